Source: an optimization exercise on an open RTL-to-GDS flow (aim: small area). Production flows keep margins and buffers that such runs may drop. RTL that was checked went through simulation tests only; none was proved equivalent to the original. The runs stand in the order in which they began. Some may have run side by side, so a run need not build on the results above it, and the first need not be the original design. Some runs may be left out. An edit can pass the tests and still lose a function that they never use. No functional check of the RTL was part of runs 3 to 10, 14 and 20 to 22. Power is estimated from default activity; no workload was simulated.

### design/flow/config.mk
export PLATFORM = sky130hd
export DESIGN_NAME = tb_hw
export DESIGN_NICKNAME = tb_hw
export VERILOG_FILES = /design/flow/design.v
export SDC_FILE = /design/flow/constraint.sdc
export NUM_CORES = 4
export LEC_CHECK = 0
export CAP_MARGIN = 20
export CORE_MARGIN = 2
export CORE_UTILIZATION = 40
export SLEW_MARGIN = 20
export SYNTH_MEMORY_MAX_BITS = 262144
### design/flow/constraint.sdc
create_clock -name core_clock -period 10.0 [get_ports {clk}]
set_input_delay 2.0000 -clock core_clock [delete_from_list [all_inputs] [get_ports {clk}]]
set_output_delay 2.0000 -clock core_clock [all_outputs]
set_load 0.01 [all_outputs]
### design/flow/design.v
`default_nettype none
module sync (
    input clk,
    input in,
    input rst,
    output reg sync_out
);
    reg intermediate;
    always @(posedge clk) begin
        if ( rst ) begin
            intermediate <= 0;
        end else begin
            intermediate <= in;
        end
    end
    always @(posedge clk) begin
        if ( rst ) begin
            sync_out <= 0;
        end else begin
            sync_out <= intermediate;
        end
    end
endmodule
module edge_detect (
    input clk,
    input rst,
    input signal,
    output reg p_edge,
    output reg n_edge
);
    reg [1:0] ff;
    always @(posedge clk) begin
        if ( rst ) begin
            ff <= 2'b00;
        end else begin
            ff <= {ff[0],signal};
        end
    end
    always @(*) begin
        if (ff == 2'b01 ) begin
            p_edge = 1;
            n_edge = 0;
        end else if (ff == 2'b10 ) begin
            p_edge = 0;
            n_edge = 1;
        end else begin
            p_edge = 0;
            n_edge = 0;
        end
    end
endmodule
`default_nettype none
module i2s_decoder (
    input clk,
    input rst,
    input sck,
    input ws,
    input sd,
    output reg [15:0] left_channel,
    output reg [15:0] right_channel,
    output sample_clk
    );
    reg [15:0] buffer;
    reg [3:0] counter;
    wire sck_p;
    wire sck_n;
    wire ws_p;
    wire ws_n;
    reg wsd;
    reg wsd1;
    wire wsp;
    edge_detect u_edge_detect_sck(
    	.clk    (clk    ),
        .rst    (rst    ),
        .signal (sck ),
        .p_edge (sck_p ),
        .n_edge (sck_n) 
    );
    always @(posedge clk) begin
        if (rst) begin
            wsd <= 0;
        end else if (sck_p) begin
            wsd <= ws;
        end
    end
    always @(posedge clk) begin
        if (rst) begin
            wsd1 <= 0;
        end else if (sck_p) begin
            wsd1 <= wsd;
        end
    end
    assign wsp = wsd ^ wsd1;
    always @(posedge clk) begin
        if (rst) begin
            counter <= 4'd0;
        end else if (sck_n) begin
            if (wsp) begin
                counter <= 4'd15;
            end
            else if (counter != 0) begin
                counter <= counter - 1;
            end 
        end
    end
    always @(posedge clk) begin
        if (rst) begin
            buffer <= 16'd0;
        end else if (sck_p) begin
            buffer[counter] <= sd;
        end
    end
    always @(posedge clk) begin
        if (rst) begin
            right_channel <= 16'd0;
            left_channel <= 16'd0;
        end else if (sck_p) begin
            if ( wsp & ~wsd ) begin
                right_channel <= buffer;
            end else if (wsp & wsd) begin
                left_channel <= buffer;
            end 
        end
    end
    assign sample_clk = wsp & ~wsd;
endmodule
`default_nettype none
module dsdac(input clk, input rst, input en, input signed [15:0] signal, output reg bitstream);
    reg signed [16:0] signal_register;
    reg signed [16:0] ddc;
    always @(posedge clk) begin
        if (rst) begin
            signal_register <= 0;
        end else if (en) begin
            signal_register <= signal_register + signal - ddc;    
        end
    end
   always @(*) begin
        if ( signal_register > 0 ) begin
            bitstream = 1;
            ddc = 32767;
        end else begin
            bitstream = 0;
            ddc = -32768;
        end
    end
endmodule
module ema_filter (
    input clk,
    input rst,
    input sample_clk,
    input signed [15:0] alpha,
    input signed [15:0] signal_in,
    output reg signed [15:0] filtered
);
    reg signed [31:0] state;  
    reg signed [15:0] state_trunc;  
/*verilator lint_off WIDTH*/
    always @(posedge clk) begin
        if (rst) begin
            state <= 0;
        end else if (sample_clk) begin
            state <= state + (alpha*(signal_in-state_trunc));
        end
    end
    always_comb begin
        state_trunc = state[31:16];
        filtered = state_trunc;
    end
endmodule
/*verilator lint_on WIDTH*/
module log10_filter (
    input clk,
    input rst,
    input sample_clk,
    input [14:0] signal,
    output reg [5:0] out_log
);
  reg [5:0] log_table [0:2**15-1];  
    initial begin
        $readmemb("log_lut.mem",log_table);
    end
    always @(posedge clk) begin
        if (rst) begin
            out_log <= 6'd0;
        end else if (sample_clk) begin
            out_log <= log_table[signal];
        end
    end
endmodule
module abs_filter (
    input clk,
    input rst,
    input signed [15:0] signal,
    output [14:0] out_abs
);
    reg [15:0] out_abs_int;
    always @(posedge clk) begin
        if (rst) begin
            out_abs_int <= 16'd0;
        end else if ( signal < 0 ) begin
            out_abs_int <= -signal;
        end else begin
            out_abs_int <= signal;
        end
    end
    assign out_abs = out_abs_int[14:0];
endmodule
`default_nettype none
module tb_hw (
    input clk, 
    input rst,
    output out_test, 
    input uart_rx, 
    output rpi_tx, 
    input sck_in,
    input ws_in,
    input sd_in,
    output out_test2,
    output [7:0] led
);
    wire [15:0] right_channel;
    wire [15:0] left_channel;
    wire sample_clk;
    dsdac u_dsdac_left(
    	.clk    (clk    ),
        .rst    (rst    ),
        .en (1'b1),
        .signal (left_channel ),
        .bitstream (out_test)
    );
    dsdac u_dsdac_right(
    	.clk    (clk    ),
        .rst    (rst    ),
        .en (1'b1),
        .signal (right_channel ),
        .bitstream (out_test2)
    );
    sync u_sync_2(
        .clk      (clk      ),
        .in       (uart_rx       ),
        .rst      (rst      ),
        .sync_out (rpi_tx )
    );
    wire sck;
    wire ws;
    wire sd;
    sync u_sync_sck(
    	.clk      (clk      ),
        .in       (sck_in       ),
        .rst      (rst      ),
        .sync_out (sck) 
    );
    sync u_sync_ws(
        .clk      (clk      ),
        .in       (ws_in       ),
        .rst      (rst      ),
        .sync_out (ws )
    );
    sync u_sync_sd(
    	.clk      (clk      ),
        .in       (sd_in       ),
        .rst      (rst      ),
        .sync_out (sd )
    );
    i2s_decoder u_i2s_decoder(
    	.clk           (clk           ),
        .rst           (rst           ),
        .sck           (sck           ),
        .ws            (ws            ),
        .sd            (sd            ),
        .left_channel  (left_channel  ),
        .right_channel (right_channel ),
        .sample_clk    ( sample_clk  )
    );
    wire [15:0] ema_filtered;
    ema_filter u_ema_filter(
    	.clk        (clk        ),
        .rst        (rst        ),
        .sample_clk (sample_clk ),
        .alpha      (16'sd10      ),
        .signal_in  (right_channel  ),
        .filtered   (ema_filtered   )
    );
    wire [14:0] abs_signal;
    abs_filter u_abs_filter(
    	.clk     (clk     ),
        .rst     (rst     ),
        .signal  (ema_filtered  ),
        .out_abs (abs_signal )
    );
    wire [5:0] log_signal;
    log10_filter u_log10_filter(
    	.clk        (clk        ),
        .rst        (rst        ),
        .sample_clk (1'b1 ),
        .signal     (abs_signal     ),
        .out_log    (log_signal    )
    );
    reg [7:0] led1;
    wire [7:0] led_rev;
    always @(posedge clk) begin
        if (rst) begin
            led1 <= 8'b0000_0000;
        end else if ( log_signal <= 7 ) begin
            led1 <= 8'b0000_0001;
        end else if (log_signal > 7 && log_signal <= 13) begin
            led1 <= 8'b0000_0011;
        end else if (log_signal > 13 && log_signal <= 20) begin
            led1 <= 8'b0000_0111;
        end else if (log_signal > 20 && log_signal <= 26) begin
            led1 <= 8'b0000_1111;
        end else if (log_signal > 26 && log_signal <= 32) begin
            led1 <= 8'b0001_1111;
        end else if (log_signal > 32 && log_signal <= 39) begin
            led1 <= 8'b0011_1111;
        end else if (log_signal > 39 && log_signal < 46) begin
            led1 <= 8'b0111_1111;
        end else if (log_signal >= 46) begin
            led1 <= 8'b1111_1111;
        end
    end 
    assign led_rev = ~led1;
    assign led = {led_rev[0],led_rev[1],led_rev[2],led_rev[3],led_rev[4],led_rev[5],led_rev[6],led_rev[7]};
endmodule
### design/flow/log_lut.mem
000000
000001
000100
000110
000111
001000
001001
001001
001010
001010
001011
001011
001100
001100
001100
001101
001101
001101
001101
001110
001110
001110
001110
001110
001111
001111
001111
001111
001111
001111
010000
010000
010000
010000
010000
010000
010000
010001
010001
010001
010001
010001
010001
010001
010001
010001
010001
010010
010010
010010
010010
010010
010010
010010
010010
010010
010010
010010
010010
010011
010011
010011
010011
010011
010011
010011
010011
010011
010011
010011
010011
010011
010011
010011
010100
010100
010100
010100
010100
010100
010100
010100
010100
010100
010100
010100
010100
010100
010100
010100
010100
010100
010100
010101
010101
010101
010101
010101
010101
010101
010101
010101
010101
010101
010101
010101
010101
010101
010101
010101
010101
010101
010101
010101
010101
010101
010101
010110
010110
010110
010110
010110
010110
010110
010110
010110
010110
010110
010110
010110
010110
010110
010110
010110
010110
010110
010110
010110
010110
010110
010110
010110
010110
010110
010110
010110
010110
010111
010111
010111
010111
010111
010111
010111
010111
010111
010111
010111
010111
010111
010111
010111
010111
010111
010111
010111
010111
010111
010111
010111
010111
010111
010111
010111
010111
010111
010111
010111
010111
010111
010111
010111
010111
010111
010111
011000
011000
011000
011000
011000
011000
011000
011000
011000
011000
011000
011000
011000
011000
011000
011000
011000
011000
011000
011000
011000
011000
011000
011000
011000
011000
011000
011000
011000
011000
011000
011000
011000
011000
011000
011000
011000
011000
011000
011000
011000
011000
011000
011000
011000
011000
011000
011001
011001
011001
011001
011001
011001
011001
011001
011001
011001
011001
011001
011001
011001
011001
011001
011001
011001
011001
011001
011001
011001
011001
011001
011001
011001
011001
011001
011001
011001
011001
011001
011001
011001
011001
011001
011001
011001
011001
011001
011001
011001
011001
011001
011001
011001
011001
011001
011001
011001
011001
011001
011001
011001
011001
011001
011001
011001
011001
011001
011001
011010
011010
011010
011010
011010
011010
011010
011010
011010
011010
011010
011010
011010
011010
011010
011010
011010
011010
011010
011010
011010
011010
011010
011010
011010
011010
011010
011010
011010
011010
011010
011010
011010
011010
011010
011010
011010
011010
011010
011010
011010
011010
011010
011010
011010
011010
011010
011010
011010
011010
011010
011010
011010
011010
011010
011010
011010
011010
011010
011010
011010
011010
011010
011010
011010
011010
011010
011010
011010
011010
011010
011010
011010
011010
011010
011011
011011
011011
011011
011011
011011
011011
011011
011011
011011
011011
011011
011011
011011
011011
011011
011011
011011
011011
011011
011011
011011
011011
011011
011011
011011
011011
011011
011011
011011
011011
011011
011011
011011
011011
011011
011011
011011
011011
011011
011011
011011
011011
011011
011011
011011
011011
011011
011011
011011
011011
011011
011011
011011
011011
011011
011011
011011
011011
011011
011011
011011
011011
011011
011011
011011
011011
011011
011011
011011
011011
011011
011011
011011
011011
011011
011011
011011
011011
011011
011011
011011
011011
011011
011011
011011
011011
011011
011011
011011
011011
011011
011011
011011
011011
011100
011100
011100
011100
011100
011100
011100
011100
011100
011100
011100
011100
011100
011100
011100
011100
011100
011100
011100
011100
011100
011100
011100
011100
011100
011100
011100
011100
011100
011100
011100
011100
011100
011100
011100
011100
011100
011100
011100
011100
011100
011100
011100
011100
011100
011100
011100
011100
011100
011100
011100
011100
011100
011100
011100
011100
011100
011100
011100
011100
011100
011100
011100
011100
011100
011100
011100
011100
011100
011100
011100
011100
011100
011100
011100
011100
011100
011100
011100
011100
011100
011100
011100
011100
011100
011100
011100
011100
011100
011100
011100
011100
011100
011100
011100
011100
011100
011100
011100
011100
011100
011100
011100
011100
011100
011100
011100
011100
011100
011100
011100
011100
011100
011100
011100
011100
011100
011100
011100
011100
011101
011101
011101
011101
011101
011101
011101
011101
011101
011101
011101
011101
011101
011101
011101
011101
011101
011101
011101
011101
011101
011101
011101
011101
011101
011101
011101
011101
011101
011101
011101
011101
011101
011101
011101
011101
011101
011101
011101
011101
011101
011101
011101
011101
011101
011101
011101
011101
011101
011101
011101
011101
011101
011101
011101
011101
011101
011101
011101
011101
011101
011101
011101
011101
011101
011101
011101
011101
011101
011101
011101
011101
011101
011101
011101
011101
011101
011101
011101
011101
011101
011101
011101
011101
011101
011101
011101
011101
011101
011101
011101
011101
011101
011101
011101
011101
011101
011101
011101
011101
011101
011101
011101
011101
011101
011101
011101
011101
011101
011101
011101
011101
011101
011101
011101
011101
011101
011101
011101
011101
011101
011101
011101
011101
011101
011101
011101
011101
011101
011101
011101
011101
011101
011101
011101
011101
011101
011101
011101
011101
011101
011101
011101
011101
011101
011101
011101
011101
011101
011101
011101
011110
011110
011110
011110
011110
011110
011110
011110
011110
011110
011110
011110
011110
011110
011110
011110
011110
011110
011110
011110
011110
011110
011110
011110
011110
011110
011110
011110
011110
011110
011110
011110
011110
011110
011110
011110
011110
011110
011110
011110
011110
011110
011110
011110
011110
011110
011110
011110
011110
011110
011110
011110
011110
011110
011110
011110
011110
011110
011110
011110
011110
011110
011110
011110
011110
011110
011110
011110
011110
011110
011110
011110
011110
011110
011110
011110
011110
011110
011110
011110
011110
011110
011110
011110
011110
011110
011110
011110
011110
011110
011110
011110
011110
011110
011110
011110
011110
011110
011110
011110
011110
011110
011110
011110
011110
011110
011110
011110
011110
011110
011110
011110
011110
011110
011110
011110
011110
011110
011110
011110
011110
011110
011110
011110
011110
011110
011110
011110
011110
011110
011110
011110
011110
011110
011110
011110
011110
011110
011110
011110
011110
011110
011110
011110
011110
011110
011110
011110
011110
011110
011110
011110
011110
011110
011110
011110
011110
011110
011110
011110
011110
011110
011110
011110
011110
011110
011110
011110
011110
011110
011110
011110
011110
011110
011110
011110
011110
011110
011110
011110
011110
011110
011110
011110
011110
011110
011110
011110
011110
011110
011111
011111
011111
011111
011111
011111
011111
011111
011111
011111
011111
011111
011111
011111
011111
011111
011111
011111
011111
011111
011111
011111
011111
011111
011111
011111
011111
011111
011111
011111
011111
011111
011111
011111
011111
011111
011111
011111
011111
011111
011111
011111
011111
011111
011111
011111
011111
011111
011111
011111
011111
011111
011111
011111
011111
011111
011111
011111
011111
011111
011111
011111
011111
011111
011111
011111
011111
011111
011111
011111
011111
011111
011111
011111
011111
011111
011111
011111
011111
011111
011111
011111
011111
011111
011111
011111
011111
011111
011111
011111
011111
011111
011111
011111
011111
011111
011111
011111
011111
011111
011111
011111
011111
011111
011111
011111
011111
011111
011111
011111
011111
011111
011111
011111
011111
011111
011111
011111
011111
011111
011111
011111
011111
011111
011111
011111
011111
011111
011111
011111
011111
011111
011111
011111
011111
011111
011111
011111
011111
011111
011111
011111
011111
011111
011111
011111
011111
011111
011111
011111
011111
011111
011111
011111
011111
011111
011111
011111
011111
011111
011111
011111
011111
011111
011111
011111
011111
011111
011111
011111
011111
011111
011111
011111
011111
011111
011111
011111
011111
011111
011111
011111
011111
011111
011111
011111
011111
011111
011111
011111
011111
011111
011111
011111
011111
011111
011111
011111
011111
011111
011111
011111
011111
011111
011111
011111
011111
011111
011111
011111
011111
011111
011111
011111
011111
011111
011111
011111
011111
011111
011111
011111
011111
011111
011111
011111
011111
011111
011111
011111
011111
011111
011111
011111
011111
011111
011111
011111
011111
100000
100000
100000
100000
100000
100000
100000
100000
100000
100000
100000
100000
100000
100000
100000
100000
100000
100000
100000
100000
100000
100000
100000
100000
100000
100000
100000
100000
100000
100000
100000
100000
100000
100000
100000
100000
100000
100000
100000
100000
100000
100000
100000
100000
100000
100000
100000
100000
100000
100000
100000
100000
100000
100000
100000
100000
100000
100000
100000
100000
100000
100000
100000
100000
100000
100000
100000
100000
100000
100000
100000
100000
100000
100000
100000
100000
100000
100000
100000
100000
100000
100000
100000
100000
100000
100000
100000
100000
100000
100000
100000
100000
100000
100000
100000
100000
100000
100000
100000
100000
100000
100000
100000
100000
100000
100000
100000
100000
100000
100000
100000
100000
100000
100000
100000
100000
100000
100000
100000
100000
100000
100000
100000
100000
100000
100000
100000
100000
100000
100000
100000
100000
100000
100000
100000
100000
100000
100000
100000
100000
100000
100000
100000
100000
100000
100000
100000
100000
100000
100000
100000
100000
100000
100000
100000
100000
100000
100000
100000
100000
100000
100000
100000
100000
100000
100000
100000
100000
100000
100000
100000
100000
100000
100000
100000
100000
100000
100000
100000
100000
100000
100000
100000
100000
100000
100000
100000
100000
100000
100000
100000
100000
100000
100000
100000
100000
100000
100000
100000
100000
100000
100000
100000
100000
100000
100000
100000
100000
100000
100000
100000
100000
100000
100000
100000
100000
100000
100000
100000
100000
100000
100000
100000
100000
100000
100000
100000
100000
100000
100000
100000
100000
100000
100000
100000
100000
100000
100000
100000
100000
100000
100000
100000
100000
100000
100000
100000
100000
100000
100000
100000
100000
100000
100000
100000
100000
100000
100000
100000
100000
100000
100000
100000
100000
100000
100000
100000
100000
100000
100000
100000
100000
100000
100000
100000
100000
100000
100000
100000
100000
100000
100000
100000
100000
100000
100000
100000
100000
100000
100000
100000
100000
100000
100000
100000
100000
100000
100000
100000
100000
100000
100001
100001
100001
100001
100001
100001
100001
100001
100001
100001
100001
100001
100001
100001
100001
100001
100001
100001
100001
100001
100001
100001
100001
100001
100001
100001
100001
100001
100001
100001
100001
100001
100001
100001
100001
100001
100001
100001
100001
100001
100001
100001
100001
100001
100001
100001
100001
100001
100001
100001
100001
100001
100001
100001
100001
100001
100001
100001
100001
100001
100001
100001
100001
100001
100001
100001
100001
100001
100001
100001
100001
100001
100001
100001
100001
100001
100001
100001
100001
100001
100001
100001
100001
100001
100001
100001
100001
100001
100001
100001
100001
100001
100001
100001
100001
100001
100001
100001
100001
100001
100001
100001
100001
100001
100001
100001
100001
100001
100001
100001
100001
100001
100001
100001
100001
100001
100001
100001
100001
100001
100001
100001
100001
100001
100001
100001
100001
100001
100001
100001
100001
100001
100001
100001
100001
100001
100001
100001
100001
100001
100001
100001
100001
100001
100001
100001
100001
100001
100001
100001
100001
100001
100001
100001
100001
100001
100001
100001
100001
100001
100001
100001
100001
100001
100001
100001
100001
100001
100001
100001
100001
100001
100001
100001
100001
100001
100001
100001
100001
100001
100001
100001
100001
100001
100001
100001
100001
100001
100001
100001
100001
100001
100001
100001
100001
100001
100001
100001
100001
100001
100001
100001
100001
100001
100001
100001
100001
100001
100001
100001
100001
100001
100001
100001
100001
100001
100001
100001
100001
100001
100001
100001
100001
100001
100001
100001
100001
100001
100001
100001
100001
100001
100001
100001
100001
100001
100001
100001
100001
100001
100001
100001
100001
100001
100001
100001
100001
100001
100001
100001
100001
100001
100001
100001
100001
100001
100001
100001
100001
100001
100001
100001
100001
100001
100001
100001
100001
100001
100001
100001
100001
100001
100001
100001
100001
100001
100001
100001
100001
100001
100001
100001
100001
100001
100001
100001
100001
100001
100001
100001
100001
100001
100001
100001
100001
100001
100001
100001
100001
100001
100001
100001
100001
100001
100001
100001
100001
100001
100001
100001
100001
100001
100001
100001
100001
100001
100001
100001
100001
100001
100001
100001
100001
100001
100001
100001
100001
100001
100001
100001
100001
100001
100001
100001
100001
100001
100001
100001
100001
100001
100001
100001
100001
100001
100001
100001
100001
100001
100001
100001
100001
100001
100001
100001
100001
100001
100001
100001
100001
100001
100001
100001
100001
100001
100001
100001
100001
100001
100001
100001
100001
100001
100001
100001
100001
100001
100001
100001
100001
100010
100010
100010
100010
100010
100010
100010
100010
100010
100010
100010
100010
100010
100010
100010
100010
100010
100010
100010
100010
100010
100010
100010
100010
100010
100010
100010
100010
100010
100010
100010
100010
100010
100010
100010
100010
100010
100010
100010
100010
100010
100010
100010
100010
100010
100010
100010
100010
100010
100010
100010
100010
100010
100010
100010
100010
100010
100010
100010
100010
100010
100010
100010
100010
100010
100010
100010
100010
100010
100010
100010
100010
100010
100010
100010
100010
100010
100010
100010
100010
100010
100010
100010
100010
100010
100010
100010
100010
100010
100010
100010
100010
100010
100010
100010
100010
100010
100010
100010
100010
100010
100010
100010
100010
100010
100010
100010
100010
100010
100010
100010
100010
100010
100010
100010
100010
100010
100010
100010
100010
100010
100010
100010
100010
100010
100010
100010
100010
100010
100010
100010
100010
100010
100010
100010
100010
100010
100010
100010
100010
100010
100010
100010
100010
100010
100010
100010
100010
100010
100010
100010
100010
100010
100010
100010
100010
100010
100010
100010
100010
100010
100010
100010
100010
100010
100010
100010
100010
100010
100010
100010
100010
100010
100010
100010
100010
100010
100010
100010
100010
100010
100010
100010
100010
100010
100010
100010
100010
100010
100010
100010
100010
100010
100010
100010
100010
100010
100010
100010
100010
100010
100010
100010
100010
100010
100010
100010
100010
100010
100010
100010
100010
100010
100010
100010
100010
100010
100010
100010
100010
100010
100010
100010
100010
100010
100010
100010
100010
100010
100010
100010
100010
100010
100010
100010
100010
100010
100010
100010
100010
100010
100010
100010
100010
100010
100010
100010
100010
100010
100010
100010
100010
100010
100010
100010
100010
100010
100010
100010
100010
100010
100010
100010
100010
100010
100010
100010
100010
100010
100010
100010
100010
100010
100010
100010
100010
100010
100010
100010
100010
100010
100010
100010
100010
100010
100010
100010
100010
100010
100010
100010
100010
100010
100010
100010
100010
100010
100010
100010
100010
100010
100010
100010
100010
100010
100010
100010
100010
100010
100010
100010
100010
100010
100010
100010
100010
100010
100010
100010
100010
100010
100010
100010
100010
100010
100010
100010
100010
100010
100010
100010
100010
100010
100010
100010
100010
100010
100010
100010
100010
100010
100010
100010
100010
100010
100010
100010
100010
100010
100010
100010
100010
100010
100010
100010
100010
100010
100010
100010
100010
100010
100010
100010
100010
100010
100010
100010
100010
100010
100010
100010
100010
100010
100010
100010
100010
100010
100010
100010
100010
100010
100010
100010
100010
100010
100010
100010
100010
100010
100010
100010
100010
100010
100010
100010
100010
100010
100010
100010
100010
100010
100010
100010
100010
100010
100010
100010
100010
100010
100010
100010
100010
100010
100010
100010
100010
100010
100010
100010
100010
100010
100010
100010
100010
100010
100010
100010
100010
100010
100010
100010
100010
100010
100010
100010
100010
100010
100010
100010
100010
100010
100010
100010
100010
100010
100010
100010
100010
100010
100010
100010
100010
100010
100010
100010
100010
100010
100010
100010
100010
100010
100010
100010
100010
100010
100010
100010
100010
100010
100010
100010
100010
100010
100010
100010
100010
100010
100011
100011
100011
100011
100011
100011
100011
100011
100011
100011
100011
100011
100011
100011
100011
100011
100011
100011
100011
100011
100011
100011
100011
100011
100011
100011
100011
100011
100011
100011
100011
100011
100011
100011
100011
100011
100011
100011
100011
100011
100011
100011
100011
100011
100011
100011
100011
100011
100011
100011
100011
100011
100011
100011
100011
100011
100011
100011
100011
100011
100011
100011
100011
100011
100011
100011
100011
100011
100011
100011
100011
100011
100011
100011
100011
100011
100011
100011
100011
100011
100011
100011
100011
100011
100011
100011
100011
100011
100011
100011
100011
100011
100011
100011
100011
100011
100011
100011
100011
100011
100011
100011
100011
100011
100011
100011
100011
100011
100011
100011
100011
100011
100011
100011
100011
100011
100011
100011
100011
100011
100011
100011
100011
100011
100011
100011
100011
100011
100011
100011
100011
100011
100011
100011
100011
100011
100011
100011
100011
100011
100011
100011
100011
100011
100011
100011
100011
100011
100011
100011
100011
100011
100011
100011
100011
100011
100011
100011
100011
100011
100011
100011
100011
100011
100011
100011
100011
100011
100011
100011
100011
100011
100011
100011
100011
100011
100011
100011
100011
100011
100011
100011
100011
100011
100011
100011
100011
100011
100011
100011
100011
100011
100011
100011
100011
100011
100011
100011
100011
100011
100011
100011
100011
100011
100011
100011
100011
100011
100011
100011
100011
100011
100011
100011
100011
100011
100011
100011
100011
100011
100011
100011
100011
100011
100011
100011
100011
100011
100011
100011
100011
100011
100011
100011
100011
100011
100011
100011
100011
100011
100011
100011
100011
100011
100011
100011
100011
100011
100011
100011
100011
100011
100011
100011
100011
100011
100011
100011
100011
100011
100011
100011
100011
100011
100011
100011
100011
100011
100011
100011
100011
100011
100011
100011
100011
100011
100011
100011
100011
100011
100011
100011
100011
100011
100011
100011
100011
100011
100011
100011
100011
100011
100011
100011
100011
100011
100011
100011
100011
100011
100011
100011
100011
100011
100011
100011
100011
100011
100011
100011
100011
100011
100011
100011
100011
100011
100011
100011
100011
100011
100011
100011
100011
100011
100011
100011
100011
100011
100011
100011
100011
100011
100011
100011
100011
100011
100011
100011
100011
100011
100011
100011
100011
100011
100011
100011
100011
100011
100011
100011
100011
100011
100011
100011
100011
100011
100011
100011
100011
100011
100011
100011
100011
100011
100011
100011
100011
100011
100011
100011
100011
100011
100011
100011
100011
100011
100011
100011
100011
100011
100011
100011
100011
100011
100011
100011
100011
100011
100011
100011
100011
100011
100011
100011
100011
100011
100011
100011
100011
100011
100011
100011
100011
100011
100011
100011
100011
100011
100011
100011
100011
100011
100011
100011
100011
100011
100011
100011
100011
100011
100011
100011
100011
100011
100011
100011
100011
100011
100011
100011
100011
100011
100011
100011
100011
100011
100011
100011
100011
100011
100011
100011
100011
100011
100011
100011
100011
100011
100011
100011
100011
100011
100011
100011
100011
100011
100011
100011
100011
100011
100011
100011
100011
100011
100011
100011
100011
100011
100011
100011
100011
100011
100011
100011
100011
100011
100011
100011
100011
100011
100011
100011
100011
100011
100011
100011
100011
100011
100011
100011
100011
100011
100011
100011
100011
100011
100011
100011
100011
100011
100011
100011
100011
100011
100011
100011
100011
100011
100011
100011
100011
100011
100011
100011
100011
100011
100011
100011
100011
100011
100011
100011
100011
100011
100011
100011
100011
100011
100011
100011
100011
100011
100011
100011
100011
100011
100011
100011
100011
100011
100011
100011
100011
100011
100011
100011
100011
100011
100011
100011
100011
100011
100011
100011
100011
100011
100011
100011
100011
100011
100011
100011
100011
100011
100011
100011
100011
100011
100011
100011
100011
100011
100011
100011
100011
100011
100011
100011
100011
100011
100011
100011
100011
100011
100011
100011
100011
100011
100011
100011
100011
100011
100011
100011
100011
100011
100011
100011
100011
100011
100011
100100
100100
100100
100100
100100
100100
100100
100100
100100
100100
100100
100100
100100
100100
100100
100100
100100
100100
100100
100100
100100
100100
100100
100100
100100
100100
100100
100100
100100
100100
100100
100100
100100
100100
100100
100100
100100
100100
100100
100100
100100
100100
100100
100100
100100
100100
100100
100100
100100
100100
100100
100100
100100
100100
100100
100100
100100
100100
100100
100100
100100
100100
100100
100100
100100
100100
100100
100100
100100
100100
100100
100100
100100
100100
100100
100100
100100
100100
100100
100100
100100
100100
100100
100100
100100
100100
100100
100100
100100
100100
100100
100100
100100
100100
100100
100100
100100
100100
100100
100100
100100
100100
100100
100100
100100
100100
100100
100100
100100
100100
100100
100100
100100
100100
100100
100100
100100
100100
100100
100100
100100
100100
100100
100100
100100
100100
100100
100100
100100
100100
100100
100100
100100
100100
100100
100100
100100
100100
100100
100100
100100
100100
100100
100100
100100
100100
100100
100100
100100
100100
100100
100100
100100
100100
100100
100100
100100
100100
100100
100100
100100
100100
100100
100100
100100
100100
100100
100100
100100
100100
100100
100100
100100
100100
100100
100100
100100
100100
100100
100100
100100
100100
100100
100100
100100
100100
100100
100100
100100
100100
100100
100100
100100
100100
100100
100100
100100
100100
100100
100100
100100
100100
100100
100100
100100
100100
100100
100100
100100
100100
100100
100100
100100
100100
100100
100100
100100
100100
100100
100100
100100
100100
100100
100100
100100
100100
100100
100100
100100
100100
100100
100100
100100
100100
100100
100100
100100
100100
100100
100100
100100
100100
100100
100100
100100
100100
100100
100100
100100
100100
100100
100100
100100
100100
100100
100100
100100
100100
100100
100100
100100
100100
100100
100100
100100
100100
100100
100100
100100
100100
100100
100100
100100
100100
100100
100100
100100
100100
100100
100100
100100
100100
100100
100100
100100
100100
100100
100100
100100
100100
100100
100100
100100
100100
100100
100100
100100
100100
100100
100100
100100
100100
100100
100100
100100
100100
100100
100100
100100
100100
100100
100100
100100
100100
100100
100100
100100
100100
100100
100100
100100
100100
100100
100100
100100
100100
100100
100100
100100
100100
100100
100100
100100
100100
100100
100100
100100
100100
100100
100100
100100
100100
100100
100100
100100
100100
100100
100100
100100
100100
100100
100100
100100
100100
100100
100100
100100
100100
100100
100100
100100
100100
100100
100100
100100
100100
100100
100100
100100
100100
100100
100100
100100
100100
100100
100100
100100
100100
100100
100100
100100
100100
100100
100100
100100
100100
100100
100100
100100
100100
100100
100100
100100
100100
100100
100100
100100
100100
100100
100100
100100
100100
100100
100100
100100
100100
100100
100100
100100
100100
100100
100100
100100
100100
100100
100100
100100
100100
100100
100100
100100
100100
100100
100100
100100
100100
100100
100100
100100
100100
100100
100100
100100
100100
100100
100100
100100
100100
100100
100100
100100
100100
100100
100100
100100
100100
100100
100100
100100
100100
100100
100100
100100
100100
100100
100100
100100
100100
100100
100100
100100
100100
100100
100100
100100
100100
100100
100100
100100
100100
100100
100100
100100
100100
100100
100100
100100
100100
100100
100100
100100
100100
100100
100100
100100
100100
100100
100100
100100
100100
100100
100100
100100
100100
100100
100100
100100
100100
100100
100100
100100
100100
100100
100100
100100
100100
100100
100100
100100
100100
100100
100100
100100
100100
100100
100100
100100
100100
100100
100100
100100
100100
100100
100100
100100
100100
100100
100100
100100
100100
100100
100100
100100
100100
100100
100100
100100
100100
100100
100100
100100
100100
100100
100100
100100
100100
100100
100100
100100
100100
100100
100100
100100
100100
100100
100100
100100
100100
100100
100100
100100
100100
100100
100100
100100
100100
100100
100100
100100
100100
100100
100100
100100
100100
100100
100100
100100
100100
100100
100100
100100
100100
100100
100100
100100
100100
100100
100100
100100
100100
100100
100100
100100
100100
100100
100100
100100
100100
100100
100100
100100
100100
100100
100100
100100
100100
100100
100100
100100
100100
100100
100100
100100
100100
100100
100100
100100
100100
100100
100100
100100
100100
100100
100100
100100
100100
100100
100100
100100
100100
100100
100100
100100
100100
100100
100100
100100
100100
100100
100100
100100
100100
100100
100100
100100
100100
100100
100100
100100
100100
100100
100100
100100
100100
100100
100100
100100
100100
100100
100100
100100
100100
100100
100100
100100
100100
100100
100100
100100
100100
100100
100100
100100
100100
100100
100100
100100
100100
100100
100100
100100
100100
100100
100100
100100
100100
100100
100100
100100
100100
100100
100100
100100
100100
100100
100100
100100
100100
100100
100100
100100
100100
100100
100100
100100
100100
100100
100100
100100
100100
100100
100100
100100
100100
100100
100100
100100
100100
100100
100100
100100
100100
100100
100100
100100
100100
100100
100100
100100
100100
100100
100100
100100
100100
100100
100100
100100
100100
100100
100100
100100
100100
100100
100100
100100
100100
100100
100100
100100
100100
100100
100100
100100
100100
100100
100100
100101
100101
100101
100101
100101
100101
100101
100101
100101
100101
100101
100101
100101
100101
100101
100101
100101
100101
100101
100101
100101
100101
100101
100101
100101
100101
100101
100101
100101
100101
100101
100101
100101
100101
100101
100101
100101
100101
100101
100101
100101
100101
100101
100101
100101
100101
100101
100101
100101
100101
100101
100101
100101
100101
100101
100101
100101
100101
100101
100101
100101
100101
100101
100101
100101
100101
100101
100101
100101
100101
100101
100101
100101
100101
100101
100101
100101
100101
100101
100101
100101
100101
100101
100101
100101
100101
100101
100101
100101
100101
100101
100101
100101
100101
100101
100101
100101
100101
100101
100101
100101
100101
100101
100101
100101
100101
100101
100101
100101
100101
100101
100101
100101
100101
100101
100101
100101
100101
100101
100101
100101
100101
100101
100101
100101
100101
100101
100101
100101
100101
100101
100101
100101
100101
100101
100101
100101
100101
100101
100101
100101
100101
100101
100101
100101
100101
100101
100101
100101
100101
100101
100101
100101
100101
100101
100101
100101
100101
100101
100101
100101
100101
100101
100101
100101
100101
100101
100101
100101
100101
100101
100101
100101
100101
100101
100101
100101
100101
100101
100101
100101
100101
100101
100101
100101
100101
100101
100101
100101
100101
100101
100101
100101
100101
100101
100101
100101
100101
100101
100101
100101
100101
100101
100101
100101
100101
100101
100101
100101
100101
100101
100101
100101
100101
100101
100101
100101
100101
100101
100101
100101
100101
100101
100101
100101
100101
100101
100101
100101
100101
100101
100101
100101
100101
100101
100101
100101
100101
100101
100101
100101
100101
100101
100101
100101
100101
100101
100101
100101
100101
100101
100101
100101
100101
100101
100101
100101
100101
100101
100101
100101
100101
100101
100101
100101
100101
100101
100101
100101
100101
100101
100101
100101
100101
100101
100101
100101
100101
100101
100101
100101
100101
100101
100101
100101
100101
100101
100101
100101
100101
100101
100101
100101
100101
100101
100101
100101
100101
100101
100101
100101
100101
100101
100101
100101
100101
100101
100101
100101
100101
100101
100101
100101
100101
100101
100101
100101
100101
100101
100101
100101
100101
100101
100101
100101
100101
100101
100101
100101
100101
100101
100101
100101
100101
100101
100101
100101
100101
100101
100101
100101
100101
100101
100101
100101
100101
100101
100101
100101
100101
100101
100101
100101
100101
100101
100101
100101
100101
100101
100101
100101
100101
100101
100101
100101
100101
100101
100101
100101
100101
100101
100101
100101
100101
100101
100101
100101
100101
100101
100101
100101
100101
100101
100101
100101
100101
100101
100101
100101
100101
100101
100101
100101
100101
100101
100101
100101
100101
100101
100101
100101
100101
100101
100101
100101
100101
100101
100101
100101
100101
100101
100101
100101
100101
100101
100101
100101
100101
100101
100101
100101
100101
100101
100101
100101
100101
100101
100101
100101
100101
100101
100101
100101
100101
100101
100101
100101
100101
100101
100101
100101
100101
100101
100101
100101
100101
100101
100101
100101
100101
100101
100101
100101
100101
100101
100101
100101
100101
100101
100101
100101
100101
100101
100101
100101
100101
100101
100101
100101
100101
100101
100101
100101
100101
100101
100101
100101
100101
100101
100101
100101
100101
100101
100101
100101
100101
100101
100101
100101
100101
100101
100101
100101
100101
100101
100101
100101
100101
100101
100101
100101
100101
100101
100101
100101
100101
100101
100101
100101
100101
100101
100101
100101
100101
100101
100101
100101
100101
100101
100101
100101
100101
100101
100101
100101
100101
100101
100101
100101
100101
100101
100101
100101
100101
100101
100101
100101
100101
100101
100101
100101
100101
100101
100101
100101
100101
100101
100101
100101
100101
100101
100101
100101
100101
100101
100101
100101
100101
100101
100101
100101
100101
100101
100101
100101
100101
100101
100101
100101
100101
100101
100101
100101
100101
100101
100101
100101
100101
100101
100101
100101
100101
100101
100101
100101
100101
100101
100101
100101
100101
100101
100101
100101
100101
100101
100101
100101
100101
100101
100101
100101
100101
100101
100101
100101
100101
100101
100101
100101
100101
100101
100101
100101
100101
100101
100101
100101
100101
100101
100101
100101
100101
100101
100101
100101
100101
100101
100101
100101
100101
100101
100101
100101
100101
100101
100101
100101
100101
100101
100101
100101
100101
100101
100101
100101
100101
100101
100101
100101
100101
100101
100101
100101
100101
100101
100101
100101
100101
100101
100101
100101
100101
100101
100101
100101
100101
100101
100101
100101
100101
100101
100101
100101
100101
100101
100101
100101
100101
100101
100101
100101
100101
100101
100101
100101
100101
100101
100101
100101
100101
100101
100101
100101
100101
100101
100101
100101
100101
100101
100101
100101
100101
100101
100101
100101
100101
100101
100101
100101
100101
100101
100101
100101
100101
100101
100101
100101
100101
100101
100101
100101
100101
100101
100101
100101
100101
100101
100101
100101
100101
100101
100101
100101
100101
100101
100101
100101
100101
100101
100101
100101
100101
100101
100101
100101
100101
100101
100101
100101
100101
100101
100101
100101
100101
100101
100101
100101
100101
100101
100101
100101
100101
100101
100101
100101
100101
100101
100101
100101
100101
100101
100101
100101
100101
100101
100101
100101
100101
100101
100101
100101
100101
100101
100101
100101
100101
100101
100101
100101
100101
100101
100101
100101
100101
100101
100101
100101
100101
100101
100101
100101
100101
100101
100101
100101
100101
100101
100101
100101
100101
100101
100101
100101
100101
100101
100101
100101
100101
100101
100101
100101
100101
100101
100101
100101
100101
100101
100101
100101
100101
100101
100101
100101
100101
100101
100101
100101
100101
100101
100101
100101
100101
100101
100101
100101
100101
100101
100101
100101
100101
100101
100101
100101
100101
100101
100101
100101
100101
100101
100101
100101
100101
100101
100101
100101
100101
100101
100101
100101
100101
100101
100101
100101
100101
100101
100101
100101
100101
100101
100101
100101
100101
100101
100101
100101
100101
100101
100101
100101
100101
100101
100101
100101
100101
100101
100101
100101
100101
100101
100101
100101
100101
100101
100101
100101
100101
100101
100101
100101
100101
100101
100101
100101
100101
100101
100101
100101
100101
100101
100101
100101
100101
100101
100101
100101
100101
100101
100101
100101
100101
100101
100101
100101
100101
100101
100101
100101
100101
100101
100101
100101
100101
100101
100101
100101
100101
100101
100101
100101
100101
100101
100101
100110
100110
100110
100110
100110
100110
100110
100110
100110
100110
100110
100110
100110
100110
100110
100110
100110
100110
100110
100110
100110
100110
100110
100110
100110
100110
100110
100110
100110
100110
100110
100110
100110
100110
100110
100110
100110
100110
100110
100110
100110
100110
100110
100110
100110
100110
100110
100110
100110
100110
100110
100110
100110
100110
100110
100110
100110
100110
100110
100110
100110
100110
100110
100110
100110
100110
100110
100110
100110
100110
100110
100110
100110
100110
100110
100110
100110
100110
100110
100110
100110
100110
100110
100110
100110
100110
100110
100110
100110
100110
100110
100110
100110
100110
100110
100110
100110
100110
100110
100110
100110
100110
100110
100110
100110
100110
100110
100110
100110
100110
100110
100110
100110
100110
100110
100110
100110
100110
100110
100110
100110
100110
100110
100110
100110
100110
100110
100110
100110
100110
100110
100110
100110
100110
100110
100110
100110
100110
100110
100110
100110
100110
100110
100110
100110
100110
100110
100110
100110
100110
100110
100110
100110
100110
100110
100110
100110
100110
100110
100110
100110
100110
100110
100110
100110
100110
100110
100110
100110
100110
100110
100110
100110
100110
100110
100110
100110
100110
100110
100110
100110
100110
100110
100110
100110
100110
100110
100110
100110
100110
100110
100110
100110
100110
100110
100110
100110
100110
100110
100110
100110
100110
100110
100110
100110
100110
100110
100110
100110
100110
100110
100110
100110
100110
100110
100110
100110
100110
100110
100110
100110
100110
100110
100110
100110
100110
100110
100110
100110
100110
100110
100110
100110
100110
100110
100110
100110
100110
100110
100110
100110
100110
100110
100110
100110
100110
100110
100110
100110
100110
100110
100110
100110
100110
100110
100110
100110
100110
100110
100110
100110
100110
100110
100110
100110
100110
100110
100110
100110
100110
100110
100110
100110
100110
100110
100110
100110
100110
100110
100110
100110
100110
100110
100110
100110
100110
100110
100110
100110
100110
100110
100110
100110
100110
100110
100110
100110
100110
100110
100110
100110
100110
100110
100110
100110
100110
100110
100110
100110
100110
100110
100110
100110
100110
100110
100110
100110
100110
100110
100110
100110
100110
100110
100110
100110
100110
100110
100110
100110
100110
100110
100110
100110
100110
100110
100110
100110
100110
100110
100110
100110
100110
100110
100110
100110
100110
100110
100110
100110
100110
100110
100110
100110
100110
100110
100110
100110
100110
100110
100110
100110
100110
100110
100110
100110
100110
100110
100110
100110
100110
100110
100110
100110
100110
100110
100110
100110
100110
100110
100110
100110
100110
100110
100110
100110
100110
100110
100110
100110
100110
100110
100110
100110
100110
100110
100110
100110
100110
100110
100110
100110
100110
100110
100110
100110
100110
100110
100110
100110
100110
100110
100110
100110
100110
100110
100110
100110
100110
100110
100110
100110
100110
100110
100110
100110
100110
100110
100110
100110
100110
100110
100110
100110
100110
100110
100110
100110
100110
100110
100110
100110
100110
100110
100110
100110
100110
100110
100110
100110
100110
100110
100110
100110
100110
100110
100110
100110
100110
100110
100110
100110
100110
100110
100110
100110
100110
100110
100110
100110
100110
100110
100110
100110
100110
100110
100110
100110
100110
100110
100110
100110
100110
100110
100110
100110
100110
100110
100110
100110
100110
100110
100110
100110
100110
100110
100110
100110
100110
100110
100110
100110
100110
100110
100110
100110
100110
100110
100110
100110
100110
100110
100110
100110
100110
100110
100110
100110
100110
100110
100110
100110
100110
100110
100110
100110
100110
100110
100110
100110
100110
100110
100110
100110
100110
100110
100110
100110
100110
100110
100110
100110
100110
100110
100110
100110
100110
100110
100110
100110
100110
100110
100110
100110
100110
100110
100110
100110
100110
100110
100110
100110
100110
100110
100110
100110
100110
100110
100110
100110
100110
100110
100110
100110
100110
100110
100110
100110
100110
100110
100110
100110
100110
100110
100110
100110
100110
100110
100110
100110
100110
100110
100110
100110
100110
100110
100110
100110
100110
100110
100110
100110
100110
100110
100110
100110
100110
100110
100110
100110
100110
100110
100110
100110
100110
100110
100110
100110
100110
100110
100110
100110
100110
100110
100110
100110
100110
100110
100110
100110
100110
100110
100110
100110
100110
100110
100110
100110
100110
100110
100110
100110
100110
100110
100110
100110
100110
100110
100110
100110
100110
100110
100110
100110
100110
100110
100110
100110
100110
100110
100110
100110
100110
100110
100110
100110
100110
100110
100110
100110
100110
100110
100110
100110
100110
100110
100110
100110
100110
100110
100110
100110
100110
100110
100110
100110
100110
100110
100110
100110
100110
100110
100110
100110
100110
100110
100110
100110
100110
100110
100110
100110
100110
100110
100110
100110
100110
100110
100110
100110
100110
100110
100110
100110
100110
100110
100110
100110
100110
100110
100110
100110
100110
100110
100110
100110
100110
100110
100110
100110
100110
100110
100110
100110
100110
100110
100110
100110
100110
100110
100110
100110
100110
100110
100110
100110
100110
100110
100110
100110
100110
100110
100110
100110
100110
100110
100110
100110
100110
100110
100110
100110
100110
100110
100110
100110
100110
100110
100110
100110
100110
100110
100110
100110
100110
100110
100110
100110
100110
100110
100110
100110
100110
100110
100110
100110
100110
100110
100110
100110
100110
100110
100110
100110
100110
100110
100110
100110
100110
100110
100110
100110
100110
100110
100110
100110
100110
100110
100110
100110
100110
100110
100110
100110
100110
100110
100110
100110
100110
100110
100110
100110
100110
100110
100110
100110
100110
100110
100110
100110
100110
100110
100110
100110
100110
100110
100110
100110
100110
100110
100110
100110
100110
100110
100110
100110
100110
100110
100110
100110
100110
100110
100110
100110
100110
100110
100110
100110
100110
100110
100110
100110
100110
100110
100110
100110
100110
100110
100110
100110
100110
100110
100110
100110
100110
100110
100110
100110
100110
100110
100110
100110
100110
100110
100110
100110
100110
100110
100110
100110
100110
100110
100110
100110
100110
100110
100110
100110
100110
100110
100110
100110
100110
100110
100110
100110
100110
100110
100110
100110
100110
100110
100110
100110
100110
100110
100110
100110
100110
100110
100110
100110
100110
100110
100110
100110
100110
100110
100110
100110
100110
100110
100110
100110
100110
100110
100110
100110
100110
100110
100110
100110
100110
100110
100110
100110
100110
100110
100110
100110
100110
100110
100110
100110
100110
100110
100110
100110
100110
100110
100110
100110
100110
100110
100110
100110
100110
100110
100110
100110
100110
100110
100110
100110
100110
100110
100110
100110
100110
100110
100110
100110
100110
100110
100110
100110
100110
100110
100110
100110
100110
100110
100110
100110
100110
100110
100110
100110
100110
100110
100110
100110
100110
100110
100110
100110
100110
100110
100110
100110
100110
100110
100110
100110
100110
100110
100110
100110
100110
100110
100110
100110
100110
100110
100110
100110
100110
100110
100110
100110
100110
100110
100110
100110
100110
100110
100110
100110
100110
100110
100110
100110
100110
100110
100110
100110
100110
100110
100110
100110
100110
100110
100110
100110
100110
100110
100110
100110
100110
100110
100110
100110
100110
100110
100110
100110
100110
100110
100110
100110
100110
100110
100110
100110
100110
100110
100110
100110
100110
100110
100110
100110
100110
100110
100110
100110
100110
100110
100110
100110
100110
100110
100110
100110
100110
100110
100110
100110
100110
100110
100110
100110
100110
100110
100110
100110
100110
100110
100110
100110
100110
100110
100110
100110
100110
100110
100110
100110
100110
100110
100110
100110
100110
100110
100110
100110
100110
100110
100110
100110
100110
100110
100110
100110
100110
100110
100110
100110
100110
100110
100110
100110
100110
100110
100110
100110
100110
100110
100110
100110
100110
100110
100110
100110
100110
100110
100110
100110
100110
100110
100110
100110
100110
100110
100110
100110
100110
100110
100110
100110
100110
100110
100110
100110
100110
100110
100110
100110
100110
100110
100110
100110
100110
100110
100110
100110
100110
100110
100110
100110
100110
100110
100110
100110
100110
100110
100110
100110
100110
100110
100111
100111
100111
100111
100111
100111
100111
100111
100111
100111
100111
100111
100111
100111
100111
100111
100111
100111
100111
100111
100111
100111
100111
100111
100111
100111
100111
100111
100111
100111
100111
100111
100111
100111
100111
100111
100111
100111
100111
100111
100111
100111
100111
100111
100111
100111
100111
100111
100111
100111
100111
100111
100111
100111
100111
100111
100111
100111
100111
100111
100111
100111
100111
100111
100111
100111
100111
100111
100111
100111
100111
100111
100111
100111
100111
100111
100111
100111
100111
100111
100111
100111
100111
100111
100111
100111
100111
100111
100111
100111
100111
100111
100111
100111
100111
100111
100111
100111
100111
100111
100111
100111
100111
100111
100111
100111
100111
100111
100111
100111
100111
100111
100111
100111
100111
100111
100111
100111
100111
100111
100111
100111
100111
100111
100111
100111
100111
100111
100111
100111
100111
100111
100111
100111
100111
100111
100111
100111
100111
100111
100111
100111
100111
100111
100111
100111
100111
100111
100111
100111
100111
100111
100111
100111
100111
100111
100111
100111
100111
100111
100111
100111
100111
100111
100111
100111
100111
100111
100111
100111
100111
100111
100111
100111
100111
100111
100111
100111
100111
100111
100111
100111
100111
100111
100111
100111
100111
100111
100111
100111
100111
100111
100111
100111
100111
100111
100111
100111
100111
100111
100111
100111
100111
100111
100111
100111
100111
100111
100111
100111
100111
100111
100111
100111
100111
100111
100111
100111
100111
100111
100111
100111
100111
100111
100111
100111
100111
100111
100111
100111
100111
100111
100111
100111
100111
100111
100111
100111
100111
100111
100111
100111
100111
100111
100111
100111
100111
100111
100111
100111
100111
100111
100111
100111
100111
100111
100111
100111
100111
100111
100111
100111
100111
100111
100111
100111
100111
100111
100111
100111
100111
100111
100111
100111
100111
100111
100111
100111
100111
100111
100111
100111
100111
100111
100111
100111
100111
100111
100111
100111
100111
100111
100111
100111
100111
100111
100111
100111
100111
100111
100111
100111
100111
100111
100111
100111
100111
100111
100111
100111
100111
100111
100111
100111
100111
100111
100111
100111
100111
100111
100111
100111
100111
100111
100111
100111
100111
100111
100111
100111
100111
100111
100111
100111
100111
100111
100111
100111
100111
100111
100111
100111
100111
100111
100111
100111
100111
100111
100111
100111
100111
100111
100111
100111
100111
100111
100111
100111
100111
100111
100111
100111
100111
100111
100111
100111
100111
100111
100111
100111
100111
100111
100111
100111
100111
100111
100111
100111
100111
100111
100111
100111
100111
100111
100111
100111
100111
100111
100111
100111
100111
100111
100111
100111
100111
100111
100111
100111
100111
100111
100111
100111
100111
100111
100111
100111
100111
100111
100111
100111
100111
100111
100111
100111
100111
100111
100111
100111
100111
100111
100111
100111
100111
100111
100111
100111
100111
100111
100111
100111
100111
100111
100111
100111
100111
100111
100111
100111
100111
100111
100111
100111
100111
100111
100111
100111
100111
100111
100111
100111
100111
100111
100111
100111
100111
100111
100111
100111
100111
100111
100111
100111
100111
100111
100111
100111
100111
100111
100111
100111
100111
100111
100111
100111
100111
100111
100111
100111
100111
100111
100111
100111
100111
100111
100111
100111
100111
100111
100111
100111
100111
100111
100111
100111
100111
100111
100111
100111
100111
100111
100111
100111
100111
100111
100111
100111
100111
100111
100111
100111
100111
100111
100111
100111
100111
100111
100111
100111
100111
100111
100111
100111
100111
100111
100111
100111
100111
100111
100111
100111
100111
100111
100111
100111
100111
100111
100111
100111
100111
100111
100111
100111
100111
100111
100111
100111
100111
100111
100111
100111
100111
100111
100111
100111
100111
100111
100111
100111
100111
100111
100111
100111
100111
100111
100111
100111
100111
100111
100111
100111
100111
100111
100111
100111
100111
100111
100111
100111
100111
100111
100111
100111
100111
100111
100111
100111
100111
100111
100111
100111
100111
100111
100111
100111
100111
100111
100111
100111
100111
100111
100111
100111
100111
100111
100111
100111
100111
100111
100111
100111
100111
100111
100111
100111
100111
100111
100111
100111
100111
100111
100111
100111
100111
100111
100111
100111
100111
100111
100111
100111
100111
100111
100111
100111
100111
100111
100111
100111
100111
100111
100111
100111
100111
100111
100111
100111
100111
100111
100111
100111
100111
100111
100111
100111
100111
100111
100111
100111
100111
100111
100111
100111
100111
100111
100111
100111
100111
100111
100111
100111
100111
100111
100111
100111
100111
100111
100111
100111
100111
100111
100111
100111
100111
100111
100111
100111
100111
100111
100111
100111
100111
100111
100111
100111
100111
100111
100111
100111
100111
100111
100111
100111
100111
100111
100111
100111
100111
100111
100111
100111
100111
100111
100111
100111
100111
100111
100111
100111
100111
100111
100111
100111
100111
100111
100111
100111
100111
100111
100111
100111
100111
100111
100111
100111
100111
100111
100111
100111
100111
100111
100111
100111
100111
100111
100111
100111
100111
100111
100111
100111
100111
100111
100111
100111
100111
100111
100111
100111
100111
100111
100111
100111
100111
100111
100111
100111
100111
100111
100111
100111
100111
100111
100111
100111
100111
100111
100111
100111
100111
100111
100111
100111
100111
100111
100111
100111
100111
100111
100111
100111
100111
100111
100111
100111
100111
100111
100111
100111
100111
100111
100111
100111
100111
100111
100111
100111
100111
100111
100111
100111
100111
100111
100111
100111
100111
100111
100111
100111
100111
100111
100111
100111
100111
100111
100111
100111
100111
100111
100111
100111
100111
100111
100111
100111
100111
100111
100111
100111
100111
100111
100111
100111
100111
100111
100111
100111
100111
100111
100111
100111
100111
100111
100111
100111
100111
100111
100111
100111
100111
100111
100111
100111
100111
100111
100111
100111
100111
100111
100111
100111
100111
100111
100111
100111
100111
100111
100111
100111
100111
100111
100111
100111
100111
100111
100111
100111
100111
100111
100111
100111
100111
100111
100111
100111
100111
100111
100111
100111
100111
100111
100111
100111
100111
100111
100111
100111
100111
100111
100111
100111
100111
100111
100111
100111
100111
100111
100111
100111
100111
100111
100111
100111
100111
100111
100111
100111
100111
100111
100111
100111
100111
100111
100111
100111
100111
100111
100111
100111
100111
100111
100111
100111
100111
100111
100111
100111
100111
100111
100111
100111
100111
100111
100111
100111
100111
100111
100111
100111
100111
100111
100111
100111
100111
100111
100111
100111
100111
100111
100111
100111
100111
100111
100111
100111
100111
100111
100111
100111
100111
100111
100111
100111
100111
100111
100111
100111
100111
100111
100111
100111
100111
100111
100111
100111
100111
100111
100111
100111
100111
100111
100111
100111
100111
100111
100111
100111
100111
100111
100111
100111
100111
100111
100111
100111
100111
100111
100111
100111
100111
100111
100111
100111
100111
100111
100111
100111
100111
100111
100111
100111
100111
100111
100111
100111
100111
100111
100111
100111
100111
100111
100111
100111
100111
100111
100111
100111
100111
100111
100111
100111
100111
100111
100111
100111
100111
100111
100111
100111
100111
100111
100111
100111
100111
100111
100111
100111
100111
100111
100111
100111
100111
100111
100111
100111
100111
100111
100111
100111
100111
100111
100111
100111
100111
100111
100111
100111
100111
100111
100111
100111
100111
100111
100111
100111
100111
100111
100111
100111
100111
100111
100111
100111
100111
100111
100111
100111
100111
100111
100111
100111
100111
100111
100111
100111
100111
100111
100111
100111
100111
100111
100111
100111
100111
100111
100111
100111
100111
100111
100111
100111
100111
100111
100111
100111
100111
100111
100111
100111
100111
100111
100111
100111
100111
100111
100111
100111
100111
100111
100111
100111
100111
100111
100111
100111
100111
100111
100111
100111
100111
100111
100111
100111
100111
100111
100111
100111
100111
100111
100111
100111
100111
100111
100111
100111
100111
100111
100111
100111
100111
100111
100111
100111
100111
100111
100111
100111
100111
100111
100111
100111
100111
100111
100111
100111
100111
100111
100111
100111
100111
100111
100111
100111
100111
100111
100111
100111
100111
100111
100111
100111
100111
100111
100111
100111
100111
100111
100111
100111
100111
100111
100111
100111
100111
100111
100111
100111
100111
100111
100111
100111
100111
100111
100111
100111
100111
100111
100111
100111
100111
100111
100111
100111
100111
100111
100111
100111
100111
100111
100111
100111
100111
100111
100111
100111
100111
100111
100111
100111
100111
100111
100111
100111
100111
100111
100111
100111
100111
100111
100111
100111
100111
100111
100111
100111
100111
100111
100111
100111
100111
100111
100111
100111
100111
100111
100111
100111
100111
100111
100111
100111
100111
100111
100111
100111
100111
100111
100111
100111
100111
100111
100111
100111
100111
100111
100111
100111
100111
100111
100111
100111
100111
100111
100111
100111
100111
100111
100111
100111
100111
100111
100111
100111
100111
100111
100111
100111
100111
100111
100111
100111
100111
100111
100111
100111
100111
100111
100111
100111
100111
100111
100111
100111
100111
100111
100111
100111
100111
100111
100111
100111
100111
100111
100111
100111
100111
100111
100111
100111
100111
100111
100111
100111
100111
100111
100111
100111
100111
100111
100111
100111
100111
100111
100111
100111
100111
100111
100111
100111
100111
100111
100111
100111
100111
100111
100111
100111
100111
100111
100111
100111
100111
100111
100111
100111
100111
100111
100111
100111
100111
100111
100111
100111
100111
100111
100111
100111
100111
100111
100111
100111
100111
100111
100111
100111
100111
100111
100111
100111
100111
100111
100111
100111
100111
100111
100111
100111
100111
100111
100111
100111
100111
100111
100111
100111
100111
100111
100111
100111
100111
100111
100111
100111
100111
100111
100111
100111
100111
100111
100111
100111
100111
100111
100111
100111
100111
100111
100111
100111
100111
100111
100111
100111
100111
100111
100111
100111
100111
100111
100111
100111
100111
100111
100111
100111
100111
100111
100111
100111
100111
100111
100111
100111
100111
100111
100111
100111
100111
100111
100111
100111
100111
100111
100111
100111
100111
100111
100111
100111
100111
100111
100111
100111
100111
100111
100111
100111
100111
100111
101000
101000
101000
101000
101000
101000
101000
101000
101000
101000
101000
101000
101000
101000
101000
101000
101000
101000
101000
101000
101000
101000
101000
101000
101000
101000
101000
101000
101000
101000
101000
101000
101000
101000
101000
101000
101000
101000
101000
101000
101000
101000
101000
101000
101000
101000
101000
101000
101000
101000
101000
101000
101000
101000
101000
101000
101000
101000
101000
101000
101000
101000
101000
101000
101000
101000
101000
101000
101000
101000
101000
101000
101000
101000
101000
101000
101000
101000
101000
101000
101000
101000
101000
101000
101000
101000
101000
101000
101000
101000
101000
101000
101000
101000
101000
101000
101000
101000
101000
101000
101000
101000
101000
101000
101000
101000
101000
101000
101000
101000
101000
101000
101000
101000
101000
101000
101000
101000
101000
101000
101000
101000
101000
101000
101000
101000
101000
101000
101000
101000
101000
101000
101000
101000
101000
101000
101000
101000
101000
101000
101000
101000
101000
101000
101000
101000
101000
101000
101000
101000
101000
101000
101000
101000
101000
101000
101000
101000
101000
101000
101000
101000
101000
101000
101000
101000
101000
101000
101000
101000
101000
101000
101000
101000
101000
101000
101000
101000
101000
101000
101000
101000
101000
101000
101000
101000
101000
101000
101000
101000
101000
101000
101000
101000
101000
101000
101000
101000
101000
101000
101000
101000
101000
101000
101000
101000
101000
101000
101000
101000
101000
101000
101000
101000
101000
101000
101000
101000
101000
101000
101000
101000
101000
101000
101000
101000
101000
101000
101000
101000
101000
101000
101000
101000
101000
101000
101000
101000
101000
101000
101000
101000
101000
101000
101000
101000
101000
101000
101000
101000
101000
101000
101000
101000
101000
101000
101000
101000
101000
101000
101000
101000
101000
101000
101000
101000
101000
101000
101000
101000
101000
101000
101000
101000
101000
101000
101000
101000
101000
101000
101000
101000
101000
101000
101000
101000
101000
101000
101000
101000
101000
101000
101000
101000
101000
101000
101000
101000
101000
101000
101000
101000
101000
101000
101000
101000
101000
101000
101000
101000
101000
101000
101000
101000
101000
101000
101000
101000
101000
101000
101000
101000
101000
101000
101000
101000
101000
101000
101000
101000
101000
101000
101000
101000
101000
101000
101000
101000
101000
101000
101000
101000
101000
101000
101000
101000
101000
101000
101000
101000
101000
101000
101000
101000
101000
101000
101000
101000
101000
101000
101000
101000
101000
101000
101000
101000
101000
101000
101000
101000
101000
101000
101000
101000
101000
101000
101000
101000
101000
101000
101000
101000
101000
101000
101000
101000
101000
101000
101000
101000
101000
101000
101000
101000
101000
101000
101000
101000
101000
101000
101000
101000
101000
101000
101000
101000
101000
101000
101000
101000
101000
101000
101000
101000
101000
101000
101000
101000
101000
101000
101000
101000
101000
101000
101000
101000
101000
101000
101000
101000
101000
101000
101000
101000
101000
101000
101000
101000
101000
101000
101000
101000
101000
101000
101000
101000
101000
101000
101000
101000
101000
101000
101000
101000
101000
101000
101000
101000
101000
101000
101000
101000
101000
101000
101000
101000
101000
101000
101000
101000
101000
101000
101000
101000
101000
101000
101000
101000
101000
101000
101000
101000
101000
101000
101000
101000
101000
101000
101000
101000
101000
101000
101000
101000
101000
101000
101000
101000
101000
101000
101000
101000
101000
101000
101000
101000
101000
101000
101000
101000
101000
101000
101000
101000
101000
101000
101000
101000
101000
101000
101000
101000
101000
101000
101000
101000
101000
101000
101000
101000
101000
101000
101000
101000
101000
101000
101000
101000
101000
101000
101000
101000
101000
101000
101000
101000
101000
101000
101000
101000
101000
101000
101000
101000
101000
101000
101000
101000
101000
101000
101000
101000
101000
101000
101000
101000
101000
101000
101000
101000
101000
101000
101000
101000
101000
101000
101000
101000
101000
101000
101000
101000
101000
101000
101000
101000
101000
101000
101000
101000
101000
101000
101000
101000
101000
101000
101000
101000
101000
101000
101000
101000
101000
101000
101000
101000
101000
101000
101000
101000
101000
101000
101000
101000
101000
101000
101000
101000
101000
101000
101000
101000
101000
101000
101000
101000
101000
101000
101000
101000
101000
101000
101000
101000
101000
101000
101000
101000
101000
101000
101000
101000
101000
101000
101000
101000
101000
101000
101000
101000
101000
101000
101000
101000
101000
101000
101000
101000
101000
101000
101000
101000
101000
101000
101000
101000
101000
101000
101000
101000
101000
101000
101000
101000
101000
101000
101000
101000
101000
101000
101000
101000
101000
101000
101000
101000
101000
101000
101000
101000
101000
101000
101000
101000
101000
101000
101000
101000
101000
101000
101000
101000
101000
101000
101000
101000
101000
101000
101000
101000
101000
101000
101000
101000
101000
101000
101000
101000
101000
101000
101000
101000
101000
101000
101000
101000
101000
101000
101000
101000
101000
101000
101000
101000
101000
101000
101000
101000
101000
101000
101000
101000
101000
101000
101000
101000
101000
101000
101000
101000
101000
101000
101000
101000
101000
101000
101000
101000
101000
101000
101000
101000
101000
101000
101000
101000
101000
101000
101000
101000
101000
101000
101000
101000
101000
101000
101000
101000
101000
101000
101000
101000
101000
101000
101000
101000
101000
101000
101000
101000
101000
101000
101000
101000
101000
101000
101000
101000
101000
101000
101000
101000
101000
101000
101000
101000
101000
101000
101000
101000
101000
101000
101000
101000
101000
101000
101000
101000
101000
101000
101000
101000
101000
101000
101000
101000
101000
101000
101000
101000
101000
101000
101000
101000
101000
101000
101000
101000
101000
101000
101000
101000
101000
101000
101000
101000
101000
101000
101000
101000
101000
101000
101000
101000
101000
101000
101000
101000
101000
101000
101000
101000
101000
101000
101000
101000
101000
101000
101000
101000
101000
101000
101000
101000
101000
101000
101000
101000
101000
101000
101000
101000
101000
101000
101000
101000
101000
101000
101000
101000
101000
101000
101000
101000
101000
101000
101000
101000
101000
101000
101000
101000
101000
101000
101000
101000
101000
101000
101000
101000
101000
101000
101000
101000
101000
101000
101000
101000
101000
101000
101000
101000
101000
101000
101000
101000
101000
101000
101000
101000
101000
101000
101000
101000
101000
101000
101000
101000
101000
101000
101000
101000
101000
101000
101000
101000
101000
101000
101000
101000
101000
101000
101000
101000
101000
101000
101000
101000
101000
101000
101000
101000
101000
101000
101000
101000
101000
101000
101000
101000
101000
101000
101000
101000
101000
101000
101000
101000
101000
101000
101000
101000
101000
101000
101000
101000
101000
101000
101000
101000
101000
101000
101000
101000
101000
101000
101000
101000
101000
101000
101000
101000
101000
101000
101000
101000
101000
101000
101000
101000
101000
101000
101000
101000
101000
101000
101000
101000
101000
101000
101000
101000
101000
101000
101000
101000
101000
101000
101000
101000
101000
101000
101000
101000
101000
101000
101000
101000
101000
101000
101000
101000
101000
101000
101000
101000
101000
101000
101000
101000
101000
101000
101000
101000
101000
101000
101000
101000
101000
101000
101000
101000
101000
101000
101000
101000
101000
101000
101000
101000
101000
101000
101000
101000
101000
101000
101000
101000
101000
101000
101000
101000
101000
101000
101000
101000
101000
101000
101000
101000
101000
101000
101000
101000
101000
101000
101000
101000
101000
101000
101000
101000
101000
101000
101000
101000
101000
101000
101000
101000
101000
101000
101000
101000
101000
101000
101000
101000
101000
101000
101000
101000
101000
101000
101000
101000
101000
101000
101000
101000
101000
101000
101000
101000
101000
101000
101000
101000
101000
101000
101000
101000
101000
101000
101000
101000
101000
101000
101000
101000
101000
101000
101000
101000
101000
101000
101000
101000
101000
101000
101000
101000
101000
101000
101000
101000
101000
101000
101000
101000
101000
101000
101000
101000
101000
101000
101000
101000
101000
101000
101000
101000
101000
101000
101000
101000
101000
101000
101000
101000
101000
101000
101000
101000
101000
101000
101000
101000
101000
101000
101000
101000
101000
101000
101000
101000
101000
101000
101000
101000
101000
101000
101000
101000
101000
101000
101000
101000
101000
101000
101000
101000
101000
101000
101000
101000
101000
101000
101000
101000
101000
101000
101000
101000
101000
101000
101000
101000
101000
101000
101000
101000
101000
101000
101000
101000
101000
101000
101000
101000
101000
101000
101000
101000
101000
101000
101000
101000
101000
101000
101000
101000
101000
101000
101000
101000
101000
101000
101000
101000
101000
101000
101000
101000
101000
101000
101000
101000
101000
101000
101000
101000
101000
101000
101000
101000
101000
101000
101000
101000
101000
101000
101000
101000
101000
101000
101000
101000
101000
101000
101000
101000
101000
101000
101000
101000
101000
101000
101000
101000
101000
101000
101000
101000
101000
101000
101000
101000
101000
101000
101000
101000
101000
101000
101000
101000
101000
101000
101000
101000
101000
101000
101000
101000
101000
101000
101000
101000
101000
101000
101000
101000
101000
101000
101000
101000
101000
101000
101000
101000
101000
101000
101000
101000
101000
101000
101000
101000
101000
101000
101000
101000
101000
101000
101000
101000
101000
101000
101000
101000
101000
101000
101000
101000
101000
101000
101000
101000
101000
101000
101000
101000
101000
101000
101000
101000
101000
101000
101000
101000
101000
101000
101000
101000
101000
101000
101000
101000
101000
101000
101000
101000
101000
101000
101000
101000
101000
101000
101000
101000
101000
101000
101000
101000
101000
101000
101000
101000
101000
101000
101000
101000
101000
101000
101000
101000
101000
101000
101000
101000
101000
101000
101000
101000
101000
101000
101000
101000
101000
101000
101000
101000
101000
101000
101000
101000
101000
101000
101000
101000
101000
101000
101000
101000
101000
101000
101000
101000
101000
101000
101000
101000
101000
101000
101000
101000
101000
101000
101000
101000
101000
101000
101000
101000
101000
101000
101000
101000
101000
101000
101000
101000
101000
101000
101000
101000
101000
101000
101000
101000
101000
101000
101000
101000
101000
101000
101000
101000
101000
101000
101000
101000
101000
101000
101000
101000
101000
101000
101000
101000
101000
101000
101000
101000
101000
101000
101000
101000
101000
101000
101000
101000
101000
101000
101000
101000
101000
101000
101000
101000
101000
101000
101000
101000
101000
101000
101000
101000
101000
101000
101000
101000
101000
101000
101000
101000
101000
101000
101000
101000
101000
101000
101000
101000
101000
101000
101000
101000
101000
101000
101000
101000
101000
101000
101000
101000
101000
101000
101000
101000
101000
101000
101000
101000
101000
101000
101000
101000
101000
101000
101000
101000
101000
101000
101000
101000
101000
101000
101000
101000
101000
101000
101000
101000
101000
101000
101000
101000
101000
101000
101000
101000
101000
101000
101000
101000
101000
101000
101000
101000
101000
101000
101000
101000
101000
101000
101000
101000
101000
101000
101000
101000
101000
101000
101000
101000
101000
101000
101000
101000
101000
101000
101000
101000
101000
101000
101000
101000
101000
101000
101000
101000
101000
101000
101000
101000
101000
101000
101000
101000
101000
101000
101000
101000
101000
101000
101000
101000
101000
101000
101000
101000
101000
101000
101000
101000
101000
101000
101000
101000
101000
101000
101000
101000
101000
101000
101000
101000
101000
101000
101000
101000
101000
101000
101000
101000
101000
101000
101000
101000
101000
101000
101000
101000
101000
101000
101000
101000
101000
101000
101000
101000
101000
101000
101000
101000
101000
101000
101000
101000
101000
101000
101000
101000
101000
101000
101000
101000
101000
101000
101000
101000
101000
101000
101000
101000
101000
101000
101000
101000
101000
101000
101000
101000
101000
101000
101000
101000
101000
101000
101000
101000
101000
101000
101000
101000
101000
101000
101000
101000
101000
101000
101000
101000
101000
101000
101000
101000
101000
101000
101000
101000
101000
101000
101000
101000
101000
101000
101000
101000
101000
101000
101000
101000
101000
101000
101000
101000
101000
101000
101000
101000
101000
101000
101000
101000
101000
101000
101000
101000
101000
101000
101000
101000
101000
101000
101000
101000
101000
101000
101000
101000
101000
101000
101000
101000
101000
101000
101000
101000
101000
101000
101000
101000
101000
101000
101000
101000
101000
101000
101000
101000
101000
101000
101000
101000
101000
101000
101000
101000
101000
101000
101000
101000
101000
101000
101000
101000
101000
101000
101000
101000
101000
101000
101000
101000
101000
101000
101000
101000
101000
101000
101000
101000
101000
101000
101000
101000
101000
101000
101000
101000
101000
101000
101000
101000
101000
101000
101000
101000
101000
101000
101000
101000
101000
101000
101000
101000
101000
101000
101000
101000
101000
101000
101000
101000
101000
101000
101000
101000
101000
101000
101000
101000
101000
101000
101000
101000
101000
101000
101001
101001
101001
101001
101001
101001
101001
101001
101001
101001
101001
101001
101001
101001
101001
101001
101001
101001
101001
101001
101001
101001
101001
101001
101001
101001
101001
101001
101001
101001
101001
101001
101001
101001
101001
101001
101001
101001
101001
101001
101001
101001
101001
101001
101001
101001
101001
101001
101001
101001
101001
101001
101001
101001
101001
101001
101001
101001
101001
101001
101001
101001
101001
101001
101001
101001
101001
101001
101001
101001
101001
101001
101001
101001
101001
101001
101001
101001
101001
101001
101001
101001
101001
101001
101001
101001
101001
101001
101001
101001
101001
101001
101001
101001
101001
101001
101001
101001
101001
101001
101001
101001
101001
101001
101001
101001
101001
101001
101001
101001
101001
101001
101001
101001
101001
101001
101001
101001
101001
101001
101001
101001
101001
101001
101001
101001
101001
101001
101001
101001
101001
101001
101001
101001
101001
101001
101001
101001
101001
101001
101001
101001
101001
101001
101001
101001
101001
101001
101001
101001
101001
101001
101001
101001
101001
101001
101001
101001
101001
101001
101001
101001
101001
101001
101001
101001
101001
101001
101001
101001
101001
101001
101001
101001
101001
101001
101001
101001
101001
101001
101001
101001
101001
101001
101001
101001
101001
101001
101001
101001
101001
101001
101001
101001
101001
101001
101001
101001
101001
101001
101001
101001
101001
101001
101001
101001
101001
101001
101001
101001
101001
101001
101001
101001
101001
101001
101001
101001
101001
101001
101001
101001
101001
101001
101001
101001
101001
101001
101001
101001
101001
101001
101001
101001
101001
101001
101001
101001
101001
101001
101001
101001
101001
101001
101001
101001
101001
101001
101001
101001
101001
101001
101001
101001
101001
101001
101001
101001
101001
101001
101001
101001
101001
101001
101001
101001
101001
101001
101001
101001
101001
101001
101001
101001
101001
101001
101001
101001
101001
101001
101001
101001
101001
101001
101001
101001
101001
101001
101001
101001
101001
101001
101001
101001
101001
101001
101001
101001
101001
101001
101001
101001
101001
101001
101001
101001
101001
101001
101001
101001
101001
101001
101001
101001
101001
101001
101001
101001
101001
101001
101001
101001
101001
101001
101001
101001
101001
101001
101001
101001
101001
101001
101001
101001
101001
101001
101001
101001
101001
101001
101001
101001
101001
101001
101001
101001
101001
101001
101001
101001
101001
101001
101001
101001
101001
101001
101001
101001
101001
101001
101001
101001
101001
101001
101001
101001
101001
101001
101001
101001
101001
101001
101001
101001
101001
101001
101001
101001
101001
101001
101001
101001
101001
101001
101001
101001
101001
101001
101001
101001
101001
101001
101001
101001
101001
101001
101001
101001
101001
101001
101001
101001
101001
101001
101001
101001
101001
101001
101001
101001
101001
101001
101001
101001
101001
101001
101001
101001
101001
101001
101001
101001
101001
101001
101001
101001
101001
101001
101001
101001
101001
101001
101001
101001
101001
101001
101001
101001
101001
101001
101001
101001
101001
101001
101001
101001
101001
101001
101001
101001
101001
101001
101001
101001
101001
101001
101001
101001
101001
101001
101001
101001
101001
101001
101001
101001
101001
101001
101001
101001
101001
101001
101001
101001
101001
101001
101001
101001
101001
101001
101001
101001
101001
101001
101001
101001
101001
101001
101001
101001
101001
101001
101001
101001
101001
101001
101001
101001
101001
101001
101001
101001
101001
101001
101001
101001
101001
101001
101001
101001
101001
101001
101001
101001
101001
101001
101001
101001
101001
101001
101001
101001
101001
101001
101001
101001
101001
101001
101001
101001
101001
101001
101001
101001
101001
101001
101001
101001
101001
101001
101001
101001
101001
101001
101001
101001
101001
101001
101001
101001
101001
101001
101001
101001
101001
101001
101001
101001
101001
101001
101001
101001
101001
101001
101001
101001
101001
101001
101001
101001
101001
101001
101001
101001
101001
101001
101001
101001
101001
101001
101001
101001
101001
101001
101001
101001
101001
101001
101001
101001
101001
101001
101001
101001
101001
101001
101001
101001
101001
101001
101001
101001
101001
101001
101001
101001
101001
101001
101001
101001
101001
101001
101001
101001
101001
101001
101001
101001
101001
101001
101001
101001
101001
101001
101001
101001
101001
101001
101001
101001
101001
101001
101001
101001
101001
101001
101001
101001
101001
101001
101001
101001
101001
101001
101001
101001
101001
101001
101001
101001
101001
101001
101001
101001
101001
101001
101001
101001
101001
101001
101001
101001
101001
101001
101001
101001
101001
101001
101001
101001
101001
101001
101001
101001
101001
101001
101001
101001
101001
101001
101001
101001
101001
101001
101001
101001
101001
101001
101001
101001
101001
101001
101001
101001
101001
101001
101001
101001
101001
101001
101001
101001
101001
101001
101001
101001
101001
101001
101001
101001
101001
101001
101001
101001
101001
101001
101001
101001
101001
101001
101001
101001
101001
101001
101001
101001
101001
101001
101001
101001
101001
101001
101001
101001
101001
101001
101001
101001
101001
101001
101001
101001
101001
101001
101001
101001
101001
101001
101001
101001
101001
101001
101001
101001
101001
101001
101001
101001
101001
101001
101001
101001
101001
101001
101001
101001
101001
101001
101001
101001
101001
101001
101001
101001
101001
101001
101001
101001
101001
101001
101001
101001
101001
101001
101001
101001
101001
101001
101001
101001
101001
101001
101001
101001
101001
101001
101001
101001
101001
101001
101001
101001
101001
101001
101001
101001
101001
101001
101001
101001
101001
101001
101001
101001
101001
101001
101001
101001
101001
101001
101001
101001
101001
101001
101001
101001
101001
101001
101001
101001
101001
101001
101001
101001
101001
101001
101001
101001
101001
101001
101001
101001
101001
101001
101001
101001
101001
101001
101001
101001
101001
101001
101001
101001
101001
101001
101001
101001
101001
101001
101001
101001
101001
101001
101001
101001
101001
101001
101001
101001
101001
101001
101001
101001
101001
101001
101001
101001
101001
101001
101001
101001
101001
101001
101001
101001
101001
101001
101001
101001
101001
101001
101001
101001
101001
101001
101001
101001
101001
101001
101001
101001
101001
101001
101001
101001
101001
101001
101001
101001
101001
101001
101001
101001
101001
101001
101001
101001
101001
101001
101001
101001
101001
101001
101001
101001
101001
101001
101001
101001
101001
101001
101001
101001
101001
101001
101001
101001
101001
101001
101001
101001
101001
101001
101001
101001
101001
101001
101001
101001
101001
101001
101001
101001
101001
101001
101001
101001
101001
101001
101001
101001
101001
101001
101001
101001
101001
101001
101001
101001
101001
101001
101001
101001
101001
101001
101001
101001
101001
101001
101001
101001
101001
101001
101001
101001
101001
101001
101001
101001
101001
101001
101001
101001
101001
101001
101001
101001
101001
101001
101001
101001
101001
101001
101001
101001
101001
101001
101001
101001
101001
101001
101001
101001
101001
101001
101001
101001
101001
101001
101001
101001
101001
101001
101001
101001
101001
101001
101001
101001
101001
101001
101001
101001
101001
101001
101001
101001
101001
101001
101001
101001
101001
101001
101001
101001
101001
101001
101001
101001
101001
101001
101001
101001
101001
101001
101001
101001
101001
101001
101001
101001
101001
101001
101001
101001
101001
101001
101001
101001
101001
101001
101001
101001
101001
101001
101001
101001
101001
101001
101001
101001
101001
101001
101001
101001
101001
101001
101001
101001
101001
101001
101001
101001
101001
101001
101001
101001
101001
101001
101001
101001
101001
101001
101001
101001
101001
101001
101001
101001
101001
101001
101001
101001
101001
101001
101001
101001
101001
101001
101001
101001
101001
101001
101001
101001
101001
101001
101001
101001
101001
101001
101001
101001
101001
101001
101001
101001
101001
101001
101001
101001
101001
101001
101001
101001
101001
101001
101001
101001
101001
101001
101001
101001
101001
101001
101001
101001
101001
101001
101001
101001
101001
101001
101001
101001
101001
101001
101001
101001
101001
101001
101001
101001
101001
101001
101001
101001
101001
101001
101001
101001
101001
101001
101001
101001
101001
101001
101001
101001
101001
101001
101001
101001
101001
101001
101001
101001
101001
101001
101001
101001
101001
101001
101001
101001
101001
101001
101001
101001
101001
101001
101001
101001
101001
101001
101001
101001
101001
101001
101001
101001
101001
101001
101001
101001
101001
101001
101001
101001
101001
101001
101001
101001
101001
101001
101001
101001
101001
101001
101001
101001
101001
101001
101001
101001
101001
101001
101001
101001
101001
101001
101001
101001
101001
101001
101001
101001
101001
101001
101001
101001
101001
101001
101001
101001
101001
101001
101001
101001
101001
101001
101001
101001
101001
101001
101001
101001
101001
101001
101001
101001
101001
101001
101001
101001
101001
101001
101001
101001
101001
101001
101001
101001
101001
101001
101001
101001
101001
101001
101001
101001
101001
101001
101001
101001
101001
101001
101001
101001
101001
101001
101001
101001
101001
101001
101001
101001
101001
101001
101001
101001
101001
101001
101001
101001
101001
101001
101001
101001
101001
101001
101001
101001
101001
101001
101001
101001
101001
101001
101001
101001
101001
101001
101001
101001
101001
101001
101001
101001
101001
101001
101001
101001
101001
101001
101001
101001
101001
101001
101001
101001
101001
101001
101001
101001
101001
101001
101001
101001
101001
101001
101001
101001
101001
101001
101001
101001
101001
101001
101001
101001
101001
101001
101001
101001
101001
101001
101001
101001
101001
101001
101001
101001
101001
101001
101001
101001
101001
101001
101001
101001
101001
101001
101001
101001
101001
101001
101001
101001
101001
101001
101001
101001
101001
101001
101001
101001
101001
101001
101001
101001
101001
101001
101001
101001
101001
101001
101001
101001
101001
101001
101001
101001
101001
101001
101001
101001
101001
101001
101001
101001
101001
101001
101001
101001
101001
101001
101001
101001
101001
101001
101001
101001
101001
101001
101001
101001
101001
101001
101001
101001
101001
101001
101001
101001
101001
101001
101001
101001
101001
101001
101001
101001
101001
101001
101001
101001
101001
101001
101001
101001
101001
101001
101001
101001
101001
101001
101001
101001
101001
101001
101001
101001
101001
101001
101001
101001
101001
101001
101001
101001
101001
101001
101001
101001
101001
101001
101001
101001
101001
101001
101001
101001
101001
101001
101001
101001
101001
101001
101001
101001
101001
101001
101001
101001
101001
101001
101001
101001
101001
101001
101001
101001
101001
101001
101001
101001
101001
101001
101001
101001
101001
101001
101001
101001
101001
101001
101001
101001
101001
101001
101001
101001
101001
101001
101001
101001
101001
101001
101001
101001
101001
101001
101001
101001
101001
101001
101001
101001
101001
101001
101001
101001
101001
101001
101001
101001
101001
101001
101001
101001
101001
101001
101001
101001
101001
101001
101001
101001
101001
101001
101001
101001
101001
101001
101001
101001
101001
101001
101001
101001
101001
101001
101001
101001
101001
101001
101001
101001
101001
101001
101001
101001
101001
101001
101001
101001
101001
101001
101001
101001
101001
101001
101001
101001
101001
101001
101001
101001
101001
101001
101001
101001
101001
101001
101001
101001
101001
101001
101001
101001
101001
101001
101001
101001
101001
101001
101001
101001
101001
101001
101001
101001
101001
101001
101001
101001
101001
101001
101001
101001
101001
101001
101001
101001
101001
101001
101001
101001
101001
101001
101001
101001
101001
101001
101001
101001
101001
101001
101001
101001
101001
101001
101001
101001
101001
101001
101001
101001
101001
101001
101001
101001
101001
101001
101001
101001
101001
101001
101001
101001
101001
101001
101001
101001
101001
101001
101001
101001
101001
101001
101001
101001
101001
101001
101001
101001
101001
101001
101001
101001
101001
101001
101001
101001
101001
101001
101001
101001
101001
101001
101001
101001
101001
101001
101001
101001
101001
101001
101001
101001
101001
101001
101001
101001
101001
101001
101001
101001
101001
101001
101001
101001
101001
101001
101001
101001
101001
101001
101001
101001
101001
101001
101001
101001
101001
101001
101001
101001
101001
101001
101001
101001
101001
101001
101001
101001
101001
101001
101001
101001
101001
101001
101001
101001
101001
101001
101001
101001
101001
101001
101001
101001
101001
101001
101001
101001
101001
101001
101001
101001
101001
101001
101001
101001
101001
101001
101001
101001
101001
101001
101001
101001
101001
101001
101001
101001
101001
101001
101001
101001
101001
101001
101001
101001
101001
101001
101001
101001
101001
101001
101001
101001
101001
101001
101001
101001
101001
101001
101001
101001
101001
101001
101001
101001
101001
101001
101001
101001
101001
101001
101001
101001
101001
101001
101001
101001
101001
101001
101001
101001
101001
101001
101001
101001
101001
101001
101001
101001
101001
101001
101001
101001
101001
101001
101001
101001
101001
101001
101001
101001
101001
101001
101001
101001
101001
101001
101001
101001
101001
101001
101001
101001
101001
101001
101001
101001
101001
101001
101001
101001
101001
101001
101001
101001
101001
101001
101001
101001
101001
101001
101001
101001
101001
101001
101001
101001
101001
101001
101001
101001
101001
101001
101001
101001
101001
101001
101001
101001
101001
101001
101001
101001
101001
101001
101001
101001
101001
101001
101001
101001
101001
101001
101001
101001
101001
101001
101001
101001
101001
101001
101001
101001
101001
101001
101001
101001
101001
101001
101001
101001
101001
101001
101001
101001
101001
101001
101001
101001
101001
101001
101001
101001
101001
101001
101001
101001
101001
101001
101001
101001
101001
101001
101001
101001
101001
101001
101001
101001
101001
101001
101001
101001
101001
101001
101001
101001
101001
101001
101001
101001
101001
101001
101001
101001
101001
101001
101001
101001
101001
101001
101001
101001
101001
101001
101001
101001
101001
101001
101001
101001
101001
101001
101001
101001
101001
101001
101001
101001
101001
101001
101001
101001
101001
101001
101001
101001
101001
101001
101001
101001
101001
101001
101001
101001
101001
101001
101001
101001
101001
101001
101001
101001
101001
101001
101001
101001
101001
101001
101001
101001
101001
101001
101001
101001
101001
101001
101001
101001
101001
101001
101001
101001
101001
101001
101001
101001
101001
101001
101001
101001
101001
101001
101001
101001
101001
101001
101001
101001
101001
101001
101001
101001
101001
101001
101001
101001
101001
101001
101001
101001
101001
101001
101001
101001
101001
101001
101001
101001
101001
101001
101001
101001
101001
101001
101001
101001
101001
101001
101001
101001
101001
101001
101001
101001
101001
101001
101001
101001
101001
101001
101001
101001
101001
101001
101001
101001
101001
101001
101001
101001
101001
101001
101001
101001
101001
101001
101001
101001
101001
101001
101001
101001
101001
101001
101001
101001
101001
101001
101001
101001
101001
101001
101001
101001
101001
101001
101001
101001
101001
101001
101001
101001
101001
101001
101001
101001
101001
101001
101001
101001
101001
101001
101001
101001
101001
101001
101001
101001
101001
101001
101001
101001
101001
101001
101001
101001
101001
101001
101001
101001
101001
101001
101001
101001
101001
101001
101001
101001
101001
101001
101001
101001
101001
101001
101001
101001
101001
101001
101001
101001
101001
101001
101001
101001
101001
101001
101001
101001
101001
101001
101001
101001
101001
101001
101001
101001
101001
101001
101001
101001
101001
101001
101001
101001
101001
101001
101001
101001
101001
101001
101001
101001
101001
101001
101001
101001
101001
101001
101001
101001
101001
101001
101001
101001
101001
101001
101001
101001
101001
101001
101001
101001
101001
101001
101001
101001
101001
101001
101001
101001
101001
101001
101001
101001
101001
101001
101001
101001
101001
101001
101001
101001
101001
101001
101001
101001
101001
101001
101001
101001
101001
101001
101001
101001
101001
101001
101001
101001
101001
101001
101001
101001
101001
101001
101001
101001
101001
101001
101001
101001
101001
101001
101001
101001
101001
101001
101001
101001
101001
101001
101001
101001
101001
101001
101001
101001
101001
101001
101001
101001
101001
101001
101001
101001
101001
101001
101001
101001
101001
101001
101001
101001
101001
101001
101001
101001
101001
101001
101001
101001
101001
101001
101001
101001
101001
101001
101001
101001
101001
101001
101001
101001
101001
101001
101001
101001
101001
101001
101001
101001
101001
101001
101001
101001
101001
101001
101001
101001
101001
101010
101010
101010
101010
101010
101010
101010
101010
101010
101010
101010
101010
101010
101010
101010
101010
101010
101010
101010
101010
101010
101010
101010
101010
101010
101010
101010
101010
101010
101010
101010
101010
101010
101010
101010
101010
101010
101010
101010
101010
101010
101010
101010
101010
101010
101010
101010
101010
101010
101010
101010
101010
101010
101010
101010
101010
101010
101010
101010
101010
101010
101010
101010
101010
101010
101010
101010
101010
101010
101010
101010
101010
101010
101010
101010
101010
101010
101010
101010
101010
101010
101010
101010
101010
101010
101010
101010
101010
101010
101010
101010
101010
101010
101010
101010
101010
101010
101010
101010
101010
101010
101010
101010
101010
101010
101010
101010
101010
101010
101010
101010
101010
101010
101010
101010
101010
101010
101010
101010
101010
101010
101010
101010
101010
101010
101010
101010
101010
101010
101010
101010
101010
101010
101010
101010
101010
101010
101010
101010
101010
101010
101010
101010
101010
101010
101010
101010
101010
101010
101010
101010
101010
101010
101010
101010
101010
101010
101010
101010
101010
101010
101010
101010
101010
101010
101010
101010
101010
101010
101010
101010
101010
101010
101010
101010
101010
101010
101010
101010
101010
101010
101010
101010
101010
101010
101010
101010
101010
101010
101010
101010
101010
101010
101010
101010
101010
101010
101010
101010
101010
101010
101010
101010
101010
101010
101010
101010
101010
101010
101010
101010
101010
101010
101010
101010
101010
101010
101010
101010
101010
101010
101010
101010
101010
101010
101010
101010
101010
101010
101010
101010
101010
101010
101010
101010
101010
101010
101010
101010
101010
101010
101010
101010
101010
101010
101010
101010
101010
101010
101010
101010
101010
101010
101010
101010
101010
101010
101010
101010
101010
101010
101010
101010
101010
101010
101010
101010
101010
101010
101010
101010
101010
101010
101010
101010
101010
101010
101010
101010
101010
101010
101010
101010
101010
101010
101010
101010
101010
101010
101010
101010
101010
101010
101010
101010
101010
101010
101010
101010
101010
101010
101010
101010
101010
101010
101010
101010
101010
101010
101010
101010
101010
101010
101010
101010
101010
101010
101010
101010
101010
101010
101010
101010
101010
101010
101010
101010
101010
101010
101010
101010
101010
101010
101010
101010
101010
101010
101010
101010
101010
101010
101010
101010
101010
101010
101010
101010
101010
101010
101010
101010
101010
101010
101010
101010
101010
101010
101010
101010
101010
101010
101010
101010
101010
101010
101010
101010
101010
101010
101010
101010
101010
101010
101010
101010
101010
101010
101010
101010
101010
101010
101010
101010
101010
101010
101010
101010
101010
101010
101010
101010
101010
101010
101010
101010
101010
101010
101010
101010
101010
101010
101010
101010
101010
101010
101010
101010
101010
101010
101010
101010
101010
101010
101010
101010
101010
101010
101010
101010
101010
101010
101010
101010
101010
101010
101010
101010
101010
101010
101010
101010
101010
101010
101010
101010
101010
101010
101010
101010
101010
101010
101010
101010
101010
101010
101010
101010
101010
101010
101010
101010
101010
101010
101010
101010
101010
101010
101010
101010
101010
101010
101010
101010
101010
101010
101010
101010
101010
101010
101010
101010
101010
101010
101010
101010
101010
101010
101010
101010
101010
101010
101010
101010
101010
101010
101010
101010
101010
101010
101010
101010
101010
101010
101010
101010
101010
101010
101010
101010
101010
101010
101010
101010
101010
101010
101010
101010
101010
101010
101010
101010
101010
101010
101010
101010
101010
101010
101010
101010
101010
101010
101010
101010
101010
101010
101010
101010
101010
101010
101010
101010
101010
101010
101010
101010
101010
101010
101010
101010
101010
101010
101010
101010
101010
101010
101010
101010
101010
101010
101010
101010
101010
101010
101010
101010
101010
101010
101010
101010
101010
101010
101010
101010
101010
101010
101010
101010
101010
101010
101010
101010
101010
101010
101010
101010
101010
101010
101010
101010
101010
101010
101010
101010
101010
101010
101010
101010
101010
101010
101010
101010
101010
101010
101010
101010
101010
101010
101010
101010
101010
101010
101010
101010
101010
101010
101010
101010
101010
101010
101010
101010
101010
101010
101010
101010
101010
101010
101010
101010
101010
101010
101010
101010
101010
101010
101010
101010
101010
101010
101010
101010
101010
101010
101010
101010
101010
101010
101010
101010
101010
101010
101010
101010
101010
101010
101010
101010
101010
101010
101010
101010
101010
101010
101010
101010
101010
101010
101010
101010
101010
101010
101010
101010
101010
101010
101010
101010
101010
101010
101010
101010
101010
101010
101010
101010
101010
101010
101010
101010
101010
101010
101010
101010
101010
101010
101010
101010
101010
101010
101010
101010
101010
101010
101010
101010
101010
101010
101010
101010
101010
101010
101010
101010
101010
101010
101010
101010
101010
101010
101010
101010
101010
101010
101010
101010
101010
101010
101010
101010
101010
101010
101010
101010
101010
101010
101010
101010
101010
101010
101010
101010
101010
101010
101010
101010
101010
101010
101010
101010
101010
101010
101010
101010
101010
101010
101010
101010
101010
101010
101010
101010
101010
101010
101010
101010
101010
101010
101010
101010
101010
101010
101010
101010
101010
101010
101010
101010
101010
101010
101010
101010
101010
101010
101010
101010
101010
101010
101010
101010
101010
101010
101010
101010
101010
101010
101010
101010
101010
101010
101010
101010
101010
101010
101010
101010
101010
101010
101010
101010
101010
101010
101010
101010
101010
101010
101010
101010
101010
101010
101010
101010
101010
101010
101010
101010
101010
101010
101010
101010
101010
101010
101010
101010
101010
101010
101010
101010
101010
101010
101010
101010
101010
101010
101010
101010
101010
101010
101010
101010
101010
101010
101010
101010
101010
101010
101010
101010
101010
101010
101010
101010
101010
101010
101010
101010
101010
101010
101010
101010
101010
101010
101010
101010
101010
101010
101010
101010
101010
101010
101010
101010
101010
101010
101010
101010
101010
101010
101010
101010
101010
101010
101010
101010
101010
101010
101010
101010
101010
101010
101010
101010
101010
101010
101010
101010
101010
101010
101010
101010
101010
101010
101010
101010
101010
101010
101010
101010
101010
101010
101010
101010
101010
101010
101010
101010
101010
101010
101010
101010
101010
101010
101010
101010
101010
101010
101010
101010
101010
101010
101010
101010
101010
101010
101010
101010
101010
101010
101010
101010
101010
101010
101010
101010
101010
101010
101010
101010
101010
101010
101010
101010
101010
101010
101010
101010
101010
101010
101010
101010
101010
101010
101010
101010
101010
101010
101010
101010
101010
101010
101010
101010
101010
101010
101010
101010
101010
101010
101010
101010
101010
101010
101010
101010
101010
101010
101010
101010
101010
101010
101010
101010
101010
101010
101010
101010
101010
101010
101010
101010
101010
101010
101010
101010
101010
101010
101010
101010
101010
101010
101010
101010
101010
101010
101010
101010
101010
101010
101010
101010
101010
101010
101010
101010
101010
101010
101010
101010
101010
101010
101010
101010
101010
101010
101010
101010
101010
101010
101010
101010
101010
101010
101010
101010
101010
101010
101010
101010
101010
101010
101010
101010
101010
101010
101010
101010
101010
101010
101010
101010
101010
101010
101010
101010
101010
101010
101010
101010
101010
101010
101010
101010
101010
101010
101010
101010
101010
101010
101010
101010
101010
101010
101010
101010
101010
101010
101010
101010
101010
101010
101010
101010
101010
101010
101010
101010
101010
101010
101010
101010
101010
101010
101010
101010
101010
101010
101010
101010
101010
101010
101010
101010
101010
101010
101010
101010
101010
101010
101010
101010
101010
101010
101010
101010
101010
101010
101010
101010
101010
101010
101010
101010
101010
101010
101010
101010
101010
101010
101010
101010
101010
101010
101010
101010
101010
101010
101010
101010
101010
101010
101010
101010
101010
101010
101010
101010
101010
101010
101010
101010
101010
101010
101010
101010
101010
101010
101010
101010
101010
101010
101010
101010
101010
101010
101010
101010
101010
101010
101010
101010
101010
101010
101010
101010
101010
101010
101010
101010
101010
101010
101010
101010
101010
101010
101010
101010
101010
101010
101010
101010
101010
101010
101010
101010
101010
101010
101010
101010
101010
101010
101010
101010
101010
101010
101010
101010
101010
101010
101010
101010
101010
101010
101010
101010
101010
101010
101010
101010
101010
101010
101010
101010
101010
101010
101010
101010
101010
101010
101010
101010
101010
101010
101010
101010
101010
101010
101010
101010
101010
101010
101010
101010
101010
101010
101010
101010
101010
101010
101010
101010
101010
101010
101010
101010
101010
101010
101010
101010
101010
101010
101010
101010
101010
101010
101010
101010
101010
101010
101010
101010
101010
101010
101010
101010
101010
101010
101010
101010
101010
101010
101010
101010
101010
101010
101010
101010
101010
101010
101010
101010
101010
101010
101010
101010
101010
101010
101010
101010
101010
101010
101010
101010
101010
101010
101010
101010
101010
101010
101010
101010
101010
101010
101010
101010
101010
101010
101010
101010
101010
101010
101010
101010
101010
101010
101010
101010
101010
101010
101010
101010
101010
101010
101010
101010
101010
101010
101010
101010
101010
101010
101010
101010
101010
101010
101010
101010
101010
101010
101010
101010
101010
101010
101010
101010
101010
101010
101010
101010
101010
101010
101010
101010
101010
101010
101010
101010
101010
101010
101010
101010
101010
101010
101010
101010
101010
101010
101010
101010
101010
101010
101010
101010
101010
101010
101010
101010
101010
101010
101010
101010
101010
101010
101010
101010
101010
101010
101010
101010
101010
101010
101010
101010
101010
101010
101010
101010
101010
101010
101010
101010
101010
101010
101010
101010
101010
101010
101010
101010
101010
101010
101010
101010
101010
101010
101010
101010
101010
101010
101010
101010
101010
101010
101010
101010
101010
101010
101010
101010
101010
101010
101010
101010
101010
101010
101010
101010
101010
101010
101010
101010
101010
101010
101010
101010
101010
101010
101010
101010
101010
101010
101010
101010
101010
101010
101010
101010
101010
101010
101010
101010
101010
101010
101010
101010
101010
101010
101010
101010
101010
101010
101010
101010
101010
101010
101010
101010
101010
101010
101010
101010
101010
101010
101010
101010
101010
101010
101010
101010
101010
101010
101010
101010
101010
101010
101010
101010
101010
101010
101010
101010
101010
101010
101010
101010
101010
101010
101010
101010
101010
101010
101010
101010
101010
101010
101010
101010
101010
101010
101010
101010
101010
101010
101010
101010
101010
101010
101010
101010
101010
101010
101010
101010
101010
101010
101010
101010
101010
101010
101010
101010
101010
101010
101010
101010
101010
101010
101010
101010
101010
101010
101010
101010
101010
101010
101010
101010
101010
101010
101010
101010
101010
101010
101010
101010
101010
101010
101010
101010
101010
101010
101010
101010
101010
101010
101010
101010
101010
101010
101010
101010
101010
101010
101010
101010
101010
101010
101010
101010
101010
101010
101010
101010
101010
101010
101010
101010
101010
101010
101010
101010
101010
101010
101010
101010
101010
101010
101010
101010
101010
101010
101010
101010
101010
101010
101010
101010
101010
101010
101010
101010
101010
101010
101010
101010
101010
101010
101010
101010
101010
101010
101010
101010
101010
101010
101010
101010
101010
101010
101010
101010
101010
101010
101010
101010
101010
101010
101010
101010
101010
101010
101010
101010
101010
101010
101010
101010
101010
101010
101010
101010
101010
101010
101010
101010
101010
101010
101010
101010
101010
101010
101010
101010
101010
101010
101010
101010
101010
101010
101010
101010
101010
101010
101010
101010
101010
101010
101010
101010
101010
101010
101010
101010
101010
101010
101010
101010
101010
101010
101010
101010
101010
101010
101010
101010
101010
101010
101010
101010
101010
101010
101010
101010
101010
101010
101010
101010
101010
101010
101010
101010
101010
101010
101010
101010
101010
101010
101010
101010
101010
101010
101010
101010
101010
101010
101010
101010
101010
101010
101010
101010
101010
101010
101010
101010
101010
101010
101010
101010
101010
101010
101010
101010
101010
101010
101010
101010
101010
101010
101010
101010
101010
101010
101010
101010
101010
101010
101010
101010
101010
101010
101010
101010
101010
101010
101010
101010
101010
101010
101010
101010
101010
101010
101010
101010
101010
101010
101010
101010
101010
101010
101010
101010
101010
101010
101010
101010
101010
101010
101010
101010
101010
101010
101010
101010
101010
101010
101010
101010
101010
101010
101010
101010
101010
101010
101010
101010
101010
101010
101010
101010
101010
101010
101010
101010
101010
101010
101010
101010
101010
101010
101010
101010
101010
101010
101010
101010
101010
101010
101010
101010
101010
101010
101010
101010
101010
101010
101010
101010
101010
101010
101010
101010
101010
101010
101010
101010
101010
101010
101010
101010
101010
101010
101010
101010
101010
101010
101010
101010
101010
101010
101010
101010
101010
101010
101010
101010
101010
101010
101010
101010
101010
101010
101010
101010
101010
101010
101010
101010
101010
101010
101010
101010
101010
101010
101010
101010
101010
101010
101010
101010
101010
101010
101010
101010
101010
101010
101010
101010
101010
101010
101010
101010
101010
101010
101010
101010
101010
101010
101010
101010
101010
101010
101010
101010
101010
101010
101010
101010
101010
101010
101010
101010
101010
101010
101010
101010
101010
101010
101010
101010
101010
101010
101010
101010
101010
101010
101010
101010
101010
101010
101010
101010
101010
101010
101010
101010
101010
101010
101010
101010
101010
101010
101010
101010
101010
101010
101010
101010
101010
101010
101010
101010
101010
101010
101010
101010
101010
101010
101010
101010
101010
101010
101010
101010
101010
101010
101010
101010
101010
101010
101010
101010
101010
101010
101010
101010
101010
101010
101010
101010
101010
101010
101010
101010
101010
101010
101010
101010
101010
101010
101010
101010
101010
101010
101010
101010
101010
101010
101010
101010
101010
101010
101010
101010
101010
101010
101010
101010
101010
101010
101010
101010
101010
101010
101010
101010
101010
101010
101010
101010
101010
101010
101010
101010
101010
101010
101010
101010
101010
101010
101010
101010
101010
101010
101010
101010
101010
101010
101010
101010
101010
101010
101010
101010
101010
101010
101010
101010
101010
101010
101010
101010
101010
101010
101010
101010
101010
101010
101010
101010
101010
101010
101010
101010
101010
101010
101010
101010
101010
101010
101010
101010
101010
101010
101010
101010
101010
101010
101010
101010
101010
101010
101010
101010
101010
101010
101010
101010
101010
101010
101010
101010
101010
101010
101010
101010
101010
101010
101010
101010
101010
101010
101010
101010
101010
101010
101010
101010
101010
101010
101010
101010
101010
101010
101010
101010
101010
101010
101010
101010
101010
101010
101010
101010
101010
101010
101010
101010
101010
101010
101010
101010
101010
101010
101010
101010
101010
101010
101010
101010
101010
101010
101010
101010
101010
101010
101010
101010
101010
101010
101010
101010
101010
101010
101010
101010
101010
101010
101010
101010
101010
101010
101010
101010
101010
101010
101010
101010
101010
101010
101010
101010
101010
101010
101010
101010
101010
101010
101010
101010
101010
101010
101010
101010
101010
101010
101010
101010
101010
101010
101010
101010
101010
101010
101010
101010
101010
101010
101010
101010
101010
101010
101010
101010
101010
101010
101010
101010
101010
101010
101010
101010
101010
101010
101010
101010
101010
101010
101010
101010
101010
101010
101010
101010
101010
101010
101010
101010
101010
101010
101010
101010
101010
101010
101010
101010
101010
101010
101010
101010
101010
101010
101010
101010
101010
101010
101010
101010
101010
101010
101010
101010
101010
101010
101010
101010
101010
101010
101010
101010
101010
101010
101010
101010
101010
101010
101010
101010
101010
101010
101010
101010
101010
101010
101010
101010
101010
101010
101010
101010
101010
101010
101010
101010
101010
101010
101010
101010
101010
101010
101010
101010
101010
101010
101010
101010
101010
101010
101010
101010
101010
101010
101010
101010
101010
101010
101010
101010
101010
101010
101010
101010
101010
101010
101010
101010
101010
101010
101010
101010
101010
101010
101010
101010
101010
101010
101010
101010
101010
101010
101010
101010
101010
101010
101010
101010
101010
101010
101010
101010
101010
101010
101010
101010
101010
101010
101010
101010
101010
101010
101010
101010
101010
101010
101010
101010
101010
101010
101010
101010
101010
101010
101010
101010
101010
101010
101010
101010
101010
101010
101010
101010
101010
101010
101010
101010
101010
101010
101010
101010
101010
101010
101010
101010
101010
101010
101010
101010
101010
101010
101010
101010
101010
101010
101010
101010
101010
101010
101010
101010
101010
101010
101010
101010
101010
101010
101010
101010
101010
101010
101010
101010
101010
101010
101010
101010
101010
101010
101010
101010
101010
101010
101010
101010
101010
101010
101010
101010
101010
101010
101010
101010
101010
101010
101010
101010
101010
101010
101010
101010
101010
101010
101010
101010
101010
101010
101010
101010
101010
101010
101010
101010
101010
101010
101010
101010
101010
101010
101010
101010
101010
101010
101010
101010
101010
101010
101010
101010
101010
101010
101010
101010
101010
101010
101010
101010
101010
101010
101010
101010
101010
101010
101010
101010
101010
101010
101010
101010
101010
101010
101010
101010
101010
101010
101010
101010
101010
101010
101010
101010
101010
101010
101010
101010
101010
101010
101010
101010
101010
101010
101010
101010
101010
101010
101010
101010
101010
101010
101010
101010
101010
101010
101010
101010
101010
101010
101010
101010
101010
101010
101010
101010
101010
101010
101010
101010
101010
101010
101010
101010
101010
101010
101010
101010
101010
101010
101010
101010
101010
101010
101010
101010
101010
101010
101010
101010
101010
101010
101010
101010
101010
101010
101010
101010
101010
101010
101010
101010
101010
101010
101010
101010
101010
101010
101010
101010
101010
101010
101010
101010
101010
101010
101010
101010
101010
101010
101010
101010
101010
101010
101010
101010
101010
101010
101010
101010
101010
101010
101010
101010
101010
101010
101010
101010
101010
101010
101010
101010
101010
101010
101010
101010
101010
101010
101010
101010
101010
101010
101010
101010
101010
101010
101010
101010
101010
101010
101010
101010
101010
101010
101010
101010
101010
101010
101010
101010
101010
101010
101010
101010
101010
101010
101010
101010
101010
101010
101010
101010
101010
101010
101010
101010
101010
101010
101010
101010
101010
101010
101010
101010
101010
101010
101010
101010
101010
101010
101010
101010
101010
101010
101010
101010
101010
101010
101010
101010
101010
101010
101010
101010
101010
101010
101010
101010
101010
101010
101010
101010
101010
101010
101010
101010
101010
101010
101010
101010
101010
101010
101010
101010
101010
101010
101010
101010
101010
101010
101010
101010
101010
101010
101010
101010
101010
101010
101010
101010
101010
101010
101010
101010
101010
101010
101010
101010
101010
101010
101010
101010
101010
101010
101010
101010
101010
101010
101010
101010
101010
101010
101010
101010
101010
101010
101010
101010
101010
101010
101010
101010
101010
101010
101010
101010
101010
101010
101010
101010
101010
101010
101010
101010
101010
101010
101010
101010
101010
101010
101010
101010
101010
101010
101010
101010
101010
101010
101010
101010
101010
101010
101010
101010
101010
101010
101010
101010
101010
101010
101010
101010
101010
101010
101010
101010
101010
101010
101010
101010
101010
101010
101010
101010
101010
101010
101010
101010
101010
101010
101010
101010
101010
101010
101010
101010
101010
101010
101010
101010
101010
101010
101010
101010
101010
101010
101010
101010
101010
101010
101010
101010
101010
101010
101010
101010
101010
101010
101010
101010
101010
101010
101010
101010
101010
101010
101010
101010
101010
101010
101010
101010
101010
101010
101010
101010
101010
101010
101010
101010
101010
101010
101010
101010
101010
101010
101010
101010
101010
101010
101010
101010
101010
101010
101010
101010
101010
101010
101010
101010
101010
101010
101010
101010
101010
101010
101010
101010
101010
101010
101010
101010
101010
101010
101010
101010
101010
101010
101010
101010
101010
101010
101010
101010
101010
101010
101010
101010
101010
101010
101010
101010
101010
101010
101010
101010
101010
101010
101010
101010
101010
101010
101010
101010
101010
101010
101010
101010
101010
101010
101010
101010
101010
101010
101010
101010
101010
101010
101010
101010
101010
101010
101010
101010
101010
101010
101010
101010
101010
101010
101010
101010
101010
101010
101010
101010
101010
101010
101010
101010
101010
101010
101010
101010
101010
101010
101010
101010
101010
101010
101010
101010
101010
101010
101010
101011
101011
101011
101011
101011
101011
101011
101011
101011
101011
101011
101011
101011
101011
101011
101011
101011
101011
101011
101011
101011
101011
101011
101011
101011
101011
101011
101011
101011
101011
101011
101011
101011
101011
101011
101011
101011
101011
101011
101011
101011
101011
101011
101011
101011
101011
101011
101011
101011
101011
101011
101011
101011
101011
101011
101011
101011
101011
101011
101011
101011
101011
101011
101011
101011
101011
101011
101011
101011
101011
101011
101011
101011
101011
101011
101011
101011
101011
101011
101011
101011
101011
101011
101011
101011
101011
101011
101011
101011
101011
101011
101011
101011
101011
101011
101011
101011
101011
101011
101011
101011
101011
101011
101011
101011
101011
101011
101011
101011
101011
101011
101011
101011
101011
101011
101011
101011
101011
101011
101011
101011
101011
101011
101011
101011
101011
101011
101011
101011
101011
101011
101011
101011
101011
101011
101011
101011
101011
101011
101011
101011
101011
101011
101011
101011
101011
101011
101011
101011
101011
101011
101011
101011
101011
101011
101011
101011
101011
101011
101011
101011
101011
101011
101011
101011
101011
101011
101011
101011
101011
101011
101011
101011
101011
101011
101011
101011
101011
101011
101011
101011
101011
101011
101011
101011
101011
101011
101011
101011
101011
101011
101011
101011
101011
101011
101011
101011
101011
101011
101011
101011
101011
101011
101011
101011
101011
101011
101011
101011
101011
101011
101011
101011
101011
101011
101011
101011
101011
101011
101011
101011
101011
101011
101011
101011
101011
101011
101011
101011
101011
101011
101011
101011
101011
101011
101011
101011
101011
101011
101011
101011
101011
101011
101011
101011
101011
101011
101011
101011
101011
101011
101011
101011
101011
101011
101011
101011
101011
101011
101011
101011
101011
101011
101011
101011
101011
101011
101011
101011
101011
101011
101011
101011
101011
101011
101011
101011
101011
101011
101011
101011
101011
101011
101011
101011
101011
101011
101011
101011
101011
101011
101011
101011
101011
101011
101011
101011
101011
101011
101011
101011
101011
101011
101011
101011
101011
101011
101011
101011
101011
101011
101011
101011
101011
101011
101011
101011
101011
101011
101011
101011
101011
101011
101011
101011
101011
101011
101011
101011
101011
101011
101011
101011
101011
101011
101011
101011
101011
101011
101011
101011
101011
101011
101011
101011
101011
101011
101011
101011
101011
101011
101011
101011
101011
101011
101011
101011
101011
101011
101011
101011
101011
101011
101011
101011
101011
101011
101011
101011
101011
101011
101011
101011
101011
101011
101011
101011
101011
101011
101011
101011
101011
101011
101011
101011
101011
101011
101011
101011
101011
101011
101011
101011
101011
101011
101011
101011
101011
101011
101011
101011
101011
101011
101011
101011
101011
101011
101011
101011
101011
101011
101011
101011
101011
101011
101011
101011
101011
101011
101011
101011
101011
101011
101011
101011
101011
101011
101011
101011
101011
101011
101011
101011
101011
101011
101011
101011
101011
101011
101011
101011
101011
101011
101011
101011
101011
101011
101011
101011
101011
101011
101011
101011
101011
101011
101011
101011
101011
101011
101011
101011
101011
101011
101011
101011
101011
101011
101011
101011
101011
101011
101011
101011
101011
101011
101011
101011
101011
101011
101011
101011
101011
101011
101011
101011
101011
101011
101011
101011
101011
101011
101011
101011
101011
101011
101011
101011
101011
101011
101011
101011
101011
101011
101011
101011
101011
101011
101011
101011
101011
101011
101011
101011
101011
101011
101011
101011
101011
101011
101011
101011
101011
101011
101011
101011
101011
101011
101011
101011
101011
101011
101011
101011
101011
101011
101011
101011
101011
101011
101011
101011
101011
101011
101011
101011
101011
101011
101011
101011
101011
101011
101011
101011
101011
101011
101011
101011
101011
101011
101011
101011
101011
101011
101011
101011
101011
101011
101011
101011
101011
101011
101011
101011
101011
101011
101011
101011
101011
101011
101011
101011
101011
101011
101011
101011
101011
101011
101011
101011
101011
101011
101011
101011
101011
101011
101011
101011
101011
101011
101011
101011
101011
101011
101011
101011
101011
101011
101011
101011
101011
101011
101011
101011
101011
101011
101011
101011
101011
101011
101011
101011
101011
101011
101011
101011
101011
101011
101011
101011
101011
101011
101011
101011
101011
101011
101011
101011
101011
101011
101011
101011
101011
101011
101011
101011
101011
101011
101011
101011
101011
101011
101011
101011
101011
101011
101011
101011
101011
101011
101011
101011
101011
101011
101011
101011
101011
101011
101011
101011
101011
101011
101011
101011
101011
101011
101011
101011
101011
101011
101011
101011
101011
101011
101011
101011
101011
101011
101011
101011
101011
101011
101011
101011
101011
101011
101011
101011
101011
101011
101011
101011
101011
101011
101011
101011
101011
101011
101011
101011
101011
101011
101011
101011
101011
101011
101011
101011
101011
101011
101011
101011
101011
101011
101011
101011
101011
101011
101011
101011
101011
101011
101011
101011
101011
101011
101011
101011
101011
101011
101011
101011
101011
101011
101011
101011
101011
101011
101011
101011
101011
101011
101011
101011
101011
101011
101011
101011
101011
101011
101011
101011
101011
101011
101011
101011
101011
101011
101011
101011
101011
101011
101011
101011
101011
101011
101011
101011
101011
101011
101011
101011
101011
101011
101011
101011
101011
101011
101011
101011
101011
101011
101011
101011
101011
101011
101011
101011
101011
101011
101011
101011
101011
101011
101011
101011
101011
101011
101011
101011
101011
101011
101011
101011
101011
101011
101011
101011
101011
101011
101011
101011
101011
101011
101011
101011
101011
101011
101011
101011
101011
101011
101011
101011
101011
101011
101011
101011
101011
101011
101011
101011
101011
101011
101011
101011
101011
101011
101011
101011
101011
101011
101011
101011
101011
101011
101011
101011
101011
101011
101011
101011
101011
101011
101011
101011
101011
101011
101011
101011
101011
101011
101011
101011
101011
101011
101011
101011
101011
101011
101011
101011
101011
101011
101011
101011
101011
101011
101011
101011
101011
101011
101011
101011
101011
101011
101011
101011
101011
101011
101011
101011
101011
101011
101011
101011
101011
101011
101011
101011
101011
101011
101011
101011
101011
101011
101011
101011
101011
101011
101011
101011
101011
101011
101011
101011
101011
101011
101011
101011
101011
101011
101011
101011
101011
101011
101011
101011
101011
101011
101011
101011
101011
101011
101011
101011
101011
101011
101011
101011
101011
101011
101011
101011
101011
101011
101011
101011
101011
101011
101011
101011
101011
101011
101011
101011
101011
101011
101011
101011
101011
101011
101011
101011
101011
101011
101011
101011
101011
101011
101011
101011
101011
101011
101011
101011
101011
101011
101011
101011
101011
101011
101011
101011
101011
101011
101011
101011
101011
101011
101011
101011
101011
101011
101011
101011
101011
101011
101011
101011
101011
101011
101011
101011
101011
101011
101011
101011
101011
101011
101011
101011
101011
101011
101011
101011
101011
101011
101011
101011
101011
101011
101011
101011
101011
101011
101011
101011
101011
101011
101011
101011
101011
101011
101011
101011
101011
101011
101011
101011
101011
101011
101011
101011
101011
101011
101011
101011
101011
101011
101011
101011
101011
101011
101011
101011
101011
101011
101011
101011
101011
101011
101011
101011
101011
101011
101011
101011
101011
101011
101011
101011
101011
101011
101011
101011
101011
101011
101011
101011
101011
101011
101011
101011
101011
101011
101011
101011
101011
101011
101011
101011
101011
101011
101011
101011
101011
101011
101011
101011
101011
101011
101011
101011
101011
101011
101011
101011
101011
101011
101011
101011
101011
101011
101011
101011
101011
101011
101011
101011
101011
101011
101011
101011
101011
101011
101011
101011
101011
101011
101011
101011
101011
101011
101011
101011
101011
101011
101011
101011
101011
101011
101011
101011
101011
101011
101011
101011
101011
101011
101011
101011
101011
101011
101011
101011
101011
101011
101011
101011
101011
101011
101011
101011
101011
101011
101011
101011
101011
101011
101011
101011
101011
101011
101011
101011
101011
101011
101011
101011
101011
101011
101011
101011
101011
101011
101011
101011
101011
101011
101011
101011
101011
101011
101011
101011
101011
101011
101011
101011
101011
101011
101011
101011
101011
101011
101011
101011
101011
101011
101011
101011
101011
101011
101011
101011
101011
101011
101011
101011
101011
101011
101011
101011
101011
101011
101011
101011
101011
101011
101011
101011
101011
101011
101011
101011
101011
101011
101011
101011
101011
101011
101011
101011
101011
101011
101011
101011
101011
101011
101011
101011
101011
101011
101011
101011
101011
101011
101011
101011
101011
101011
101011
101011
101011
101011
101011
101011
101011
101011
101011
101011
101011
101011
101011
101011
101011
101011
101011
101011
101011
101011
101011
101011
101011
101011
101011
101011
101011
101011
101011
101011
101011
101011
101011
101011
101011
101011
101011
101011
101011
101011
101011
101011
101011
101011
101011
101011
101011
101011
101011
101011
101011
101011
101011
101011
101011
101011
101011
101011
101011
101011
101011
101011
101011
101011
101011
101011
101011
101011
101011
101011
101011
101011
101011
101011
101011
101011
101011
101011
101011
101011
101011
101011
101011
101011
101011
101011
101011
101011
101011
101011
101011
101011
101011
101011
101011
101011
101011
101011
101011
101011
101011
101011
101011
101011
101011
101011
101011
101011
101011
101011
101011
101011
101011
101011
101011
101011
101011
101011
101011
101011
101011
101011
101011
101011
101011
101011
101011
101011
101011
101011
101011
101011
101011
101011
101011
101011
101011
101011
101011
101011
101011
101011
101011
101011
101011
101011
101011
101011
101011
101011
101011
101011
101011
101011
101011
101011
101011
101011
101011
101011
101011
101011
101011
101011
101011
101011
101011
101011
101011
101011
101011
101011
101011
101011
101011
101011
101011
101011
101011
101011
101011
101011
101011
101011
101011
101011
101011
101011
101011
101011
101011
101011
101011
101011
101011
101011
101011
101011
101011
101011
101011
101011
101011
101011
101011
101011
101011
101011
101011
101011
101011
101011
101011
101011
101011
101011
101011
101011
101011
101011
101011
101011
101011
101011
101011
101011
101011
101011
101011
101011
101011
101011
101011
101011
101011
101011
101011
101011
101011
101011
101011
101011
101011
101011
101011
101011
101011
101011
101011
101011
101011
101011
101011
101011
101011
101011
101011
101011
101011
101011
101011
101011
101011
101011
101011
101011
101011
101011
101011
101011
101011
101011
101011
101011
101011
101011
101011
101011
101011
101011
101011
101011
101011
101011
101011
101011
101011
101011
101011
101011
101011
101011
101011
101011
101011
101011
101011
101011
101011
101011
101011
101011
101011
101011
101011
101011
101011
101011
101011
101011
101011
101011
101011
101011
101011
101011
101011
101011
101011
101011
101011
101011
101011
101011
101011
101011
101011
101011
101011
101011
101011
101011
101011
101011
101011
101011
101011
101011
101011
101011
101011
101011
101011
101011
101011
101011
101011
101011
101011
101011
101011
101011
101011
101011
101011
101011
101011
101011
101011
101011
101011
101011
101011
101011
101011
101011
101011
101011
101011
101011
101011
101011
101011
101011
101011
101011
101011
101011
101011
101011
101011
101011
101011
101011
101011
101011
101011
101011
101011
101011
101011
101011
101011
101011
101011
101011
101011
101011
101011
101011
101011
101011
101011
101011
101011
101011
101011
101011
101011
101011
101011
101011
101011
101011
101011
101011
101011
101011
101011
101011
101011
101011
101011
101011
101011
101011
101011
101011
101011
101011
101011
101011
101011
101011
101011
101011
101011
101011
101011
101011
101011
101011
101011
101011
101011
101011
101011
101011
101011
101011
101011
101011
101011
101011
101011
101011
101011
101011
101011
101011
101011
101011
101011
101011
101011
101011
101011
101011
101011
101011
101011
101011
101011
101011
101011
101011
101011
101011
101011
101011
101011
101011
101011
101011
101011
101011
101011
101011
101011
101011
101011
101011
101011
101011
101011
101011
101011
101011
101011
101011
101011
101011
101011
101011
101011
101011
101011
101011
101011
101011
101011
101011
101011
101011
101011
101011
101011
101011
101011
101011
101011
101011
101011
101011
101011
101011
101011
101011
101011
101011
101011
101011
101011
101011
101011
101011
101011
101011
101011
101011
101011
101011
101011
101011
101011
101011
101011
101011
101011
101011
101011
101011
101011
101011
101011
101011
101011
101011
101011
101011
101011
101011
101011
101011
101011
101011
101011
101011
101011
101011
101011
101011
101011
101011
101011
101011
101011
101011
101011
101011
101011
101011
101011
101011
101011
101011
101011
101011
101011
101011
101011
101011
101011
101011
101011
101011
101011
101011
101011
101011
101011
101011
101011
101011
101011
101011
101011
101011
101011
101011
101011
101011
101011
101011
101011
101011
101011
101011
101011
101011
101011
101011
101011
101011
101011
101011
101011
101011
101011
101011
101011
101011
101011
101011
101011
101011
101011
101011
101011
101011
101011
101011
101011
101011
101011
101011
101011
101011
101011
101011
101011
101011
101011
101011
101011
101011
101011
101011
101011
101011
101011
101011
101011
101011
101011
101011
101011
101011
101011
101011
101011
101011
101011
101011
101011
101011
101011
101011
101011
101011
101011
101011
101011
101011
101011
101011
101011
101011
101011
101011
101011
101011
101011
101011
101011
101011
101011
101011
101011
101011
101011
101011
101011
101011
101011
101011
101011
101011
101011
101011
101011
101011
101011
101011
101011
101011
101011
101011
101011
101011
101011
101011
101011
101011
101011
101011
101011
101011
101011
101011
101011
101011
101011
101011
101011
101011
101011
101011
101011
101011
101011
101011
101011
101011
101011
101011
101011
101011
101011
101011
101011
101011
101011
101011
101011
101011
101011
101011
101011
101011
101011
101011
101011
101011
101011
101011
101011
101011
101011
101011
101011
101011
101011
101011
101011
101011
101011
101011
101011
101011
101011
101011
101011
101011
101011
101011
101011
101011
101011
101011
101011
101011
101011
101011
101011
101011
101011
101011
101011
101011
101011
101011
101011
101011
101011
101011
101011
101011
101011
101011
101011
101011
101011
101011
101011
101011
101011
101011
101011
101011
101011
101011
101011
101011
101011
101011
101011
101011
101011
101011
101011
101011
101011
101011
101011
101011
101011
101011
101011
101011
101011
101011
101011
101011
101011
101011
101011
101011
101011
101011
101011
101011
101011
101011
101011
101011
101011
101011
101011
101011
101011
101011
101011
101011
101011
101011
101011
101011
101011
101011
101011
101011
101011
101011
101011
101011
101011
101011
101011
101011
101011
101011
101011
101011
101011
101011
101011
101011
101011
101011
101011
101011
101011
101011
101011
101011
101011
101011
101011
101011
101011
101011
101011
101011
101011
101011
101011
101011
101011
101011
101011
101011
101011
101011
101011
101011
101011
101011
101011
101011
101011
101011
101011
101011
101011
101011
101011
101011
101011
101011
101011
101011
101011
101011
101011
101011
101011
101011
101011
101011
101011
101011
101011
101011
101011
101011
101011
101011
101011
101011
101011
101011
101011
101011
101011
101011
101011
101011
101011
101011
101011
101011
101011
101011
101011
101011
101011
101011
101011
101011
101011
101011
101011
101011
101011
101011
101011
101011
101011
101011
101011
101011
101011
101011
101011
101011
101011
101011
101011
101011
101011
101011
101011
101011
101011
101011
101011
101011
101011
101011
101011
101011
101011
101011
101011
101011
101011
101011
101011
101011
101011
101011
101011
101011
101011
101011
101011
101011
101011
101011
101011
101011
101011
101011
101011
101011
101011
101011
101011
101011
101011
101011
101011
101011
101011
101011
101011
101011
101011
101011
101011
101011
101011
101011
101011
101011
101011
101011
101011
101011
101011
101011
101011
101011
101011
101011
101011
101011
101011
101011
101011
101011
101011
101011
101011
101011
101011
101011
101011
101011
101011
101011
101011
101011
101011
101011
101011
101011
101011
101011
101011
101011
101011
101011
101011
101011
101011
101011
101011
101011
101011
101011
101011
101011
101011
101011
101011
101011
101011
101011
101011
101011
101011
101011
101011
101011
101011
101011
101011
101011
101011
101011
101011
101011
101011
101011
101011
101011
101011
101011
101011
101011
101011
101011
101011
101011
101011
101011
101011
101011
101011
101011
101011
101011
101011
101011
101011
101011
101011
101011
101011
101011
101011
101011
101011
101011
101011
101011
101011
101011
101011
101011
101011
101011
101011
101011
101011
101011
101011
101011
101011
101011
101011
101011
101011
101011
101011
101011
101011
101011
101011
101011
101011
101011
101011
101011
101011
101011
101011
101011
101011
101011
101011
101011
101011
101011
101011
101011
101011
101011
101011
101011
101011
101011
101011
101011
101011
101011
101011
101011
101011
101011
101011
101011
101011
101011
101011
101011
101011
101011
101011
101011
101011
101011
101011
101011
101011
101011
101011
101011
101011
101011
101011
101011
101011
101011
101011
101011
101011
101011
101011
101011
101011
101011
101011
101011
101011
101011
101011
101011
101011
101011
101011
101011
101011
101011
101011
101011
101011
101011
101011
101011
101011
101011
101011
101011
101011
101011
101011
101011
101011
101011
101011
101011
101011
101011
101011
101011
101011
101011
101011
101011
101011
101011
101011
101011
101011
101011
101011
101011
101011
101011
101011
101011
101011
101011
101011
101011
101011
101011
101011
101011
101011
101011
101011
101011
101011
101011
101011
101011
101011
101011
101011
101011
101011
101011
101011
101011
101011
101011
101011
101011
101011
101011
101011
101011
101011
101011
101011
101011
101011
101011
101011
101011
101011
101011
101011
101011
101011
101011
101011
101011
101011
101011
101011
101011
101011
101011
101011
101011
101011
101011
101011
101011
101011
101011
101011
101011
101011
101011
101011
101011
101011
101011
101011
101011
101011
101011
101011
101011
101011
101011
101011
101011
101011
101011
101011
101011
101011
101011
101011
101011
101011
101011
101011
101011
101011
101011
101011
101011
101011
101011
101011
101011
101011
101011
101011
101011
101011
101011
101011
101011
101011
101011
101011
101011
101011
101011
101011
101011
101011
101011
101011
101011
101011
101011
101011
101011
101011
101011
101011
101011
101011
101011
101011
101011
101011
101011
101011
101011
101011
101011
101011
101011
101011
101011
101011
101011
101011
101011
101011
101011
101011
101011
101011
101011
101011
101011
101011
101011
101011
101011
101011
101011
101011
101011
101011
101011
101011
101011
101011
101011
101011
101011
101011
101011
101011
101011
101011
101011
101011
101011
101011
101011
101011
101011
101011
101011
101011
101011
101011
101011
101011
101011
101011
101011
101011
101011
101011
101011
101011
101011
101011
101011
101011
101011
101011
101011
101011
101011
101011
101011
101011
101011
101011
101011
101011
101011
101011
101011
101011
101011
101011
101011
101011
101011
101011
101011
101011
101011
101011
101011
101011
101011
101011
101011
101011
101011
101011
101011
101011
101011
101011
101011
101011
101011
101011
101011
101011
101011
101011
101011
101011
101011
101011
101011
101011
101011
101011
101011
101011
101011
101011
101011
101011
101011
101011
101011
101011
101011
101011
101011
101011
101011
101011
101011
101011
101011
101011
101011
101011
101011
101011
101011
101011
101011
101011
101011
101011
101011
101011
101011
101011
101011
101011
101011
101011
101011
101011
101011
101011
101011
101011
101011
101011
101011
101011
101011
101011
101011
101011
101011
101011
101011
101011
101011
101011
101011
101011
101011
101011
101011
101011
101011
101011
101011
101011
101011
101011
101011
101011
101011
101011
101011
101011
101011
101011
101011
101011
101011
101011
101011
101011
101011
101011
101011
101011
101011
101011
101011
101011
101011
101011
101011
101011
101011
101011
101011
101011
101011
101011
101011
101011
101011
101011
101011
101011
101011
101011
101011
101011
101011
101011
101011
101011
101011
101011
101011
101011
101011
101011
101011
101011
101011
101011
101011
101011
101011
101011
101011
101011
101011
101011
101011
101011
101011
101011
101011
101011
101011
101011
101011
101011
101011
101011
101011
101011
101011
101011
101011
101011
101011
101011
101011
101011
101011
101011
101011
101011
101011
101011
101011
101011
101011
101011
101011
101011
101011
101011
101011
101011
101011
101011
101011
101011
101011
101011
101011
101011
101011
101011
101011
101011
101011
101011
101011
101011
101011
101011
101011
101011
101011
101011
101011
101011
101011
101011
101011
101011
101011
101011
101011
101011
101011
101011
101011
101011
101011
101011
101011
101011
101011
101011
101011
101011
101011
101011
101011
101011
101011
101011
101011
101011
101011
101011
101011
101011
101011
101011
101011
101011
101011
101011
101011
101011
101011
101011
101011
101011
101011
101011
101011
101011
101011
101011
101011
101011
101011
101011
101011
101011
101011
101011
101011
101011
101011
101011
101011
101011
101011
101011
101011
101011
101011
101011
101011
101011
101011
101011
101011
101011
101011
101011
101011
101011
101011
101011
101011
101011
101011
101011
101011
101011
101011
101011
101011
101011
101011
101011
101011
101011
101011
101011
101011
101011
101011
101011
101011
101011
101011
101011
101011
101011
101011
101011
101011
101011
101011
101011
101011
101011
101011
101011
101011
101011
101011
101011
101011
101011
101011
101011
101011
101011
101011
101011
101011
101011
101011
101011
101011
101011
101011
101011
101011
101011
101011
101011
101011
101011
101011
101011
101011
101011
101011
101011
101011
101011
101011
101011
101011
101011
101011
101011
101011
101011
101011
101011
101011
101011
101011
101011
101011
101011
101011
101011
101011
101011
101011
101011
101011
101011
101011
101011
101011
101011
101011
101011
101011
101011
101011
101011
101011
101011
101011
101011
101011
101011
101011
101011
101011
101011
101011
101011
101011
101011
101011
101011
101011
101011
101011
101011
101011
101011
101011
101011
101011
101011
101011
101011
101011
101011
101011
101011
101011
101011
101011
101011
101011
101011
101011
101011
101011
101011
101011
101011
101011
101011
101011
101011
101011
101011
101011
101011
101011
101011
101011
101011
101011
101011
101011
101011
101011
101011
101011
101011
101011
101011
101011
101011
101011
101011
101011
101011
101011
101011
101011
101011
101011
101011
101011
101011
101011
101011
101011
101011
101011
101011
101011
101011
101011
101011
101011
101011
101011
101011
101011
101011
101011
101011
101011
101011
101011
101011
101011
101011
101011
101011
101011
101011
101011
101011
101011
101011
101011
101011
101011
101011
101011
101011
101011
101011
101011
101011
101011
101011
101011
101011
101011
101011
101011
101011
101011
101011
101011
101011
101011
101011
101011
101011
101011
101011
101011
101011
101011
101011
101011
101011
101011
101011
101011
101011
101011
101011
101011
101011
101011
101011
101011
101011
101011
101011
101011
101011
101011
101011
101011
101011
101011
101011
101011
101011
101011
101011
101011
101011
101011
101011
101011
101011
101011
101011
101011
101011
101011
101011
101011
101011
101011
101011
101011
101011
101011
101011
101011
101011
101011
101011
101011
101011
101011
101011
101011
101011
101011
101011
101011
101011
101011
101011
101011
101011
101011
101011
101011
101011
101011
101011
101011
101011
101011
101011
101011
101011
101011
101011
101011
101011
101011
101011
101011
101011
101011
101011
101011
101011
101011
101011
101011
101011
101011
101011
101011
101011
101011
101011
101011
101011
101011
101011
101011
101011
101011
101011
101011
101011
101011
101011
101011
101011
101011
101011
101011
101011
101011
101011
101011
101011
101011
101011
101011
101011
101011
101011
101011
101011
101011
101011
101011
101011
101011
101011
101011
101011
101011
101011
101011
101011
101011
101011
101011
101011
101011
101011
101011
101011
101011
101011
101011
101011
101011
101011
101011
101011
101011
101011
101011
101011
101011
101011
101011
101011
101011
101011
101011
101011
101011
101011
101011
101011
101011
101011
101011
101011
101011
101011
101011
101011
101011
101011
101011
101011
101011
101011
101011
101011
101011
101011
101011
101011
101011
101011
101011
101011
101011
101011
101011
101011
101011
101011
101011
101011
101011
101011
101011
101011
101011
101011
101011
101011
101011
101011
101011
101011
101011
101011
101011
101011
101011
101011
101011
101011
101011
101011
101011
101011
101011
101011
101011
101011
101011
101011
101011
101011
101011
101011
101011
101011
101011
101011
101011
101011
101011
101011
101011
101011
101011
101011
101011
101011
101011
101011
101011
101011
101011
101011
101011
101011
101011
101011
101011
101011
101011
101011
101011
101011
101011
101011
101011
101011
101011
101011
101011
101011
101011
101011
101011
101011
101011
101011
101011
101011
101011
101011
101011
101011
101011
101011
101011
101011
101011
101011
101011
101011
101011
101011
101011
101011
101011
101011
101011
101011
101011
101011
101011
101011
101011
101011
101011
101011
101011
101011
101011
101011
101011
101011
101011
101011
101011
101011
101011
101011
101011
101011
101011
101011
101011
101011
101011
101011
101011
101011
101011
101011
101011
101011
101011
101011
101011
101011
101011
101011
101011
101011
101011
101011
101011
101011
101011
101011
101011
101011
101011
101011
101011
101011
101011
101011
101011
101011
101011
101011
101011
101011
101011
101011
101011
101011
101011
101011
101011
101011
101011
101011
101011
101011
101011
101011
101011
101011
101011
101011
101011
101011
101011
101011
101011
101011
101011
101011
101011
101011
101011
101011
101011
101011
101011
101011
101011
101011
101011
101011
101011
101011
101011
101011
101011
101011
101011
101011
101011
101011
101011
101011
101011
101011
101011
101011
101011
101011
101011
101011
101011
101011
101011
101011
101011
101011
101011
101011
101011
101011
101011
101011
101011
101011
101011
101011
101011
101011
101011
101011
101011
101011
101011
101011
101011
101011
101011
101011
101100
101100
101100
101100
101100
101100
101100
101100
101100
101100
101100
101100
101100
101100
101100
101100
101100
101100
101100
101100
101100
101100
101100
101100
101100
101100
101100
101100
101100
101100
101100
101100
101100
101100
101100
101100
101100
101100
101100
101100
101100
101100
101100
101100
101100
101100
101100
101100
101100
101100
101100
101100
101100
101100
101100
101100
101100
101100
101100
101100
101100
101100
101100
101100
101100
101100
101100
101100
101100
101100
101100
101100
101100
101100
101100
101100
101100
101100
101100
101100
101100
101100
101100
101100
101100
101100
101100
101100
101100
101100
101100
101100
101100
101100
101100
101100
101100
101100
101100
101100
101100
101100
101100
101100
101100
101100
101100
101100
101100
101100
101100
101100
101100
101100
101100
101100
101100
101100
101100
101100
101100
101100
101100
101100
101100
101100
101100
101100
101100
101100
101100
101100
101100
101100
101100
101100
101100
101100
101100
101100
101100
101100
101100
101100
101100
101100
101100
101100
101100
101100
101100
101100
101100
101100
101100
101100
101100
101100
101100
101100
101100
101100
101100
101100
101100
101100
101100
101100
101100
101100
101100
101100
101100
101100
101100
101100
101100
101100
101100
101100
101100
101100
101100
101100
101100
101100
101100
101100
101100
101100
101100
101100
101100
101100
101100
101100
101100
101100
101100
101100
101100
101100
101100
101100
101100
101100
101100
101100
101100
101100
101100
101100
101100
101100
101100
101100
101100
101100
101100
101100
101100
101100
101100
101100
101100
101100
101100
101100
101100
101100
101100
101100
101100
101100
101100
101100
101100
101100
101100
101100
101100
101100
101100
101100
101100
101100
101100
101100
101100
101100
101100
101100
101100
101100
101100
101100
101100
101100
101100
101100
101100
101100
101100
101100
101100
101100
101100
101100
101100
101100
101100
101100
101100
101100
101100
101100
101100
101100
101100
101100
101100
101100
101100
101100
101100
101100
101100
101100
101100
101100
101100
101100
101100
101100
101100
101100
101100
101100
101100
101100
101100
101100
101100
101100
101100
101100
101100
101100
101100
101100
101100
101100
101100
101100
101100
101100
101100
101100
101100
101100
101100
101100
101100
101100
101100
101100
101100
101100
101100
101100
101100
101100
101100
101100
101100
101100
101100
101100
101100
101100
101100
101100
101100
101100
101100
101100
101100
101100
101100
101100
101100
101100
101100
101100
101100
101100
101100
101100
101100
101100
101100
101100
101100
101100
101100
101100
101100
101100
101100
101100
101100
101100
101100
101100
101100
101100
101100
101100
101100
101100
101100
101100
101100
101100
101100
101100
101100
101100
101100
101100
101100
101100
101100
101100
101100
101100
101100
101100
101100
101100
101100
101100
101100
101100
101100
101100
101100
101100
101100
101100
101100
101100
101100
101100
101100
101100
101100
101100
101100
101100
101100
101100
101100
101100
101100
101100
101100
101100
101100
101100
101100
101100
101100
101100
101100
101100
101100
101100
101100
101100
101100
101100
101100
101100
101100
101100
101100
101100
101100
101100
101100
101100
101100
101100
101100
101100
101100
101100
101100
101100
101100
101100
101100
101100
101100
101100
101100
101100
101100
101100
101100
101100
101100
101100
101100
101100
101100
101100
101100
101100
101100
101100
101100
101100
101100
101100
101100
101100
101100
101100
101100
101100
101100
101100
101100
101100
101100
101100
101100
101100
101100
101100
101100
101100
101100
101100
101100
101100
101100
101100
101100
101100
101100
101100
101100
101100
101100
101100
101100
101100
101100
101100
101100
101100
101100
101100
101100
101100
101100
101100
101100
101100
101100
101100
101100
101100
101100
101100
101100
101100
101100
101100
101100
101100
101100
101100
101100
101100
101100
101100
101100
101100
101100
101100
101100
101100
101100
101100
101100
101100
101100
101100
101100
101100
101100
101100
101100
101100
101100
101100
101100
101100
101100
101100
101100
101100
101100
101100
101100
101100
101100
101100
101100
101100
101100
101100
101100
101100
101100
101100
101100
101100
101100
101100
101100
101100
101100
101100
101100
101100
101100
101100
101100
101100
101100
101100
101100
101100
101100
101100
101100
101100
101100
101100
101100
101100
101100
101100
101100
101100
101100
101100
101100
101100
101100
101100
101100
101100
101100
101100
101100
101100
101100
101100
101100
101100
101100
101100
101100
101100
101100
101100
101100
101100
101100
101100
101100
101100
101100
101100
101100
101100
101100
101100
101100
101100
101100
101100
101100
101100
101100
101100
101100
101100
101100
101100
101100
101100
101100
101100
101100
101100
101100
101100
101100
101100
101100
101100
101100
101100
101100
101100
101100
101100
101100
101100
101100
101100
101100
101100
101100
101100
101100
101100
101100
101100
101100
101100
101100
101100
101100
101100
101100
101100
101100
101100
101100
101100
101100
101100
101100
101100
101100
101100
101100
101100
101100
101100
101100
101100
101100
101100
101100
101100
101100
101100
101100
101100
101100
101100
101100
101100
101100
101100
101100
101100
101100
101100
101100
101100
101100
101100
101100
101100
101100
101100
101100
101100
101100
101100
101100
101100
101100
101100
101100
101100
101100
101100
101100
101100
101100
101100
101100
101100
101100
101100
101100
101100
101100
101100
101100
101100
101100
101100
101100
101100
101100
101100
101100
101100
101100
101100
101100
101100
101100
101100
101100
101100
101100
101100
101100
101100
101100
101100
101100
101100
101100
101100
101100
101100
101100
101100
101100
101100
101100
101100
101100
101100
101100
101100
101100
101100
101100
101100
101100
101100
101100
101100
101100
101100
101100
101100
101100
101100
101100
101100
101100
101100
101100
101100
101100
101100
101100
101100
101100
101100
101100
101100
101100
101100
101100
101100
101100
101100
101100
101100
101100
101100
101100
101100
101100
101100
101100
101100
101100
101100
101100
101100
101100
101100
101100
101100
101100
101100
101100
101100
101100
101100
101100
101100
101100
101100
101100
101100
101100
101100
101100
101100
101100
101100
101100
101100
101100
101100
101100
101100
101100
101100
101100
101100
101100
101100
101100
101100
101100
101100
101100
101100
101100
101100
101100
101100
101100
101100
101100
101100
101100
101100
101100
101100
101100
101100
101100
101100
101100
101100
101100
101100
101100
101100
101100
101100
101100
101100
101100
101100
101100
101100
101100
101100
101100
101100
101100
101100
101100
101100
101100
101100
101100
101100
101100
101100
101100
101100
101100
101100
101100
101100
101100
101100
101100
101100
101100
101100
101100
101100
101100
101100
101100
101100
101100
101100
101100
101100
101100
101100
101100
101100
101100
101100
101100
101100
101100
101100
101100
101100
101100
101100
101100
101100
101100
101100
101100
101100
101100
101100
101100
101100
101100
101100
101100
101100
101100
101100
101100
101100
101100
101100
101100
101100
101100
101100
101100
101100
101100
101100
101100
101100
101100
101100
101100
101100
101100
101100
101100
101100
101100
101100
101100
101100
101100
101100
101100
101100
101100
101100
101100
101100
101100
101100
101100
101100
101100
101100
101100
101100
101100
101100
101100
101100
101100
101100
101100
101100
101100
101100
101100
101100
101100
101100
101100
101100
101100
101100
101100
101100
101100
101100
101100
101100
101100
101100
101100
101100
101100
101100
101100
101100
101100
101100
101100
101100
101100
101100
101100
101100
101100
101100
101100
101100
101100
101100
101100
101100
101100
101100
101100
101100
101100
101100
101100
101100
101100
101100
101100
101100
101100
101100
101100
101100
101100
101100
101100
101100
101100
101100
101100
101100
101100
101100
101100
101100
101100
101100
101100
101100
101100
101100
101100
101100
101100
101100
101100
101100
101100
101100
101100
101100
101100
101100
101100
101100
101100
101100
101100
101100
101100
101100
101100
101100
101100
101100
101100
101100
101100
101100
101100
101100
101100
101100
101100
101100
101100
101100
101100
101100
101100
101100
101100
101100
101100
101100
101100
101100
101100
101100
101100
101100
101100
101100
101100
101100
101100
101100
101100
101100
101100
101100
101100
101100
101100
101100
101100
101100
101100
101100
101100
101100
101100
101100
101100
101100
101100
101100
101100
101100
101100
101100
101100
101100
101100
101100
101100
101100
101100
101100
101100
101100
101100
101100
101100
101100
101100
101100
101100
101100
101100
101100
101100
101100
101100
101100
101100
101100
101100
101100
101100
101100
101100
101100
101100
101100
101100
101100
101100
101100
101100
101100
101100
101100
101100
101100
101100
101100
101100
101100
101100
101100
101100
101100
101100
101100
101100
101100
101100
101100
101100
101100
101100
101100
101100
101100
101100
101100
101100
101100
101100
101100
101100
101100
101100
101100
101100
101100
101100
101100
101100
101100
101100
101100
101100
101100
101100
101100
101100
101100
101100
101100
101100
101100
101100
101100
101100
101100
101100
101100
101100
101100
101100
101100
101100
101100
101100
101100
101100
101100
101100
101100
101100
101100
101100
101100
101100
101100
101100
101100
101100
101100
101100
101100
101100
101100
101100
101100
101100
101100
101100
101100
101100
101100
101100
101100
101100
101100
101100
101100
101100
101100
101100
101100
101100
101100
101100
101100
101100
101100
101100
101100
101100
101100
101100
101100
101100
101100
101100
101100
101100
101100
101100
101100
101100
101100
101100
101100
101100
101100
101100
101100
101100
101100
101100
101100
101100
101100
101100
101100
101100
101100
101100
101100
101100
101100
101100
101100
101100
101100
101100
101100
101100
101100
101100
101100
101100
101100
101100
101100
101100
101100
101100
101100
101100
101100
101100
101100
101100
101100
101100
101100
101100
101100
101100
101100
101100
101100
101100
101100
101100
101100
101100
101100
101100
101100
101100
101100
101100
101100
101100
101100
101100
101100
101100
101100
101100
101100
101100
101100
101100
101100
101100
101100
101100
101100
101100
101100
101100
101100
101100
101100
101100
101100
101100
101100
101100
101100
101100
101100
101100
101100
101100
101100
101100
101100
101100
101100
101100
101100
101100
101100
101100
101100
101100
101100
101100
101100
101100
101100
101100
101100
101100
101100
101100
101100
101100
101100
101100
101100
101100
101100
101100
101100
101100
101100
101100
101100
101100
101100
101100
101100
101100
101100
101100
101100
101100
101100
101100
101100
101100
101100
101100
101100
101100
101100
101100
101100
101100
101100
101100
101100
101100
101100
101100
101100
101100
101100
101100
101100
101100
101100
101100
101100
101100
101100
101100
101100
101100
101100
101100
101100
101100
101100
101100
101100
101100
101100
101100
101100
101100
101100
101100
101100
101100
101100
101100
101100
101100
101100
101100
101100
101100
101100
101100
101100
101100
101100
101100
101100
101100
101100
101100
101100
101100
101100
101100
101100
101100
101100
101100
101100
101100
101100
101100
101100
101100
101100
101100
101100
101100
101100
101100
101100
101100
101100
101100
101100
101100
101100
101100
101100
101100
101100
101100
101100
101100
101100
101100
101100
101100
101100
101100
101100
101100
101100
101100
101100
101100
101100
101100
101100
101100
101100
101100
101100
101100
101100
101100
101100
101100
101100
101100
101100
101100
101100
101100
101100
101100
101100
101100
101100
101100
101100
101100
101100
101100
101100
101100
101100
101100
101100
101100
101100
101100
101100
101100
101100
101100
101100
101100
101100
101100
101100
101100
101100
101100
101100
101100
101100
101100
101100
101100
101100
101100
101100
101100
101100
101100
101100
101100
101100
101100
101100
101100
101100
101100
101100
101100
101100
101100
101100
101100
101100
101100
101100
101100
101100
101100
101100
101100
101100
101100
101100
101100
101100
101100
101100
101100
101100
101100
101100
101100
101100
101100
101100
101100
101100
101100
101100
101100
101100
101100
101100
101100
101100
101100
101100
101100
101100
101100
101100
101100
101100
101100
101100
101100
101100
101100
101100
101100
101100
101100
101100
101100
101100
101100
101100
101100
101100
101100
101100
101100
101100
101100
101100
101100
101100
101100
101100
101100
101100
101100
101100
101100
101100
101100
101100
101100
101100
101100
101100
101100
101100
101100
101100
101100
101100
101100
101100
101100
101100
101100
101100
101100
101100
101100
101100
101100
101100
101100
101100
101100
101100
101100
101100
101100
101100
101100
101100
101100
101100
101100
101100
101100
101100
101100
101100
101100
101100
101100
101100
101100
101100
101100
101100
101100
101100
101100
101100
101100
101100
101100
101100
101100
101100
101100
101100
101100
101100
101100
101100
101100
101100
101100
101100
101100
101100
101100
101100
101100
101100
101100
101100
101100
101100
101100
101100
101100
101100
101100
101100
101100
101100
101100
101100
101100
101100
101100
101100
101100
101100
101100
101100
101100
101100
101100
101100
101100
101100
101100
101100
101100
101100
101100
101100
101100
101100
101100
101100
101100
101100
101100
101100
101100
101100
101100
101100
101100
101100
101100
101100
101100
101100
101100
101100
101100
101100
101100
101100
101100
101100
101100
101100
101100
101100
101100
101100
101100
101100
101100
101100
101100
101100
101100
101100
101100
101100
101100
101100
101100
101100
101100
101100
101100
101100
101100
101100
101100
101100
101100
101100
101100
101100
101100
101100
101100
101100
101100
101100
101100
101100
101100
101100
101100
101100
101100
101100
101100
101100
101100
101100
101100
101100
101100
101100
101100
101100
101100
101100
101100
101100
101100
101100
101100
101100
101100
101100
101100
101100
101100
101100
101100
101100
101100
101100
101100
101100
101100
101100
101100
101100
101100
101100
101100
101100
101100
101100
101100
101100
101100
101100
101100
101100
101100
101100
101100
101100
101100
101100
101100
101100
101100
101100
101100
101100
101100
101100
101100
101100
101100
101100
101100
101100
101100
101100
101100
101100
101100
101100
101100
101100
101100
101100
101100
101100
101100
101100
101100
101100
101100
101100
101100
101100
101100
101100
101100
101100
101100
101100
101100
101100
101100
101100
101100
101100
101100
101100
101100
101100
101100
101100
101100
101100
101100
101100
101100
101100
101100
101100
101100
101100
101100
101100
101100
101100
101100
101100
101100
101100
101100
101100
101100
101100
101100
101100
101100
101100
101100
101100
101100
101100
101100
101100
101100
101100
101100
101100
101100
101100
101100
101100
101100
101100
101100
101100
101100
101100
101100
101100
101100
101100
101100
101100
101100
101100
101100
101100
101100
101100
101100
101100
101100
101100
101100
101100
101100
101100
101100
101100
101100
101100
101100
101100
101100
101100
101100
101100
101100
101100
101100
101100
101100
101100
101100
101100
101100
101100
101100
101100
101100
101100
101100
101100
101100
101100
101100
101100
101100
101100
101100
101100
101100
101100
101100
101100
101100
101100
101100
101100
101100
101100
101100
101100
101100
101100
101100
101100
101100
101100
101100
101100
101100
101100
101100
101100
101100
101100
101100
101100
101100
101100
101100
101100
101100
101100
101100
101100
101100
101100
101100
101100
101100
101100
101100
101100
101100
101100
101100
101100
101100
101100
101100
101100
101100
101100
101100
101100
101100
101100
101100
101100
101100
101100
101100
101100
101100
101100
101100
101100
101100
101100
101100
101100
101100
101100
101100
101100
101100
101100
101100
101100
101100
101100
101100
101100
101100
101100
101100
101100
101100
101100
101100
101100
101100
101100
101100
101100
101100
101100
101100
101100
101100
101100
101100
101100
101100
101100
101100
101100
101100
101100
101100
101100
101100
101100
101100
101100
101100
101100
101100
101100
101100
101100
101100
101100
101100
101100
101100
101100
101100
101100
101100
101100
101100
101100
101100
101100
101100
101100
101100
101100
101100
101100
101100
101100
101100
101100
101100
101100
101100
101100
101100
101100
101100
101100
101100
101100
101100
101100
101100
101100
101100
101100
101100
101100
101100
101100
101100
101100
101100
101100
101100
101100
101100
101100
101100
101100
101100
101100
101100
101100
101100
101100
101100
101100
101100
101100
101100
101100
101100
101100
101100
101100
101100
101100
101100
101100
101100
101100
101100
101100
101100
101100
101100
101100
101100
101100
101100
101100
101100
101100
101100
101100
101100
101100
101100
101100
101100
101100
101100
101100
101100
101100
101100
101100
101100
101100
101100
101100
101100
101100
101100
101100
101100
101100
101100
101100
101100
101100
101100
101100
101100
101100
101100
101100
101100
101100
101100
101100
101100
101100
101100
101100
101100
101100
101100
101100
101100
101100
101100
101100
101100
101100
101100
101100
101100
101100
101100
101100
101100
101100
101100
101100
101100
101100
101100
101100
101100
101100
101100
101100
101100
101100
101100
101100
101100
101100
101100
101100
101100
101100
101100
101100
101100
101100
101100
101100
101100
101100
101100
101100
101100
101100
101100
101100
101100
101100
101100
101100
101100
101100
101100
101100
101100
101100
101100
101100
101100
101100
101100
101100
101100
101100
101100
101100
101100
101100
101100
101100
101100
101100
101100
101100
101100
101100
101100
101100
101100
101100
101100
101100
101100
101100
101100
101100
101100
101100
101100
101100
101100
101100
101100
101100
101100
101100
101100
101100
101100
101100
101100
101100
101100
101100
101100
101100
101100
101100
101100
101100
101100
101100
101100
101100
101100
101100
101100
101100
101100
101100
101100
101100
101100
101100
101100
101100
101100
101100
101100
101100
101100
101100
101100
101100
101100
101100
101100
101100
101100
101100
101100
101100
101100
101100
101100
101100
101100
101100
101100
101100
101100
101100
101100
101100
101100
101100
101100
101100
101100
101100
101100
101100
101100
101100
101100
101100
101100
101100
101100
101100
101100
101100
101100
101100
101100
101100
101100
101100
101100
101100
101100
101100
101100
101100
101100
101100
101100
101100
101100
101100
101100
101100
101100
101100
101100
101100
101100
101100
101100
101100
101100
101100
101100
101100
101100
101100
101100
101100
101100
101100
101100
101100
101100
101100
101100
101100
101100
101100
101100
101100
101100
101100
101100
101100
101100
101100
101100
101100
101100
101100
101100
101100
101100
101100
101100
101100
101100
101100
101100
101100
101100
101100
101100
101100
101100
101100
101100
101100
101100
101100
101100
101100
101100
101100
101100
101100
101100
101100
101100
101100
101100
101100
101100
101100
101100
101100
101100
101100
101100
101100
101100
101100
101100
101100
101100
101100
101100
101100
101100
101100
101100
101100
101100
101100
101100
101100
101100
101100
101100
101100
101100
101100
101100
101100
101100
101100
101100
101100
101100
101100
101100
101100
101100
101100
101100
101100
101100
101100
101100
101100
101100
101100
101100
101100
101100
101100
101100
101100
101100
101100
101100
101100
101100
101100
101100
101100
101100
101100
101100
101100
101100
101100
101100
101100
101100
101100
101100
101100
101100
101100
101100
101100
101100
101100
101100
101100
101100
101100
101100
101100
101100
101100
101100
101100
101100
101100
101100
101100
101100
101100
101100
101100
101100
101100
101100
101100
101100
101100
101100
101100
101100
101100
101100
101100
101100
101100
101100
101100
101100
101100
101100
101100
101100
101100
101100
101100
101100
101100
101100
101100
101100
101100
101100
101100
101100
101100
101100
101100
101100
101100
101100
101100
101100
101100
101100
101100
101100
101100
101100
101100
101100
101100
101100
101100
101100
101100
101100
101100
101100
101100
101100
101100
101100
101100
101100
101100
101100
101100
101100
101100
101100
101100
101100
101100
101100
101100
101100
101100
101100
101100
101100
101100
101100
101100
101100
101100
101100
101100
101100
101100
101100
101100
101100
101100
101100
101100
101100
101100
101100
101100
101100
101100
101100
101100
101100
101100
101100
101100
101100
101100
101100
101100
101100
101100
101100
101100
101100
101100
101100
101100
101100
101100
101100
101100
101100
101100
101100
101100
101100
101100
101100
101100
101100
101100
101100
101100
101100
101100
101100
101100
101100
101100
101100
101100
101100
101100
101100
101100
101100
101100
101100
101100
101100
101100
101100
101100
101100
101100
101100
101100
101100
101100
101100
101100
101100
101100
101100
101100
101100
101100
101100
101100
101100
101100
101100
101100
101100
101100
101100
101100
101100
101100
101100
101100
101100
101100
101100
101100
101100
101100
101100
101100
101100
101100
101100
101100
101100
101100
101100
101100
101100
101100
101100
101100
101100
101100
101100
101100
101100
101100
101100
101100
101100
101100
101100
101100
101100
101100
101100
101100
101100
101100
101100
101100
101100
101100
101100
101100
101100
101100
101100
101100
101100
101100
101100
101100
101100
101100
101100
101100
101100
101100
101100
101100
101100
101100
101100
101100
101100
101100
101100
101100
101100
101100
101100
101100
101100
101100
101100
101100
101100
101100
101100
101100
101100
101100
101100
101100
101100
101100
101100
101100
101100
101100
101100
101100
101100
101100
101100
101100
101100
101100
101100
101100
101100
101100
101100
101100
101100
101100
101100
101100
101100
101100
101100
101100
101100
101100
101100
101100
101100
101100
101100
101100
101100
101100
101100
101100
101100
101100
101100
101100
101100
101100
101100
101100
101100
101100
101100
101100
101100
101100
101100
101100
101100
101100
101100
101100
101100
101100
101100
101100
101100
101100
101100
101100
101100
101100
101100
101100
101100
101100
101100
101100
101100
101100
101100
101100
101100
101100
101100
101100
101100
101100
101100
101100
101100
101100
101100
101100
101100
101100
101100
101100
101100
101100
101100
101100
101100
101100
101100
101100
101100
101100
101100
101100
101100
101100
101100
101100
101100
101100
101100
101100
101100
101100
101100
101100
101100
101100
101100
101100
101100
101100
101100
101100
101100
101100
101100
101100
101100
101100
101100
101100
101100
101100
101100
101100
101100
101100
101100
101100
101100
101100
101100
101100
101100
101100
101100
101100
101100
101100
101100
101100
101100
101100
101100
101100
101100
101100
101100
101100
101100
101100
101100
101100
101100
101100
101100
101100
101100
101100
101100
101100
101100
101100
101100
101100
101100
101100
101100
101100
101100
101100
101100
101100
101100
101100
101100
101100
101100
101100
101100
101100
101100
101100
101100
101100
101100
101100
101100
101100
101100
101100
101100
101100
101100
101100
101100
101100
101100
101100
101100
101100
101100
101100
101100
101100
101100
101100
101100
101100
101100
101100
101100
101100
101100
101100
101100
101100
101100
101100
101100
101100
101100
101100
101100
101100
101100
101100
101100
101100
101100
101100
101100
101100
101100
101100
101100
101100
101100
101100
101100
101100
101100
101100
101100
101100
101100
101100
101100
101100
101100
101100
101100
101100
101100
101100
101100
101100
101100
101100
101100
101100
101100
101100
101100
101100
101100
101100
101100
101100
101100
101100
101100
101100
101100
101100
101100
101100
101100
101100
101100
101100
101100
101100
101100
101100
101100
101100
101100
101100
101100
101100
101100
101100
101100
101100
101100
101100
101100
101100
101100
101100
101100
101100
101100
101100
101100
101100
101100
101100
101100
101100
101100
101100
101100
101100
101100
101100
101100
101100
101100
101100
101100
101100
101100
101100
101100
101100
101100
101100
101100
101100
101100
101100
101100
101100
101100
101100
101100
101100
101100
101100
101100
101100
101100
101100
101100
101100
101100
101100
101100
101100
101100
101100
101100
101100
101100
101100
101100
101100
101100
101100
101100
101100
101100
101100
101100
101100
101100
101100
101100
101100
101100
101100
101100
101100
101100
101100
101100
101100
101100
101100
101100
101100
101100
101100
101100
101100
101100
101100
101100
101100
101100
101100
101100
101100
101100
101100
101100
101100
101100
101100
101100
101100
101100
101100
101100
101100
101100
101100
101100
101100
101100
101100
101100
101100
101100
101100
101100
101100
101100
101100
101100
101100
101100
101100
101100
101100
101100
101100
101100
101100
101100
101100
101100
101100
101100
101100
101100
101100
101100
101100
101100
101100
101100
101100
101100
101100
101100
101100
101100
101100
101100
101100
101100
101100
101100
101100
101100
101100
101100
101100
101100
101100
101100
101100
101100
101100
101100
101100
101100
101100
101100
101100
101100
101100
101100
101100
101100
101100
101100
101100
101100
101100
101100
101100
101100
101100
101100
101100
101100
101100
101100
101100
101100
101100
101100
101100
101100
101100
101100
101100
101100
101100
101100
101100
101100
101100
101100
101100
101100
101100
101100
101100
101100
101100
101100
101100
101100
101100
101100
101100
101100
101100
101100
101100
101100
101100
101100
101100
101100
101100
101100
101100
101100
101100
101100
101100
101100
101100
101100
101100
101100
101100
101100
101100
101100
101100
101100
101100
101100
101100
101100
101100
101100
101100
101100
101100
101100
101100
101100
101100
101100
101100
101100
101100
101100
101100
101100
101100
101100
101100
101100
101100
101100
101100
101100
101100
101100
101100
101100
101100
101100
101100
101100
101100
101100
101100
101100
101100
101100
101100
101100
101100
101100
101100
101100
101100
101100
101100
101100
101100
101100
101100
101100
101100
101100
101100
101100
101100
101100
101100
101100
101100
101100
101100
101100
101100
101100
101100
101100
101100
101100
101100
101100
101100
101100
101100
101100
101100
101100
101100
101100
101100
101100
101100
101100
101100
101100
101100
101100
101100
101100
101100
101100
101100
101100
101100
101100
101100
101100
101100
101100
101100
101100
101100
101100
101100
101100
101100
101100
101100
101100
101100
101100
101100
101100
101100
101100
101100
101100
101100
101100
101100
101100
101100
101100
101100
101100
101100
101100
101100
101100
101100
101100
101100
101100
101100
101100
101100
101100
101100
101100
101100
101100
101100
101100
101100
101100
101100
101100
101100
101100
101100
101100
101100
101100
101100
101100
101100
101100
101100
101100
101100
101100
101100
101100
101100
101100
101100
101100
101100
101100
101100
101100
101100
101100
101100
101100
101100
101100
101100
101100
101100
101100
101100
101100
101100
101100
101100
101100
101100
101100
101100
101100
101100
101100
101100
101100
101100
101100
101100
101100
101100
101100
101100
101100
101100
101100
101100
101100
101100
101100
101100
101100
101100
101100
101100
101100
101100
101100
101100
101100
101100
101100
101100
101100
101100
101100
101100
101100
101100
101100
101100
101100
101100
101100
101100
101100
101100
101100
101100
101100
101100
101100
101100
101100
101100
101100
101100
101100
101100
101100
101100
101100
101100
101100
101100
101100
101100
101100
101100
101100
101100
101100
101100
101100
101100
101100
101100
101100
101100
101100
101100
101100
101100
101100
101100
101100
101100
101100
101100
101100
101100
101100
101100
101100
101100
101100
101100
101100
101100
101100
101100
101100
101100
101100
101100
101100
101100
101100
101100
101100
101100
101100
101100
101100
101100
101100
101100
101100
101100
101100
101100
101100
101100
101100
101100
101100
101100
101100
101100
101100
101100
101100
101100
101100
101100
101100
101100
101100
101100
101100
101100
101100
101100
101100
101100
101100
101100
101100
101100
101100
101100
101100
101100
101100
101100
101100
101100
101100
101100
101100
101100
101100
101100
101100
101100
101100
101100
101100
101100
101100
101100
101100
101100
101100
101100
101100
101100
101100
101100
101100
101100
101100
101100
101100
101100
101100
101100
101100
101100
101100
101100
101100
101100
101100
101100
101100
101100
101100
101100
101100
101100
101100
101100
101100
101100
101100
101100
101100
101100
101100
101100
101100
101100
101100
101100
101100
101100
101100
101100
101100
101100
101100
101100
101100
101100
101100
101100
101100
101100
101100
101100
101100
101100
101100
101100
101100
101100
101100
101100
101100
101100
101100
101100
101100
101100
101100
101100
101100
101100
101100
101100
101100
101100
101100
101100
101100
101100
101100
101100
101100
101100
101100
101100
101100
101100
101100
101100
101100
101100
101100
101100
101100
101100
101100
101100
101100
101100
101100
101100
101100
101100
101100
101100
101100
101100
101100
101100
101100
101100
101100
101100
101100
101100
101100
101100
101100
101100
101100
101100
101100
101100
101100
101100
101100
101100
101100
101100
101100
101100
101100
101100
101100
101100
101100
101100
101100
101100
101100
101100
101100
101100
101100
101100
101100
101100
101100
101100
101100
101100
101100
101100
101100
101100
101100
101100
101100
101100
101100
101100
101100
101100
101100
101100
101100
101100
101100
101100
101100
101100
101100
101100
101100
101100
101100
101100
101100
101100
101100
101100
101100
101100
101100
101100
101100
101100
101100
101100
101100
101100
101100
101100
101100
101100
101100
101100
101100
101100
101100
101100
101100
101100
101100
101100
101100
101100
101100
101100
101100
101100
101100
101100
101100
101100
101100
101100
101100
101100
101100
101100
101100
101100
101100
101100
101100
101100
101100
101100
101100
101100
101100
101100
101100
101100
101100
101100
101100
101100
101100
101100
101100
101100
101100
101100
101100
101100
101100
101100
101100
101100
101100
101100
101100
101100
101100
101100
101100
101100
101100
101100
101100
101100
101100
101100
101100
101100
101100
101100
101100
101100
101100
101100
101100
101100
101100
101100
101100
101100
101100
101100
101100
101100
101100
101100
101100
101100
101100
101100
101100
101100
101100
101100
101100
101100
101100
101100
101100
101100
101100
101100
101100
101100
101100
101100
101100
101100
101100
101100
101100
101100
101100
101100
101100
101100
101100
101100
101100
101100
101100
101100
101100
101100
101100
101100
101100
101100
101100
101100
101100
101100
101100
101100
101100
101100
101100
101100
101100
101100
101100
101100
101100
101100
101100
101100
101100
101100
101100
101100
101100
101100
101100
101100
101100
101100
101100
101100
101100
101100
101100
101100
101100
101100
101100
101100
101100
101100
101100
101100
101100
101100
101100
101100
101100
101100
101100
101100
101100
101100
101100
101100
101100
101100
101100
101100
101100
101100
101100
101100
101100
101100
101100
101100
101100
101100
101100
101100
101100
101100
101100
101100
101100
101100
101100
101100
101100
101100
101100
101100
101100
101100
101100
101100
101100
101100
101100
101100
101100
101100
101100
101100
101100
101100
101100
101100
101100
101100
101100
101100
101100
101100
101100
101100
101100
101100
101100
101100
101100
101100
101100
101100
101100
101100
101100
101100
101100
101100
101100
101100
101100
101100
101100
101100
101100
101100
101100
101100
101100
101100
101100
101100
101100
101100
101100
101100
101100
101100
101100
101100
101100
101100
101100
101100
101100
101100
101100
101100
101100
101100
101100
101100
101100
101100
101100
101100
101100
101100
101100
101100
101100
101100
101100
101100
101100
101100
101100
101100
101100
101100
101100
101100
101100
101100
101100
101100
101100
101100
101100
101100
101100
101100
101100
101100
101100
101100
101100
101100
101100
101100
101100
101100
101100
101100
101100
101100
101100
101100
101100
101100
101100
101100
101100
101100
101100
101100
101100
101100
101100
101100
101100
101100
101100
101100
101100
101100
101100
101100
101100
101100
101100
101100
101100
101100
101100
101100
101100
101100
101100
101100
101100
101100
101100
101100
101100
101100
101100
101100
101100
101100
101100
101100
101100
101100
101100
101100
101100
101100
101100
101100
101100
101100
101100
101100
101100
101100
101100
101100
101100
101100
101100
101100
101100
101100
101100
101100
101100
101100
101100
101100
101100
101100
101100
101100
101100
101100
101100
101100
101100
101100
101100
101100
101100
101100
101100
101100
101100
101100
101100
101100
101100
101100
101100
101100
101100
101100
101100
101100
101100
101100
101100
101100
101100
101100
101100
101100
101100
101100
101100
101100
101100
101100
101100
101100
101100
101100
101100
101100
101100
101100
101100
101100
101100
101100
101100
101100
101100
101100
101100
101100
101100
101100
101100
101100
101100
101100
101100
101100
101100
101100
101100
101100
101100
101100
101100
101100
101100
101100
101100
101100
101100
101100
101100
101100
101100
101100
101100
101100
101100
101100
101100
101100
101100
101100
101100
101100
101100
101100
101100
101100
101100
101100
101100
101100
101100
101100
101100
101100
101100
101100
101100
101100
101100
101100
101100
101100
101100
101100
101100
101100
101100
101100
101100
101100
101100
101100
101100
101100
101100
101100
101100
101100
101100
101100
101100
101100
101100
101100
101100
101100
101100
101100
101100
101100
101100
101100
101100
101100
101100
101100
101100
101100
101100
101100
101100
101100
101100
101100
101100
101100
101100
101100
101100
101100
101100
101100
101100
101100
101100
101100
101100
101100
101100
101100
101100
101100
101100
101100
101100
101100
101100
101100
101100
101100
101100
101100
101100
101100
101100
101100
101100
101100
101100
101100
101100
101100
101100
101100
101100
101100
101100
101100
101100
101101
101101
101101
101101
101101
101101
101101
101101
101101
101101
101101
101101
101101
101101
101101
101101
101101
101101
101101
101101
101101
101101
101101
101101
101101
101101
101101
101101
101101
101101
101101
101101
101101
101101
101101
101101
101101
101101
101101
101101
101101
101101
101101
101101
101101
101101
101101
101101
101101
101101
101101
101101
101101
101101
101101
101101
101101
101101
101101
101101
101101
101101
101101
101101
101101
101101
101101
101101
101101
101101
101101
101101
101101
101101
101101
101101
101101
101101
101101
101101
101101
101101
101101
101101
101101
101101
101101
101101
101101
101101
101101
101101
101101
101101
101101
101101
101101
101101
101101
101101
101101
101101
101101
101101
101101
101101
101101
101101
101101
101101
101101
101101
101101
101101
101101
101101
101101
101101
101101
101101
101101
101101
101101
101101
101101
101101
101101
101101
101101
101101
101101
101101
101101
101101
101101
101101
101101
101101
101101
101101
101101
101101
101101
101101
101101
101101
101101
101101
101101
101101
101101
101101
101101
101101
101101
101101
101101
101101
101101
101101
101101
101101
101101
101101
101101
101101
101101
101101
101101
101101
101101
101101
101101
101101
101101
101101
101101
101101
101101
101101
101101
101101
101101
101101
101101
101101
101101
101101
101101
101101
101101
101101
101101
101101
101101
101101
101101
101101
101101
101101
101101
101101
101101
101101
101101
101101
101101
101101
101101
101101
101101
101101
101101
101101
101101
101101
101101
101101
101101
101101
101101
101101
101101
101101
101101
101101
101101
101101
101101
101101
101101
101101
101101
101101
101101
101101
101101
101101
101101
101101
101101
101101
101101
101101
101101
101101
101101
101101
101101
101101
101101
101101
101101
101101
101101
101101
101101
101101
101101
101101
101101
101101
101101
101101
101101
101101
101101
101101
101101
101101
101101
101101
101101
101101
101101
101101
101101
101101
101101
101101
101101
101101
101101
101101
101101
101101
101101
101101
101101
101101
101101
101101
101101
101101
101101
101101
101101
101101
101101
101101
101101
101101
101101
101101
101101
101101
101101
101101
101101
101101
101101
101101
101101
101101
101101
101101
101101
101101
101101
101101
101101
101101
101101
101101
101101
101101
101101
101101
101101
101101
101101
101101
101101
101101
101101
101101
101101
101101
101101
101101
101101
101101
101101
101101
101101
101101
101101
101101
101101
101101
101101
101101
101101
101101
101101
101101
101101
101101
101101
101101
101101
101101
101101
101101
101101
101101
101101
101101
101101
101101
101101
101101
101101
101101
101101
101101
101101
101101
101101
101101
101101
101101
101101
101101
101101
101101
101101
101101
101101
101101
101101
101101
101101
101101
101101
101101
101101
101101
101101
101101
101101
101101
101101
101101
101101
101101
101101
101101
101101
101101
101101
101101
101101
101101
101101
101101
101101
101101
101101
101101
101101
101101
101101
101101
101101
101101
101101
101101
101101
101101
101101
101101
101101
101101
101101
101101
101101
101101
101101
101101
101101
101101
101101
101101
101101
101101
101101
101101
101101
101101
101101
101101
101101
101101
101101
101101
101101
101101
101101
101101
101101
101101
101101
101101
101101
101101
101101
101101
101101
101101
101101
101101
101101
101101
101101
101101
101101
101101
101101
101101
101101
101101
101101
101101
101101
101101
101101
101101
101101
101101
101101
101101
101101
101101
101101
101101
101101
101101
101101
101101
101101
101101
101101
101101
101101
101101
101101
101101
101101
101101
101101
101101
101101
101101
101101
101101
101101
101101
101101
101101
101101
101101
101101
101101
101101
101101
101101
101101
101101
101101
101101
101101
101101
101101
101101
101101
101101
101101
101101
101101
101101
101101
101101
101101
101101
101101
101101
101101
101101
101101
101101
101101
101101
101101
101101
101101
101101
101101
101101
101101
101101
101101
101101
101101
101101
101101
101101
101101
101101
101101
101101
101101
101101
101101
101101
101101
101101
101101
101101
101101
101101
101101
101101
101101
101101
101101
101101
101101
101101
101101
101101
101101
101101
101101
101101
101101
101101
101101
101101
101101
101101
101101
101101
101101
101101
101101
101101
101101
101101
101101
101101
101101
101101
101101
101101
101101
101101
101101
101101
101101
101101
101101
101101
101101
101101
101101
101101
101101
101101
101101
101101
101101
101101
101101
101101
101101
101101
101101
101101
101101
101101
101101
101101
101101
101101
101101
101101
101101
101101
101101
101101
101101
101101
101101
101101
101101
101101
101101
101101
101101
101101
101101
101101
101101
101101
101101
101101
101101
101101
101101
101101
101101
101101
101101
101101
101101
101101
101101
101101
101101
101101
101101
101101
101101
101101
101101
101101
101101
101101
101101
101101
101101
101101
101101
101101
101101
101101
101101
101101
101101
101101
101101
101101
101101
101101
101101
101101
101101
101101
101101
101101
101101
101101
101101
101101
101101
101101
101101
101101
101101
101101
101101
101101
101101
101101
101101
101101
101101
101101
101101
101101
101101
101101
101101
101101
101101
101101
101101
101101
101101
101101
101101
101101
101101
101101
101101
101101
101101
101101
101101
101101
101101
101101
101101
101101
101101
101101
101101
101101
101101
101101
101101
101101
101101
101101
101101
101101
101101
101101
101101
101101
101101
101101
101101
101101
101101
101101
101101
101101
101101
101101
101101
101101
101101
101101
101101
101101
101101
101101
101101
101101
101101
101101
101101
101101
101101
101101
101101
101101
101101
101101
101101
101101
101101
101101
101101
101101
101101
101101
101101
101101
101101
101101
101101
101101
101101
101101
101101
101101
101101
101101
101101
101101
101101
101101
101101
101101
101101
101101
101101
101101
101101
101101
101101
101101
101101
101101
101101
101101
101101
101101
101101
101101
101101
101101
101101
101101
101101
101101
101101
101101
101101
101101
101101
101101
101101
101101
101101
101101
101101
101101
101101
101101
101101
101101
101101
101101
101101
101101
101101
101101
101101
101101
101101
101101
101101
101101
101101
101101
101101
101101
101101
101101
101101
101101
101101
101101
101101
101101
101101
101101
101101
101101
101101
101101
101101
101101
101101
101101
101101
101101
101101
101101
101101
101101
101101
101101
101101
101101
101101
101101
101101
101101
101101
101101
101101
101101
101101
101101
101101
101101
101101
101101
101101
101101
101101
101101
101101
101101
101101
101101
101101
101101
101101
101101
101101
101101
101101
101101
101101
101101
101101
101101
101101
101101
101101
101101
101101
101101
101101
101101
101101
101101
101101
101101
101101
101101
101101
101101
101101
101101
101101
101101
101101
101101
101101
101101
101101
101101
101101
101101
101101
101101
101101
101101
101101
101101
101101
101101
101101
101101
101101
101101
101101
101101
101101
101101
101101
101101
101101
101101
101101
101101
101101
101101
101101
101101
101101
101101
101101
101101
101101
101101
101101
101101
101101
101101
101101
101101
101101
101101
101101
101101
101101
101101
101101
101101
101101
101101
101101
101101
101101
101101
101101
101101
101101
101101
101101
101101
101101
101101
101101
101101
101101
101101
101101
101101
101101
101101
101101
101101
101101
101101
101101
101101
101101
101101
101101
101101
101101
101101
101101
101101
101101
101101
101101
101101
101101
101101
101101
101101
101101
101101
101101
101101
101101
101101
101101
101101
101101
101101
101101
101101
101101
101101
101101
101101
101101
101101
101101
101101
101101
101101
101101
101101
101101
101101
101101
101101
101101
101101
101101
101101
101101
101101
101101
101101
101101
101101
101101
101101
101101
101101
101101
101101
101101
101101
101101
101101
101101
101101
101101
101101
101101
101101
101101
101101
101101
101101
101101
101101
101101
101101
101101
101101
101101
101101
101101
101101
101101
101101
101101
101101
101101
101101
101101
101101
101101
101101
101101
101101
101101
101101
101101
101101
101101
101101
101101
101101
101101
101101
101101
101101
101101
101101
101101
101101
101101
101101
101101
101101
101101
101101
101101
101101
101101
101101
101101
101101
101101
101101
101101
101101
101101
101101
101101
101101
101101
101101
101101
101101
101101
101101
101101
101101
101101
101101
101101
101101
101101
101101
101101
101101
101101
101101
101101
101101
101101
101101
101101
101101
101101
101101
101101
101101
101101
101101
101101
101101
101101
101101
101101
101101
101101
101101
101101
101101
101101
101101
101101
101101
101101
101101
101101
101101
101101
101101
101101
101101
101101
101101
101101
101101
101101
101101
101101
101101
101101
101101
101101
101101
101101
101101
101101
101101
101101
101101
101101
101101
101101
101101
101101
101101
101101
101101
101101
101101
101101
101101
101101
101101
101101
101101
101101
101101
101101
101101
101101
101101
101101
101101
101101
101101
101101
101101
101101
101101
101101
101101
101101
101101
101101
101101
101101
101101
101101
101101
101101
101101
101101
101101
101101
101101
101101
101101
101101
101101
101101
101101
101101
101101
101101
101101
101101
101101
101101
101101
101101
101101
101101
101101
101101
101101
101101
101101
101101
101101
101101
101101
101101
101101
101101
101101
101101
101101
101101
101101
101101
101101
101101
101101
101101
101101
101101
101101
101101
101101
101101
101101
101101
101101
101101
101101
101101
101101
101101
101101
101101
101101
101101
101101
101101
101101
101101
101101
101101
101101
101101
101101
101101
101101
101101
101101
101101
101101
101101
101101
101101
101101
101101
101101
101101
101101
101101
101101
101101
101101
101101
101101
101101
101101
101101
101101
101101
101101
101101
101101
101101
101101
101101
101101
101101
101101
101101
101101
101101
101101
101101
101101
101101
101101
101101
101101
101101
101101
101101
101101
101101
101101
101101
101101
101101
101101
101101
101101
101101
101101
101101
101101
101101
101101
101101
101101
101101
101101
101101
101101
101101
101101
101101
101101
101101
101101
101101
101101
101101
101101
101101
101101
101101
101101
101101
101101
101101
101101
101101
101101
101101
101101
101101
101101
101101
101101
101101
101101
101101
101101
101101
101101
101101
101101
101101
101101
101101
101101
101101
101101
101101
101101
101101
101101
101101
101101
101101
101101
101101
101101
101101
101101
101101
101101
101101
101101
101101
101101
101101
101101
101101
101101
101101
101101
101101
101101
101101
101101
101101
101101
101101
101101
101101
101101
101101
101101
101101
101101
101101
101101
101101
101101
101101
101101
101101
101101
101101
101101
101101
101101
101101
101101
101101
101101
101101
101101
101101
101101
101101
101101
101101
101101
101101
101101
101101
101101
101101
101101
101101
101101
101101
101101
101101
101101
101101
101101
101101
101101
101101
101101
101101
101101
101101
101101
101101
101101
101101
101101
101101
101101
101101
101101
101101
101101
101101
101101
101101
101101
101101
101101
101101
101101
101101
101101
101101
101101
101101
101101
101101
101101
101101
101101
101101
101101
101101
101101
101101
101101
101101
101101
101101
101101
101101
101101
101101
101101
101101
101101
101101
101101
101101
101101
101101
101101
101101
101101
101101
101101
101101
101101
101101
101101
101101
101101
101101
101101
101101
101101
101101
101101
101101
101101
101101
101101
101101
101101
101101
101101
101101
101101
101101
101101
101101
101101
101101
101101
101101
101101
101101
101101
101101
101101
101101
101101
101101
101101
101101
101101
101101
101101
101101
101101
101101
101101
101101
101101
101101
101101
101101
101101
101101
101101
101101
101101
101101
101101
101101
101101
101101
101101
101101
101101
101101
101101
101101
101101
101101
101101
101101
101101
101101
101101
101101
101101
101101
101101
101101
101101
101101
101101
101101
101101
101101
101101
101101
101101
101101
101101
101101
101101
101101
101101
101101
101101
101101
101101
101101
101101
101101
101101
101101
101101
101101
101101
101101
101101
101101
101101
101101
101101
101101
101101
101101
101101
101101
101101
101101
101101
101101
101101
101101
101101
101101
101101
101101
101101
101101
101101
101101
101101
101101
101101
101101
101101
101101
101101
101101
101101
101101
101101
101101
101101
101101
101101
101101
101101
101101
101101
101101
101101
101101
101101
101101
101101
101101
101101
101101
101101
101101
101101
101101
101101
101101
101101
101101
101101
101101
101101
101101
101101
101101
101101
101101
101101
101101
101101
101101
101101
101101
101101
101101
101101
101101
101101
101101
101101
101101
101101
101101
101101
101101
101101
101101
101101
101101
101101
101101
101101
101101
101101
101101
101101
101101
101101
101101
101101
101101
101101
101101
101101
101101
101101
101101
101101
101101
101101
101101
101101
101101
101101
101101
101101
101101
101101
101101
101101
101101
101101
101101
101101
101101
101101
101101
101101
101101
101101
101101
101101
101101
101101
101101
101101
101101
101101
101101
101101
101101
101101
101101
101101
101101
101101
101101
101101
101101
101101
101101
101101
101101
101101
101101
101101
101101
101101
101101
101101
101101
101101
101101
101101
101101
101101
101101
101101
101101
101101
101101
101101
101101
101101
101101
101101
101101
101101
101101
101101
101101
101101
101101
101101
101101
101101
101101
101101
101101
101101
101101
101101
101101
101101
101101
101101
101101
101101
101101
101101
101101
101101
101101
101101
101101
101101
101101
101101
101101
101101
101101
101101
101101
101101
101101
101101
101101
101101
101101
101101
101101
101101
101101
101101
101101
101101
101101
101101
101101
101101
101101
101101
101101
101101
101101
101101
101101
101101
101101
101101
101101
101101
101101
101101
101101
101101
101101
101101
101101
101101
101101
101101
101101
101101
101101
101101
101101
101101
101101
101101
101101
101101
101101
101101
101101
101101
101101
101101
101101
101101
101101
101101
101101
101101
101101
101101
101101
101101
101101
101101
101101
101101
101101
101101
101101
101101
101101
101101
101101
101101
101101
101101
101101
101101
101101
101101
101101
101101
101101
101101
101101
101101
101101
101101
101101
101101
101101
101101
101101
101101
101101
101101
101101
101101
101101
101101
101101
101101
101101
101101
101101
101101
101101
101101
101101
101101
101101
101101
101101
101101
101101
101101
101101
101101
101101
101101
101101
101101
101101
101101
101101
101101
101101
101101
101101
101101
101101
101101
101101
101101
101101
101101
101101
101101
101101
101101
101101
101101
101101
101101
101101
101101
101101
101101
101101
101101
101101
101101
101101
101101
101101
101101
101101
101101
101101
101101
101101
101101
101101
101101
101101
101101
101101
101101
101101
101101
101101
101101
101101
101101
101101
101101
101101
101101
101101
101101
101101
101101
101101
101101
101101
101101
101101
101101
101101
101101
101101
101101
101101
101101
101101
101101
101101
101101
101101
101101
101101
101101
101101
101101
101101
101101
101101
101101
101101
101101
101101
101101
101101
101101
101101
101101
101101
101101
101101
101101
101101
101101
101101
101101
101101
101101
101101
101101
101101
101101
101101
101101
101101
101101
101101
101101
101101
101101
101101
101101
101101
101101
101101
101101
101101
101101
101101
101101
101101
101101
101101
101101
101101
101101
101101
101101
101101
101101
101101
101101
101101
101101
101101
101101
101101
101101
101101
101101
101101
101101
101101
101101
101101
101101
101101
101101
101101
101101
101101
101101
101101
101101
101101
101101
101101
101101
101101
101101
101101
101101
101101
101101
101101
101101
101101
101101
101101
101101
101101
101101
101101
101101
101101
101101
101101
101101
101101
101101
101101
101101
101101
101101
101101
101101
101101
101101
101101
101101
101101
101101
101101
101101
101101
101101
101101
101101
101101
101101
101101
101101
101101
101101
101101
101101
101101
101101
101101
101101
101101
101101
101101
101101
101101
101101
101101
101101
101101
101101
101101
101101
101101
101101
101101
101101
101101
101101
101101
101101
101101
101101
101101
101101
101101
101101
101101
101101
101101
101101
101101
101101
101101
101101
101101
101101
101101
101101
101101
101101
101101
101101
101101
101101
101101
101101
101101
101101
101101
101101
101101
101101
101101
101101
101101
101101
101101
101101
101101
101101
101101
101101
101101
101101
101101
101101
101101
101101
101101
101101
101101
101101
101101
101101
101101
101101
101101
101101
101101
101101
101101
101101
101101
101101
101101
101101
101101
101101
101101
101101
101101
101101
101101
101101
101101
101101
101101
101101
101101
101101
101101
101101
101101
101101
101101
101101
101101
101101
101101
101101
101101
101101
101101
101101
101101
101101
101101
101101
101101
101101
101101
101101
101101
101101
101101
101101
101101
101101
101101
101101
101101
101101
101101
101101
101101
101101
101101
101101
101101
101101
101101
101101
101101
101101
101101
101101
101101
101101
101101
101101
101101
101101
101101
101101
101101
101101
101101
101101
101101
101101
101101
101101
101101
101101
101101
101101
101101
101101
101101
101101
101101
101101
101101
101101
101101
101101
101101
101101
101101
101101
101101
101101
101101
101101
101101
101101
101101
101101
101101
101101
101101
101101
101101
101101
101101
101101
101101
101101
101101
101101
101101
101101
101101
101101
101101
101101
101101
101101
101101
101101
101101
101101
101101
101101
101101
101101
101101
101101
101101
101101
101101
101101
101101
101101
101101
101101
101101
101101
101101
101101
101101
101101
101101
101101
101101
101101
101101
101101
101101
101101
101101
101101
101101
101101
101101
101101
101101
101101
101101
101101
101101
101101
101101
101101
101101
101101
101101
101101
101101
101101
101101
101101
101101
101101
101101
101101
101101
101101
101101
101101
101101
101101
101101
101101
101101
101101
101101
101101
101101
101101
101101
101101
101101
101101
101101
101101
101101
101101
101101
101101
101101
101101
101101
101101
101101
101101
101101
101101
101101
101101
101101
101101
101101
101101
101101
101101
101101
101101
101101
101101
101101
101101
101101
101101
101101
101101
101101
101101
101101
101101
101101
101101
101101
101101
101101
101101
101101
101101
101101
101101
101101
101101
101101
101101
101101
101101
101101
101101
101101
101101
101101
101101
101101
101101
101101
101101
101101
101101
101101
101101
101101
101101
101101
101101
101101
101101
101101
101101
101101
101101
101101
101101
101101
101101
101101
101101
101101
101101
101101
101101
101101
101101
101101
101101
101101
101101
101101
101101
101101
101101
101101
101101
101101
101101
101101
101101
101101
101101
101101
101101
101101
101101
101101
101101
101101
101101
101101
101101
101101
101101
101101
101101
101101
101101
101101
101101
101101
101101
101101
101101
101101
101101
101101
101101
101101
101101
101101
101101
101101
101101
101101
101101
101101
101101
101101
101101
101101
101101
101101
101101
101101
101101
101101
101101
101101
101101
101101
101101
101101
101101
101101
101101
101101
101101
101101
101101
101101
101101
101101
101101
101101
101101
101101
101101
101101
101101
101101
101101
101101
101101
101101
101101
101101
101101
101101
101101
101101
101101
101101
101101
101101
101101
101101
101101
101101
101101
101101
101101
101101
101101
101101
101101
101101
101101
101101
101101
101101
101101
101101
101101
101101
101101
101101
101101
101101
101101
101101
101101
101101
101101
101101
101101
101101
101101
101101
101101
101101
101101
101101
101101
101101
101101
101101
101101
101101
101101
101101
101101
101101
101101
101101
101101
101101
101101
101101
101101
101101
101101
101101
101101
101101
101101
101101
101101
101101
101101
101101
101101
101101
101101
101101
101101
101101
101101
101101
101101
101101
101101
101101
101101
101101
101101
101101
101101
101101
101101
101101
101101
101101
101101
101101
101101
101101
101101
101101
101101
101101
101101
101101
101101
101101
101101
101101
101101
101101
101101
101101
101101
101101
101101
101101
101101
101101
101101
101101
101101
101101
101101
101101
101101
101101
101101
101101
101101
101101
101101
101101
101101
101101
101101
101101
101101
101101
101101
101101
101101
101101
101101
101101
101101
101101
101101
101101
101101
101101
101101
101101
101101
101101
101101
101101
101101
101101
101101
101101
101101
101101
101101
101101
101101
101101
101101
101101
101101
101101
101101
101101
101101
101101
101101
101101
101101
101101
101101
101101
101101
101101
101101
101101
101101
101101
101101
101101
101101
101101
101101
101101
101101
101101
101101
101101
101101
101101
101101
101101
101101
101101
101101
101101
101101
101101
101101
101101
101101
101101
101101
101101
101101
101101
101101
101101
101101
101101
101101
101101
101101
101101
101101
101101
101101
101101
101101
101101
101101
101101
101101
101101
101101
101101
101101
101101
101101
101101
101101
101101
101101
101101
101101
101101
101101
101101
101101
101101
101101
101101
101101
101101
101101
101101
101101
101101
101101
101101
101101
101101
101101
101101
101101
101101
101101
101101
101101
101101
101101
101101
101101
101101
101101
101101
101101
101101
101101
101101
101101
101101
101101
101101
101101
101101
101101
101101
101101
101101
101101
101101
101101
101101
101101
101101
101101
101101
101101
101101
101101
101101
101101
101101
101101
101101
101101
101101
101101
101101
101101
101101
101101
101101
101101
101101
101101
101101
101101
101101
101101
101101
101101
101101
101101
101101
101101
101101
101101
101101
101101
101101
101101
101101
101101
101101
101101
101101
101101
101101
101101
101101
101101
101101
101101
101101
101101
101101
101101
101101
101101
101101
101101
101101
101101
101101
101101
101101
101101
101101
101101
101101
101101
101101
101101
101101
101101
101101
101101
101101
101101
101101
101101
101101
101101
101101
101101
101101
101101
101101
101101
101101
101101
101101
101101
101101
101101
101101
101101
101101
101101
101101
101101
101101
101101
101101
101101
101101
101101
101101
101101
101101
101101
101101
101101
101101
101101
101101
101101
101101
101101
101101
101101
101101
101101
101101
101101
101101
101101
101101
101101
101101
101101
101101
101101
101101
101101
101101
101101
101101
101101
101101
101101
101101
101101
101101
101101
101101
101101
101101
101101
101101
101101
101101
101101
101101
101101
101101
101101
101101
101101
101101
101101
101101
101101
101101
101101
101101
101101
101101
101101
101101
101101
101101
101101
101101
101101
101101
101101
101101
101101
101101
101101
101101
101101
101101
101101
101101
101101
101101
101101
101101
101101
101101
101101
101101
101101
101101
101101
101101
101101
101101
101101
101101
101101
101101
101101
101101
101101
101101
101101
101101
101101
101101
101101
101101
101101
101101
101101
101101
101101
101101
101101
101101
101101
101101
101101
101101
101101
101101
101101
101101
101101
101101
101101
101101
101101
101101
101101
101101
101101
101101
101101
101101
101101
101101
101101
101101
101101
101101
101101
101101
101101
101101
101101
101101
101101
101101
101101
101101
101101
101101
101101
101101
101101
101101
101101
101101
101101
101101
101101
101101
101101
101101
101101
101101
101101
101101
101101
101101
101101
101101
101101
101101
101101
101101
101101
101101
101101
101101
101101
101101
101101
101101
101101
101101
101101
101101
101101
101101
101101
101101
101101
101101
101101
101101
101101
101101
101101
101101
101101
101101
101101
101101
101101
101101
101101
101101
101101
101101
101101
101101
101101
101101
101101
101101
101101
101101
101101
101101
101101
101101
101101
101101
101101
101101
101101
101101
101101
101101
101101
101101
101101
101101
101101
101101
101101
101101
101101
101101
101101
101101
101101
101101
101101
101101
101101
101101
101101
101101
101101
101101
101101
101101
101101
101101
101101
101101
101101
101101
101101
101101
101101
101101
101101
101101
101101
101101
101101
101101
101101
101101
101101
101101
101101
101101
101101
101101
101101
101101
101101
101101
101101
101101
101101
101101
101101
101101
101101
101101
101101
101101
101101
101101
101101
101101
101101
101101
101101
101101
101101
101101
101101
101101
101101
101101
101101
101101
101101
101101
101101
101101
101101
101101
101101
101101
101101
101101
101101
101101
101101
101101
101101
101101
101101
101101
101101
101101
101101
101101
101101
101101
101101
101101
101101
101101
101101
101101
101101
101101
101101
101101
101101
101101
101101
101101
101101
101101
101101
101101
101101
101101
101101
101101
101101
101101
101101
101101
101101
101101
101101
101101
101101
101101
101101
101101
101101
101101
101101
101101
101101
101101
101101
101101
101101
101101
101101
101101
101101
101101
101101
101101
101101
101101
101101
101101
101101
101101
101101
101101
101101
101101
101101
101101
101101
101101
101101
101101
101101
101101
101101
101101
101101
101101
101101
101101
101101
101101
101101
101101
101101
101101
101101
101101
101101
101101
101101
101101
101101
101101
101101
101101
101101
101101
101101
101101
101101
101101
101101
101101
101101
101101
101101
101101
101101
101101
101101
101101
101101
101101
101101
101101
101101
101101
101101
101101
101101
101101
101101
101101
101101
101101
101101
101101
101101
101101
101101
101101
101101
101101
101101
101101
101101
101101
101101
101101
101101
101101
101101
101101
101101
101101
101101
101101
101101
101101
101101
101101
101101
101101
101101
101101
101101
101101
101101
101101
101101
101101
101101
101101
101101
101101
101101
101101
101101
101101
101101
101101
101101
101101
101101
101101
101101
101101
101101
101101
101101
101101
101101
101101
101101
101101
101101
101101
101101
101101
101101
101101
101101
101101
101101
101101
101101
101101
101101
101101
101101
101101
101101
101101
101101
101101
101101
101101
101101
101101
101101
101101
101101
101101
101101
101101
101101
101101
101101
101101
101101
101101
101101
101101
101101
101101
101101
101101
101101
101101
101101
101101
101101
101101
101101
101101
101101
101101
101101
101101
101101
101101
101101
101101
101101
101101
101101
101101
101101
101101
101101
101101
101101
101101
101101
101101
101101
101101
101101
101101
101101
101101
101101
101101
101101
101101
101101
101101
101101
101101
101101
101101
101101
101101
101101
101101
101101
101101
101101
101101
101101
101101
101101
101101
101101
101101
101101
101101
101101
101101
101101
101101
101101
101101
101101
101101
101101
101101
101101
101101
101101
101101
101101
101101
101101
101101
101101
101101
101101
101101
101101
101101
101101
101101
101101
101101
101101
101101
101101
101101
101101
101101
101101
101101
101101
101101
101101
101101
101101
101101
101101
101101
101101
101101
101101
101101
101101
101101
101101
101101
101101
101101
101101
101101
101101
101101
101101
101101
101101
101101
101101
101101
101101
101101
101101
101101
101101
101101
101101
101101
101101
101101
101101
101101
101101
101101
101101
101101
101101
101101
101101
101101
101101
101101
101101
101101
101101
101101
101101
101101
101101
101101
101101
101101
101101
101101
101101
101101
101101
101101
101101
101101
101101
101101
101101
101101
101101
101101
101101
101101
101101
101101
101101
101101
101101
101101
101101
101101
101101
101101
101101
101101
101101
101101
101101
101101
101101
101101
101101
101101
101101
101101
101101
101101
101101
101101
101101
101101
101101
101101
101101
101101
101101
101101
101101
101101
101101
101101
101101
101101
101101
101101
101101
101101
101101
101101
101101
101101
101101
101101
101101
101101
101101
101101
101101
101101
101101
101101
101101
101101
101101
101101
101101
101101
101101
101101
101101
101101
101101
101101
101101
101101
101101
101101
101101
101101
101101
101101
101101
101101
101101
101101
101101
101101
101101
101101
101101
101101
101101
101101
101101
101101
101101
101101
101101
101101
101101
101101
101101
101101
101101
101101
101101
101101
101101
101101
101101
101101
101101
101101
101101
101101
101101
101101
101101
101101
101101
101101
101101
101101
101101
101101
101101
101101
101101
101101
101101
101101
101101
101101
101101
101101
101101
101101
101101
101101
101101
101101
101101
101101
101101
101101
101101
101101
101101
101101
101101
101101
101101
101101
101101
101101
101101
101101
101101
101101
101101
101101
101101
101101
101101
101101
101101
101101
101101
101101
101101
101101
101101
101101
101101
101101
101101
101101
101101
101101
101101
101101
101101
101101
101101
101101
101101
101101
101101
101101
101101
101101
101101
101101
101101
101101
101101
101101
101101
101101
101101
101101
101101
101101
101101
101101
101101
101101
101101
101101
101101
101101
101101
101101
101101
101101
101101
101101
101101
101101
101101
101101
101101
101101
101101
101101
101101
101101
101101
101101
101101
101101
101101
101101
101101
101101
101101
101101
101101
101101
101101
101101
101101
101101
101101
101101
101101
101101
101101
101101
101101
101101
101101
101101
101101
101101
101101
101101
101101
101101
101101
101101
101101
101101
101101
101101
101101
101101
101101
101101
101101
101101
101101
101101
101101
101101
101101
101101
101101
101101
101101
101101
101101
101101
101101
101101
101101
101101
101101
101101
101101
101101
101101
101101
101101
101101
101101
101101
101101
101101
101101
101101
101101
101101
101101
101101
101101
101101
101101
101101
101101
101101
101101
101101
101101
101101
101101
101101
101101
101101
101101
101101
101101
101101
101101
101101
101101
101101
101101
101101
101101
101101
101101
101101
101101
101101
101101
101101
101101
101101
101101
101101
101101
101101
101101
101101
101101
101101
101101
101101
101101
101101
101101
101101
101101
101101
101101
101101
101101
101101
101101
101101
101101
101101
101101
101101
101101
101101
101101
101101
101101
101101
101101
101101
101101
101101
101101
101101
101101
101101
101101
101101
101101
101101
101101
101101
101101
101101
101101
101101
101101
101101
101101
101101
101101
101101
101101
101101
101101
101101
101101
101101
101101
101101
101101
101101
101101
101101
101101
101101
101101
101101
101101
101101
101101
101101
101101
101101
101101
101101
101101
101101
101101
101101
101101
101101
101101
101101
101101
101101
101101
101101
101101
101101
101101
101101
101101
101101
101101
101101
101101
101101
101101
101101
101101
101101
101101
101101
101101
101101
101101
101101
101101
101101
101101
101101
101101
101101
101101
101101
101101
101101
101101
101101
101101
101101
101101
101101
101101
101101
101101
101101
101101
101101
101101
101101
101101
101101
101101
101101
101101
101101
101101
101101
101101
101101
101101
101101
101101
101101
101101
101101
101101
101101
101101
101101
101101
101101
101101
101101
101101
101101
101101
101101
101101
101101
101101
101101
101101
101101
101101
101101
101101
101101
101101
101101
101101
101101
101101
101101
101101
101101
101101
101101
101101
101101
101101
101101
101101
101101
101101
101101
101101
101101
101101
101101
101101
101101
101101
101101
101101
101101
101101
101101
101101
101101
101101
101101
101101
101101
101101
101101
101101
101101
101101
101101
101101
101101
101101
101101
101101
101101
101101
101101
101101
101101
101101
101101
101101
101101
101101
101101
101101
101101
101101
101101
101101
101101
101101
101101
101101
101101
101101
101101
101101
101101
101101
101101
101101
101101
101101
101101
101101
101101
101101
101101
101101
101101
101101
101101
101101
101101
101101
101101
101101
101101
101101
101101
101101
101101
101101
101101
101101
101101
101101
101101
101101
101101
101101
101101
101101
101101
101101
101101
101101
101101
101101
101101
101101
101101
101101
101101
101101
101101
101101
101101
101101
101101
101101
101101
101101
101101
101101
101101
101101
101101
101101
101101
101101
101101
101101
101101
101101
101101
101101
101101
101101
101101
101101
101101
101101
101101
101101
101101
101101
101101
101101
101101
101101
101101
101101
101101
101101
101101
101101
101101
101101
101101
101101
101101
101101
101101
101101
101101
101101
101101
101101
101101
101101
101101
101101
101101
101101
101101
101101
101101
101101
101101
101101
101101
101101
101101
101101
101101
101101
101101
101101
101101
101101
101101
101101
101101
101101
101101
101101
101101
101101
101101
101101
101101
101101
101101
101101
101101
101101
101101
101101
101101
101101
101101
101101
101101
101101
101101
101101
101101
101101
101101
101101
101101
101101
101101
101101
101101
101101
101101
101101
101101
101101
101101
101101
101101
101101
101101
101101
101101
101101
101101
101101
101101
101101
101101
101101
101101
101101
101101
101101
101101
101101
101101
101101
101101
101101
101101
101101
101101
101101
101101
101101
101101
101101
101101
101101
101101
101101
101101
101101
101101
101101
101101
101101
101101
101101
101101
101101
101101
101101
101101
101101
101101
101101
101101
101101
101101
101101
101101
101101
101101
101101
101101
101101
101101
101101
101101
101101
101101
101101
101101
101101
101101
101101
101101
101101
101101
101101
101101
101101
101101
101101
101101
101101
101101
101101
101101
101101
101101
101101
101101
101101
101101
101101
101101
101101
101101
101101
101101
101101
101101
101101
101101
101101
101101
101101
101101
101101
101101
101101
101101
101101
101101
101101
101101
101101
101101
101101
101101
101101
101101
101101
101101
101101
101101
101101
101101
101101
101101
101101
101101
101101
101101
101101
101101
101101
101101
101101
101101
101101
101101
101101
101101
101101
101101
101101
101101
101101
101101
101101
101101
101101
101101
101101
101101
101101
101101
101101
101101
101101
101101
101101
101101
101101
101101
101101
101101
101101
101101
101101
101101
101101
101101
101101
101101
101101
101101
101101
101101
101101
101101
101101
101101
101101
101101
101101
101101
101101
101101
101101
101101
101101
101101
101101
101101
101101
101101
101101
101101
101101
101101
101101
101101
101101
101101
101101
101101
101101
101101
101101
101101
101101
101101
101101
101101
101101
101101
101101
101101
101101
101101
101101
101101
101101
101101
101101
101101
101101
101101
101101
101101
101101
101101
101101
101101
101101
101101
101101
101101
101101
101101
101101
101101
101101
101101
101101
101101
101101
101101
101101
101101
101101
101101
101101
101101
101101
101101
101101
101101
101101
101101
101101
101101
101101
101101
101101
101101
101101
101101
101101
101101
101101
101101
101101
101101
101101
101101
101101
101101
101101
101101
101101
101101
101101
101101
101101
101101
101101
101101
101101
101101
101101
101101
101101
101101
101101
101101
101101
101101
101101
101101
101101
101101
101101
101101
101101
101101
101101
101101
101101
101101
101101
101101
101101
101101
101101
101101
101101
101101
101101
101101
101101
101101
101101
101101
101101
101101
101101
101101
101101
101101
101101
101101
101101
101101
101101
101101
101101
101101
101101
101101
101101
101101
101101
101101
101101
101101
101101
101101
101101
101101
101101
101101
101101
101101
101101
101101
101101
101101
101101
101101
101101
101101
101101
101101
101101
101101
101101
101101
101101
101101
101101
101101
101101
101101
101101
101101
101101
101101
101101
101101
101101
101101
101101
101101
101101
101101
101101
101101
101101
101101
101101
101101
101101
101101
101101
101101
101101
101101
101101
101101
101101
101101
101101
101101
101101
101101
101101
101101
101101
101101
101101
101101
101101
101101
101101
101101
101101
101101
101101
101101
101101
101101
101101
101101
101101
101101
101101
101101
101101
101101
101101
101101
101101
101101
101101
101101
101101
101101
101101
101101
101101
101101
101101
101101
101101
101101
101101
101101
101101
101101
101101
101101
101101
101101
101101
101101
101101
101101
101101
101101
101101
101101
101101
101101
101101
101101
101101
101101
101101
101101
101101
101101
101101
101101
101101
101101
101101
101101
101101
101101
101101
101101
101101
101101
101101
101101
101101
101101
101101
101101
101101
101101
101101
101101
101101
101101
101101
101101
101101
101101
101101
101101
101101
101101
101101
101101
101101
101101
101101
101101
101101
101101
101101
101101
101101
101101
101101
101101
101101
101101
101101
101101
101101
101101
101101
101101
101101
101101
101101
101101
101101
101101
101101
101101
101101
101101
101101
101101
101101
101101
101101
101101
101101
101101
101101
101101
101101
101101
101101
101101
101101
101101
101101
101101
101101
101101
101101
101101
101101
101101
101101
101101
101101
101101
101101
101101
101101
101101
101101
101101
101101
101101
101101
101101
101101
101101
101101
101101
101101
101101
101101
101101
101101
101101
101101
101101
101101
101101
101101
101101
101101
101101
101101
101101
101101
101101
101101
101101
101101
101101
101101
101101
101101
101101
101101
101101
101101
101101
101101
101101
101101
101101
101101
101101
101101
101101
101101
101101
101101
101101
101101
101101
101101
101101
101101
101101
101101
101101
101101
101101
101101
101101
101101
101101
101101
101101
101101
101101
101101
101101
101101
101101
101101
101101
101101
101101
101101
101101
101101
101101
101101
101101
101101
101101
101101
101101
101101
101101
101101
101101
101101
101101
101101
101101
101101
101101
101101
101101
101101
101101
101101
101101
101101
101101
101101
101101
101101
101101
101101
101101
101101
101101
101101
101101
101101
101101
101101
101101
101101
101101
101101
101101
101101
101101
101101
101101
101101
101101
101101
101101
101101
101101
101101
101101
101101
101101
101101
101101
101101
101101
101101
101101
101101
101101
101101
101101
101101
101101
101101
101101
101101
101101
101101
101101
101101
101101
101101
101101
101101
101101
101101
101101
101101
101101
101101
101101
101101
101101
101101
101101
101101
101101
101101
101101
101101
101101
101101
101101
101101
101101
101101
101101
101101
101101
101101
101101
101101
101101
101101
101101
101101
101101
101101
101101
101101
101101
101101
101101
101101
101101
101101
101101
101101
101101
101101
101101
101101
101101
101101
101101
101101
101101
101101
101101
101101
101101
101101
101101
101101
101101
101101
101101
101101
101101
101101
101101
101101
101101
101101
101101
101101
101101
101101
101101
101101
101101
101101
101101
101101
101101
101101
101101
101101
101101
101101
101101
101101
101101
101101
101101
101101
101101
101101
101101
101101
101101
101101
101101
101101
101101
101101
101101
101101
101101
101101
101101
101101
101101
101101
101101
101101
101101
101101
101101
101101
101101
101101
101101
101101
101101
101101
101101
101101
101101
101101
101101
101101
101101
101101
101101
101101
101101
101101
101101
101101
101101
101101
101101
101101
101101
101101
101101
101101
101101
101101
101101
101101
101101
101101
101101
101101
101101
101101
101101
101101
101101
101101
101101
101101
101101
101101
101101
101101
101101
101101
101101
101101
101101
101101
101101
101101
101101
101101
101101
101101
101101
101101
101101
101101
101101
101101
101101
101101
101101
101101
101101
101101
101101
101101
101101
101101
101101
101101
101101
101101
101101
101101
101101
101101
101101
101101
101101
101101
101101
101101
101101
101101
101101
101101
101101
101101
101101
101101
101101
101101
101101
101101
101101
101101
101101
101101
101101
101101
101101
101101
101101
101101
101101
101101
101101
101101
101101
101101
101101
101101
101101
101101
101101
101101
101101
101101
101101
101101
101101
101101
101101
101101
101101
101101
101101
101101
101101
101101
101101
101101
101101
101101
101101
101101
101101
101101
101101
101101
101101
101101
101101
101101
101101
101101
101101
101101
101101
101101
101101
101101
101101
101101
101101
101101
101101
101101
101101
101101
101101
101101
101101
101101
101101
101101
101101
101101
101101
101101
101101
101101
101101
101101
101101
101101
101101
101101
101101
101101
101101
101101
101101
101101
101101
101101
101101
101101
101101
101101
101101
101101
101101
101101
101101
101101
101101
101101
101101
101101
101101
101101
101101
101101
101101
101101
101101
101101
101101
101101
101101
101101
101101
101101
101101
101101
101101
101101
101101
101101
101101
101101
101101
101101
101101
101101
101101
101101
101101
101101
101101
101101
101101
101101
101101
101101
101101
101101
101101
101101
101101
101101
101101
101101
101101
101101
101101
101101
101101
101101
101101
101101
101101
101101
101101
101101
101101
101101
101101
101101
101101
101101
101101
101101
101101
101101
101101
101101
101101
101101
101101
101101
101101
101101
101101
101101
101101
101101
101101
101101
101101
101101
101101
101101
101101
101101
101101
101101
101101
101101
101101
101101
101101
101101
101101
101101
101101
101101
101101
101101
101101
101101
101101
101101
101101
101101
101101
101101
101101
101101
101101
101101
101101
101101
101101
101101
101101
101101
101101
101101
101101
101101
101101
101101
101101
101101
101101
101101
101101
101101
101101
101101
101101
101101
101101
101101
101101
101101
101101
101101
101101
101101
101101
101101
101101
101101
101101
101101
101101
101101
101101
101101
101101
101101
101101
101101
101101
101101
101101
101101
101101
101101
101101
101101
101101
101101
101101
101101
101101
101101
101101
101101
101101
101101
101101
101101
101101
101101
101101
101101
101101
101101
101101
101101
101101
101101
101101
101101
101101
101101
101101
101101
101101
101101
101101
101101
101101
101101
101101
101101
101101
101101
101101
101101
101101
101101
101101
101101
101101
101101
101101
101101
101101
101101
101101
101101
101101
101101
101101
101101
101101
101101
101101
101101
101101
101101
101101
101101
101101
101101
101101
101101
101101
101101
101101
101101
101101
101101
101101
101101
101101
101101
101101
101101
101101
101101
101101
101101
101101
101101
101101
101101
101101
101101
101101
101101
101101
101101
101101
101101
101101
101101
101101
101101
101101
101101
101101
101101
101101
101101
101101
101101
101101
101101
101101
101101
101101
101101
101101
101101
101101
101101
101101
101101
101101
101101
101101
101101
101101
101101
101101
101101
101101
101101
101101
101101
101101
101101
101101
101101
101101
101101
101101
101101
101101
101101
101101
101101
101101
101101
101101
101101
101101
101101
101101
101101
101101
101101
101101
101101
101101
101101
101101
101101
101101
101101
101101
101101
101101
101101
101101
101101
101101
101101
101101
101101
101101
101101
101101
101101
101101
101101
101101
101101
101101
101101
101101
101101
101101
101101
101101
101101
101101
101101
101110
101110
101110
101110
101110
101110
101110
101110
101110
101110
101110
101110
101110
101110
101110
101110
101110
101110
101110
101110
101110
101110
101110
101110
101110
101110
101110
101110
101110
101110
101110
101110
101110
101110
101110
101110
101110
101110
101110
101110
101110
101110
101110
101110
101110
101110
101110
101110
101110
101110
101110
101110
101110
101110
101110
101110
101110
101110
101110
101110
101110
101110
101110
101110
101110
101110
101110
101110
101110
101110
101110
101110
101110
101110
101110
101110
101110
101110
101110
101110
101110
101110
101110
101110
101110
101110
101110
101110
101110
101110
101110
101110
101110
101110
101110
101110
101110
101110
101110
101110
101110
101110
101110
101110
101110
101110
101110
101110
101110
101110
101110
101110
101110
101110
101110
101110
101110
101110
101110
101110
101110
101110
101110
101110
101110
101110
101110
101110
101110
101110
101110
101110
101110
101110
101110
101110
101110
101110
101110
101110
101110
101110
101110
101110
101110
101110
101110
101110
101110
101110
101110
101110
101110
101110
101110
101110
101110
101110
101110
101110
101110
101110
101110
101110
101110
101110
101110
101110
101110
101110
101110
101110
101110
101110
101110
101110
101110
101110
101110
101110
101110
101110
101110
101110
101110
101110
101110
101110
101110
101110
101110
101110
101110
101110
101110
101110
101110
101110
101110
101110
101110
101110
101110
101110
101110
101110
101110
101110
101110
101110
101110
101110
101110
101110
101110
101110
101110
101110
101110
101110
101110
101110
101110
101110
101110
101110
101110
101110
101110
101110
101110
101110
101110
101110
101110
101110
101110
101110
101110
101110
101110
101110
101110
101110
101110
101110
101110
101110
101110
101110
101110
101110
101110
101110
101110
101110
101110
101110
101110
101110
101110
101110
101110
101110
101110
101110
101110
101110
101110
101110
101110
101110
101110
101110
101110
101110
101110
101110
101110
101110
101110
101110
101110
101110
101110
101110
101110
101110
101110
101110
101110
101110
101110
101110
101110
101110
101110
101110
101110
101110
101110
101110
101110
101110
101110
101110
101110
101110
101110
101110
101110
101110
101110
101110
101110
101110
101110
101110
101110
101110
101110
101110
101110
101110
101110
101110
101110
101110
101110
101110
101110
101110
101110
101110
101110
101110
101110
101110
101110
101110
101110
101110
101110
101110
101110
101110
101110
101110
101110
101110
101110
101110
101110
101110
101110
101110
101110
101110
101110
101110
101110
101110
101110
101110
101110
101110
101110
101110
101110
101110
101110
101110
101110
101110
101110
101110
101110
101110
101110
101110
101110
101110
101110
101110
101110
101110
101110
101110
101110
101110
101110
101110
101110
101110
101110
101110
101110
101110
101110
101110
101110
101110
101110
101110
101110
101110
101110
101110
101110
101110
101110
101110
101110
101110
101110
101110
101110
101110
101110
101110
101110
101110
101110
101110
101110
101110
101110
101110
101110
101110
101110
101110
101110
101110
101110
101110
101110
101110
101110
101110
101110
101110
101110
101110
101110
101110
101110
101110
101110
101110
101110
101110
101110
101110
101110
101110
101110
101110
101110
101110
101110
101110
101110
101110
101110
101110
101110
101110
101110
101110
101110
101110
101110
101110
101110
101110
101110
101110
101110
101110
101110
101110
101110
101110
101110
101110
101110
101110
101110
101110
101110
101110
101110
101110
101110
101110
101110
101110
101110
101110
101110
101110
101110
101110
101110
101110
101110
101110
101110
101110
101110
101110
101110
101110
101110
101110
101110
101110
101110
101110
101110
101110
101110
101110
101110
101110
101110
101110
101110
101110
101110
101110
101110
101110
101110
101110
101110
101110
101110
101110
101110
101110
101110
101110
101110
101110
101110
101110
101110
101110
101110
101110
101110
101110
101110
101110
101110
101110
101110
101110
101110
101110
101110
101110
101110
101110
101110
101110
101110
101110
101110
101110
101110
101110
101110
101110
101110
101110
101110
101110
101110
101110
101110
101110
101110
101110
101110
101110
101110
101110
101110
101110
101110
101110
101110
101110
101110
101110
101110
101110
101110
101110
101110
101110
101110
101110
101110
101110
101110
101110
101110
101110
101110
101110
101110
101110
101110
101110
101110
101110
101110
101110
101110
101110
101110
101110
101110
101110
101110
101110
101110
101110
101110
101110
101110
101110
101110
101110
101110
101110
101110
101110
101110
101110
101110
101110
101110
101110
101110
101110
101110
101110
101110
101110
101110
101110
101110
101110
101110
101110
101110
101110
101110
101110
101110
101110
101110
101110
101110
101110
101110
101110
101110
101110
101110
101110
101110
101110
101110
101110
101110
101110
101110
101110
101110
101110
101110
101110
101110
101110
101110
101110
101110
101110
101110
101110
101110
101110
101110
101110
101110
101110
101110
101110
101110
101110
101110
101110
101110
101110
101110
101110
101110
101110
101110
101110
101110
101110
101110
101110
101110
101110
101110
101110
101110
101110
101110
101110
101110
101110
101110
101110
101110
101110
101110
101110
101110
101110
101110
101110
101110
101110
101110
101110
101110
101110
101110
101110
101110
101110
101110
101110
101110
101110
101110
101110
101110
101110
101110
101110
101110
101110
101110
101110
101110
101110
101110
101110
101110
101110
101110
101110
101110
101110
101110
101110
101110
101110
101110
101110
101110
101110
101110
101110
101110
101110
101110
101110
101110
101110
101110
101110
101110
101110
101110
101110
101110
101110
101110
101110
101110
101110
101110
101110
101110
101110
101110
101110
101110
101110
101110
101110
101110
101110
101110
101110
101110
101110
101110
101110
101110
101110
101110
101110
101110
101110
101110
101110
101110
101110
101110
101110
101110
101110
101110
101110
101110
101110
101110
101110
101110
101110
101110
101110
101110
101110
101110
101110
101110
101110
101110
101110
101110
101110
101110
101110
101110
101110
101110
101110
101110
101110
101110
101110
101110
101110
101110
101110
101110
101110
101110
101110
101110
101110
101110
101110
101110
101110
101110
101110
101110
101110
101110
101110
101110
101110
101110
101110
101110
101110
101110
101110
101110
101110
101110
101110
101110
101110
101110
101110
101110
101110
101110
101110
101110
101110
101110
101110
101110
101110
101110
101110
101110
101110
101110
101110
101110
101110
101110
101110
101110
101110
101110
101110
101110
101110
101110
101110
101110
101110
101110
101110
101110
101110
101110
101110
101110
101110
101110
101110
101110
101110
101110
101110
101110
101110
101110
101110
101110
101110
101110
101110
101110
101110
101110
101110
101110
101110
101110
101110
101110
101110
101110
101110
101110
101110
101110
101110
101110
101110
101110
101110
101110
101110
101110
101110
101110
101110
101110
101110
101110
101110
101110
101110
101110
101110
101110
101110
101110
101110
101110
101110
101110
101110
101110
101110
101110
101110
101110
101110
101110
101110
101110
101110
101110
101110
101110
101110
101110
101110
101110
101110
101110
101110
101110
101110
101110
101110
101110
101110
101110
101110
101110
101110
101110
101110
101110
101110
101110
101110
101110
101110
101110
101110
101110
101110
101110
101110
101110
101110
101110
101110
101110
101110
101110
101110
101110
101110
101110
101110
101110
101110
101110
101110
101110
101110
101110
101110
101110
101110
101110
101110
101110
101110
101110
101110
101110
101110
101110
101110
101110
101110
101110
101110
101110
101110
101110
101110
101110
101110
101110
101110
101110
101110
101110
101110
101110
101110
101110
101110
101110
101110
101110
101110
101110
101110
101110
101110
101110
101110
101110
101110
101110
101110
101110
101110
101110
101110
101110
101110
101110
101110
101110
101110
101110
101110
101110
101110
101110
101110
101110
101110
101110
101110
101110
101110
101110
101110
101110
101110
101110
101110
101110
101110
101110
101110
101110
101110
101110
101110
101110
101110
101110
101110
101110
101110
101110
101110
101110
101110
101110
101110
101110
101110
101110
101110
101110
101110
101110
101110
101110
101110
101110
101110
101110
101110
101110
101110
101110
101110
101110
101110
101110
101110
101110
101110
101110
101110
101110
101110
101110
101110
101110
101110
101110
101110
101110
101110
101110
101110
101110
101110
101110
101110
101110
101110
101110
101110
101110
101110
101110
101110
101110
101110
101110
101110
101110
101110
101110
101110
101110
101110
101110
101110
101110
101110
101110
101110
101110
101110
101110
101110
101110
101110
101110
101110
101110
101110
101110
101110
101110
101110
101110
101110
101110
101110
101110
101110
101110
101110
101110
101110
101110
101110
101110
101110
101110
101110
101110
101110
101110
101110
101110
101110
101110
101110
101110
101110
101110
101110
101110
101110
101110
101110
101110
101110
101110
101110
101110
101110
101110
101110
101110
101110
101110
101110
101110
101110
101110
101110
101110
101110
101110
101110
101110
101110
101110
101110
101110
101110
101110
101110
101110
101110
101110
101110
101110
101110
101110
101110
101110
101110
101110
101110
101110
101110
101110
101110
101110
101110
101110
101110
101110
101110
101110
101110
101110
101110
101110
101110
101110
101110
101110
101110
101110
101110
101110
101110
101110
101110
101110
101110
101110
101110
101110
101110
101110
101110
101110
101110
101110
101110
101110
101110
101110
101110
101110
101110
101110
101110
101110
101110
101110
101110
101110
101110
101110
101110
101110
101110
101110
101110
101110
101110
101110
101110
101110
101110
101110
101110
101110
101110
101110
101110
101110
101110
101110
101110
101110
101110
101110
101110
101110
101110
101110
101110
101110
101110
101110
101110
101110
101110
101110
101110
101110
101110
101110
101110
101110
101110
101110
101110
101110
101110
101110
101110
101110
101110
101110
101110
101110
101110
101110
101110
101110
101110
101110
101110
101110
101110
101110
101110
101110
101110
101110
101110
101110
101110
101110
101110
101110
101110
101110
101110
101110
101110
101110
101110
101110
101110
101110
101110
101110
101110
101110
101110
101110
101110
101110
101110
101110
101110
101110
101110
101110
101110
101110
101110
101110
101110
101110
101110
101110
101110
101110
101110
101110
101110
101110
101110
101110
101110
101110
101110
101110
101110
101110
101110
101110
101110
101110
101110
101110
101110
101110
101110
101110
101110
101110
101110
101110
101110
101110
101110
101110
101110
101110
101110
101110
101110
101110
101110
101110
101110
101110
101110
101110
101110
101110
101110
101110
101110
101110
101110
101110
101110
101110
101110
101110
101110
101110
101110
101110
101110
101110
101110
101110
101110
101110
101110
101110
101110
101110
101110
101110
101110
101110
101110
101110
101110
101110
101110
101110
101110
101110
101110
101110
101110
101110
101110
101110
101110
101110
101110
101110
101110
101110
101110
101110
101110
101110
101110
101110
101110
101110
101110
101110
101110
101110
101110
101110
101110
101110
101110
101110
101110
101110
101110
101110
101110
101110
101110
101110
101110
101110
101110
101110
101110
101110
101110
101110
101110
101110
101110
101110
101110
101110
101110
101110
101110
101110
101110
101110
101110
101110
101110
101110
101110
101110
101110
101110
101110
101110
101110
101110
101110
101110
101110
101110
101110
101110
101110
101110
101110
101110
101110
101110
101110
101110
101110
101110
101110
101110
101110
101110
101110
101110
101110
101110
101110
101110
101110
101110
101110
101110
101110
101110
101110
101110
101110
101110
101110
101110
101110
101110
101110
101110
101110
101110
101110
101110
101110
101110
101110
101110
101110
101110
101110
101110
101110
101110
101110
101110
101110
101110
101110
101110
101110
101110
101110
101110
101110
101110
101110
101110
101110
101110
101110
101110
101110
101110
101110
101110
101110
101110
101110
101110
101110
101110
101110
101110
101110
101110
101110
101110
101110
101110
101110
101110
101110
101110
101110
101110
101110
101110
101110
101110
101110
101110
101110
101110
101110
101110
101110
101110
101110
101110
101110
101110
101110
101110
101110
101110
101110
101110
101110
101110
101110
101110
101110
101110
101110
101110
101110
101110
101110
101110
101110
101110
101110
101110
101110
101110
101110
101110
101110
101110
101110
101110
101110
101110
101110
101110
101110
101110
101110
101110
101110
101110
101110
101110
101110
101110
101110
101110
101110
101110
101110
101110
101110
101110
101110
101110
101110
101110
101110
101110
101110
101110
101110
101110
101110
101110
101110
101110
101110
101110
101110
101110
101110
101110
101110
101110
101110
101110
101110
101110
101110
101110
101110
101110
101110
101110
101110
101110
101110
101110
101110
101110
101110
101110
101110
101110
101110
101110
101110
101110
101110
101110
101110
101110
101110
101110
101110
101110
101110
101110
101110
101110
101110
101110
101110
101110
101110
101110
101110
101110
101110
101110
101110
101110
101110
101110
101110
101110
101110
101110
101110
101110
101110
101110
101110
101110
101110
101110
101110
101110
101110
101110
101110
101110
101110
101110
101110
101110
101110
101110
101110
101110
101110
101110
101110
101110
101110
101110
101110
101110
101110
101110
101110
101110
101110
101110
101110
101110
101110
101110
101110
101110
101110
101110
101110
101110
101110
101110
101110
101110
101110
101110
101110
101110
101110
101110
101110
101110
101110
101110
101110
101110
101110
101110
101110
101110
101110
101110
101110
101110
101110
101110
101110
101110
101110
101110
101110
101110
101110
101110
101110
101110
101110
101110
101110
101110
101110
101110
101110
101110
101110
101110
101110
101110
101110
101110
101110
101110
101110
101110
101110
101110
101110
101110
101110
101110
101110
101110
101110
101110
101110
101110
101110
101110
101110
101110
101110
101110
101110
101110
101110
101110
101110
101110
101110
101110
101110
101110
101110
101110
101110
101110
101110
101110
101110
101110
101110
101110
101110
101110
101110
101110
101110
101110
101110
101110
101110
101110
101110
101110
101110
101110
101110
101110
101110
101110
101110
101110
101110
101110
101110
101110
101110
101110
101110
101110
101110
101110
101110
101110
101110
101110
101110
101110
101110
101110
101110
101110
101110
101110
101110
101110
101110
101110
101110
101110
101110
101110
101110
101110
101110
101110
101110
101110
101110
101110
101110
101110
101110
101110
101110
101110
101110
101110
101110
101110
101110
101110
101110
101110
101110
101110
101110
101110
101110
101110
101110
101110
101110
101110
101110
101110
101110
101110
101110
101110
101110
101110
101110
101110
101110
101110
101110
101110
101110
101110
101110
101110
101110
101110
101110
101110
101110
101110
101110
101110
101110
101110
101110
101110
101110
101110
101110
101110
101110
101110
101110
101110
101110
101110
101110
101110
101110
101110
101110
101110
101110
101110
101110
101110
101110
101110
101110
101110
101110
101110
101110
101110
101110
101110
101110
101110
101110
101110
101110
101110
101110
101110
101110
101110
101110
101110
101110
101110
101110
101110
101110
101110
101110
101110
101110
101110
101110
101110
101110
101110
101110
101110
101110
101110
101110
101110
101110
101110
101110
101110
101110
101110
101110
101110
101110
101110
101110
101110
101110
101110
101110
101110
101110
101110
101110
101110
101110
101110
101110
101110
101110
101110
101110
101110
101110
101110
101110
101110
101110
101110
101110
101110
101110
101110
101110
101110
101110
101110
101110
101110
101110
101110
101110
101110
101110
101110
101110
101110
101110
101110
101110
101110
101110
101110
101110
101110
101110
101110
101110
101110
101110
101110
101110
101110
101110
101110
101110
101110
101110
101110
101110
101110
101110
101110
101110
101110
101110
101110
101110
101110
101110
101110
101110
101110
101110
101110
101110
101110
101110
101110
101110
101110
101110
101110
101110
101110
101110
101110
101110
101110
101110
101110
101110
101110
101110
101110
101110
101110
101110
101110
101110
101110
101110
101110
101110
101110
101110
101110
101110
101110
101110
101110
101110
101110
101110
101110
101110
101110
101110
101110
101110
101110
101110
101110
101110
101110
101110
101110
101110
101110
101110
101110
101110
101110
101110
101110
101110
101110
101110
101110
101110
101110
101110
101110
101110
101110
101110
101110
101110
101110
101110
101110
101110
101110
101110
101110
101110
101110
101110
101110
101110
101110
101110
101110
101110
101110
101110
101110
101110
101110
101110
101110
101110
101110
101110
101110
101110
101110
101110
101110
101110
101110
101110
101110
101110
101110
101110
101110
101110
101110
101110
101110
101110
101110
101110
101110
101110
101110
101110
101110
101110
101110
101110
101110
101110
101110
101110
101110
101110
101110
101110
101110
101110
101110
101110
101110
101110
101110
101110
101110
101110
101110
101110
101110
101110
101110
101110
101110
101110
101110
101110
101110
101110
101110
101110
101110
101110
101110
101110
101110
101110
101110
101110
101110
101110
101110
101110
101110
101110
101110
101110
101110
101110
101110
101110
101110
101110
101110
101110
101110
101110
101110
101110
101110
101110
101110
101110
101110
101110
101110
101110
101110
101110
101110
101110
101110
101110
101110
101110
101110
101110
101110
101110
101110
101110
101110
101110
101110
101110
101110
101110
101110
101110
101110
101110
101110
101110
101110
101110
101110
101110
101110
101110
101110
101110
101110
101110
101110
101110
101110
101110
101110
101110
101110
101110
101110
101110
101110
101110
101110
101110
101110
101110
101110
101110
101110
101110
101110
101110
101110
101110
101110
101110
101110
101110
101110
101110
101110
101110
101110
101110
101110
101110
101110
101110
101110
101110
101110
101110
101110
101110
101110
101110
101110
101110
101110
101110
101110
101110
101110
101110
101110
101110
101110
101110
101110
101110
101110
101110
101110
101110
101110
101110
101110
101110
101110
101110
101110
101110
101110
101110
101110
101110
101110
101110
101110
101110
101110
101110
101110
101110
101110
101110
101110
101110
101110
101110
101110
101110
101110
101110
101110
101110
101110
101110
101110
101110
101110
101110
101110
101110
101110
101110
101110
101110
101110
101110
101110
101110
101110
101110
101110
101110
101110
101110
101110
101110
101110
101110
101110
101110
101110
101110
101110
101110
101110
101110
101110
101110
101110
101110
101110
101110
101110
101110
101110
101110
101110
101110
101110
101110
101110
101110
101110
101110
101110
101110
101110
101110
101110
101110
101110
101110
101110
101110
101110
101110
101110
101110
101110
101110
101110
101110
101110
101110
101110
101110
101110
101110
101110
101110
101110
101110
101110
101110
101110
101110
101110
101110
101110
101110
101110
101110
101110
101110
101110
101110
101110
101110
101110
101110
101110
101110
101110
101110
101110
101110
101110
101110
101110
101110
101110
101110
101110
101110
101110
101110
101110
101110
101110
101110
101110
101110
101110
101110
101110
101110
101110
101110
101110
101110
101110
101110
101110
101110
101110
101110
101110
101110
101110
101110
101110
101110
101110
101110
101110
101110
101110
101110
101110
101110
101110
101110
101110
101110
101110
101110
101110
101110
101110
101110
101110
101110
101110
101110
101110
101110
101110
101110
101110
101110
101110
101110
101110
101110
101110
101110
101110
101110
101110
101110
101110
101110
101110
101110
101110
101110
101110
101110
101110
101110
101110
101110
101110
101110
101110
101110
101110
101110
101110
101110
101110
101110
101110
101110
101110
101110
101110
101110
101110
101110
101110
101110
101110
101110
101110
101110
101110
101110
101110
101110
101110
101110
101110
101110
101110
101110
101110
101110
101110
101110
101110
101110
101110
101110
101110
101110
101110
101110
101110
101110
101110
101110
101110
101110
101110
101110
101110
101110
101110
101110
101110
101110
101110
101110
101110
101110
101110
101110
101110
101110
101110
101110
101110
101110
101110
101110
101110
101110
101110
101110
101110
101110
101110
101110
101110
101110
101110
101110
101110
101110
101110
101110
101110
101110
101110
101110
101110
101110
101110
101110
101110
101110
101110
101110
101110
101110
101110
101110
101110
101110
101110
101110
101110
101110
101110
101110
101110
101110
101110
101110
101110
101110
101110
101110
101110
101110
101110
101110
101110
101110
101110
101110
101110
101110
101110
101110
101110
101110
101110
101110
101110
101110
101110
101110
101110
101110
101110
101110
101110
101110
101110
101110
101110
101110
101110
101110
101110
101110
101110
101110
101110
101110
101110
101110
101110
101110
101110
101110
101110
101110
101110
101110
101110
101110
101110
101110
101110
101110
101110
101110
101110
101110
101110
101110
101110
101110
101110
101110
101110
101110
101110
101110
101110
101110
101110
101110
101110
101110
101110
101110
101110
101110
101110
101110
101110
101110
101110
101110
101110
101110
101110
101110
101110
101110
101110
101110
101110
101110
101110
101110
101110
101110
101110
101110
101110
101110
101110
101110
101110
101110
101110
101110
101110
101110
101110
101110
101110
101110
101110
101110
101110
101110
101110
101110
101110
101110
101110
101110
101110
101110
101110
101110
101110
101110
101110
101110
101110
101110
101110
101110
101110
101110
101110
101110
101110
101110
101110
101110
101110
101110
101110
101110
101110
101110
101110
101110
101110
101110
101110
101110
101110
101110
101110
101110
101110
101110
101110
101110
101110
101110
101110
101110
101110
101110
101110
101110
101110
101110
101110
101110
101110
101110
101110
101110
101110
101110
101110
101110
101110
101110
101110
101110
101110
101110
101110
101110
101110
101110
101110
101110
101110
101110
101110
101110
101110
101110
101110
101110
101110
101110
101110
101110
101110
101110
101110
101110
101110
101110
101110
101110
101110
101110
101110
101110
101110
101110
101110
101110
101110
101110
101110
101110
101110
101110
101110
101110
101110
101110
101110
101110
101110
101110
101110
101110
101110
101110
101110
101110
101110
101110
101110
101110
101110
101110
101110
101110
101110
101110
101110
101110
101110
101110
101110
101110
101110
101110
101110
101110
101110
101110
101110
101110
101110
101110
101110
101110
101110
101110
101110
101110
101110
101110
101110
101110
101110
101110
101110
101110
101110
101110
101110
101110
101110
101110
101110
101110
101110
101110
101110
101110
101110
101110
101110
101110
101110
101110
101110
101110
101110
101110
101110
101110
101110
101110
101110
101110
101110
101110
101110
101110
101110
101110
101110
101110
101110
101110
101110
101110
101110
101110
101110
101110
101110
101110
101110
101110
101110
101110
101110
101110
101110
101110
101110
101110
101110
101110
101110
101110
101110
101110
101110
101110
101110
101110
101110
101110
101110
101110
101110
101110
101110
101110
101110
101110
101110
101110
101110
101110
101110
101110
101110
101110
101110
101110
101110
101110
101110
101110
101110
101110
101110
101110
101110
101110
101110
101110
101110
101110
101110
101110
101110
101110
101110
101110
101110
101110
101110
101110
101110
101110
101110
101110
101110
101110
101110
101110
101110
101110
101110
101110
101110
101110
101110
101110
101110
101110
101110
101110
101110
101110
101110
101110
101110
101110
101110
101110
101110
101110
101110
101110
101110
101110
101110
101110
101110
101110
101110
101110
101110
101110
101110
101110
101110
101110
101110
101110
101110
101110
101110
101110
101110
101110
101110
101110
101110
101110
101110
101110
101110
101110
101110
101110
101110
101110
101110
101110
101110
101110
101110
101110
101110
101110
101110
101110
101110
101110
101110
101110
101110
101110
101110
101110
101110
101110
101110
101110
101110
101110
101110
101110
101110
101110
101110
101110
101110
101110
101110
101110
101110
101110
101110
101110
101110
101110
101110
101110
101110
101110
101110
101110
101110
101110
101110
101110
101110
101110
101110
101110
101110
101110
101110
101110
101110
101110
101110
101110
101110
101110
101110
101110
101110
101110
101110
101110
101110
101110
101110
101110
101110
101110
101110
101110
101110
101110
101110
101110
101110
101110
101110
101110
101110
101110
101110
101110
101110
101110
101110
101110
101110
101110
101110
101110
101110
101110
101110
101110
101110
101110
101110
101110
101110
101110
101110
101110
101110
101110
101110
101110
101110
101110
101110
101110
101110
101110
101110
101110
101110
101110
101110
101110
101110
101110
101110
101110
101110
101110
101110
101110
101110
101110
101110
101110
101110
101110
101110
101110
101110
101110
101110
101110
101110
101110
101110
101110
101110
101110
101110
101110
101110
101110
101110
101110
101110
101110
101110
101110
101110
101110
101110
101110
101110
101110
101110
101110
101110
101110
101110
101110
101110
101110
101110
101110
101110
101110
101110
101110
101110
101110
101110
101110
101110
101110
101110
101110
101110
101110
101110
101110
101110
101110
101110
101110
101110
101110
101110
101110
101110
101110
101110
### design/flow/run.sh
#!/bin/bash
# synth_recipe.tcl (not shown) runs the flow's synth.tcl, then flattens the netlist and writes it again
# the make line also repeats each setting of config.mk as NAME=value (left out here)
make -C /OpenROAD-flow-scripts/flow DESIGN_CONFIG=/design/flow/config.mk WORK_HOME=/design/flow/orfs CLKGATE_MAP_FILE= SYNTH_SCRIPT=/design/flow/synth_recipe.tcl finish
==> run notes, run 1 <==
By area the synthesized netlist is led by sky130_fd_sc_hd__dfxtp_1, sky130_fd_sc_hd__ha_1, sky130_fd_sc_hd__fa_1, sky130_fd_sc_hd__inv_1, sky130_fd_sc_hd__a21oi_1. For this block, the via count after detailed routing is 10,059. The logs give 1,671 for the final-stage net count and 7910 µm² for the area taken by multi-input logic gates.

Via count of the first global-routing pass: 9,498. Endpoint of the worst register-to-register path: u_ema_filter.state[25]. TritonCTS built the clock tree.

The library cell contributing the largest single delay on the critical path was sky130_fd_sc_hd__dfxtp_1. The total routing usage reported by global routing is 0.182. Cell type contributing the most total cell area after synthesis: sky130_fd_sc_hd__dfxtp_1. The post-synthesis register bit count was 158; the largest net degree at the start of global routing was 88. For hold timing, the worst endpoint is u_i2s_decoder.u_edge_detect_sck.ff[0]. For the violation count after the first detailed-routing iteration, the log shows 696. The final core utilization was 0.442; the worst hold path depth was 1.

The accumulated negative setup slack is 0 ns, and the worst setup slack for register-to-register paths is 3.12 ns. Detailed routing placed a total of 12.8 mm of wire on met2. In this run the number of H-tree levels came out at 4. The core region is 29,600 µm². The gate count of the mapped netlist was 1,528; the post-CTS setup buffer count was 0. The worst register-to-register path begins at u_ema_filter.state[17].

For this design the static power due to leakage is 0.00559 µW. The buffer type at the clock tree root is sky130_fd_sc_hd__clkbuf_16. The number of nets handed over by synthesis was 1,687. For the required time at the worst-slack endpoint, the log shows 10.28 ns. The logs give 20.7 mm for the half-perimeter wire length after placement and 0 for the post-route DRC violation count.

The share of the synthesized area in the top cell type was 0.265. The basic-gate share of the synthesized area counting and, or, nand and nor cells works out to 0.186. Summing all flip-flop and latch instances after layout gives 3160 µm².

The Yosys warning count is 8, and the total length of routed met3 wires is 928 µm. The initial antenna violation count was 1; the total of max-cap violations was 0. TritonCTS created 17 clock buffers.

Ratio of final minimum period to clock period: 0.688. Synthesized-area fraction occupied by xor and xnor cells: 0.0667. Once routing completed, OpenROAD measured the worst setup slack at 3.12 ns. The run gives 0.404 as the effective utilization at floorplan. The congestion estimate from routability-driven global placement came to 0.880. The area share of fa/ha/maj cells after synthesis came out at 0.182. VDD sags by at most 119 µV. Maximum clock skew at final layout: 0.0111 ns. For this run, the top clock speed supported by timing is 145 MHz.

The portion of the post-synthesis area used by sequential elements was 0.265; the actual slew at the worst max-slew pin was 0.979 ns. For this block, the routed nets add up to 27.3 mm of wire. The fraction of registers with async set or reset after synthesis is 0, and the final antenna diode count is 0.

The number of cells on the worst reg-to-reg path is 29. The logs give 0.439 ns for the worst hold margin and 31,300 µm² for the overall die area. By area, the combinational part of the netlist is dominated by compound AO/OA/AOI/OAI gates. The worst slew margin relative to its limit is 0.347.

The clock network latency to the later pin of the worst-skew pair is 0.43 ns. Along the worst path, the maximum fanout reaches 6. The class of the tightest hold or removal check is register to register.

After synthesis, the netlist uses 68 different library cells. The setup-violating endpoint count in the final report is 0, and the power density over the cells is 182 nW/µm². The worst setup path is captured at a register. Using the TritonRoute via totals, the vias-per-cell ratio works out to 5.26. 17 I/O pins were placed. The layout cell share with drive strength beyond 1 was 0.0322. The post-synthesis area per instance was 7.82 µm².

On the worst path, the slowest cell contributes a delay of 0.45 ns. In this run the core area contains 63 standard-cell rows. The worst path in the final design needs a cycle of 6.88 ns, including I/O delays and setup. The total overflow left after global routing is 0.

For the arrival time at the worst endpoint, the log shows 7.16 ns. The worst hold path begins at u_sync_sck.sync_out. Prior to clock tree synthesis, the placed netlist has a worst setup slack of 3.19 ns.

After clock tree synthesis, the clock-pin slew on the worst setup and hold paths is 0.07 ns. The first global-routing pass estimated 46.4 mm of wire. The post-cts hold buffer count was 0.

Counting flops with a built-in enable in the synthesized netlist gives 0. The logs give 0 for the total count of hold-check failures in the final report and 5 for the number of iterations in the first detailed-routing pass. The number of sinks on the clock net is 158, and the routed wire length per instance is 14.3 µm. The synthesized netlist occupies a cell area of 12,000 µm². From synthesis to final layout, the design area changed by 9.28%. Max-slew violation total from the final report: 0. The most used flip-flop cell after synthesis is sky130_fd_sc_hd__dfxtp_1. The tools report the sort of element at the start of the critical path as a register. The number of cells upsized or downsized after cts is 0, and the compound-gate portion of the synthesized area is 0.196. Counting along the longest clock path gives a buffer depth of 2. The flow ran to the end and the layout has no timing, DRC or antenna violations. Critical path's most frequent cell: sky130_fd_sc_hd__ha_1. The layout has 3,030 filler cells.

The die outline width is 177 µm. Setup repair after global routing left no endpoint under its margin. The number of nets with antenna violations after routing was 0. The critical path in this run is classified as register to register. The mux contribution to synthesized area was 0.0295; the routed length on met1 was 13.2 mm. From bottom edge to top edge, the die measures 177 µm.

The highest signal layer in the routed design is met4. The number of buffer cells added on primary ports was 16.
-- sequential cells by signal, indices dropped and copies added (netlist names), 4 cells and up --
signal / flops
u_i2s_decoder.left_channel: 16
led1: 8
u_i2s_decoder.counter: 4
u_i2s_decoder.right_channel: 16
u_i2s_decoder.buffer: 16
u_abs_filter.out_abs_int: 15
u_dsdac_left.signal_register: 17
u_ema_filter.state: 31
u_log10_filter.out_log: 6
u_dsdac_right.signal_register: 17
-- per-stage QoR --
step | std cells | power, µW | area [µm²]
floorplan | 1528 | 1490 | 12000
global placement | 1883 | 1660 | 12400
detailed placement | 1883 | 1680 | 12400
CTS | 1914 | 2420 | 13100
global route | 1914 | 2590 | 13100
finish | 1914 | 2380 | 13100
-- how the worst max path moves through the flow --
stage	startpoint	endpoint	slack [ns]	cells after the start
floorplan	u_ema_filter.state[17]	u_ema_filter.state[31]	3.78	29
global placement	u_ema_filter.state[17]	u_ema_filter.state[31]	3.29	29
detailed placement	u_ema_filter.state[17]	u_ema_filter.state[31]	3.19	29
CTS	u_ema_filter.state[17]	u_ema_filter.state[31]	3.16	29
global route	u_ema_filter.state[17]	u_ema_filter.state[25]	2.46	30
finish	u_ema_filter.state[17]	u_ema_filter.state[25]	3.12	29
-- cell usage after synthesis (all sizes together) (17+ instances only) --
master  count
a31oi      17
nand2     148
inv       182
xor2       25
a21oi     134
xnor2      66
nor2      163
o21ai      68
nor3       26
mux2i      33
nor2b      30
fa         35
a21o       27
nand3      29
clkbuf     49
dfxtp     158
ha        118
-- cell usage in the layout, fill, tap and decap left out, types with 14 or more instances in the layout --
cell type                         Yosys  final
sky130_fd_sc_hd__xor2_1              25     25
sky130_fd_sc_hd__a31oi_1             17     17
sky130_fd_sc_hd__clkbuf_16            0     17
sky130_fd_sc_hd__inv_1              182    182
sky130_fd_sc_hd__nor3_1              25     25
sky130_fd_sc_hd__clkdlybuf4s50_1      0     15
sky130_fd_sc_hd__xnor2_1             66     66
sky130_fd_sc_hd__a21oi_1            134    134
sky130_fd_sc_hd__nand2_1            148    148
sky130_fd_sc_hd__ha_1               118    117
sky130_fd_sc_hd__mux2i_1             33     33
sky130_fd_sc_hd__nand2b_1            14     14
sky130_fd_sc_hd__a22oi_1             14     14
sky130_fd_sc_hd__o21ai_0             64     64
sky130_fd_sc_hd__nor2_1             163    163
sky130_fd_sc_hd__and3_1              14     14
sky130_fd_sc_hd__fa_1                35     35
sky130_fd_sc_hd__a211oi_1            14     14
sky130_fd_sc_hd__a21o_1              27     27
sky130_fd_sc_hd__nand3_1             29     29
sky130_fd_sc_hd__dfxtp_1            158    158
sky130_fd_sc_hd__and2_1              15     15
sky130_fd_sc_hd__nor2b_1             30     28
-- report_power, final --
part / internal, µW / switching, µW / leakage, µW / total (µW)
combinational: 407 / 536 / 0.00400 / 943
clock: 434 / 280 / 0.000305 / 714
sequential: 693 / 33.5 / 0.00128 / 726
total: 1530 / 849 / 0.00559 / 2380
-- per-layer routing --
metal  vias to the layer above  track usage
met5                         -            0
met4                         0       0.0503
met3                        22       0.0249
met2                       158        0.302
met1                      4682        0.246
li1                       5197            -
-- layout make-up --
class	count	share of cell area
timing repair buffer	20	0.0144
inverter	183	0.0526
clock inverter	11	0.0136
sequential	158	0.242
multi-input combinational	1132	0.605
tap	390	0.0373
clock buffer	20	0.0350
-- worst max-delay path: cells and delay by family, from the launching register on --
| kind | cells | cell delay [ns] |
|---|---|---|
| flip-flops | 1 | 0.45 |
| XOR/XNOR | 2 | 0.38 |
| AO/OA/AOI/OAI | 14 | 3.08 |
| adder cells (fa/ha/maj) | 4 | 1.20 |
| buffers and inverters | 1 | 0.12 |
| AND/OR/NAND/NOR | 7 | 1.28 |
| multiplexers | 1 | 0.20 |
-- cell families (layout without fill, tap and decap cells) --
kind of cell | count (synthesis) | in the layout
xor gates and xnor gates | 91 | 91
muxes | 35 | 35
and+or+nand+nor | 484 | 484
DFF | 158 | 158
adders and majority gates | 153 | 153
buffers and inverters | 238 | 234
AOI/OAI and AO/OA | 369 | 369
==> run 2: changes to the inputs <==
==> design/flow/design.v (replaced) <==
`default_nettype none
`default_nettype none
`default_nettype none
module rca #(parameter N = 8) (
    input  [N-1:0] a,
    input  [N-1:0] b,
    input          ci,
    output [N-1:0] s
);
    wire [N:0] c;
    assign c[0] = ci;
    genvar i;
    generate
        for (i = 0; i < N; i = i + 1) begin : bit_
            assign s[i]   = a[i] ^ b[i] ^ c[i];
            assign c[i+1] = (a[i] & b[i]) | (c[i] & (a[i] ^ b[i]));
        end
    endgenerate
endmodule
`default_nettype none
module tb_hw (
    input clk,
    input rst,
    output out_test,
    input uart_rx,
    output rpi_tx,
    input sck_in,
    input ws_in,
    input sd_in,
    output out_test2,
    output [7:0] led
);
    reg uart_m, uart_s;
    reg sck_m, sck_s;
    reg ws_m, ws_s;
    reg sd_m, sd_s;
    always @(posedge clk) begin
        if (rst) begin
            uart_m <= 1'b0; uart_s <= 1'b0;
            sck_m  <= 1'b0; sck_s  <= 1'b0;
        end else begin
            uart_m <= uart_rx; uart_s <= uart_m;
            sck_m  <= sck_in;  sck_s  <= sck_m;
        end
    end
    always @(posedge clk) begin
        ws_m <= ws_in; ws_s <= ws_m;
        sd_m <= sd_in; sd_s <= sd_m;
    end
    assign rpi_tx = uart_s;
    reg [1:0] sck_ff;
    always @(posedge clk) begin
        if (rst) sck_ff <= 2'b00;
        else     sck_ff <= {sck_ff[0], sck_s};
    end
    wire sck_p = sck_ff[0] & ~sck_ff[1];
    wire sck_n = ~sck_ff[0] & sck_ff[1];
    reg wsd, wsd1;
    always @(posedge clk) begin
        if (rst) begin
            wsd <= 1'b0; wsd1 <= 1'b0;
        end else if (sck_p) begin
            wsd <= ws_s; wsd1 <= wsd;
        end
    end
    wire wsp = wsd ^ wsd1;
    wire sample_clk = wsp & ~wsd;
    reg [3:0] counter;
    always @(posedge clk) begin
        if (rst) counter <= 4'd0;
        else if (sck_n) begin
            if (wsp) counter <= 4'd15;
            else if (counter != 4'd0) counter <= counter - 4'd1;
        end
    end
    reg [15:0] buffer;
    always @(posedge clk) begin
        if (rst) buffer <= 16'd0;
        else if (sck_p) buffer[counter] <= sd_s;
    end
    reg [15:0] left_channel, right_channel;
    always @(posedge clk) begin
        if (rst) begin
            left_channel <= 16'd0; right_channel <= 16'd0;
        end else if (sck_p & wsp) begin
            if (wsd) left_channel  <= buffer;
            else     right_channel <= buffer;
        end
    end
    reg [16:0] dac_l, dac_r;
    wire [16:0] dac_l_nx, dac_r_nx;
    wire pos_l = ~dac_l[16];
    wire pos_r = ~dac_r[16];
    rca #(17) u_add_l (.a(dac_l), .b({pos_l, ~left_channel[15],  left_channel[14:0]}),  .ci(pos_l), .s(dac_l_nx));
    rca #(17) u_add_r (.a(dac_r), .b({pos_r, ~right_channel[15], right_channel[14:0]}), .ci(pos_r), .s(dac_r_nx));
    always @(posedge clk) begin
        if (rst) begin
            dac_l <= {17{1'b1}}; dac_r <= {17{1'b1}};
        end else begin
            dac_l <= dac_l_nx;
            dac_r <= dac_r_nx;
        end
    end
    assign out_test  = pos_l;
    assign out_test2 = pos_r;
    reg [30:0] ema;
    wire [15:0] ema_hi = ema[30:15];
    wire [16:0] ema_d;
    wire [19:0] ema_d5;
    wire [30:0] ema_nx;
    rca #(17) u_ema_sub (.a({right_channel[15], right_channel}), .b(~{ema_hi[15], ema_hi}), .ci(1'b1), .s(ema_d));
    wire [16:0] ema_dg = ema_d & {17{sample_clk}};
    rca #(18) u_ema_x5 (.a({{3{ema_dg[16]}}, ema_dg[16:2]}), .b({ema_dg[16], ema_dg}), .ci(1'b0), .s(ema_d5[19:2]));
    assign ema_d5[1:0] = ema_dg[1:0];
    rca #(31) u_ema_acc (.a(ema), .b({{11{ema_d5[19]}}, ema_d5}), .ci(1'b0), .s(ema_nx));
    always @(posedge clk) begin
        if (rst) ema <= 31'd0;
        else ema <= ema_nx;
    end
    wire [14:0] mag = ema_hi[15] ? (~ema_hi[14:0] + 15'd1) : ema_hi[14:0];
    wire [2:0] lvl = {2'b00, mag >= 15'd5} + {2'b00, mag >= 15'd19} + {2'b00, mag >= 15'd93}
                   + {2'b00, mag >= 15'd368} + {2'b00, mag >= 15'd1464} + {2'b00, mag >= 15'd7336}
                   + {2'b00, mag >= 15'd29205};
    reg [2:0] lvl1, lvl2, lvl3;
    reg on;
    always @(posedge clk) begin
        if (rst) begin
            lvl1 <= 3'd0; lvl2 <= 3'd0;
        end else begin
            lvl1 <= lvl; lvl2 <= lvl1;
        end
    end
    always @(posedge clk) begin
        lvl3 <= lvl2;
        on <= ~rst;
    end
    wire [7:0] bar = {8{on}} & {lvl3 == 3'd7, lvl3 >= 3'd6, lvl3 >= 3'd5, lvl3 >= 3'd4,
                                lvl3 >= 3'd3, lvl3 >= 3'd2, lvl3 >= 3'd1, 1'b1};
    assign led = ~{bar[0], bar[1], bar[2], bar[3], bar[4], bar[5], bar[6], bar[7]};
endmodule
removed: design/flow/log_lut.mem
==> run notes, run 2 <==
The run finished, with violations left. The layout checks failed on negative setup slack. The deepest level of the CTS H-tree is 4 (unchanged), and the effective utilization at floorplan is 0.410 (was 0.404).

The post-route DRC violation count is 0 (unchanged), and the floorplan core area is 18,000 µm² (was 29,600 µm²). The upper clock frequency limit was 79.9 MHz (was 145 MHz); the clock network latency to the later pin of the worst-skew pair was 0.43 ns (about the same). The tools report the largest net degree at the start of global routing as 102 (was 88).

The startpoint-to-endpoint class of the critical path was register to register (unchanged). The run gives 890 (was 1,671) as the final-stage net count. Number of nets with antenna violations after routing: 0 (unchanged).

The post-cts hold buffer count is 0 (unchanged), and the worst hold margin is 0.328 ns (was 0.439 ns). The final setup slack of the worst path is -2.52 ns (was 3.12 ns), and the routed wire length per instance is 14.8 µm (was 14.3 µm). The post-route minimum period is 12.52 ns (was 6.88 ns). The number of library cell types mapped by synthesis is 55 (was 68).

The routed via count divided by cell count came out at 4.96 (was 5.26). The tools report the source of the critical timing path as right_channel[0] (was u_ema_filter.state[17]). The I/O pin total is 17 (unchanged), and the post-CTS setup buffer count is 0 (unchanged). The number of sinks on the clock net is 139 (was 158). The peak supply drop was 134 µV (was 119 µV). Most common cell in the netlist: sky130_fd_sc_hd__dfxtp_1 (was sky130_fd_sc_hd__inv_1). The power density over the cells came out at 173 nW/µm² (was 182 nW/µm²). Largest registers: ema x31, dac_l x17, dac_r x17 (was u_ema_filter.state x31, u_dsdac_left.signal_register x17, u_dsdac_right.signal_register x17). The launch point of the worst hold path is lvl2[2] (was u_sync_sck.sync_out). The via count of the routed design is 5,072 (was 10,059), and the maximum clock skew at final layout is 0.00967 ns (was 0.0111 ns). Cell type contributing the most total cell area after synthesis: sky130_fd_sc_hd__dfxtp_1 (unchanged). Setup repair after global routing could not meet its margin everywhere. Maximum number of buffers from clock root to sink: 2 (unchanged).

The number of enable flip-flop cells after synthesis is 0 (unchanged). The layout cell share with drive strength beyond 1 was 0.227 (was 0.0322). The run gives 1,655 (was 3,030) as the number of fill cells. The critical path's largest stage delay was 0.58 ns (was 0.45 ns); the area taken by flip-flops and latches was 2790 µm² (was 3160 µm²). The initial antenna violation count is 0 (was 1), and the clock-pin slew on the worst setup and hold paths is 0.07 ns (about the same). The class of the tightest hold or removal check was register to register (unchanged). The growth of design area from synthesis to finish came out at 19.5% (was 9.28%).

The via count of the first global-routing pass is 5,356 (was 9,498). The violation count after the first detailed-routing iteration is 229 (was 696), and the number of buffer cells added on primary ports is 16 (unchanged). The library cell contributing the largest single delay on the critical path was sky130_fd_sc_hd__fa_2 (was sky130_fd_sc_hd__dfxtp_1).

The maximum fanout along the worst path works out to 2 (was 6). The logs give 0 (unchanged) for the total count of hold-check failures in the final report and 8 (was 0) for the setup-violating endpoint count in the final report. The total routing usage reported by global routing is 0.167 (was 0.182).

The tools report the critical path capture point type as a register (unchanged). The flip-flop count of the largest register, all copies and words added was 31 (unchanged). The critical path's most frequent cell was sky130_fd_sc_hd__fa_2 (was sky130_fd_sc_hd__ha_1). Overall die area: 19,600 µm² (was 31,300 µm²). Post-synthesis area per instance: 10.0 µm² (was 7.82 µm²). The routability congestion estimate is 0.875 (was 0.880).

The sort of element at the start of the critical path is a register (unchanged). The total number of placement rows came out at 49 (was 63). The worst hold path depth was 0 (was 1); the gate count of the mapped netlist was 735 (was 1,528). Net count after synthesis: 845 (was 1,687). The tools report the buffer type at the clock tree root as sky130_fd_sc_hd__clkbuf_16 (unchanged).

Portion of the post-synthesis area used by sequential elements: 0.377 (was 0.265). For the required time at the worst-slack endpoint, the log shows 10.28 ns (about the same). The worst setup slack after placement was -2.57 ns (was 3.19 ns). The tools report the overflow left after global routing as 0 (unchanged). For the synthesized area, the log shows 7390 µm² (was 12,000 µm²). Startpoint of the worst-slack reg-to-reg timing path: right_channel[0] (was u_ema_filter.state[17]). Top library cells by usage in the layout, fill and taps aside: sky130_fd_sc_hd__dfxtp_1, sky130_fd_sc_hd__nand2_1, sky130_fd_sc_hd__inv_1 (was sky130_fd_sc_hd__inv_1, sky130_fd_sc_hd__nor2_1, sky130_fd_sc_hd__dfxtp_1). The total leakage power is 0.00313 µW (was 0.00559 µW).

The die span in y was 140 µm (was 177 µm). The primary flip-flop cell chosen by synthesis mapping is sky130_fd_sc_hd__dfxtp_1 (unchanged). Actual slew at the worst max-slew pin: 0.970 ns (was 0.979 ns). The total placed instance area was 8180 µm² (was 12,400 µm²); the cell count of the worst reg-to-reg path was 38 (was 29).

Register containing the most flip-flops in the final layout: ema (was u_ema_filter.state). The total of max-cap violations was 0 (unchanged). The TritonCTS buffer count is 17 (unchanged), and the max-slew violation total from the final report is 0 (unchanged). The post-synthesis register bit count was 139 (was 158); the die outline width was 140 µm (was 177 µm). The accumulated negative setup slack came out at -11.54 ns (was 0 ns). Area taken by multi-input logic gates: 4420 µm² (was 7910 µm²). Commonest non-fill, non-tap cell in the layout: sky130_fd_sc_hd__dfxtp_1 (was sky130_fd_sc_hd__inv_1).

The first-pass GRT wire length came out at 26.1 mm (was 46.4 mm). List of most frequent post-synthesis cells: sky130_fd_sc_hd__dfxtp_1, sky130_fd_sc_hd__nand2_1, sky130_fd_sc_hd__fa_1 (was sky130_fd_sc_hd__inv_1, sky130_fd_sc_hd__nor2_1, sky130_fd_sc_hd__dfxtp_1). The run gives 4 (was 5) as the number of iterations in the first detailed-routing pass.

TritonCTS built the clock tree. The summed area of non-filler cells in the final layout is 8830 µm² (was 13,100 µm²), and the Yosys warning count is 1 (was 8). The share of the synthesized area in the top cell type works out to 0.377 (was 0.265). The run gives 11.3 mm (was 20.7 mm) as the half-perimeter wire length after placement. The arrival time at the worst endpoint is 12.80 ns (was 7.16 ns), and the wire length after detailed routing is 15.1 mm (was 27.3 mm).

Fraction of registers with async set or reset after synthesis: 0 (unchanged). Area contributors post-synth: sky130_fd_sc_hd__dfxtp_1, sky130_fd_sc_hd__fa_1, sky130_fd_sc_hd__nand2_1, sky130_fd_sc_hd__a21oi_1, sky130_fd_sc_hd__inv_1 (was sky130_fd_sc_hd__dfxtp_1, sky130_fd_sc_hd__ha_1, sky130_fd_sc_hd__fa_1, sky130_fd_sc_hd__inv_1, sky130_fd_sc_hd__a21oi_1). The ratio of final minimum period to clock period was 1.25 (was 0.688). The logs give 0 (unchanged) for the final antenna diode count and 0.353 (was 0.347) for the worst slew margin relative to its limit.
-- run 2: cell count changes after synthesis, moves of 23 or more --
cell	change
sky130_fd_sc_hd__or2_2	+32
sky130_fd_sc_hd__ha_1	-109
sky130_fd_sc_hd__o21ai_0	-60
sky130_fd_sc_hd__a21oi_1	-84
sky130_fd_sc_hd__nand2_1	-45
sky130_fd_sc_hd__inv_1	-119
sky130_fd_sc_hd__mux2i_1	-30
sky130_fd_sc_hd__a21o_1	-26
sky130_fd_sc_hd__nor2_1	-106
sky130_fd_sc_hd__xnor2_1	-54
sky130_fd_sc_hd__fa_1	+60
sky130_fd_sc_hd__xor2_1	-23
-- run 2: stage by stage --
| stage | utilization | power (µW) | instances |
|---|---|---|---|
| 3_3_place_gp | 0.454 | 855 | 990 |
| 2_1_floorplan | - | 805 | 735 |
| 4_1_cts | 0.489 | 1550 | 1022 |
| 5_1_grt | 0.490 | 1610 | 1022 |
| 6_report | 0.490 | 1530 | 1022 |
| 3_5_place_dp | 0.454 | 863 | 990 |
-- run 2: timing repair --
| action | in CTS | in global routing |
|---|---|---|
| gates resized for setup | 0 | 2 |
| pin swaps | 0 | 3 |
| setup endpoints to repair | 8 | 9 |
-- run 2: worst max-delay path: cells and delay by family, from the launching register on --
family	cells	cell delay (ns)
xor gates and xnor gates	2	0.36
adders and majority gates	32	11.49
buffers and inverters	2	0.09
DFF	1	0.32
and+or+nand+nor	2	0.11
-- run 2: layer usage --
layer  wire (µm)  GRT usage  share of wire
met1        6830      0.213           0.45
met2        7650      0.283           0.51
met3         413     0.0323          0.027
met4         241     0.0605          0.016
met5           0          0              0
-- run 2: cell type report --
| type | count | area share |
|---|---|---|
| flip-flops and latches | 139 | 0.316 |
| repair buffers | 57 | 0.0527 |
| clock buffers | 17 | 0.0482 |
| well taps | 229 | 0.0325 |
| multi-input cells | 502 | 0.501 |
| inverters | 63 | 0.0268 |
| clock inverters | 15 | 0.0232 |
-- run 2: logic make-up after synthesis --
family,after synthesis,synth area share
adder cells (fa/ha/maj),104,0.273
AO/OA/AOI/OAI,104,0.0971
AND/OR/NAND/NOR,277,0.185
multiplexers,3,0.00407
XOR/XNOR,14,0.0166
buffers and inverters,94,0.0479
flip-flops,139,0.377
-- run 2: worst paths after layout --
check	to	slack, ns
worst max-delay path	ema[30]	-2.52
worst min-delay path	lvl3[2]	0.33
worst max register to register	ema[30]	-2.52
worst min register to register	lvl3[2]	0.33
-- run 2: report_power, final --
part           leakage, µW  total (µW)  internal [µW]  switching (µW)
Combinational      0.00169         203            112            91.2
Sequential         0.00113         653            620            33.2
Clock             0.000308         671            403             268
Total              0.00313        1530           1130             393
==> run 3: changes to the inputs <==
==> design/flow/design.v (replaced) <==
`default_nettype none
`default_nettype none
`default_nettype none
module rca #(parameter N = 8) (
    input  [N-1:0] a,
    input  [N-1:0] b,
    input          ci,
    output [N-1:0] s
);
    wire [N:0] c;
    assign c[0] = ci;
    genvar i;
    generate
        for (i = 0; i < N; i = i + 1) begin : bit_
            assign s[i]   = a[i] ^ b[i] ^ c[i];
            assign c[i+1] = (a[i] & b[i]) | (c[i] & (a[i] ^ b[i]));
        end
    endgenerate
endmodule
`default_nettype none
module tb_hw (
    input clk,
    input rst,
    output out_test,
    input uart_rx,
    output rpi_tx,
    input sck_in,
    input ws_in,
    input sd_in,
    output out_test2,
    output [7:0] led
);
    wire rstn = ~rst;
    reg uart_m, uart_s;
    reg sck_m, sck_s;
    reg ws_m, ws_s;
    reg sd_m, sd_s;
    always @(posedge clk) begin
        uart_m <= uart_rx & rstn;
        uart_s <= uart_m & rstn;
        sck_m  <= sck_in & rstn;
        sck_s  <= sck_m & rstn;
    end
    always @(posedge clk) begin
        ws_m <= ws_in; ws_s <= ws_m;
        sd_m <= sd_in; sd_s <= sd_m;
    end
    assign rpi_tx = uart_s;
    reg sck_d1, sck_d2;
    always @(posedge clk) begin
        sck_d1 <= sck_s & rstn;
        sck_d2 <= sck_d1 & rstn;
    end
    wire sck_p = sck_d1 & ~sck_d2;
    wire sck_n = ~sck_d1 & sck_d2;
    wire p_ld = sck_p & rstn;
    wire p_hd = ~sck_p & rstn;
    reg wsd, wsd1;
    always @(posedge clk) begin
        wsd  <= (ws_s & p_ld) | (wsd  & p_hd);
        wsd1 <= (wsd  & p_ld) | (wsd1 & p_hd);
    end
    wire wsp = wsd ^ wsd1;
    wire sample_clk = wsp & ~wsd;
    reg [3:0] counter;
    always @(posedge clk) begin
        if (rst) counter <= 4'd0;
        else if (sck_n) begin
            if (wsp) counter <= 4'd15;
            else if (counter != 4'd0) counter <= counter - 4'd1;
        end
    end
    reg [15:0] buffer;
    wire sd_r = sd_s & rstn;
    genvar gi;
    generate
        for (gi = 0; gi < 16; gi = gi + 1) begin : g_buf
            wire wr = rst | (sck_p & (counter == gi));
            always @(posedge clk) buffer[gi] <= wr ? sd_r : buffer[gi];
        end
    endgenerate
    reg [15:0] left_channel, right_channel;
    wire ld_l = sck_p & wsp & wsd;
    wire ld_r = sck_p & wsp & ~wsd;
    wire l_ld = ld_l & rstn, l_hd = ~ld_l & rstn;
    wire r_ld = ld_r & rstn, r_hd = ~ld_r & rstn;
    always @(posedge clk) begin
        left_channel  <= (buffer & {16{l_ld}}) | (left_channel  & {16{l_hd}});
        right_channel <= (buffer & {16{r_ld}}) | (right_channel & {16{r_hd}});
    end
    reg [16:0] dac_l, dac_r;
    wire [16:0] dac_l_nx, dac_r_nx;
    wire pos_l = ~dac_l[16];
    wire pos_r = ~dac_r[16];
    rca #(17) u_add_l (.a(dac_l), .b({pos_l, ~left_channel[15],  left_channel[14:0]}),  .ci(pos_l), .s(dac_l_nx));
    rca #(17) u_add_r (.a(dac_r), .b({pos_r, ~right_channel[15], right_channel[14:0]}), .ci(pos_r), .s(dac_r_nx));
    always @(posedge clk) begin
        dac_l <= dac_l_nx | {17{rst}};
        dac_r <= dac_r_nx | {17{rst}};
    end
    assign out_test  = pos_l;
    assign out_test2 = pos_r;
    reg [30:0] ema;
    wire [15:0] ema_hi = ema[30:15];
    wire [16:0] ema_d;
    wire [19:0] ema_d5;
    rca #(17) u_ema_sub (.a({right_channel[15], right_channel}), .b(~{ema_hi[15], ema_hi}), .ci(1'b1), .s(ema_d));
    wire [16:0] ema_dg = ema_d & {17{sample_clk}};
    rca #(18) u_ema_x5 (.a({{3{ema_dg[16]}}, ema_dg[16:2]}), .b({ema_dg[16], ema_dg}), .ci(1'b0), .s(ema_d5[19:2]));
    assign ema_d5[1:0] = ema_dg[1:0];
    wire [20:0] ema_lo_nx;
    rca #(21) u_ema_lo (.a({1'b0, ema[19:0]}), .b({1'b0, ema_d5}), .ci(1'b0), .s(ema_lo_nx));
    wire ema_inc = ema_lo_nx[20] & ~ema_d5[19];
    wire ema_dec = ~ema_lo_nx[20] & ema_d5[19];
    wire [10:0] ones, zeros;
    assign ones[0] = 1'b1;
    assign zeros[0] = 1'b1;
    generate
        for (gi = 1; gi < 11; gi = gi + 1) begin : g_pre
            assign ones[gi]  = ones[gi-1] & ema[19+gi];
            assign zeros[gi] = zeros[gi-1] & ~ema[19+gi];
        end
    endgenerate
    wire [10:0] ema_flip = ({11{ema_inc}} & ones) | ({11{ema_dec}} & zeros);
    wire [30:0] ema_nx = {ema[30:20] ^ ema_flip, ema_lo_nx[19:0]};
    always @(posedge clk) ema <= ema_nx & {31{rstn}};
    wire [14:0] mlo = ema_hi[14:0];
    wire neg = ema_hi[15];
    function automatic ge(input n, input [14:0] lo, input [15:0] t);
        ge = n ? (lo != 15'd0) && ({1'b0, lo} <= 16'd32768 - t) : ({1'b0, lo} >= t);
    endfunction
    wire [6:0] th = {ge(neg, mlo, 16'd29205), ge(neg, mlo, 16'd7336), ge(neg, mlo, 16'd1464),
                     ge(neg, mlo, 16'd368), ge(neg, mlo, 16'd93), ge(neg, mlo, 16'd19), ge(neg, mlo, 16'd5)};
    wire [2:0] lvl = {th[3], th[5] | (th[1] & ~th[3]), th[6] | (th[4] & ~th[5]) | (th[2] & ~th[3]) | (th[0] & ~th[1])};
    reg [2:0] lvl1, lvl2, lvl3;
    reg on;
    always @(posedge clk) begin
        lvl1 <= lvl & {3{rstn}};
        lvl2 <= lvl1 & {3{rstn}};
        lvl3 <= lvl2;
        on <= rstn;
    end
    wire [7:0] bar = {8{on}} & {lvl3 == 3'd7, lvl3 >= 3'd6, lvl3 >= 3'd5, lvl3 >= 3'd4,
                                lvl3 >= 3'd3, lvl3 >= 3'd2, lvl3 >= 3'd1, 1'b1};
    assign led = ~{bar[0], bar[1], bar[2], bar[3], bar[4], bar[5], bar[6], bar[7]};
endmodule
==> run notes, run 3 <==
The setup-violating endpoint count in the final report came out at 0 (was 8). Most common cell in the netlist: sky130_fd_sc_hd__dfxtp_1 (unchanged). The total of max-cap violations was 0 (unchanged); the area share of fa/ha/maj cells after synthesis was 0.230 (was 0.273). The post-synthesis register bit count is 139 (unchanged), and the number of enable flip-flop cells after synthesis is 16 (was 0).

The buffer type at the clock tree root was sky130_fd_sc_hd__clkbuf_16 (unchanged). The via count of the first global-routing pass is 4,749 (was 5,356), and the total number of placement rows is 48 (was 49). The run gives 737 (was 845) as the net count after synthesis.

Maximum number of buffers from clock root to sink: 2 (unchanged). The startpoint-to-endpoint class of the critical path was register to register (unchanged). For the number of fill cells, the log shows 1,533 (was 1,655). Largest registers: ema x31, dac_l x17, dac_r x17 (unchanged). The fraction of registers with async set or reset after synthesis is 0 (unchanged).

The post-CTS setup buffer count was 0 (unchanged). The peak supply drop came out at 120 µV (was 134 µV). Critical path capture point type: a register (unchanged). The worst setup slack after placement was -0.266 ns (was -2.57 ns); the flip-flop count of the largest register, all copies and words added was 31 (unchanged). The post-synthesis area per instance was 11.2 µm² (was 10.0 µm²). The I/O pin total is 17 (unchanged), and the final antenna diode count is 0 (unchanged). Number of sinks on the clock net: 139 (unchanged). Cell type contributing the most total cell area after synthesis: sky130_fd_sc_hd__dfxtp_1 (unchanged).

The tools report the largest net degree at the start of global routing as 88 (was 102). The mux contribution to synthesized area is 0.00140 (was 0.00407), and the final setup slack of the worst path is 0.294 ns (was -2.52 ns). The portion of the post-synthesis area used by sequential elements came out at 0.412 (was 0.377). The tools report the overflow left after global routing as 0 (unchanged). List of most frequent post-synthesis cells: sky130_fd_sc_hd__dfxtp_1, sky130_fd_sc_hd__fa_1, sky130_fd_sc_hd__inv_1 (was sky130_fd_sc_hd__dfxtp_1, sky130_fd_sc_hd__nand2_1, sky130_fd_sc_hd__fa_1). The post-route minimum period came out at 9.71 ns (was 12.52 ns).

The tools report the sort of element at the start of the critical path as a register (unchanged). The run gives 4,695 (was 5,072) as the via count of the routed design. The maximum fanout along the worst path is 4 (was 2). Area contributors post-synth: sky130_fd_sc_hd__dfxtp_1, sky130_fd_sc_hd__fa_1, sky130_fd_sc_hd__edfxtp_1, sky130_fd_sc_hd__ha_1, sky130_fd_sc_hd__a22o_1 (was sky130_fd_sc_hd__dfxtp_1, sky130_fd_sc_hd__fa_1, sky130_fd_sc_hd__nand2_1, sky130_fd_sc_hd__a21oi_1, sky130_fd_sc_hd__inv_1). For the Yosys warning count, the log shows 1 (unchanged).

Library cell contributing the largest single delay on the critical path: sky130_fd_sc_hd__fa_2 (unchanged). The run finished with no timing, DRC or antenna violations. For the number of library cell types mapped by synthesis, the log shows 55 (unchanged). The run gives 0 (unchanged) as the initial antenna violation count. For the overall die area, the log shows 18,900 µm² (was 19,600 µm²). The run gives 0.367 (was 0.353) as the worst slew margin relative to its limit. The total leakage power is 0.00321 µW (was 0.00313 µW).

The run gives 17 (unchanged) as the TritonCTS buffer count. The startpoint of the worst-slack reg-to-reg timing path is right_channel[0] (unchanged). The layout cell share with drive strength beyond 1 is 0.245 (was 0.227), and the effective utilization at floorplan is 0.412 (was 0.410). Commonest non-fill, non-tap cell in the layout: sky130_fd_sc_hd__dfxtp_1 (unchanged). The run gives 0.0143 ns (was 0.00967 ns) as the maximum clock skew at final layout.

The ratio of final minimum period to clock period is 0.971 (was 1.25). The max-slew violation total from the final report was 0 (unchanged); the total count of hold-check failures in the final report was 0 (unchanged). The number of buffer cells added on primary ports came out at 16 (unchanged). The wire length after detailed routing is 14.6 mm (was 15.1 mm), and the worst setup slack for register-to-register paths is 0.29 ns (was -2.52 ns).

The dominant combinational cell family by area after synthesis is adder cells (unchanged). Half-perimeter wire length after placement: 10.4 mm (was 11.3 mm). The die outline width is 138 µm (was 140 µm).

The tools report the worst min-delay path endpoint as ws_s (was lvl3[2]). The run gives 17,400 µm² (was 18,000 µm²) as the floorplan core area. The run gives 0.167 (about the same) as the total routing usage reported by global routing. The tools report the endpoint of the worst register-to-register path as ema[28] (was ema[30]). Critical path's largest stage delay: 0.47 ns (was 0.58 ns).

Class of the tightest hold or removal check: register to register (unchanged). The tools report the clock network latency to the later pin of the worst-skew pair as 0.42 ns (was 0.43 ns). The compound-gate portion of the synthesized area is 0.129 (was 0.0971).

The routed wire length per instance came out at 16.1 µm (was 14.8 µm). The launch point of the worst hold path is ws_m (was lvl2[2]). The post-cts hold buffer count came out at 0 (unchanged). The violation count after the first detailed-routing iteration is 320 (was 229). Worst hold path depth: 0 (unchanged). Top library cells by usage in the layout, fill and taps aside: sky130_fd_sc_hd__dfxtp_1, sky130_fd_sc_hd__fa_1, sky130_fd_sc_hd__inv_1 (was sky130_fd_sc_hd__dfxtp_1, sky130_fd_sc_hd__nand2_1, sky130_fd_sc_hd__inv_1). The share of the synthesized area in the top cell type was 0.345 (was 0.377); the cell count of the worst reg-to-reg path was 45 (was 38). Synthesized-area fraction occupied by xor and xnor cells: 0.0331 (was 0.0166). The required time at the worst-slack endpoint was 10.27 ns (was 10.28 ns).

TritonCTS built the clock tree. For the final core utilization, the log shows 0.488 (was 0.490). The upper clock frequency limit is 103 MHz (was 79.9 MHz).

The clock-pin slew on the worst setup and hold paths was 0.06 ns (was 0.07 ns). The tools report the number of nets with antenna violations after routing as 0 (unchanged). The number of iterations in the first detailed-routing pass was 5 (was 4); the growth of design area from synthesis to finish was 18.5% (was 19.5%). The routed via count divided by cell count works out to 5.18 (was 4.96).

The final-stage net count came out at 765 (was 890). The basic-gate share of the synthesized area counting and, or, nand and nor cells was 0.147 (was 0.185). The synthesized area was 7140 µm² (was 7390 µm²); the actual slew at the worst max-slew pin was 0.947 ns (was 0.970 ns). Primary flip-flop cell chosen by synthesis mapping: sky130_fd_sc_hd__dfxtp_1 (unchanged). For the deepest level of the CTS H-tree, the log shows 4 (unchanged). The die span in y works out to 138 µm (was 140 µm). The critical path's most frequent cell was sky130_fd_sc_hd__ha_4 (was sky130_fd_sc_hd__fa_2). The tools report the total power as 1370 µW (was 1530 µW).

The first-pass GRT wire length is 24.1 mm (was 26.1 mm). The register containing the most flip-flops in the final layout is ema (unchanged). The post-route DRC violation count was 0 (unchanged). The gate count of the mapped netlist was 640 (was 735). Power density over the cells: 162 nW/µm² (was 173 nW/µm²). The routability congestion estimate is 0.853 (was 0.875), and the arrival time at the worst endpoint is 9.98 ns (was 12.80 ns).
-- run 3: layout make-up --
type / instances / area [µm²] / area share
timing repair buffer: 45 / 377 / 0.0445
tap: 225 / 282 / 0.0333
sequential: 139 / 2950 / 0.348
multi-input combinational: 430 / 4190 / 0.495
clock buffer: 17 / 425 / 0.0503
clock inverter: 15 / 110 / 0.0130
inverter: 35 / 131 / 0.0155
-- run 3: metrics by stage --
| stage | std cells | hold slack (ns) | setup TNS [ns] | area, µm² |
|---|---|---|---|---|
| 6_report | 906 | 0.331 | 0 | 8460 |
| 5_1_grt | 906 | 0.343 | -0.0248 | 8460 |
| 4_1_cts | 906 | 0.332 | 0 | 8250 |
| 3_5_place_dp | 874 | 0.314 | -1.24 | 7640 |
| 3_3_place_gp | 874 | 0.312 | -0.362 | 7640 |
| 2_1_floorplan | 640 | 0.310 | 0 | 7190 |
-- run 3: worst max-delay path by stage --
stage                           startpoint      end  slack (ns)  depth (start not counted)
after detailed placement  right_channel[0]  ema[28]       -0.27                         41
after global placement    right_channel[0]  ema[28]        -0.1                         43
after floorplan                    ema[15]  ema[28]        0.03                         32
after CTS                 right_channel[0]  ema[28]       0.003                         42
final                     right_channel[0]  ema[28]        0.29                         45
after global routing      right_channel[0]  ema[28]       -0.02                         45
-- run 3: power by group --
part           internal (µW)  switching, µW
combinational           87.7           73.5
clock                    320            251
sequential               614           24.7
total                   1020            350
-- run 3: metal layers --
layer | share of wire | wire length, µm | global-route usage | up-vias
met4 | 0.015 | 224 | 0.0596 | 0
li1 | - | - | - | 2257
met2 | 0.46 | 6790 | 0.258 | 105
met1 | 0.47 | 6880 | 0.226 | 2314
met3 | 0.049 | 715 | 0.0442 | 19
met5 | 0 | 0 | 0 | -
-- run 3: logic make-up (layout without fill, tap and decap cells) --
group,Yosys count,count (layout)
buffers and inverters,71,112
multiplexers,1,1
flip-flops,139,139
XOR/XNOR,27,27
AND/OR/NAND/NOR,186,186
AO/OA/AOI/OAI,125,125
adder cells (fa/ha/maj),91,91
-- run 3: critical path: cells and delay by family (launching register included) --
family | cells | cell delay, ns
AO/OA/AOI/OAI | 13 | 2.63
XOR/XNOR | 2 | 0.33
adder cells (fa/ha/maj) | 22 | 5.01
buffers and inverters | 2 | 0.09
flip-flops | 1 | 0.32
multiplexers | 1 | 0.15
AND/OR/NAND/NOR | 5 | 1.00
-- run 3: what timing repair did --
item / 4_1_cts / 5_1_grt
hold endpoints to repair: 0 / 0
gates resized for setup: 15 / 40
setup endpoints to repair: 9 / 9
pin swaps: 13 / 23
==> run 4: changes to the inputs <==
--- a/design/flow/config.mk
+++ b/design/flow/config.mk
@@ -9,4 +9,6 @@
 export CORE_MARGIN = 2
 export CORE_UTILIZATION = 40
+export CTS_BUF_LIST = sky130_fd_sc_hd__clkbuf_4 sky130_fd_sc_hd__clkbuf_8 sky130_fd_sc_hd__clkbuf_16
+export GPL_TIMING_DRIVEN = 0
 export SLEW_MARGIN = 20
 export SYNTH_MEMORY_MAX_BITS = 262144
==> run notes, run 4 <==
The flow ran to the end and the layout has no timing, DRC or antenna violations. For the final antenna diode count, the log shows 0 (unchanged). The actual slew at the worst max-slew pin was 0.784 ns (was 0.947 ns). Number of library cell types mapped by synthesis: 55 (unchanged). The run gives 0 (unchanged) as the overflow left after global routing. Primary flip-flop cell chosen by synthesis mapping: sky130_fd_sc_hd__dfxtp_1 (unchanged). The largest delay contributor family on the critical path is adder cells (unchanged). Register containing the most flip-flops in the final layout: ema (unchanged). Number of buffer cells added on primary ports: 16 (unchanged). Area contributors post-synth: sky130_fd_sc_hd__dfxtp_1, sky130_fd_sc_hd__fa_1, sky130_fd_sc_hd__edfxtp_1, sky130_fd_sc_hd__ha_1, sky130_fd_sc_hd__a22o_1 (unchanged). The gate count of the mapped netlist was 640 (unchanged). The library cell contributing the largest single delay on the critical path is sky130_fd_sc_hd__fa_2 (unchanged).

The logs give 135 µV (was 120 µV) for the peak supply drop and 7140 µm² (unchanged) for the synthesized area. The worst setup slack after placement is -0.669 ns (was -0.266 ns), and the post-route minimum period is 9.83 ns (was 9.71 ns). Power density over the cells: 169 nW/µm² (was 162 nW/µm²). The logs give 17 (unchanged) for the I/O pin total and 16.2 mm (was 14.6 mm) for the wire length after detailed routing. For the maximum clock skew at final layout, the log shows 0.0169 ns (was 0.0143 ns). The post-route DRC violation count is 0 (unchanged), and the largest net degree at the start of global routing is 17 (was 88). Routed via count divided by cell count: 5.21 (was 5.18). The TritonCTS buffer count is 17 (unchanged).

TritonCTS built the clock tree. For the final setup slack of the worst path, the log shows 0.170 ns (was 0.294 ns). The ratio of final minimum period to clock period was 0.983 (was 0.971); the layout cell share with drive strength beyond 1 was 0.243 (was 0.245).

Area taken by multi-input logic gates: 4180 µm² (was 4190 µm²). The area taken by flip-flops and latches was 2950 µm² (about the same); the max-slew violation total from the final report was 0 (unchanged). The tools report the effective utilization at floorplan as 0.412 (unchanged). Class of the tightest hold or removal check: register to register (unchanged).

The number of fill cells was 1,531 (was 1,533); the initial antenna violation count was 0 (unchanged). Top library cells by usage in the layout, fill and taps aside: sky130_fd_sc_hd__dfxtp_1, sky130_fd_sc_hd__fa_1, sky130_fd_sc_hd__inv_1, sky130_fd_sc_hd__or2_2 (was sky130_fd_sc_hd__dfxtp_1, sky130_fd_sc_hd__fa_1, sky130_fd_sc_hd__inv_1). The via count of the routed design is 4,821 (was 4,695), and the total leakage power is 0.00330 µW (was 0.00321 µW).

The logs give 0.476 (was 0.367) for the worst slew margin relative to its limit and 0 (unchanged) for the setup-violating endpoint count in the final report. The die span in y was 138 µm (unchanged). The routed wire length per instance is 17.5 µm (was 16.1 µm). The tools report the sort of element at the start of the critical path as a register (unchanged). The Yosys warning count is 1 (unchanged).

List of most frequent post-synthesis cells: sky130_fd_sc_hd__dfxtp_1, sky130_fd_sc_hd__fa_1, sky130_fd_sc_hd__inv_1 (unchanged). The tools report the accumulated negative setup slack as 0 ns (unchanged). The number of sinks on the clock net is 139 (unchanged), and the deepest level of the CTS H-tree is 4 (unchanged). The first-pass GRT wire length came out at 26.2 mm (was 24.1 mm). The critical path's largest stage delay was 0.60 ns (was 0.47 ns); the via count of the first global-routing pass was 4,873 (was 4,749). The tools report the critical path capture point type as a register (unchanged).

The routability congestion estimate is 0.913 (was 0.853), and the fraction of registers with async set or reset after synthesis is 0 (unchanged). The number of placed instances, taps included is 881 (was 874). The run gives 18,900 µm² (unchanged) as the overall die area. The summed area of non-filler cells in the final layout was 8640 µm² (was 8460 µm²); the die outline width was 138 µm (unchanged). The run gives 17,400 µm² (unchanged) as the floorplan core area. Setup repair after global routing could not meet its margin everywhere.

The most common cell in the netlist is sky130_fd_sc_hd__dfxtp_1 (unchanged). The run gives 0 (unchanged) as the total count of hold-check failures in the final report. The tools report the number of iterations in the first detailed-routing pass as 6 (was 5).

The buffering stage count on the worst path with inverters included is 2 (unchanged). Portion of the post-synthesis area used by sequential elements: 0.412 (unchanged). The flip-flop count of the largest register, all copies and words added works out to 31 (unchanged). Largest registers: ema x31, dac_l x17, dac_r x17 (unchanged).

Half-perimeter wire length after placement: 11.7 mm (was 10.4 mm). The critical path's most frequent cell is sky130_fd_sc_hd__fa_2 (was sky130_fd_sc_hd__ha_4). The number of nets with antenna violations after routing is 0 (unchanged). Required time at the worst-slack endpoint: 10.31 ns (was 10.27 ns). The logs give 7630 µm² (was 7640 µm²) for the total placed instance area and 0 (unchanged) for the total of max-cap violations.

The maximum fanout along the worst path came out at 4 (unchanged). The cell type contributing the most total cell area after synthesis was sky130_fd_sc_hd__dfxtp_1 (unchanged). The share of the synthesized area in the top cell type came out at 0.345 (unchanged). The violation count after the first detailed-routing iteration is 332 (was 320).

The arrival time at the worst endpoint was 10.14 ns (was 9.98 ns); the post-synthesis area per instance was 11.2 µm² (unchanged). Commonest non-fill, non-tap cell in the layout: sky130_fd_sc_hd__dfxtp_1 (unchanged). The startpoint-to-endpoint class of the critical path was register to register (unchanged). The maximum number of buffers from clock root to sink is 2 (unchanged), and the post-synthesis register bit count is 139 (unchanged). The non-filler instance count after layout was 926 (was 906); the total routing usage reported by global routing was 0.185 (was 0.167).

The tools report the clock network latency to the later pin of the worst-skew pair as 0.43 ns (was 0.42 ns). The total number of placement rows is 48 (unchanged). For the upper clock frequency limit, the log shows 102 MHz (was 103 MHz). Buffer type at the clock tree root: sky130_fd_sc_hd__clkbuf_16 (unchanged).

The number of enable flip-flop cells after synthesis came out at 16 (unchanged). Growth of design area from synthesis to finish: 21.0% (was 18.5%). The final-stage net count is 785 (was 765).

Clock-pin slew on the worst setup and hold paths: 0.07 ns (was 0.06 ns). Net count after synthesis: 737 (unchanged).
==> run 4: cell counts after synthesis <==
No cell type changed its count.
==> run 4: layer usage <==
layer  vias up  track usage  part of all wire
li1       2295            -                 -
met1      2360        0.250              0.46
met2       141        0.296              0.48
met3        25       0.0372             0.042
met4         0       0.0647             0.017
met5         -            0                 0
==> run 4: cell families after synthesis <==
logic type / after synthesis / synth area share
DFF: 139 / 0.412
AOI/OAI and AO/OA: 125 / 0.129
xor gates and xnor gates: 27 / 0.0331
buffers and inverters: 71 / 0.0478
muxes: 1 / 0.00140
and+or+nand+nor: 186 / 0.147
adders and majority gates: 91 / 0.230
==> run 4: final timing paths <==
check                                       from  endpoint  slack (ns)  cells past startpoint
worst max-delay path            right_channel[0]   ema[28]        0.17                     32
worst min-delay path                     lvl2[0]   lvl3[0]        0.33                      0
worst max register to register  right_channel[0]   ema[28]        0.17                     32
worst min register to register           lvl2[0]   lvl3[0]        0.33                      0
==> run 4: metrics by stage <==
| step | power, µW | utilization | hold WS, ns |
|---|---|---|---|
| 4_1_cts | 1480 | 0.485 | 0.329 |
| 2_1_floorplan | 766 | - | 0.310 |
| 3_3_place_gp | 809 | 0.440 | 0.313 |
| 5_1_grt | 1540 | 0.498 | 0.334 |
| 3_5_place_dp | 821 | 0.440 | 0.312 |
| 6_report | 1460 | 0.498 | 0.326 |
==> run 4: area by class of cell <==
cell class | instances | share of cell area
clock inverter | 14 | 0.0194
tap | 225 | 0.0326
buffer | 36 | 0.0250
multi-input combinational | 430 | 0.484
inverter | 35 | 0.0155
sequential | 139 | 0.341
timing repair buffer | 29 | 0.0298
clock buffer | 18 | 0.0521
==> run 4: what timing repair did <==
| action | in CTS | in global routing |
|---|---|---|
| hold buffers | 0 | 0 |
| setup buffers | 9 | 4 |
| endpoints found under the setup margin | 10 | 9 |
| gates resized for setup | 25 | 30 |
| pin swaps | 12 | 26 |
==> run 4: power breakdown <==
part	internal, µW	total [µW]	switching [µW]
Sequential	614	640	25.9
Clock	373	651	278
Combinational	90.3	168	77.5
==> run 5: changes to the inputs <==
--- a/design/flow/config.mk
+++ b/design/flow/config.mk
@@ -9,6 +9,6 @@
 export CORE_MARGIN = 2
 export CORE_UTILIZATION = 40
-export CTS_BUF_LIST = sky130_fd_sc_hd__clkbuf_4 sky130_fd_sc_hd__clkbuf_8 sky130_fd_sc_hd__clkbuf_16
-export GPL_TIMING_DRIVEN = 0
+export CTS_CLUSTER_DIAMETER = 100
+export CTS_CLUSTER_SIZE = 40
 export SLEW_MARGIN = 20
 export SYNTH_MEMORY_MAX_BITS = 262144
==> run notes, run 5 <==
Primary flip-flop cell chosen by synthesis mapping: sky130_fd_sc_hd__dfxtp_1 (unchanged). Library cell contributing the largest single delay on the critical path: sky130_fd_sc_hd__fa_2 (unchanged). The flip-flop count of the largest register, all copies and words added came out at 31 (unchanged). Area taken by multi-input logic gates: 4190 µm² (was 4180 µm²). Top library cells by usage in the layout, fill and taps aside: sky130_fd_sc_hd__dfxtp_1, sky130_fd_sc_hd__fa_1, sky130_fd_sc_hd__inv_1 (was sky130_fd_sc_hd__dfxtp_1, sky130_fd_sc_hd__fa_1, sky130_fd_sc_hd__inv_1, sky130_fd_sc_hd__or2_2). The logs give 0 (unchanged) for the max-slew violation total from the final report and 0 (unchanged) for the total count of hold-check failures in the final report.

For the overall die area, the log shows 18,900 µm² (unchanged). The Yosys warning count is 1 (unchanged), and the maximum number of buffers from clock root to sink is 2 (unchanged). The run gives 2950 µm² (about the same) as the area taken by flip-flops and latches. The worst min-delay path endpoint was ws_s (was lvl3[0]). The run finished with no timing, DRC or antenna violations. The tools report the total leakage power as 0.00321 µW (was 0.00330 µW).

Area contributors post-synth: sky130_fd_sc_hd__dfxtp_1, sky130_fd_sc_hd__fa_1, sky130_fd_sc_hd__edfxtp_1, sky130_fd_sc_hd__ha_1, sky130_fd_sc_hd__a22o_1 (unchanged). The portion of the post-synthesis area used by sequential elements is 0.412 (unchanged), and the layout cell share with drive strength beyond 1 is 0.245 (was 0.243). List of most frequent post-synthesis cells: sky130_fd_sc_hd__dfxtp_1, sky130_fd_sc_hd__fa_1, sky130_fd_sc_hd__inv_1 (unchanged). Ratio of final minimum period to clock period: 0.971 (was 0.983). The largest net degree at the start of global routing is 88 (was 17), and the number of library cell types mapped by synthesis is 55 (unchanged).

The run gives 7140 µm² (unchanged) as the synthesized area. The tools report the startpoint of the worst-slack reg-to-reg timing path as right_channel[0] (unchanged). Cell count of the worst reg-to-reg path: 45 (was 32). Number of buffer cells added on primary ports: 16 (unchanged). The run gives 0 (unchanged) as the post-route DRC violation count. The worst slew margin relative to its limit was 0.367 (was 0.476). The via count of the routed design is 4,695 (was 4,821). The effective utilization at floorplan was 0.412 (unchanged); the non-filler instance count after layout was 906 (was 926). The tools report the buffer type at the clock tree root as sky130_fd_sc_hd__clkbuf_16 (unchanged). Startpoint-to-endpoint class of the critical path: register to register (unchanged).

The tools report the critical path capture point type as a register (unchanged). The commonest non-fill, non-tap cell in the layout was sky130_fd_sc_hd__dfxtp_1 (unchanged). The actual slew at the worst max-slew pin is 0.947 ns (was 0.784 ns), and the post-synthesis register bit count is 139 (unchanged).

The switching share of total power was 0.255 (was 0.262). The growth of design area from synthesis to finish is 18.5% (was 21.0%). The run gives 1020 µW (was 1080 µW) as the internal cell power. The number of fill cells is 1,533 (was 1,531), and the number of iterations in the first detailed-routing pass is 5 (was 6). Class of the tightest hold or removal check: register to register (unchanged). The fraction of registers with async set or reset after synthesis was 0 (unchanged); the via count of the first global-routing pass was 4,749 (was 4,873).

The clock-pin slew on the worst setup and hold paths was 0.06 ns (was 0.07 ns). The post-route minimum period came out at 9.71 ns (was 9.83 ns). The critical path's most frequent cell was sky130_fd_sc_hd__ha_4 (was sky130_fd_sc_hd__fa_2). The tools report the routability congestion estimate as 0.853 (was 0.913). The net count after synthesis was 737 (unchanged); the die outline width was 138 µm (unchanged). The wire length after detailed routing was 14.6 mm (was 16.2 mm); the total routing usage reported by global routing was 0.167 (was 0.185). The total number of placement rows is 48 (unchanged).

For the gate count of the mapped netlist, the log shows 640 (unchanged). The logs give 0 (was 9) for the post-CTS setup buffer count and 1370 µW (was 1460 µW) for the total power. The share of the synthesized area in the top cell type was 0.345 (unchanged). The register containing the most flip-flops in the final layout was ema (unchanged). The run gives 10.4 mm (was 11.7 mm) as the half-perimeter wire length after placement. I/O pin total: 17 (unchanged). The critical path's largest stage delay works out to 0.47 ns (was 0.60 ns). For the clock network latency to the later pin of the worst-skew pair, the log shows 0.42 ns (was 0.43 ns). For the overflow left after global routing, the log shows 0 (unchanged).

For the total of max-cap violations, the log shows 0 (unchanged). The worst setup slack for register-to-register paths is 0.29 ns (was 0.17 ns), and the floorplan core area is 17,400 µm² (unchanged). The deepest level of the CTS H-tree was 4 (unchanged); the initial antenna violation count was 0 (unchanged). The required time at the worst-slack endpoint was 10.27 ns (was 10.31 ns); the number of enable flip-flop cells after synthesis was 16 (unchanged).

The post-synthesis area per instance was 11.2 µm² (unchanged); the number of nets with antenna violations after routing was 0 (unchanged). The tools report the number of sinks on the clock net as 139 (unchanged). Endpoint of the worst register-to-register path: ema[28] (unchanged). The die span in y was 138 µm (unchanged); the arrival time at the worst endpoint was 9.98 ns (was 10.14 ns). The worst hold path depth is 0 (unchanged). The cell type contributing the most total cell area after synthesis was sky130_fd_sc_hd__dfxtp_1 (unchanged). Largest registers: ema x31, dac_l x17, dac_r x17 (unchanged). TritonCTS built the clock tree. The tools report the launch point of the worst hold path as ws_m (was lvl2[0]). For the final antenna diode count, the log shows 0 (unchanged).

Routed wire length per instance: 16.1 µm (was 17.5 µm). The switching power total is 350 µW (was 382 µW), and the routed via count divided by cell count is 5.18 (was 5.21). The upper clock frequency limit was 103 MHz (was 102 MHz). The tools report the number of placed instances, taps included as 874 (was 881).

The sort of element at the start of the critical path is a register (unchanged). The most common cell in the netlist was sky130_fd_sc_hd__dfxtp_1 (unchanged). The logs give 0.416 (was 0.446) for the proportion of power drawn by the clock network and 120 µV (was 135 µV) for the peak supply drop.

The power density over the cells is 162 nW/µm² (was 169 nW/µm²), and the relative contribution of combinational cells to total power is 0.118 (was 0.115). The TritonCTS buffer count is 17 (unchanged). The tools report the setup-violating endpoint count in the final report as 0 (unchanged). The tools report the first-pass GRT wire length as 24.1 mm (was 26.2 mm).

The tools report the maximum clock skew at final layout as 0.0143 ns (was 0.0169 ns). The maximum fanout along the worst path was 4 (unchanged). The sequential power share was 0.466 (was 0.439); the violation count after the first detailed-routing iteration was 320 (was 332).

The tools report the final-stage net count as 765 (was 785).
==> run 5: cell counts after synthesis <==
No cell type changed its count.
==> run 5: kinds of logic (layout without fill, tap and decap cells) <==
logic type / count (synthesis) / after routing / share of synthesized area
AO/OA/AOI/OAI: 125 / 125 / 0.129
XOR/XNOR: 27 / 27 / 0.0331
adder cells (fa/ha/maj): 91 / 91 / 0.230
buffers and inverters: 71 / 112 / 0.0478
flip-flops: 139 / 139 / 0.412
multiplexers: 1 / 1 / 0.00140
AND/OR/NAND/NOR: 186 / 186 / 0.147
==> run 5: how the worst max path moves through the flow <==
stage                           startpoint      end
final                     right_channel[0]  ema[28]
after global routing      right_channel[0]  ema[28]
after CTS                 right_channel[0]  ema[28]
after detailed placement  right_channel[0]  ema[28]
after global placement    right_channel[0]  ema[28]
after floorplan                    ema[15]  ema[28]
==> run 5: layout make-up <==
cell class,instances,area share
Clock buffer,17,0.0503
Clock inverter,15,0.0130
Inverter,35,0.0155
Multi-Input combinational cell,430,0.495
Sequential cell,139,0.348
Tap cell,225,0.0333
Timing Repair Buffer,45,0.0445
==> run 5: layer usage <==
layer / share of wire / vias to the layer above / track usage / wire length, µm
li1: - / 2257 / - / -
met1: 0.47 / 2314 / 0.226 / 6880
met2: 0.46 / 105 / 0.258 / 6790
met4: 0.015 / 0 / 0.0596 / 224
met3: 0.049 / 19 / 0.0442 / 715
met5: 0 / - / 0 / 0
==> run 5: repair_timing <==
action                                  in CTS  in global routing
pin swaps                                   13                 23
hold endpoints to repair                     0                  0
resized for setup                           15                 40
endpoints found under the setup margin       9                  9
hold buffers                                 0                  0
==> run 5: metrics by stage <==
| stage | utilization | instance area (µm²) | hold WS, ns | TNS (ns) | worst slack [ns] |
|---|---|---|---|---|---|
| 2_1_floorplan | - | 7190 | 0.310 | 0 | 0.0341 |
| 3_3_place_gp | 0.440 | 7640 | 0.312 | -0.362 | -0.0991 |
| 3_5_place_dp | 0.440 | 7640 | 0.314 | -1.24 | -0.266 |
| 4_1_cts | 0.475 | 8250 | 0.332 | 0 | 0.00294 |
| 5_1_grt | 0.488 | 8460 | 0.343 | -0.0248 | -0.0248 |
| 6_report | 0.488 | 8460 | 0.331 | 0 | 0.294 |
==> run 5: power by group through the flow <==
stage	clock, µW	combinational, µW	sequential [µW]
after floorplan	0	120	646
after CTS	585	166	640
after global placement	0	156	651
after detailed placement	0	160	652
final	571	161	639
after global routing	607	196	646
==> run 5: worst max-delay path, delay by kind of cell, from the launching register on <==
kind                       cells  cell delay [ns]
xor gates and xnor gates       2             0.33
AOI/OAI and AO/OA             13             2.63
adders and majority gates     22             5.01
muxes                          1             0.15
and+or+nand+nor                5             1.00
buffers and inverters          2             0.09
DFF                            1             0.32
==> run 6: changes to the inputs <==
--- a/design/flow/config.mk
+++ b/design/flow/config.mk
@@ -9,6 +9,7 @@
 export CORE_MARGIN = 2
 export CORE_UTILIZATION = 40
-export CTS_CLUSTER_DIAMETER = 100
-export CTS_CLUSTER_SIZE = 40
+export CTS_BUF_LIST = sky130_fd_sc_hd__clkbuf_8
+export CTS_CLUSTER_DIAMETER = 80
+export CTS_CLUSTER_SIZE = 30
 export SLEW_MARGIN = 20
 export SYNTH_MEMORY_MAX_BITS = 262144
==> run notes, run 6 <==
The setup-violating endpoint count in the final report is 0 (unchanged). Largest registers: ema x31, dac_l x17, dac_r x17 (unchanged). The deepest level of the CTS H-tree was 4 (unchanged). The power density over the cells was 145 nW/µm² (was 162 nW/µm²). I/O pin total: 17 (unchanged). Commonest non-fill, non-tap cell in the layout: sky130_fd_sc_hd__dfxtp_1 (unchanged).

The violation count after the first detailed-routing iteration was 353 (was 320). The run gives 737 (unchanged) as the net count after synthesis. The tools report the buffer type at the clock tree root as sky130_fd_sc_hd__clkbuf_8 (was sky130_fd_sc_hd__clkbuf_16). For the upper clock frequency limit, the log shows 103 MHz (about the same). The tools report the post-route DRC violation count as 0 (unchanged). Sort of element at the start of the critical path: a register (unchanged). List of most frequent post-synthesis cells: sky130_fd_sc_hd__dfxtp_1, sky130_fd_sc_hd__fa_1, sky130_fd_sc_hd__inv_1 (unchanged). The flip-flop count of the largest register, all copies and words added is 31 (unchanged), and the ratio of final minimum period to clock period is 0.971 (about the same).

The half-perimeter wire length after placement was 10.4 mm (unchanged); the post-cts hold buffer count was 0 (unchanged). The run gives 0 (unchanged) as the total count of hold-check failures in the final report. The largest net degree at the start of global routing is 88 (unchanged).

Number of library cell types mapped by synthesis: 55 (unchanged). The effective utilization at floorplan was 0.412 (unchanged); the routed wire length per instance was 16.2 µm (was 16.1 µm). The final antenna diode count is 0 (unchanged), and the accumulated negative setup slack is 0 ns (unchanged).

The run gives 906 (unchanged) as the non-filler instance count after layout. The run gives 24.2 mm (was 24.1 mm) as the first-pass GRT wire length. The layout cell share with drive strength beyond 1 works out to 0.247 (was 0.245).

The total placed instance area is 7640 µm² (unchanged). The TritonCTS buffer count was 17 (unchanged). The synthesized area was 7140 µm² (unchanged); the number of buffer cells added on primary ports was 16 (unchanged). The run gives 0 (unchanged) as the number of nets with antenna violations after routing. The clock-pin slew on the worst setup and hold paths was 0.08 ns (was 0.06 ns). The post-route minimum period is 9.71 ns (about the same), and the max-slew violation total from the final report is 0 (unchanged). The die span in y came out at 138 µm (unchanged). The run gives 0.477 (was 0.488) as the final core utilization.

The initial antenna violation count is 0 (unchanged). Area contributors post-synth: sky130_fd_sc_hd__dfxtp_1, sky130_fd_sc_hd__fa_1, sky130_fd_sc_hd__edfxtp_1, sky130_fd_sc_hd__ha_1, sky130_fd_sc_hd__a22o_1 (unchanged). The class of the tightest hold or removal check is register to register (unchanged). For the Yosys warning count, the log shows 1 (unchanged). TritonCTS built the clock tree. The growth of design area from synthesis to finish works out to 15.9% (was 18.5%).

The worst slew margin relative to its limit was 0.391 (was 0.367). The number of enable flip-flop cells after synthesis is 16 (unchanged). The cell type contributing the most total cell area after synthesis was sky130_fd_sc_hd__dfxtp_1 (unchanged).

The critical path's largest stage delay works out to 0.55 ns (was 0.47 ns). Number of placed instances, taps included: 874 (unchanged). Most common cell in the netlist: sky130_fd_sc_hd__dfxtp_1 (unchanged). Top library cells by usage in the layout, fill and taps aside: sky130_fd_sc_hd__dfxtp_1, sky130_fd_sc_hd__fa_1, sky130_fd_sc_hd__inv_1 (unchanged). Register containing the most flip-flops in the final layout: ema (unchanged). The library cell contributing the largest single delay on the critical path is sky130_fd_sc_hd__fa_1 (was sky130_fd_sc_hd__fa_2). The clock network latency to the later pin of the worst-skew pair was 0.45 ns (was 0.42 ns). The total of max-cap violations was 0 (unchanged).

The run gives 4,750 (was 4,749) as the via count of the first global-routing pass. The number of iterations in the first detailed-routing pass is 5 (unchanged), and the maximum number of buffers from clock root to sink is 2 (unchanged). The routability congestion estimate is 0.853 (unchanged). The run gives 48 (unchanged) as the total number of placement rows. The tools report the gate count of the mapped netlist as 640 (unchanged).

The primary flip-flop cell chosen by synthesis mapping was sky130_fd_sc_hd__dfxtp_1 (unchanged). The fraction of registers with async set or reset after synthesis is 0 (unchanged), and the total power is 1200 µW (was 1370 µW). The critical path capture point type was a register (unchanged).

The via count of the routed design was 4,688 (was 4,695). The routed via count divided by cell count was 5.17 (was 5.18). The critical path's most frequent cell is sky130_fd_sc_hd__ha_4 (unchanged). The maximum fanout along the worst path is 4 (unchanged), and the die outline width is 138 µm (unchanged). The number of sinks on the clock net is 139 (unchanged), and the total routing usage reported by global routing is 0.168 (was 0.167).

The overflow left after global routing came out at 0 (unchanged). The flow ran to the end and the layout has no timing, DRC or antenna violations. The peak supply drop came out at 99.6 µV (was 120 µV). The wire length after detailed routing was 14.6 mm (about the same); the number of fill cells was 1,563 (was 1,533).

Startpoint-to-endpoint class of the critical path: register to register (unchanged). The total leakage power was 0.00313 µW (was 0.00321 µW). The logs give 0 (unchanged) for the post-CTS setup buffer count and 8280 µm² (was 8460 µm²) for the summed area of non-filler cells in the final layout.

The tools report the portion of the post-synthesis area used by sequential elements as 0.412 (unchanged). For the final-stage net count, the log shows 765 (unchanged). The overall die area is 18,900 µm² (unchanged), and the required time at the worst-slack endpoint is 10.29 ns (was 10.27 ns). The share of the synthesized area in the top cell type was 0.345 (unchanged). The post-synthesis area per instance is 11.2 µm² (unchanged), and the floorplan core area is 17,400 µm² (unchanged). For the maximum clock skew at final layout, the log shows 0.0175 ns (was 0.0143 ns). The post-synthesis register bit count is 139 (unchanged), and the actual slew at the worst max-slew pin is 0.912 ns (was 0.947 ns).

The arrival time at the worst endpoint is 10.00 ns (was 9.98 ns).
run 6: cell type report:
| type | count | area (µm²) | area share |
|---|---|---|---|
| Clock buffer | 17 | 234 | 0.0282 |
| Clock inverter | 15 | 110 | 0.0133 |
| Inverter | 35 | 131 | 0.0159 |
| Multi-Input combinational cell | 430 | 4200 | 0.507 |
| Sequential cell | 139 | 2950 | 0.356 |
| Tap cell | 225 | 282 | 0.0340 |
| Timing Repair Buffer | 45 | 377 | 0.0455 |
run 6: metal layers:
metal  vias up  track usage  routed length [µm]
met5         -            0                   0
met4         0       0.0647                 272
met2       103        0.260                6770
met3        20       0.0412                 626
met1      2315        0.227                6970
li1       2250            -                   -
run 6: kinds of logic after synthesis:
family,share of synthesized area
compound gates,0.129
xor+xnor,0.0331
fa+ha+maj,0.230
buf+inv,0.0478
flops,0.412
mux,0.00140
simple gates,0.147
run 6: worst max-delay path, delay by kind of cell (launching register included):
family	cells	cell delay [ns]
fa+ha+maj	22	5.61
xor+xnor	2	0.33
flops	1	0.32
buf+inv	2	0.09
compound gates	10	1.96
mux	1	0.15
simple gates	5	1.05
run 6: metrics by stage:
stage | hold WS [ns] | setup slack [ns]
floorplan | 0.310 | 0.0341
global placement | 0.312 | -0.0991
detailed placement | 0.314 | -0.266
CTS | 0.337 | 0.00927
global route | 0.349 | -0.0299
finish | 0.335 | 0.293
run 6: what timing repair did:
item	CTS	global route
pin swaps	14	23
resized for setup	16	43
setup endpoints to repair	9	9
run 6: where the power goes:
group / leakage, µW / switching (µW) / internal (µW) / total, µW
Clock: 0.000175 / 230 / 174 / 405
Combinational: 0.00179 / 73.5 / 87.6 / 161
Sequential: 0.00117 / 24.7 / 613 / 638
Total: 0.00313 / 328 / 875 / 1200
run 6: worst paths after layout:
kind                         start  depth (start not counted)       to  slack, ns
setup / recovery  right_channel[0]                         42  ema[28]       0.29
hold / removal                ws_m                          0     ws_s       0.34
setup reg to reg  right_channel[0]                         42  ema[28]       0.29
hold reg to reg               ws_m                          0     ws_s       0.34
==> run 7: changes to the inputs <==
--- a/design/flow/design.v
+++ b/design/flow/design.v
@@ -105,6 +105,8 @@
     wire [16:0] ema_d;
     wire [19:0] ema_d5;
-    rca #(17) u_ema_sub (.a({right_channel[15], right_channel}), .b(~{ema_hi[15], ema_hi}), .ci(1'b1), .s(ema_d));
-    wire [16:0] ema_dg = ema_d & {17{sample_clk}};
+    wire [15:0] ema_x  = right_channel & {16{sample_clk}};
+    wire [15:0] ema_nh = ~(ema_hi & {16{sample_clk}});
+    rca #(17) u_ema_sub (.a({ema_x[15], ema_x}), .b({ema_nh[15], ema_nh}), .ci(1'b1), .s(ema_d));
+    wire [16:0] ema_dg = ema_d;
     rca #(18) u_ema_x5 (.a({{3{ema_dg[16]}}, ema_dg[16:2]}), .b({ema_dg[16], ema_dg}), .ci(1'b0), .s(ema_d5[19:2]));
     assign ema_d5[1:0] = ema_dg[1:0];
--- a/design/flow/config.mk
+++ b/design/flow/config.mk
@@ -10,6 +10,4 @@
 export CORE_UTILIZATION = 40
 export CTS_BUF_LIST = sky130_fd_sc_hd__clkbuf_8
-export CTS_CLUSTER_DIAMETER = 80
-export CTS_CLUSTER_SIZE = 30
 export SLEW_MARGIN = 20
 export SYNTH_MEMORY_MAX_BITS = 262144
==> run notes, run 7 <==
The post-synthesis register bit count is 139 (unchanged). Startpoint-to-endpoint class of the critical path: register to register (unchanged). For the global-route track usage on met2, the log shows 0.246 (was 0.260). The tools report the peak supply drop as 81.4 µV (was 99.6 µV).

The maximum number of buffers from clock root to sink was 2 (unchanged). Largest registers: ema x31, dac_l x17, dac_r x17 (unchanged). The most common cell in the netlist was sky130_fd_sc_hd__dfxtp_1 (unchanged). The run gives 0 (unchanged) as the number of nets with antenna violations after routing.

The floorplan core area is 17,400 µm² (unchanged). The number of placed instances, taps included was 857 (was 874); the violation count after the first detailed-routing iteration was 422 (was 353). The tools report the gate count of the mapped netlist as 625 (was 640). The met3 track demand over resource was 0.0438 (was 0.0412). Post-route minimum period: 9.65 ns (was 9.71 ns). The met1 routing resource usage after global routing is 0.219 (was 0.227).

The setup-violating endpoint count in the final report was 0 (unchanged). The logs give 88 (unchanged) for the largest net degree at the start of global routing and 0 ns (unchanged) for the accumulated negative setup slack. The die outline width works out to 137 µm (was 138 µm).

The register containing the most flip-flops in the final layout was ema (unchanged). For the total leakage power, the log shows 0.00313 µW (about the same). The class of the tightest hold or removal check is register to register (unchanged).

The fraction of registers with async set or reset after synthesis works out to 0 (unchanged). Total number of placement rows: 48 (unchanged). For the routability congestion estimate, the log shows 0.865 (was 0.853).

The via count of the first global-routing pass was 4,730 (was 4,750). The growth of design area from synthesis to finish is 14.6% (was 15.9%). For the final setup slack of the worst path, the log shows 0.348 ns (was 0.293 ns).

The first-pass GRT wire length was 23.3 mm (was 24.2 mm). Area contributors post-synth: sky130_fd_sc_hd__dfxtp_1, sky130_fd_sc_hd__fa_1, sky130_fd_sc_hd__edfxtp_1, sky130_fd_sc_hd__a22o_1, sky130_fd_sc_hd__or2_2 (was sky130_fd_sc_hd__dfxtp_1, sky130_fd_sc_hd__fa_1, sky130_fd_sc_hd__edfxtp_1, sky130_fd_sc_hd__ha_1, sky130_fd_sc_hd__a22o_1). The worst hold margin was 0.334 ns (was 0.335 ns); the effective utilization at floorplan was 0.410 (was 0.412). The critical path capture point type was a register (unchanged). The die span in y is 137 µm (was 138 µm). For the maximum clock skew at final layout, the log shows 0.0139 ns (was 0.0175 ns).

The initial antenna violation count was 0 (unchanged); the total of max-cap violations was 0 (unchanged). The via count of the routed design was 4,500 (was 4,688). The number of library cell types mapped by synthesis came out at 61 (was 55). Post-synthesis area per instance: 11.4 µm² (was 11.2 µm²). The commonest non-fill, non-tap cell in the layout is sky130_fd_sc_hd__dfxtp_1 (unchanged). The logs give 0.413 (was 0.412) for the portion of the post-synthesis area used by sequential elements and 10.31 ns (was 10.29 ns) for the required time at the worst-slack endpoint. Top library cells by usage in the layout, fill and taps aside: sky130_fd_sc_hd__dfxtp_1, sky130_fd_sc_hd__fa_2, sky130_fd_sc_hd__fa_1 (was sky130_fd_sc_hd__dfxtp_1, sky130_fd_sc_hd__fa_1, sky130_fd_sc_hd__inv_1). For the deepest level of the CTS H-tree, the log shows 4 (unchanged).

For the clock network latency to the later pin of the worst-skew pair, the log shows 0.46 ns (was 0.45 ns). The TritonCTS buffer count is 17 (unchanged). The tools report the buffer type at the clock tree root as sky130_fd_sc_hd__clkbuf_8 (unchanged). Power density over the cells: 158 nW/µm² (was 145 nW/µm²). Sort of element at the start of the critical path: a register (unchanged). The share of the synthesized area in the top cell type came out at 0.346 (was 0.345). The critical path's largest stage delay is 0.52 ns (was 0.55 ns). The critical path's most frequent cell was sky130_fd_sc_hd__fa_2 (was sky130_fd_sc_hd__ha_4). Number of sinks on the clock net: 139 (unchanged).

TritonCTS built the clock tree. The maximum fanout along the worst path was 6 (was 4); the overall die area was 18,900 µm² (about the same). The post-route DRC violation count was 0 (unchanged).

The logs give 104 MHz (was 103 MHz) for the upper clock frequency limit and 753 (was 765) for the final-stage net count. The actual slew at the worst max-slew pin was 0.966 ns (was 0.912 ns). For the worst setup slack after placement, the log shows -0.313 ns (was -0.266 ns). List of most frequent post-synthesis cells: sky130_fd_sc_hd__dfxtp_1, sky130_fd_sc_hd__fa_1, sky130_fd_sc_hd__inv_1 (unchanged). The tools report the net count after synthesis as 725 (was 737). The half-perimeter wire length after placement is 9.46 mm (was 10.4 mm), and the arrival time at the worst endpoint is 9.96 ns (was 10.00 ns).

Number of iterations in the first detailed-routing pass: 5 (unchanged). The run gives 891 (was 906) as the non-filler instance count after layout. The final antenna diode count is 0 (unchanged). The flip-flop count of the largest register, all copies and words added came out at 31 (unchanged). The routed via count divided by cell count was 5.05 (was 5.17). The Yosys warning count was 1 (unchanged); the layout cell share with drive strength beyond 1 was 0.252 (was 0.247). Post-cts hold buffer count: 0 (unchanged). The number of enable flip-flop cells after synthesis came out at 16 (unchanged).

The clock-pin slew on the worst setup and hold paths was 0.08 ns (about the same); the wire length after detailed routing was 13.6 mm (was 14.6 mm). The run gives 17 (unchanged) as the I/O pin total. The flow ran to the end and the layout has no timing, DRC or antenna violations.

The ratio of final minimum period to clock period was 0.965 (was 0.971). The routed wire length per instance is 15.2 µm (was 16.2 µm). Primary flip-flop cell chosen by synthesis mapping: sky130_fd_sc_hd__dfxtp_1 (unchanged). For the max-slew violation total from the final report, the log shows 0 (unchanged). The number of buffer cells added on primary ports is 16 (unchanged).

The tools report the worst slew margin relative to its limit as 0.355 (was 0.391). The tools report the total count of hold-check failures in the final report as 0 (unchanged). The synthesized area was 7120 µm² (was 7140 µm²).

The run gives 0 (unchanged) as the overflow left after global routing. Library cell contributing the largest single delay on the critical path: sky130_fd_sc_hd__fa_2 (was sky130_fd_sc_hd__fa_1). Cell type contributing the most total cell area after synthesis: sky130_fd_sc_hd__dfxtp_1 (unchanged). For the total routing usage reported by global routing, the log shows 0.161 (was 0.168).

The most crowded layer after global routing is met2 (unchanged).
==> run 7: layer usage <==
metal  wire, µm  share of wire  vias to the layer above
li1           -              -                     2151
met2       6530           0.48                      110
met1       6260           0.46                     2222
met3        620          0.046                       17
met5          0              0                        -
met4        169          0.012                        0
==> run 7: report_power, final <==
| group | internal, µW | switching [µW] |
|---|---|---|
| Clock | 252 | 238 |
| Combinational | 87.1 | 73.9 |
| Sequential | 614 | 24.0 |
==> run 7: worst max-delay path, delay by kind of cell, from the launching register on <==
| kind | cells | cell delay (ns) |
|---|---|---|
| adder cells (fa/ha/maj) | 24 | 7.96 |
| AO/OA/AOI/OAI | 1 | 0.06 |
| buffers and inverters | 5 | 0.30 |
| flip-flops | 1 | 0.34 |
| XOR/XNOR | 1 | 0.18 |
| AND/OR/NAND/NOR | 4 | 0.69 |
==> run 7: through the flow <==
step	total power (µW)	cell area [µm²]	utilization
6_report	1290	8160	0.470
5_1_grt	1360	8160	0.470
4_1_cts	1310	8090	0.466
3_5_place_dp	813	7580	0.437
3_3_place_gp	808	7580	0.437
2_1_floorplan	767	7150	-
==> run 7: worst paths after layout <==
kind / start / end / slack (ns) / cells past startpoint
hold reg to reg: ws_m / ws_s / 0.33 / 0
hold / removal: ws_m / ws_s / 0.33 / 0
setup / recovery: wsd / ema[30] / 0.35 / 35
setup reg to reg: wsd / ema[30] / 0.35 / 35
==> run 7: what timing repair did <==
item | in CTS | in global routing
setup buffers | 2 | 0
resized for setup | 23 | 30
endpoints found under the setup margin | 9 | 9
pin swaps | 9 | 13
==> run 7: kinds of logic (layout without fill, tap and decap cells) <==
| logic type | Yosys count | in the layout | synth area share |
|---|---|---|---|
| buf+inv | 79 | 120 | 0.0525 |
| xor+xnor | 12 | 12 | 0.0148 |
| compound gates | 102 | 102 | 0.105 |
| simple gates | 197 | 197 | 0.160 |
| mux | 2 | 2 | 0.00281 |
| fa+ha+maj | 94 | 94 | 0.252 |
| flops | 139 | 139 | 0.413 |
==> run 7: layout make-up <==
type                       count  area, µm²
clock buffer                  17        234
fill                        1565       9200
multi-input combinational    407       3980
clock inverter                15        188
timing repair buffer          45        373
inverter                      43        161
tap                          225        282
sequential                   139       2950
==> run 8: changes to the inputs <==
==> design/flow/flow/run.sh (new file) <==
#!/bin/bash
# Standard ORFS layout with three changes: ports buffered with buf_1 cells,
# clock tree built from clkbuf_8 cells without dummy loads, and larger
# sink clusters.  Each tool's output is in orfs/logs; make's own output goes
# to flow_make.log.
set -euo pipefail
bash standard.sh \
  "BUFFER_PORTS_ARGS=-buffer_cell sky130_fd_sc_hd__buf_1" \
  "CTS_ARGS=-sink_clustering_enable -repair_clock_nets -dont_use_dummy_load -buf_list sky130_fd_sc_hd__clkbuf_8 -sink_clustering_size 20 -sink_clustering_max_diameter 60" \
  finish > flow_make.log 2>&1
==> design/flow/standard.sh (new file) <==
#!/bin/bash
# synth_recipe.tcl (not shown) runs the flow's synth.tcl, then flattens the netlist and writes it again
# the make line also repeats each setting of config.mk as NAME=value (left out here)
make -C /OpenROAD-flow-scripts/flow DESIGN_CONFIG=/design/flow/config.mk WORK_HOME=/design/flow/orfs CLKGATE_MAP_FILE= SYNTH_SCRIPT=/design/flow/synth_recipe.tcl "${@:-finish}"
removed: design/flow/run.sh
==> run notes, run 8 <==
The number of buffer cells added on primary ports was 16 (unchanged). The class of the tightest hold or removal check is register to register (unchanged). The post-synthesis register bit count is 139 (unchanged), and the maximum fanout along the worst path is 6 (unchanged). Global-route track usage on met2: 0.244 (was 0.246). The max-slew violation total from the final report came out at 0 (unchanged).

The overflow left after global routing was 0 (unchanged). The initial antenna violation count was 0 (unchanged); the routed wire length per instance was 15.4 µm (was 15.2 µm). For the overall die area, the log shows 18,900 µm² (unchanged). The commonest non-fill, non-tap cell in the layout was sky130_fd_sc_hd__dfxtp_1 (unchanged). For the number of library cell types mapped by synthesis, the log shows 61 (unchanged).

Cell type contributing the most total cell area after synthesis: sky130_fd_sc_hd__dfxtp_1 (unchanged). The number of enable flip-flop cells after synthesis works out to 16 (unchanged). The clock-pin slew on the worst setup and hold paths is 0.08 ns (about the same), and the portion of the post-synthesis area used by sequential elements is 0.413 (unchanged). The upper clock frequency limit is 104 MHz (about the same). The buffer type at the clock tree root was sky130_fd_sc_hd__clkbuf_8 (unchanged). The growth of design area from synthesis to finish is 10.6% (was 14.6%), and the setup-violating endpoint count in the final report is 0 (unchanged).

Wire length after detailed routing: 13.5 mm (was 13.6 mm). The post-route minimum period was 9.65 ns (about the same). The startpoint-to-endpoint class of the critical path is register to register (unchanged). Yosys warning count: 1 (unchanged). The maximum number of buffers from clock root to sink is 2 (unchanged).

The flow ran to the end and the layout has no timing, DRC or antenna violations. The startpoint of the worst-slack reg-to-reg timing path is wsd (unchanged). The critical path's largest stage delay was 0.45 ns (was 0.52 ns); the final antenna diode count was 0 (unchanged). The required time at the worst-slack endpoint is 10.28 ns (was 10.31 ns), and the TritonCTS buffer count is 17 (unchanged). For the net count after synthesis, the log shows 725 (unchanged). The run gives 48 (unchanged) as the total number of placement rows. The arrival time at the worst endpoint was 9.93 ns (was 9.96 ns); the synthesized area was 7120 µm² (unchanged). The power density over the cells is 143 nW/µm² (was 158 nW/µm²).

The post-synthesis area per instance came out at 11.4 µm² (unchanged). The worst setup slack for register-to-register paths is 0.35 ns (about the same). For the half-perimeter wire length after placement, the log shows 9.58 mm (was 9.46 mm). Share of the synthesized area in the top cell type: 0.346 (unchanged). The flip-flop count of the largest register, all copies and words added is 31 (unchanged). The run gives 0.0338 (was 0.0438) as the met3 track demand over resource. Largest registers: ema x31, dac_l x17, dac_r x17 (unchanged). List of most frequent post-synthesis cells: sky130_fd_sc_hd__dfxtp_1, sky130_fd_sc_hd__fa_1, sky130_fd_sc_hd__inv_1 (unchanged). The tools report the final setup slack of the worst path as 0.353 ns (was 0.348 ns). The clock network latency to the later pin of the worst-skew pair was 0.44 ns (was 0.46 ns). Most crowded layer after global routing: met2 (unchanged). The via count of the routed design was 4,455 (was 4,500); the die outline width was 137 µm (unchanged). Library cell contributing the largest single delay on the critical path: sky130_fd_sc_hd__fa_2 (unchanged).

The tools report the largest net degree at the start of global routing as 85 (was 88). The number of iterations in the first detailed-routing pass was 4 (was 5); the ratio of final minimum period to clock period was 0.965 (about the same). The register containing the most flip-flops in the final layout was ema (unchanged).

The tools report the total routing usage reported by global routing as 0.160 (was 0.161). The worst setup path endpoint was ema[29] (was ema[30]). The post-route DRC violation count was 0 (unchanged); the fraction of registers with async set or reset after synthesis was 0 (unchanged). The final-stage net count is 754 (was 753). The area taken by multi-input logic gates is 3970 µm² (was 3980 µm²), and the summed area of non-filler cells in the final layout is 7880 µm² (was 8160 µm²).

The deepest level of the CTS H-tree is 4 (unchanged). Sort of element at the start of the critical path: a register (unchanged). The number of sinks on the clock net was 139 (unchanged); the number of nets with antenna violations after routing was 0 (unchanged). The total leakage power was 0.00300 µW (was 0.00313 µW).

The non-filler instance count after layout is 877 (was 891), and the peak supply drop is 70.5 µV (was 81.4 µV). The largest delay contributor family on the critical path is adder cells (unchanged). The cell count of the worst reg-to-reg path was 35 (unchanged). Total of max-cap violations: 0 (unchanged). The most common cell in the netlist was sky130_fd_sc_hd__dfxtp_1 (unchanged). The run gives 279 (was 422) as the violation count after the first detailed-routing iteration. Top library cells by usage in the layout, fill and taps aside: sky130_fd_sc_hd__dfxtp_1, sky130_fd_sc_hd__fa_1, sky130_fd_sc_hd__fa_2 (was sky130_fd_sc_hd__dfxtp_1, sky130_fd_sc_hd__fa_2, sky130_fd_sc_hd__fa_1). The logs give 17,400 µm² (unchanged) for the floorplan core area and 0.410 (unchanged) for the effective utilization at floorplan. The number of placed instances, taps included was 858 (was 857). The routed via count divided by cell count is 5.08 (was 5.05), and the gate count of the mapped netlist is 625 (unchanged). Actual slew at the worst max-slew pin: 0.940 ns (was 0.966 ns).

The number of cells on the critical path was 35 (unchanged). The routability congestion estimate was 0.800 (was 0.865); the die span in y was 137 µm (unchanged). The critical path capture point type was a register (unchanged). The via count of the first global-routing pass was 4,628 (was 4,730). The worst setup slack after placement is -0.303 ns (was -0.313 ns), and the first-pass GRT wire length is 23.2 mm (was 23.3 mm). The worst hold path depth works out to 0 (unchanged).

Met1 routing resource usage after global routing: 0.220 (was 0.219). Buffering stage count on the worst path with inverters included: 5 (unchanged). The total count of hold-check failures in the final report is 0 (unchanged). Critical path's most frequent cell: sky130_fd_sc_hd__fa_2 (unchanged). For the total power, the log shows 1130 µW (was 1290 µW). Primary flip-flop cell chosen by synthesis mapping: sky130_fd_sc_hd__dfxtp_1 (unchanged). The endpoint of the worst register-to-register path was ema[29] (was ema[30]). The tools report the source of the critical timing path as wsd (unchanged). The run gives 0.454 (was 0.470) as the final core utilization. Area taken by flip-flops and latches: 2940 µm² (was 2950 µm²).

TritonCTS built the clock tree. Layout cell share with drive strength beyond 1: 0.227 (was 0.252). The worst slew margin relative to its limit is 0.372 (was 0.355), and the total placed instance area is 7500 µm² (was 7580 µm²). Area contributors post-synth: sky130_fd_sc_hd__dfxtp_1, sky130_fd_sc_hd__fa_1, sky130_fd_sc_hd__edfxtp_1, sky130_fd_sc_hd__a22o_1, sky130_fd_sc_hd__or2_2 (unchanged).

The I/O pin total is 17 (unchanged), and the number of fill cells is 1,612 (was 1,565). The tools report the maximum clock skew at final layout as 0.0268 ns (was 0.0139 ns).
## run 8: cell families (layout without fill, tap and decap cells)
group | after synthesis | count (layout) | share of synthesized area
AND/OR/NAND/NOR | 197 | 197 | 0.160
AO/OA/AOI/OAI | 102 | 102 | 0.105
XOR/XNOR | 12 | 12 | 0.0148
adder cells (fa/ha/maj) | 94 | 94 | 0.252
multiplexers | 2 | 2 | 0.00281
buffers and inverters | 79 | 106 | 0.0525
flip-flops | 139 | 139 | 0.413
## run 8: worst min path at each step
stage,startpoint,endpoint
after floorplan,lvl2[0],lvl3[0]
after global placement,ws_m,ws_s
after detailed placement,lvl2[0],lvl3[0]
after CTS,lvl2[0],lvl3[0]
after global routing,lvl2[2],lvl3[2]
final,lvl2[0],lvl3[0]
## run 8: layer usage
metal | up-vias | part of all wire
li1 | 2136 | -
met1 | 2219 | 0.48
met2 | 76 | 0.46
met3 | 24 | 0.035
met4 | 0 | 0.024
met5 | - | 0
## run 8: power breakdown
part | leakage (µW) | total (µW) | internal (µW) | switching, µW
clock network | 0.000122 | 330 | 149 | 181
registers | 0.00116 | 639 | 614 | 24.9
logic | 0.00171 | 159 | 84.1 | 75.4
## run 8: worst register-to-register path, delay by kind of cell, from the launching register on
family / cells / cell delay (ns)
buffers and inverters: 5 / 0.33
DFF: 1 / 0.33
xor gates and xnor gates: 1 / 0.16
adders and majority gates: 24 / 7.92
and+or+nand+nor: 4 / 0.67
muxes: 1 / 0.08
## run 8: what timing repair did
| item | in CTS | in global routing |
|---|---|---|
| pin swaps | 6 | 3 |
| endpoints found under the setup margin | 10 | 10 |
| hold buffers | 0 | 0 |
| buffers inserted | 1 | 1 |
| gates resized for setup | 21 | 24 |
## run 8: area by class of cell
type,count,area share
Multi-Input combinational cell,407,0.504
Timing Repair Buffer,46,0.0364
Sequential cell,139,0.374
Inverter,43,0.0205
Clock buffer,17,0.0297
Tap cell,225,0.0357
## run 8: per-stage QoR
| stage | TNS, ns | hold WS, ns |
|---|---|---|
| final | 0 | 0.325 |
| after global routing | -0.0237 | 0.338 |
| after CTS | 0 | 0.328 |
| after detailed placement | -1.96 | 0.315 |
| after global placement | -0.578 | 0.313 |
| after floorplan | 0 | 0.310 |
==> run 9: changes to the inputs <==
--- a/design/flow/config.mk
+++ b/design/flow/config.mk
@@ -8,6 +8,6 @@
 export CAP_MARGIN = 20
 export CORE_MARGIN = 2
-export CORE_UTILIZATION = 40
-export CTS_BUF_LIST = sky130_fd_sc_hd__clkbuf_8
+export CORE_UTILIZATION = 65
+export GPL_TIMING_DRIVEN = 1
 export SLEW_MARGIN = 20
 export SYNTH_MEMORY_MAX_BITS = 262144
==> run notes, run 9 <==
The flow ran to the end and the layout has no timing, DRC or antenna violations. The run gives 0 (unchanged) as the overflow left after global routing. Primary flip-flop cell chosen by synthesis mapping: sky130_fd_sc_hd__dfxtp_1 (unchanged). Commonest non-fill, non-tap cell in the layout: sky130_fd_sc_hd__dfxtp_1 (unchanged). The class of the tightest hold or removal check was register to register (unchanged).

The maximum fanout along the worst path was 4 (was 6). The cell type contributing the most total cell area after synthesis was sky130_fd_sc_hd__dfxtp_1 (unchanged). The tools report the met3 track demand over resource as 0.0622 (was 0.0338).

The actual slew at the worst max-slew pin was 0.929 ns (was 0.940 ns); the worst setup slack after placement was -0.356 ns (was -0.303 ns). The portion of the post-synthesis area used by sequential elements was 0.413 (unchanged). The ratio of final minimum period to clock period is 0.974 (was 0.965), and the deepest level of the CTS H-tree is 4 (unchanged). The clock network latency to the later pin of the worst-skew pair is 0.44 ns (about the same). The die span in y is 109 µm (was 137 µm). The critical path's most frequent cell was sky130_fd_sc_hd__fa_2 (unchanged). The run gives 2 (unchanged) as the maximum number of buffers from clock root to sink. The via count of the first global-routing pass was 4,758 (was 4,628).

The run gives 0 (unchanged) as the number of nets with antenna violations after routing. The logs give 625 (unchanged) for the gate count of the mapped netlist and 38 (was 48) for the total number of placement rows. The final-stage net count was 749 (was 754).

For the worst slew margin relative to its limit, the log shows 0.379 (was 0.372). Area contributors post-synth: sky130_fd_sc_hd__dfxtp_1, sky130_fd_sc_hd__fa_1, sky130_fd_sc_hd__edfxtp_1, sky130_fd_sc_hd__a22o_1, sky130_fd_sc_hd__or2_2 (unchanged). The synthesized area is 7120 µm² (unchanged), and the routed wire length per instance is 17.6 µm (was 15.4 µm). Most crowded layer after global routing: met2 (unchanged). For the maximum clock skew at final layout, the log shows 0.0220 ns (was 0.0268 ns).

The run gives 0.287 (was 0.292) as the proportion of power drawn by the clock network. The tools report the number of iterations in the first detailed-routing pass as 5 (was 4). The fraction of registers with async set or reset after synthesis is 0 (unchanged), and the post-synthesis area per instance is 11.4 µm² (unchanged). The run gives 282 µW (was 281 µW) as the switching power total. The sort of element at the start of the critical path was a register (unchanged). The critical path capture point type was a register (unchanged).

The run gives 61 (unchanged) as the number of library cell types mapped by synthesis. The relative contribution of combinational cells to total power came out at 0.146 (was 0.141). The switching share of total power was 0.249 (about the same). Largest registers: ema x31, dac_l x17, dac_r x17 (unchanged). The run gives 2950 µm² (was 2940 µm²) as the area taken by flip-flops and latches. The flip-flop count of the largest register, all copies and words added is 31 (unchanged).

The tools report the arrival time at the worst endpoint as 10.02 ns (was 9.93 ns). List of most frequent post-synthesis cells: sky130_fd_sc_hd__dfxtp_1, sky130_fd_sc_hd__fa_1, sky130_fd_sc_hd__inv_1 (unchanged). The total leakage power is 0.00298 µW (was 0.00300 µW). The setup-violating endpoint count in the final report came out at 0 (unchanged). The run gives 0.871 (was 0.800) as the routability congestion estimate.

The post-synthesis register bit count is 139 (unchanged). The critical path's largest stage delay was 0.44 ns (was 0.45 ns). For the total count of hold-check failures in the final report, the log shows 0 (unchanged). The number of fill cells is 759 (was 1,612), and the accumulated negative setup slack is 0 ns (unchanged).

The logs give 0.663 (was 0.410) for the effective utilization at floorplan and 4,521 (was 4,455) for the via count of the routed design. Top library cells by usage in the layout, fill and taps aside: sky130_fd_sc_hd__dfxtp_1, sky130_fd_sc_hd__fa_1, sky130_fd_sc_hd__inv_1 (was sky130_fd_sc_hd__dfxtp_1, sky130_fd_sc_hd__fa_1, sky130_fd_sc_hd__fa_2). The required time at the worst-slack endpoint came out at 10.29 ns (was 10.28 ns).

The routed via count divided by cell count works out to 5.74 (was 5.08). Final antenna diode count: 0 (unchanged). The sequential power share is 0.567 (was 0.566), and the upper clock frequency limit is 103 MHz (was 104 MHz). The violation count after the first detailed-routing iteration was 309 (was 279); the post-route minimum period was 9.74 ns (was 9.65 ns).

The growth of design area from synthesis to finish works out to 8.38% (was 10.6%). Final setup slack of the worst path: 0.261 ns (was 0.353 ns). The total of max-cap violations is 0 (unchanged). The global-route track usage on met2 is 0.414 (was 0.244). The register containing the most flip-flops in the final layout is ema (unchanged).

TritonCTS built the clock tree. The tools report the met1 routing resource usage after global routing as 0.354 (was 0.220). The buffer type at the clock tree root was sky130_fd_sc_hd__clkbuf_8 (unchanged). For the overall die area, the log shows 11,800 µm² (was 18,900 µm²). Area taken by multi-input logic gates: 3950 µm² (was 3970 µm²). The floorplan core area is 10,700 µm² (was 17,400 µm²), and the largest net degree at the start of global routing is 85 (unchanged). Net count after synthesis: 725 (unchanged). The library cell contributing the largest single delay on the critical path was sky130_fd_sc_hd__fa_1 (was sky130_fd_sc_hd__fa_2). The initial antenna violation count was 0 (unchanged); the clock-pin slew on the worst setup and hold paths was 0.07 ns (was 0.08 ns). The share of the synthesized area in the top cell type came out at 0.346 (unchanged). The layout cell share with drive strength beyond 1 was 0.215 (was 0.227). The number of sinks on the clock net is 139 (unchanged), and the power density over the cells is 147 nW/µm² (was 143 nW/µm²).

The TritonCTS buffer count was 17 (unchanged); the total power was 1130 µW (about the same). The startpoint-to-endpoint class of the critical path is register to register (unchanged). The half-perimeter wire length after placement is 9.55 mm (was 9.58 mm). For the max-slew violation total from the final report, the log shows 0 (unchanged). The first-pass GRT wire length came out at 23.1 mm (was 23.2 mm). The number of buffer cells added on primary ports came out at 16 (unchanged).

The die outline width is 109 µm (was 137 µm). The number of enable flip-flop cells after synthesis was 16 (unchanged). The post-route DRC violation count was 0 (unchanged).

The internal cell power was 850 µW (was 848 µW). The I/O pin total is 17 (unchanged), and the Yosys warning count is 1 (unchanged). Most common cell in the netlist: sky130_fd_sc_hd__dfxtp_1 (unchanged). The tools report the wire length after detailed routing as 13.9 mm (was 13.5 mm).

The logs give 0.260 (was 0.160) for the total routing usage reported by global routing and 129 µV (was 70.5 µV) for the peak supply drop.
## run 9: cell counts after synthesis
Identical to the previous run, type by type.
## run 9: per-layer routing
metal | part of all wire | vias up
met5 | 0 | -
met4 | 0.010 | 0
met3 | 0.041 | 13
met2 | 0.50 | 102
met1 | 0.45 | 2274
li1 | - | 2132
## run 9: cell families after synthesis
group	count (synthesis)	synth area share
AO/OA/AOI/OAI	102	0.105
XOR/XNOR	12	0.0148
adder cells (fa/ha/maj)	94	0.252
buffers and inverters	79	0.0525
flip-flops	139	0.413
multiplexers	2	0.00281
AND/OR/NAND/NOR	197	0.160
## run 9: stage by stage
stage	instance area [µm²]	std cells	util	hold slack (ns)
after floorplan	7150	625	-	0.310
after global placement	7340	766	0.683	0.312
after detailed placement	7340	766	0.683	0.312
after CTS	7660	785	0.713	0.313
after global routing	7720	787	0.718	0.311
final	7720	787	0.718	0.311
## run 9: cell type report
cell class / instances / area share
Sequential cell: 139 / 0.382
Clock buffer: 17 / 0.0303
Timing Repair Buffer: 41 / 0.0323
Inverter: 43 / 0.0209
Multi-Input combinational cell: 407 / 0.512
Tap cell: 140 / 0.0227
## run 9: what timing repair did
| item | in CTS | in global routing |
|---|---|---|
| endpoints found under the setup margin | 10 | 9 |
| pin swaps | 6 | 7 |
| buffers inserted | 2 | 2 |
| gates resized for setup | 23 | 18 |
| hold buffers | 0 | 0 |
## run 9: worst paths after layout
kind,slack [ns],to,cells past startpoint,start
worst max-delay path,0.26,ema[29],35,wsd
worst min register to register,0.31,lvl3[2],0,lvl2[2]
worst max register to register,0.26,ema[29],35,wsd
worst min-delay path,0.31,lvl3[2],0,lvl2[2]
## run 9: critical path, delay by kind of cell, from the launching register on
kind / cells / cell delay [ns]
buffers and inverters: 5 / 0.36
flip-flops: 1 / 0.32
multiplexers: 1 / 0.10
adder cells (fa/ha/maj): 24 / 7.98
AND/OR/NAND/NOR: 4 / 0.64
XOR/XNOR: 1 / 0.17
## run 9: power groups by stage
stage / Combinational (µW) / Sequential (µW) / Clock [µW]
after floorplan: 121 / 647 / 0
after global placement: 148 / 652 / 0
after detailed placement: 165 / 653 / 0
after CTS: 169 / 643 / 335
after global routing: 194 / 647 / 358
final: 165 / 642 / 325
==> run 10: changes to the inputs <==
--- a/design/flow/flow/run.sh
+++ b/design/flow/flow/run.sh
@@ -7,4 +7,4 @@
 bash standard.sh \
   "BUFFER_PORTS_ARGS=-buffer_cell sky130_fd_sc_hd__buf_1" \
-  "CTS_ARGS=-sink_clustering_enable -repair_clock_nets -dont_use_dummy_load -buf_list sky130_fd_sc_hd__clkbuf_8 -sink_clustering_size 20 -sink_clustering_max_diameter 60" \
+  "CTS_ARGS=-sink_clustering_enable -repair_clock_nets -dont_use_dummy_load -buf_list sky130_fd_sc_hd__clkbuf_4 -sink_clustering_size 20 -sink_clustering_max_diameter 60" \
   finish > flow_make.log 2>&1
==> run notes, run 10 <==
The logs give 0.257 (was 0.260) for the total routing usage reported by global routing and 0.871 (unchanged) for the routability congestion estimate. The logs give 13.8 mm (was 13.9 mm) for the wire length after detailed routing and 7340 µm² (unchanged) for the total placed instance area. The clock-pin slew on the worst setup and hold paths was 0.10 ns (was 0.07 ns); the buffering stage count on the worst path with inverters included was 5 (unchanged).

The total count of hold-check failures in the final report came out at 0 (unchanged). The final antenna diode count was 0 (unchanged). The register containing the most flip-flops in the final layout is ema (unchanged).

The largest delay contributor family on the critical path is adder cells (unchanged). The final core utilization came out at 0.710 (was 0.718). The growth of design area from synthesis to finish works out to 7.15% (was 8.38%).

The final-stage net count was 749 (unchanged). The via count of the routed design is 4,558 (was 4,521). The number of sinks on the clock net was 139 (unchanged). The maximum clock skew at final layout is 0.0378 ns (was 0.0220 ns), and the post-route minimum period is 9.70 ns (was 9.74 ns). Area contributors post-synth: sky130_fd_sc_hd__dfxtp_1, sky130_fd_sc_hd__fa_1, sky130_fd_sc_hd__edfxtp_1, sky130_fd_sc_hd__a22o_1, sky130_fd_sc_hd__or2_2 (unchanged). The run gives 0 (unchanged) as the initial antenna violation count. The run gives 0.413 (unchanged) as the portion of the post-synthesis area used by sequential elements. The cell type contributing the most total cell area after synthesis was sky130_fd_sc_hd__dfxtp_1 (unchanged). The post-synthesis register bit count is 139 (unchanged). The die span in y works out to 109 µm (unchanged).

The buffer type at the clock tree root was sky130_fd_sc_hd__clkbuf_4 (was sky130_fd_sc_hd__clkbuf_8). The ratio of final minimum period to clock period is 0.970 (was 0.974). The logs give 725 (unchanged) for the net count after synthesis and 119 µV (was 129 µV) for the peak supply drop.

The most common cell in the netlist was sky130_fd_sc_hd__dfxtp_1 (unchanged). The share of the synthesized area in the top cell type is 0.346 (unchanged). The run gives 10.39 ns (was 10.29 ns) as the required time at the worst-slack endpoint.

The run finished with no timing, DRC or antenna violations. The run gives 0.663 (unchanged) as the effective utilization at floorplan. The via count of the first global-routing pass was 4,719 (was 4,758); the violation count after the first detailed-routing iteration was 348 (was 309). The routed wire length per instance came out at 17.5 µm (was 17.6 µm).

The gate count of the mapped netlist is 625 (unchanged), and the total of max-cap violations is 0 (unchanged). The TritonCTS buffer count is 17 (unchanged), and the fraction of registers with async set or reset after synthesis is 0 (unchanged). The first-pass GRT wire length is 22.8 mm (was 23.1 mm). The tools report the number of iterations in the first detailed-routing pass as 5 (unchanged).

The critical path's largest stage delay came out at 0.53 ns (was 0.44 ns). Primary flip-flop cell chosen by synthesis mapping: sky130_fd_sc_hd__dfxtp_1 (unchanged). The run gives 0.389 (was 0.379) as the worst slew margin relative to its limit. The commonest non-fill, non-tap cell in the layout was sky130_fd_sc_hd__dfxtp_1 (unchanged). Startpoint-to-endpoint class of the critical path: register to register (unchanged).

The post-synthesis area per instance is 11.4 µm² (unchanged), and the post-route DRC violation count is 0 (unchanged). Critical path's most frequent cell: sky130_fd_sc_hd__fa_2 (unchanged). For the number of nets with antenna violations after routing, the log shows 0 (unchanged). Power density over the cells: 138 nW/µm² (was 147 nW/µm²). Largest registers: ema x31, dac_l x17, dac_r x17 (unchanged).

The tools report the critical path capture point type as a register (unchanged). For the overflow left after global routing, the log shows 0 (unchanged). The logs give 61 (unchanged) for the number of library cell types mapped by synthesis and 0.00294 µW (was 0.00298 µW) for the total leakage power.

The run gives 0.55 ns (was 0.44 ns) as the clock network latency to the later pin of the worst-skew pair. The layout cell share with drive strength beyond 1 was 0.218 (was 0.215); the maximum fanout along the worst path was 4 (unchanged). The largest net degree at the start of global routing is 85 (unchanged).

Number of enable flip-flop cells after synthesis: 16 (unchanged). For the setup-violating endpoint count in the final report, the log shows 0 (unchanged). The overall die area is 11,800 µm² (unchanged). Top library cells by usage in the layout, fill and taps aside: sky130_fd_sc_hd__dfxtp_1, sky130_fd_sc_hd__fa_1, sky130_fd_sc_hd__inv_1 (unchanged).

The I/O pin total came out at 17 (unchanged). The deepest level of the CTS H-tree was 4 (unchanged); the number of buffer cells added on primary ports was 16 (unchanged). The floorplan core area was 10,700 µm² (unchanged); the synthesized area was 7120 µm² (unchanged). The Yosys warning count came out at 1 (unchanged).

The class of the tightest hold or removal check is register to register (unchanged). The library cell contributing the largest single delay on the critical path was sky130_fd_sc_hd__fa_2 (was sky130_fd_sc_hd__fa_1). The post-cts hold buffer count came out at 0 (unchanged). Upper clock frequency limit: 103 MHz (about the same). TritonCTS built the clock tree. The max-slew violation total from the final report is 0 (unchanged), and the number of fill cells is 777 (was 759).

Summed area of non-filler cells in the final layout: 7630 µm² (was 7720 µm²). The sort of element at the start of the critical path was a register (unchanged). Routed via count divided by cell count: 5.79 (was 5.74). List of most frequent post-synthesis cells: sky130_fd_sc_hd__dfxtp_1, sky130_fd_sc_hd__fa_1, sky130_fd_sc_hd__inv_1 (unchanged). Half-perimeter wire length after placement: 9.55 mm (unchanged). The run gives 10.08 ns (was 10.02 ns) as the arrival time at the worst endpoint. The logs give 0.30 ns (was 0.26 ns) for the worst setup slack for register-to-register paths and 2 (unchanged) for the maximum number of buffers from clock root to sink.

The actual slew at the worst max-slew pin works out to 0.914 ns (was 0.929 ns). Total number of placement rows: 38 (unchanged). The flip-flop count of the largest register, all copies and words added is 31 (unchanged), and the die outline width is 109 µm (unchanged).
## run 10: routing by layer
metal | share of wire | vias to the layer above | wire [µm] | track usage
li1 | - | 2139 | - | -
met1 | 0.45 | 2270 | 6170 | 0.353
met2 | 0.48 | 123 | 6650 | 0.399
met3 | 0.049 | 26 | 670 | 0.0646
met4 | 0.019 | 0 | 268 | 0.0998
met5 | 0 | - | 0 | 0
## run 10: cells by family (layout without fill, tap and decap cells)
kind of cell               Yosys count  count (layout)  synth area share
AOI/OAI and AO/OA                  102             102             0.105
and+or+nand+nor                    197             197             0.160
DFF                                139             139             0.413
buffers and inverters               79             101            0.0525
muxes                                2               2           0.00281
adders and majority gates           94              94             0.252
xor gates and xnor gates            12              12            0.0148
## run 10: repair_timing
action | 4_1_cts | 5_1_grt
setup buffers | 2 | 2
pin swaps | 5 | 6
setup endpoints to repair | 10 | 9
cloned | 0 | 0
gates resized for setup | 20 | 25
## run 10: per-stage QoR
| step | instances | setup TNS [ns] | power (µW) | setup slack [ns] | hold slack [ns] |
|---|---|---|---|---|---|
| floorplan | 625 | 0 | 767 | 0.0104 | 0.310 |
| global placement | 766 | -0.387 | 799 | -0.0833 | 0.312 |
| detailed placement | 766 | -2.43 | 818 | -0.356 | 0.312 |
| CTS | 785 | 0 | 1060 | 0.00393 | 0.312 |
| global route | 787 | -0.0972 | 1120 | -0.0567 | 0.304 |
| finish | 787 | 0 | 1050 | 0.301 | 0.308 |
## run 10: final cells by class
| class | count | area, µm² | area share |
|---|---|---|---|
| clock buffer | 17 | 128 | 0.0167 |
| tap | 140 | 175 | 0.0230 |
| inverter | 43 | 161 | 0.0212 |
| multi-input combinational | 407 | 3970 | 0.521 |
| sequential | 139 | 2950 | 0.386 |
| timing repair buffer | 41 | 249 | 0.0326 |
## run 10: power breakdown
part	total (µW)	switching, µW	internal (µW)	leakage [µW]
Combinational	167	79.7	86.8	0.00170
Sequential	640	26.7	614	0.00117
Clock	243	165	77.5	0.0000782
## run 10: path summary, 6_finish.rpt
| path | start | to | cells past startpoint |
|---|---|---|---|
| worst min-delay path | lvl2[2] | lvl3[2] | 0 |
| worst max register to register | wsd | ema[29] | 35 |
| worst max-delay path | wsd | ema[29] | 35 |
| worst min register to register | lvl2[2] | lvl3[2] | 0 |
## run 10: worst register-to-register path, delay by kind of cell, from the launching register on
kind / cells / cell delay, ns
adders and majority gates: 24 / 7.93
muxes: 1 / 0.10
xor gates and xnor gates: 1 / 0.18
and+or+nand+nor: 4 / 0.70
DFF: 1 / 0.33
buffers and inverters: 5 / 0.31
==> run 11: changes to the inputs <==
--- a/design/flow/design.v
+++ b/design/flow/design.v
@@ -104,15 +104,23 @@
     wire [15:0] ema_hi = ema[30:15];
     wire [16:0] ema_d;
-    wire [19:0] ema_d5;
     wire [15:0] ema_x  = right_channel & {16{sample_clk}};
     wire [15:0] ema_nh = ~(ema_hi & {16{sample_clk}});
     rca #(17) u_ema_sub (.a({ema_x[15], ema_x}), .b({ema_nh[15], ema_nh}), .ci(1'b1), .s(ema_d));
-    wire [16:0] ema_dg = ema_d;
-    rca #(18) u_ema_x5 (.a({{3{ema_dg[16]}}, ema_dg[16:2]}), .b({ema_dg[16], ema_dg}), .ci(1'b0), .s(ema_d5[19:2]));
-    assign ema_d5[1:0] = ema_dg[1:0];
+    wire s = ema_d[16];
+    wire [19:0] dx  = {{3{s}}, ema_d};              
+    wire [19:0] d4x = {s, ema_d[16:0], 2'b00};       
+    wire [19:0] cs_s;                                 
+    wire [20:0] cs_c;                                 
+    assign cs_c[0] = 1'b0;
+    generate
+        for (gi = 0; gi < 20; gi = gi + 1) begin : g_csa
+            assign cs_s[gi]   = ema[gi] ^ dx[gi] ^ d4x[gi];
+            assign cs_c[gi+1] = (ema[gi] & dx[gi]) | (ema[gi] & d4x[gi]) | (dx[gi] & d4x[gi]);
+        end
+    endgenerate
     wire [20:0] ema_lo_nx;
-    rca #(21) u_ema_lo (.a({1'b0, ema[19:0]}), .b({1'b0, ema_d5}), .ci(1'b0), .s(ema_lo_nx));
-    wire ema_inc = ema_lo_nx[20] & ~ema_d5[19];
-    wire ema_dec = ~ema_lo_nx[20] & ema_d5[19];
+    rca #(21) u_ema_lo (.a({1'b0, cs_s}), .b({1'b0, cs_c[19:0]}), .ci(1'b0), .s(ema_lo_nx));
+    wire ema_inc = ema_lo_nx[20] & ~s;
+    wire ema_dec = ~ema_lo_nx[20] & s;
     wire [10:0] ones, zeros;
     assign ones[0] = 1'b1;
--- a/design/flow/config.mk
+++ b/design/flow/config.mk
@@ -9,5 +9,4 @@
 export CORE_MARGIN = 2
 export CORE_UTILIZATION = 65
-export GPL_TIMING_DRIVEN = 1
 export SLEW_MARGIN = 20
 export SYNTH_MEMORY_MAX_BITS = 262144
==> run notes, run 11 <==
The fraction of registers with async set or reset after synthesis was 0 (unchanged); the deepest level of the CTS H-tree was 4 (unchanged). Arrival time at the worst endpoint: 10.07 ns (was 10.08 ns). The initial antenna violation count came out at 0 (unchanged). The via count of the routed design came out at 4,623 (was 4,558). The largest delay contributor family on the critical path was adder cells (unchanged). The peak supply drop is 124 µV (was 119 µV).

The post-route minimum period works out to 9.71 ns (was 9.70 ns). Setup repair after global routing could not meet its margin everywhere. The logs give 17 (unchanged) for the TritonCTS buffer count and 0 (unchanged) for the post-route DRC violation count. List of most frequent post-synthesis cells: sky130_fd_sc_hd__dfxtp_1, sky130_fd_sc_hd__fa_1, sky130_fd_sc_hd__nand2_1 (was sky130_fd_sc_hd__dfxtp_1, sky130_fd_sc_hd__fa_1, sky130_fd_sc_hd__inv_1).

The run gives 0.317 ns (was 0.308 ns) as the worst hold margin. TritonCTS built the clock tree. The largest net degree at the start of global routing was 86 (was 85).

The number of iterations in the first detailed-routing pass came out at 6 (was 5). The flip-flop count of the largest register, all copies and words added was 31 (unchanged); the buffering stage count on the worst path with inverters included was 6 (was 5). The share of the synthesized area in the top cell type was 0.347 (was 0.346); the number of fill cells was 844 (was 777). The clock-pin slew on the worst setup and hold paths came out at 0.09 ns (was 0.10 ns). The tools report the launch point of the worst hold path as lvl2[2] (unchanged). The final core utilization was 0.702 (was 0.710). The total count of hold-check failures in the final report came out at 0 (unchanged).

The most common cell in the netlist was sky130_fd_sc_hd__dfxtp_1 (unchanged). Area contributors post-synth: sky130_fd_sc_hd__dfxtp_1, sky130_fd_sc_hd__fa_1, sky130_fd_sc_hd__edfxtp_1, sky130_fd_sc_hd__xnor2_1, sky130_fd_sc_hd__a22o_1 (was sky130_fd_sc_hd__dfxtp_1, sky130_fd_sc_hd__fa_1, sky130_fd_sc_hd__edfxtp_1, sky130_fd_sc_hd__a22o_1, sky130_fd_sc_hd__or2_2). The run gives 38 (unchanged) as the total number of placement rows. The maximum fanout along the worst path is 14 (was 4), and the portion of the post-synthesis area used by sequential elements is 0.415 (was 0.413).

For the area taken by multi-input logic gates, the log shows 3980 µm² (was 3970 µm²). Overall die area: 11,800 µm² (about the same). The half-perimeter wire length after placement came out at 9.69 mm (was 9.55 mm).

The critical path's largest stage delay was 0.55 ns (was 0.53 ns). The commonest non-fill, non-tap cell in the layout was sky130_fd_sc_hd__dfxtp_1 (unchanged). The library cell contributing the largest single delay on the critical path is sky130_fd_sc_hd__fa_2 (unchanged).

The routed via count divided by cell count was 5.76 (was 5.79); the net count after synthesis was 734 (was 725). The logs give 2940 µm² (was 2950 µm²) for the area taken by flip-flops and latches and 0.0340 ns (was 0.0378 ns) for the maximum clock skew at final layout. The die span in y came out at 108 µm (was 109 µm). Via count of the first global-routing pass: 4,675 (was 4,719). The layout cell share with drive strength beyond 1 was 0.159 (was 0.218); the worst slew margin relative to its limit was 0.368 (was 0.389). The run gives 0.903 (was 0.871) as the routability congestion estimate. The total power was 1040 µW (was 1050 µW); the power density over the cells was 138 nW/µm² (about the same). The die outline width works out to 108 µm (was 109 µm). Sort of element at the start of the critical path: a register (unchanged). The tools report the total leakage power as 0.00286 µW (was 0.00294 µW). For the Yosys warning count, the log shows 1 (unchanged). The tools report the buffer type at the clock tree root as sky130_fd_sc_hd__clkbuf_4 (unchanged).

The number of enable flip-flop cells after synthesis was 16 (unchanged). The number of sinks on the clock net is 139 (unchanged). Largest registers: ema x31, dac_l x17, dac_r x17 (unchanged). The post-cts hold buffer count was 0 (unchanged); the number of buffer cells added on primary ports was 16 (unchanged). The register containing the most flip-flops in the final layout was ema (unchanged). The tools report the source of the critical timing path as wsd (unchanged). Top library cells by usage in the layout, fill and taps aside: sky130_fd_sc_hd__dfxtp_1, sky130_fd_sc_hd__fa_1, sky130_fd_sc_hd__nand2_1 (was sky130_fd_sc_hd__dfxtp_1, sky130_fd_sc_hd__fa_1, sky130_fd_sc_hd__inv_1). The tools report the total of max-cap violations as 0 (unchanged). The actual slew at the worst max-slew pin is 0.946 ns (was 0.914 ns). Max-slew violation total from the final report: 0 (unchanged). The logs give 0 (unchanged) for the number of nets with antenna violations after routing and 0 (unchanged) for the overflow left after global routing. The tools report the synthesized area as 7090 µm² (was 7120 µm²).

The required time at the worst-slack endpoint is 10.36 ns (was 10.39 ns). The tools report the floorplan core area as 10,700 µm² (unchanged). The run gives 0 (unchanged) as the setup-violating endpoint count in the final report. The effective utilization at floorplan is 0.660 (was 0.663). The startpoint-to-endpoint class of the critical path was register to register (unchanged). The critical path capture point type was a register (unchanged).

For the I/O pin total, the log shows 17 (unchanged). The ratio of final minimum period to clock period is 0.971 (was 0.970). Gate count of the mapped netlist: 649 (was 625).

Critical path's most frequent cell: sky130_fd_sc_hd__fa_2 (unchanged). The tools report the clock network latency to the later pin of the worst-skew pair as 0.53 ns (was 0.55 ns). The logs give 0 (unchanged) for the final antenna diode count and 293 (was 348) for the violation count after the first detailed-routing iteration.

Cell type contributing the most total cell area after synthesis: sky130_fd_sc_hd__dfxtp_1 (unchanged). The startpoint of the worst-slack reg-to-reg timing path is wsd (unchanged). The wire length after detailed routing is 13.5 mm (was 13.8 mm). The run finished with no timing, DRC or antenna violations. Maximum number of buffers from clock root to sink: 2 (unchanged). The upper clock frequency limit came out at 103 MHz (about the same).

The post-synthesis area per instance works out to 10.9 µm² (was 11.4 µm²). The post-synthesis register bit count is 139 (unchanged), and the growth of design area from synthesis to finish is 6.37% (was 7.15%). Total routing usage reported by global routing: 0.252 (was 0.257).

The first-pass GRT wire length was 22.8 mm (unchanged). Primary flip-flop cell chosen by synthesis mapping: sky130_fd_sc_hd__dfxtp_1 (unchanged). The class of the tightest hold or removal check was register to register (unchanged). The number of library cell types mapped by synthesis was 59 (was 61); the routed wire length per instance was 16.8 µm (was 17.5 µm). The final-stage net count is 749 (unchanged).
-- run 11: cell count changes after synthesis, moves of 4 or more --
cell / before / now
sky130_fd_sc_hd__buf_2: 8 / 4
sky130_fd_sc_hd__buf_6: 5 / 1
sky130_fd_sc_hd__clkbuf_1: 19 / 31
sky130_fd_sc_hd__fa_1: 82 / 66
sky130_fd_sc_hd__inv_1: 43 / 25
sky130_fd_sc_hd__maj3_1: 0 / 13
sky130_fd_sc_hd__nand2b_1: 2 / 6
sky130_fd_sc_hd__nor3_1: 10 / 5
sky130_fd_sc_hd__o21ai_0: 19 / 23
sky130_fd_sc_hd__xnor2_1: 4 / 36
-- run 11: worst paths after layout --
check	slack, ns	to	depth (start not counted)
max	0.29	ema[23]	35
max reg2reg	0.29	ema[23]	35
min	0.32	lvl3[2]	0
min reg2reg	0.32	lvl3[2]	0
-- run 11: where the power goes --
part,internal [µW],switching (µW)
sequential,614,25.1
combinational,83.6,74.3
clock,77.6,166
-- run 11: final cells by class --
class	count	area share
multi-input cells	445	0.528
flip-flops and latches	139	0.390
repair buffers	36	0.0297
well taps	140	0.0232
clock buffers	17	0.0169
inverters	25	0.0124
-- run 11: cell families after synthesis --
kind of cell | count (synthesis) | share of synthesized area
and+or+nand+nor | 201 | 0.156
xor gates and xnor gates | 43 | 0.0531
muxes | 1 | 0.00141
buffers and inverters | 65 | 0.0372
AOI/OAI and AO/OA | 108 | 0.110
adders and majority gates | 92 | 0.228
DFF | 139 | 0.415
-- run 11: what timing repair did --
item                                    4_1_cts  5_1_grt
buffers inserted                              2        0
endpoints found under the setup margin        9       11
pin swaps                                     1        1
gates resized for setup                      10        9
-- run 11: metrics by stage --
step	area (µm²)	setup WS [ns]	instances	setup TNS, ns
global placement	7340	0.0185	783	0
floorplan	7130	0.0126	649	0
detailed placement	7340	-0.264	783	-1.49
CTS	7510	0.0336	802	0
global route	7540	0.0000204	802	0
finish	7540	0.287	802	0
-- run 11: layer usage --
layer | vias up | routed length, µm | track usage
met4 | 0 | 139 | 0.0714
met5 | - | 0 | 0
met1 | 2273 | 6150 | 0.344
met3 | 16 | 606 | 0.0669
met2 | 115 | 6600 | 0.400
li1 | 2219 | - | -
==> run 12: changes to the inputs <==
--- a/design/flow/config.mk
+++ b/design/flow/config.mk
@@ -8,5 +8,5 @@
 export CAP_MARGIN = 20
 export CORE_MARGIN = 2
-export CORE_UTILIZATION = 65
+export CORE_UTILIZATION = 55
 export SLEW_MARGIN = 20
 export SYNTH_MEMORY_MAX_BITS = 262144
==> run notes, run 12 <==
The run finished with no timing, DRC or antenna violations. Portion of the post-synthesis area used by sequential elements: 0.415 (unchanged). Area taken by multi-input logic gates: 3980 µm² (unchanged).

The largest delay contributor family on the critical path is adder cells (unchanged). The number of enable flip-flop cells after synthesis works out to 16 (unchanged). The tools report the worst setup slack after placement as -0.187 ns (was -0.264 ns). Post-cts hold buffer count: 0 (unchanged). Area contributors post-synth: sky130_fd_sc_hd__dfxtp_1, sky130_fd_sc_hd__fa_1, sky130_fd_sc_hd__edfxtp_1, sky130_fd_sc_hd__xnor2_1, sky130_fd_sc_hd__a22o_1 (unchanged). The ratio of final minimum period to clock period is 0.969 (was 0.971). Startpoint of the worst-slack reg-to-reg timing path: wsd (unchanged). For the TritonCTS buffer count, the log shows 17 (unchanged). TritonCTS built the clock tree. The met3 track demand over resource was 0.0499 (was 0.0669).

The I/O pin total was 17 (unchanged); the total count of hold-check failures in the final report was 0 (unchanged). The effective utilization at floorplan is 0.562 (was 0.660), and the final-stage net count is 746 (was 749). The net count after synthesis was 734 (unchanged); the flip-flop count of the largest register, all copies and words added was 31 (unchanged).

The layout cell share with drive strength beyond 1 was 0.162 (was 0.159). Endpoint of the worst register-to-register path: ema[23] (unchanged). The post-route minimum period is 9.69 ns (was 9.71 ns). The tools report the wire length after detailed routing as 13.6 mm (was 13.5 mm). Die span in y: 118 µm (was 108 µm). The routed via count divided by cell count was 5.49 (was 5.76). The number of sinks on the clock net came out at 139 (unchanged). Source of the critical timing path: wsd (unchanged). The cell type contributing the most total cell area after synthesis is sky130_fd_sc_hd__dfxtp_1 (unchanged). The area taken by flip-flops and latches was 2950 µm² (was 2940 µm²). The number of library cell types mapped by synthesis is 59 (unchanged). Most crowded layer after global routing: met2 (unchanged). The primary flip-flop cell chosen by synthesis mapping was sky130_fd_sc_hd__dfxtp_1 (unchanged). The buffer type at the clock tree root is sky130_fd_sc_hd__clkbuf_4 (unchanged). The run gives 0 (unchanged) as the post-route DRC violation count.

The share of the synthesized area in the top cell type works out to 0.347 (unchanged). The buffering stage count on the worst path with inverters included is 5 (was 6), and the non-filler instance count after layout is 831 (was 802). The logs give 4 (was 6) for the number of iterations in the first detailed-routing pass and 0 (unchanged) for the initial antenna violation count. Sort of element at the start of the critical path: a register (unchanged).

For the deepest level of the CTS H-tree, the log shows 4 (unchanged). Largest registers: ema x31, dac_l x17, dac_r x17 (unchanged). Maximum number of buffers from clock root to sink: 2 (unchanged). For the met1 routing resource usage after global routing, the log shows 0.295 (was 0.344). For the largest net degree at the start of global routing, the log shows 86 (unchanged). The worst setup path endpoint was ema[23] (unchanged). The worst slew margin relative to its limit was 0.342 (was 0.368). The logs give 0.333 (was 0.400) for the global-route track usage on met2 and 0.598 (was 0.702) for the final core utilization. For the gate count of the mapped netlist, the log shows 649 (unchanged). Upper clock frequency limit: 103 MHz (about the same). The fraction of registers with async set or reset after synthesis works out to 0 (unchanged). The total of max-cap violations is 0 (unchanged), and the power density over the cells is 138 nW/µm² (about the same). The total number of placement rows is 41 (was 38), and the first-pass GRT wire length is 23.3 mm (was 22.8 mm). Setup repair after global routing left no endpoint under its margin.

The library cell contributing the largest single delay on the critical path was sky130_fd_sc_hd__fa_2 (unchanged). The cell count of the worst reg-to-reg path was 34 (was 35). The most common cell in the netlist is sky130_fd_sc_hd__dfxtp_1 (unchanged). The critical path capture point type is a register (unchanged).

The logs give 7090 µm² (unchanged) for the synthesized area and 0 ns (unchanged) for the accumulated negative setup slack. Via count of the routed design: 4,561 (was 4,623). Register containing the most flip-flops in the final layout: ema (unchanged).

Routed wire length per instance: 16.3 µm (was 16.8 µm). The overall die area was 13,800 µm² (was 11,800 µm²). List of most frequent post-synthesis cells: sky130_fd_sc_hd__dfxtp_1, sky130_fd_sc_hd__fa_1, sky130_fd_sc_hd__nand2_1 (unchanged). The growth of design area from synthesis to finish is 6.46% (was 6.37%).

The startpoint-to-endpoint class of the critical path was register to register (unchanged). The floorplan core area is 12,600 µm² (was 10,700 µm²). The number of cells on the critical path works out to 34 (was 35).

The overflow left after global routing came out at 0 (unchanged). The critical path's most frequent cell was sky130_fd_sc_hd__fa_2 (unchanged). The number of fill cells was 1,094 (was 844). The actual slew at the worst max-slew pin was 0.985 ns (was 0.946 ns); the peak supply drop was 98.1 µV (was 124 µV). Top library cells by usage in the layout, fill and taps aside: sky130_fd_sc_hd__dfxtp_1, sky130_fd_sc_hd__nand2_1, sky130_fd_sc_hd__fa_1 (was sky130_fd_sc_hd__dfxtp_1, sky130_fd_sc_hd__fa_1, sky130_fd_sc_hd__nand2_1).

The max-slew violation total from the final report came out at 0 (unchanged). The maximum fanout along the worst path came out at 6 (was 14). The commonest non-fill, non-tap cell in the layout was sky130_fd_sc_hd__dfxtp_1 (unchanged). The worst setup slack for register-to-register paths is 0.31 ns (was 0.29 ns). The required time at the worst-slack endpoint was 10.36 ns (about the same). The post-synthesis area per instance is 10.9 µm² (unchanged). The setup-violating endpoint count in the final report is 0 (unchanged), and the clock network latency to the later pin of the worst-skew pair is 0.53 ns (about the same). The clock-pin slew on the worst setup and hold paths was 0.11 ns (was 0.09 ns); the critical path's largest stage delay was 0.58 ns (was 0.55 ns).

For the summed area of non-filler cells in the final layout, the log shows 7550 µm² (was 7540 µm²). The final setup slack of the worst path was 0.311 ns (was 0.287 ns). The half-perimeter wire length after placement came out at 9.62 mm (was 9.69 mm). The total placed instance area came out at 7340 µm² (about the same). The tools report the arrival time at the worst endpoint as 10.05 ns (was 10.07 ns). The run gives 0.0327 ns (was 0.0340 ns) as the maximum clock skew at final layout. The via count of the first global-routing pass came out at 4,689 (was 4,675). The number of nets with antenna violations after routing is 0 (unchanged). The total leakage power was 0.00283 µW (was 0.00286 µW).

The die outline width was 118 µm (was 108 µm); the number of buffer cells added on primary ports was 16 (unchanged). The routability congestion estimate is 0.852 (was 0.903). The post-synthesis register bit count is 139 (unchanged), and the violation count after the first detailed-routing iteration is 305 (was 293). The total routing usage reported by global routing came out at 0.212 (was 0.252). Final antenna diode count: 0 (unchanged). The class of the tightest hold or removal check is register to register (unchanged). The logs give 1 (unchanged) for the Yosys warning count and 811 (was 783) for the number of placed instances, taps included.
## run 12: cell counts after synthesis
No cell type changed its count.
## run 12: cell families (layout without fill, tap and decap cells)
logic type | count (synthesis) | after routing | share of synthesized area
xor gates and xnor gates | 43 | 43 | 0.0531
muxes | 1 | 1 | 0.00141
DFF | 139 | 139 | 0.415
buffers and inverters | 65 | 75 | 0.0372
AOI/OAI and AO/OA | 108 | 108 | 0.110
and+or+nand+nor | 201 | 201 | 0.156
adders and majority gates | 92 | 92 | 0.228
## run 12: layout make-up
type | count | share of cell area
tap | 172 | 0.0285
sequential | 139 | 0.390
timing repair buffer | 33 | 0.0250
clock buffer | 17 | 0.0169
multi-input combinational | 445 | 0.527
inverter | 25 | 0.0124
## run 12: what timing repair did
item	in CTS	in global routing
gates resized for setup	5	19
buffers inserted	2	1
pin swaps	2	4
setup endpoints to repair	9	11
## run 12: how the worst min path moves through the flow
stage	from	endpoint	cells after the start
after global placement	sd_m	sd_s	0
final	lvl2[0]	lvl3[0]	0
after floorplan	lvl2[0]	lvl3[0]	0
after detailed placement	ws_m	ws_s	0
after global routing	lvl2[0]	lvl3[0]	0
after CTS	ws_m	ws_s	0
## run 12: where the power goes
group | total, µW | internal [µW] | switching, µW
Clock | 246 | 77.7 | 168
Combinational | 158 | 84.1 | 73.7
Sequential | 640 | 614 | 26.0
Total | 1040 | 775 | 268
## run 12: metal layers
layer  up-vias  wire length, µm
met5         -                0
met3        14              554
met2        92             6320
li1       2207                -
met1      2248             6530
met4         0              176
## run 12: worst register-to-register path: cells and delay by family, from the launching register on
kind	cells	cell delay, ns
simple gates	4	0.70
fa+ha+maj	23	7.96
xor+xnor	1	0.16
flops	1	0.34
compound gates	1	0.06
buf+inv	5	0.31
## run 12: per-stage QoR
stage,hold WS (ns),power [µW]
after global routing,0.340,1110
after floorplan,0.310,767
after CTS,0.335,1060
after global placement,0.311,800
final,0.333,1040
after detailed placement,0.312,813
==> run 13: changes to the inputs <==
--- a/design/flow/config.mk
+++ b/design/flow/config.mk
@@ -8,5 +8,6 @@
 export CAP_MARGIN = 20
 export CORE_MARGIN = 2
-export CORE_UTILIZATION = 55
+export CORE_UTILIZATION = 45
+export PLACE_DENSITY = 0.9
 export SLEW_MARGIN = 20
 export SYNTH_MEMORY_MAX_BITS = 262144
==> run notes, run 13 <==
The die outline width is 130 µm (was 118 µm). The total power is 1040 µW (about the same), and the peak supply drop is 88.4 µV (was 98.1 µV). The required time at the worst-slack endpoint was 10.40 ns (was 10.36 ns); the number of placed instances, taps included was 853 (was 811). The number of fill cells came out at 1,344 (was 1,094).

The routed via count divided by cell count came out at 5.45 (was 5.49). Largest delay contributor family on the critical path: adder cells (unchanged). The number of nets with antenna violations after routing was 0 (unchanged); the maximum number of buffers from clock root to sink was 2 (unchanged). The run gives 749 (was 746) as the final-stage net count.

The run gives 139 (unchanged) as the number of sinks on the clock net. The share of the synthesized area in the top cell type came out at 0.347 (unchanged). The run gives 0.330 ns (was 0.333 ns) as the worst hold margin.

The arrival time at the worst endpoint is 10.06 ns (was 10.05 ns), and the via count of the first global-routing pass is 4,529 (was 4,689). TritonCTS built the clock tree. For the total leakage power, the log shows 0.00285 µW (was 0.00283 µW).

The TritonCTS buffer count was 17 (unchanged). The tools report the portion of the post-synthesis area used by sequential elements as 0.415 (unchanged). The register containing the most flip-flops in the final layout was ema (unchanged).

The upper clock frequency limit was 103 MHz (about the same); the gate count of the mapped netlist was 649 (unchanged). The violation count after the first detailed-routing iteration came out at 323 (was 305). The post-synthesis register bit count is 139 (unchanged), and the floorplan core area is 15,300 µm² (was 12,600 µm²). The class of the tightest hold or removal check was register to register (unchanged). The maximum fanout along the worst path is 8 (was 6). Buffering stage count on the worst path with inverters included: 5 (unchanged). Commonest non-fill, non-tap cell in the layout: sky130_fd_sc_hd__dfxtp_1 (unchanged). Primary flip-flop cell chosen by synthesis mapping: sky130_fd_sc_hd__dfxtp_1 (unchanged). The sort of element at the start of the critical path was a register (unchanged). The most common cell in the netlist is sky130_fd_sc_hd__dfxtp_1 (unchanged). The flip-flop count of the largest register, all copies and words added is 31 (unchanged). The actual slew at the worst max-slew pin is 0.969 ns (was 0.985 ns). List of most frequent post-synthesis cells: sky130_fd_sc_hd__dfxtp_1, sky130_fd_sc_hd__fa_1, sky130_fd_sc_hd__nand2_1 (unchanged).

The mux contribution to synthesized area was 0.00141 (unchanged); the accumulated negative setup slack was 0 ns (unchanged). The via count of the routed design is 4,763 (was 4,561). The total routing usage reported by global routing came out at 0.168 (was 0.212). Clock network latency to the later pin of the worst-skew pair: 0.54 ns (was 0.53 ns).

The run gives 13.1 mm (was 13.6 mm) as the wire length after detailed routing. The die span in y is 130 µm (was 118 µm), and the worst hold path depth is 0 (unchanged). The area taken by flip-flops and latches is 2940 µm² (was 2950 µm²). The final core utilization was 0.497 (was 0.598). The run gives 0 (unchanged) as the post-route DRC violation count.

The critical path's most frequent cell was sky130_fd_sc_hd__fa_2 (unchanged). The logs give 45 (was 41) for the total number of placement rows and 0 (unchanged) for the total count of hold-check failures in the final report. The worst slew margin relative to its limit is 0.352 (was 0.342). The critical path's largest stage delay came out at 0.51 ns (was 0.58 ns).

Routability congestion estimate: 0.910 (was 0.852). The initial antenna violation count is 1 (was 0), and the clock-pin slew on the worst setup and hold paths is 0.09 ns (was 0.11 ns). The number of iterations in the first detailed-routing pass is 5 (was 4).

The endpoint of the worst register-to-register path was ema[23] (unchanged). The Yosys warning count was 1 (unchanged); the I/O pin total was 17 (unchanged). The number of buffer cells added on primary ports works out to 16 (unchanged). The tools report the synthesized area as 7090 µm² (unchanged). The post-route minimum period was 9.67 ns (was 9.69 ns). The critical path capture point type was a register (unchanged). The layout cell share with drive strength beyond 1 is 0.159 (was 0.162). The tools report the max-slew violation total from the final report as 0 (unchanged). Largest registers: ema x31, dac_l x17, dac_r x17 (unchanged). The worst setup slack for register-to-register paths came out at 0.33 ns (was 0.31 ns).

The compound-gate portion of the synthesized area works out to 0.110 (unchanged). For the overflow left after global routing, the log shows 0 (unchanged). Top library cells by usage in the layout, fill and taps aside: sky130_fd_sc_hd__dfxtp_1, sky130_fd_sc_hd__fa_1, sky130_fd_sc_hd__nand2_1 (was sky130_fd_sc_hd__dfxtp_1, sky130_fd_sc_hd__nand2_1, sky130_fd_sc_hd__fa_1). The synthesized-area fraction occupied by xor and xnor cells works out to 0.0531 (unchanged). The area share of fa/ha/maj cells after synthesis works out to 0.228 (unchanged).

The growth of design area from synthesis to finish is 7.39% (was 6.46%), and the non-filler instance count after layout is 874 (was 831). The run gives 0 (unchanged) as the setup-violating endpoint count in the final report. The ratio of final minimum period to clock period came out at 0.967 (was 0.969). Cell type contributing the most total cell area after synthesis: sky130_fd_sc_hd__dfxtp_1 (unchanged).

Library cell contributing the largest single delay on the critical path: sky130_fd_sc_hd__fa_1 (was sky130_fd_sc_hd__fa_2). The maximum clock skew at final layout is 0.0364 ns (was 0.0327 ns), and the cell count of the worst reg-to-reg path is 33 (was 34). For the overall die area, the log shows 16,800 µm² (was 13,800 µm²). Dominant combinational cell family by area after synthesis: adder cells (unchanged).

The net count after synthesis is 734 (unchanged). The effective utilization at floorplan came out at 0.463 (was 0.562). The total of max-cap violations was 0 (unchanged).

The flow ran to the end and the layout has no timing, DRC or antenna violations. The tools report the startpoint of the worst-slack reg-to-reg timing path as wsd (unchanged). Worst min-delay path endpoint: lvl3[2] (was lvl3[0]).

Setup repair after global routing left no endpoint under its margin. The number of enable flip-flop cells after synthesis was 16 (unchanged). The run gives 86 (unchanged) as the largest net degree at the start of global routing.

Startpoint-to-endpoint class of the critical path: register to register (unchanged). The power density over the cells is 137 nW/µm² (was 138 nW/µm²). The tools report the launch point of the worst hold path as lvl2[2] (was lvl2[0]). The number of library cell types mapped by synthesis was 59 (unchanged); the routed wire length per instance was 15.0 µm (was 16.3 µm).

The deepest level of the CTS H-tree is 4 (unchanged). Area contributors post-synth: sky130_fd_sc_hd__dfxtp_1, sky130_fd_sc_hd__fa_1, sky130_fd_sc_hd__edfxtp_1, sky130_fd_sc_hd__xnor2_1, sky130_fd_sc_hd__a22o_1 (unchanged). The post-synthesis area per instance was 10.9 µm² (unchanged). The tools report the first-pass GRT wire length as 21.9 mm (was 23.3 mm). The area taken by multi-input logic gates was 3970 µm² (was 3980 µm²); the half-perimeter wire length after placement was 9.19 mm (was 9.62 mm). The basic-gate share of the synthesized area counting and, or, nand and nor cells works out to 0.156 (unchanged). The buffer type at the clock tree root was sky130_fd_sc_hd__clkbuf_4 (unchanged).

The fraction of registers with async set or reset after synthesis was 0 (unchanged).
run 13: repair_timing:
item	4_1_cts	5_1_grt
setup buffers	2	1
endpoints found under the setup margin	7	11
resized for setup	5	13
pin swaps	2	4
hold buffers	0	0
run 13: where the power goes:
| group | switching, µW | total [µW] | internal (µW) | leakage [µW] |
|---|---|---|---|---|
| clock network | 159 | 237 | 77.4 | 0.0000782 |
| registers | 26.5 | 640 | 614 | 0.00116 |
| logic | 77.3 | 163 | 85.9 | 0.00161 |
| total | 263 | 1040 | 777 | 0.00285 |
run 13: area by class of cell:
cell class                      count  area share
Multi-Input combinational cell    445       0.522
Sequential cell                   139       0.386
Tap cell                          211      0.0347
Timing Repair Buffer               36      0.0278
Clock buffer                       17      0.0168
Inverter                           25      0.0123
Antenna cell                        1    0.000329
run 13: cell families after synthesis:
group                      after synthesis
adders and majority gates               92
xor gates and xnor gates                43
AOI/OAI and AO/OA                      108
DFF                                    139
buffers and inverters                   65
muxes                                    1
and+or+nand+nor                        201
run 13: worst max-delay path by stage:
stage,startpoint,to,slack [ns],cells after the start
after detailed placement,wsd,ema[23],-0.22,33
after CTS,wsd,ema[23],0.02,33
after floorplan,wsd,ema[22],0.01,35
final,wsd,ema[23],0.33,33
after global placement,wsd,ema[23],-0.007,33
after global routing,wsd,ema[23],0.01,33
run 13: through the flow:
stage,cell area [µm²],setup WS (ns)
after floorplan,7130,0.0126
after global placement,7410,-0.00687
after detailed placement,7410,-0.215
after CTS,7570,0.0227
after global routing,7620,0.0135
final,7620,0.334
run 13: per-layer routing:
layer  global-route usage  wire (µm)  part of all wire  up-vias
met5                    0          0                 0        -
met4               0.0708        418             0.032        0
met3               0.0438        782             0.060       44
met2                0.265       6390              0.49      181
met1                0.221       5540              0.42     2324
li1                     -          -                 -     2214
==> run 14: changes to the inputs <==
--- a/design/flow/design.v
+++ b/design/flow/design.v
@@ -62,5 +62,5 @@
     end
     wire wsp = wsd ^ wsd1;
-    wire sample_clk = wsp & ~wsd;
+    wire sample_clk = wsd1 & ~wsd;
     reg [3:0] counter;
     always @(posedge clk) begin
@@ -81,6 +81,6 @@
     endgenerate
     reg [15:0] left_channel, right_channel;
-    wire ld_l = sck_p & wsp & wsd;
-    wire ld_r = sck_p & wsp & ~wsd;
+    wire ld_l = sck_p & wsd & ~wsd1;
+    wire ld_r = sck_p & sample_clk;
     wire l_ld = ld_l & rstn, l_hd = ~ld_l & rstn;
     wire r_ld = ld_r & rstn, r_hd = ~ld_r & rstn;
--- a/design/flow/config.mk
+++ b/design/flow/config.mk
@@ -8,6 +8,5 @@
 export CAP_MARGIN = 20
 export CORE_MARGIN = 2
-export CORE_UTILIZATION = 45
-export PLACE_DENSITY = 0.9
+export CORE_UTILIZATION = 55
 export SLEW_MARGIN = 20
 export SYNTH_MEMORY_MAX_BITS = 262144
==> run notes, run 14 <==
The number of enable flip-flop cells after synthesis works out to 16 (unchanged). Violation count after the first detailed-routing iteration: 327 (was 323). The initial antenna violation count came out at 0 (was 1). The most common cell in the netlist was sky130_fd_sc_hd__dfxtp_1 (unchanged).

Total routing usage reported by global routing: 0.212 (was 0.168). The logs give 0.566 (was 0.463) for the effective utilization at floorplan and 0 (unchanged) for the overflow left after global routing. The upper clock frequency limit came out at 104 MHz (was 103 MHz). The cell type contributing the most total cell area after synthesis was sky130_fd_sc_hd__dfxtp_1 (unchanged). The run gives 0 (unchanged) as the post-route DRC violation count.

I/O pin total: 17 (unchanged). The overall die area is 14,000 µm² (was 16,800 µm²), and the total number of placement rows is 41 (was 45). The tools report the sort of element at the start of the critical path as a register (unchanged). The arrival time at the worst endpoint is 10.05 ns (was 10.06 ns), and the critical path's largest stage delay is 0.55 ns (was 0.51 ns).

The tools report the floorplan core area as 12,700 µm² (was 15,300 µm²). The tools report the critical path capture point type as a register (unchanged). The maximum clock skew at final layout is 0.0280 ns (was 0.0364 ns), and the growth of design area from synthesis to finish is 6.96% (was 7.39%).

The actual slew at the worst max-slew pin is 0.954 ns (was 0.969 ns). The run gives 0 (unchanged) as the setup-violating endpoint count in the final report. The area share of fa/ha/maj cells after synthesis was 0.225 (was 0.228). The tools report the launch point of the worst hold path as ws_m (was lvl2[2]). The die outline width is 118 µm (was 130 µm).

The logs give 4 (was 5) for the number of iterations in the first detailed-routing pass and 0 (unchanged) for the number of nets with antenna violations after routing. The largest net degree at the start of global routing came out at 86 (unchanged). Maximum number of buffers from clock root to sink: 2 (unchanged). The routed wire length per instance works out to 16.2 µm (was 15.0 µm).

The portion of the post-synthesis area used by sequential elements is 0.410 (was 0.415). The post-synthesis register bit count was 139 (unchanged). The post-synthesis area per instance works out to 10.9 µm² (about the same). The library cell contributing the largest single delay on the critical path was sky130_fd_sc_hd__fa_2 (was sky130_fd_sc_hd__fa_1). The number of buffer cells added on primary ports was 16 (unchanged). The routed length on met1 came out at 6.72 mm (was 5.54 mm). List of most frequent post-synthesis cells: sky130_fd_sc_hd__dfxtp_1, sky130_fd_sc_hd__fa_1, sky130_fd_sc_hd__nand2_1 (unchanged). Wire length after detailed routing: 13.7 mm (was 13.1 mm).

The flip-flop count of the largest register, all copies and words added came out at 31 (unchanged). The summed area of non-filler cells in the final layout was 7680 µm² (was 7620 µm²). The tools report the source of the critical timing path as wsd (unchanged). For the routability congestion estimate, the log shows 0.860 (was 0.910).

The net count after synthesis was 745 (was 734). Largest registers: ema x31, dac_l x17, dac_r x17 (unchanged). The post-route minimum period is 9.66 ns (was 9.67 ns). Basic-gate share of the synthesized area counting and, or, nand and nor cells: 0.173 (was 0.156). The run gives 7180 µm² (was 7090 µm²) as the synthesized area. TritonCTS built the clock tree. The critical path's most frequent cell is sky130_fd_sc_hd__fa_2 (unchanged). The worst slew margin relative to its limit was 0.362 (was 0.352). The final-stage net count is 763 (was 749), and the compound-gate portion of the synthesized area is 0.0982 (was 0.110). The total length of routed met3 wires was 669 µm (was 782 µm). The total placed instance area came out at 7450 µm² (was 7410 µm²). Area contributors post-synth: sky130_fd_sc_hd__dfxtp_1, sky130_fd_sc_hd__fa_1, sky130_fd_sc_hd__edfxtp_1, sky130_fd_sc_hd__a22o_1, sky130_fd_sc_hd__xnor2_1 (was sky130_fd_sc_hd__dfxtp_1, sky130_fd_sc_hd__fa_1, sky130_fd_sc_hd__edfxtp_1, sky130_fd_sc_hd__xnor2_1, sky130_fd_sc_hd__a22o_1). Accumulated negative setup slack: 0 ns (unchanged). Die span in y: 118 µm (was 130 µm). The commonest non-fill, non-tap cell in the layout was sky130_fd_sc_hd__dfxtp_1 (unchanged).

The routed via count divided by cell count is 5.40 (was 5.45). The run gives 0 (unchanged) as the post-cts hold buffer count. The total power was 1100 µW (was 1040 µW); the number of fill cells was 1,116 (was 1,344). The run gives -0.116 ns (was -0.215 ns) as the worst setup slack after placement. The logs give 1 (unchanged) for the Yosys warning count and 0 (unchanged) for the max-slew violation total from the final report.

The TritonCTS buffer count was 17 (unchanged). The run finished with no timing, DRC or antenna violations. The first-pass GRT wire length is 23.4 mm (was 21.9 mm), and the power density over the cells is 143 nW/µm² (was 137 nW/µm²). The final setup slack of the worst path was 0.339 ns (was 0.334 ns); the final core utilization was 0.606 (was 0.497). The via count of the routed design is 4,578 (was 4,763). The synthesized-area fraction occupied by xor and xnor cells came out at 0.0525 (was 0.0531). The highest signal layer in the routed design is met4 (unchanged). The via count of the first global-routing pass was 4,594 (was 4,529). The clock network latency to the later pin of the worst-skew pair is 0.53 ns (was 0.54 ns), and the fraction of registers with async set or reset after synthesis is 0 (unchanged). Required time at the worst-slack endpoint: 10.39 ns (was 10.40 ns). Clock-pin slew on the worst setup and hold paths: 0.10 ns (was 0.09 ns). The dominant combinational cell family by area after synthesis is adder cells (unchanged). The total leakage power came out at 0.00293 µW (was 0.00285 µW).

The startpoint-to-endpoint class of the critical path was register to register (unchanged). For the half-perimeter wire length after placement, the log shows 9.66 mm (was 9.19 mm). Register containing the most flip-flops in the final layout: ema (unchanged).

Primary flip-flop cell chosen by synthesis mapping: sky130_fd_sc_hd__dfxtp_1 (unchanged). The maximum fanout along the worst path works out to 7 (was 8). The peak supply drop is 94.2 µV (was 88.4 µV), and the ratio of final minimum period to clock period is 0.966 (was 0.967). Top library cells by usage in the layout, fill and taps aside: sky130_fd_sc_hd__dfxtp_1, sky130_fd_sc_hd__nand2_1, sky130_fd_sc_hd__fa_1 (was sky130_fd_sc_hd__dfxtp_1, sky130_fd_sc_hd__fa_1, sky130_fd_sc_hd__nand2_1). The layout cell share with drive strength beyond 1 was 0.172 (was 0.159). The logs give 660 (was 649) for the gate count of the mapped netlist and 139 (unchanged) for the number of sinks on the clock net. Total count of hold-check failures in the final report: 0 (unchanged). The deepest level of the CTS H-tree is 4 (unchanged), and the share of the synthesized area in the top cell type is 0.343 (was 0.347).

The met2 wirelength from detailed routing was 6.20 mm (was 6.39 mm). The class of the tightest hold or removal check was register to register (unchanged). The worst setup slack for register-to-register paths is 0.34 ns (was 0.33 ns). Startpoint of the worst-slack reg-to-reg timing path: wsd (unchanged). The buffer type at the clock tree root is sky130_fd_sc_hd__clkbuf_4 (unchanged).

For the number of library cell types mapped by synthesis, the log shows 63 (was 59). The run gives 0 (was 1) as the final antenna diode count. Mux contribution to synthesized area: 0.00279 (was 0.00141). The run gives 0 (unchanged) as the total of max-cap violations.
[run 14: cells by family (layout without fill, tap and decap cells)]
logic type               after synthesis  after routing
AO/OA/AOI/OAI                         91             91
XOR/XNOR                              43             43
adder cells (fa/ha/maj)               92             92
buffers and inverters                 67             83
flip-flops                           139            139
multiplexers                           2              2
AND/OR/NAND/NOR                      226            226
[run 14: worst max-delay path, delay by kind of cell, from the launching register on]
family | cells | cell delay [ns]
AO/OA/AOI/OAI | 1 | 0.15
XOR/XNOR | 1 | 0.13
adder cells (fa/ha/maj) | 23 | 7.99
AND/OR/NAND/NOR | 4 | 0.60
flip-flops | 1 | 0.33
buffers and inverters | 5 | 0.30
[run 14: layout make-up]
type	count	area, µm²	share of cell area
clock buffers	17	128	0.0166
inverters	26	97.6	0.0127
multi-input cells	454	4050	0.528
flip-flops and latches	139	2940	0.383
well taps	172	215	0.0280
repair buffers	40	241	0.0315
[run 14: through the flow]
| step | hold slack [ns] | std cells |
|---|---|---|
| 4_1_cts | 0.339 | 845 |
| 3_5_place_dp | 0.313 | 827 |
| 2_1_floorplan | 0.310 | 660 |
| 3_3_place_gp | 0.315 | 827 |
| 6_report | 0.337 | 848 |
| 5_1_grt | 0.347 | 848 |
[run 14: path summary, 6_finish.rpt]
check / to / cells past startpoint
setup / recovery: ema[23] / 34
hold / removal: ws_s / 0
setup reg to reg: ema[23] / 34
hold reg to reg: ws_s / 0
[run 14: where the power goes]
group	leakage, µW	total [µW]	switching, µW	internal (µW)
clock	0.0000782	246	169	77.7
combinational	0.00169	188	86.9	101
sequential	0.00116	664	33.2	630
total	0.00293	1100	289	809
[run 14: what timing repair did]
action,CTS,global route
pin swaps,2,3
setup buffers,1,3
cloned,0,0
resized for setup,4,16
setup endpoints to repair,8,11
[run 14: routing by layer]
metal,global-route usage,up-vias
met5,0,-
met3,0.0579,16
met1,0.303,2219
li1,-,2234
met2,0.316,109
met4,0.0617,0
==> run 15: changes to the inputs <==
--- a/design/flow/design.v
+++ b/design/flow/design.v
@@ -108,30 +108,31 @@
     rca #(17) u_ema_sub (.a({ema_x[15], ema_x}), .b({ema_nh[15], ema_nh}), .ci(1'b1), .s(ema_d));
     wire s = ema_d[16];
-    wire [19:0] dx  = {{3{s}}, ema_d};              
-    wire [19:0] d4x = {s, ema_d[16:0], 2'b00};       
-    wire [19:0] cs_s;                                 
-    wire [20:0] cs_c;                                 
+    wire [18:0] dx  = {{2{s}}, ema_d};               
+    wire [18:0] d4x = {ema_d[16:0], 2'b00};          
+    wire [18:0] cs_s;                                 
+    wire [18:0] cs_c;                                 
     assign cs_c[0] = 1'b0;
     generate
-        for (gi = 0; gi < 20; gi = gi + 1) begin : g_csa
+        for (gi = 0; gi < 18; gi = gi + 1) begin : g_csa
             assign cs_s[gi]   = ema[gi] ^ dx[gi] ^ d4x[gi];
             assign cs_c[gi+1] = (ema[gi] & dx[gi]) | (ema[gi] & d4x[gi]) | (dx[gi] & d4x[gi]);
         end
     endgenerate
-    wire [20:0] ema_lo_nx;
-    rca #(21) u_ema_lo (.a({1'b0, cs_s}), .b({1'b0, cs_c[19:0]}), .ci(1'b0), .s(ema_lo_nx));
-    wire ema_inc = ema_lo_nx[20] & ~s;
-    wire ema_dec = ~ema_lo_nx[20] & s;
-    wire [10:0] ones, zeros;
+    assign cs_s[18] = ema[18];
+    wire [19:0] ema_lo_nx;
+    rca #(20) u_ema_lo (.a({1'b0, cs_s}), .b({1'b0, cs_c}), .ci(1'b0), .s(ema_lo_nx));
+    wire ema_inc = ema_lo_nx[19] & ~s;
+    wire ema_dec = ~ema_lo_nx[19] & s;
+    wire [11:0] ones, zeros;
     assign ones[0] = 1'b1;
     assign zeros[0] = 1'b1;
     generate
-        for (gi = 1; gi < 11; gi = gi + 1) begin : g_pre
-            assign ones[gi]  = ones[gi-1] & ema[19+gi];
-            assign zeros[gi] = zeros[gi-1] & ~ema[19+gi];
+        for (gi = 1; gi < 12; gi = gi + 1) begin : g_pre
+            assign ones[gi]  = ones[gi-1] & ema[18+gi];
+            assign zeros[gi] = zeros[gi-1] & ~ema[18+gi];
         end
     endgenerate
-    wire [10:0] ema_flip = ({11{ema_inc}} & ones) | ({11{ema_dec}} & zeros);
-    wire [30:0] ema_nx = {ema[30:20] ^ ema_flip, ema_lo_nx[19:0]};
+    wire [11:0] ema_flip = ({12{ema_inc}} & ones) | ({12{ema_dec}} & zeros);
+    wire [30:0] ema_nx = {ema[30:19] ^ ema_flip, ema_lo_nx[18:0]};
     always @(posedge clk) ema <= ema_nx & {31{rstn}};
     wire [14:0] mlo = ema_hi[14:0];
==> design/flow/flow/run.sh (replaced) <==
#!/bin/bash
# Layout flow: the standard ORFS flow with these changes.
#  - Ports are buffered with buf_1 cells.
#  - The clock tree uses clkbuf_4 cells and no dummy loads.
# Every tool writes its log under orfs/logs (and orfs_ref/logs); make's own
# output goes to make_*.log here.
set -euo pipefail
W=$PWD
RES=orfs/results/$FLOW_PLATFORM/tb_hw/base
REF=orfs_ref/results/$FLOW_PLATFORM/tb_hw/base

bash standard.sh WORK_HOME=$W/orfs_ref synth > make_ref_synth.log 2>&1

own_ok=1
bash standard.sh SYNTH_ARGS=-noabc synth > make_own_synth.log 2>&1 || own_ok=0
if [[ $own_ok == 1 ]] && python3 flow/check_regs.py $REF/1_2_yosys.v $RES/1_2_yosys.v > check_regs.log 2>&1; then
  echo "own synthesis used" >> check_regs.log
else
  echo "standard synthesis used" >> check_regs.log
  rm -rf orfs
  bash standard.sh synth > make_std_synth.log 2>&1
fi

bash standard.sh \
  "BUFFER_PORTS_ARGS=-buffer_cell sky130_fd_sc_hd__buf_1" \
  "CTS_ARGS=-sink_clustering_enable -repair_clock_nets -dont_use_dummy_load -buf_list sky130_fd_sc_hd__clkbuf_4" \
  finish > make_finish.log 2>&1
==> design/flow/flow/check_regs.py (new file) <==
# Compare the registers of two netlists: same instance names, same cell
# type apart from the drive strength.  Exit 1 on any difference.
import re, sys
def regs(path):
    txt = open(path).read()
    out = {}
    for typ, name in re.findall(r'^\s*(sky130_fd_sc_hd__\w+)\s+(\S+)\s*\(', txt, re.M):
        base = re.sub(r'_\d+$', '', typ)
        if re.search(r'__(e|s|se)?df|__dl', base):
            out[name] = base
    return out
a, b = regs(sys.argv[1]), regs(sys.argv[2])
if a != b or not a:
    print("register mismatch:", len(a), len(b))
    for k in sorted(set(a) ^ set(b))[:20]:
        print("  only in one:", k)
    for k in sorted(set(a) & set(b)):
        if a[k] != b[k]:
            print("  type differs:", k, a[k], b[k])
    sys.exit(1)
print("registers match:", len(a))
==> run notes, run 15 <==
The internal cell power came out at 815 µW (was 809 µW). The critical path's most frequent cell is sky130_fd_sc_hd__fa_2 (unchanged). List of most frequent post-synthesis cells: sky130_fd_sc_hd__dfxtp_1, sky130_fd_sc_hd__nand2_1, sky130_fd_sc_hd__fa_1 (was sky130_fd_sc_hd__dfxtp_1, sky130_fd_sc_hd__fa_1, sky130_fd_sc_hd__nand2_1). The number of sinks on the clock net was 139 (unchanged); the initial antenna violation count was 0 (unchanged). The via count of the first global-routing pass was 4,719 (was 4,594). The logs give 10.41 ns (was 10.39 ns) for the required time at the worst-slack endpoint and 665 (was 660) for the gate count of the mapped netlist. The growth of design area from synthesis to finish was 8.79% (was 6.96%); the final antenna diode count was 0 (unchanged).

The layout cell share with drive strength beyond 1 is 0.192 (was 0.172). The tools report the total of max-cap violations as 0 (unchanged). The total routing usage reported by global routing was 0.220 (was 0.212).

The flip-flop count of the largest register, all copies and words added was 31 (unchanged); the area share of fa/ha/maj cells after synthesis was 0.249 (was 0.225). The fraction of registers with async set or reset after synthesis is 0 (unchanged), and the number of library cell types mapped by synthesis is 54 (was 63). The power density over the cells came out at 144 nW/µm² (was 143 nW/µm²). For the non-filler instance count after layout, the log shows 863 (was 848).

Library cell contributing the largest single delay on the critical path: sky130_fd_sc_hd__fa_2 (unchanged). The first-pass GRT wire length was 23.0 mm (was 23.4 mm). The post-route DRC violation count is 0 (unchanged), and the mux contribution to synthesized area is 0.00426 (was 0.00279). The critical path's largest stage delay works out to 0.53 ns (was 0.55 ns). The global-route track usage on met2 is 0.341 (was 0.316). The violation count after the first detailed-routing iteration is 323 (was 327).

Post-synthesis register bit count: 139 (unchanged). The register containing the most flip-flops in the final layout is ema (unchanged). The overall die area was 13,700 µm² (was 14,000 µm²); the switching power total was 292 µW (was 289 µW). The ratio of final minimum period to clock period came out at 0.981 (was 0.966). The arrival time at the worst endpoint was 10.22 ns (was 10.05 ns). The actual slew at the worst max-slew pin works out to 0.968 ns (was 0.954 ns).

The logs give 0 (unchanged) for the max-slew violation total from the final report and 841 (was 827) for the number of placed instances, taps included. The most common cell in the netlist is sky130_fd_sc_hd__dfxtp_1 (unchanged). The run gives -0.165 ns (was -0.116 ns) as the worst setup slack after placement. Effective utilization at floorplan: 0.560 (was 0.566).

The tools report the peak supply drop as 98.5 µV (was 94.2 µV). The routed via count divided by cell count was 5.36 (was 5.40). The tools report the total count of hold-check failures in the final report as 0 (unchanged). The tools report the total number of placement rows as 41 (unchanged). Cell type contributing the most total cell area after synthesis: sky130_fd_sc_hd__dfxtp_1 (unchanged). The post-cts hold buffer count was 0 (unchanged); the summed area of non-filler cells in the final layout was 7660 µm² (was 7680 µm²). The commonest non-fill, non-tap cell in the layout was sky130_fd_sc_hd__dfxtp_1 (unchanged). Overflow left after global routing: 0 (unchanged).

Area contributors post-synth: sky130_fd_sc_hd__dfxtp_1, sky130_fd_sc_hd__fa_1, sky130_fd_sc_hd__edfxtp_1, sky130_fd_sc_hd__nand2_1, sky130_fd_sc_hd__or2_2 (was sky130_fd_sc_hd__dfxtp_1, sky130_fd_sc_hd__fa_1, sky130_fd_sc_hd__edfxtp_1, sky130_fd_sc_hd__a22o_1, sky130_fd_sc_hd__xnor2_1). Sequential power share: 0.603 (was 0.605). The relative contribution of combinational cells to total power is 0.175 (was 0.171). The maximum number of buffers from clock root to sink came out at 2 (unchanged).

TritonCTS built the clock tree. The wire length after detailed routing is 13.6 mm (was 13.7 mm), and the die span in y is 117 µm (was 118 µm). Top library cells by usage in the layout, fill and taps aside: sky130_fd_sc_hd__dfxtp_1, sky130_fd_sc_hd__nand2_1, sky130_fd_sc_hd__fa_1 (unchanged). The final setup slack of the worst path was 0.195 ns (was 0.339 ns). Setup repair after global routing could not meet its margin everywhere. The deepest level of the CTS H-tree is 4 (unchanged), and the switching share of total power is 0.264 (was 0.263). Routed wire length per instance: 15.7 µm (was 16.2 µm). The I/O pin total came out at 17 (unchanged). The proportion of power drawn by the clock network is 0.222 (was 0.224). The clock network latency to the later pin of the worst-skew pair is 0.54 ns (was 0.53 ns), and the die outline width is 117 µm (was 118 µm). The tools report the largest net degree at the start of global routing as 55 (was 86).

The worst slew margin relative to its limit was 0.353 (was 0.362); the Yosys warning count was 1 (unchanged). Largest registers: ema x31, dac_l x17, dac_r x17 (unchanged). Most crowded layer after global routing: met2 (unchanged). The total leakage power is 0.00307 µW (was 0.00293 µW), and the clock-pin slew on the worst setup and hold paths is 0.10 ns (about the same). The post-synthesis area per instance came out at 10.6 µm² (was 10.9 µm²).

The number of iterations in the first detailed-routing pass is 5 (was 4), and the via count of the routed design is 4,626 (was 4,578). The half-perimeter wire length after placement came out at 9.78 mm (was 9.66 mm). The worst hold margin was 0.328 ns (was 0.337 ns); the share of the synthesized area in the top cell type was 0.350 (was 0.343).

For the routability congestion estimate, the log shows 0.803 (was 0.860). The logs give 12,600 µm² (was 12,700 µm²) for the floorplan core area and 7420 µm² (was 7450 µm²) for the total placed instance area. Met3 track demand over resource: 0.0566 (was 0.0579). Primary flip-flop cell chosen by synthesis mapping: sky130_fd_sc_hd__dfxtp_1 (unchanged). The sort of element at the start of the critical path was a register (unchanged). The portion of the post-synthesis area used by sequential elements was 0.418 (was 0.410); the post-route minimum period was 9.81 ns (was 9.66 ns). The run finished with no timing, DRC or antenna violations.

The synthesized area came out at 7040 µm² (was 7180 µm²). The buffer type at the clock tree root is sky130_fd_sc_hd__clkbuf_4 (unchanged). For the accumulated negative setup slack, the log shows 0 ns (unchanged). For the TritonCTS buffer count, the log shows 17 (unchanged). The number of buffer cells added on primary ports was 16 (unchanged); the compound-gate portion of the synthesized area was 0.0858 (was 0.0982). The net count after synthesis came out at 763 (was 745).

The final-stage net count was 791 (was 763); the maximum fanout along the worst path was 6 (was 7). The maximum clock skew at final layout is 0.0382 ns (was 0.0280 ns), and the number of nets with antenna violations after routing is 0 (unchanged). Synthesized-area fraction occupied by xor and xnor cells: 0.0137 (was 0.0525).

The startpoint-to-endpoint class of the critical path was register to register (unchanged). The tools report the critical path capture point type as a register (unchanged). The number of enable flip-flop cells after synthesis was 16 (unchanged); the met1 routing resource usage after global routing was 0.306 (was 0.303). The dominant combinational cell family by area after synthesis is adder cells (unchanged).

The class of the tightest hold or removal check is register to register (unchanged). The tools report the upper clock frequency limit as 102 MHz (was 104 MHz). Setup-violating endpoint count in the final report: 0 (unchanged). The basic-gate share of the synthesized area counting and, or, nand and nor cells was 0.189 (was 0.173).
==> run 15: final timing paths <==
kind | start | to | slack [ns] | cells after the start
max | wsd | ema[28] | 0.19 | 33
min | lvl2[0] | lvl3[0] | 0.33 | 0
max reg2reg | wsd | ema[28] | 0.19 | 33
min reg2reg | lvl2[0] | lvl3[0] | 0.33 | 0
==> run 15: cells by family after synthesis <==
logic type / Yosys count
DFF: 139
and+or+nand+nor: 260
AOI/OAI and AO/OA: 89
xor gates and xnor gates: 11
adders and majority gates: 92
buffers and inverters: 71
muxes: 3
==> run 15: worst max-delay path, delay by kind of cell, from the launching register on <==
kind,cells,cell delay [ns]
buffers and inverters,3,0.16
DFF,1,0.34
and+or+nand+nor,5,1.07
adders and majority gates,23,7.78
xor gates and xnor gates,1,0.14
muxes,1,0.18
==> run 15: layer usage <==
metal / wire [µm] / vias up
met4: 202 / 0
li1: - / 2227
met1: 6370 / 2273
met2: 6420 / 108
met5: 0 / -
met3: 603 / 18
==> run 15: power by group through the flow <==
stage                     Clock (µW)  Sequential [µW]  Combinational [µW]
after detailed placement           0              682                 192
final                            246              667                 193
after floorplan                    0              675                 147
after global placement             0              681                 182
after CTS                        255              670                 198
after global routing             275              678                 233
==> run 15: per-stage QoR <==
stage | utilization | power (µW)
after global routing | 0.610 | 1190
after detailed placement | 0.591 | 874
after CTS | 0.603 | 1120
after floorplan | - | 821
final | 0.610 | 1110
after global placement | 0.591 | 862
==> run 15: layout make-up <==
class	instances	area [µm²]
inverter	33	124
timing repair buffer	47	294
clock buffer	17	128
multi-input combinational	455	3960
tap	172	215
sequential	139	2940
fill	1090	4910
==> run 15: what timing repair did <==
item                                    4_1_cts  5_1_grt
hold endpoints to repair                      0        0
buffers inserted                              0        5
gates resized for setup                       4       16
pin swaps                                     2       14
endpoints found under the setup margin        6        8
==> run 16: changes to the inputs <==
==> design/flow/flow/run.sh (replaced) <==
#!/bin/bash
# Standard ORFS layout with three changes: ports buffered with buf_1 cells,
# clock tree built from clkbuf_8 cells without dummy loads, and larger
# sink clusters.  Each tool's output is in orfs/logs; make's own output goes
# to flow_make.log.
set -euo pipefail
bash standard.sh \
  "BUFFER_PORTS_ARGS=-buffer_cell sky130_fd_sc_hd__buf_1" \
  "CTS_ARGS=-sink_clustering_enable -repair_clock_nets -dont_use_dummy_load -buf_list sky130_fd_sc_hd__clkbuf_4 -sink_clustering_size 20 -sink_clustering_max_diameter 60" \
  finish > flow_make.log 2>&1
--- a/design/flow/config.mk
+++ b/design/flow/config.mk
@@ -6,7 +6,7 @@
 export NUM_CORES = 4
 export LEC_CHECK = 0
-export CAP_MARGIN = 20
+export CAP_MARGIN = 0
 export CORE_MARGIN = 2
 export CORE_UTILIZATION = 55
-export SLEW_MARGIN = 20
+export SLEW_MARGIN = 0
 export SYNTH_MEMORY_MAX_BITS = 262144
removed: design/flow/flow/check_regs.py
==> run notes, run 16 <==
The Yosys warning count is 1 (unchanged). Commonest non-fill, non-tap cell in the layout: sky130_fd_sc_hd__dfxtp_1 (unchanged). The via count of the routed design is 4,582 (was 4,626). The half-perimeter wire length after placement came out at 9.95 mm (was 9.78 mm). The share of the synthesized area in the top cell type is 0.350 (about the same). The logs give 1100 µW (was 1110 µW) for the total power and 653 (was 665) for the gate count of the mapped netlist. The class of the tightest hold or removal check was register to register (unchanged). The routed wire length per instance came out at 16.6 µm (was 15.7 µm).

The most common cell in the netlist was sky130_fd_sc_hd__dfxtp_1 (unchanged). The max-slew violation total from the final report is 0 (unchanged), and the die outline width is 117 µm (about the same). The flip-flop count of the largest register, all copies and words added was 31 (unchanged); the ratio of final minimum period to clock period was 0.985 (was 0.981).

Arrival time at the worst endpoint: 10.27 ns (was 10.22 ns). Post-synthesis register bit count: 139 (unchanged). The critical path capture point type was a register (unchanged). The total leakage power came out at 0.00285 µW (was 0.00307 µW).

The post-route minimum period is 9.85 ns (was 9.81 ns). The run gives 0.832 (was 0.803) as the routability congestion estimate. For the post-route DRC violation count, the log shows 0 (unchanged). The tools report the final antenna diode count as 0 (unchanged). The via count of the first global-routing pass came out at 4,651 (was 4,719).

Area contributors post-synth: sky130_fd_sc_hd__dfxtp_1, sky130_fd_sc_hd__fa_1, sky130_fd_sc_hd__edfxtp_1, sky130_fd_sc_hd__a22o_1, sky130_fd_sc_hd__xnor2_1 (was sky130_fd_sc_hd__dfxtp_1, sky130_fd_sc_hd__fa_1, sky130_fd_sc_hd__edfxtp_1, sky130_fd_sc_hd__nand2_1, sky130_fd_sc_hd__or2_2). The power density over the cells was 146 nW/µm² (was 144 nW/µm²). The number of library cell types mapped by synthesis was 50 (was 54); the portion of the post-synthesis area used by sequential elements was 0.419 (was 0.418). The run gives 0.222 (was 0.353) as the worst slew margin relative to its limit. For the number of sinks on the clock net, the log shows 139 (unchanged). The tools report the upper clock frequency limit as 102 MHz (about the same). The tools report the number of nets with antenna violations after routing as 0 (unchanged).

For the net count after synthesis, the log shows 736 (was 763). The run gives 4 (unchanged) as the deepest level of the CTS H-tree. Top library cells by usage in the layout, fill and taps aside: sky130_fd_sc_hd__dfxtp_1, sky130_fd_sc_hd__fa_1, sky130_fd_sc_hd__nand2_1 (was sky130_fd_sc_hd__dfxtp_1, sky130_fd_sc_hd__nand2_1, sky130_fd_sc_hd__fa_1). The largest delay contributor family on the critical path was adder cells (unchanged). The post-synthesis area per instance came out at 10.8 µm² (was 10.6 µm²).

The tools report the first-pass GRT wire length as 22.6 mm (was 23.0 mm). The sort of element at the start of the critical path was a register (unchanged). The TritonCTS buffer count was 17 (unchanged). The library cell contributing the largest single delay on the critical path was sky130_fd_sc_hd__fa_2 (unchanged).

The number of enable flip-flop cells after synthesis is 16 (unchanged). Register containing the most flip-flops in the final layout: ema (unchanged). Die span in y: 117 µm (about the same).

Setup repair after global routing could not meet its margin everywhere. The violation count after the first detailed-routing iteration was 346 (was 323); the total number of placement rows was 41 (unchanged). The number of iterations in the first detailed-routing pass was 5 (unchanged). The cell type contributing the most total cell area after synthesis was sky130_fd_sc_hd__dfxtp_1 (unchanged). The tools report the maximum number of buffers from clock root to sink as 2 (unchanged). The clock-pin slew on the worst setup and hold paths works out to 0.09 ns (was 0.10 ns).

The flow ran to the end and the layout has no timing, DRC or antenna violations. The buffer type at the clock tree root was sky130_fd_sc_hd__clkbuf_4 (unchanged). The actual slew at the worst max-slew pin was 1.17 ns (was 0.968 ns); the synthesized area was 7030 µm² (was 7040 µm²). List of most frequent post-synthesis cells: sky130_fd_sc_hd__dfxtp_1, sky130_fd_sc_hd__fa_1, sky130_fd_sc_hd__nand2_1 (was sky130_fd_sc_hd__dfxtp_1, sky130_fd_sc_hd__nand2_1, sky130_fd_sc_hd__fa_1). The overall die area is 13,700 µm² (about the same).

The clock network latency to the later pin of the worst-skew pair was 0.54 ns (about the same); the critical path's largest stage delay was 0.55 ns (was 0.53 ns). The effective utilization at floorplan is 0.559 (was 0.560). The setup-violating endpoint count in the final report came out at 0 (unchanged). The logs give 10.42 ns (was 10.41 ns) for the required time at the worst-slack endpoint and 749 (was 791) for the final-stage net count. The primary flip-flop cell chosen by synthesis mapping was sky130_fd_sc_hd__dfxtp_1 (unchanged). The layout cell share with drive strength beyond 1 is 0.157 (was 0.192).

The initial antenna violation count was 0 (unchanged); the I/O pin total was 17 (unchanged). The overflow left after global routing was 0 (unchanged); the routed via count divided by cell count was 5.48 (was 5.36). The buffering stage count on the worst path with inverters included was 5 (was 3). The growth of design area from synthesis to finish was 7.21% (was 8.79%); the total count of hold-check failures in the final report was 0 (unchanged).

The run gives 0 (unchanged) as the post-cts hold buffer count. TritonCTS built the clock tree. The number of buffer cells added on primary ports was 16 (unchanged); the total of max-cap violations was 0 (unchanged). The run gives -0.0545 ns (was -0.165 ns) as the worst setup slack after placement. Largest registers: ema x31, dac_l x17, dac_r x17 (unchanged). The run gives 0.154 ns (was 0.195 ns) as the final setup slack of the worst path. The critical path's most frequent cell was sky130_fd_sc_hd__fa_2 (unchanged). Peak supply drop: 94.8 µV (was 98.5 µV).

The floorplan core area came out at 12,600 µm² (unchanged). The startpoint-to-endpoint class of the critical path was register to register (unchanged). The wire length after detailed routing was 13.8 mm (was 13.6 mm).

The tools report the maximum clock skew at final layout as 0.0413 ns (was 0.0382 ns). The maximum fanout along the worst path was 13 (was 6); the total routing usage reported by global routing was 0.218 (was 0.220). The fraction of registers with async set or reset after synthesis works out to 0 (unchanged).

For the largest net degree at the start of global routing, the log shows 83 (was 55).
## run 16: per-stage QoR
stage	instances	hold slack, ns	TNS (ns)	area (µm²)	utilization
2_1_floorplan	653	0.310	0	7090	-
3_3_place_gp	819	0.310	0	7360	0.586
3_5_place_dp	819	0.312	-0.0545	7360	0.586
4_1_cts	836	0.336	0	7510	0.597
5_1_grt	836	0.342	-0.128	7540	0.600
6_report	836	0.334	0	7540	0.600
## run 16: power by group
group	switching, µW	internal, µW	total [µW]
Clock	169	77.6	246
Combinational	85.6	100	186
Sequential	34.4	630	665
Total	289	808	1100
## run 16: cells by family (layout without fill, tap and decap cells)
kind of cell / Yosys count / in the layout / synth area share
compound gates: 111 / 111 / 0.112
xor+xnor: 41 / 41 / 0.0511
fa+ha+maj: 90 / 90 / 0.225
buf+inv: 64 / 75 / 0.0342
flops: 139 / 139 / 0.419
simple gates: 208 / 208 / 0.159
## run 16: layer usage
metal,global-route usage,routed length (µm),share of wire
met1,0.291,6590,0.48
met2,0.350,6460,0.47
met3,0.0572,553,0.040
met4,0.0729,239,0.017
met5,0,0,0
## run 16: final cells by class
| class | count | area, µm² |
|---|---|---|
| clock buffers | 17 | 128 |
| fillers | 1070 | 5030 |
| inverters | 24 | 90.1 |
| multi-input cells | 450 | 3950 |
| flip-flops and latches | 139 | 2940 |
| well taps | 172 | 215 |
| repair buffers | 34 | 209 |
## run 16: worst paths after layout
check	from	end	slack [ns]	depth (start not counted)
setup / recovery	wsd	ema[29]	0.15	34
hold / removal	lvl2[2]	lvl3[2]	0.33	0
setup reg to reg	wsd	ema[29]	0.15	34
hold reg to reg	lvl2[2]	lvl3[2]	0.33	0
## run 16: what timing repair did
item / CTS / global route
endpoints found under the setup margin: 1 / 6
buffers inserted: 0 / 0
hold endpoints to repair: 0 / 0
gates resized for setup: 5 / 9
pin swaps: 0 / 1
==> run 17: changes to the inputs <==
--- a/design/flow/config.mk
+++ b/design/flow/config.mk
@@ -6,7 +6,7 @@
 export NUM_CORES = 4
 export LEC_CHECK = 0
-export CAP_MARGIN = 0
+export CAP_MARGIN = 5
 export CORE_MARGIN = 2
 export CORE_UTILIZATION = 55
-export SLEW_MARGIN = 0
+export SLEW_MARGIN = 5
 export SYNTH_MEMORY_MAX_BITS = 262144
==> run notes, run 17 <==
The run finished with no timing, DRC or antenna violations. Top library cells by usage in the layout, fill and taps aside: sky130_fd_sc_hd__dfxtp_1, sky130_fd_sc_hd__fa_1, sky130_fd_sc_hd__nand2_1 (unchanged). The first-pass GRT wire length was 22.6 mm (unchanged); the maximum number of buffers from clock root to sink was 2 (unchanged).

Cell type contributing the most total cell area after synthesis: sky130_fd_sc_hd__dfxtp_1 (unchanged). List of most frequent post-synthesis cells: sky130_fd_sc_hd__dfxtp_1, sky130_fd_sc_hd__fa_1, sky130_fd_sc_hd__nand2_1 (unchanged). The overflow left after global routing is 0 (unchanged). The maximum fanout along the worst path was 13 (unchanged). The fraction of registers with async set or reset after synthesis is 0 (unchanged), and the number of buffer cells added on primary ports is 16 (unchanged).

The run gives 0.218 (unchanged) as the total routing usage reported by global routing. For the via count of the routed design, the log shows 4,582 (unchanged). Proportion of power drawn by the clock network: 0.225 (about the same).

Endpoint of the worst register-to-register path: ema[29] (unchanged). Startpoint of the worst-slack reg-to-reg timing path: wsd (unchanged). The I/O pin total is 17 (unchanged), and the worst setup slack after placement is -0.0545 ns (unchanged).

The post-synthesis register bit count was 139 (unchanged). For the TritonCTS buffer count, the log shows 17 (unchanged). The number of library cell types mapped by synthesis was 50 (unchanged); the number of enable flip-flop cells after synthesis was 16 (unchanged). The portion of the post-synthesis area used by sequential elements was 0.419 (unchanged).

The post-route minimum period came out at 9.85 ns (unchanged). The logs give 0 (unchanged) for the number of nets with antenna violations after routing and 7030 µm² (unchanged) for the synthesized area. The critical path's largest stage delay came out at 0.55 ns (about the same).

The summed area of non-filler cells in the final layout came out at 7540 µm² (unchanged). For the floorplan core area, the log shows 12,600 µm² (unchanged). The tools report the sort of element at the start of the critical path as a register (unchanged).

The critical path's most frequent cell was sky130_fd_sc_hd__fa_2 (unchanged). The startpoint-to-endpoint class of the critical path is register to register (unchanged). The ratio of final minimum period to clock period is 0.985 (unchanged). Accumulated negative setup slack: 0 ns (unchanged).

Worst min-delay path endpoint: lvl3[2] (unchanged). The initial antenna violation count was 0 (unchanged). Arrival time at the worst endpoint: 10.27 ns (about the same). The most common cell in the netlist is sky130_fd_sc_hd__dfxtp_1 (unchanged). Cell count of the worst reg-to-reg path: 34 (unchanged).

The net count after synthesis was 736 (unchanged). Setup repair after global routing could not meet its margin everywhere. Sequential power share: 0.606 (about the same).

The tools report the peak supply drop as 94.8 µV (unchanged). The post-route DRC violation count is 0 (unchanged), and the maximum clock skew at final layout is 0.0413 ns (unchanged). The growth of design area from synthesis to finish came out at 7.21% (unchanged). For the final setup slack of the worst path, the log shows 0.154 ns (unchanged). The number of sinks on the clock net came out at 139 (unchanged). Library cell contributing the largest single delay on the critical path: sky130_fd_sc_hd__fa_2 (unchanged).

Deepest level of the CTS H-tree: 4 (unchanged). Area contributors post-synth: sky130_fd_sc_hd__dfxtp_1, sky130_fd_sc_hd__fa_1, sky130_fd_sc_hd__edfxtp_1, sky130_fd_sc_hd__a22o_1, sky130_fd_sc_hd__xnor2_1 (unchanged). The relative contribution of combinational cells to total power is 0.170 (about the same), and the overall die area is 13,700 µm² (unchanged).

The routed wire length per instance is 16.6 µm (unchanged). The total of max-cap violations was 0 (unchanged). The flip-flop count of the largest register, all copies and words added came out at 31 (unchanged). Largest net degree at the start of global routing: 83 (unchanged).

The wire length after detailed routing is 13.8 mm (unchanged). The routability congestion estimate was 0.832 (unchanged); the total placed instance area was 7360 µm² (unchanged). The tools report the half-perimeter wire length after placement as 9.95 mm (unchanged).

The die span in y is 117 µm (unchanged). The tools report the worst slew margin relative to its limit as 0.222 (unchanged). The max-slew violation total from the final report is 0 (unchanged), and the post-synthesis area per instance is 10.8 µm² (unchanged). The total leakage power was 0.00285 µW (unchanged).

The register containing the most flip-flops in the final layout was ema (unchanged). Switching share of total power: 0.263 (unchanged). The share of the synthesized area in the top cell type is 0.350 (unchanged). The run gives 808 µW (unchanged) as the internal cell power. The worst setup slack for register-to-register paths is 0.15 ns (about the same), and the number of iterations in the first detailed-routing pass is 5 (unchanged).

Routed via count divided by cell count: 5.48 (unchanged). Yosys warning count: 1 (unchanged). The launch point of the worst hold path is lvl2[2] (unchanged). The area taken by multi-input logic gates was 3950 µm² (unchanged); the actual slew at the worst max-slew pin was 1.17 ns (unchanged).

The worst hold path depth came out at 0 (unchanged). The final-stage net count was 749 (unchanged); the die outline width was 117 µm (unchanged). The layout cell share with drive strength beyond 1 was 0.157 (unchanged); the clock-pin slew on the worst setup and hold paths was 0.09 ns (about the same). The tools report the total number of placement rows as 41 (unchanged).

Largest registers: ema x31, dac_l x17, dac_r x17 (unchanged). The buffer type at the clock tree root is sky130_fd_sc_hd__clkbuf_4 (unchanged). The run gives 2940 µm² (unchanged) as the area taken by flip-flops and latches.

The final antenna diode count was 0 (unchanged). The tools report the number of fill cells as 1,070 (unchanged). The class of the tightest hold or removal check was register to register (unchanged). Required time at the worst-slack endpoint: 10.42 ns (about the same). Power density over the cells: 146 nW/µm² (unchanged). The setup-violating endpoint count in the final report was 0 (unchanged); the upper clock frequency limit was 102 MHz (unchanged).

TritonCTS built the clock tree. The logs give 653 (unchanged) for the gate count of the mapped netlist and 4,651 (unchanged) for the via count of the first global-routing pass. Primary flip-flop cell chosen by synthesis mapping: sky130_fd_sc_hd__dfxtp_1 (unchanged). Violation count after the first detailed-routing iteration: 346 (unchanged).

The total count of hold-check failures in the final report is 0 (unchanged). The tools report the critical path capture point type as a register (unchanged). For the clock network latency to the later pin of the worst-skew pair, the log shows 0.54 ns (about the same). Commonest non-fill, non-tap cell in the layout: sky130_fd_sc_hd__dfxtp_1 (unchanged).

The effective utilization at floorplan is 0.559 (unchanged). The run gives 289 µW (unchanged) as the switching power total.
## run 17: cell counts in the layout (fill, tap and decap cells not counted)
No cell type changed its count.
## run 17: worst max path at each step
stage                     from       to  slack, ns  cells past startpoint
after global routing       wsd  ema[29]      -0.13                     34
after CTS                  wsd  ema[29]       0.01                     34
after global placement     wsd  ema[29]       0.06                     34
after floorplan            wsd  ema[29]       0.04                     35
final                      wsd  ema[29]       0.15                     34
after detailed placement   wsd  ema[29]      -0.05                     34
## run 17: cell type report
cell class,instances,share of cell area
multi-input combinational,450,0.524
sequential,139,0.391
tap,172,0.0286
timing repair buffer,34,0.0277
clock buffer,17,0.0169
inverter,24,0.0120
## run 17: cell families (layout without fill, tap and decap cells)
group / Yosys count / after routing / share of synthesized area
flip-flops: 139 / 139 / 0.419
AO/OA/AOI/OAI: 111 / 111 / 0.112
XOR/XNOR: 41 / 41 / 0.0511
adder cells (fa/ha/maj): 90 / 90 / 0.225
AND/OR/NAND/NOR: 208 / 208 / 0.159
buffers and inverters: 64 / 75 / 0.0342
## run 17: repair_timing
item / CTS / global route
buffers inserted: 0 / 0
gates cloned: 0 / 0
pin swaps: 0 / 1
hold buffers: 0 / 0
setup endpoints to repair: 1 / 6
endpoints found under the hold margin: 0 / 0
gates resized for setup: 5 / 9
## run 17: power by group through the flow
| stage | Combinational [µW] | Clock (µW) | Sequential, µW |
|---|---|---|---|
| 2_1_floorplan | 141 | 0 | 670 |
| 3_3_place_gp | 173 | 0 | 676 |
| 3_5_place_dp | 187 | 0 | 678 |
| 4_1_cts | 193 | 254 | 666 |
| 5_1_grt | 224 | 279 | 673 |
| 6_report | 186 | 246 | 665 |
## run 17: metal layers
metal	up-vias	GRT usage	part of all wire
met5	-	0	0
met4	0	0.0729	0.017
met3	21	0.0572	0.040
met2	100	0.350	0.47
met1	2240	0.291	0.48
li1	2221	-	-
## run 17: worst max-delay path, delay by kind of cell, from the launching register on
kind | cells | cell delay, ns
flops | 1 | 0.35
xor+xnor | 1 | 0.09
fa+ha+maj | 22 | 7.60
simple gates | 5 | 1.06
buf+inv | 5 | 0.34
compound gates | 1 | 0.29
## run 17: stage by stage
stage / cells / util / power [µW] / hold WS [ns]
finish: 836 / 0.600 / 1100 / 0.334
CTS: 836 / 0.597 / 1110 / 0.336
floorplan: 653 / - / 812 / 0.310
detailed placement: 819 / 0.586 / 865 / 0.312
global route: 836 / 0.600 / 1180 / 0.342
global placement: 819 / 0.586 / 849 / 0.310
==> run 18: changes to the inputs <==
==> design/flow/flow/run.sh (replaced) <==
#!/bin/bash
# Layout flow: the standard ORFS flow with these changes.
#  - Ports are buffered with buf_1 cells.
#  - The clock tree uses clkbuf_4 cells and no dummy loads.
# Every tool writes its log under orfs/logs (and orfs_ref/logs); make's own
# output goes to make_*.log here.
set -euo pipefail
W=$PWD
RES=orfs/results/$FLOW_PLATFORM/tb_hw/base
REF=orfs_ref/results/$FLOW_PLATFORM/tb_hw/base

# reference: the standard synthesis
bash standard.sh WORK_HOME=$W/orfs_ref synth > make_ref_synth.log 2>&1

# own synthesis
mkdir -p own
sed 's#^\(\s*\)log_cmd abc {\*}\$abc_args#\1set abc_args [lreplace $abc_args 1 1 '"$W"'/flow/abc_area.script]\n\1log_cmd abc {*}$abc_args#' \
  "$FLOW_HOME/scripts/synth.tcl" > own/synth_core.tcl
grep -q "flow/abc_area.script" own/synth_core.tcl
sed "s#source \$::env(SCRIPTS_DIR)/synth.tcl#source $W/own/synth_core.tcl#" synth_recipe.tcl > own/synth.tcl
grep -q "own/synth_core.tcl" own/synth.tcl
own_ok=1
bash standard.sh SYNTH_SCRIPT=$W/own/synth.tcl SYNTH_ARGS=-noabc synth > make_own_synth.log 2>&1 || own_ok=0
if [[ $own_ok == 1 ]] && python3 flow/check_regs.py $REF/1_2_yosys.v $RES/1_2_yosys.v > check_regs.log 2>&1; then
  echo "own synthesis used" >> check_regs.log
else
  echo "standard synthesis used" >> check_regs.log
  rm -rf orfs
  bash standard.sh synth > make_std_synth.log 2>&1
fi

bash standard.sh \
  "BUFFER_PORTS_ARGS=-buffer_cell sky130_fd_sc_hd__buf_1" \
  "CTS_ARGS=-sink_clustering_enable -repair_clock_nets -dont_use_dummy_load -buf_list sky130_fd_sc_hd__clkbuf_4" \
  finish > make_finish.log 2>&1
==> design/flow/flow/abc_area.script (new file) <==
strash
dc2
&get -n
&st
&dch -f
&nf -p -R 1000
&st
&dch -f
&nf -p -R 1000
&put
topo
==> design/flow/flow/check_regs.py (new file) <==
# Compare the registers of two netlists: same instance names, same cell
# type apart from the drive strength.  Exit 1 on any difference.
import re, sys
def regs(path):
    txt = open(path).read()
    out = {}
    for typ, name in re.findall(r'^\s*(sky130_fd_sc_hd__\w+)\s+(\S+)\s*\(', txt, re.M):
        base = re.sub(r'_\d+$', '', typ)
        if re.search(r'__(e|s|se)?df|__dl', base):
            out[name] = base
    return out
a, b = regs(sys.argv[1]), regs(sys.argv[2])
if a != b or not a:
    print("register mismatch:", len(a), len(b))
    for k in sorted(set(a) ^ set(b))[:20]:
        print("  only in one:", k)
    for k in sorted(set(a) & set(b)):
        if a[k] != b[k]:
            print("  type differs:", k, a[k], b[k])
    sys.exit(1)
print("registers match:", len(a))
--- a/design/flow/config.mk
+++ b/design/flow/config.mk
@@ -6,7 +6,7 @@
 export NUM_CORES = 4
 export LEC_CHECK = 0
-export CAP_MARGIN = 5
+export CAP_MARGIN = 20
 export CORE_MARGIN = 2
 export CORE_UTILIZATION = 55
-export SLEW_MARGIN = 5
+export SLEW_MARGIN = 20
 export SYNTH_MEMORY_MAX_BITS = 262144
==> run notes, run 18 <==
The flow ran to the end and the layout has no timing, DRC or antenna violations. The number of sinks on the clock net is 139 (unchanged), and the met1 routing resource usage after global routing is 0.315 (was 0.291). The half-perimeter wire length after placement came out at 9.74 mm (was 9.95 mm).

The synthesized area is 6800 µm² (was 7030 µm²). Overall die area: 13,300 µm² (was 13,700 µm²). Number of fill cells: 973 (was 1,070). The tools report the largest net degree at the start of global routing as 77 (was 83).

Most crowded layer after global routing: met2 (unchanged). Setup repair after global routing could not meet its margin everywhere. The startpoint of the worst-slack reg-to-reg timing path was wsd (unchanged). The effective utilization at floorplan was 0.564 (was 0.559); the portion of the post-synthesis area used by sequential elements was 0.433 (was 0.419).

Number of enable flip-flop cells after synthesis: 16 (unchanged). The run gives 7700 µm² (was 7540 µm²) as the summed area of non-filler cells in the final layout. For the overflow left after global routing, the log shows 0 (unchanged). The max-slew violation total from the final report is 0 (unchanged). The tools report the endpoint of the worst register-to-register path as ema[29] (unchanged). The run gives 0 (unchanged) as the total of max-cap violations. The largest delay contributor family on the critical path was adder cells (unchanged). The post-synthesis area per instance came out at 11.2 µm² (was 10.8 µm²). The cell type contributing the most total cell area after synthesis is sky130_fd_sc_hd__dfxtp_1 (unchanged). The growth of design area from synthesis to finish is 13.2% (was 7.21%), and the share of the synthesized area in the top cell type is 0.362 (was 0.350). The clock-pin slew on the worst setup and hold paths is 0.09 ns (about the same). The wire length after detailed routing is 13.5 mm (was 13.8 mm), and the clock network latency to the later pin of the worst-skew pair is 0.53 ns (was 0.54 ns). Top library cells by usage in the layout, fill and taps aside: sky130_fd_sc_hd__dfxtp_1, sky130_fd_sc_hd__nand2_1, sky130_fd_sc_hd__fa_1 (was sky130_fd_sc_hd__dfxtp_1, sky130_fd_sc_hd__fa_1, sky130_fd_sc_hd__nand2_1). The primary flip-flop cell chosen by synthesis mapping was sky130_fd_sc_hd__dfxtp_1 (unchanged). The class of the tightest hold or removal check is register to register (unchanged). The logs give 102 MHz (about the same) for the upper clock frequency limit and 12,100 µm² (was 12,600 µm²) for the floorplan core area.

The tools report the peak supply drop as 84.3 µV (was 94.8 µV). The run gives 0.226 (was 0.218) as the total routing usage reported by global routing. The die span in y is 115 µm (was 117 µm). The final core utilization is 0.638 (was 0.600), and the total count of hold-check failures in the final report is 0 (unchanged).

The run gives 10.19 ns (was 10.27 ns) as the arrival time at the worst endpoint. The via count of the routed design was 4,654 (was 4,582); the total power was 1070 µW (was 1100 µW). The tools report the number of nets with antenna violations after routing as 0 (unchanged). The tools report the worst min-delay path endpoint as lvl3[0] (was lvl3[2]). The first-pass GRT wire length is 22.7 mm (was 22.6 mm). The TritonCTS buffer count came out at 17 (unchanged). The die outline width was 115 µm (was 117 µm). The actual slew at the worst max-slew pin is 0.970 ns (was 1.17 ns), and the met3 track demand over resource is 0.0601 (was 0.0572).

The maximum clock skew at final layout came out at 0.0432 ns (was 0.0413 ns). The run gives 10.42 ns (about the same) as the required time at the worst-slack endpoint. The run gives 778 (was 749) as the final-stage net count. Final antenna diode count: 0 (unchanged). The violation count after the first detailed-routing iteration is 426 (was 346).

The logs give 38 (was 50) for the number of library cell types mapped by synthesis and 0 (unchanged) for the post-cts hold buffer count. The tools report the I/O pin total as 17 (unchanged). The buffer type at the clock tree root is sky130_fd_sc_hd__clkbuf_4 (unchanged). The critical path's largest stage delay was 0.56 ns (was 0.55 ns); the worst hold path depth was 0 (unchanged). The via count of the first global-routing pass was 4,637 (was 4,651).

The logs give 0.864 (was 0.832) for the routability congestion estimate and 0.00303 µW (was 0.00285 µW) for the total leakage power. The library cell contributing the largest single delay on the critical path was sky130_fd_sc_hd__fa_2 (unchanged). Number of buffer cells added on primary ports: 16 (unchanged). List of most frequent post-synthesis cells: sky130_fd_sc_hd__dfxtp_1, sky130_fd_sc_hd__fa_1, sky130_fd_sc_hd__nand2_1 (unchanged). The register containing the most flip-flops in the final layout is ema (unchanged).

The post-synthesis register bit count came out at 139 (unchanged). The power density over the cells is 139 nW/µm² (was 146 nW/µm²). The run gives 2 (unchanged) as the maximum number of buffers from clock root to sink. The startpoint-to-endpoint class of the critical path is register to register (unchanged).

TritonCTS built the clock tree. Commonest non-fill, non-tap cell in the layout: sky130_fd_sc_hd__dfxtp_1 (unchanged). The routed wire length per instance came out at 15.9 µm (was 16.6 µm).

The tools report the launch point of the worst hold path as lvl2[0] (was lvl2[2]). The most common cell in the netlist was sky130_fd_sc_hd__dfxtp_1 (unchanged). The tools report the total placed instance area as 7390 µm² (was 7360 µm²). The total number of placement rows was 40 (was 41); the gate count of the mapped netlist was 605 (was 653). The initial antenna violation count came out at 0 (unchanged). The critical path's most frequent cell was sky130_fd_sc_hd__fa_2 (unchanged). The post-route minimum period is 9.77 ns (was 9.85 ns). Largest registers: ema x31, dac_l x17, dac_r x17 (unchanged). The worst slew margin relative to its limit was 0.349 (was 0.222). The Yosys warning count is 1 (unchanged). The net count after synthesis was 703 (was 736). Area contributors post-synth: sky130_fd_sc_hd__dfxtp_1, sky130_fd_sc_hd__fa_1, sky130_fd_sc_hd__edfxtp_1, sky130_fd_sc_hd__a22o_1, sky130_fd_sc_hd__nor2b_1 (was sky130_fd_sc_hd__dfxtp_1, sky130_fd_sc_hd__fa_1, sky130_fd_sc_hd__edfxtp_1, sky130_fd_sc_hd__a22o_1, sky130_fd_sc_hd__xnor2_1).

The tools report the global-route track usage on met2 as 0.346 (was 0.350). The sort of element at the start of the critical path is a register (unchanged). The fraction of registers with async set or reset after synthesis was 0 (unchanged). The ratio of final minimum period to clock period was 0.977 (was 0.985). The number of iterations in the first detailed-routing pass is 5 (unchanged), and the buffering stage count on the worst path with inverters included is 3 (was 5). The setup-violating endpoint count in the final report is 0 (unchanged). The deepest level of the CTS H-tree was 4 (unchanged).

Worst setup slack for register-to-register paths: 0.23 ns (was 0.15 ns). The number of placed instances, taps included was 823 (was 819); the layout cell share with drive strength beyond 1 was 0.176 (was 0.157). The critical path capture point type is a register (unchanged). Accumulated negative setup slack: 0 ns (unchanged).

The routed via count divided by cell count was 5.50 (was 5.48). The maximum fanout along the worst path was 7 (was 13). The flip-flop count of the largest register, all copies and words added came out at 31 (unchanged). The cell count of the worst reg-to-reg path was 35 (was 34); the post-route DRC violation count was 0 (unchanged). The non-filler instance count after layout came out at 846 (was 836).
[run 18: timing repair]
item                                    in CTS  in global routing
cloned                                       0                  0
pin swaps                                    8                 11
endpoints found under the setup margin       7                  9
setup buffers                                1                  5
resized for setup                           18                 31
[run 18: logic make-up after synthesis]
logic type	synth area share
and+or+nand+nor	0.179
muxes	0.00331
buffers and inverters	0.0177
DFF	0.433
xor gates and xnor gates	0.00386
adders and majority gates	0.258
AOI/OAI and AO/OA	0.106
[run 18: layout make-up]
class / instances / area [µm²] / area share
clock buffers: 17 / 128 / 0.0166
inverters: 32 / 143 / 0.0185
multi-input cells: 434 / 3910 / 0.508
flip-flops and latches: 139 / 2950 / 0.383
well taps: 168 / 210 / 0.0273
repair buffers: 56 / 362 / 0.0470
[run 18: how the worst max path moves through the flow]
stage,from,cells after the start,endpoint
detailed placement,wsd,35,ema[29]
finish,wsd,35,ema[29]
CTS,wsd,35,ema[29]
global route,wsd,35,ema[29]
global placement,wsd,35,ema[29]
floorplan,wsd,35,ema[29]
[run 18: metrics by stage]
step                      hold slack, ns  worst slack (ns)
final                              0.333             0.232
after detailed placement           0.314            -0.359
after global placement             0.311            -0.165
after CTS                          0.336            0.0178
after global routing               0.343           -0.0942
after floorplan                    0.310           0.00264
[run 18: power breakdown]
group	leakage, µW	internal [µW]	switching, µW
registers	0.00117	627	31.5
logic	0.00179	86.6	86.6
clock network	0.0000782	77.6	162
total	0.00303	792	280
[run 18: metal layers]
| layer | part of all wire | vias to the layer above |
|---|---|---|
| li1 | - | 2227 |
| met1 | 0.46 | 2283 |
| met2 | 0.47 | 118 |
| met3 | 0.050 | 26 |
| met4 | 0.017 | 0 |
| met5 | 0 | - |
==> run 19: changes to the inputs <==
==> design/flow/flow/run.sh (replaced) <==
#!/bin/bash
# Standard ORFS layout with three changes: ports buffered with buf_1 cells,
# clock tree built from clkbuf_8 cells without dummy loads, and larger
# sink clusters.  Each tool's output is in orfs/logs; make's own output goes
# to flow_make.log.
set -euo pipefail
bash standard.sh \
  "BUFFER_PORTS_ARGS=-buffer_cell sky130_fd_sc_hd__buf_1" \
  "CTS_ARGS=-sink_clustering_enable -repair_clock_nets -dont_use_dummy_load -buf_list sky130_fd_sc_hd__clkbuf_4 -sink_clustering_size 20 -sink_clustering_max_diameter 60" \
  finish > flow_make.log 2>&1
removed: design/flow/flow/abc_area.script
removed: design/flow/flow/check_regs.py
==> run notes, run 19 <==
The die outline width is 117 µm (was 115 µm). The Yosys warning count was 1 (unchanged). The run gives 10.27 ns (was 10.19 ns) as the arrival time at the worst endpoint. The critical path's most frequent cell is sky130_fd_sc_hd__fa_2 (unchanged). The growth of design area from synthesis to finish was 7.26% (was 13.2%); the post-synthesis area per instance was 10.8 µm² (was 11.2 µm²). The power density over the cells works out to 146 nW/µm² (was 139 nW/µm²).

The register containing the most flip-flops in the final layout is ema (unchanged). The run gives 50 (was 38) as the number of library cell types mapped by synthesis. The startpoint-to-endpoint class of the critical path was register to register (unchanged).

The total count of hold-check failures in the final report was 0 (unchanged); the routed via count divided by cell count was 5.51 (was 5.50). The class of the tightest hold or removal check was register to register (unchanged). The share of the synthesized area in the top cell type is 0.350 (was 0.362).

The logs give 17 (unchanged) for the I/O pin total and 836 (was 846) for the non-filler instance count after layout. The area share of fa/ha/maj cells after synthesis was 0.225 (was 0.258); the synthesized-area fraction occupied by xor and xnor cells was 0.0511 (was 0.00386). The tools report the wire length after detailed routing as 13.8 mm (was 13.5 mm). The tools report the total routing usage reported by global routing as 0.218 (was 0.226). The total number of placement rows is 41 (was 40). Fraction of registers with async set or reset after synthesis: 0 (unchanged).

The tools report the final-stage net count as 749 (was 778). Required time at the worst-slack endpoint: 10.42 ns (about the same). The tools report the sort of element at the start of the critical path as a register (unchanged). Routability congestion estimate: 0.832 (was 0.864). Compound-gate portion of the synthesized area: 0.112 (was 0.106). The cell type contributing the most total cell area after synthesis was sky130_fd_sc_hd__dfxtp_1 (unchanged). Number of buffer cells added on primary ports: 16 (unchanged). The die span in y is 117 µm (was 115 µm), and the floorplan core area is 12,600 µm² (was 12,100 µm²). The initial antenna violation count came out at 0 (unchanged). Setup repair after global routing could not meet its margin everywhere. The run gives 7360 µm² (was 7390 µm²) as the total placed instance area. Buffer type at the clock tree root: sky130_fd_sc_hd__clkbuf_4 (unchanged). The library cell contributing the largest single delay on the critical path is sky130_fd_sc_hd__fa_2 (unchanged).

Area contributors post-synth: sky130_fd_sc_hd__dfxtp_1, sky130_fd_sc_hd__fa_1, sky130_fd_sc_hd__edfxtp_1, sky130_fd_sc_hd__a22o_1, sky130_fd_sc_hd__xnor2_1 (was sky130_fd_sc_hd__dfxtp_1, sky130_fd_sc_hd__fa_1, sky130_fd_sc_hd__edfxtp_1, sky130_fd_sc_hd__a22o_1, sky130_fd_sc_hd__nor2b_1). The run gives 359 (was 426) as the violation count after the first detailed-routing iteration. Dominant combinational cell family by area after synthesis: adder cells (unchanged). The half-perimeter wire length after placement was 9.95 mm (was 9.74 mm); the maximum fanout along the worst path was 13 (was 7). The final antenna diode count is 0 (unchanged), and the maximum number of buffers from clock root to sink is 2 (unchanged). The tools report the max-slew violation total from the final report as 0 (unchanged). The layout cell share with drive strength beyond 1 was 0.158 (was 0.176). The post-cts hold buffer count is 0 (unchanged), and the clock-pin slew on the worst setup and hold paths is 0.10 ns (was 0.09 ns). The run gives 13,700 µm² (was 13,300 µm²) as the overall die area. The routed wire length per instance works out to 16.5 µm (was 15.9 µm).

The tools report the number of placed instances, taps included as 819 (was 823). Worst slew margin relative to its limit: 0.335 (was 0.349). The basic-gate share of the synthesized area counting and, or, nand and nor cells was 0.159 (was 0.179). The number of nets with antenna violations after routing was 0 (unchanged).

The effective utilization at floorplan is 0.559 (was 0.564). The tools report the via count of the routed design as 4,603 (was 4,654). For the post-CTS setup buffer count, the log shows 0 (was 1). The most common cell in the netlist is sky130_fd_sc_hd__dfxtp_1 (unchanged).

The synthesized area came out at 7030 µm² (was 6800 µm²). TritonCTS built the clock tree. The deepest level of the CTS H-tree was 4 (unchanged). The number of enable flip-flop cells after synthesis is 16 (unchanged). Total leakage power: 0.00285 µW (was 0.00303 µW). The run gives 83 (was 77) as the largest net degree at the start of global routing. Post-route minimum period: 9.85 ns (was 9.77 ns). The critical path capture point type is a register (unchanged). The tools report the first-pass GRT wire length as 22.6 mm (was 22.7 mm). Commonest non-fill, non-tap cell in the layout: sky130_fd_sc_hd__dfxtp_1 (unchanged). The run gives 0 (unchanged) as the total of max-cap violations. The tools report the TritonCTS buffer count as 17 (unchanged). The launch point of the worst hold path is lvl2[2] (was lvl2[0]). Setup-violating endpoint count in the final report: 0 (unchanged). The logs give 4,651 (was 4,637) for the via count of the first global-routing pass and 0.419 (was 0.433) for the portion of the post-synthesis area used by sequential elements. The primary flip-flop cell chosen by synthesis mapping was sky130_fd_sc_hd__dfxtp_1 (unchanged). The tools report the source of the critical timing path as wsd (unchanged). The post-route DRC violation count is 0 (unchanged), and the actual slew at the worst max-slew pin is 0.996 ns (was 0.970 ns). Number of sinks on the clock net: 139 (unchanged).

The logs give 95.3 µV (was 84.3 µV) for the peak supply drop and 102 MHz (about the same) for the upper clock frequency limit. The summed area of non-filler cells in the final layout is 7540 µm² (was 7700 µm²), and the net count after synthesis is 736 (was 703). The ratio of final minimum period to clock period is 0.985 (was 0.977).

The number of fill cells is 1,071 (was 973). Top library cells by usage in the layout, fill and taps aside: sky130_fd_sc_hd__dfxtp_1, sky130_fd_sc_hd__fa_1, sky130_fd_sc_hd__nand2_1 (was sky130_fd_sc_hd__dfxtp_1, sky130_fd_sc_hd__nand2_1, sky130_fd_sc_hd__fa_1). The worst hold margin is 0.335 ns (was 0.333 ns).

The maximum clock skew at final layout is 0.0413 ns (was 0.0432 ns), and the critical path's largest stage delay is 0.55 ns (was 0.56 ns). The overflow left after global routing was 0 (unchanged). The clock network latency to the later pin of the worst-skew pair was 0.54 ns (was 0.53 ns). List of most frequent post-synthesis cells: sky130_fd_sc_hd__dfxtp_1, sky130_fd_sc_hd__fa_1, sky130_fd_sc_hd__nand2_1 (unchanged). The startpoint of the worst-slack reg-to-reg timing path is wsd (unchanged). The number of iterations in the first detailed-routing pass came out at 4 (was 5).

The flow ran to the end and the layout has no timing, DRC or antenna violations. The post-synthesis register bit count was 139 (unchanged). Largest registers: ema x31, dac_l x17, dac_r x17 (unchanged).

Mux contribution to synthesized area: 0 (was 0.00331). The gate count of the mapped netlist is 653 (was 605), and the flip-flop count of the largest register, all copies and words added is 31 (unchanged).
run 19: cell count changes after synthesis, moves of 13 or more:
cell	previous run	this run
sky130_fd_sc_hd__and2_0	19	0
sky130_fd_sc_hd__maj3_1	0	13
sky130_fd_sc_hd__and2_1	0	19
sky130_fd_sc_hd__clkinv_1	32	0
sky130_fd_sc_hd__or2_2	0	34
sky130_fd_sc_hd__inv_1	0	24
sky130_fd_sc_hd__nand2_1	56	38
sky130_fd_sc_hd__fa_1	80	65
sky130_fd_sc_hd__nand3_1	27	11
sky130_fd_sc_hd__xnor2_1	1	31
sky130_fd_sc_hd__clkbuf_1	0	36
sky130_fd_sc_hd__or2_0	33	1
sky130_fd_sc_hd__nor2_1	22	36
run 19: cell type report:
| type | instances | area (µm²) | area share |
|---|---|---|---|
| Tap cell | 172 | 215 | 0.0285 |
| Sequential cell | 139 | 2940 | 0.390 |
| Clock buffer | 17 | 128 | 0.0169 |
| Multi-Input combinational cell | 450 | 3960 | 0.524 |
| Inverter | 24 | 90.1 | 0.0119 |
| Timing Repair Buffer | 34 | 209 | 0.0277 |
run 19: power by group:
group / leakage [µW] / switching, µW / internal (µW) / total [µW]
sequential: 0.00116 / 34.4 / 630 / 664
clock: 0.0000782 / 169 / 77.6 / 246
combinational: 0.00161 / 85.7 / 101 / 186
total: 0.00285 / 289 / 808 / 1100
run 19: cell families (layout without fill, tap and decap cells):
logic type,count (synthesis),count (layout)
AND/OR/NAND/NOR,208,208
AO/OA/AOI/OAI,111,111
adder cells (fa/ha/maj),90,90
flip-flops,139,139
XOR/XNOR,41,41
buffers and inverters,64,75
run 19: per-layer routing:
metal	track usage	part of all wire	vias up
li1	-	-	2225
met1	0.291	0.47	2250
met2	0.350	0.47	108
met3	0.0572	0.043	20
met4	0.0729	0.017	0
met5	0	0	-
run 19: worst max-delay path, delay by kind of cell, from the launching register on:
kind / cells / cell delay, ns
AND/OR/NAND/NOR: 5 / 1.06
XOR/XNOR: 1 / 0.09
AO/OA/AOI/OAI: 1 / 0.30
flip-flops: 1 / 0.35
adder cells (fa/ha/maj): 22 / 7.60
buffers and inverters: 5 / 0.34
run 19: worst paths after layout:
check	slack [ns]	endpoint	cells after the start
setup / recovery	0.15	ema[29]	34
hold / removal	0.33	lvl3[2]	0
setup reg to reg	0.15	ema[29]	34
hold reg to reg	0.33	lvl3[2]	0
run 19: metrics by stage:
| step | setup TNS, ns | power [µW] | utilization | setup WS, ns |
|---|---|---|---|---|
| 6_report | 0 | 1100 | 0.600 | 0.152 |
| 5_1_grt | -0.128 | 1180 | 0.600 | -0.127 |
| 4_1_cts | 0 | 1110 | 0.597 | 0.0116 |
| 3_5_place_dp | -0.0545 | 865 | 0.586 | -0.0545 |
| 3_3_place_gp | 0 | 849 | 0.586 | 0.0598 |
| 2_1_floorplan | 0 | 812 | - | 0.0433 |
run 19: timing repair:
item	4_1_cts	5_1_grt
setup endpoints to repair	1	6
pin swaps	0	1
resized for setup	5	9
==> run 20: changes to the inputs <==
--- a/design/flow/design.v
+++ b/design/flow/design.v
@@ -2,9 +2,38 @@
 `default_nettype none
 `default_nettype none
+module fadd (
+    input  a,
+    input  b,
+    input  c,
+    output s,
+    output co
+);
+    assign s  = a ^ b ^ c;
+    assign co = (a & b) | (c & (a ^ b));
+endmodule
+module hadd (
+    input  a,
+    input  b,
+    output s,
+    output co
+);
+    assign s  = a ^ b;
+    assign co = a & b;
+endmodule
+module ao22 (
+    input  a,
+    input  b,
+    input  c,
+    input  d,
+    output y
+);
+    assign y = (a & b) | (c & d);
+endmodule
 module rca #(parameter N = 8) (
     input  [N-1:0] a,
     input  [N-1:0] b,
     input          ci,
-    output [N-1:0] s
+    output [N-1:0] s,
+    output         co
 );
     wire [N:0] c;
@@ -13,8 +42,8 @@
     generate
         for (i = 0; i < N; i = i + 1) begin : bit_
-            assign s[i]   = a[i] ^ b[i] ^ c[i];
-            assign c[i+1] = (a[i] & b[i]) | (c[i] & (a[i] ^ b[i]));
-        end
-    endgenerate
+            fadd u_fa (.a(a[i]), .b(b[i]), .c(c[i]), .s(s[i]), .co(c[i+1]));
+        end
+    endgenerate
+    assign co = c[N];
 endmodule
 `default_nettype none
@@ -85,17 +114,25 @@
     wire l_ld = ld_l & rstn, l_hd = ~ld_l & rstn;
     wire r_ld = ld_r & rstn, r_hd = ~ld_r & rstn;
-    always @(posedge clk) begin
-        left_channel  <= (buffer & {16{l_ld}}) | (left_channel  & {16{l_hd}});
-        right_channel <= (buffer & {16{r_ld}}) | (right_channel & {16{r_hd}});
+    wire [15:0] left_nx, right_nx;
+    generate
+        for (gi = 0; gi < 16; gi = gi + 1) begin : g_chan
+            ao22 u_l (.a(buffer[gi]), .b(l_ld), .c(left_channel[gi]),  .d(l_hd), .y(left_nx[gi]));
+            ao22 u_r (.a(buffer[gi]), .b(r_ld), .c(right_channel[gi]), .d(r_hd), .y(right_nx[gi]));
+        end
+    endgenerate
+    always @(posedge clk) begin
+        left_channel  <= left_nx;
+        right_channel <= right_nx;
     end
     reg [16:0] dac_l, dac_r;
-    wire [16:0] dac_l_nx, dac_r_nx;
+    wire [15:0] dac_l_nx, dac_r_nx;
+    wire dac_l_co, dac_r_co;
     wire pos_l = ~dac_l[16];
     wire pos_r = ~dac_r[16];
-    rca #(17) u_add_l (.a(dac_l), .b({pos_l, ~left_channel[15],  left_channel[14:0]}),  .ci(pos_l), .s(dac_l_nx));
-    rca #(17) u_add_r (.a(dac_r), .b({pos_r, ~right_channel[15], right_channel[14:0]}), .ci(pos_r), .s(dac_r_nx));
-    always @(posedge clk) begin
-        dac_l <= dac_l_nx | {17{rst}};
-        dac_r <= dac_r_nx | {17{rst}};
+    rca #(16) u_add_l (.a(dac_l[15:0]), .b({~left_channel[15],  left_channel[14:0]}),  .ci(pos_l), .s(dac_l_nx), .co(dac_l_co));
+    rca #(16) u_add_r (.a(dac_r[15:0]), .b({~right_channel[15], right_channel[14:0]}), .ci(pos_r), .s(dac_r_nx), .co(dac_r_co));
+    always @(posedge clk) begin
+        dac_l <= {~dac_l_co, dac_l_nx} | {17{rst}};
+        dac_r <= {~dac_r_co, dac_r_nx} | {17{rst}};
     end
     assign out_test  = pos_l;
@@ -106,5 +143,8 @@
     wire [15:0] ema_x  = right_channel & {16{sample_clk}};
     wire [15:0] ema_nh = ~(ema_hi & {16{sample_clk}});
-    rca #(17) u_ema_sub (.a({ema_x[15], ema_x}), .b({ema_nh[15], ema_nh}), .ci(1'b1), .s(ema_d));
+    wire ema_sub_c1 = ema_x[0] | ema_nh[0];
+    assign ema_d[0] = ~(ema_x[0] ^ ema_nh[0]);
+    wire ema_sub_co;
+    rca #(16) u_ema_sub (.a({ema_x[15], ema_x[15:1]}), .b({ema_nh[15], ema_nh[15:1]}), .ci(ema_sub_c1), .s(ema_d[16:1]), .co(ema_sub_co));
     wire s = ema_d[16];
     wire [18:0] dx  = {{2{s}}, ema_d};               
@@ -114,12 +154,17 @@
     assign cs_c[0] = 1'b0;
     generate
-        for (gi = 0; gi < 18; gi = gi + 1) begin : g_csa
-            assign cs_s[gi]   = ema[gi] ^ dx[gi] ^ d4x[gi];
-            assign cs_c[gi+1] = (ema[gi] & dx[gi]) | (ema[gi] & d4x[gi]) | (dx[gi] & d4x[gi]);
+        for (gi = 0; gi < 2; gi = gi + 1) begin : g_csa_h
+            hadd u_ha (.a(ema[gi]), .b(dx[gi]), .s(cs_s[gi]), .co(cs_c[gi+1]));
+        end
+        for (gi = 2; gi < 18; gi = gi + 1) begin : g_csa
+            fadd u_fa (.a(ema[gi]), .b(dx[gi]), .c(d4x[gi]), .s(cs_s[gi]), .co(cs_c[gi+1]));
         end
     endgenerate
     assign cs_s[18] = ema[18];
     wire [19:0] ema_lo_nx;
-    rca #(20) u_ema_lo (.a({1'b0, cs_s}), .b({1'b0, cs_c}), .ci(1'b0), .s(ema_lo_nx));
+    wire ema_lo_c2;
+    assign ema_lo_nx[0] = cs_s[0];
+    hadd u_ema_lo1 (.a(cs_s[1]), .b(cs_c[1]), .s(ema_lo_nx[1]), .co(ema_lo_c2));
+    rca #(17) u_ema_lo (.a(cs_s[18:2]), .b(cs_c[18:2]), .ci(ema_lo_c2), .s(ema_lo_nx[18:2]), .co(ema_lo_nx[19]));
     wire ema_inc = ema_lo_nx[19] & ~s;
     wire ema_dec = ~ema_lo_nx[19] & s;
--- a/design/flow/config.mk
+++ b/design/flow/config.mk
@@ -10,3 +10,5 @@
 export CORE_UTILIZATION = 55
 export SLEW_MARGIN = 20
+export SYNTH_HIERARCHICAL = 1
 export SYNTH_MEMORY_MAX_BITS = 262144
+export SYNTH_MINIMUM_KEEP_SIZE = 0
==> run notes, run 20 <==
The wire length after detailed routing is 13.6 mm (was 13.8 mm), and the total leakage power is 0.00301 µW (was 0.00285 µW). The buffering stage count on the worst path with inverters included is 4 (was 5). The number of iterations in the first detailed-routing pass is 7 (was 4), and the actual slew at the worst max-slew pin is 0.958 ns (was 0.996 ns).

The flip-flop count of the largest register, all copies and words added was 31 (unchanged); the critical path's largest stage delay was 0.61 ns (was 0.55 ns). The required time at the worst-slack endpoint is 10.42 ns (about the same). The half-perimeter wire length after placement was 9.87 mm (was 9.95 mm); the portion of the post-synthesis area used by sequential elements was 0.420 (was 0.419).

The run gives 0.54 ns (about the same) as the clock network latency to the later pin of the worst-skew pair. List of most frequent post-synthesis cells: sky130_fd_sc_hd__dfxtp_1, sky130_fd_sc_hd__fa_1, sky130_fd_sc_hd__nand2_1 (unchanged). The TritonCTS buffer count is 17 (unchanged). The worst hold margin was 0.316 ns (was 0.335 ns). The critical path's most frequent cell is sky130_fd_sc_hd__fa_2 (unchanged). Primary flip-flop cell chosen by synthesis mapping: sky130_fd_sc_hd__dfxtp_1 (unchanged).

The maximum fanout along the worst path was 7 (was 13). The deepest level of the CTS H-tree is 4 (unchanged). The I/O pin total is 17 (unchanged). The tools report the total power as 1070 µW (was 1100 µW). The run gives 715 (was 736) as the net count after synthesis. Setup repair after global routing could not meet its margin everywhere. The critical path capture point type is a register (unchanged). The final-stage net count is 754 (was 749).

Class of the tightest hold or removal check: register to register (unchanged). The post-synthesis area per instance is 11.4 µm² (was 10.8 µm²), and the number of buffer cells added on primary ports is 16 (unchanged). The routed wire length per instance works out to 16.5 µm (about the same).

The peak supply drop is 105 µV (was 95.3 µV). The power density over the cells was 141 nW/µm² (was 146 nW/µm²). The growth of design area from synthesis to finish was 8.94% (was 7.26%); the number of sinks on the clock net was 139 (unchanged). The violation count after the first detailed-routing iteration is 429 (was 359).

The tools report the overall die area as 13,600 µm² (was 13,700 µm²). The logs give 803 (was 819) for the number of placed instances, taps included and 22.7 mm (was 22.6 mm) for the first-pass GRT wire length. The cell type contributing the most total cell area after synthesis was sky130_fd_sc_hd__dfxtp_1 (unchanged). The arrival time at the worst endpoint is 10.23 ns (was 10.27 ns), and the upper clock frequency limit is 102 MHz (about the same).

Top library cells by usage in the layout, fill and taps aside: sky130_fd_sc_hd__dfxtp_1, sky130_fd_sc_hd__nand2_1, sky130_fd_sc_hd__fa_1 (was sky130_fd_sc_hd__dfxtp_1, sky130_fd_sc_hd__fa_1, sky130_fd_sc_hd__nand2_1). The gate count of the mapped netlist came out at 616 (was 653). The final setup slack of the worst path was 0.188 ns (was 0.152 ns); the number of enable flip-flop cells after synthesis was 16 (unchanged).

Fraction of registers with async set or reset after synthesis: 0 (unchanged). Share of the synthesized area in the top cell type: 0.352 (was 0.350). For the maximum clock skew at final layout, the log shows 0.0313 ns (was 0.0413 ns). The number of nets with antenna violations after routing was 0 (unchanged). The ratio of final minimum period to clock period is 0.981 (was 0.985), and the die outline width is 117 µm (about the same).

Register containing the most flip-flops in the final layout: ema (unchanged). Sort of element at the start of the critical path: a register (unchanged). The routability congestion estimate is 0.921 (was 0.832). Largest registers: ema x31, dac_l x17, dac_r x17 (unchanged). The routed via count divided by cell count is 5.48 (was 5.51). The post-synthesis register bit count was 139 (unchanged); the total routing usage reported by global routing was 0.221 (was 0.218). The number of library cell types mapped by synthesis was 57 (was 50). Area contributors post-synth: sky130_fd_sc_hd__dfxtp_1, sky130_fd_sc_hd__fa_1, sky130_fd_sc_hd__edfxtp_1, sky130_fd_sc_hd__nand2_1, sky130_fd_sc_hd__a22o_1 (was sky130_fd_sc_hd__dfxtp_1, sky130_fd_sc_hd__fa_1, sky130_fd_sc_hd__edfxtp_1, sky130_fd_sc_hd__a22o_1, sky130_fd_sc_hd__xnor2_1).

The clock-pin slew on the worst setup and hold paths is 0.10 ns (about the same). The via count of the routed design is 4,527 (was 4,603). The total count of hold-check failures in the final report is 0 (unchanged).

The layout cell share with drive strength beyond 1 was 0.211 (was 0.158). Post-route minimum period: 9.81 ns (was 9.85 ns). The non-filler instance count after layout was 826 (was 836). The run gives 0 (unchanged) as the total of max-cap violations. The library cell contributing the largest single delay on the critical path is sky130_fd_sc_hd__fa_2 (unchanged). The logs give 0 (unchanged) for the overflow left after global routing and 0.559 (about the same) for the effective utilization at floorplan. The run gives 7 (was 1) as the Yosys warning count. The flow ran to the end and the layout has no timing, DRC or antenna violations.

TritonCTS built the clock tree. The floorplan core area came out at 12,500 µm² (was 12,600 µm²). For the worst slew margin relative to its limit, the log shows 0.360 (was 0.335). The most common cell in the netlist was sky130_fd_sc_hd__dfxtp_1 (unchanged).

Via count of the first global-routing pass: 4,527 (was 4,651). The run gives 0 (unchanged) as the max-slew violation total from the final report. The tools report the total number of placement rows as 41 (unchanged). The synthesized area came out at 7000 µm² (was 7030 µm²). The run gives 0 (unchanged) as the setup-violating endpoint count in the final report.

The post-route DRC violation count was 0 (unchanged). The largest net degree at the start of global routing came out at 56 (was 83). Commonest non-fill, non-tap cell in the layout: sky130_fd_sc_hd__dfxtp_1 (unchanged).

The die span in y came out at 117 µm (about the same). Initial antenna violation count: 1 (was 0). The buffer type at the clock tree root is sky130_fd_sc_hd__clkbuf_4 (unchanged). The startpoint-to-endpoint class of the critical path is register to register (unchanged). Worst setup slack for register-to-register paths: 0.19 ns (was 0.15 ns). The maximum number of buffers from clock root to sink came out at 2 (unchanged). The largest delay contributor family on the critical path was adder cells (unchanged). The worst setup slack after placement was -0.258 ns (was -0.0545 ns).
[run 20: cell count changes in the layout (fill, tap and decap cells not counted), sizes merged, moves of 4 or more]
cell	previous run	this run
buf	33	50
fa	65	81
inv	24	16
maj3	13	0
nand2	38	81
nand2b	7	0
nor2	36	26
o21ai	22	10
xnor2	31	8
xor2	10	6
[run 20: timing repair]
item | CTS | global route
hold buffers | 0 | 0
pin swaps | 11 | 21
hold endpoints to repair | 0 | 0
gates resized for setup | 7 | 16
endpoints found under the setup margin | 3 | 7
buffers inserted | 0 | 5
[run 20: logic make-up (layout without fill, tap and decap cells)]
group | after synthesis | after routing | share of synthesized area
buffers and inverters | 48 | 85 | 0.0390
AO/OA/AOI/OAI | 93 | 93 | 0.100
flip-flops | 139 | 139 | 0.420
other | 0 | 1 | 0
XOR/XNOR | 14 | 14 | 0.0175
AND/OR/NAND/NOR | 227 | 227 | 0.167
multiplexers | 2 | 2 | 0.00286
adder cells (fa/ha/maj) | 93 | 93 | 0.253
[run 20: report_power, final]
group          internal (µW)  leakage (µW)  switching [µW]
logic                   93.1       0.00177            78.6
clock network           77.5     0.0000782             167
registers                623       0.00116            34.4
total                    794       0.00301             280
[run 20: per-stage QoR]
stage	utilization	cell area, µm²	setup TNS [ns]
after global routing	0.609	7630	-0.204
after detailed placement	0.590	7380	-0.507
after CTS	0.602	7530	0
after floorplan	-	7070	0
final	0.609	7630	0
after global placement	0.590	7380	-0.154
[run 20: path summary, 6_finish.rpt]
kind / startpoint / end / cells past startpoint
worst max-delay path: wsd / ema[29] / 34
worst min-delay path: lvl2[1] / lvl3[1] / 0
worst max register to register: wsd / ema[29] / 34
worst min register to register: lvl2[1] / lvl3[1] / 0
[run 20: worst reg2reg max path, delay by kind of cell, from the launching register on]
kind | cells | cell delay (ns)
XOR/XNOR | 1 | 0.13
AO/OA/AOI/OAI | 1 | 0.13
adder cells (fa/ha/maj) | 23 | 8.01
buffers and inverters | 4 | 0.29
AND/OR/NAND/NOR | 5 | 0.82
flip-flops | 1 | 0.34
[run 20: layer usage]
| layer | up-vias | GRT usage | routed length [µm] |
|---|---|---|---|
| met2 | 121 | 0.330 | 6180 |
| met1 | 2239 | 0.316 | 6460 |
| met4 | 0 | 0.0816 | 208 |
| li1 | 2147 | - | - |
| met3 | 20 | 0.0520 | 768 |
| met5 | - | 0 | 0 |
[run 20: layout make-up]
cell class                 instances  area [µm²]
antenna                            1        2.50
clock buffer                      17         128
fill                            1105        4890
inverter                          16        60.1
multi-input combinational        429        3940
sequential                       139        2940
tap                              172         215
timing repair buffer              52         342
[run 20: per-module statistics from Yosys, one instance, submodules excluded, excerpt]
module / times used / area, µm² / flops+latches
fadd: 81 / 20.0 / 0
hadd: 3 / 12.5 / 0
tb_hw: 1 / 5060 / 139
ao22: 32 / 8.76 / 0
==> run 21: changes to the inputs <==
--- a/design/flow/design.v
+++ b/design/flow/design.v
@@ -158,5 +158,5 @@
         end
         for (gi = 2; gi < 18; gi = gi + 1) begin : g_csa
-            fadd u_fa (.a(ema[gi]), .b(dx[gi]), .c(d4x[gi]), .s(cs_s[gi]), .co(cs_c[gi+1]));
+            fadd u_fa (.a(ema[gi]), .b(d4x[gi]), .c(dx[gi]), .s(cs_s[gi]), .co(cs_c[gi+1]));
         end
     endgenerate
@@ -166,5 +166,5 @@
     assign ema_lo_nx[0] = cs_s[0];
     hadd u_ema_lo1 (.a(cs_s[1]), .b(cs_c[1]), .s(ema_lo_nx[1]), .co(ema_lo_c2));
-    rca #(17) u_ema_lo (.a(cs_s[18:2]), .b(cs_c[18:2]), .ci(ema_lo_c2), .s(ema_lo_nx[18:2]), .co(ema_lo_nx[19]));
+    rca #(17) u_ema_lo (.a(cs_c[18:2]), .b(cs_s[18:2]), .ci(ema_lo_c2), .s(ema_lo_nx[18:2]), .co(ema_lo_nx[19]));
     wire ema_inc = ema_lo_nx[19] & ~s;
     wire ema_dec = ~ema_lo_nx[19] & s;
==> run notes, run 21 <==
Setup repair after global routing could not meet its margin everywhere. The class of the tightest hold or removal check was register to register (unchanged). List of most frequent post-synthesis cells: sky130_fd_sc_hd__dfxtp_1, sky130_fd_sc_hd__fa_1, sky130_fd_sc_hd__nand2_1 (unchanged). The run gives 328 (was 429) as the violation count after the first detailed-routing iteration. The tools report the total leakage power as 0.00301 µW (about the same). Startpoint-to-endpoint class of the critical path: register to register (unchanged). Most common cell in the netlist: sky130_fd_sc_hd__dfxtp_1 (unchanged). The peak supply drop is 103 µV (was 105 µV).

For the maximum number of buffers from clock root to sink, the log shows 2 (unchanged). The tools report the synthesized area as 7000 µm² (unchanged). The required time at the worst-slack endpoint came out at 10.39 ns (was 10.42 ns). The cell type contributing the most total cell area after synthesis is sky130_fd_sc_hd__dfxtp_1 (unchanged).

The arrival time at the worst endpoint came out at 10.18 ns (was 10.23 ns). The number of cells on the critical path is 34 (unchanged), and the share of the synthesized area in the top cell type is 0.352 (unchanged). The final antenna diode count is 0 (was 1). The upper clock frequency limit was 102 MHz (about the same).

The logs give 0.910 (was 0.921) for the routability congestion estimate and 0 (unchanged) for the total of max-cap violations. The flip-flop count of the largest register, all copies and words added works out to 31 (unchanged). The logs give 758 (was 754) for the final-stage net count and 0.221 (about the same) for the total routing usage reported by global routing. The commonest non-fill, non-tap cell in the layout is sky130_fd_sc_hd__dfxtp_1 (unchanged). The final core utilization is 0.613 (was 0.609). The primary flip-flop cell chosen by synthesis mapping was sky130_fd_sc_hd__dfxtp_1 (unchanged). The buffering stage count on the worst path with inverters included was 4 (unchanged); the I/O pin total was 17 (unchanged).

The total number of placement rows was 41 (unchanged). The via count of the first global-routing pass is 4,527 (unchanged), and the via count of the routed design is 4,429 (was 4,527). The largest net degree at the start of global routing was 59 (was 56). The critical path's largest stage delay came out at 0.57 ns (was 0.61 ns).

The flow ran to the end and the layout has no timing, DRC or antenna violations. The portion of the post-synthesis area used by sequential elements is 0.420 (unchanged). The area taken by multi-input logic gates came out at 3940 µm² (about the same). The critical path capture point type was a register (unchanged).

The fraction of registers with async set or reset after synthesis is 0 (unchanged). Area taken by flip-flops and latches: 2940 µm² (unchanged). For the number of nets with antenna violations after routing, the log shows 0 (unchanged). The run gives 0.559 (unchanged) as the effective utilization at floorplan.

The deepest level of the CTS H-tree was 4 (unchanged); the max-slew violation total from the final report was 0 (unchanged). The maximum clock skew at final layout is 0.0561 ns (was 0.0313 ns), and the Yosys warning count is 7 (unchanged). The clock network latency to the later pin of the worst-skew pair came out at 0.53 ns (was 0.54 ns).

The die outline width was 117 µm (unchanged); the floorplan core area was 12,500 µm² (unchanged). The post-synthesis area per instance is 11.4 µm² (unchanged), and the clock-pin slew on the worst setup and hold paths is 0.10 ns (about the same). The number of buffer cells added on primary ports is 16 (unchanged). The overall die area was 13,600 µm² (unchanged); the number of library cell types mapped by synthesis was 57 (unchanged). For the non-filler instance count after layout, the log shows 829 (was 826). The routed wire length per instance came out at 16.3 µm (was 16.5 µm). The number of enable flip-flop cells after synthesis is 16 (unchanged), and the number of placed instances, taps included is 802 (was 803). The half-perimeter wire length after placement came out at 9.71 mm (was 9.87 mm).

The post-synthesis register bit count came out at 139 (unchanged). The growth of design area from synthesis to finish was 9.65% (was 8.94%); the maximum fanout along the worst path was 5 (was 7). Register containing the most flip-flops in the final layout: ema (unchanged). The tools report the setup-violating endpoint count in the final report as 0 (unchanged).

The die span in y was 117 µm (unchanged). Ratio of final minimum period to clock period: 0.979 (was 0.981). The cell count of the worst reg-to-reg path was 34 (unchanged). The buffer type at the clock tree root is sky130_fd_sc_hd__clkbuf_4 (unchanged). Net count after synthesis: 715 (unchanged). Overflow left after global routing: 0 (unchanged). The tools report the sort of element at the start of the critical path as a register (unchanged). The layout cell share with drive strength beyond 1 is 0.225 (was 0.211).

The routed via count divided by cell count is 5.34 (was 5.48), and the wire length after detailed routing is 13.5 mm (was 13.6 mm). The power density over the cells was 138 nW/µm² (was 141 nW/µm²). The library cell contributing the largest single delay on the critical path was sky130_fd_sc_hd__fa_2 (unchanged). The largest delay contributor family on the critical path was adder cells (unchanged).

Worst hold path depth: 0 (unchanged). The tools report the number of iterations in the first detailed-routing pass as 5 (was 7). The post-route minimum period is 9.79 ns (was 9.81 ns).

For the post-route DRC violation count, the log shows 0 (unchanged). The number of sinks on the clock net is 139 (unchanged). The TritonCTS buffer count came out at 17 (unchanged). The run gives 0 (was 1) as the initial antenna violation count. The worst slew margin relative to its limit was 0.335 (was 0.360); the gate count of the mapped netlist was 616 (unchanged). The total power was 1060 µW (was 1070 µW); the accumulated negative setup slack was 0 ns (unchanged). The post-cts hold buffer count is 0 (unchanged), and the final setup slack of the worst path is 0.214 ns (was 0.188 ns). The first-pass GRT wire length was 22.7 mm (about the same); the worst setup slack after placement was -0.280 ns (was -0.258 ns). Area contributors post-synth: sky130_fd_sc_hd__dfxtp_1, sky130_fd_sc_hd__fa_1, sky130_fd_sc_hd__edfxtp_1, sky130_fd_sc_hd__nand2_1, sky130_fd_sc_hd__a22o_1 (unchanged). The actual slew at the worst max-slew pin was 0.995 ns (was 0.958 ns).

Top library cells by usage in the layout, fill and taps aside: sky130_fd_sc_hd__dfxtp_1, sky130_fd_sc_hd__nand2_1, sky130_fd_sc_hd__fa_1 (unchanged). Largest registers: ema x31, dac_l x17, dac_r x17 (unchanged). For the number of fill cells, the log shows 1,096 (was 1,105). TritonCTS built the clock tree. Critical path's most frequent cell: sky130_fd_sc_hd__fa_2 (unchanged).

The total count of hold-check failures in the final report is 0 (unchanged).
==> run 21: cell counts after synthesis <==
Identical to the previous run, type by type.
==> run 21: power by group <==
| part | internal (µW) | switching [µW] | total, µW | leakage, µW |
|---|---|---|---|---|
| Sequential | 623 | 34.4 | 658 | 0.00116 |
| Combinational | 92.0 | 76.3 | 168 | 0.00176 |
| Clock | 77.5 | 159 | 237 | 0.0000782 |
==> run 21: timing repair <==
action / CTS / global route
gates resized for setup: 9 / 17
endpoints found under the hold margin: 0 / 0
gates cloned: 0 / 1
setup buffers: 2 / 7
endpoints found under the setup margin: 5 / 7
pin swaps: 12 / 28
==> run 21: cell type report <==
type / count / area share
repair buffers: 56 / 0.0510
clock buffers: 17 / 0.0166
inverters: 16 / 0.00782
multi-input cells: 429 / 0.513
well taps: 172 / 0.0280
flip-flops and latches: 139 / 0.384
==> run 21: stage by stage <==
step | hold WS (ns) | area, µm²
after CTS | 0.332 | 7540
after global routing | 0.330 | 7680
after detailed placement | 0.313 | 7370
final | 0.325 | 7680
after floorplan | 0.310 | 7070
after global placement | 0.313 | 7370
==> run 21: kinds of logic (layout without fill, tap and decap cells) <==
group                      count (synthesis)  count (layout)  share of synthesized area
AOI/OAI and AO/OA                         93              93                      0.100
and+or+nand+nor                          227             227                      0.167
buffers and inverters                     48              89                     0.0390
adders and majority gates                 93              93                      0.253
xor gates and xnor gates                  14              14                     0.0175
DFF                                      139             139                      0.420
muxes                                      2               2                    0.00286
==> run 21: worst paths after layout <==
check | from | endpoint | slack, ns
worst min-delay path | ws_m | ws_s | 0.32
worst max-delay path | wsd | ema[29] | 0.21
worst max register to register | wsd | ema[29] | 0.21
worst min register to register | ws_m | ws_s | 0.32
==> run 21: Yosys stat by module (local to each module, per instance), a selection <==
module	flops+latches	cells inside
tb_hw	139	500
fadd	0	1
ao22	0	1
hadd	0	1
==> run 21: per-layer routing <==
layer / global-route usage / routed length [µm] / vias to the layer above
met5: 0 / 0 / -
met4: 0.0675 / 110 / 0
met3: 0.0597 / 610 / 9
met2: 0.338 / 6360 / 111
met1: 0.310 / 6410 / 2163
li1: - / - / 2146
==> run 21: worst reg2reg max path, delay by kind of cell, from the launching register on <==
kind            cells  cell delay, ns
flops               1            0.34
xor+xnor            1            0.13
buf+inv             4            0.28
fa+ha+maj          23            7.96
simple gates        5            0.80
compound gates      1            0.15
==> run 22: changes to the inputs <==
--- a/design/flow/design.v
+++ b/design/flow/design.v
@@ -158,5 +158,5 @@
         end
         for (gi = 2; gi < 18; gi = gi + 1) begin : g_csa
-            fadd u_fa (.a(ema[gi]), .b(d4x[gi]), .c(dx[gi]), .s(cs_s[gi]), .co(cs_c[gi+1]));
+            fadd u_fa (.a(ema[gi]), .b(dx[gi]), .c(d4x[gi]), .s(cs_s[gi]), .co(cs_c[gi+1]));
         end
     endgenerate
@@ -166,5 +166,5 @@
     assign ema_lo_nx[0] = cs_s[0];
     hadd u_ema_lo1 (.a(cs_s[1]), .b(cs_c[1]), .s(ema_lo_nx[1]), .co(ema_lo_c2));
-    rca #(17) u_ema_lo (.a(cs_c[18:2]), .b(cs_s[18:2]), .ci(ema_lo_c2), .s(ema_lo_nx[18:2]), .co(ema_lo_nx[19]));
+    rca #(17) u_ema_lo (.a(cs_s[18:2]), .b(cs_c[18:2]), .ci(ema_lo_c2), .s(ema_lo_nx[18:2]), .co(ema_lo_nx[19]));
     wire ema_inc = ema_lo_nx[19] & ~s;
     wire ema_dec = ~ema_lo_nx[19] & s;
--- a/design/flow/config.mk
+++ b/design/flow/config.mk
@@ -9,4 +9,5 @@
 export CORE_MARGIN = 2
 export CORE_UTILIZATION = 55
+export GPL_TIMING_DRIVEN = 0
 export SLEW_MARGIN = 20
 export SYNTH_HIERARCHICAL = 1
==> run notes, run 22 <==
The die span in y was 117 µm (unchanged). The switching share of total power was 0.262 (was 0.254); the Yosys warning count was 7 (unchanged). The final core utilization is 0.617 (was 0.613). The tools report the critical path capture point type as a register (unchanged).

For the max-slew violation total from the final report, the log shows 0 (unchanged). The run gives 804 (was 802) as the number of placed instances, taps included. The class of the tightest hold or removal check was register to register (unchanged). The worst setup slack after placement was -0.807 ns (was -0.280 ns); the routability congestion estimate was 0.894 (was 0.910).

The fraction of registers with async set or reset after synthesis was 0 (unchanged). The startpoint-to-endpoint class of the critical path is register to register (unchanged). The cell type contributing the most total cell area after synthesis was sky130_fd_sc_hd__dfxtp_1 (unchanged). The final-stage net count came out at 765 (was 758). The library cell contributing the largest single delay on the critical path is sky130_fd_sc_hd__fa_2 (unchanged). TritonCTS built the clock tree.

The number of library cell types mapped by synthesis is 57 (unchanged), and the growth of design area from synthesis to finish is 10.3% (was 9.65%). The effective utilization at floorplan came out at 0.559 (unchanged). The commonest non-fill, non-tap cell in the layout was sky130_fd_sc_hd__dfxtp_1 (unchanged). The most common cell in the netlist was sky130_fd_sc_hd__dfxtp_1 (unchanged). The tools report the worst setup path endpoint as ema[29] (unchanged). The number of cells on the critical path was 33 (was 34). The register containing the most flip-flops in the final layout was ema (unchanged). The deepest level of the CTS H-tree was 4 (unchanged). List of most frequent post-synthesis cells: sky130_fd_sc_hd__dfxtp_1, sky130_fd_sc_hd__fa_1, sky130_fd_sc_hd__nand2_1 (unchanged). The logs give 0.228 (was 0.221) for the total routing usage reported by global routing and 616 (unchanged) for the gate count of the mapped netlist. The half-perimeter wire length after placement is 10.8 mm (was 9.71 mm), and the maximum fanout along the worst path is 6 (was 5). The total of max-cap violations is 0 (unchanged). Worst setup slack for register-to-register paths: 0.12 ns (was 0.21 ns). The accumulated negative setup slack came out at 0 ns (unchanged). Largest delay contributor family on the critical path: adder cells (unchanged).

For the via count of the first global-routing pass, the log shows 4,585 (was 4,527). The share of the synthesized area in the top cell type is 0.352 (unchanged), and the required time at the worst-slack endpoint is 10.40 ns (was 10.39 ns). The tools report the proportion of power drawn by the clock network as 0.228 (was 0.223).

The tools report the post-cts hold buffer count as 0 (unchanged). The post-route minimum period was 9.88 ns (was 9.79 ns); the total number of placement rows was 41 (unchanged). The synthesized area is 7000 µm² (unchanged), and the sequential power share is 0.609 (was 0.619).

The tools report the upper clock frequency limit as 101 MHz (was 102 MHz). The maximum number of buffers from clock root to sink was 2 (unchanged). The tools report the first-pass GRT wire length as 23.3 mm (was 22.7 mm). Largest registers: ema x31, dac_l x17, dac_r x17 (unchanged). Endpoint of the worst register-to-register path: ema[29] (unchanged). The net count after synthesis is 715 (unchanged). The maximum clock skew at final layout was 0.0328 ns (was 0.0561 ns); the die outline width was 117 µm (unchanged). Buffer type at the clock tree root: sky130_fd_sc_hd__clkbuf_4 (unchanged). The via count of the routed design was 4,598 (was 4,429). Top library cells by usage in the layout, fill and taps aside: sky130_fd_sc_hd__dfxtp_1, sky130_fd_sc_hd__nand2_1, sky130_fd_sc_hd__fa_1 (unchanged). Final antenna diode count: 0 (unchanged).

Largest net degree at the start of global routing: 17 (was 59). The sort of element at the start of the critical path is a register (unchanged). The overflow left after global routing is 0 (unchanged), and the flip-flop count of the largest register, all copies and words added is 31 (unchanged).

The violation count after the first detailed-routing iteration was 381 (was 328); the routed wire length per instance was 17.1 µm (was 16.3 µm). The initial antenna violation count is 0 (unchanged), and the overall die area is 13,600 µm² (unchanged). The run gives 99.1 µV (was 103 µV) as the peak supply drop. Number of sinks on the clock net: 139 (unchanged). The flow ran to the end and the layout has no timing, DRC or antenna violations.

The portion of the post-synthesis area used by sequential elements came out at 0.420 (unchanged). The worst hold margin is 0.333 ns (was 0.325 ns). Primary flip-flop cell chosen by synthesis mapping: sky130_fd_sc_hd__dfxtp_1 (unchanged). The post-synthesis area per instance works out to 11.4 µm² (unchanged). For the relative contribution of combinational cells to total power, the log shows 0.163 (was 0.158). Arrival time at the worst endpoint: 10.28 ns (was 10.18 ns).

The post-synthesis register bit count came out at 139 (unchanged). The logs give 0 (unchanged) for the number of nets with antenna violations after routing and 14.3 mm (was 13.5 mm) for the wire length after detailed routing. The run gives 836 (was 829) as the non-filler instance count after layout.

The worst slew margin relative to its limit was 0.357 (was 0.335). The number of enable flip-flop cells after synthesis was 16 (unchanged). The number of iterations in the first detailed-routing pass was 5 (unchanged); the total leakage power was 0.00301 µW (about the same). The cell count of the worst reg-to-reg path is 33 (was 34), and the buffering stage count on the worst path with inverters included is 3 (was 4). Power density over the cells: 140 nW/µm² (was 138 nW/µm²). The number of buffer cells added on primary ports is 15 (was 16). Internal cell power: 795 µW (was 793 µW). Source of the critical timing path: wsd (unchanged). Critical path's most frequent cell: sky130_fd_sc_hd__fa_2 (unchanged). The floorplan core area was 12,500 µm² (unchanged); the post-route DRC violation count was 0 (unchanged). For the setup-violating endpoint count in the final report, the log shows 0 (unchanged).

The critical path's largest stage delay is 0.57 ns (about the same), and the routed via count divided by cell count is 5.50 (was 5.34). The switching power total is 282 µW (was 270 µW). Setup repair after global routing could not meet its margin everywhere.

The startpoint of the worst-slack reg-to-reg timing path was wsd (unchanged). The ratio of final minimum period to clock period was 0.988 (was 0.979). The TritonCTS buffer count was 17 (unchanged). The clock network latency to the later pin of the worst-skew pair was 0.54 ns (was 0.53 ns).

Area contributors post-synth: sky130_fd_sc_hd__dfxtp_1, sky130_fd_sc_hd__fa_1, sky130_fd_sc_hd__edfxtp_1, sky130_fd_sc_hd__nand2_1, sky130_fd_sc_hd__a22o_1 (unchanged). The I/O pin total was 17 (unchanged); the final setup slack of the worst path was 0.124 ns (was 0.214 ns). The clock-pin slew on the worst setup and hold paths is 0.09 ns (was 0.10 ns). The layout cell share with drive strength beyond 1 was 0.217 (was 0.225); the actual slew at the worst max-slew pin was 0.963 ns (was 0.995 ns). The number of fill cells was 1,079 (was 1,096); the total count of hold-check failures in the final report was 0 (unchanged).
run 22: cell counts after synthesis:
Identical to the previous run, type by type.
run 22: power groups by stage:
stage               Combinational (µW)  Clock (µW)  Sequential [µW]
detailed placement                 174           0              671
CTS                                181         257              659
finish                             176         246              656
global placement                   162           0              669
global route                       210         280              666
floorplan                          129           0              664
run 22: worst min path at each step:
| stage | slack (ns) | cells past startpoint | from | endpoint |
|---|---|---|---|---|
| finish | 0.33 | 0 | lvl2[2] | lvl3[2] |
| global route | 0.33 | 0 | sd_m | sd_s |
| CTS | 0.33 | 0 | sd_m | sd_s |
| detailed placement | 0.32 | 0 | lvl2[2] | lvl3[2] |
| global placement | 0.31 | 0 | sd_m | sd_s |
| floorplan | 0.31 | 0 | lvl2[0] | lvl3[0] |
run 22: routing by layer:
metal,share of wire,vias to the layer above,routed length (µm),global-route usage
met1,0.46,2270,6590,0.320
met3,0.055,21,782,0.0474
met2,0.47,135,6640,0.357
met5,0,-,0,0
met4,0.017,0,248,0.0769
li1,-,2172,-,-
run 22: cells by family after synthesis:
logic type / Yosys count / share of synthesized area
mux: 2 / 0.00286
xor+xnor: 14 / 0.0175
simple gates: 227 / 0.167
buf+inv: 48 / 0.0390
flops: 139 / 0.420
fa+ha+maj: 93 / 0.253
compound gates: 93 / 0.100
run 22: per-module statistics from Yosys, one instance, submodules excluded, excerpt:
module	flip-flops and latches	area [µm²]	cells
ao22	0	8.76	1
fadd	0	20.0	1
hadd	0	12.5	1
tb_hw	139	5060	500
run 22: layout make-up:
cell class / instances / area [µm²] / area share
buffer: 32 / 235 / 0.0305
clock buffer: 17 / 128 / 0.0165
tap: 172 / 215 / 0.0279
sequential: 139 / 2950 / 0.382
inverter: 16 / 60.1 / 0.00778
multi-input combinational: 429 / 3960 / 0.513
timing repair buffer: 31 / 174 / 0.0225
run 22: through the flow:
step	total power, µW	instance area, µm²
final	1080	7720
after detailed placement	845	7350
after CTS	1100	7630
after global placement	831	7340
after floorplan	793	7070
after global routing	1160	7720
run 22: what timing repair did:
| item | 4_1_cts | 5_1_grt |
|---|---|---|
| endpoints found under the setup margin | 11 | 5 |
| buffers inserted | 10 | 5 |
| gates resized for setup | 23 | 17 |
| pin swaps | 30 | 6 |
run 22: worst register-to-register path: cells and delay by family (launching register included):
kind / cells / cell delay [ns]
compound gates: 1 / 0.14
xor+xnor: 1 / 0.13
fa+ha+maj: 23 / 8.00
buf+inv: 3 / 0.20
flops: 1 / 0.33
simple gates: 5 / 0.99
==> run 23: changes to the inputs <==
==> design/flow/design.v: back to that of run 15 <==
--- a/design/flow/config.mk
+++ b/design/flow/config.mk
@@ -11,5 +11,3 @@
 export GPL_TIMING_DRIVEN = 0
 export SLEW_MARGIN = 20
-export SYNTH_HIERARCHICAL = 1
 export SYNTH_MEMORY_MAX_BITS = 262144
-export SYNTH_MINIMUM_KEEP_SIZE = 0
==> run notes, run 23 <==
The dominant combinational cell family by area after synthesis was adder cells (unchanged). The effective utilization at floorplan was 0.559 (about the same). The tools report the endpoint of the worst register-to-register path as ema[29] (unchanged). Top library cells by usage in the layout, fill and taps aside: sky130_fd_sc_hd__dfxtp_1, sky130_fd_sc_hd__fa_1, sky130_fd_sc_hd__nand2_1 (was sky130_fd_sc_hd__dfxtp_1, sky130_fd_sc_hd__nand2_1, sky130_fd_sc_hd__fa_1).

The ratio of final minimum period to clock period is 1.00 (was 0.988). The worst hold path depth came out at 0 (unchanged). List of most frequent post-synthesis cells: sky130_fd_sc_hd__dfxtp_1, sky130_fd_sc_hd__fa_1, sky130_fd_sc_hd__nand2_1 (unchanged). The buffering stage count on the worst path with inverters included was 5 (was 3); the die outline width was 117 µm (about the same). The final core utilization was 0.607 (was 0.617).

The cell type contributing the most total cell area after synthesis is sky130_fd_sc_hd__dfxtp_1 (unchanged). The post-synthesis register bit count came out at 139 (unchanged). The number of library cell types mapped by synthesis is 50 (was 57). The mux contribution to synthesized area works out to 0 (was 0.00286).

The most common cell in the netlist was sky130_fd_sc_hd__dfxtp_1 (unchanged). The run gives 1,075 (was 1,079) as the number of fill cells. Launch point of the worst hold path: ws_m (was lvl2[2]). The maximum clock skew at final layout was 0.0377 ns (was 0.0328 ns). The number of nets with antenna violations after routing is 0 (unchanged).

The area share of fa/ha/maj cells after synthesis was 0.225 (was 0.253). The run gives 0.360 (was 0.357) as the worst slew margin relative to its limit. Startpoint of the worst-slack reg-to-reg timing path: wsd (unchanged). For the via count of the first global-routing pass, the log shows 4,698 (was 4,585). TritonCTS built the clock tree. The share of the synthesized area in the top cell type came out at 0.350 (was 0.352). The maximum fanout along the worst path came out at 7 (was 6). The largest delay contributor family on the critical path was adder cells (unchanged). The tools report the via count of the routed design as 4,734 (was 4,598). The worst min-delay path endpoint was ws_s (was lvl3[2]).

The total count of hold-check failures in the final report is 0 (unchanged). The tools report the number of sinks on the clock net as 139 (unchanged). Largest registers: ema x31, dac_l x17, dac_r x17 (unchanged).

The portion of the post-synthesis area used by sequential elements is 0.419 (was 0.420). The class of the tightest hold or removal check is register to register (unchanged). The maximum number of buffers from clock root to sink was 2 (unchanged). The critical path capture point type is a register (unchanged). Critical path's largest stage delay: 0.59 ns (was 0.57 ns). The growth of design area from synthesis to finish was 8.56% (was 10.3%); the max-slew violation total from the final report was 0 (unchanged). The fraction of registers with async set or reset after synthesis was 0 (unchanged).

Sort of element at the start of the critical path: a register (unchanged). The primary flip-flop cell chosen by synthesis mapping is sky130_fd_sc_hd__dfxtp_1 (unchanged). The upper clock frequency limit is 100 MHz (was 101 MHz). Arrival time at the worst endpoint: 10.41 ns (was 10.28 ns). The Yosys warning count was 1 (was 7); the first-pass GRT wire length was 23.6 mm (was 23.3 mm).

The layout cell share with drive strength beyond 1 was 0.144 (was 0.217). The startpoint-to-endpoint class of the critical path is register to register (unchanged). The logs give -0.00423 ns (was 0.124 ns) for the final setup slack of the worst path and 1 (was 0) for the setup-violating endpoint count in the final report. The tools report the total routing usage reported by global routing as 0.229 (was 0.228).

The flow ran to the end, but the layout failed its checks. The post-route DRC violation count was 0 (unchanged). The post-route minimum period works out to 10.00 ns (was 9.88 ns). The flip-flop count of the largest register, all copies and words added was 31 (unchanged). Actual slew at the worst max-slew pin: 0.958 ns (was 0.963 ns).

The violation count after the first detailed-routing iteration was 326 (was 381). The worst setup slack for register-to-register paths is -0.004 ns (was 0.12 ns), and the basic-gate share of the synthesized area counting and, or, nand and nor cells is 0.159 (was 0.167). Power density over the cells: 143 nW/µm² (was 140 nW/µm²). The commonest non-fill, non-tap cell in the layout was sky130_fd_sc_hd__dfxtp_1 (unchanged).

The total of max-cap violations is 0 (unchanged), and the deepest level of the CTS H-tree is 4 (unchanged). The net count after synthesis is 736 (was 715), and the routed wire length per instance is 16.6 µm (was 17.1 µm). The post-synthesis area per instance was 10.8 µm² (was 11.4 µm²); the clock network latency to the later pin of the worst-skew pair was 0.53 ns (was 0.54 ns). The run did not pass the layout checks because of negative setup slack. For the required time at the worst-slack endpoint, the log shows 10.41 ns (was 10.40 ns). Number of buffer cells added on primary ports: 16 (was 15).

The largest net degree at the start of global routing was 17 (unchanged). The routed via count divided by cell count was 5.47 (was 5.50). The compound-gate portion of the synthesized area came out at 0.112 (was 0.100). The half-perimeter wire length after placement came out at 11.0 mm (was 10.8 mm).

The overall die area came out at 13,700 µm² (was 13,600 µm²). The total number of placement rows was 41 (unchanged). The peak supply drop is 94.7 µV (was 99.1 µV), and the total leakage power is 0.00284 µW (was 0.00301 µW). The logs give 5 (unchanged) for the number of iterations in the first detailed-routing pass and 17 (unchanged) for the I/O pin total. Register containing the most flip-flops in the final layout: ema (unchanged). The run gives 653 (was 616) as the gate count of the mapped netlist. The library cell contributing the largest single delay on the critical path is sky130_fd_sc_hd__fa_2 (unchanged). The floorplan core area is 12,600 µm² (was 12,500 µm²), and the overflow left after global routing is 0 (unchanged).

Die span in y: 117 µm (about the same). Critical path's most frequent cell: sky130_fd_sc_hd__fa_2 (unchanged). Setup repair after global routing could not meet its margin everywhere. The synthesized-area fraction occupied by xor and xnor cells works out to 0.0511 (was 0.0175). The clock-pin slew on the worst setup and hold paths was 0.10 ns (was 0.09 ns); the TritonCTS buffer count was 17 (unchanged). The synthesized area was 7030 µm² (was 7000 µm²). The routability congestion estimate is 0.877 (was 0.894). The buffer type at the clock tree root was sky130_fd_sc_hd__clkbuf_4 (unchanged).

Cell count of the worst reg-to-reg path: 34 (was 33). The tools report the wire length after detailed routing as 14.3 mm (about the same). The worst hold margin came out at 0.335 ns (was 0.333 ns). The initial antenna violation count is 0 (unchanged), and the final-stage net count is 778 (was 765). The number of enable flip-flop cells after synthesis is 16 (unchanged). Area contributors post-synth: sky130_fd_sc_hd__dfxtp_1, sky130_fd_sc_hd__fa_1, sky130_fd_sc_hd__edfxtp_1, sky130_fd_sc_hd__a22o_1, sky130_fd_sc_hd__xnor2_1 (was sky130_fd_sc_hd__dfxtp_1, sky130_fd_sc_hd__fa_1, sky130_fd_sc_hd__edfxtp_1, sky130_fd_sc_hd__nand2_1, sky130_fd_sc_hd__a22o_1).
[run 23: cell types whose count changed in the layout (fill, tap and decap cells not counted), sizes merged, moves of 13 or more]
cell / delta
fa: -16
maj3: +13
xnor2: +23
nand2: -43
buf: -14
clkbuf: +14
[run 23: power by group]
part	total (µW)	switching, µW	internal (µW)
Combinational	188	86.8	101
Sequential	663	32.5	630
Clock	244	166	77.7
[run 23: layer usage]
layer	up-vias	wire, µm	track usage
met1	2319	6640	0.316
met2	119	6760	0.360
met4	0	200	0.0604
met3	20	739	0.0602
met5	-	0	0
li1	2276	-	-
[run 23: area by class of cell]
type                       instances  area, µm²  area share
timing repair buffer              23        116      0.0152
multi-input combinational        450       3980       0.521
tap                              172        215      0.0282
inverter                          24       90.1      0.0118
clock buffer                      17        128      0.0167
sequential                       139       2940       0.386
antenna                            1       2.50    0.000328
buffer                            40        161      0.0211
[run 23: stage by stage]
step	total power [µW]	area, µm²	worst slack, ns	TNS [ns]	cells
6_report	1090	7630	-0.00423	-0.00423	866
5_1_grt	1170	7630	-0.245	-0.431	865
4_1_cts	1110	7570	-0.0713	-0.0713	861
3_5_place_dp	867	7360	-0.519	-0.952	841
3_3_place_gp	854	7360	-0.405	-0.551	841
2_1_floorplan	812	7090	0.0433	0	653
[run 23: cells by family (layout without fill, tap and decap cells)]
logic type	Yosys count	after routing
adder cells (fa/ha/maj)	90	90
AND/OR/NAND/NOR	208	208
flip-flops	139	139
buffers and inverters	64	104
XOR/XNOR	41	41
other	0	1
AO/OA/AOI/OAI	111	111
[run 23: worst max path at each step]
stage                     startpoint  endpoint  slack, ns  cells after the start
after floorplan                  wsd   ema[29]       0.04                     35
after global placement           wsd   ema[29]      -0.40                     34
after detailed placement         wsd   ema[29]      -0.52                     35
after CTS                        wsd   ema[29]      -0.07                     34
after global routing             wsd   ema[29]      -0.24                     34
final                            wsd   ema[29]     -0.004                     34
[run 23: timing repair]
action	CTS	global route
hold buffers	0	0
setup endpoints to repair	4	4
gates cloned	0	0
pin swaps	3	2
resized for setup	15	10
hold endpoints to repair	0	0
setup buffers	3	4

static timing again, ports no longer ideal:
The flow's constraints put no driver on any port. The routed layouts listed below were extracted and timed again, unchanged, in two steps.
Step 1 sets driving cells, clkbuf_16 on the clock port and buf_2 on the other inputs (assumed; they add their load-dependent delay and slew).
Step 2 also shifts input and output timing later by t, the mid clock arrival at the registers, as if the neighbouring blocks saw the same clock.
a / b / c = no drivers / after step 1 / after step 2; a / b = the first two.
run	shift t [ns]	slack for setup (ns)	clock arrival spread, ns	slew at the worst register clock pin (ns)	worst slew at a driven data input, ns
run 1	0.477	3.123 / 3.123 / 3.123	0.011 / 0.011	0.07 / 0.07	0.03
run 2	0.462	-2.519 / -2.519 / -2.519	0.009 / 0.009	0.07 / 0.07	0.04
run 3	0.459	0.294 / 0.294 / 0.294	0.015 / 0.015	0.07 / 0.07	0.05
run 4	0.469	0.170 / 0.170 / 0.170	0.017 / 0.017	0.07 / 0.07	0.03
run 5	0.459	0.294 / 0.294 / 0.294	0.015 / 0.015	0.07 / 0.07	0.05
run 6	0.481	0.293 / 0.293 / 0.293	0.018 / 0.018	0.09 / 0.09	0.05
run 7	0.490	0.348 / 0.348 / 0.348	0.014 / 0.014	0.09 / 0.09	0.03
run 8	0.467	0.353 / 0.353 / 0.353	0.032 / 0.032	0.08 / 0.08	0.03
run 9	0.465	0.261 / 0.261 / 0.261	0.022 / 0.022	0.08 / 0.08	0.03
run 10	0.564	0.301 / 0.301 / 0.301	0.038 / 0.038	0.12 / 0.12	0.03
run 11	0.545	0.287 / 0.287 / 0.287	0.034 / 0.034	0.11 / 0.11	0.03
run 12	0.550	0.311 / 0.311 / 0.311	0.036 / 0.036	0.12 / 0.12	0.03
run 13	0.564	0.334 / 0.334 / 0.334	0.049 / 0.049	0.12 / 0.12	0.03
run 14	0.555	0.339 / 0.339 / 0.339	0.031 / 0.031	0.12 / 0.12	0.03
run 15	0.559	0.195 / 0.195 / 0.195	0.044 / 0.045	0.11 / 0.11	0.03
run 16	0.555	0.154 / 0.154 / 0.154	0.042 / 0.041	0.12 / 0.12	0.03
run 17	0.555	0.154 / 0.154 / 0.154	0.042 / 0.041	0.12 / 0.12	0.03
run 18	0.544	0.232 / 0.232 / 0.232	0.043 / 0.043	0.11 / 0.11	0.03
run 19	0.553	0.152 / 0.152 / 0.152	0.042 / 0.041	0.12 / 0.12	0.03
run 20	0.562	0.188 / 0.188 / 0.188	0.031 / 0.031	0.11 / 0.11	0.03
run 21	0.535	0.214 / 0.214 / 0.214	0.056 / 0.056	0.12 / 0.12	0.03
run 22	0.559	0.124 / 0.124 / 0.124	0.033 / 0.033	0.12 / 0.12	0.09
run 23	0.545	-0.004 / -0.004 / -0.004	0.039 / 0.038	0.12 / 0.12	0.03
